From an optimization exercise on the open Yosys and OpenROAD flow, aimed at small area, a short achievable clock period and few clock cycles per item; shortcuts taken in it are not production practice.
Only simulation tests tie the RTL to the original design; equivalence was not proved.
Order is by start time. A run may have started before the one above it ended, and the first run may already hold edits.
The series may have gaps, and a smaller design here may also do less where the tests do not look.
Power figures rest on the tool's default switching activity, not on a simulated workload.

===== design.v =====
`timescale 1ns / 1ps
module lzc32 (
    input wire signed [31:0] data_in,
    output wire [4:0] leading_bits
);
    wire [31:0] diff = {data_in[30:0] ^ {31{data_in[31]}}, 1'b1};
    wire [15:0] v16 = (diff[31:16] == 16'd0) ? diff[15:0] : diff[31:16];
    wire [7:0]  v8  = (v16[15:8] == 8'd0) ? v16[7:0] : v16[15:8];
    wire [3:0]  v4  = (v8[7:4] == 4'd0) ? v8[3:0] : v8[7:4];
    wire [1:0]  v2  = (v4[3:2] == 2'd0) ? v4[1:0] : v4[3:2];
    assign leading_bits = {diff[31:16] == 16'd0, v16[15:8] == 8'd0, v8[7:4] == 4'd0,
                           v4[3:2] == 2'd0, ~v2[1]};
endmodule
`timescale 1ns / 1ps
module sabcm_32x32 (
    input clk,
    input rst_n,
    input start,
    input signed [31:0] operand_a,
    input signed [31:0] operand_b,
    output reg done,
    output wire signed [63:0] product_out,
    output wire [4:0] op_a_leading_bits,
    output wire [4:0] op_b_leading_bits
);
    lzc32 lzc_a (.data_in(operand_a), .leading_bits(op_a_leading_bits));
    lzc32 lzc_b (.data_in(operand_b), .leading_bits(op_b_leading_bits));
    wire [32:0] a_ext = {operand_a[31], operand_a};
    wire s1;
    wire c2;
    wire s3;
    wire c4;
    wire s5;
    wire c6;
    wire s7;
    wire c8;
    wire s9;
    wire c10;
    wire s11;
    wire c12;
    wire s13;
    wire c14;
    wire s15;
    wire c16;
    wire s17;
    wire c18;
    wire s19;
    wire c20;
    wire s21;
    wire c22;
    wire s23;
    wire c24;
    wire s25;
    wire c26;
    wire s27;
    wire c28;
    wire s29;
    wire c30;
    wire s31;
    wire c32;
    wire s33;
    wire c34;
    wire s35;
    wire c36;
    wire s37;
    wire c38;
    wire s39;
    wire c40;
    wire s41;
    wire c42;
    wire s43;
    wire c44;
    wire s45;
    wire c46;
    wire s47;
    wire c48;
    wire s49;
    wire c50;
    wire s51;
    wire c52;
    wire s53;
    wire c54;
    wire s55;
    wire c56;
    wire s57;
    wire c58;
    wire s59;
    wire c60;
    wire s61;
    wire c62;
    wire s63;
    wire c64;
    wire s65;
    wire c66;
    wire s67;
    wire c68;
    wire s69;
    wire c70;
    wire s71;
    wire c72;
    wire s73;
    wire c74;
    wire s75;
    wire c76;
    wire s77;
    wire c78;
    wire s79;
    wire c80;
    wire s81;
    wire c82;
    wire s83;
    wire c84;
    wire s85;
    wire c86;
    wire s87;
    wire c88;
    wire s89;
    wire c90;
    wire s91;
    wire c92;
    wire s93;
    wire c94;
    wire s95;
    wire c96;
    wire s97;
    wire c98;
    wire s99;
    wire c100;
    wire s101;
    wire c102;
    wire s103;
    wire c104;
    wire s105;
    wire c106;
    wire s107;
    wire c108;
    wire s109;
    wire c110;
    wire s111;
    wire c112;
    wire s113;
    wire c114;
    wire s115;
    wire c116;
    wire s117;
    wire c118;
    wire s119;
    wire c120;
    wire s121;
    wire c122;
    wire s123;
    wire c124;
    wire s125;
    wire c126;
    wire s127;
    wire c128;
    wire s129;
    wire c130;
    wire s131;
    wire c132;
    wire s133;
    wire c134;
    wire s135;
    wire c136;
    wire s137;
    wire c138;
    wire s139;
    wire c140;
    wire s141;
    wire c142;
    wire s143;
    wire c144;
    wire s145;
    wire c146;
    wire s147;
    wire c148;
    wire s149;
    wire c150;
    wire s151;
    wire c152;
    wire s153;
    wire c154;
    wire s155;
    wire c156;
    wire s157;
    wire c158;
    wire s159;
    wire c160;
    wire s161;
    wire c162;
    wire s163;
    wire c164;
    wire s165;
    wire c166;
    wire s167;
    wire c168;
    wire s169;
    wire c170;
    wire s171;
    wire c172;
    wire s173;
    wire c174;
    wire s175;
    wire c176;
    wire s177;
    wire c178;
    wire s179;
    wire c180;
    wire s181;
    wire c182;
    wire s183;
    wire c184;
    wire s185;
    wire c186;
    wire s187;
    wire c188;
    wire s189;
    wire c190;
    wire s191;
    wire c192;
    wire s193;
    wire c194;
    wire s195;
    wire c196;
    wire s197;
    wire c198;
    wire s199;
    wire c200;
    wire s201;
    wire c202;
    wire s203;
    wire c204;
    wire s205;
    wire c206;
    wire s207;
    wire c208;
    wire s209;
    wire c210;
    wire s211;
    wire c212;
    wire s213;
    wire c214;
    wire s215;
    wire c216;
    wire s217;
    wire c218;
    wire s219;
    wire c220;
    wire s221;
    wire c222;
    wire s223;
    wire c224;
    wire s225;
    wire c226;
    wire s227;
    wire c228;
    wire s229;
    wire c230;
    wire s231;
    wire c232;
    wire s233;
    wire c234;
    wire s235;
    wire c236;
    wire s237;
    wire c238;
    wire s239;
    wire c240;
    wire s241;
    wire c242;
    wire s243;
    wire c244;
    wire s245;
    wire c246;
    wire s247;
    wire c248;
    wire s249;
    wire c250;
    wire s251;
    wire c252;
    wire s253;
    wire c254;
    wire s255;
    wire c256;
    wire s257;
    wire c258;
    wire s259;
    wire c260;
    wire s261;
    wire c262;
    wire s263;
    wire c264;
    wire s265;
    wire c266;
    wire s267;
    wire c268;
    wire s269;
    wire c270;
    wire s271;
    wire c272;
    wire s273;
    wire c274;
    wire s275;
    wire c276;
    wire s277;
    wire c278;
    wire s279;
    wire c280;
    wire s281;
    wire c282;
    wire s283;
    wire c284;
    wire s285;
    wire c286;
    wire s287;
    wire c288;
    wire s289;
    wire c290;
    wire s291;
    wire c292;
    wire s293;
    wire c294;
    wire s295;
    wire c296;
    wire s297;
    wire c298;
    wire s299;
    wire c300;
    wire s301;
    wire c302;
    wire s303;
    wire c304;
    wire s305;
    wire c306;
    wire s307;
    wire c308;
    wire s309;
    wire c310;
    wire s311;
    wire c312;
    wire s313;
    wire c314;
    wire s315;
    wire c316;
    wire s317;
    wire c318;
    wire s319;
    wire c320;
    wire s321;
    wire c322;
    wire s323;
    wire c324;
    wire s325;
    wire c326;
    wire s327;
    wire c328;
    wire s329;
    wire c330;
    wire s331;
    wire c332;
    wire s333;
    wire c334;
    wire s335;
    wire c336;
    wire s337;
    wire c338;
    wire s339;
    wire c340;
    wire s341;
    wire c342;
    wire s343;
    wire c344;
    wire s345;
    wire c346;
    wire s347;
    wire c348;
    wire s349;
    wire c350;
    wire s351;
    wire c352;
    wire s353;
    wire c354;
    wire s355;
    wire c356;
    wire s357;
    wire c358;
    wire s359;
    wire c360;
    wire s361;
    wire c362;
    wire s363;
    wire c364;
    wire s365;
    wire c366;
    wire s367;
    wire c368;
    wire s369;
    wire c370;
    wire s371;
    wire c372;
    wire s373;
    wire c374;
    wire s375;
    wire c376;
    wire s377;
    wire c378;
    wire s379;
    wire c380;
    wire s381;
    wire c382;
    wire s383;
    wire c384;
    wire s385;
    wire c386;
    wire s387;
    wire c388;
    wire s389;
    wire c390;
    wire s391;
    wire c392;
    wire s393;
    wire c394;
    wire s395;
    wire c396;
    wire s397;
    wire c398;
    wire s399;
    wire c400;
    wire s401;
    wire c402;
    wire s403;
    wire c404;
    wire s405;
    wire c406;
    wire s407;
    wire c408;
    wire s409;
    wire c410;
    wire s411;
    wire c412;
    wire s413;
    wire c414;
    wire s415;
    wire c416;
    wire s417;
    wire c418;
    wire s419;
    wire c420;
    wire s421;
    wire c422;
    wire s423;
    wire c424;
    wire s425;
    wire c426;
    wire s427;
    wire c428;
    wire s429;
    wire c430;
    wire s431;
    wire c432;
    wire s433;
    wire c434;
    wire s435;
    wire c436;
    wire s437;
    wire c438;
    wire s439;
    wire c440;
    wire s441;
    wire c442;
    wire s443;
    wire c444;
    wire s445;
    wire c446;
    wire s447;
    wire c448;
    wire s449;
    wire c450;
    wire s451;
    wire c452;
    wire s453;
    wire c454;
    wire s455;
    wire c456;
    wire s457;
    wire c458;
    wire s459;
    wire c460;
    wire s461;
    wire c462;
    wire s463;
    wire c464;
    wire s465;
    wire c466;
    wire s467;
    wire c468;
    wire s469;
    wire c470;
    wire s471;
    wire c472;
    wire s473;
    wire c474;
    wire s475;
    wire c476;
    wire s477;
    wire c478;
    wire s479;
    wire c480;
    wire s481;
    wire c482;
    wire s483;
    wire c484;
    wire s485;
    wire c486;
    wire s487;
    wire c488;
    wire s489;
    wire c490;
    wire s491;
    wire c492;
    wire s493;
    wire c494;
    wire s495;
    wire c496;
    wire s497;
    wire c498;
    wire s499;
    wire c500;
    wire s501;
    wire c502;
    wire s503;
    wire c504;
    wire s505;
    wire c506;
    wire s507;
    wire c508;
    wire s509;
    wire c510;
    wire s511;
    wire c512;
    wire s513;
    wire c514;
    wire s515;
    wire c516;
    wire s517;
    wire c518;
    wire s519;
    wire c520;
    wire s521;
    wire c522;
    wire s523;
    wire c524;
    wire s525;
    wire c526;
    wire s527;
    wire c528;
    wire s529;
    wire c530;
    wire s531;
    wire c532;
    wire s533;
    wire c534;
    wire s535;
    wire c536;
    wire s537;
    wire c538;
    wire s539;
    wire c540;
    wire s541;
    wire c542;
    wire s543;
    wire c544;
    wire s545;
    wire c546;
    wire s547;
    wire c548;
    wire s549;
    wire c550;
    wire s551;
    wire c552;
    wire s553;
    wire c554;
    wire s555;
    wire c556;
    wire s557;
    wire c558;
    wire s559;
    wire c560;
    wire s561;
    wire c562;
    wire s563;
    wire c564;
    wire s565;
    wire c566;
    wire s567;
    wire c568;
    wire s569;
    wire c570;
    wire s571;
    wire c572;
    wire s573;
    wire c574;
    wire s575;
    wire c576;
    wire s577;
    wire c578;
    wire s579;
    wire c580;
    wire s581;
    wire c582;
    wire s583;
    wire c584;
    wire s585;
    wire c586;
    wire s587;
    wire c588;
    wire s589;
    wire c590;
    wire s591;
    wire c592;
    wire s593;
    wire c594;
    wire s595;
    wire c596;
    wire s597;
    wire c598;
    wire s599;
    wire c600;
    wire s601;
    wire c602;
    wire s603;
    wire c604;
    wire s605;
    wire c606;
    wire s607;
    wire c608;
    wire s609;
    wire c610;
    wire s611;
    wire c612;
    wire s613;
    wire c614;
    wire s615;
    wire c616;
    wire s617;
    wire c618;
    wire s619;
    wire c620;
    wire s621;
    wire c622;
    wire s623;
    wire c624;
    wire s625;
    wire c626;
    wire s627;
    wire c628;
    wire s629;
    wire c630;
    wire s631;
    wire c632;
    wire s633;
    wire c634;
    wire s635;
    wire c636;
    wire s637;
    wire c638;
    wire s639;
    wire c640;
    wire s641;
    wire c642;
    wire s643;
    wire c644;
    wire s645;
    wire c646;
    wire s647;
    wire c648;
    wire s649;
    wire c650;
    wire s651;
    wire c652;
    wire s653;
    wire c654;
    wire s655;
    wire c656;
    wire s657;
    wire c658;
    wire s659;
    wire c660;
    wire s661;
    wire c662;
    wire s663;
    wire c664;
    wire s665;
    wire c666;
    wire s667;
    wire c668;
    wire s669;
    wire c670;
    wire s671;
    wire c672;
    wire s673;
    wire c674;
    wire s675;
    wire c676;
    wire s677;
    wire c678;
    wire s679;
    wire c680;
    wire s681;
    wire c682;
    wire s683;
    wire c684;
    wire s685;
    wire c686;
    wire s687;
    wire c688;
    wire s689;
    wire c690;
    wire s691;
    wire c692;
    wire s693;
    wire c694;
    wire s695;
    wire c696;
    wire s697;
    wire c698;
    wire s699;
    wire c700;
    wire s701;
    wire c702;
    wire s703;
    wire c704;
    wire s705;
    wire c706;
    wire s707;
    wire c708;
    wire s709;
    wire c710;
    wire s711;
    wire c712;
    wire s713;
    wire c714;
    wire s715;
    wire c716;
    wire s717;
    wire c718;
    wire s719;
    wire c720;
    wire s721;
    wire c722;
    wire s723;
    wire c724;
    wire s725;
    wire c726;
    wire s727;
    wire c728;
    wire s729;
    wire c730;
    wire s731;
    wire c732;
    wire s733;
    wire c734;
    wire s735;
    wire c736;
    wire s737;
    wire c738;
    wire s739;
    wire c740;
    wire s741;
    wire c742;
    wire s743;
    wire c744;
    wire s745;
    wire c746;
    wire s747;
    wire c748;
    wire s749;
    wire c750;
    wire s751;
    wire c752;
    wire s753;
    wire c754;
    wire s755;
    wire c756;
    wire s757;
    wire c758;
    wire s759;
    wire c760;
    wire s761;
    wire c762;
    wire s763;
    wire c764;
    wire s765;
    wire c766;
    wire s767;
    wire c768;
    wire s769;
    wire c770;
    wire s771;
    wire c772;
    wire s773;
    wire c774;
    wire s775;
    wire c776;
    wire s777;
    wire c778;
    wire s779;
    wire c780;
    wire s781;
    wire c782;
    wire s783;
    wire c784;
    wire s785;
    wire c786;
    wire s787;
    wire c788;
    wire s789;
    wire c790;
    wire s791;
    wire c792;
    wire s793;
    wire c794;
    wire s795;
    wire c796;
    wire s797;
    wire c798;
    wire s799;
    wire c800;
    wire s801;
    wire c802;
    wire s803;
    wire c804;
    wire s805;
    wire c806;
    wire s807;
    wire c808;
    wire s809;
    wire c810;
    wire s811;
    wire c812;
    wire s813;
    wire c814;
    wire s815;
    wire c816;
    wire s817;
    wire c818;
    wire s819;
    wire c820;
    wire s821;
    wire c822;
    wire s823;
    wire c824;
    wire s825;
    wire c826;
    wire s827;
    wire c828;
    wire s829;
    wire c830;
    wire s831;
    wire c832;
    wire s833;
    wire c834;
    wire s835;
    wire c836;
    wire s837;
    wire c838;
    wire s839;
    wire c840;
    wire s841;
    wire c842;
    wire s843;
    wire c844;
    wire s845;
    wire c846;
    wire s847;
    wire c848;
    wire s849;
    wire c850;
    wire s851;
    wire c852;
    wire s853;
    wire c854;
    wire s855;
    wire c856;
    wire s857;
    wire c858;
    wire s859;
    wire c860;
    wire s861;
    wire c862;
    wire s863;
    wire c864;
    wire s865;
    wire c866;
    wire s867;
    wire c868;
    wire s869;
    wire c870;
    wire s871;
    wire c872;
    wire s873;
    wire c874;
    wire s875;
    wire c876;
    wire s877;
    wire c878;
    wire s879;
    wire c880;
    wire s881;
    wire c882;
    wire s883;
    wire c884;
    wire s885;
    wire c886;
    wire s887;
    wire c888;
    wire s889;
    wire c890;
    wire s891;
    wire c892;
    wire s893;
    wire c894;
    wire s895;
    wire c896;
    wire s897;
    wire c898;
    wire s899;
    wire c900;
    wire s901;
    wire c902;
    wire s903;
    wire c904;
    wire s905;
    wire c906;
    wire s907;
    wire c908;
    wire s909;
    wire c910;
    wire s911;
    wire c912;
    wire s913;
    wire c914;
    wire s915;
    wire c916;
    wire s917;
    wire c918;
    wire s919;
    wire c920;
    wire s921;
    wire c922;
    wire s923;
    wire c924;
    wire s925;
    wire c926;
    wire s927;
    wire c928;
    wire s929;
    wire c930;
    wire s931;
    wire c932;
    wire s933;
    wire c934;
    wire s935;
    wire c936;
    wire s937;
    wire c938;
    wire s939;
    wire c940;
    wire s941;
    wire c942;
    wire s943;
    wire c944;
    wire s945;
    wire c946;
    wire s947;
    wire c948;
    wire s949;
    wire c950;
    wire s951;
    wire c952;
    wire s953;
    wire c954;
    wire s955;
    wire c956;
    wire s957;
    wire c958;
    wire s959;
    wire c960;
    wire s961;
    wire c962;
    wire s963;
    wire c964;
    wire s965;
    wire c966;
    wire s967;
    wire c968;
    wire s969;
    wire c970;
    wire s971;
    wire c972;
    wire s973;
    wire c974;
    wire s975;
    wire c976;
    wire s977;
    wire c978;
    wire s979;
    wire c980;
    wire s981;
    wire c982;
    wire s983;
    wire c984;
    wire s985;
    wire c986;
    wire s987;
    wire c988;
    wire s989;
    wire c990;
    wire s991;
    wire c992;
    wire s993;
    wire c994;
    wire s995;
    wire c996;
    wire s997;
    wire c998;
    wire s999;
    wire c1000;
    wire s1001;
    wire c1002;
    wire one0 = operand_b[0] ^ 1'b0;
    wire two0 = (operand_b[1] & ~operand_b[0] & ~1'b0) | (~operand_b[1] & operand_b[0] & 1'b0);
    wire neg0 = operand_b[1];
    wire [32:0] pp0;
    assign pp0 = ({33{one0}} & a_ext) ^ ({33{two0}} & {a_ext[31:0], 1'b0}) ^ {33{neg0}};
    wire one1 = operand_b[2] ^ operand_b[1];
    wire two1 = (operand_b[3] & ~operand_b[2] & ~operand_b[1]) | (~operand_b[3] & operand_b[2] & operand_b[1]);
    wire neg1 = operand_b[3];
    wire [32:0] pp1;
    assign pp1 = ({33{one1}} & a_ext) ^ ({33{two1}} & {a_ext[31:0], 1'b0}) ^ {33{neg1}};
    wire one2 = operand_b[4] ^ operand_b[3];
    wire two2 = (operand_b[5] & ~operand_b[4] & ~operand_b[3]) | (~operand_b[5] & operand_b[4] & operand_b[3]);
    wire neg2 = operand_b[5];
    wire [32:0] pp2;
    assign pp2 = ({33{one2}} & a_ext) ^ ({33{two2}} & {a_ext[31:0], 1'b0}) ^ {33{neg2}};
    wire one3 = operand_b[6] ^ operand_b[5];
    wire two3 = (operand_b[7] & ~operand_b[6] & ~operand_b[5]) | (~operand_b[7] & operand_b[6] & operand_b[5]);
    wire neg3 = operand_b[7];
    wire [32:0] pp3;
    assign pp3 = ({33{one3}} & a_ext) ^ ({33{two3}} & {a_ext[31:0], 1'b0}) ^ {33{neg3}};
    wire one4 = operand_b[8] ^ operand_b[7];
    wire two4 = (operand_b[9] & ~operand_b[8] & ~operand_b[7]) | (~operand_b[9] & operand_b[8] & operand_b[7]);
    wire neg4 = operand_b[9];
    wire [32:0] pp4;
    assign pp4 = ({33{one4}} & a_ext) ^ ({33{two4}} & {a_ext[31:0], 1'b0}) ^ {33{neg4}};
    wire one5 = operand_b[10] ^ operand_b[9];
    wire two5 = (operand_b[11] & ~operand_b[10] & ~operand_b[9]) | (~operand_b[11] & operand_b[10] & operand_b[9]);
    wire neg5 = operand_b[11];
    wire [32:0] pp5;
    assign pp5 = ({33{one5}} & a_ext) ^ ({33{two5}} & {a_ext[31:0], 1'b0}) ^ {33{neg5}};
    wire one6 = operand_b[12] ^ operand_b[11];
    wire two6 = (operand_b[13] & ~operand_b[12] & ~operand_b[11]) | (~operand_b[13] & operand_b[12] & operand_b[11]);
    wire neg6 = operand_b[13];
    wire [32:0] pp6;
    assign pp6 = ({33{one6}} & a_ext) ^ ({33{two6}} & {a_ext[31:0], 1'b0}) ^ {33{neg6}};
    wire one7 = operand_b[14] ^ operand_b[13];
    wire two7 = (operand_b[15] & ~operand_b[14] & ~operand_b[13]) | (~operand_b[15] & operand_b[14] & operand_b[13]);
    wire neg7 = operand_b[15];
    wire [32:0] pp7;
    assign pp7 = ({33{one7}} & a_ext) ^ ({33{two7}} & {a_ext[31:0], 1'b0}) ^ {33{neg7}};
    wire one8 = operand_b[16] ^ operand_b[15];
    wire two8 = (operand_b[17] & ~operand_b[16] & ~operand_b[15]) | (~operand_b[17] & operand_b[16] & operand_b[15]);
    wire neg8 = operand_b[17];
    wire [32:0] pp8;
    assign pp8 = ({33{one8}} & a_ext) ^ ({33{two8}} & {a_ext[31:0], 1'b0}) ^ {33{neg8}};
    wire one9 = operand_b[18] ^ operand_b[17];
    wire two9 = (operand_b[19] & ~operand_b[18] & ~operand_b[17]) | (~operand_b[19] & operand_b[18] & operand_b[17]);
    wire neg9 = operand_b[19];
    wire [32:0] pp9;
    assign pp9 = ({33{one9}} & a_ext) ^ ({33{two9}} & {a_ext[31:0], 1'b0}) ^ {33{neg9}};
    wire one10 = operand_b[20] ^ operand_b[19];
    wire two10 = (operand_b[21] & ~operand_b[20] & ~operand_b[19]) | (~operand_b[21] & operand_b[20] & operand_b[19]);
    wire neg10 = operand_b[21];
    wire [32:0] pp10;
    assign pp10 = ({33{one10}} & a_ext) ^ ({33{two10}} & {a_ext[31:0], 1'b0}) ^ {33{neg10}};
    wire one11 = operand_b[22] ^ operand_b[21];
    wire two11 = (operand_b[23] & ~operand_b[22] & ~operand_b[21]) | (~operand_b[23] & operand_b[22] & operand_b[21]);
    wire neg11 = operand_b[23];
    wire [32:0] pp11;
    assign pp11 = ({33{one11}} & a_ext) ^ ({33{two11}} & {a_ext[31:0], 1'b0}) ^ {33{neg11}};
    wire one12 = operand_b[24] ^ operand_b[23];
    wire two12 = (operand_b[25] & ~operand_b[24] & ~operand_b[23]) | (~operand_b[25] & operand_b[24] & operand_b[23]);
    wire neg12 = operand_b[25];
    wire [32:0] pp12;
    assign pp12 = ({33{one12}} & a_ext) ^ ({33{two12}} & {a_ext[31:0], 1'b0}) ^ {33{neg12}};
    wire one13 = operand_b[26] ^ operand_b[25];
    wire two13 = (operand_b[27] & ~operand_b[26] & ~operand_b[25]) | (~operand_b[27] & operand_b[26] & operand_b[25]);
    wire neg13 = operand_b[27];
    wire [32:0] pp13;
    assign pp13 = ({33{one13}} & a_ext) ^ ({33{two13}} & {a_ext[31:0], 1'b0}) ^ {33{neg13}};
    wire one14 = operand_b[28] ^ operand_b[27];
    wire two14 = (operand_b[29] & ~operand_b[28] & ~operand_b[27]) | (~operand_b[29] & operand_b[28] & operand_b[27]);
    wire neg14 = operand_b[29];
    wire [32:0] pp14;
    assign pp14 = ({33{one14}} & a_ext) ^ ({33{two14}} & {a_ext[31:0], 1'b0}) ^ {33{neg14}};
    wire one15 = operand_b[30] ^ operand_b[29];
    wire two15 = (operand_b[31] & ~operand_b[30] & ~operand_b[29]) | (~operand_b[31] & operand_b[30] & operand_b[29]);
    wire neg15 = operand_b[31];
    wire [32:0] pp15;
    assign pp15 = ({33{one15}} & a_ext) ^ ({33{two15}} & {a_ext[31:0], 1'b0}) ^ {33{neg15}};
    assign s1 = neg12 ^ pp0[24];
    assign c2 = neg12 & pp0[24];
    assign s3 = pp0[25] ^ pp1[23];
    assign c4 = pp0[25] & pp1[23];
    assign s5 = neg13 ^ pp0[26] ^ pp1[24];
    assign c6 = (neg13 & pp0[26]) | (neg13 & pp1[24]) | (pp0[26] & pp1[24]);
    assign s7 = pp2[22] ^ pp3[20];
    assign c8 = pp2[22] & pp3[20];
    assign s9 = pp0[27] ^ pp1[25] ^ pp2[23];
    assign c10 = (pp0[27] & pp1[25]) | (pp0[27] & pp2[23]) | (pp1[25] & pp2[23]);
    assign s11 = pp3[21] ^ pp4[19];
    assign c12 = pp3[21] & pp4[19];
    assign s13 = neg14 ^ pp0[28] ^ pp1[26];
    assign c14 = (neg14 & pp0[28]) | (neg14 & pp1[26]) | (pp0[28] & pp1[26]);
    assign s15 = pp2[24] ^ pp3[22] ^ pp4[20];
    assign c16 = (pp2[24] & pp3[22]) | (pp2[24] & pp4[20]) | (pp3[22] & pp4[20]);
    assign s17 = pp5[18] ^ pp6[16];
    assign c18 = pp5[18] & pp6[16];
    assign s19 = pp0[29] ^ pp1[27] ^ pp2[25];
    assign c20 = (pp0[29] & pp1[27]) | (pp0[29] & pp2[25]) | (pp1[27] & pp2[25]);
    assign s21 = pp3[23] ^ pp4[21] ^ pp5[19];
    assign c22 = (pp3[23] & pp4[21]) | (pp3[23] & pp5[19]) | (pp4[21] & pp5[19]);
    assign s23 = pp6[17] ^ pp7[15];
    assign c24 = pp6[17] & pp7[15];
    assign s25 = neg15 ^ pp0[30] ^ pp1[28];
    assign c26 = (neg15 & pp0[30]) | (neg15 & pp1[28]) | (pp0[30] & pp1[28]);
    assign s27 = pp2[26] ^ pp3[24] ^ pp4[22];
    assign c28 = (pp2[26] & pp3[24]) | (pp2[26] & pp4[22]) | (pp3[24] & pp4[22]);
    assign s29 = pp5[20] ^ pp6[18] ^ pp7[16];
    assign c30 = (pp5[20] & pp6[18]) | (pp5[20] & pp7[16]) | (pp6[18] & pp7[16]);
    assign s31 = pp8[14] ^ pp9[12];
    assign c32 = pp8[14] & pp9[12];
    assign s33 = pp0[31] ^ pp1[29] ^ pp2[27];
    assign c34 = (pp0[31] & pp1[29]) | (pp0[31] & pp2[27]) | (pp1[29] & pp2[27]);
    assign s35 = pp3[25] ^ pp4[23] ^ pp5[21];
    assign c36 = (pp3[25] & pp4[23]) | (pp3[25] & pp5[21]) | (pp4[23] & pp5[21]);
    assign s37 = pp6[19] ^ pp7[17] ^ pp8[15];
    assign c38 = (pp6[19] & pp7[17]) | (pp6[19] & pp8[15]) | (pp7[17] & pp8[15]);
    assign s39 = pp9[13] ^ pp10[11];
    assign c40 = pp9[13] & pp10[11];
    assign s41 = pp0[32] ^ pp1[30] ^ pp2[28];
    assign c42 = (pp0[32] & pp1[30]) | (pp0[32] & pp2[28]) | (pp1[30] & pp2[28]);
    assign s43 = pp3[26] ^ pp4[24] ^ pp5[22];
    assign c44 = (pp3[26] & pp4[24]) | (pp3[26] & pp5[22]) | (pp4[24] & pp5[22]);
    assign s45 = pp6[20] ^ pp7[18] ^ pp8[16];
    assign c46 = (pp6[20] & pp7[18]) | (pp6[20] & pp8[16]) | (pp7[18] & pp8[16]);
    assign s47 = pp9[14] ^ pp10[12];
    assign c48 = pp9[14] & pp10[12];
    assign s49 = 1'b1 ^ pp1[31] ^ pp2[29];
    assign c50 = (1'b1 & pp1[31]) | (1'b1 & pp2[29]) | (pp1[31] & pp2[29]);
    assign s51 = pp3[27] ^ pp4[25] ^ pp5[23];
    assign c52 = (pp3[27] & pp4[25]) | (pp3[27] & pp5[23]) | (pp4[25] & pp5[23]);
    assign s53 = pp6[21] ^ pp7[19] ^ pp8[17];
    assign c54 = (pp6[21] & pp7[19]) | (pp6[21] & pp8[17]) | (pp7[19] & pp8[17]);
    assign s55 = pp9[15] ^ pp10[13] ^ pp11[11];
    assign c56 = (pp9[15] & pp10[13]) | (pp9[15] & pp11[11]) | (pp10[13] & pp11[11]);
    assign s57 = 1'b1 ^ pp1[32] ^ pp2[30];
    assign c58 = (1'b1 & pp1[32]) | (1'b1 & pp2[30]) | (pp1[32] & pp2[30]);
    assign s59 = pp3[28] ^ pp4[26] ^ pp5[24];
    assign c60 = (pp3[28] & pp4[26]) | (pp3[28] & pp5[24]) | (pp4[26] & pp5[24]);
    assign s61 = pp6[22] ^ pp7[20] ^ pp8[18];
    assign c62 = (pp6[22] & pp7[20]) | (pp6[22] & pp8[18]) | (pp7[20] & pp8[18]);
    assign s63 = pp9[16] ^ pp10[14];
    assign c64 = pp9[16] & pp10[14];
    assign s65 = pp2[31] ^ pp3[29] ^ pp4[27];
    assign c66 = (pp2[31] & pp3[29]) | (pp2[31] & pp4[27]) | (pp3[29] & pp4[27]);
    assign s67 = pp5[25] ^ pp6[23] ^ pp7[21];
    assign c68 = (pp5[25] & pp6[23]) | (pp5[25] & pp7[21]) | (pp6[23] & pp7[21]);
    assign s69 = pp8[19] ^ pp9[17] ^ pp10[15];
    assign c70 = (pp8[19] & pp9[17]) | (pp8[19] & pp10[15]) | (pp9[17] & pp10[15]);
    assign s71 = 1'b1 ^ pp2[32] ^ pp3[30];
    assign c72 = (1'b1 & pp2[32]) | (1'b1 & pp3[30]) | (pp2[32] & pp3[30]);
    assign s73 = pp4[28] ^ pp5[26] ^ pp6[24];
    assign c74 = (pp4[28] & pp5[26]) | (pp4[28] & pp6[24]) | (pp5[26] & pp6[24]);
    assign s75 = pp7[22] ^ pp8[20];
    assign c76 = pp7[22] & pp8[20];
    assign s77 = pp3[31] ^ pp4[29] ^ pp5[27];
    assign c78 = (pp3[31] & pp4[29]) | (pp3[31] & pp5[27]) | (pp4[29] & pp5[27]);
    assign s79 = pp6[25] ^ pp7[23] ^ pp8[21];
    assign c80 = (pp6[25] & pp7[23]) | (pp6[25] & pp8[21]) | (pp7[23] & pp8[21]);
    assign s81 = 1'b1 ^ pp3[32] ^ pp4[30];
    assign c82 = (1'b1 & pp3[32]) | (1'b1 & pp4[30]) | (pp3[32] & pp4[30]);
    assign s83 = pp5[28] ^ pp6[26];
    assign c84 = pp5[28] & pp6[26];
    assign s85 = pp4[31] ^ pp5[29] ^ pp6[27];
    assign c86 = (pp4[31] & pp5[29]) | (pp4[31] & pp6[27]) | (pp5[29] & pp6[27]);
    assign s87 = 1'b1 ^ pp4[32];
    assign c88 = 1'b1 & pp4[32];
    assign s89 = neg8 ^ pp0[16];
    assign c90 = neg8 & pp0[16];
    assign s91 = pp0[17] ^ pp1[15];
    assign c92 = pp0[17] & pp1[15];
    assign s93 = neg9 ^ pp0[18] ^ pp1[16];
    assign c94 = (neg9 & pp0[18]) | (neg9 & pp1[16]) | (pp0[18] & pp1[16]);
    assign s95 = pp2[14] ^ pp3[12];
    assign c96 = pp2[14] & pp3[12];
    assign s97 = pp0[19] ^ pp1[17] ^ pp2[15];
    assign c98 = (pp0[19] & pp1[17]) | (pp0[19] & pp2[15]) | (pp1[17] & pp2[15]);
    assign s99 = pp3[13] ^ pp4[11];
    assign c100 = pp3[13] & pp4[11];
    assign s101 = neg10 ^ pp0[20] ^ pp1[18];
    assign c102 = (neg10 & pp0[20]) | (neg10 & pp1[18]) | (pp0[20] & pp1[18]);
    assign s103 = pp2[16] ^ pp3[14] ^ pp4[12];
    assign c104 = (pp2[16] & pp3[14]) | (pp2[16] & pp4[12]) | (pp3[14] & pp4[12]);
    assign s105 = pp5[10] ^ pp6[8];
    assign c106 = pp5[10] & pp6[8];
    assign s107 = pp0[21] ^ pp1[19] ^ pp2[17];
    assign c108 = (pp0[21] & pp1[19]) | (pp0[21] & pp2[17]) | (pp1[19] & pp2[17]);
    assign s109 = pp3[15] ^ pp4[13] ^ pp5[11];
    assign c110 = (pp3[15] & pp4[13]) | (pp3[15] & pp5[11]) | (pp4[13] & pp5[11]);
    assign s111 = pp6[9] ^ pp7[7];
    assign c112 = pp6[9] & pp7[7];
    assign s113 = neg11 ^ pp0[22] ^ pp1[20];
    assign c114 = (neg11 & pp0[22]) | (neg11 & pp1[20]) | (pp0[22] & pp1[20]);
    assign s115 = pp2[18] ^ pp3[16] ^ pp4[14];
    assign c116 = (pp2[18] & pp3[16]) | (pp2[18] & pp4[14]) | (pp3[16] & pp4[14]);
    assign s117 = pp5[12] ^ pp6[10] ^ pp7[8];
    assign c118 = (pp5[12] & pp6[10]) | (pp5[12] & pp7[8]) | (pp6[10] & pp7[8]);
    assign s119 = pp8[6] ^ pp9[4];
    assign c120 = pp8[6] & pp9[4];
    assign s121 = pp0[23] ^ pp1[21] ^ pp2[19];
    assign c122 = (pp0[23] & pp1[21]) | (pp0[23] & pp2[19]) | (pp1[21] & pp2[19]);
    assign s123 = pp3[17] ^ pp4[15] ^ pp5[13];
    assign c124 = (pp3[17] & pp4[15]) | (pp3[17] & pp5[13]) | (pp4[15] & pp5[13]);
    assign s125 = pp6[11] ^ pp7[9] ^ pp8[7];
    assign c126 = (pp6[11] & pp7[9]) | (pp6[11] & pp8[7]) | (pp7[9] & pp8[7]);
    assign s127 = pp9[5] ^ pp10[3];
    assign c128 = pp9[5] & pp10[3];
    assign s129 = pp1[22] ^ pp2[20] ^ pp3[18];
    assign c130 = (pp1[22] & pp2[20]) | (pp1[22] & pp3[18]) | (pp2[20] & pp3[18]);
    assign s131 = pp4[16] ^ pp5[14] ^ pp6[12];
    assign c132 = (pp4[16] & pp5[14]) | (pp4[16] & pp6[12]) | (pp5[14] & pp6[12]);
    assign s133 = pp7[10] ^ pp8[8] ^ pp9[6];
    assign c134 = (pp7[10] & pp8[8]) | (pp7[10] & pp9[6]) | (pp8[8] & pp9[6]);
    assign s135 = pp10[4] ^ pp11[2] ^ pp12[0];
    assign c136 = (pp10[4] & pp11[2]) | (pp10[4] & pp12[0]) | (pp11[2] & pp12[0]);
    assign s137 = pp2[21] ^ pp3[19] ^ pp4[17];
    assign c138 = (pp2[21] & pp3[19]) | (pp2[21] & pp4[17]) | (pp3[19] & pp4[17]);
    assign s139 = pp5[15] ^ pp6[13] ^ pp7[11];
    assign c140 = (pp5[15] & pp6[13]) | (pp5[15] & pp7[11]) | (pp6[13] & pp7[11]);
    assign s141 = pp8[9] ^ pp9[7] ^ pp10[5];
    assign c142 = (pp8[9] & pp9[7]) | (pp8[9] & pp10[5]) | (pp9[7] & pp10[5]);
    assign s143 = pp11[3] ^ pp12[1] ^ c2;
    assign c144 = (pp11[3] & pp12[1]) | (pp11[3] & c2) | (pp12[1] & c2);
    assign s145 = pp4[18] ^ pp5[16] ^ pp6[14];
    assign c146 = (pp4[18] & pp5[16]) | (pp4[18] & pp6[14]) | (pp5[16] & pp6[14]);
    assign s147 = pp7[12] ^ pp8[10] ^ pp9[8];
    assign c148 = (pp7[12] & pp8[10]) | (pp7[12] & pp9[8]) | (pp8[10] & pp9[8]);
    assign s149 = pp10[6] ^ pp11[4] ^ pp12[2];
    assign c150 = (pp10[6] & pp11[4]) | (pp10[6] & pp12[2]) | (pp11[4] & pp12[2]);
    assign s151 = pp13[0] ^ c4 ^ s7;
    assign c152 = (pp13[0] & c4) | (pp13[0] & s7) | (c4 & s7);
    assign s153 = pp5[17] ^ pp6[15] ^ pp7[13];
    assign c154 = (pp5[17] & pp6[15]) | (pp5[17] & pp7[13]) | (pp6[15] & pp7[13]);
    assign s155 = pp8[11] ^ pp9[9] ^ pp10[7];
    assign c156 = (pp8[11] & pp9[9]) | (pp8[11] & pp10[7]) | (pp9[9] & pp10[7]);
    assign s157 = pp11[5] ^ pp12[3] ^ pp13[1];
    assign c158 = (pp11[5] & pp12[3]) | (pp11[5] & pp13[1]) | (pp12[3] & pp13[1]);
    assign s159 = c8 ^ s11 ^ c6;
    assign c160 = (c8 & s11) | (c8 & c6) | (s11 & c6);
    assign s161 = pp7[14] ^ pp8[12] ^ pp9[10];
    assign c162 = (pp7[14] & pp8[12]) | (pp7[14] & pp9[10]) | (pp8[12] & pp9[10]);
    assign s163 = pp10[8] ^ pp11[6] ^ pp12[4];
    assign c164 = (pp10[8] & pp11[6]) | (pp10[8] & pp12[4]) | (pp11[6] & pp12[4]);
    assign s165 = pp13[2] ^ pp14[0] ^ c12;
    assign c166 = (pp13[2] & pp14[0]) | (pp13[2] & c12) | (pp14[0] & c12);
    assign s167 = s17 ^ c10 ^ s13;
    assign c168 = (s17 & c10) | (s17 & s13) | (c10 & s13);
    assign s169 = pp8[13] ^ pp9[11] ^ pp10[9];
    assign c170 = (pp8[13] & pp9[11]) | (pp8[13] & pp10[9]) | (pp9[11] & pp10[9]);
    assign s171 = pp11[7] ^ pp12[5] ^ pp13[3];
    assign c172 = (pp11[7] & pp12[5]) | (pp11[7] & pp13[3]) | (pp12[5] & pp13[3]);
    assign s173 = pp14[1] ^ c18 ^ s23;
    assign c174 = (pp14[1] & c18) | (pp14[1] & s23) | (c18 & s23);
    assign s175 = c14 ^ c16 ^ s19;
    assign c176 = (c14 & c16) | (c14 & s19) | (c16 & s19);
    assign s177 = pp10[10] ^ pp11[8] ^ pp12[6];
    assign c178 = (pp10[10] & pp11[8]) | (pp10[10] & pp12[6]) | (pp11[8] & pp12[6]);
    assign s179 = pp13[4] ^ pp14[2] ^ pp15[0];
    assign c180 = (pp13[4] & pp14[2]) | (pp13[4] & pp15[0]) | (pp14[2] & pp15[0]);
    assign s181 = c24 ^ s31 ^ c20;
    assign c182 = (c24 & s31) | (c24 & c20) | (s31 & c20);
    assign s183 = c22 ^ s25 ^ s27;
    assign c184 = (c22 & s25) | (c22 & s27) | (s25 & s27);
    assign s185 = pp11[9] ^ pp12[7] ^ pp13[5];
    assign c186 = (pp11[9] & pp12[7]) | (pp11[9] & pp13[5]) | (pp12[7] & pp13[5]);
    assign s187 = pp14[3] ^ pp15[1] ^ c32;
    assign c188 = (pp14[3] & pp15[1]) | (pp14[3] & c32) | (pp15[1] & c32);
    assign s189 = s39 ^ c26 ^ c28;
    assign c190 = (s39 & c26) | (s39 & c28) | (c26 & c28);
    assign s191 = c30 ^ s33 ^ s35;
    assign c192 = (c30 & s33) | (c30 & s35) | (s33 & s35);
    assign s193 = pp11[10] ^ pp12[8] ^ pp13[6];
    assign c194 = (pp11[10] & pp12[8]) | (pp11[10] & pp13[6]) | (pp12[8] & pp13[6]);
    assign s195 = pp14[4] ^ pp15[2] ^ c40;
    assign c196 = (pp14[4] & pp15[2]) | (pp14[4] & c40) | (pp15[2] & c40);
    assign s197 = s47 ^ c34 ^ c36;
    assign c198 = (s47 & c34) | (s47 & c36) | (c34 & c36);
    assign s199 = c38 ^ s41 ^ s43;
    assign c200 = (c38 & s41) | (c38 & s43) | (s41 & s43);
    assign s201 = pp12[9] ^ pp13[7] ^ pp14[5];
    assign c202 = (pp12[9] & pp13[7]) | (pp12[9] & pp14[5]) | (pp13[7] & pp14[5]);
    assign s203 = pp15[3] ^ ~pp0[32] ^ c48;
    assign c204 = (pp15[3] & ~pp0[32]) | (pp15[3] & c48) | (~pp0[32] & c48);
    assign s205 = c42 ^ c44 ^ c46;
    assign c206 = (c42 & c44) | (c42 & c46) | (c44 & c46);
    assign s207 = s49 ^ s51 ^ s53;
    assign c208 = (s49 & s51) | (s49 & s53) | (s51 & s53);
    assign s209 = pp11[12] ^ pp12[10] ^ pp13[8];
    assign c210 = (pp11[12] & pp12[10]) | (pp11[12] & pp13[8]) | (pp12[10] & pp13[8]);
    assign s211 = pp14[6] ^ pp15[4] ^ s63;
    assign c212 = (pp14[6] & pp15[4]) | (pp14[6] & s63) | (pp15[4] & s63);
    assign s213 = c50 ^ c52 ^ c54;
    assign c214 = (c50 & c52) | (c50 & c54) | (c52 & c54);
    assign s215 = c56 ^ s57 ^ s59;
    assign c216 = (c56 & s57) | (c56 & s59) | (s57 & s59);
    assign s217 = pp11[13] ^ pp12[11] ^ pp13[9];
    assign c218 = (pp11[13] & pp12[11]) | (pp11[13] & pp13[9]) | (pp12[11] & pp13[9]);
    assign s219 = pp14[7] ^ pp15[5] ^ ~pp1[32];
    assign c220 = (pp14[7] & pp15[5]) | (pp14[7] & ~pp1[32]) | (pp15[5] & ~pp1[32]);
    assign s221 = c64 ^ c58 ^ c60;
    assign c222 = (c64 & c58) | (c64 & c60) | (c58 & c60);
    assign s223 = c62 ^ s65 ^ s67;
    assign c224 = (c62 & s65) | (c62 & s67) | (s65 & s67);
    assign s225 = pp9[18] ^ pp10[16] ^ pp11[14];
    assign c226 = (pp9[18] & pp10[16]) | (pp9[18] & pp11[14]) | (pp10[16] & pp11[14]);
    assign s227 = pp12[12] ^ pp13[10] ^ pp14[8];
    assign c228 = (pp12[12] & pp13[10]) | (pp12[12] & pp14[8]) | (pp13[10] & pp14[8]);
    assign s229 = pp15[6] ^ s75 ^ c66;
    assign c230 = (pp15[6] & s75) | (pp15[6] & c66) | (s75 & c66);
    assign s231 = c68 ^ c70 ^ s71;
    assign c232 = (c68 & c70) | (c68 & s71) | (c70 & s71);
    assign s233 = pp9[19] ^ pp10[17] ^ pp11[15];
    assign c234 = (pp9[19] & pp10[17]) | (pp9[19] & pp11[15]) | (pp10[17] & pp11[15]);
    assign s235 = pp12[13] ^ pp13[11] ^ pp14[9];
    assign c236 = (pp12[13] & pp13[11]) | (pp12[13] & pp14[9]) | (pp13[11] & pp14[9]);
    assign s237 = pp15[7] ^ ~pp2[32] ^ c76;
    assign c238 = (pp15[7] & ~pp2[32]) | (pp15[7] & c76) | (~pp2[32] & c76);
    assign s239 = c72 ^ c74 ^ s77;
    assign c240 = (c72 & c74) | (c72 & s77) | (c74 & s77);
    assign s241 = pp7[24] ^ pp8[22] ^ pp9[20];
    assign c242 = (pp7[24] & pp8[22]) | (pp7[24] & pp9[20]) | (pp8[22] & pp9[20]);
    assign s243 = pp10[18] ^ pp11[16] ^ pp12[14];
    assign c244 = (pp10[18] & pp11[16]) | (pp10[18] & pp12[14]) | (pp11[16] & pp12[14]);
    assign s245 = pp13[12] ^ pp14[10] ^ pp15[8];
    assign c246 = (pp13[12] & pp14[10]) | (pp13[12] & pp15[8]) | (pp14[10] & pp15[8]);
    assign s247 = s83 ^ c78 ^ c80;
    assign c248 = (s83 & c78) | (s83 & c80) | (c78 & c80);
    assign s249 = pp7[25] ^ pp8[23] ^ pp9[21];
    assign c250 = (pp7[25] & pp8[23]) | (pp7[25] & pp9[21]) | (pp8[23] & pp9[21]);
    assign s251 = pp10[19] ^ pp11[17] ^ pp12[15];
    assign c252 = (pp10[19] & pp11[17]) | (pp10[19] & pp12[15]) | (pp11[17] & pp12[15]);
    assign s253 = pp13[13] ^ pp14[11] ^ pp15[9];
    assign c254 = (pp13[13] & pp14[11]) | (pp13[13] & pp15[9]) | (pp14[11] & pp15[9]);
    assign s255 = ~pp3[32] ^ c84 ^ c82;
    assign c256 = (~pp3[32] & c84) | (~pp3[32] & c82) | (c84 & c82);
    assign s257 = pp5[30] ^ pp6[28] ^ pp7[26];
    assign c258 = (pp5[30] & pp6[28]) | (pp5[30] & pp7[26]) | (pp6[28] & pp7[26]);
    assign s259 = pp8[24] ^ pp9[22] ^ pp10[20];
    assign c260 = (pp8[24] & pp9[22]) | (pp8[24] & pp10[20]) | (pp9[22] & pp10[20]);
    assign s261 = pp11[18] ^ pp12[16] ^ pp13[14];
    assign c262 = (pp11[18] & pp12[16]) | (pp11[18] & pp13[14]) | (pp12[16] & pp13[14]);
    assign s263 = pp14[12] ^ pp15[10] ^ s87;
    assign c264 = (pp14[12] & pp15[10]) | (pp14[12] & s87) | (pp15[10] & s87);
    assign s265 = pp5[31] ^ pp6[29] ^ pp7[27];
    assign c266 = (pp5[31] & pp6[29]) | (pp5[31] & pp7[27]) | (pp6[29] & pp7[27]);
    assign s267 = pp8[25] ^ pp9[23] ^ pp10[21];
    assign c268 = (pp8[25] & pp9[23]) | (pp8[25] & pp10[21]) | (pp9[23] & pp10[21]);
    assign s269 = pp11[19] ^ pp12[17] ^ pp13[15];
    assign c270 = (pp11[19] & pp12[17]) | (pp11[19] & pp13[15]) | (pp12[17] & pp13[15]);
    assign s271 = pp14[13] ^ pp15[11] ^ ~pp4[32];
    assign c272 = (pp14[13] & pp15[11]) | (pp14[13] & ~pp4[32]) | (pp15[11] & ~pp4[32]);
    assign s273 = 1'b1 ^ pp5[32] ^ pp6[30];
    assign c274 = (1'b1 & pp5[32]) | (1'b1 & pp6[30]) | (pp5[32] & pp6[30]);
    assign s275 = pp7[28] ^ pp8[26] ^ pp9[24];
    assign c276 = (pp7[28] & pp8[26]) | (pp7[28] & pp9[24]) | (pp8[26] & pp9[24]);
    assign s277 = pp10[22] ^ pp11[20] ^ pp12[18];
    assign c278 = (pp10[22] & pp11[20]) | (pp10[22] & pp12[18]) | (pp11[20] & pp12[18]);
    assign s279 = pp13[16] ^ pp14[14];
    assign c280 = pp13[16] & pp14[14];
    assign s281 = pp6[31] ^ pp7[29] ^ pp8[27];
    assign c282 = (pp6[31] & pp7[29]) | (pp6[31] & pp8[27]) | (pp7[29] & pp8[27]);
    assign s283 = pp9[25] ^ pp10[23] ^ pp11[21];
    assign c284 = (pp9[25] & pp10[23]) | (pp9[25] & pp11[21]) | (pp10[23] & pp11[21]);
    assign s285 = pp12[19] ^ pp13[17] ^ pp14[15];
    assign c286 = (pp12[19] & pp13[17]) | (pp12[19] & pp14[15]) | (pp13[17] & pp14[15]);
    assign s287 = 1'b1 ^ pp6[32] ^ pp7[30];
    assign c288 = (1'b1 & pp6[32]) | (1'b1 & pp7[30]) | (pp6[32] & pp7[30]);
    assign s289 = pp8[28] ^ pp9[26] ^ pp10[24];
    assign c290 = (pp8[28] & pp9[26]) | (pp8[28] & pp10[24]) | (pp9[26] & pp10[24]);
    assign s291 = pp11[22] ^ pp12[20];
    assign c292 = pp11[22] & pp12[20];
    assign s293 = pp7[31] ^ pp8[29] ^ pp9[27];
    assign c294 = (pp7[31] & pp8[29]) | (pp7[31] & pp9[27]) | (pp8[29] & pp9[27]);
    assign s295 = pp10[25] ^ pp11[23] ^ pp12[21];
    assign c296 = (pp10[25] & pp11[23]) | (pp10[25] & pp12[21]) | (pp11[23] & pp12[21]);
    assign s297 = 1'b1 ^ pp7[32] ^ pp8[30];
    assign c298 = (1'b1 & pp7[32]) | (1'b1 & pp8[30]) | (pp7[32] & pp8[30]);
    assign s299 = pp9[28] ^ pp10[26];
    assign c300 = pp9[28] & pp10[26];
    assign s301 = pp8[31] ^ pp9[29] ^ pp10[27];
    assign c302 = (pp8[31] & pp9[29]) | (pp8[31] & pp10[27]) | (pp9[29] & pp10[27]);
    assign s303 = 1'b1 ^ pp8[32];
    assign c304 = 1'b1 & pp8[32];
    assign s305 = neg5 ^ pp0[10];
    assign c306 = neg5 & pp0[10];
    assign s307 = pp0[11] ^ pp1[9];
    assign c308 = pp0[11] & pp1[9];
    assign s309 = neg6 ^ pp0[12] ^ pp1[10];
    assign c310 = (neg6 & pp0[12]) | (neg6 & pp1[10]) | (pp0[12] & pp1[10]);
    assign s311 = pp2[8] ^ pp3[6];
    assign c312 = pp2[8] & pp3[6];
    assign s313 = pp0[13] ^ pp1[11] ^ pp2[9];
    assign c314 = (pp0[13] & pp1[11]) | (pp0[13] & pp2[9]) | (pp1[11] & pp2[9]);
    assign s315 = pp3[7] ^ pp4[5];
    assign c316 = pp3[7] & pp4[5];
    assign s317 = neg7 ^ pp0[14] ^ pp1[12];
    assign c318 = (neg7 & pp0[14]) | (neg7 & pp1[12]) | (pp0[14] & pp1[12]);
    assign s319 = pp2[10] ^ pp3[8] ^ pp4[6];
    assign c320 = (pp2[10] & pp3[8]) | (pp2[10] & pp4[6]) | (pp3[8] & pp4[6]);
    assign s321 = pp5[4] ^ pp6[2];
    assign c322 = pp5[4] & pp6[2];
    assign s323 = pp0[15] ^ pp1[13] ^ pp2[11];
    assign c324 = (pp0[15] & pp1[13]) | (pp0[15] & pp2[11]) | (pp1[13] & pp2[11]);
    assign s325 = pp3[9] ^ pp4[7] ^ pp5[5];
    assign c326 = (pp3[9] & pp4[7]) | (pp3[9] & pp5[5]) | (pp4[7] & pp5[5]);
    assign s327 = pp6[3] ^ pp7[1];
    assign c328 = pp6[3] & pp7[1];
    assign s329 = pp1[14] ^ pp2[12] ^ pp3[10];
    assign c330 = (pp1[14] & pp2[12]) | (pp1[14] & pp3[10]) | (pp2[12] & pp3[10]);
    assign s331 = pp4[8] ^ pp5[6] ^ pp6[4];
    assign c332 = (pp4[8] & pp5[6]) | (pp4[8] & pp6[4]) | (pp5[6] & pp6[4]);
    assign s333 = pp7[2] ^ pp8[0] ^ s89;
    assign c334 = (pp7[2] & pp8[0]) | (pp7[2] & s89) | (pp8[0] & s89);
    assign s335 = pp2[13] ^ pp3[11] ^ pp4[9];
    assign c336 = (pp2[13] & pp3[11]) | (pp2[13] & pp4[9]) | (pp3[11] & pp4[9]);
    assign s337 = pp5[7] ^ pp6[5] ^ pp7[3];
    assign c338 = (pp5[7] & pp6[5]) | (pp5[7] & pp7[3]) | (pp6[5] & pp7[3]);
    assign s339 = pp8[1] ^ c90 ^ s91;
    assign c340 = (pp8[1] & c90) | (pp8[1] & s91) | (c90 & s91);
    assign s341 = pp4[10] ^ pp5[8] ^ pp6[6];
    assign c342 = (pp4[10] & pp5[8]) | (pp4[10] & pp6[6]) | (pp5[8] & pp6[6]);
    assign s343 = pp7[4] ^ pp8[2] ^ pp9[0];
    assign c344 = (pp7[4] & pp8[2]) | (pp7[4] & pp9[0]) | (pp8[2] & pp9[0]);
    assign s345 = c92 ^ s95 ^ s93;
    assign c346 = (c92 & s95) | (c92 & s93) | (s95 & s93);
    assign s347 = pp5[9] ^ pp6[7] ^ pp7[5];
    assign c348 = (pp5[9] & pp6[7]) | (pp5[9] & pp7[5]) | (pp6[7] & pp7[5]);
    assign s349 = pp8[3] ^ pp9[1] ^ c96;
    assign c350 = (pp8[3] & pp9[1]) | (pp8[3] & c96) | (pp9[1] & c96);
    assign s351 = s99 ^ c94 ^ s97;
    assign c352 = (s99 & c94) | (s99 & s97) | (c94 & s97);
    assign s353 = pp7[6] ^ pp8[4] ^ pp9[2];
    assign c354 = (pp7[6] & pp8[4]) | (pp7[6] & pp9[2]) | (pp8[4] & pp9[2]);
    assign s355 = pp10[0] ^ c100 ^ s105;
    assign c356 = (pp10[0] & c100) | (pp10[0] & s105) | (c100 & s105);
    assign s357 = c98 ^ s101 ^ s103;
    assign c358 = (c98 & s101) | (c98 & s103) | (s101 & s103);
    assign s359 = pp8[5] ^ pp9[3] ^ pp10[1];
    assign c360 = (pp8[5] & pp9[3]) | (pp8[5] & pp10[1]) | (pp9[3] & pp10[1]);
    assign s361 = c106 ^ s111 ^ c102;
    assign c362 = (c106 & s111) | (c106 & c102) | (s111 & c102);
    assign s363 = c104 ^ s107 ^ s109;
    assign c364 = (c104 & s107) | (c104 & s109) | (s107 & s109);
    assign s365 = pp10[2] ^ pp11[0] ^ c112;
    assign c366 = (pp10[2] & pp11[0]) | (pp10[2] & c112) | (pp11[0] & c112);
    assign s367 = s119 ^ c108 ^ c110;
    assign c368 = (s119 & c108) | (s119 & c110) | (c108 & c110);
    assign s369 = s113 ^ s115 ^ s117;
    assign c370 = (s113 & s115) | (s113 & s117) | (s115 & s117);
    assign s371 = pp11[1] ^ c120 ^ s127;
    assign c372 = (pp11[1] & c120) | (pp11[1] & s127) | (c120 & s127);
    assign s373 = c114 ^ c116 ^ c118;
    assign c374 = (c114 & c116) | (c114 & c118) | (c116 & c118);
    assign s375 = s121 ^ s123 ^ s125;
    assign c376 = (s121 & s123) | (s121 & s125) | (s123 & s125);
    assign s377 = c128 ^ s1 ^ c122;
    assign c378 = (c128 & s1) | (c128 & c122) | (s1 & c122);
    assign s379 = c124 ^ c126 ^ s129;
    assign c380 = (c124 & c126) | (c124 & s129) | (c126 & s129);
    assign s381 = s131 ^ s133 ^ s135;
    assign c382 = (s131 & s133) | (s131 & s135) | (s133 & s135);
    assign s383 = s3 ^ c130 ^ c132;
    assign c384 = (s3 & c130) | (s3 & c132) | (c130 & c132);
    assign s385 = c134 ^ c136 ^ s137;
    assign c386 = (c134 & c136) | (c134 & s137) | (c136 & s137);
    assign s387 = s139 ^ s141 ^ s143;
    assign c388 = (s139 & s141) | (s139 & s143) | (s141 & s143);
    assign s389 = c138 ^ c140 ^ c142;
    assign c390 = (c138 & c140) | (c138 & c142) | (c140 & c142);
    assign s391 = s145 ^ s147 ^ s149;
    assign c392 = (s145 & s147) | (s145 & s149) | (s147 & s149);
    assign s393 = s5 ^ c144 ^ s151;
    assign c394 = (s5 & c144) | (s5 & s151) | (c144 & s151);
    assign s395 = c146 ^ c148 ^ c150;
    assign c396 = (c146 & c148) | (c146 & c150) | (c148 & c150);
    assign s397 = s153 ^ s155 ^ s157;
    assign c398 = (s153 & s155) | (s153 & s157) | (s155 & s157);
    assign s399 = s9 ^ c152 ^ s159;
    assign c400 = (s9 & c152) | (s9 & s159) | (c152 & s159);
    assign s401 = c154 ^ c156 ^ c158;
    assign c402 = (c154 & c156) | (c154 & c158) | (c156 & c158);
    assign s403 = s161 ^ s163 ^ s15;
    assign c404 = (s161 & s163) | (s161 & s15) | (s163 & s15);
    assign s405 = s165 ^ c160 ^ s167;
    assign c406 = (s165 & c160) | (s165 & s167) | (c160 & s167);
    assign s407 = c162 ^ c164 ^ s169;
    assign c408 = (c162 & c164) | (c162 & s169) | (c164 & s169);
    assign s409 = s171 ^ s21 ^ c166;
    assign c410 = (s171 & s21) | (s171 & c166) | (s21 & c166);
    assign s411 = s173 ^ c168 ^ s175;
    assign c412 = (s173 & c168) | (s173 & s175) | (c168 & s175);
    assign s413 = c170 ^ c172 ^ s177;
    assign c414 = (c170 & c172) | (c170 & s177) | (c172 & s177);
    assign s415 = s179 ^ s29 ^ c174;
    assign c416 = (s179 & s29) | (s179 & c174) | (s29 & c174);
    assign s417 = c176 ^ s181 ^ s183;
    assign c418 = (c176 & s181) | (c176 & s183) | (s181 & s183);
    assign s419 = c178 ^ c180 ^ s185;
    assign c420 = (c178 & c180) | (c178 & s185) | (c180 & s185);
    assign s421 = s37 ^ s187 ^ c182;
    assign c422 = (s37 & s187) | (s37 & c182) | (s187 & c182);
    assign s423 = c184 ^ s189 ^ s191;
    assign c424 = (c184 & s189) | (c184 & s191) | (s189 & s191);
    assign s425 = c186 ^ s193 ^ s45;
    assign c426 = (c186 & s193) | (c186 & s45) | (s193 & s45);
    assign s427 = c188 ^ s195 ^ c190;
    assign c428 = (c188 & s195) | (c188 & c190) | (s195 & c190);
    assign s429 = c192 ^ s197 ^ s199;
    assign c430 = (c192 & s197) | (c192 & s199) | (s197 & s199);
    assign s431 = c194 ^ s201 ^ s55;
    assign c432 = (c194 & s201) | (c194 & s55) | (s201 & s55);
    assign s433 = c196 ^ s203 ^ c198;
    assign c434 = (c196 & s203) | (c196 & c198) | (s203 & c198);
    assign s435 = c200 ^ s205 ^ s207;
    assign c436 = (c200 & s205) | (c200 & s207) | (s205 & s207);
    assign s437 = c202 ^ s209 ^ s61;
    assign c438 = (c202 & s209) | (c202 & s61) | (s209 & s61);
    assign s439 = c204 ^ c206 ^ s211;
    assign c440 = (c204 & c206) | (c204 & s211) | (c206 & s211);
    assign s441 = c208 ^ s213 ^ s215;
    assign c442 = (c208 & s213) | (c208 & s215) | (s213 & s215);
    assign s443 = c210 ^ s217 ^ s69;
    assign c444 = (c210 & s217) | (c210 & s69) | (s217 & s69);
    assign s445 = s219 ^ c212 ^ c214;
    assign c446 = (s219 & c212) | (s219 & c214) | (c212 & c214);
    assign s447 = c216 ^ s221 ^ s223;
    assign c448 = (c216 & s221) | (c216 & s223) | (s221 & s223);
    assign s449 = c218 ^ s225 ^ s227;
    assign c450 = (c218 & s225) | (c218 & s227) | (s225 & s227);
    assign s451 = s73 ^ c220 ^ c222;
    assign c452 = (s73 & c220) | (s73 & c222) | (c220 & c222);
    assign s453 = c224 ^ s229 ^ s231;
    assign c454 = (c224 & s229) | (c224 & s231) | (s229 & s231);
    assign s455 = c226 ^ c228 ^ s233;
    assign c456 = (c226 & c228) | (c226 & s233) | (c228 & s233);
    assign s457 = s235 ^ s79 ^ s237;
    assign c458 = (s235 & s79) | (s235 & s237) | (s79 & s237);
    assign s459 = c230 ^ c232 ^ s239;
    assign c460 = (c230 & c232) | (c230 & s239) | (c232 & s239);
    assign s461 = c234 ^ c236 ^ s241;
    assign c462 = (c234 & c236) | (c234 & s241) | (c236 & s241);
    assign s463 = s243 ^ s245 ^ s81;
    assign c464 = (s243 & s245) | (s243 & s81) | (s245 & s81);
    assign s465 = c238 ^ c240 ^ s247;
    assign c466 = (c238 & c240) | (c238 & s247) | (c240 & s247);
    assign s467 = c242 ^ c244 ^ c246;
    assign c468 = (c242 & c244) | (c242 & c246) | (c244 & c246);
    assign s469 = s249 ^ s251 ^ s253;
    assign c470 = (s249 & s251) | (s249 & s253) | (s251 & s253);
    assign s471 = s85 ^ c248 ^ s255;
    assign c472 = (s85 & c248) | (s85 & s255) | (c248 & s255);
    assign s473 = c250 ^ c252 ^ c254;
    assign c474 = (c250 & c252) | (c250 & c254) | (c252 & c254);
    assign s475 = c86 ^ s257 ^ s259;
    assign c476 = (c86 & s257) | (c86 & s259) | (s257 & s259);
    assign s477 = s261 ^ c256 ^ s263;
    assign c478 = (s261 & c256) | (s261 & s263) | (c256 & s263);
    assign s479 = c88 ^ c258 ^ c260;
    assign c480 = (c88 & c258) | (c88 & c260) | (c258 & c260);
    assign s481 = c262 ^ s265 ^ s267;
    assign c482 = (c262 & s265) | (c262 & s267) | (s265 & s267);
    assign s483 = s269 ^ s271 ^ c264;
    assign c484 = (s269 & s271) | (s269 & c264) | (s271 & c264);
    assign s485 = pp15[12] ^ s279 ^ c266;
    assign c486 = (pp15[12] & s279) | (pp15[12] & c266) | (s279 & c266);
    assign s487 = c268 ^ c270 ^ s273;
    assign c488 = (c268 & c270) | (c268 & s273) | (c270 & s273);
    assign s489 = s275 ^ s277 ^ c272;
    assign c490 = (s275 & s277) | (s275 & c272) | (s277 & c272);
    assign s491 = pp15[13] ^ ~pp5[32] ^ c280;
    assign c492 = (pp15[13] & ~pp5[32]) | (pp15[13] & c280) | (~pp5[32] & c280);
    assign s493 = c274 ^ c276 ^ c278;
    assign c494 = (c274 & c276) | (c274 & c278) | (c276 & c278);
    assign s495 = s281 ^ s283 ^ s285;
    assign c496 = (s281 & s283) | (s281 & s285) | (s283 & s285);
    assign s497 = pp13[18] ^ pp14[16] ^ pp15[14];
    assign c498 = (pp13[18] & pp14[16]) | (pp13[18] & pp15[14]) | (pp14[16] & pp15[14]);
    assign s499 = s291 ^ c282 ^ c284;
    assign c500 = (s291 & c282) | (s291 & c284) | (c282 & c284);
    assign s501 = c286 ^ s287 ^ s289;
    assign c502 = (c286 & s287) | (c286 & s289) | (s287 & s289);
    assign s503 = pp13[19] ^ pp14[17] ^ pp15[15];
    assign c504 = (pp13[19] & pp14[17]) | (pp13[19] & pp15[15]) | (pp14[17] & pp15[15]);
    assign s505 = ~pp6[32] ^ c292 ^ c288;
    assign c506 = (~pp6[32] & c292) | (~pp6[32] & c288) | (c292 & c288);
    assign s507 = c290 ^ s293 ^ s295;
    assign c508 = (c290 & s293) | (c290 & s295) | (s293 & s295);
    assign s509 = pp11[24] ^ pp12[22] ^ pp13[20];
    assign c510 = (pp11[24] & pp12[22]) | (pp11[24] & pp13[20]) | (pp12[22] & pp13[20]);
    assign s511 = pp14[18] ^ pp15[16] ^ s299;
    assign c512 = (pp14[18] & pp15[16]) | (pp14[18] & s299) | (pp15[16] & s299);
    assign s513 = c294 ^ c296 ^ s297;
    assign c514 = (c294 & c296) | (c294 & s297) | (c296 & s297);
    assign s515 = pp11[25] ^ pp12[23] ^ pp13[21];
    assign c516 = (pp11[25] & pp12[23]) | (pp11[25] & pp13[21]) | (pp12[23] & pp13[21]);
    assign s517 = pp14[19] ^ pp15[17] ^ ~pp7[32];
    assign c518 = (pp14[19] & pp15[17]) | (pp14[19] & ~pp7[32]) | (pp15[17] & ~pp7[32]);
    assign s519 = c300 ^ c298 ^ s301;
    assign c520 = (c300 & c298) | (c300 & s301) | (c298 & s301);
    assign s521 = pp9[30] ^ pp10[28] ^ pp11[26];
    assign c522 = (pp9[30] & pp10[28]) | (pp9[30] & pp11[26]) | (pp10[28] & pp11[26]);
    assign s523 = pp12[24] ^ pp13[22] ^ pp14[20];
    assign c524 = (pp12[24] & pp13[22]) | (pp12[24] & pp14[20]) | (pp13[22] & pp14[20]);
    assign s525 = pp15[18] ^ s303 ^ c302;
    assign c526 = (pp15[18] & s303) | (pp15[18] & c302) | (s303 & c302);
    assign s527 = pp9[31] ^ pp10[29] ^ pp11[27];
    assign c528 = (pp9[31] & pp10[29]) | (pp9[31] & pp11[27]) | (pp10[29] & pp11[27]);
    assign s529 = pp12[25] ^ pp13[23] ^ pp14[21];
    assign c530 = (pp12[25] & pp13[23]) | (pp12[25] & pp14[21]) | (pp13[23] & pp14[21]);
    assign s531 = pp15[19] ^ ~pp8[32] ^ c304;
    assign c532 = (pp15[19] & ~pp8[32]) | (pp15[19] & c304) | (~pp8[32] & c304);
    assign s533 = 1'b1 ^ pp9[32] ^ pp10[30];
    assign c534 = (1'b1 & pp9[32]) | (1'b1 & pp10[30]) | (pp9[32] & pp10[30]);
    assign s535 = pp11[28] ^ pp12[26] ^ pp13[24];
    assign c536 = (pp11[28] & pp12[26]) | (pp11[28] & pp13[24]) | (pp12[26] & pp13[24]);
    assign s537 = pp14[22] ^ pp15[20];
    assign c538 = pp14[22] & pp15[20];
    assign s539 = pp10[31] ^ pp11[29] ^ pp12[27];
    assign c540 = (pp10[31] & pp11[29]) | (pp10[31] & pp12[27]) | (pp11[29] & pp12[27]);
    assign s541 = pp13[25] ^ pp14[23] ^ pp15[21];
    assign c542 = (pp13[25] & pp14[23]) | (pp13[25] & pp15[21]) | (pp14[23] & pp15[21]);
    assign s543 = 1'b1 ^ pp10[32] ^ pp11[30];
    assign c544 = (1'b1 & pp10[32]) | (1'b1 & pp11[30]) | (pp10[32] & pp11[30]);
    assign s545 = pp12[28] ^ pp13[26];
    assign c546 = pp12[28] & pp13[26];
    assign s547 = pp11[31] ^ pp12[29] ^ pp13[27];
    assign c548 = (pp11[31] & pp12[29]) | (pp11[31] & pp13[27]) | (pp12[29] & pp13[27]);
    assign s549 = 1'b1 ^ pp11[32];
    assign c550 = 1'b1 & pp11[32];
    assign s551 = neg3 ^ pp0[6];
    assign c552 = neg3 & pp0[6];
    assign s553 = pp0[7] ^ pp1[5];
    assign c554 = pp0[7] & pp1[5];
    assign s555 = neg4 ^ pp0[8] ^ pp1[6];
    assign c556 = (neg4 & pp0[8]) | (neg4 & pp1[6]) | (pp0[8] & pp1[6]);
    assign s557 = pp2[4] ^ pp3[2];
    assign c558 = pp2[4] & pp3[2];
    assign s559 = pp0[9] ^ pp1[7] ^ pp2[5];
    assign c560 = (pp0[9] & pp1[7]) | (pp0[9] & pp2[5]) | (pp1[7] & pp2[5]);
    assign s561 = pp3[3] ^ pp4[1];
    assign c562 = pp3[3] & pp4[1];
    assign s563 = pp1[8] ^ pp2[6] ^ pp3[4];
    assign c564 = (pp1[8] & pp2[6]) | (pp1[8] & pp3[4]) | (pp2[6] & pp3[4]);
    assign s565 = pp4[2] ^ pp5[0] ^ s305;
    assign c566 = (pp4[2] & pp5[0]) | (pp4[2] & s305) | (pp5[0] & s305);
    assign s567 = pp2[7] ^ pp3[5] ^ pp4[3];
    assign c568 = (pp2[7] & pp3[5]) | (pp2[7] & pp4[3]) | (pp3[5] & pp4[3]);
    assign s569 = pp5[1] ^ c306 ^ s307;
    assign c570 = (pp5[1] & c306) | (pp5[1] & s307) | (c306 & s307);
    assign s571 = pp4[4] ^ pp5[2] ^ pp6[0];
    assign c572 = (pp4[4] & pp5[2]) | (pp4[4] & pp6[0]) | (pp5[2] & pp6[0]);
    assign s573 = c308 ^ s311 ^ s309;
    assign c574 = (c308 & s311) | (c308 & s309) | (s311 & s309);
    assign s575 = pp5[3] ^ pp6[1] ^ c312;
    assign c576 = (pp5[3] & pp6[1]) | (pp5[3] & c312) | (pp6[1] & c312);
    assign s577 = s315 ^ c310 ^ s313;
    assign c578 = (s315 & c310) | (s315 & s313) | (c310 & s313);
    assign s579 = pp7[0] ^ c316 ^ s321;
    assign c580 = (pp7[0] & c316) | (pp7[0] & s321) | (c316 & s321);
    assign s581 = c314 ^ s317 ^ s319;
    assign c582 = (c314 & s317) | (c314 & s319) | (s317 & s319);
    assign s583 = c322 ^ s327 ^ c318;
    assign c584 = (c322 & s327) | (c322 & c318) | (s327 & c318);
    assign s585 = c320 ^ s323 ^ s325;
    assign c586 = (c320 & s323) | (c320 & s325) | (s323 & s325);
    assign s587 = c328 ^ c324 ^ c326;
    assign c588 = (c328 & c324) | (c328 & c326) | (c324 & c326);
    assign s589 = s329 ^ s331 ^ s333;
    assign c590 = (s329 & s331) | (s329 & s333) | (s331 & s333);
    assign s591 = c330 ^ c332 ^ s335;
    assign c592 = (c330 & c332) | (c330 & s335) | (c332 & s335);
    assign s593 = s337 ^ c334 ^ s339;
    assign c594 = (s337 & c334) | (s337 & s339) | (c334 & s339);
    assign s595 = c336 ^ c338 ^ s341;
    assign c596 = (c336 & c338) | (c336 & s341) | (c338 & s341);
    assign s597 = s343 ^ c340 ^ s345;
    assign c598 = (s343 & c340) | (s343 & s345) | (c340 & s345);
    assign s599 = c342 ^ c344 ^ s347;
    assign c600 = (c342 & c344) | (c342 & s347) | (c344 & s347);
    assign s601 = s349 ^ c346 ^ s351;
    assign c602 = (s349 & c346) | (s349 & s351) | (c346 & s351);
    assign s603 = c348 ^ s353 ^ c350;
    assign c604 = (c348 & s353) | (c348 & c350) | (s353 & c350);
    assign s605 = s355 ^ c352 ^ s357;
    assign c606 = (s355 & c352) | (s355 & s357) | (c352 & s357);
    assign s607 = c354 ^ s359 ^ c356;
    assign c608 = (c354 & s359) | (c354 & c356) | (s359 & c356);
    assign s609 = c358 ^ s361 ^ s363;
    assign c610 = (c358 & s361) | (c358 & s363) | (s361 & s363);
    assign s611 = c360 ^ s365 ^ c362;
    assign c612 = (c360 & s365) | (c360 & c362) | (s365 & c362);
    assign s613 = c364 ^ s367 ^ s369;
    assign c614 = (c364 & s367) | (c364 & s369) | (s367 & s369);
    assign s615 = c366 ^ c368 ^ s371;
    assign c616 = (c366 & c368) | (c366 & s371) | (c368 & s371);
    assign s617 = c370 ^ s373 ^ s375;
    assign c618 = (c370 & s373) | (c370 & s375) | (s373 & s375);
    assign s619 = c372 ^ c374 ^ c376;
    assign c620 = (c372 & c374) | (c372 & c376) | (c374 & c376);
    assign s621 = s377 ^ s379 ^ s381;
    assign c622 = (s377 & s379) | (s377 & s381) | (s379 & s381);
    assign s623 = c378 ^ c380 ^ c382;
    assign c624 = (c378 & c380) | (c378 & c382) | (c380 & c382);
    assign s625 = s383 ^ s385 ^ s387;
    assign c626 = (s383 & s385) | (s383 & s387) | (s385 & s387);
    assign s627 = c384 ^ c386 ^ s389;
    assign c628 = (c384 & c386) | (c384 & s389) | (c386 & s389);
    assign s629 = s391 ^ c388 ^ s393;
    assign c630 = (s391 & c388) | (s391 & s393) | (c388 & s393);
    assign s631 = c390 ^ c392 ^ s395;
    assign c632 = (c390 & c392) | (c390 & s395) | (c392 & s395);
    assign s633 = s397 ^ c394 ^ s399;
    assign c634 = (s397 & c394) | (s397 & s399) | (c394 & s399);
    assign s635 = c396 ^ c398 ^ s401;
    assign c636 = (c396 & c398) | (c396 & s401) | (c398 & s401);
    assign s637 = s403 ^ c400 ^ s405;
    assign c638 = (s403 & c400) | (s403 & s405) | (c400 & s405);
    assign s639 = c402 ^ c404 ^ s407;
    assign c640 = (c402 & c404) | (c402 & s407) | (c404 & s407);
    assign s641 = s409 ^ c406 ^ s411;
    assign c642 = (s409 & c406) | (s409 & s411) | (c406 & s411);
    assign s643 = c408 ^ s413 ^ c410;
    assign c644 = (c408 & s413) | (c408 & c410) | (s413 & c410);
    assign s645 = s415 ^ c412 ^ s417;
    assign c646 = (s415 & c412) | (s415 & s417) | (c412 & s417);
    assign s647 = c414 ^ s419 ^ c416;
    assign c648 = (c414 & s419) | (c414 & c416) | (s419 & c416);
    assign s649 = s421 ^ c418 ^ s423;
    assign c650 = (s421 & c418) | (s421 & s423) | (c418 & s423);
    assign s651 = c420 ^ s425 ^ c422;
    assign c652 = (c420 & s425) | (c420 & c422) | (s425 & c422);
    assign s653 = s427 ^ c424 ^ s429;
    assign c654 = (s427 & c424) | (s427 & s429) | (c424 & s429);
    assign s655 = c426 ^ s431 ^ c428;
    assign c656 = (c426 & s431) | (c426 & c428) | (s431 & c428);
    assign s657 = s433 ^ c430 ^ s435;
    assign c658 = (s433 & c430) | (s433 & s435) | (c430 & s435);
    assign s659 = c432 ^ s437 ^ c434;
    assign c660 = (c432 & s437) | (c432 & c434) | (s437 & c434);
    assign s661 = s439 ^ c436 ^ s441;
    assign c662 = (s439 & c436) | (s439 & s441) | (c436 & s441);
    assign s663 = c438 ^ s443 ^ c440;
    assign c664 = (c438 & s443) | (c438 & c440) | (s443 & c440);
    assign s665 = s445 ^ c442 ^ s447;
    assign c666 = (s445 & c442) | (s445 & s447) | (c442 & s447);
    assign s667 = c444 ^ s449 ^ c446;
    assign c668 = (c444 & s449) | (c444 & c446) | (s449 & c446);
    assign s669 = s451 ^ c448 ^ s453;
    assign c670 = (s451 & c448) | (s451 & s453) | (c448 & s453);
    assign s671 = c450 ^ s455 ^ c452;
    assign c672 = (c450 & s455) | (c450 & c452) | (s455 & c452);
    assign s673 = s457 ^ c454 ^ s459;
    assign c674 = (s457 & c454) | (s457 & s459) | (c454 & s459);
    assign s675 = c456 ^ s461 ^ s463;
    assign c676 = (c456 & s461) | (c456 & s463) | (s461 & s463);
    assign s677 = c458 ^ c460 ^ s465;
    assign c678 = (c458 & c460) | (c458 & s465) | (c460 & s465);
    assign s679 = c462 ^ c464 ^ s467;
    assign c680 = (c462 & c464) | (c462 & s467) | (c464 & s467);
    assign s681 = s469 ^ c466 ^ s471;
    assign c682 = (s469 & c466) | (s469 & s471) | (c466 & s471);
    assign s683 = c468 ^ c470 ^ s473;
    assign c684 = (c468 & c470) | (c468 & s473) | (c470 & s473);
    assign s685 = s475 ^ c472 ^ s477;
    assign c686 = (s475 & c472) | (s475 & s477) | (c472 & s477);
    assign s687 = c474 ^ c476 ^ s479;
    assign c688 = (c474 & c476) | (c474 & s479) | (c476 & s479);
    assign s689 = s481 ^ c478 ^ s483;
    assign c690 = (s481 & c478) | (s481 & s483) | (c478 & s483);
    assign s691 = c480 ^ c482 ^ s485;
    assign c692 = (c480 & c482) | (c480 & s485) | (c482 & s485);
    assign s693 = s487 ^ s489 ^ c484;
    assign c694 = (s487 & s489) | (s487 & c484) | (s489 & c484);
    assign s695 = s491 ^ c486 ^ c488;
    assign c696 = (s491 & c486) | (s491 & c488) | (c486 & c488);
    assign s697 = s493 ^ c490 ^ s495;
    assign c698 = (s493 & c490) | (s493 & s495) | (c490 & s495);
    assign s699 = s497 ^ c492 ^ c494;
    assign c700 = (s497 & c492) | (s497 & c494) | (c492 & c494);
    assign s701 = c496 ^ s499 ^ s501;
    assign c702 = (c496 & s499) | (c496 & s501) | (s499 & s501);
    assign s703 = c498 ^ s503 ^ c500;
    assign c704 = (c498 & s503) | (c498 & c500) | (s503 & c500);
    assign s705 = c502 ^ s505 ^ s507;
    assign c706 = (c502 & s505) | (c502 & s507) | (s505 & s507);
    assign s707 = c504 ^ s509 ^ c506;
    assign c708 = (c504 & s509) | (c504 & c506) | (s509 & c506);
    assign s709 = s511 ^ c508 ^ s513;
    assign c710 = (s511 & c508) | (s511 & s513) | (c508 & s513);
    assign s711 = c510 ^ s515 ^ s517;
    assign c712 = (c510 & s515) | (c510 & s517) | (s515 & s517);
    assign s713 = c512 ^ c514 ^ s519;
    assign c714 = (c512 & c514) | (c512 & s519) | (c514 & s519);
    assign s715 = c516 ^ s521 ^ s523;
    assign c716 = (c516 & s521) | (c516 & s523) | (s521 & s523);
    assign s717 = c518 ^ c520 ^ s525;
    assign c718 = (c518 & c520) | (c518 & s525) | (c520 & s525);
    assign s719 = c522 ^ c524 ^ s527;
    assign c720 = (c522 & c524) | (c522 & s527) | (c524 & s527);
    assign s721 = s529 ^ s531 ^ c526;
    assign c722 = (s529 & s531) | (s529 & c526) | (s531 & c526);
    assign s723 = s537 ^ c528 ^ c530;
    assign c724 = (s537 & c528) | (s537 & c530) | (c528 & c530);
    assign s725 = s533 ^ s535 ^ c532;
    assign c726 = (s533 & s535) | (s533 & c532) | (s535 & c532);
    assign s727 = ~pp9[32] ^ c538 ^ c534;
    assign c728 = (~pp9[32] & c538) | (~pp9[32] & c534) | (c538 & c534);
    assign s729 = c536 ^ s539 ^ s541;
    assign c730 = (c536 & s539) | (c536 & s541) | (s539 & s541);
    assign s731 = pp14[24] ^ pp15[22] ^ s545;
    assign c732 = (pp14[24] & pp15[22]) | (pp14[24] & s545) | (pp15[22] & s545);
    assign s733 = c540 ^ c542 ^ s543;
    assign c734 = (c540 & c542) | (c540 & s543) | (c542 & s543);
    assign s735 = pp14[25] ^ pp15[23] ^ ~pp10[32];
    assign c736 = (pp14[25] & pp15[23]) | (pp14[25] & ~pp10[32]) | (pp15[23] & ~pp10[32]);
    assign s737 = c546 ^ c544 ^ s547;
    assign c738 = (c546 & c544) | (c546 & s547) | (c544 & s547);
    assign s739 = pp12[30] ^ pp13[28] ^ pp14[26];
    assign c740 = (pp12[30] & pp13[28]) | (pp12[30] & pp14[26]) | (pp13[28] & pp14[26]);
    assign s741 = pp15[24] ^ s549 ^ c548;
    assign c742 = (pp15[24] & s549) | (pp15[24] & c548) | (s549 & c548);
    assign s743 = pp12[31] ^ pp13[29] ^ pp14[27];
    assign c744 = (pp12[31] & pp13[29]) | (pp12[31] & pp14[27]) | (pp13[29] & pp14[27]);
    assign s745 = pp15[25] ^ ~pp11[32] ^ c550;
    assign c746 = (pp15[25] & ~pp11[32]) | (pp15[25] & c550) | (~pp11[32] & c550);
    assign s747 = 1'b1 ^ pp12[32] ^ pp13[30];
    assign c748 = (1'b1 & pp12[32]) | (1'b1 & pp13[30]) | (pp12[32] & pp13[30]);
    assign s749 = pp14[28] ^ pp15[26];
    assign c750 = pp14[28] & pp15[26];
    assign s751 = pp13[31] ^ pp14[29] ^ pp15[27];
    assign c752 = (pp13[31] & pp14[29]) | (pp13[31] & pp15[27]) | (pp14[29] & pp15[27]);
    assign s753 = 1'b1 ^ pp13[32];
    assign c754 = 1'b1 & pp13[32];
    assign s755 = neg2 ^ pp0[4];
    assign c756 = neg2 & pp0[4];
    assign s757 = pp0[5] ^ pp1[3];
    assign c758 = pp0[5] & pp1[3];
    assign s759 = pp1[4] ^ pp2[2] ^ pp3[0];
    assign c760 = (pp1[4] & pp2[2]) | (pp1[4] & pp3[0]) | (pp2[2] & pp3[0]);
    assign s761 = pp2[3] ^ pp3[1] ^ c552;
    assign c762 = (pp2[3] & pp3[1]) | (pp2[3] & c552) | (pp3[1] & c552);
    assign s763 = pp4[0] ^ c554 ^ s557;
    assign c764 = (pp4[0] & c554) | (pp4[0] & s557) | (c554 & s557);
    assign s765 = c558 ^ s561 ^ c556;
    assign c766 = (c558 & s561) | (c558 & c556) | (s561 & c556);
    assign s767 = c562 ^ c560 ^ s563;
    assign c768 = (c562 & c560) | (c562 & s563) | (c560 & s563);
    assign s769 = c564 ^ s567 ^ c566;
    assign c770 = (c564 & s567) | (c564 & c566) | (s567 & c566);
    assign s771 = c568 ^ s571 ^ c570;
    assign c772 = (c568 & s571) | (c568 & c570) | (s571 & c570);
    assign s773 = c572 ^ s575 ^ c574;
    assign c774 = (c572 & s575) | (c572 & c574) | (s575 & c574);
    assign s775 = c576 ^ s579 ^ c578;
    assign c776 = (c576 & s579) | (c576 & c578) | (s579 & c578);
    assign s777 = c580 ^ c582 ^ s583;
    assign c778 = (c580 & c582) | (c580 & s583) | (c582 & s583);
    assign s779 = c584 ^ c586 ^ s587;
    assign c780 = (c584 & c586) | (c584 & s587) | (c586 & s587);
    assign s781 = c588 ^ s591 ^ c590;
    assign c782 = (c588 & s591) | (c588 & c590) | (s591 & c590);
    assign s783 = c592 ^ s595 ^ c594;
    assign c784 = (c592 & s595) | (c592 & c594) | (s595 & c594);
    assign s785 = c596 ^ s599 ^ c598;
    assign c786 = (c596 & s599) | (c596 & c598) | (s599 & c598);
    assign s787 = c600 ^ s603 ^ c602;
    assign c788 = (c600 & s603) | (c600 & c602) | (s603 & c602);
    assign s789 = c604 ^ s607 ^ c606;
    assign c790 = (c604 & s607) | (c604 & c606) | (s607 & c606);
    assign s791 = c608 ^ s611 ^ c610;
    assign c792 = (c608 & s611) | (c608 & c610) | (s611 & c610);
    assign s793 = c612 ^ s615 ^ c614;
    assign c794 = (c612 & s615) | (c612 & c614) | (s615 & c614);
    assign s795 = c616 ^ c618 ^ s619;
    assign c796 = (c616 & c618) | (c616 & s619) | (c618 & s619);
    assign s797 = c620 ^ c622 ^ s623;
    assign c798 = (c620 & c622) | (c620 & s623) | (c622 & s623);
    assign s799 = c624 ^ s627 ^ c626;
    assign c800 = (c624 & s627) | (c624 & c626) | (s627 & c626);
    assign s801 = c628 ^ s631 ^ c630;
    assign c802 = (c628 & s631) | (c628 & c630) | (s631 & c630);
    assign s803 = c632 ^ s635 ^ c634;
    assign c804 = (c632 & s635) | (c632 & c634) | (s635 & c634);
    assign s805 = c636 ^ s639 ^ c638;
    assign c806 = (c636 & s639) | (c636 & c638) | (s639 & c638);
    assign s807 = c640 ^ s643 ^ c642;
    assign c808 = (c640 & s643) | (c640 & c642) | (s643 & c642);
    assign s809 = c644 ^ s647 ^ c646;
    assign c810 = (c644 & s647) | (c644 & c646) | (s647 & c646);
    assign s811 = c648 ^ s651 ^ c650;
    assign c812 = (c648 & s651) | (c648 & c650) | (s651 & c650);
    assign s813 = c652 ^ s655 ^ c654;
    assign c814 = (c652 & s655) | (c652 & c654) | (s655 & c654);
    assign s815 = c656 ^ s659 ^ c658;
    assign c816 = (c656 & s659) | (c656 & c658) | (s659 & c658);
    assign s817 = c660 ^ s663 ^ c662;
    assign c818 = (c660 & s663) | (c660 & c662) | (s663 & c662);
    assign s819 = c664 ^ s667 ^ c666;
    assign c820 = (c664 & s667) | (c664 & c666) | (s667 & c666);
    assign s821 = c668 ^ s671 ^ c670;
    assign c822 = (c668 & s671) | (c668 & c670) | (s671 & c670);
    assign s823 = s675 ^ c672 ^ c674;
    assign c824 = (s675 & c672) | (s675 & c674) | (c672 & c674);
    assign s825 = c676 ^ s679 ^ c678;
    assign c826 = (c676 & s679) | (c676 & c678) | (s679 & c678);
    assign s827 = c680 ^ s683 ^ c682;
    assign c828 = (c680 & s683) | (c680 & c682) | (s683 & c682);
    assign s829 = c684 ^ s687 ^ c686;
    assign c830 = (c684 & s687) | (c684 & c686) | (s687 & c686);
    assign s831 = c688 ^ s691 ^ c690;
    assign c832 = (c688 & s691) | (c688 & c690) | (s691 & c690);
    assign s833 = c692 ^ s695 ^ s697;
    assign c834 = (c692 & s695) | (c692 & s697) | (s695 & s697);
    assign s835 = c696 ^ s699 ^ c698;
    assign c836 = (c696 & s699) | (c696 & c698) | (s699 & c698);
    assign s837 = c700 ^ s703 ^ c702;
    assign c838 = (c700 & s703) | (c700 & c702) | (s703 & c702);
    assign s839 = c704 ^ s707 ^ c706;
    assign c840 = (c704 & s707) | (c704 & c706) | (s707 & c706);
    assign s841 = s711 ^ c708 ^ c710;
    assign c842 = (s711 & c708) | (s711 & c710) | (c708 & c710);
    assign s843 = s715 ^ c712 ^ c714;
    assign c844 = (s715 & c712) | (s715 & c714) | (c712 & c714);
    assign s845 = c716 ^ s719 ^ c718;
    assign c846 = (c716 & s719) | (c716 & c718) | (s719 & c718);
    assign s847 = c720 ^ s723 ^ s725;
    assign c848 = (c720 & s723) | (c720 & s725) | (s723 & s725);
    assign s849 = c724 ^ s727 ^ s729;
    assign c850 = (c724 & s727) | (c724 & s729) | (s727 & s729);
    assign s851 = c728 ^ s731 ^ c730;
    assign c852 = (c728 & s731) | (c728 & c730) | (s731 & c730);
    assign s853 = s735 ^ c732 ^ c734;
    assign c854 = (s735 & c732) | (s735 & c734) | (c732 & c734);
    assign s855 = s739 ^ c736 ^ c738;
    assign c856 = (s739 & c736) | (s739 & c738) | (c736 & c738);
    assign s857 = c740 ^ s743 ^ s745;
    assign c858 = (c740 & s743) | (c740 & s745) | (s743 & s745);
    assign s859 = s749 ^ c744 ^ s747;
    assign c860 = (s749 & c744) | (s749 & s747) | (c744 & s747);
    assign s861 = ~pp12[32] ^ c750 ^ c748;
    assign c862 = (~pp12[32] & c750) | (~pp12[32] & c748) | (c750 & c748);
    assign s863 = pp14[30] ^ pp15[28] ^ s753;
    assign c864 = (pp14[30] & pp15[28]) | (pp14[30] & s753) | (pp15[28] & s753);
    assign s865 = pp14[31] ^ pp15[29] ^ ~pp13[32];
    assign c866 = (pp14[31] & pp15[29]) | (pp14[31] & ~pp13[32]) | (pp15[29] & ~pp13[32]);
    assign s867 = 1'b1 ^ pp14[32];
    assign c868 = 1'b1 & pp14[32];
    assign s869 = neg1 ^ pp0[2];
    assign c870 = neg1 & pp0[2];
    assign s871 = pp0[3] ^ pp1[1];
    assign c872 = pp0[3] & pp1[1];
    assign s873 = pp1[2] ^ pp2[0] ^ s755;
    assign c874 = (pp1[2] & pp2[0]) | (pp1[2] & s755) | (pp2[0] & s755);
    assign s875 = pp2[1] ^ c756 ^ s757;
    assign c876 = (pp2[1] & c756) | (pp2[1] & s757) | (c756 & s757);
    assign s877 = c758 ^ s551 ^ s759;
    assign c878 = (c758 & s551) | (c758 & s759) | (s551 & s759);
    assign s879 = s553 ^ c760 ^ s761;
    assign c880 = (s553 & c760) | (s553 & s761) | (c760 & s761);
    assign s881 = s555 ^ c762 ^ s763;
    assign c882 = (s555 & c762) | (s555 & s763) | (c762 & s763);
    assign s883 = s559 ^ c764 ^ s765;
    assign c884 = (s559 & c764) | (s559 & s765) | (c764 & s765);
    assign s885 = c766 ^ s565 ^ s767;
    assign c886 = (c766 & s565) | (c766 & s767) | (s565 & s767);
    assign s887 = s569 ^ c768 ^ s769;
    assign c888 = (s569 & c768) | (s569 & s769) | (c768 & s769);
    assign s889 = s573 ^ c770 ^ s771;
    assign c890 = (s573 & c770) | (s573 & s771) | (c770 & s771);
    assign s891 = s577 ^ c772 ^ s773;
    assign c892 = (s577 & c772) | (s577 & s773) | (c772 & s773);
    assign s893 = s581 ^ c774 ^ s775;
    assign c894 = (s581 & c774) | (s581 & s775) | (c774 & s775);
    assign s895 = s585 ^ c776 ^ s777;
    assign c896 = (s585 & c776) | (s585 & s777) | (c776 & s777);
    assign s897 = c778 ^ s589 ^ s779;
    assign c898 = (c778 & s589) | (c778 & s779) | (s589 & s779);
    assign s899 = c780 ^ s593 ^ s781;
    assign c900 = (c780 & s593) | (c780 & s781) | (s593 & s781);
    assign s901 = s597 ^ c782 ^ s783;
    assign c902 = (s597 & c782) | (s597 & s783) | (c782 & s783);
    assign s903 = s601 ^ c784 ^ s785;
    assign c904 = (s601 & c784) | (s601 & s785) | (c784 & s785);
    assign s905 = s605 ^ c786 ^ s787;
    assign c906 = (s605 & c786) | (s605 & s787) | (c786 & s787);
    assign s907 = s609 ^ c788 ^ s789;
    assign c908 = (s609 & c788) | (s609 & s789) | (c788 & s789);
    assign s909 = s613 ^ c790 ^ s791;
    assign c910 = (s613 & c790) | (s613 & s791) | (c790 & s791);
    assign s911 = s617 ^ c792 ^ s793;
    assign c912 = (s617 & c792) | (s617 & s793) | (c792 & s793);
    assign s913 = s621 ^ c794 ^ s795;
    assign c914 = (s621 & c794) | (s621 & s795) | (c794 & s795);
    assign s915 = s625 ^ c796 ^ s797;
    assign c916 = (s625 & c796) | (s625 & s797) | (c796 & s797);
    assign s917 = c798 ^ s629 ^ s799;
    assign c918 = (c798 & s629) | (c798 & s799) | (s629 & s799);
    assign s919 = s633 ^ c800 ^ s801;
    assign c920 = (s633 & c800) | (s633 & s801) | (c800 & s801);
    assign s921 = s637 ^ c802 ^ s803;
    assign c922 = (s637 & c802) | (s637 & s803) | (c802 & s803);
    assign s923 = s641 ^ c804 ^ s805;
    assign c924 = (s641 & c804) | (s641 & s805) | (c804 & s805);
    assign s925 = s645 ^ c806 ^ s807;
    assign c926 = (s645 & c806) | (s645 & s807) | (c806 & s807);
    assign s927 = s649 ^ c808 ^ s809;
    assign c928 = (s649 & c808) | (s649 & s809) | (c808 & s809);
    assign s929 = s653 ^ c810 ^ s811;
    assign c930 = (s653 & c810) | (s653 & s811) | (c810 & s811);
    assign s931 = s657 ^ c812 ^ s813;
    assign c932 = (s657 & c812) | (s657 & s813) | (c812 & s813);
    assign s933 = s661 ^ c814 ^ s815;
    assign c934 = (s661 & c814) | (s661 & s815) | (c814 & s815);
    assign s935 = s665 ^ c816 ^ s817;
    assign c936 = (s665 & c816) | (s665 & s817) | (c816 & s817);
    assign s937 = s669 ^ c818 ^ s819;
    assign c938 = (s669 & c818) | (s669 & s819) | (c818 & s819);
    assign s939 = s673 ^ c820 ^ s821;
    assign c940 = (s673 & c820) | (s673 & s821) | (c820 & s821);
    assign s941 = s677 ^ c822 ^ s823;
    assign c942 = (s677 & c822) | (s677 & s823) | (c822 & s823);
    assign s943 = s681 ^ c824 ^ s825;
    assign c944 = (s681 & c824) | (s681 & s825) | (c824 & s825);
    assign s945 = s685 ^ c826 ^ s827;
    assign c946 = (s685 & c826) | (s685 & s827) | (c826 & s827);
    assign s947 = s689 ^ c828 ^ s829;
    assign c948 = (s689 & c828) | (s689 & s829) | (c828 & s829);
    assign s949 = s693 ^ c830 ^ s831;
    assign c950 = (s693 & c830) | (s693 & s831) | (c830 & s831);
    assign s951 = c694 ^ s833 ^ c832;
    assign c952 = (c694 & s833) | (c694 & c832) | (s833 & c832);
    assign s953 = s701 ^ c834 ^ s835;
    assign c954 = (s701 & c834) | (s701 & s835) | (c834 & s835);
    assign s955 = s705 ^ c836 ^ s837;
    assign c956 = (s705 & c836) | (s705 & s837) | (c836 & s837);
    assign s957 = s709 ^ c838 ^ s839;
    assign c958 = (s709 & c838) | (s709 & s839) | (c838 & s839);
    assign s959 = s713 ^ c840 ^ s841;
    assign c960 = (s713 & c840) | (s713 & s841) | (c840 & s841);
    assign s961 = s717 ^ c842 ^ s843;
    assign c962 = (s717 & c842) | (s717 & s843) | (c842 & s843);
    assign s963 = s721 ^ c844 ^ s845;
    assign c964 = (s721 & c844) | (s721 & s845) | (c844 & s845);
    assign s965 = c722 ^ s847 ^ c846;
    assign c966 = (c722 & s847) | (c722 & c846) | (s847 & c846);
    assign s967 = c726 ^ s849 ^ c848;
    assign c968 = (c726 & s849) | (c726 & c848) | (s849 & c848);
    assign s969 = s733 ^ c850 ^ s851;
    assign c970 = (s733 & c850) | (s733 & s851) | (c850 & s851);
    assign s971 = s737 ^ c852 ^ s853;
    assign c972 = (s737 & c852) | (s737 & s853) | (c852 & s853);
    assign s973 = s741 ^ c854 ^ s855;
    assign c974 = (s741 & c854) | (s741 & s855) | (c854 & s855);
    assign s975 = c742 ^ s857 ^ c856;
    assign c976 = (c742 & s857) | (c742 & c856) | (s857 & c856);
    assign s977 = c746 ^ s859 ^ c858;
    assign c978 = (c746 & s859) | (c746 & c858) | (s859 & c858);
    assign s979 = s751 ^ c860 ^ s861;
    assign c980 = (s751 & c860) | (s751 & s861) | (c860 & s861);
    assign s981 = c752 ^ c862 ^ s863;
    assign c982 = (c752 & c862) | (c752 & s863) | (c862 & s863);
    assign s983 = c754 ^ s865 ^ c864;
    assign c984 = (c754 & s865) | (c754 & c864) | (s865 & c864);
    assign s985 = pp15[30] ^ s867 ^ c866;
    assign c986 = (pp15[30] & s867) | (pp15[30] & c866) | (s867 & c866);
    assign s987 = pp15[31] ^ ~pp14[32] ^ c868;
    assign c988 = (pp15[31] & ~pp14[32]) | (pp15[31] & c868) | (~pp14[32] & c868);
    assign s989 = 1'b1 ^ pp15[32];
    assign c990 = 1'b1 & pp15[32];
    assign s991 = neg0 ^ pp0[0];
    assign c992 = neg0 & pp0[0];
    assign s993 = pp0[1] ^ c992;
    assign c994 = pp0[1] & c992;
    assign s995 = s869 ^ pp1[0] ^ c994;
    assign c996 = (s869 & pp1[0]) | (s869 & c994) | (pp1[0] & c994);
    assign s997 = c870 ^ s871 ^ c996;
    assign c998 = (c870 & s871) | (c870 & c996) | (s871 & c996);
    assign s999 = c872 ^ s873 ^ c998;
    assign c1000 = (c872 & s873) | (c872 & c998) | (s873 & c998);
    assign s1001 = c874 ^ s875 ^ c1000;
    assign c1002 = (c874 & s875) | (c874 & c1000) | (s875 & c1000);
    wire [5:0] lo_bits = {s1001, s999, s997, s995, s993, s991};
    wire [57:0] row_a = {c990, c988, c986, c984, c982, c980, c978, c976, c974, c972, c970, c968, c966, c964, c962, c960, c958, c956, c954, c952, c950, c948, c946, c944, c942, c940, c938, c936, c934, c932, c930, c928, c926, c924, c922, c920, c918, c916, c914, c912, c910, c908, c906, c904, c902, c900, c898, c896, c894, c892, c890, c888, c886, c884, c882, c880, c878, c876};
    wire [57:0] row_b = {~pp15[32], s989, s987, s985, s983, s981, s979, s977, s975, s973, s971, s969, s967, s965, s963, s961, s959, s957, s955, s953, s951, s949, s947, s945, s943, s941, s939, s937, s935, s933, s931, s929, s927, s925, s923, s921, s919, s917, s915, s913, s911, s909, s907, s905, s903, s901, s899, s897, s895, s893, s891, s889, s887, s885, s883, s881, s879, s877};
    reg [5:0] lo_reg;
    reg cin_reg;
    reg [57:0] ra_reg;
    reg [57:0] rb_reg;
    always @(posedge clk) begin
        lo_reg <= lo_bits;
        cin_reg <= c1002;
        ra_reg <= row_a;
        rb_reg <= row_b;
    end
    always @(posedge clk or negedge rst_n) begin
        if (!rst_n)
            done <= 1'b0;
        else
            done <= start;
    end
    assign product_out = {ra_reg + rb_reg + cin_reg, lo_reg};
endmodule

===== run.sh =====
#!/bin/bash
# synth_recipe.tcl (not shown) runs the flow's synth.tcl, then flattens the netlist and writes it again
# the make line also repeats each setting of config.mk as NAME=value (left out here)
make -C /OpenROAD-flow-scripts/flow DESIGN_CONFIG=/design/flow/config.mk WORK_HOME=/design/flow/orfs CLKGATE_MAP_FILE= SYNTH_SCRIPT=/design/flow/synth_recipe.tcl finish

===== config.mk =====
export PLATFORM = sky130hd
export DESIGN_NAME = sabcm_32x32
export DESIGN_NICKNAME = sabcm_32x32
export VERILOG_FILES = /design/flow/design.v
export SDC_FILE = /design/flow/constraint.sdc
export NUM_CORES = 4
export LEC_CHECK = 0
export CAP_MARGIN = 20
export CORE_MARGIN = 2
export CORE_UTILIZATION = 30
export SLEW_MARGIN = 20

===== constraint.sdc =====
create_clock -name core_clock -period 10.0 [get_ports {clk}]
set_input_delay 2.0000 -clock core_clock [delete_from_list [all_inputs] [get_ports {clk}]]
set_output_delay 2.0000 -clock core_clock [all_outputs]
set_load 0.01 [all_outputs]

==> results.txt, run 1 <==
* **vias in the first global route** 36383
* **detailed-route vias per instance** 6.00
* **routed wire length per instance** 24.9 um
* **library cells used by synthesis** 83
* **buffer type at the clock tree root** clkbuf_16
* **hold violation total from the final report** 0
* **Seq/Total Area, Yosys** 0.0653
* **total via count after detailed routing** 40227
* **status** timing/DRC/antenna clean
* **data arrival time at the worst-slack endpoint** 6110 ps
* **Async S/R FF share, synth** 0.00813
* **relative contribution of the clock network to total power** 0.054
* **met2 track utilization from global routing** 0.362
* **leakage power summed over all cells** 16.0 nW
* **final worst path period share** 0.811
* **first-pass GRT wire length** 245 mm
* **M1 GR Usage** 0.340
* **busiest layer in global routing** met2
* **total global routing overflow** 0
* **average instance area after synthesis** 6.96 sq um
* **Yosys warning total** 1
* **clock transition at the registers of the reported paths** 70 ps
* **area enclosed by the die boundary** 129000 sq um
* **unrepaired setup endpoints after global routing** no
* **number of design-rule violations left by the first detailed-router iteration** 6017
* **Pre-antenna DRT Iters** 6
* **kind of launch point of the worst setup path** input port
* **start-to-end type of the worst setup path** in -> out
* **clock sink count** 123
* **Clock Tree Buf Depth** 2
* **Final Critical Period** 8110 ps
* **nets** 5666
* **Final GP Congestion** 0.995
* **number of flops mapped to enable cells by yosys** 0
* **all-layer global routing usage** 0.249
* **number of antenna violations at the first check in global routing** 15
* **cells taking the most area after synthesis** fa_1 23%, a21oi_1 7.7%, dfxtp_1 6.5%, nor2_1 5.5%, inv_1 5.4%
* **post-synthesis cell count** 5429
* **actual transition at the worst max-transition pin** 1240 ps
* **Core ar.** 125000 sq um
* **worst voltage drop across the vdd grid** 0.000177 V
* **DP Wirelength** 118 mm
* **CTS Hold Buffers Added** 0
* **net load switching power** 0.00625 W
* **area share of the largest cell type after synthesis** 0.231
* **Cell Int Power** 0.00520 W
* **Post-Synthesis Cell Area** 37800 sq um
* **die height** 359 um
* **final setup violation count** 0
* **headroom to the max-slew limit** 0.170
* **type of destination of the critical path** output port
* **die outline width** 359 um
* **number of nets with antenna violations after routing** 0
* **effective utilization at floorplan** 0.302
* **switching portion of total power** 0.546
* **number of standard-cell rows in the floorplan** 130
* **flip-flop and latch count after synthesis** 123
* **Detailed Route WL** 167 mm
* **Clock H-tree levels** 4
* **max frequency** 0.123 GHz
* **largest net degree at the start of global routing** 100
* **power density of the placed cells** 286 nW/um^2
* **worst setup slack after layout** 1890 ps
* **Seq pwr share** 0.087
* **Min-Delay Path Class** in -> async
* **cell taking the most area after synthesis** fa_1
* **Ports** 142
* **number of input and output port buffers inserted** 141
* **global routing met3 resource utilization** 0.0705
* **summed negative setup slack over all endpoints** 0 ps
* **WP data required** 8000 ps
* **biggest fanout along the worst timing path** 17
* **P&R area growth vs syn** 6.00%
* **ratio of cells with drive above 1 in the final layout** 0.0527
* **TritonCTS clock tree** yes
* **number of CTS-inserted buffers** 17
* **DRC violation count after routing** 0
* **pre-CTS setup slack** 1960 ps
* **number of maximum-capacitance constraint violations** 0
* **max reg flops** 58
* **most used flip-flop cell after synthesis** dfxtp_1
* **top cells by instance count after synthesis** 583 x a21oi_1, 556 x nor2_1, 542 x inv_1
* **library cell with the highest instance count after synthesis** a21oi_1
* **final number of max-transition violations** 0
* **number of buffers added for setup after CTS** 0
* **Comb power frac** 0.859
* **CTS-repair resized insts** 0
[critical path, stage by stage]
cell and delay (ps):
clkdlybuf4s50_1 980, or2_2 580, nor3_1 170, o21ai_1 210
or2_0 290, buf_4 200, o31ai_1 290, o31a_2 280
inv_1 90, o2111ai_1 220, o31ai_1 110, a21oi_1 120
clkdlybuf4s50_1 550
[through the flow]
step	hold slack, ps	power, W	area [sq um]	utilization	instances
finish	1700	0.0114	40100	0.320	6701
global route	1690	0.0126	40100	0.320	6700
CTS	1670	0.0114	40100	0.320	6700
detailed placement	2170	0.0107	39500	0.315	6668
global placement	2190	0.0106	39500	0.315	6668
floorplan	1700	0.00658	37800	-	5429
[power groups by stage]
stage,sequential [W],combinational [W],clock [W]
2_1_floorplan,0.000954,0.00562,0
3_3_place_gp,0.00100,0.00957,0
3_5_place_dp,0.00101,0.00972,0
4_1_cts,0.000999,0.00975,0.000633
5_1_grt,0.00102,0.0109,0.000649
6_report,0.00100,0.00982,0.000617
[layout make-up]
cell class | instances | area [sq um]
sequential | 123 | 2470
timing repair buffer | 276 | 2180
clock inverter | 13 | 131
tap | 1650 | 2060
inverter | 554 | 2080
multi-input combinational | 4065 | 30700
fill | 13422 | 85200
clock buffer | 19 | 453
antenna | 1 | 2.50
[cell families (layout without fill, tap and decap cells)]
kind of cell | Yosys count | count (layout) | synth area share
compound gates | 1935 | 1935 | 0.323
simple gates | 1264 | 1264 | 0.140
buf+inv | 1241 | 862 | 0.124
fa+ha+maj | 651 | 651 | 0.296
xor+xnor | 201 | 201 | 0.0466
flops | 123 | 123 | 0.0653
mux | 14 | 14 | 0.00374
other cells | 0 | 1 | 0
[final timing paths]
| kind | depth (start not counted) | startpoint | end |
|---|---|---|---|
| worst max-delay path | 13 | operand_b[28] | op_b_leading_bits[0] |
| worst min-delay path | 1 | rst_n | done |
| max in group asynchronous | 1 | rst_n | done |
| min in group core_clock | 2 | operand_b[1] | lo_reg[0] |
[routing by layer]
| metal | vias up | part of all wire |
|---|---|---|
| met4 | 12 | 0.049 |
| met5 | - | 0.00044 |
| met3 | 414 | 0.13 |
| met2 | 2689 | 0.41 |
| met1 | 19224 | 0.41 |
| li1 | 17888 | - |
[layout by cell type (no fill, tap or decap), types with 34 or more instances in the layout]
cell type        count
a221oi_1           157
clkdlybuf4s50_1     83
nand3_1             50
a22oi_1            154
nor3_1              38
fa_1               437
xnor2_1            140
o221ai_1            34
dfxtp_1            122
ha_1               125
maj3_1              89
buf_4              144
buf_2               47
o21ai_0            403
o22ai_1            227
nor2_1             548
xor2_1              60
a211oi_1           132
a21o_1              34
a21oi_1            583
inv_1              541
o211ai_1            34
nand2_1            457
nor2b_1             42
Testbench counts, summed over its fixed seeds: cycles 2,408, items 2,400.
==> inputs of run 2 (changes only) <==
==> design.v (replaced) <==
`timescale 1ns / 1ps
module lzc32 (
    input wire signed [31:0] data_in,
    output wire [4:0] leading_bits
);
    wire [31:0] d = {data_in[30:0] ^ {31{data_in[31]}}, 1'b1};
    wire [7:0] nz;
    wire [15:0] c;
    genvar k;
    generate
        for (k = 0; k < 8; k = k + 1) begin : grp
            wire [3:0] g = d[4*k+3:4*k];
            assign nz[k] = |g;
            assign c[2*k+1] = ~(g[3] | g[2]);
            assign c[2*k] = ~g[3] & (g[2] | ~g[1]);
        end
    endgenerate
    wire z7 = ~nz[7], z6 = ~nz[6], z5 = ~nz[5], z4 = ~nz[4];
    wire z3 = ~nz[3], z2 = ~nz[2], z1 = ~nz[1];
    wire hi4 = z7 & z6 & z5 & z4;
    wire i2 = hi4;
    wire i1 = hi4 ? (z3 & z2) : (z7 & z6);
    wire i0 = hi4 ? (z3 & (nz[2] | z1)) : (z7 & (nz[6] | z5));
    wire [2:0] gi = 3'd7 - {i2, i1, i0};
    wire [1:0] lc = {c[2*gi+1], c[2*gi]};
    assign leading_bits = {i2, i1, i0, lc};
endmodule
module fa_cell (
    input wire a,
    input wire b,
    input wire ci,
    output wire s,
    output wire co
);
    assign s = a ^ b ^ ci;
    assign co = (a & b) | (a & ci) | (b & ci);
endmodule
module ha_cell (
    input wire a,
    input wire b,
    output wire s,
    output wire co
);
    assign s = a ^ b;
    assign co = a & b;
endmodule
`timescale 1ns / 1ps
module sabcm_32x32 (
    input clk,
    input rst_n,
    input start,
    input signed [31:0] operand_a,
    input signed [31:0] operand_b,
    output reg done,
    output wire signed [63:0] product_out,
    output wire [4:0] op_a_leading_bits,
    output wire [4:0] op_b_leading_bits
);
    lzc32 lzc_a (.data_in(operand_a), .leading_bits(op_a_leading_bits));
    lzc32 lzc_b (.data_in(operand_b), .leading_bits(op_b_leading_bits));
    wire [32:0] a_ext = {operand_a[31], operand_a};
    wire s1;
    wire c2;
    wire s3;
    wire c4;
    wire s5;
    wire c6;
    wire s7;
    wire c8;
    wire s9;
    wire c10;
    wire s11;
    wire c12;
    wire s13;
    wire c14;
    wire s15;
    wire c16;
    wire s17;
    wire c18;
    wire s19;
    wire c20;
    wire s21;
    wire c22;
    wire s23;
    wire c24;
    wire s25;
    wire c26;
    wire s27;
    wire c28;
    wire s29;
    wire c30;
    wire s31;
    wire c32;
    wire s33;
    wire c34;
    wire s35;
    wire c36;
    wire s37;
    wire c38;
    wire s39;
    wire c40;
    wire s41;
    wire c42;
    wire s43;
    wire c44;
    wire s45;
    wire c46;
    wire s47;
    wire c48;
    wire s49;
    wire c50;
    wire s51;
    wire c52;
    wire s53;
    wire c54;
    wire s55;
    wire c56;
    wire s57;
    wire c58;
    wire s59;
    wire c60;
    wire s61;
    wire c62;
    wire s63;
    wire c64;
    wire s65;
    wire c66;
    wire s67;
    wire c68;
    wire s69;
    wire c70;
    wire s71;
    wire c72;
    wire s73;
    wire c74;
    wire s75;
    wire c76;
    wire s77;
    wire c78;
    wire s79;
    wire c80;
    wire s81;
    wire c82;
    wire s83;
    wire c84;
    wire s85;
    wire c86;
    wire s87;
    wire c88;
    wire s89;
    wire c90;
    wire s91;
    wire c92;
    wire s93;
    wire c94;
    wire s95;
    wire c96;
    wire s97;
    wire c98;
    wire s99;
    wire c100;
    wire s101;
    wire c102;
    wire s103;
    wire c104;
    wire s105;
    wire c106;
    wire s107;
    wire c108;
    wire s109;
    wire c110;
    wire s111;
    wire c112;
    wire s113;
    wire c114;
    wire s115;
    wire c116;
    wire s117;
    wire c118;
    wire s119;
    wire c120;
    wire s121;
    wire c122;
    wire s123;
    wire c124;
    wire s125;
    wire c126;
    wire s127;
    wire c128;
    wire s129;
    wire c130;
    wire s131;
    wire c132;
    wire s133;
    wire c134;
    wire s135;
    wire c136;
    wire s137;
    wire c138;
    wire s139;
    wire c140;
    wire s141;
    wire c142;
    wire s143;
    wire c144;
    wire s145;
    wire c146;
    wire s147;
    wire c148;
    wire s149;
    wire c150;
    wire s151;
    wire c152;
    wire s153;
    wire c154;
    wire s155;
    wire c156;
    wire s157;
    wire c158;
    wire s159;
    wire c160;
    wire s161;
    wire c162;
    wire s163;
    wire c164;
    wire s165;
    wire c166;
    wire s167;
    wire c168;
    wire s169;
    wire c170;
    wire s171;
    wire c172;
    wire s173;
    wire c174;
    wire s175;
    wire c176;
    wire s177;
    wire c178;
    wire s179;
    wire c180;
    wire s181;
    wire c182;
    wire s183;
    wire c184;
    wire s185;
    wire c186;
    wire s187;
    wire c188;
    wire s189;
    wire c190;
    wire s191;
    wire c192;
    wire s193;
    wire c194;
    wire s195;
    wire c196;
    wire s197;
    wire c198;
    wire s199;
    wire c200;
    wire s201;
    wire c202;
    wire s203;
    wire c204;
    wire s205;
    wire c206;
    wire s207;
    wire c208;
    wire s209;
    wire c210;
    wire s211;
    wire c212;
    wire s213;
    wire c214;
    wire s215;
    wire c216;
    wire s217;
    wire c218;
    wire s219;
    wire c220;
    wire s221;
    wire c222;
    wire s223;
    wire c224;
    wire s225;
    wire c226;
    wire s227;
    wire c228;
    wire s229;
    wire c230;
    wire s231;
    wire c232;
    wire s233;
    wire c234;
    wire s235;
    wire c236;
    wire s237;
    wire c238;
    wire s239;
    wire c240;
    wire s241;
    wire c242;
    wire s243;
    wire c244;
    wire s245;
    wire c246;
    wire s247;
    wire c248;
    wire s249;
    wire c250;
    wire s251;
    wire c252;
    wire s253;
    wire c254;
    wire s255;
    wire c256;
    wire s257;
    wire c258;
    wire s259;
    wire c260;
    wire s261;
    wire c262;
    wire s263;
    wire c264;
    wire s265;
    wire c266;
    wire s267;
    wire c268;
    wire s269;
    wire c270;
    wire s271;
    wire c272;
    wire s273;
    wire c274;
    wire s275;
    wire c276;
    wire s277;
    wire c278;
    wire s279;
    wire c280;
    wire s281;
    wire c282;
    wire s283;
    wire c284;
    wire s285;
    wire c286;
    wire s287;
    wire c288;
    wire s289;
    wire c290;
    wire s291;
    wire c292;
    wire s293;
    wire c294;
    wire s295;
    wire c296;
    wire s297;
    wire c298;
    wire s299;
    wire c300;
    wire s301;
    wire c302;
    wire s303;
    wire c304;
    wire s305;
    wire c306;
    wire s307;
    wire c308;
    wire s309;
    wire c310;
    wire s311;
    wire c312;
    wire s313;
    wire c314;
    wire s315;
    wire c316;
    wire s317;
    wire c318;
    wire s319;
    wire c320;
    wire s321;
    wire c322;
    wire s323;
    wire c324;
    wire s325;
    wire c326;
    wire s327;
    wire c328;
    wire s329;
    wire c330;
    wire s331;
    wire c332;
    wire s333;
    wire c334;
    wire s335;
    wire c336;
    wire s337;
    wire c338;
    wire s339;
    wire c340;
    wire s341;
    wire c342;
    wire s343;
    wire c344;
    wire s345;
    wire c346;
    wire s347;
    wire c348;
    wire s349;
    wire c350;
    wire s351;
    wire c352;
    wire s353;
    wire c354;
    wire s355;
    wire c356;
    wire s357;
    wire c358;
    wire s359;
    wire c360;
    wire s361;
    wire c362;
    wire s363;
    wire c364;
    wire s365;
    wire c366;
    wire s367;
    wire c368;
    wire s369;
    wire c370;
    wire s371;
    wire c372;
    wire s373;
    wire c374;
    wire s375;
    wire c376;
    wire s377;
    wire c378;
    wire s379;
    wire c380;
    wire s381;
    wire c382;
    wire s383;
    wire c384;
    wire s385;
    wire c386;
    wire s387;
    wire c388;
    wire s389;
    wire c390;
    wire s391;
    wire c392;
    wire s393;
    wire c394;
    wire s395;
    wire c396;
    wire s397;
    wire c398;
    wire s399;
    wire c400;
    wire s401;
    wire c402;
    wire s403;
    wire c404;
    wire s405;
    wire c406;
    wire s407;
    wire c408;
    wire s409;
    wire c410;
    wire s411;
    wire c412;
    wire s413;
    wire c414;
    wire s415;
    wire c416;
    wire s417;
    wire c418;
    wire s419;
    wire c420;
    wire s421;
    wire c422;
    wire s423;
    wire c424;
    wire s425;
    wire c426;
    wire s427;
    wire c428;
    wire s429;
    wire c430;
    wire s431;
    wire c432;
    wire s433;
    wire c434;
    wire s435;
    wire c436;
    wire s437;
    wire c438;
    wire s439;
    wire c440;
    wire s441;
    wire c442;
    wire s443;
    wire c444;
    wire s445;
    wire c446;
    wire s447;
    wire c448;
    wire s449;
    wire c450;
    wire s451;
    wire c452;
    wire s453;
    wire c454;
    wire s455;
    wire c456;
    wire s457;
    wire c458;
    wire s459;
    wire c460;
    wire s461;
    wire c462;
    wire s463;
    wire c464;
    wire s465;
    wire c466;
    wire s467;
    wire c468;
    wire s469;
    wire c470;
    wire s471;
    wire c472;
    wire s473;
    wire c474;
    wire s475;
    wire c476;
    wire s477;
    wire c478;
    wire s479;
    wire c480;
    wire s481;
    wire c482;
    wire s483;
    wire c484;
    wire s485;
    wire c486;
    wire s487;
    wire c488;
    wire s489;
    wire c490;
    wire s491;
    wire c492;
    wire s493;
    wire c494;
    wire s495;
    wire c496;
    wire s497;
    wire c498;
    wire s499;
    wire c500;
    wire s501;
    wire c502;
    wire s503;
    wire c504;
    wire s505;
    wire c506;
    wire s507;
    wire c508;
    wire s509;
    wire c510;
    wire s511;
    wire c512;
    wire s513;
    wire c514;
    wire s515;
    wire c516;
    wire s517;
    wire c518;
    wire s519;
    wire c520;
    wire s521;
    wire c522;
    wire s523;
    wire c524;
    wire s525;
    wire c526;
    wire s527;
    wire c528;
    wire s529;
    wire c530;
    wire s531;
    wire c532;
    wire s533;
    wire c534;
    wire s535;
    wire c536;
    wire s537;
    wire c538;
    wire s539;
    wire c540;
    wire s541;
    wire c542;
    wire s543;
    wire c544;
    wire s545;
    wire c546;
    wire s547;
    wire c548;
    wire s549;
    wire c550;
    wire s551;
    wire c552;
    wire s553;
    wire c554;
    wire s555;
    wire c556;
    wire s557;
    wire c558;
    wire s559;
    wire c560;
    wire s561;
    wire c562;
    wire s563;
    wire c564;
    wire s565;
    wire c566;
    wire s567;
    wire c568;
    wire s569;
    wire c570;
    wire s571;
    wire c572;
    wire s573;
    wire c574;
    wire s575;
    wire c576;
    wire s577;
    wire c578;
    wire s579;
    wire c580;
    wire s581;
    wire c582;
    wire s583;
    wire c584;
    wire s585;
    wire c586;
    wire s587;
    wire c588;
    wire s589;
    wire c590;
    wire s591;
    wire c592;
    wire s593;
    wire c594;
    wire s595;
    wire c596;
    wire s597;
    wire c598;
    wire s599;
    wire c600;
    wire s601;
    wire c602;
    wire s603;
    wire c604;
    wire s605;
    wire c606;
    wire s607;
    wire c608;
    wire s609;
    wire c610;
    wire s611;
    wire c612;
    wire s613;
    wire c614;
    wire s615;
    wire c616;
    wire s617;
    wire c618;
    wire s619;
    wire c620;
    wire s621;
    wire c622;
    wire s623;
    wire c624;
    wire s625;
    wire c626;
    wire s627;
    wire c628;
    wire s629;
    wire c630;
    wire s631;
    wire c632;
    wire s633;
    wire c634;
    wire s635;
    wire c636;
    wire s637;
    wire c638;
    wire s639;
    wire c640;
    wire s641;
    wire c642;
    wire s643;
    wire c644;
    wire s645;
    wire c646;
    wire s647;
    wire c648;
    wire s649;
    wire c650;
    wire s651;
    wire c652;
    wire s653;
    wire c654;
    wire s655;
    wire c656;
    wire s657;
    wire c658;
    wire s659;
    wire c660;
    wire s661;
    wire c662;
    wire s663;
    wire c664;
    wire s665;
    wire c666;
    wire s667;
    wire c668;
    wire s669;
    wire c670;
    wire s671;
    wire c672;
    wire s673;
    wire c674;
    wire s675;
    wire c676;
    wire s677;
    wire c678;
    wire s679;
    wire c680;
    wire s681;
    wire c682;
    wire s683;
    wire c684;
    wire s685;
    wire c686;
    wire s687;
    wire c688;
    wire s689;
    wire c690;
    wire s691;
    wire c692;
    wire s693;
    wire c694;
    wire s695;
    wire c696;
    wire s697;
    wire c698;
    wire s699;
    wire c700;
    wire s701;
    wire c702;
    wire s703;
    wire c704;
    wire s705;
    wire c706;
    wire s707;
    wire c708;
    wire s709;
    wire c710;
    wire s711;
    wire c712;
    wire s713;
    wire c714;
    wire s715;
    wire c716;
    wire s717;
    wire c718;
    wire s719;
    wire c720;
    wire s721;
    wire c722;
    wire s723;
    wire c724;
    wire s725;
    wire c726;
    wire s727;
    wire c728;
    wire s729;
    wire c730;
    wire s731;
    wire c732;
    wire s733;
    wire c734;
    wire s735;
    wire c736;
    wire s737;
    wire c738;
    wire s739;
    wire c740;
    wire s741;
    wire c742;
    wire s743;
    wire c744;
    wire s745;
    wire c746;
    wire s747;
    wire c748;
    wire s749;
    wire c750;
    wire s751;
    wire c752;
    wire s753;
    wire c754;
    wire s755;
    wire c756;
    wire s757;
    wire c758;
    wire s759;
    wire c760;
    wire s761;
    wire c762;
    wire s763;
    wire c764;
    wire s765;
    wire c766;
    wire s767;
    wire c768;
    wire s769;
    wire c770;
    wire s771;
    wire c772;
    wire s773;
    wire c774;
    wire s775;
    wire c776;
    wire s777;
    wire c778;
    wire s779;
    wire c780;
    wire s781;
    wire c782;
    wire s783;
    wire c784;
    wire s785;
    wire c786;
    wire s787;
    wire c788;
    wire s789;
    wire c790;
    wire s791;
    wire c792;
    wire s793;
    wire c794;
    wire s795;
    wire c796;
    wire s797;
    wire c798;
    wire s799;
    wire c800;
    wire s801;
    wire c802;
    wire s803;
    wire c804;
    wire s805;
    wire c806;
    wire s807;
    wire c808;
    wire s809;
    wire c810;
    wire s811;
    wire c812;
    wire s813;
    wire c814;
    wire s815;
    wire c816;
    wire s817;
    wire c818;
    wire s819;
    wire c820;
    wire s821;
    wire c822;
    wire s823;
    wire c824;
    wire s825;
    wire c826;
    wire s827;
    wire c828;
    wire s829;
    wire c830;
    wire s831;
    wire c832;
    wire s833;
    wire c834;
    wire s835;
    wire c836;
    wire s837;
    wire c838;
    wire s839;
    wire c840;
    wire s841;
    wire c842;
    wire s843;
    wire c844;
    wire s845;
    wire c846;
    wire s847;
    wire c848;
    wire s849;
    wire c850;
    wire s851;
    wire c852;
    wire s853;
    wire c854;
    wire s855;
    wire c856;
    wire s857;
    wire c858;
    wire s859;
    wire c860;
    wire s861;
    wire c862;
    wire s863;
    wire c864;
    wire s865;
    wire c866;
    wire s867;
    wire c868;
    wire s869;
    wire c870;
    wire s871;
    wire c872;
    wire s873;
    wire c874;
    wire s875;
    wire c876;
    wire s877;
    wire c878;
    wire s879;
    wire c880;
    wire s881;
    wire c882;
    wire s883;
    wire c884;
    wire s885;
    wire c886;
    wire s887;
    wire c888;
    wire s889;
    wire c890;
    wire s891;
    wire c892;
    wire s893;
    wire c894;
    wire s895;
    wire c896;
    wire s897;
    wire c898;
    wire s899;
    wire c900;
    wire s901;
    wire c902;
    wire s903;
    wire c904;
    wire s905;
    wire c906;
    wire s907;
    wire c908;
    wire s909;
    wire c910;
    wire s911;
    wire c912;
    wire s913;
    wire c914;
    wire s915;
    wire c916;
    wire s917;
    wire c918;
    wire s919;
    wire c920;
    wire s921;
    wire c922;
    wire s923;
    wire c924;
    wire s925;
    wire c926;
    wire s927;
    wire c928;
    wire s929;
    wire c930;
    wire s931;
    wire c932;
    wire s933;
    wire c934;
    wire s935;
    wire c936;
    wire s937;
    wire c938;
    wire s939;
    wire c940;
    wire s941;
    wire c942;
    wire s943;
    wire c944;
    wire s945;
    wire c946;
    wire s947;
    wire c948;
    wire s949;
    wire c950;
    wire s951;
    wire c952;
    wire s953;
    wire c954;
    wire s955;
    wire c956;
    wire s957;
    wire c958;
    wire s959;
    wire c960;
    wire s961;
    wire c962;
    wire s963;
    wire c964;
    wire s965;
    wire c966;
    wire s967;
    wire c968;
    wire s969;
    wire c970;
    wire s971;
    wire c972;
    wire s973;
    wire c974;
    wire s975;
    wire c976;
    wire s977;
    wire c978;
    wire s979;
    wire c980;
    wire s981;
    wire c982;
    wire s983;
    wire c984;
    wire s985;
    wire c986;
    wire s987;
    wire c988;
    wire s989;
    wire c990;
    wire s991;
    wire c992;
    wire s993;
    wire c994;
    wire s995;
    wire c996;
    wire s997;
    wire c998;
    wire s999;
    wire c1000;
    wire s1001;
    wire c1002;
    wire one0 = operand_b[0] ^ 1'b0;
    wire two0 = (operand_b[1] & ~operand_b[0] & ~1'b0) | (~operand_b[1] & operand_b[0] & 1'b0);
    wire neg0 = operand_b[1];
    wire [32:0] pp0;
    assign pp0 = ({33{one0}} & a_ext) ^ ({33{two0}} & {a_ext[31:0], 1'b0}) ^ {33{neg0}};
    wire one1 = operand_b[2] ^ operand_b[1];
    wire two1 = (operand_b[3] & ~operand_b[2] & ~operand_b[1]) | (~operand_b[3] & operand_b[2] & operand_b[1]);
    wire neg1 = operand_b[3];
    wire [32:0] pp1;
    assign pp1 = ({33{one1}} & a_ext) ^ ({33{two1}} & {a_ext[31:0], 1'b0}) ^ {33{neg1}};
    wire one2 = operand_b[4] ^ operand_b[3];
    wire two2 = (operand_b[5] & ~operand_b[4] & ~operand_b[3]) | (~operand_b[5] & operand_b[4] & operand_b[3]);
    wire neg2 = operand_b[5];
    wire [32:0] pp2;
    assign pp2 = ({33{one2}} & a_ext) ^ ({33{two2}} & {a_ext[31:0], 1'b0}) ^ {33{neg2}};
    wire one3 = operand_b[6] ^ operand_b[5];
    wire two3 = (operand_b[7] & ~operand_b[6] & ~operand_b[5]) | (~operand_b[7] & operand_b[6] & operand_b[5]);
    wire neg3 = operand_b[7];
    wire [32:0] pp3;
    assign pp3 = ({33{one3}} & a_ext) ^ ({33{two3}} & {a_ext[31:0], 1'b0}) ^ {33{neg3}};
    wire one4 = operand_b[8] ^ operand_b[7];
    wire two4 = (operand_b[9] & ~operand_b[8] & ~operand_b[7]) | (~operand_b[9] & operand_b[8] & operand_b[7]);
    wire neg4 = operand_b[9];
    wire [32:0] pp4;
    assign pp4 = ({33{one4}} & a_ext) ^ ({33{two4}} & {a_ext[31:0], 1'b0}) ^ {33{neg4}};
    wire one5 = operand_b[10] ^ operand_b[9];
    wire two5 = (operand_b[11] & ~operand_b[10] & ~operand_b[9]) | (~operand_b[11] & operand_b[10] & operand_b[9]);
    wire neg5 = operand_b[11];
    wire [32:0] pp5;
    assign pp5 = ({33{one5}} & a_ext) ^ ({33{two5}} & {a_ext[31:0], 1'b0}) ^ {33{neg5}};
    wire one6 = operand_b[12] ^ operand_b[11];
    wire two6 = (operand_b[13] & ~operand_b[12] & ~operand_b[11]) | (~operand_b[13] & operand_b[12] & operand_b[11]);
    wire neg6 = operand_b[13];
    wire [32:0] pp6;
    assign pp6 = ({33{one6}} & a_ext) ^ ({33{two6}} & {a_ext[31:0], 1'b0}) ^ {33{neg6}};
    wire one7 = operand_b[14] ^ operand_b[13];
    wire two7 = (operand_b[15] & ~operand_b[14] & ~operand_b[13]) | (~operand_b[15] & operand_b[14] & operand_b[13]);
    wire neg7 = operand_b[15];
    wire [32:0] pp7;
    assign pp7 = ({33{one7}} & a_ext) ^ ({33{two7}} & {a_ext[31:0], 1'b0}) ^ {33{neg7}};
    wire one8 = operand_b[16] ^ operand_b[15];
    wire two8 = (operand_b[17] & ~operand_b[16] & ~operand_b[15]) | (~operand_b[17] & operand_b[16] & operand_b[15]);
    wire neg8 = operand_b[17];
    wire [32:0] pp8;
    assign pp8 = ({33{one8}} & a_ext) ^ ({33{two8}} & {a_ext[31:0], 1'b0}) ^ {33{neg8}};
    wire one9 = operand_b[18] ^ operand_b[17];
    wire two9 = (operand_b[19] & ~operand_b[18] & ~operand_b[17]) | (~operand_b[19] & operand_b[18] & operand_b[17]);
    wire neg9 = operand_b[19];
    wire [32:0] pp9;
    assign pp9 = ({33{one9}} & a_ext) ^ ({33{two9}} & {a_ext[31:0], 1'b0}) ^ {33{neg9}};
    wire one10 = operand_b[20] ^ operand_b[19];
    wire two10 = (operand_b[21] & ~operand_b[20] & ~operand_b[19]) | (~operand_b[21] & operand_b[20] & operand_b[19]);
    wire neg10 = operand_b[21];
    wire [32:0] pp10;
    assign pp10 = ({33{one10}} & a_ext) ^ ({33{two10}} & {a_ext[31:0], 1'b0}) ^ {33{neg10}};
    wire one11 = operand_b[22] ^ operand_b[21];
    wire two11 = (operand_b[23] & ~operand_b[22] & ~operand_b[21]) | (~operand_b[23] & operand_b[22] & operand_b[21]);
    wire neg11 = operand_b[23];
    wire [32:0] pp11;
    assign pp11 = ({33{one11}} & a_ext) ^ ({33{two11}} & {a_ext[31:0], 1'b0}) ^ {33{neg11}};
    wire one12 = operand_b[24] ^ operand_b[23];
    wire two12 = (operand_b[25] & ~operand_b[24] & ~operand_b[23]) | (~operand_b[25] & operand_b[24] & operand_b[23]);
    wire neg12 = operand_b[25];
    wire [32:0] pp12;
    assign pp12 = ({33{one12}} & a_ext) ^ ({33{two12}} & {a_ext[31:0], 1'b0}) ^ {33{neg12}};
    wire one13 = operand_b[26] ^ operand_b[25];
    wire two13 = (operand_b[27] & ~operand_b[26] & ~operand_b[25]) | (~operand_b[27] & operand_b[26] & operand_b[25]);
    wire neg13 = operand_b[27];
    wire [32:0] pp13;
    assign pp13 = ({33{one13}} & a_ext) ^ ({33{two13}} & {a_ext[31:0], 1'b0}) ^ {33{neg13}};
    wire one14 = operand_b[28] ^ operand_b[27];
    wire two14 = (operand_b[29] & ~operand_b[28] & ~operand_b[27]) | (~operand_b[29] & operand_b[28] & operand_b[27]);
    wire neg14 = operand_b[29];
    wire [32:0] pp14;
    assign pp14 = ({33{one14}} & a_ext) ^ ({33{two14}} & {a_ext[31:0], 1'b0}) ^ {33{neg14}};
    wire one15 = operand_b[30] ^ operand_b[29];
    wire two15 = (operand_b[31] & ~operand_b[30] & ~operand_b[29]) | (~operand_b[31] & operand_b[30] & operand_b[29]);
    wire neg15 = operand_b[31];
    wire [32:0] pp15;
    assign pp15 = ({33{one15}} & a_ext) ^ ({33{two15}} & {a_ext[31:0], 1'b0}) ^ {33{neg15}};
    ha_cell u_s1 (.a(neg12), .b(pp0[24]), .s(s1), .co(c2));
    ha_cell u_s3 (.a(pp0[25]), .b(pp1[23]), .s(s3), .co(c4));
    fa_cell u_s5 (.a(neg13), .b(pp0[26]), .ci(pp1[24]), .s(s5), .co(c6));
    ha_cell u_s7 (.a(pp2[22]), .b(pp3[20]), .s(s7), .co(c8));
    fa_cell u_s9 (.a(pp0[27]), .b(pp1[25]), .ci(pp2[23]), .s(s9), .co(c10));
    ha_cell u_s11 (.a(pp3[21]), .b(pp4[19]), .s(s11), .co(c12));
    fa_cell u_s13 (.a(neg14), .b(pp0[28]), .ci(pp1[26]), .s(s13), .co(c14));
    fa_cell u_s15 (.a(pp2[24]), .b(pp3[22]), .ci(pp4[20]), .s(s15), .co(c16));
    ha_cell u_s17 (.a(pp5[18]), .b(pp6[16]), .s(s17), .co(c18));
    fa_cell u_s19 (.a(pp0[29]), .b(pp1[27]), .ci(pp2[25]), .s(s19), .co(c20));
    fa_cell u_s21 (.a(pp3[23]), .b(pp4[21]), .ci(pp5[19]), .s(s21), .co(c22));
    ha_cell u_s23 (.a(pp6[17]), .b(pp7[15]), .s(s23), .co(c24));
    fa_cell u_s25 (.a(neg15), .b(pp0[30]), .ci(pp1[28]), .s(s25), .co(c26));
    fa_cell u_s27 (.a(pp2[26]), .b(pp3[24]), .ci(pp4[22]), .s(s27), .co(c28));
    fa_cell u_s29 (.a(pp5[20]), .b(pp6[18]), .ci(pp7[16]), .s(s29), .co(c30));
    ha_cell u_s31 (.a(pp8[14]), .b(pp9[12]), .s(s31), .co(c32));
    fa_cell u_s33 (.a(pp0[31]), .b(pp1[29]), .ci(pp2[27]), .s(s33), .co(c34));
    fa_cell u_s35 (.a(pp3[25]), .b(pp4[23]), .ci(pp5[21]), .s(s35), .co(c36));
    fa_cell u_s37 (.a(pp6[19]), .b(pp7[17]), .ci(pp8[15]), .s(s37), .co(c38));
    ha_cell u_s39 (.a(pp9[13]), .b(pp10[11]), .s(s39), .co(c40));
    fa_cell u_s41 (.a(pp0[32]), .b(pp1[30]), .ci(pp2[28]), .s(s41), .co(c42));
    fa_cell u_s43 (.a(pp3[26]), .b(pp4[24]), .ci(pp5[22]), .s(s43), .co(c44));
    fa_cell u_s45 (.a(pp6[20]), .b(pp7[18]), .ci(pp8[16]), .s(s45), .co(c46));
    ha_cell u_s47 (.a(pp9[14]), .b(pp10[12]), .s(s47), .co(c48));
    fa_cell u_s49 (.a(1'b1), .b(pp1[31]), .ci(pp2[29]), .s(s49), .co(c50));
    fa_cell u_s51 (.a(pp3[27]), .b(pp4[25]), .ci(pp5[23]), .s(s51), .co(c52));
    fa_cell u_s53 (.a(pp6[21]), .b(pp7[19]), .ci(pp8[17]), .s(s53), .co(c54));
    fa_cell u_s55 (.a(pp9[15]), .b(pp10[13]), .ci(pp11[11]), .s(s55), .co(c56));
    fa_cell u_s57 (.a(1'b1), .b(pp1[32]), .ci(pp2[30]), .s(s57), .co(c58));
    fa_cell u_s59 (.a(pp3[28]), .b(pp4[26]), .ci(pp5[24]), .s(s59), .co(c60));
    fa_cell u_s61 (.a(pp6[22]), .b(pp7[20]), .ci(pp8[18]), .s(s61), .co(c62));
    ha_cell u_s63 (.a(pp9[16]), .b(pp10[14]), .s(s63), .co(c64));
    fa_cell u_s65 (.a(pp2[31]), .b(pp3[29]), .ci(pp4[27]), .s(s65), .co(c66));
    fa_cell u_s67 (.a(pp5[25]), .b(pp6[23]), .ci(pp7[21]), .s(s67), .co(c68));
    fa_cell u_s69 (.a(pp8[19]), .b(pp9[17]), .ci(pp10[15]), .s(s69), .co(c70));
    fa_cell u_s71 (.a(1'b1), .b(pp2[32]), .ci(pp3[30]), .s(s71), .co(c72));
    fa_cell u_s73 (.a(pp4[28]), .b(pp5[26]), .ci(pp6[24]), .s(s73), .co(c74));
    ha_cell u_s75 (.a(pp7[22]), .b(pp8[20]), .s(s75), .co(c76));
    fa_cell u_s77 (.a(pp3[31]), .b(pp4[29]), .ci(pp5[27]), .s(s77), .co(c78));
    fa_cell u_s79 (.a(pp6[25]), .b(pp7[23]), .ci(pp8[21]), .s(s79), .co(c80));
    fa_cell u_s81 (.a(1'b1), .b(pp3[32]), .ci(pp4[30]), .s(s81), .co(c82));
    ha_cell u_s83 (.a(pp5[28]), .b(pp6[26]), .s(s83), .co(c84));
    fa_cell u_s85 (.a(pp4[31]), .b(pp5[29]), .ci(pp6[27]), .s(s85), .co(c86));
    ha_cell u_s87 (.a(1'b1), .b(pp4[32]), .s(s87), .co(c88));
    ha_cell u_s89 (.a(neg8), .b(pp0[16]), .s(s89), .co(c90));
    ha_cell u_s91 (.a(pp0[17]), .b(pp1[15]), .s(s91), .co(c92));
    fa_cell u_s93 (.a(neg9), .b(pp0[18]), .ci(pp1[16]), .s(s93), .co(c94));
    ha_cell u_s95 (.a(pp2[14]), .b(pp3[12]), .s(s95), .co(c96));
    fa_cell u_s97 (.a(pp0[19]), .b(pp1[17]), .ci(pp2[15]), .s(s97), .co(c98));
    ha_cell u_s99 (.a(pp3[13]), .b(pp4[11]), .s(s99), .co(c100));
    fa_cell u_s101 (.a(neg10), .b(pp0[20]), .ci(pp1[18]), .s(s101), .co(c102));
    fa_cell u_s103 (.a(pp2[16]), .b(pp3[14]), .ci(pp4[12]), .s(s103), .co(c104));
    ha_cell u_s105 (.a(pp5[10]), .b(pp6[8]), .s(s105), .co(c106));
    fa_cell u_s107 (.a(pp0[21]), .b(pp1[19]), .ci(pp2[17]), .s(s107), .co(c108));
    fa_cell u_s109 (.a(pp3[15]), .b(pp4[13]), .ci(pp5[11]), .s(s109), .co(c110));
    ha_cell u_s111 (.a(pp6[9]), .b(pp7[7]), .s(s111), .co(c112));
    fa_cell u_s113 (.a(neg11), .b(pp0[22]), .ci(pp1[20]), .s(s113), .co(c114));
    fa_cell u_s115 (.a(pp2[18]), .b(pp3[16]), .ci(pp4[14]), .s(s115), .co(c116));
    fa_cell u_s117 (.a(pp5[12]), .b(pp6[10]), .ci(pp7[8]), .s(s117), .co(c118));
    ha_cell u_s119 (.a(pp8[6]), .b(pp9[4]), .s(s119), .co(c120));
    fa_cell u_s121 (.a(pp0[23]), .b(pp1[21]), .ci(pp2[19]), .s(s121), .co(c122));
    fa_cell u_s123 (.a(pp3[17]), .b(pp4[15]), .ci(pp5[13]), .s(s123), .co(c124));
    fa_cell u_s125 (.a(pp6[11]), .b(pp7[9]), .ci(pp8[7]), .s(s125), .co(c126));
    ha_cell u_s127 (.a(pp9[5]), .b(pp10[3]), .s(s127), .co(c128));
    fa_cell u_s129 (.a(pp1[22]), .b(pp2[20]), .ci(pp3[18]), .s(s129), .co(c130));
    fa_cell u_s131 (.a(pp4[16]), .b(pp5[14]), .ci(pp6[12]), .s(s131), .co(c132));
    fa_cell u_s133 (.a(pp7[10]), .b(pp8[8]), .ci(pp9[6]), .s(s133), .co(c134));
    fa_cell u_s135 (.a(pp10[4]), .b(pp11[2]), .ci(pp12[0]), .s(s135), .co(c136));
    fa_cell u_s137 (.a(pp2[21]), .b(pp3[19]), .ci(pp4[17]), .s(s137), .co(c138));
    fa_cell u_s139 (.a(pp5[15]), .b(pp6[13]), .ci(pp7[11]), .s(s139), .co(c140));
    fa_cell u_s141 (.a(pp8[9]), .b(pp9[7]), .ci(pp10[5]), .s(s141), .co(c142));
    fa_cell u_s143 (.a(pp11[3]), .b(pp12[1]), .ci(c2), .s(s143), .co(c144));
    fa_cell u_s145 (.a(pp4[18]), .b(pp5[16]), .ci(pp6[14]), .s(s145), .co(c146));
    fa_cell u_s147 (.a(pp7[12]), .b(pp8[10]), .ci(pp9[8]), .s(s147), .co(c148));
    fa_cell u_s149 (.a(pp10[6]), .b(pp11[4]), .ci(pp12[2]), .s(s149), .co(c150));
    fa_cell u_s151 (.a(pp13[0]), .b(c4), .ci(s7), .s(s151), .co(c152));
    fa_cell u_s153 (.a(pp5[17]), .b(pp6[15]), .ci(pp7[13]), .s(s153), .co(c154));
    fa_cell u_s155 (.a(pp8[11]), .b(pp9[9]), .ci(pp10[7]), .s(s155), .co(c156));
    fa_cell u_s157 (.a(pp11[5]), .b(pp12[3]), .ci(pp13[1]), .s(s157), .co(c158));
    fa_cell u_s159 (.a(c8), .b(s11), .ci(c6), .s(s159), .co(c160));
    fa_cell u_s161 (.a(pp7[14]), .b(pp8[12]), .ci(pp9[10]), .s(s161), .co(c162));
    fa_cell u_s163 (.a(pp10[8]), .b(pp11[6]), .ci(pp12[4]), .s(s163), .co(c164));
    fa_cell u_s165 (.a(pp13[2]), .b(pp14[0]), .ci(c12), .s(s165), .co(c166));
    fa_cell u_s167 (.a(s17), .b(c10), .ci(s13), .s(s167), .co(c168));
    fa_cell u_s169 (.a(pp8[13]), .b(pp9[11]), .ci(pp10[9]), .s(s169), .co(c170));
    fa_cell u_s171 (.a(pp11[7]), .b(pp12[5]), .ci(pp13[3]), .s(s171), .co(c172));
    fa_cell u_s173 (.a(pp14[1]), .b(c18), .ci(s23), .s(s173), .co(c174));
    fa_cell u_s175 (.a(c14), .b(c16), .ci(s19), .s(s175), .co(c176));
    fa_cell u_s177 (.a(pp10[10]), .b(pp11[8]), .ci(pp12[6]), .s(s177), .co(c178));
    fa_cell u_s179 (.a(pp13[4]), .b(pp14[2]), .ci(pp15[0]), .s(s179), .co(c180));
    fa_cell u_s181 (.a(c24), .b(s31), .ci(c20), .s(s181), .co(c182));
    fa_cell u_s183 (.a(c22), .b(s25), .ci(s27), .s(s183), .co(c184));
    fa_cell u_s185 (.a(pp11[9]), .b(pp12[7]), .ci(pp13[5]), .s(s185), .co(c186));
    fa_cell u_s187 (.a(pp14[3]), .b(pp15[1]), .ci(c32), .s(s187), .co(c188));
    fa_cell u_s189 (.a(s39), .b(c26), .ci(c28), .s(s189), .co(c190));
    fa_cell u_s191 (.a(c30), .b(s33), .ci(s35), .s(s191), .co(c192));
    fa_cell u_s193 (.a(pp11[10]), .b(pp12[8]), .ci(pp13[6]), .s(s193), .co(c194));
    fa_cell u_s195 (.a(pp14[4]), .b(pp15[2]), .ci(c40), .s(s195), .co(c196));
    fa_cell u_s197 (.a(s47), .b(c34), .ci(c36), .s(s197), .co(c198));
    fa_cell u_s199 (.a(c38), .b(s41), .ci(s43), .s(s199), .co(c200));
    fa_cell u_s201 (.a(pp12[9]), .b(pp13[7]), .ci(pp14[5]), .s(s201), .co(c202));
    fa_cell u_s203 (.a(pp15[3]), .b(~pp0[32]), .ci(c48), .s(s203), .co(c204));
    fa_cell u_s205 (.a(c42), .b(c44), .ci(c46), .s(s205), .co(c206));
    fa_cell u_s207 (.a(s49), .b(s51), .ci(s53), .s(s207), .co(c208));
    fa_cell u_s209 (.a(pp11[12]), .b(pp12[10]), .ci(pp13[8]), .s(s209), .co(c210));
    fa_cell u_s211 (.a(pp14[6]), .b(pp15[4]), .ci(s63), .s(s211), .co(c212));
    fa_cell u_s213 (.a(c50), .b(c52), .ci(c54), .s(s213), .co(c214));
    fa_cell u_s215 (.a(c56), .b(s57), .ci(s59), .s(s215), .co(c216));
    fa_cell u_s217 (.a(pp11[13]), .b(pp12[11]), .ci(pp13[9]), .s(s217), .co(c218));
    fa_cell u_s219 (.a(pp14[7]), .b(pp15[5]), .ci(~pp1[32]), .s(s219), .co(c220));
    fa_cell u_s221 (.a(c64), .b(c58), .ci(c60), .s(s221), .co(c222));
    fa_cell u_s223 (.a(c62), .b(s65), .ci(s67), .s(s223), .co(c224));
    fa_cell u_s225 (.a(pp9[18]), .b(pp10[16]), .ci(pp11[14]), .s(s225), .co(c226));
    fa_cell u_s227 (.a(pp12[12]), .b(pp13[10]), .ci(pp14[8]), .s(s227), .co(c228));
    fa_cell u_s229 (.a(pp15[6]), .b(s75), .ci(c66), .s(s229), .co(c230));
    fa_cell u_s231 (.a(c68), .b(c70), .ci(s71), .s(s231), .co(c232));
    fa_cell u_s233 (.a(pp9[19]), .b(pp10[17]), .ci(pp11[15]), .s(s233), .co(c234));
    fa_cell u_s235 (.a(pp12[13]), .b(pp13[11]), .ci(pp14[9]), .s(s235), .co(c236));
    fa_cell u_s237 (.a(pp15[7]), .b(~pp2[32]), .ci(c76), .s(s237), .co(c238));
    fa_cell u_s239 (.a(c72), .b(c74), .ci(s77), .s(s239), .co(c240));
    fa_cell u_s241 (.a(pp7[24]), .b(pp8[22]), .ci(pp9[20]), .s(s241), .co(c242));
    fa_cell u_s243 (.a(pp10[18]), .b(pp11[16]), .ci(pp12[14]), .s(s243), .co(c244));
    fa_cell u_s245 (.a(pp13[12]), .b(pp14[10]), .ci(pp15[8]), .s(s245), .co(c246));
    fa_cell u_s247 (.a(s83), .b(c78), .ci(c80), .s(s247), .co(c248));
    fa_cell u_s249 (.a(pp7[25]), .b(pp8[23]), .ci(pp9[21]), .s(s249), .co(c250));
    fa_cell u_s251 (.a(pp10[19]), .b(pp11[17]), .ci(pp12[15]), .s(s251), .co(c252));
    fa_cell u_s253 (.a(pp13[13]), .b(pp14[11]), .ci(pp15[9]), .s(s253), .co(c254));
    fa_cell u_s255 (.a(~pp3[32]), .b(c84), .ci(c82), .s(s255), .co(c256));
    fa_cell u_s257 (.a(pp5[30]), .b(pp6[28]), .ci(pp7[26]), .s(s257), .co(c258));
    fa_cell u_s259 (.a(pp8[24]), .b(pp9[22]), .ci(pp10[20]), .s(s259), .co(c260));
    fa_cell u_s261 (.a(pp11[18]), .b(pp12[16]), .ci(pp13[14]), .s(s261), .co(c262));
    fa_cell u_s263 (.a(pp14[12]), .b(pp15[10]), .ci(s87), .s(s263), .co(c264));
    fa_cell u_s265 (.a(pp5[31]), .b(pp6[29]), .ci(pp7[27]), .s(s265), .co(c266));
    fa_cell u_s267 (.a(pp8[25]), .b(pp9[23]), .ci(pp10[21]), .s(s267), .co(c268));
    fa_cell u_s269 (.a(pp11[19]), .b(pp12[17]), .ci(pp13[15]), .s(s269), .co(c270));
    fa_cell u_s271 (.a(pp14[13]), .b(pp15[11]), .ci(~pp4[32]), .s(s271), .co(c272));
    fa_cell u_s273 (.a(1'b1), .b(pp5[32]), .ci(pp6[30]), .s(s273), .co(c274));
    fa_cell u_s275 (.a(pp7[28]), .b(pp8[26]), .ci(pp9[24]), .s(s275), .co(c276));
    fa_cell u_s277 (.a(pp10[22]), .b(pp11[20]), .ci(pp12[18]), .s(s277), .co(c278));
    ha_cell u_s279 (.a(pp13[16]), .b(pp14[14]), .s(s279), .co(c280));
    fa_cell u_s281 (.a(pp6[31]), .b(pp7[29]), .ci(pp8[27]), .s(s281), .co(c282));
    fa_cell u_s283 (.a(pp9[25]), .b(pp10[23]), .ci(pp11[21]), .s(s283), .co(c284));
    fa_cell u_s285 (.a(pp12[19]), .b(pp13[17]), .ci(pp14[15]), .s(s285), .co(c286));
    fa_cell u_s287 (.a(1'b1), .b(pp6[32]), .ci(pp7[30]), .s(s287), .co(c288));
    fa_cell u_s289 (.a(pp8[28]), .b(pp9[26]), .ci(pp10[24]), .s(s289), .co(c290));
    ha_cell u_s291 (.a(pp11[22]), .b(pp12[20]), .s(s291), .co(c292));
    fa_cell u_s293 (.a(pp7[31]), .b(pp8[29]), .ci(pp9[27]), .s(s293), .co(c294));
    fa_cell u_s295 (.a(pp10[25]), .b(pp11[23]), .ci(pp12[21]), .s(s295), .co(c296));
    fa_cell u_s297 (.a(1'b1), .b(pp7[32]), .ci(pp8[30]), .s(s297), .co(c298));
    ha_cell u_s299 (.a(pp9[28]), .b(pp10[26]), .s(s299), .co(c300));
    fa_cell u_s301 (.a(pp8[31]), .b(pp9[29]), .ci(pp10[27]), .s(s301), .co(c302));
    ha_cell u_s303 (.a(1'b1), .b(pp8[32]), .s(s303), .co(c304));
    ha_cell u_s305 (.a(neg5), .b(pp0[10]), .s(s305), .co(c306));
    ha_cell u_s307 (.a(pp0[11]), .b(pp1[9]), .s(s307), .co(c308));
    fa_cell u_s309 (.a(neg6), .b(pp0[12]), .ci(pp1[10]), .s(s309), .co(c310));
    ha_cell u_s311 (.a(pp2[8]), .b(pp3[6]), .s(s311), .co(c312));
    fa_cell u_s313 (.a(pp0[13]), .b(pp1[11]), .ci(pp2[9]), .s(s313), .co(c314));
    ha_cell u_s315 (.a(pp3[7]), .b(pp4[5]), .s(s315), .co(c316));
    fa_cell u_s317 (.a(neg7), .b(pp0[14]), .ci(pp1[12]), .s(s317), .co(c318));
    fa_cell u_s319 (.a(pp2[10]), .b(pp3[8]), .ci(pp4[6]), .s(s319), .co(c320));
    ha_cell u_s321 (.a(pp5[4]), .b(pp6[2]), .s(s321), .co(c322));
    fa_cell u_s323 (.a(pp0[15]), .b(pp1[13]), .ci(pp2[11]), .s(s323), .co(c324));
    fa_cell u_s325 (.a(pp3[9]), .b(pp4[7]), .ci(pp5[5]), .s(s325), .co(c326));
    ha_cell u_s327 (.a(pp6[3]), .b(pp7[1]), .s(s327), .co(c328));
    fa_cell u_s329 (.a(pp1[14]), .b(pp2[12]), .ci(pp3[10]), .s(s329), .co(c330));
    fa_cell u_s331 (.a(pp4[8]), .b(pp5[6]), .ci(pp6[4]), .s(s331), .co(c332));
    fa_cell u_s333 (.a(pp7[2]), .b(pp8[0]), .ci(s89), .s(s333), .co(c334));
    fa_cell u_s335 (.a(pp2[13]), .b(pp3[11]), .ci(pp4[9]), .s(s335), .co(c336));
    fa_cell u_s337 (.a(pp5[7]), .b(pp6[5]), .ci(pp7[3]), .s(s337), .co(c338));
    fa_cell u_s339 (.a(pp8[1]), .b(c90), .ci(s91), .s(s339), .co(c340));
    fa_cell u_s341 (.a(pp4[10]), .b(pp5[8]), .ci(pp6[6]), .s(s341), .co(c342));
    fa_cell u_s343 (.a(pp7[4]), .b(pp8[2]), .ci(pp9[0]), .s(s343), .co(c344));
    fa_cell u_s345 (.a(c92), .b(s95), .ci(s93), .s(s345), .co(c346));
    fa_cell u_s347 (.a(pp5[9]), .b(pp6[7]), .ci(pp7[5]), .s(s347), .co(c348));
    fa_cell u_s349 (.a(pp8[3]), .b(pp9[1]), .ci(c96), .s(s349), .co(c350));
    fa_cell u_s351 (.a(s99), .b(c94), .ci(s97), .s(s351), .co(c352));
    fa_cell u_s353 (.a(pp7[6]), .b(pp8[4]), .ci(pp9[2]), .s(s353), .co(c354));
    fa_cell u_s355 (.a(pp10[0]), .b(c100), .ci(s105), .s(s355), .co(c356));
    fa_cell u_s357 (.a(c98), .b(s101), .ci(s103), .s(s357), .co(c358));
    fa_cell u_s359 (.a(pp8[5]), .b(pp9[3]), .ci(pp10[1]), .s(s359), .co(c360));
    fa_cell u_s361 (.a(c106), .b(s111), .ci(c102), .s(s361), .co(c362));
    fa_cell u_s363 (.a(c104), .b(s107), .ci(s109), .s(s363), .co(c364));
    fa_cell u_s365 (.a(pp10[2]), .b(pp11[0]), .ci(c112), .s(s365), .co(c366));
    fa_cell u_s367 (.a(s119), .b(c108), .ci(c110), .s(s367), .co(c368));
    fa_cell u_s369 (.a(s113), .b(s115), .ci(s117), .s(s369), .co(c370));
    fa_cell u_s371 (.a(pp11[1]), .b(c120), .ci(s127), .s(s371), .co(c372));
    fa_cell u_s373 (.a(c114), .b(c116), .ci(c118), .s(s373), .co(c374));
    fa_cell u_s375 (.a(s121), .b(s123), .ci(s125), .s(s375), .co(c376));
    fa_cell u_s377 (.a(c128), .b(s1), .ci(c122), .s(s377), .co(c378));
    fa_cell u_s379 (.a(c124), .b(c126), .ci(s129), .s(s379), .co(c380));
    fa_cell u_s381 (.a(s131), .b(s133), .ci(s135), .s(s381), .co(c382));
    fa_cell u_s383 (.a(s3), .b(c130), .ci(c132), .s(s383), .co(c384));
    fa_cell u_s385 (.a(c134), .b(c136), .ci(s137), .s(s385), .co(c386));
    fa_cell u_s387 (.a(s139), .b(s141), .ci(s143), .s(s387), .co(c388));
    fa_cell u_s389 (.a(c138), .b(c140), .ci(c142), .s(s389), .co(c390));
    fa_cell u_s391 (.a(s145), .b(s147), .ci(s149), .s(s391), .co(c392));
    fa_cell u_s393 (.a(s5), .b(c144), .ci(s151), .s(s393), .co(c394));
    fa_cell u_s395 (.a(c146), .b(c148), .ci(c150), .s(s395), .co(c396));
    fa_cell u_s397 (.a(s153), .b(s155), .ci(s157), .s(s397), .co(c398));
    fa_cell u_s399 (.a(s9), .b(c152), .ci(s159), .s(s399), .co(c400));
    fa_cell u_s401 (.a(c154), .b(c156), .ci(c158), .s(s401), .co(c402));
    fa_cell u_s403 (.a(s161), .b(s163), .ci(s15), .s(s403), .co(c404));
    fa_cell u_s405 (.a(s165), .b(c160), .ci(s167), .s(s405), .co(c406));
    fa_cell u_s407 (.a(c162), .b(c164), .ci(s169), .s(s407), .co(c408));
    fa_cell u_s409 (.a(s171), .b(s21), .ci(c166), .s(s409), .co(c410));
    fa_cell u_s411 (.a(s173), .b(c168), .ci(s175), .s(s411), .co(c412));
    fa_cell u_s413 (.a(c170), .b(c172), .ci(s177), .s(s413), .co(c414));
    fa_cell u_s415 (.a(s179), .b(s29), .ci(c174), .s(s415), .co(c416));
    fa_cell u_s417 (.a(c176), .b(s181), .ci(s183), .s(s417), .co(c418));
    fa_cell u_s419 (.a(c178), .b(c180), .ci(s185), .s(s419), .co(c420));
    fa_cell u_s421 (.a(s37), .b(s187), .ci(c182), .s(s421), .co(c422));
    fa_cell u_s423 (.a(c184), .b(s189), .ci(s191), .s(s423), .co(c424));
    fa_cell u_s425 (.a(c186), .b(s193), .ci(s45), .s(s425), .co(c426));
    fa_cell u_s427 (.a(c188), .b(s195), .ci(c190), .s(s427), .co(c428));
    fa_cell u_s429 (.a(c192), .b(s197), .ci(s199), .s(s429), .co(c430));
    fa_cell u_s431 (.a(c194), .b(s201), .ci(s55), .s(s431), .co(c432));
    fa_cell u_s433 (.a(c196), .b(s203), .ci(c198), .s(s433), .co(c434));
    fa_cell u_s435 (.a(c200), .b(s205), .ci(s207), .s(s435), .co(c436));
    fa_cell u_s437 (.a(c202), .b(s209), .ci(s61), .s(s437), .co(c438));
    fa_cell u_s439 (.a(c204), .b(c206), .ci(s211), .s(s439), .co(c440));
    fa_cell u_s441 (.a(c208), .b(s213), .ci(s215), .s(s441), .co(c442));
    fa_cell u_s443 (.a(c210), .b(s217), .ci(s69), .s(s443), .co(c444));
    fa_cell u_s445 (.a(s219), .b(c212), .ci(c214), .s(s445), .co(c446));
    fa_cell u_s447 (.a(c216), .b(s221), .ci(s223), .s(s447), .co(c448));
    fa_cell u_s449 (.a(c218), .b(s225), .ci(s227), .s(s449), .co(c450));
    fa_cell u_s451 (.a(s73), .b(c220), .ci(c222), .s(s451), .co(c452));
    fa_cell u_s453 (.a(c224), .b(s229), .ci(s231), .s(s453), .co(c454));
    fa_cell u_s455 (.a(c226), .b(c228), .ci(s233), .s(s455), .co(c456));
    fa_cell u_s457 (.a(s235), .b(s79), .ci(s237), .s(s457), .co(c458));
    fa_cell u_s459 (.a(c230), .b(c232), .ci(s239), .s(s459), .co(c460));
    fa_cell u_s461 (.a(c234), .b(c236), .ci(s241), .s(s461), .co(c462));
    fa_cell u_s463 (.a(s243), .b(s245), .ci(s81), .s(s463), .co(c464));
    fa_cell u_s465 (.a(c238), .b(c240), .ci(s247), .s(s465), .co(c466));
    fa_cell u_s467 (.a(c242), .b(c244), .ci(c246), .s(s467), .co(c468));
    fa_cell u_s469 (.a(s249), .b(s251), .ci(s253), .s(s469), .co(c470));
    fa_cell u_s471 (.a(s85), .b(c248), .ci(s255), .s(s471), .co(c472));
    fa_cell u_s473 (.a(c250), .b(c252), .ci(c254), .s(s473), .co(c474));
    fa_cell u_s475 (.a(c86), .b(s257), .ci(s259), .s(s475), .co(c476));
    fa_cell u_s477 (.a(s261), .b(c256), .ci(s263), .s(s477), .co(c478));
    fa_cell u_s479 (.a(c88), .b(c258), .ci(c260), .s(s479), .co(c480));
    fa_cell u_s481 (.a(c262), .b(s265), .ci(s267), .s(s481), .co(c482));
    fa_cell u_s483 (.a(s269), .b(s271), .ci(c264), .s(s483), .co(c484));
    fa_cell u_s485 (.a(pp15[12]), .b(s279), .ci(c266), .s(s485), .co(c486));
    fa_cell u_s487 (.a(c268), .b(c270), .ci(s273), .s(s487), .co(c488));
    fa_cell u_s489 (.a(s275), .b(s277), .ci(c272), .s(s489), .co(c490));
    fa_cell u_s491 (.a(pp15[13]), .b(~pp5[32]), .ci(c280), .s(s491), .co(c492));
    fa_cell u_s493 (.a(c274), .b(c276), .ci(c278), .s(s493), .co(c494));
    fa_cell u_s495 (.a(s281), .b(s283), .ci(s285), .s(s495), .co(c496));
    fa_cell u_s497 (.a(pp13[18]), .b(pp14[16]), .ci(pp15[14]), .s(s497), .co(c498));
    fa_cell u_s499 (.a(s291), .b(c282), .ci(c284), .s(s499), .co(c500));
    fa_cell u_s501 (.a(c286), .b(s287), .ci(s289), .s(s501), .co(c502));
    fa_cell u_s503 (.a(pp13[19]), .b(pp14[17]), .ci(pp15[15]), .s(s503), .co(c504));
    fa_cell u_s505 (.a(~pp6[32]), .b(c292), .ci(c288), .s(s505), .co(c506));
    fa_cell u_s507 (.a(c290), .b(s293), .ci(s295), .s(s507), .co(c508));
    fa_cell u_s509 (.a(pp11[24]), .b(pp12[22]), .ci(pp13[20]), .s(s509), .co(c510));
    fa_cell u_s511 (.a(pp14[18]), .b(pp15[16]), .ci(s299), .s(s511), .co(c512));
    fa_cell u_s513 (.a(c294), .b(c296), .ci(s297), .s(s513), .co(c514));
    fa_cell u_s515 (.a(pp11[25]), .b(pp12[23]), .ci(pp13[21]), .s(s515), .co(c516));
    fa_cell u_s517 (.a(pp14[19]), .b(pp15[17]), .ci(~pp7[32]), .s(s517), .co(c518));
    fa_cell u_s519 (.a(c300), .b(c298), .ci(s301), .s(s519), .co(c520));
    fa_cell u_s521 (.a(pp9[30]), .b(pp10[28]), .ci(pp11[26]), .s(s521), .co(c522));
    fa_cell u_s523 (.a(pp12[24]), .b(pp13[22]), .ci(pp14[20]), .s(s523), .co(c524));
    fa_cell u_s525 (.a(pp15[18]), .b(s303), .ci(c302), .s(s525), .co(c526));
    fa_cell u_s527 (.a(pp9[31]), .b(pp10[29]), .ci(pp11[27]), .s(s527), .co(c528));
    fa_cell u_s529 (.a(pp12[25]), .b(pp13[23]), .ci(pp14[21]), .s(s529), .co(c530));
    fa_cell u_s531 (.a(pp15[19]), .b(~pp8[32]), .ci(c304), .s(s531), .co(c532));
    fa_cell u_s533 (.a(1'b1), .b(pp9[32]), .ci(pp10[30]), .s(s533), .co(c534));
    fa_cell u_s535 (.a(pp11[28]), .b(pp12[26]), .ci(pp13[24]), .s(s535), .co(c536));
    ha_cell u_s537 (.a(pp14[22]), .b(pp15[20]), .s(s537), .co(c538));
    fa_cell u_s539 (.a(pp10[31]), .b(pp11[29]), .ci(pp12[27]), .s(s539), .co(c540));
    fa_cell u_s541 (.a(pp13[25]), .b(pp14[23]), .ci(pp15[21]), .s(s541), .co(c542));
    fa_cell u_s543 (.a(1'b1), .b(pp10[32]), .ci(pp11[30]), .s(s543), .co(c544));
    ha_cell u_s545 (.a(pp12[28]), .b(pp13[26]), .s(s545), .co(c546));
    fa_cell u_s547 (.a(pp11[31]), .b(pp12[29]), .ci(pp13[27]), .s(s547), .co(c548));
    ha_cell u_s549 (.a(1'b1), .b(pp11[32]), .s(s549), .co(c550));
    ha_cell u_s551 (.a(neg3), .b(pp0[6]), .s(s551), .co(c552));
    ha_cell u_s553 (.a(pp0[7]), .b(pp1[5]), .s(s553), .co(c554));
    fa_cell u_s555 (.a(neg4), .b(pp0[8]), .ci(pp1[6]), .s(s555), .co(c556));
    ha_cell u_s557 (.a(pp2[4]), .b(pp3[2]), .s(s557), .co(c558));
    fa_cell u_s559 (.a(pp0[9]), .b(pp1[7]), .ci(pp2[5]), .s(s559), .co(c560));
    ha_cell u_s561 (.a(pp3[3]), .b(pp4[1]), .s(s561), .co(c562));
    fa_cell u_s563 (.a(pp1[8]), .b(pp2[6]), .ci(pp3[4]), .s(s563), .co(c564));
    fa_cell u_s565 (.a(pp4[2]), .b(pp5[0]), .ci(s305), .s(s565), .co(c566));
    fa_cell u_s567 (.a(pp2[7]), .b(pp3[5]), .ci(pp4[3]), .s(s567), .co(c568));
    fa_cell u_s569 (.a(pp5[1]), .b(c306), .ci(s307), .s(s569), .co(c570));
    fa_cell u_s571 (.a(pp4[4]), .b(pp5[2]), .ci(pp6[0]), .s(s571), .co(c572));
    fa_cell u_s573 (.a(c308), .b(s311), .ci(s309), .s(s573), .co(c574));
    fa_cell u_s575 (.a(pp5[3]), .b(pp6[1]), .ci(c312), .s(s575), .co(c576));
    fa_cell u_s577 (.a(s315), .b(c310), .ci(s313), .s(s577), .co(c578));
    fa_cell u_s579 (.a(pp7[0]), .b(c316), .ci(s321), .s(s579), .co(c580));
    fa_cell u_s581 (.a(c314), .b(s317), .ci(s319), .s(s581), .co(c582));
    fa_cell u_s583 (.a(c322), .b(s327), .ci(c318), .s(s583), .co(c584));
    fa_cell u_s585 (.a(c320), .b(s323), .ci(s325), .s(s585), .co(c586));
    fa_cell u_s587 (.a(c328), .b(c324), .ci(c326), .s(s587), .co(c588));
    fa_cell u_s589 (.a(s329), .b(s331), .ci(s333), .s(s589), .co(c590));
    fa_cell u_s591 (.a(c330), .b(c332), .ci(s335), .s(s591), .co(c592));
    fa_cell u_s593 (.a(s337), .b(c334), .ci(s339), .s(s593), .co(c594));
    fa_cell u_s595 (.a(c336), .b(c338), .ci(s341), .s(s595), .co(c596));
    fa_cell u_s597 (.a(s343), .b(c340), .ci(s345), .s(s597), .co(c598));
    fa_cell u_s599 (.a(c342), .b(c344), .ci(s347), .s(s599), .co(c600));
    fa_cell u_s601 (.a(s349), .b(c346), .ci(s351), .s(s601), .co(c602));
    fa_cell u_s603 (.a(c348), .b(s353), .ci(c350), .s(s603), .co(c604));
    fa_cell u_s605 (.a(s355), .b(c352), .ci(s357), .s(s605), .co(c606));
    fa_cell u_s607 (.a(c354), .b(s359), .ci(c356), .s(s607), .co(c608));
    fa_cell u_s609 (.a(c358), .b(s361), .ci(s363), .s(s609), .co(c610));
    fa_cell u_s611 (.a(c360), .b(s365), .ci(c362), .s(s611), .co(c612));
    fa_cell u_s613 (.a(c364), .b(s367), .ci(s369), .s(s613), .co(c614));
    fa_cell u_s615 (.a(c366), .b(c368), .ci(s371), .s(s615), .co(c616));
    fa_cell u_s617 (.a(c370), .b(s373), .ci(s375), .s(s617), .co(c618));
    fa_cell u_s619 (.a(c372), .b(c374), .ci(c376), .s(s619), .co(c620));
    fa_cell u_s621 (.a(s377), .b(s379), .ci(s381), .s(s621), .co(c622));
    fa_cell u_s623 (.a(c378), .b(c380), .ci(c382), .s(s623), .co(c624));
    fa_cell u_s625 (.a(s383), .b(s385), .ci(s387), .s(s625), .co(c626));
    fa_cell u_s627 (.a(c384), .b(c386), .ci(s389), .s(s627), .co(c628));
    fa_cell u_s629 (.a(s391), .b(c388), .ci(s393), .s(s629), .co(c630));
    fa_cell u_s631 (.a(c390), .b(c392), .ci(s395), .s(s631), .co(c632));
    fa_cell u_s633 (.a(s397), .b(c394), .ci(s399), .s(s633), .co(c634));
    fa_cell u_s635 (.a(c396), .b(c398), .ci(s401), .s(s635), .co(c636));
    fa_cell u_s637 (.a(s403), .b(c400), .ci(s405), .s(s637), .co(c638));
    fa_cell u_s639 (.a(c402), .b(c404), .ci(s407), .s(s639), .co(c640));
    fa_cell u_s641 (.a(s409), .b(c406), .ci(s411), .s(s641), .co(c642));
    fa_cell u_s643 (.a(c408), .b(s413), .ci(c410), .s(s643), .co(c644));
    fa_cell u_s645 (.a(s415), .b(c412), .ci(s417), .s(s645), .co(c646));
    fa_cell u_s647 (.a(c414), .b(s419), .ci(c416), .s(s647), .co(c648));
    fa_cell u_s649 (.a(s421), .b(c418), .ci(s423), .s(s649), .co(c650));
    fa_cell u_s651 (.a(c420), .b(s425), .ci(c422), .s(s651), .co(c652));
    fa_cell u_s653 (.a(s427), .b(c424), .ci(s429), .s(s653), .co(c654));
    fa_cell u_s655 (.a(c426), .b(s431), .ci(c428), .s(s655), .co(c656));
    fa_cell u_s657 (.a(s433), .b(c430), .ci(s435), .s(s657), .co(c658));
    fa_cell u_s659 (.a(c432), .b(s437), .ci(c434), .s(s659), .co(c660));
    fa_cell u_s661 (.a(s439), .b(c436), .ci(s441), .s(s661), .co(c662));
    fa_cell u_s663 (.a(c438), .b(s443), .ci(c440), .s(s663), .co(c664));
    fa_cell u_s665 (.a(s445), .b(c442), .ci(s447), .s(s665), .co(c666));
    fa_cell u_s667 (.a(c444), .b(s449), .ci(c446), .s(s667), .co(c668));
    fa_cell u_s669 (.a(s451), .b(c448), .ci(s453), .s(s669), .co(c670));
    fa_cell u_s671 (.a(c450), .b(s455), .ci(c452), .s(s671), .co(c672));
    fa_cell u_s673 (.a(s457), .b(c454), .ci(s459), .s(s673), .co(c674));
    fa_cell u_s675 (.a(c456), .b(s461), .ci(s463), .s(s675), .co(c676));
    fa_cell u_s677 (.a(c458), .b(c460), .ci(s465), .s(s677), .co(c678));
    fa_cell u_s679 (.a(c462), .b(c464), .ci(s467), .s(s679), .co(c680));
    fa_cell u_s681 (.a(s469), .b(c466), .ci(s471), .s(s681), .co(c682));
    fa_cell u_s683 (.a(c468), .b(c470), .ci(s473), .s(s683), .co(c684));
    fa_cell u_s685 (.a(s475), .b(c472), .ci(s477), .s(s685), .co(c686));
    fa_cell u_s687 (.a(c474), .b(c476), .ci(s479), .s(s687), .co(c688));
    fa_cell u_s689 (.a(s481), .b(c478), .ci(s483), .s(s689), .co(c690));
    fa_cell u_s691 (.a(c480), .b(c482), .ci(s485), .s(s691), .co(c692));
    fa_cell u_s693 (.a(s487), .b(s489), .ci(c484), .s(s693), .co(c694));
    fa_cell u_s695 (.a(s491), .b(c486), .ci(c488), .s(s695), .co(c696));
    fa_cell u_s697 (.a(s493), .b(c490), .ci(s495), .s(s697), .co(c698));
    fa_cell u_s699 (.a(s497), .b(c492), .ci(c494), .s(s699), .co(c700));
    fa_cell u_s701 (.a(c496), .b(s499), .ci(s501), .s(s701), .co(c702));
    fa_cell u_s703 (.a(c498), .b(s503), .ci(c500), .s(s703), .co(c704));
    fa_cell u_s705 (.a(c502), .b(s505), .ci(s507), .s(s705), .co(c706));
    fa_cell u_s707 (.a(c504), .b(s509), .ci(c506), .s(s707), .co(c708));
    fa_cell u_s709 (.a(s511), .b(c508), .ci(s513), .s(s709), .co(c710));
    fa_cell u_s711 (.a(c510), .b(s515), .ci(s517), .s(s711), .co(c712));
    fa_cell u_s713 (.a(c512), .b(c514), .ci(s519), .s(s713), .co(c714));
    fa_cell u_s715 (.a(c516), .b(s521), .ci(s523), .s(s715), .co(c716));
    fa_cell u_s717 (.a(c518), .b(c520), .ci(s525), .s(s717), .co(c718));
    fa_cell u_s719 (.a(c522), .b(c524), .ci(s527), .s(s719), .co(c720));
    fa_cell u_s721 (.a(s529), .b(s531), .ci(c526), .s(s721), .co(c722));
    fa_cell u_s723 (.a(s537), .b(c528), .ci(c530), .s(s723), .co(c724));
    fa_cell u_s725 (.a(s533), .b(s535), .ci(c532), .s(s725), .co(c726));
    fa_cell u_s727 (.a(~pp9[32]), .b(c538), .ci(c534), .s(s727), .co(c728));
    fa_cell u_s729 (.a(c536), .b(s539), .ci(s541), .s(s729), .co(c730));
    fa_cell u_s731 (.a(pp14[24]), .b(pp15[22]), .ci(s545), .s(s731), .co(c732));
    fa_cell u_s733 (.a(c540), .b(c542), .ci(s543), .s(s733), .co(c734));
    fa_cell u_s735 (.a(pp14[25]), .b(pp15[23]), .ci(~pp10[32]), .s(s735), .co(c736));
    fa_cell u_s737 (.a(c546), .b(c544), .ci(s547), .s(s737), .co(c738));
    fa_cell u_s739 (.a(pp12[30]), .b(pp13[28]), .ci(pp14[26]), .s(s739), .co(c740));
    fa_cell u_s741 (.a(pp15[24]), .b(s549), .ci(c548), .s(s741), .co(c742));
    fa_cell u_s743 (.a(pp12[31]), .b(pp13[29]), .ci(pp14[27]), .s(s743), .co(c744));
    fa_cell u_s745 (.a(pp15[25]), .b(~pp11[32]), .ci(c550), .s(s745), .co(c746));
    fa_cell u_s747 (.a(1'b1), .b(pp12[32]), .ci(pp13[30]), .s(s747), .co(c748));
    ha_cell u_s749 (.a(pp14[28]), .b(pp15[26]), .s(s749), .co(c750));
    fa_cell u_s751 (.a(pp13[31]), .b(pp14[29]), .ci(pp15[27]), .s(s751), .co(c752));
    ha_cell u_s753 (.a(1'b1), .b(pp13[32]), .s(s753), .co(c754));
    ha_cell u_s755 (.a(neg2), .b(pp0[4]), .s(s755), .co(c756));
    ha_cell u_s757 (.a(pp0[5]), .b(pp1[3]), .s(s757), .co(c758));
    fa_cell u_s759 (.a(pp1[4]), .b(pp2[2]), .ci(pp3[0]), .s(s759), .co(c760));
    fa_cell u_s761 (.a(pp2[3]), .b(pp3[1]), .ci(c552), .s(s761), .co(c762));
    fa_cell u_s763 (.a(pp4[0]), .b(c554), .ci(s557), .s(s763), .co(c764));
    fa_cell u_s765 (.a(c558), .b(s561), .ci(c556), .s(s765), .co(c766));
    fa_cell u_s767 (.a(c562), .b(c560), .ci(s563), .s(s767), .co(c768));
    fa_cell u_s769 (.a(c564), .b(s567), .ci(c566), .s(s769), .co(c770));
    fa_cell u_s771 (.a(c568), .b(s571), .ci(c570), .s(s771), .co(c772));
    fa_cell u_s773 (.a(c572), .b(s575), .ci(c574), .s(s773), .co(c774));
    fa_cell u_s775 (.a(c576), .b(s579), .ci(c578), .s(s775), .co(c776));
    fa_cell u_s777 (.a(c580), .b(c582), .ci(s583), .s(s777), .co(c778));
    fa_cell u_s779 (.a(c584), .b(c586), .ci(s587), .s(s779), .co(c780));
    fa_cell u_s781 (.a(c588), .b(s591), .ci(c590), .s(s781), .co(c782));
    fa_cell u_s783 (.a(c592), .b(s595), .ci(c594), .s(s783), .co(c784));
    fa_cell u_s785 (.a(c596), .b(s599), .ci(c598), .s(s785), .co(c786));
    fa_cell u_s787 (.a(c600), .b(s603), .ci(c602), .s(s787), .co(c788));
    fa_cell u_s789 (.a(c604), .b(s607), .ci(c606), .s(s789), .co(c790));
    fa_cell u_s791 (.a(c608), .b(s611), .ci(c610), .s(s791), .co(c792));
    fa_cell u_s793 (.a(c612), .b(s615), .ci(c614), .s(s793), .co(c794));
    fa_cell u_s795 (.a(c616), .b(c618), .ci(s619), .s(s795), .co(c796));
    fa_cell u_s797 (.a(c620), .b(c622), .ci(s623), .s(s797), .co(c798));
    fa_cell u_s799 (.a(c624), .b(s627), .ci(c626), .s(s799), .co(c800));
    fa_cell u_s801 (.a(c628), .b(s631), .ci(c630), .s(s801), .co(c802));
    fa_cell u_s803 (.a(c632), .b(s635), .ci(c634), .s(s803), .co(c804));
    fa_cell u_s805 (.a(c636), .b(s639), .ci(c638), .s(s805), .co(c806));
    fa_cell u_s807 (.a(c640), .b(s643), .ci(c642), .s(s807), .co(c808));
    fa_cell u_s809 (.a(c644), .b(s647), .ci(c646), .s(s809), .co(c810));
    fa_cell u_s811 (.a(c648), .b(s651), .ci(c650), .s(s811), .co(c812));
    fa_cell u_s813 (.a(c652), .b(s655), .ci(c654), .s(s813), .co(c814));
    fa_cell u_s815 (.a(c656), .b(s659), .ci(c658), .s(s815), .co(c816));
    fa_cell u_s817 (.a(c660), .b(s663), .ci(c662), .s(s817), .co(c818));
    fa_cell u_s819 (.a(c664), .b(s667), .ci(c666), .s(s819), .co(c820));
    fa_cell u_s821 (.a(c668), .b(s671), .ci(c670), .s(s821), .co(c822));
    fa_cell u_s823 (.a(s675), .b(c672), .ci(c674), .s(s823), .co(c824));
    fa_cell u_s825 (.a(c676), .b(s679), .ci(c678), .s(s825), .co(c826));
    fa_cell u_s827 (.a(c680), .b(s683), .ci(c682), .s(s827), .co(c828));
    fa_cell u_s829 (.a(c684), .b(s687), .ci(c686), .s(s829), .co(c830));
    fa_cell u_s831 (.a(c688), .b(s691), .ci(c690), .s(s831), .co(c832));
    fa_cell u_s833 (.a(c692), .b(s695), .ci(s697), .s(s833), .co(c834));
    fa_cell u_s835 (.a(c696), .b(s699), .ci(c698), .s(s835), .co(c836));
    fa_cell u_s837 (.a(c700), .b(s703), .ci(c702), .s(s837), .co(c838));
    fa_cell u_s839 (.a(c704), .b(s707), .ci(c706), .s(s839), .co(c840));
    fa_cell u_s841 (.a(s711), .b(c708), .ci(c710), .s(s841), .co(c842));
    fa_cell u_s843 (.a(s715), .b(c712), .ci(c714), .s(s843), .co(c844));
    fa_cell u_s845 (.a(c716), .b(s719), .ci(c718), .s(s845), .co(c846));
    fa_cell u_s847 (.a(c720), .b(s723), .ci(s725), .s(s847), .co(c848));
    fa_cell u_s849 (.a(c724), .b(s727), .ci(s729), .s(s849), .co(c850));
    fa_cell u_s851 (.a(c728), .b(s731), .ci(c730), .s(s851), .co(c852));
    fa_cell u_s853 (.a(s735), .b(c732), .ci(c734), .s(s853), .co(c854));
    fa_cell u_s855 (.a(s739), .b(c736), .ci(c738), .s(s855), .co(c856));
    fa_cell u_s857 (.a(c740), .b(s743), .ci(s745), .s(s857), .co(c858));
    fa_cell u_s859 (.a(s749), .b(c744), .ci(s747), .s(s859), .co(c860));
    fa_cell u_s861 (.a(~pp12[32]), .b(c750), .ci(c748), .s(s861), .co(c862));
    fa_cell u_s863 (.a(pp14[30]), .b(pp15[28]), .ci(s753), .s(s863), .co(c864));
    fa_cell u_s865 (.a(pp14[31]), .b(pp15[29]), .ci(~pp13[32]), .s(s865), .co(c866));
    ha_cell u_s867 (.a(1'b1), .b(pp14[32]), .s(s867), .co(c868));
    ha_cell u_s869 (.a(neg1), .b(pp0[2]), .s(s869), .co(c870));
    ha_cell u_s871 (.a(pp0[3]), .b(pp1[1]), .s(s871), .co(c872));
    fa_cell u_s873 (.a(pp1[2]), .b(pp2[0]), .ci(s755), .s(s873), .co(c874));
    fa_cell u_s875 (.a(pp2[1]), .b(c756), .ci(s757), .s(s875), .co(c876));
    fa_cell u_s877 (.a(c758), .b(s551), .ci(s759), .s(s877), .co(c878));
    fa_cell u_s879 (.a(s553), .b(c760), .ci(s761), .s(s879), .co(c880));
    fa_cell u_s881 (.a(s555), .b(c762), .ci(s763), .s(s881), .co(c882));
    fa_cell u_s883 (.a(s559), .b(c764), .ci(s765), .s(s883), .co(c884));
    fa_cell u_s885 (.a(c766), .b(s565), .ci(s767), .s(s885), .co(c886));
    fa_cell u_s887 (.a(s569), .b(c768), .ci(s769), .s(s887), .co(c888));
    fa_cell u_s889 (.a(s573), .b(c770), .ci(s771), .s(s889), .co(c890));
    fa_cell u_s891 (.a(s577), .b(c772), .ci(s773), .s(s891), .co(c892));
    fa_cell u_s893 (.a(s581), .b(c774), .ci(s775), .s(s893), .co(c894));
    fa_cell u_s895 (.a(s585), .b(c776), .ci(s777), .s(s895), .co(c896));
    fa_cell u_s897 (.a(c778), .b(s589), .ci(s779), .s(s897), .co(c898));
    fa_cell u_s899 (.a(c780), .b(s593), .ci(s781), .s(s899), .co(c900));
    fa_cell u_s901 (.a(s597), .b(c782), .ci(s783), .s(s901), .co(c902));
    fa_cell u_s903 (.a(s601), .b(c784), .ci(s785), .s(s903), .co(c904));
    fa_cell u_s905 (.a(s605), .b(c786), .ci(s787), .s(s905), .co(c906));
    fa_cell u_s907 (.a(s609), .b(c788), .ci(s789), .s(s907), .co(c908));
    fa_cell u_s909 (.a(s613), .b(c790), .ci(s791), .s(s909), .co(c910));
    fa_cell u_s911 (.a(s617), .b(c792), .ci(s793), .s(s911), .co(c912));
    fa_cell u_s913 (.a(s621), .b(c794), .ci(s795), .s(s913), .co(c914));
    fa_cell u_s915 (.a(s625), .b(c796), .ci(s797), .s(s915), .co(c916));
    fa_cell u_s917 (.a(c798), .b(s629), .ci(s799), .s(s917), .co(c918));
    fa_cell u_s919 (.a(s633), .b(c800), .ci(s801), .s(s919), .co(c920));
    fa_cell u_s921 (.a(s637), .b(c802), .ci(s803), .s(s921), .co(c922));
    fa_cell u_s923 (.a(s641), .b(c804), .ci(s805), .s(s923), .co(c924));
    fa_cell u_s925 (.a(s645), .b(c806), .ci(s807), .s(s925), .co(c926));
    fa_cell u_s927 (.a(s649), .b(c808), .ci(s809), .s(s927), .co(c928));
    fa_cell u_s929 (.a(s653), .b(c810), .ci(s811), .s(s929), .co(c930));
    fa_cell u_s931 (.a(s657), .b(c812), .ci(s813), .s(s931), .co(c932));
    fa_cell u_s933 (.a(s661), .b(c814), .ci(s815), .s(s933), .co(c934));
    fa_cell u_s935 (.a(s665), .b(c816), .ci(s817), .s(s935), .co(c936));
    fa_cell u_s937 (.a(s669), .b(c818), .ci(s819), .s(s937), .co(c938));
    fa_cell u_s939 (.a(s673), .b(c820), .ci(s821), .s(s939), .co(c940));
    fa_cell u_s941 (.a(s677), .b(c822), .ci(s823), .s(s941), .co(c942));
    fa_cell u_s943 (.a(s681), .b(c824), .ci(s825), .s(s943), .co(c944));
    fa_cell u_s945 (.a(s685), .b(c826), .ci(s827), .s(s945), .co(c946));
    fa_cell u_s947 (.a(s689), .b(c828), .ci(s829), .s(s947), .co(c948));
    fa_cell u_s949 (.a(s693), .b(c830), .ci(s831), .s(s949), .co(c950));
    fa_cell u_s951 (.a(c694), .b(s833), .ci(c832), .s(s951), .co(c952));
    fa_cell u_s953 (.a(s701), .b(c834), .ci(s835), .s(s953), .co(c954));
    fa_cell u_s955 (.a(s705), .b(c836), .ci(s837), .s(s955), .co(c956));
    fa_cell u_s957 (.a(s709), .b(c838), .ci(s839), .s(s957), .co(c958));
    fa_cell u_s959 (.a(s713), .b(c840), .ci(s841), .s(s959), .co(c960));
    fa_cell u_s961 (.a(s717), .b(c842), .ci(s843), .s(s961), .co(c962));
    fa_cell u_s963 (.a(s721), .b(c844), .ci(s845), .s(s963), .co(c964));
    fa_cell u_s965 (.a(c722), .b(s847), .ci(c846), .s(s965), .co(c966));
    fa_cell u_s967 (.a(c726), .b(s849), .ci(c848), .s(s967), .co(c968));
    fa_cell u_s969 (.a(s733), .b(c850), .ci(s851), .s(s969), .co(c970));
    fa_cell u_s971 (.a(s737), .b(c852), .ci(s853), .s(s971), .co(c972));
    fa_cell u_s973 (.a(s741), .b(c854), .ci(s855), .s(s973), .co(c974));
    fa_cell u_s975 (.a(c742), .b(s857), .ci(c856), .s(s975), .co(c976));
    fa_cell u_s977 (.a(c746), .b(s859), .ci(c858), .s(s977), .co(c978));
    fa_cell u_s979 (.a(s751), .b(c860), .ci(s861), .s(s979), .co(c980));
    fa_cell u_s981 (.a(c752), .b(c862), .ci(s863), .s(s981), .co(c982));
    fa_cell u_s983 (.a(c754), .b(s865), .ci(c864), .s(s983), .co(c984));
    fa_cell u_s985 (.a(pp15[30]), .b(s867), .ci(c866), .s(s985), .co(c986));
    fa_cell u_s987 (.a(pp15[31]), .b(~pp14[32]), .ci(c868), .s(s987), .co(c988));
    ha_cell u_s989 (.a(1'b1), .b(pp15[32]), .s(s989), .co(c990));
    ha_cell u_s991 (.a(neg0), .b(pp0[0]), .s(s991), .co(c992));
    ha_cell u_s993 (.a(pp0[1]), .b(c992), .s(s993), .co(c994));
    fa_cell u_s995 (.a(s869), .b(pp1[0]), .ci(c994), .s(s995), .co(c996));
    fa_cell u_s997 (.a(c870), .b(s871), .ci(c996), .s(s997), .co(c998));
    fa_cell u_s999 (.a(c872), .b(s873), .ci(c998), .s(s999), .co(c1000));
    fa_cell u_s1001 (.a(c874), .b(s875), .ci(c1000), .s(s1001), .co(c1002));
    wire [5:0] lo_bits = {s1001, s999, s997, s995, s993, s991};
    wire [57:0] row_a = {c990, c988, c986, c984, c982, c980, c978, c976, c974, c972, c970, c968, c966, c964, c962, c960, c958, c956, c954, c952, c950, c948, c946, c944, c942, c940, c938, c936, c934, c932, c930, c928, c926, c924, c922, c920, c918, c916, c914, c912, c910, c908, c906, c904, c902, c900, c898, c896, c894, c892, c890, c888, c886, c884, c882, c880, c878, c876};
    wire [57:0] row_b = {~pp15[32], s989, s987, s985, s983, s981, s979, s977, s975, s973, s971, s969, s967, s965, s963, s961, s959, s957, s955, s953, s951, s949, s947, s945, s943, s941, s939, s937, s935, s933, s931, s929, s927, s925, s923, s921, s919, s917, s915, s913, s911, s909, s907, s905, s903, s901, s899, s897, s895, s893, s891, s889, s887, s885, s883, s881, s879, s877};
    reg [5:0] lo_reg;
    reg cin_reg;
    reg [57:0] ra_reg;
    reg [57:0] rb_reg;
    always @(posedge clk) begin
        lo_reg <= lo_bits;
        cin_reg <= c1002;
        ra_reg <= row_a;
        rb_reg <= row_b;
    end
    always @(posedge clk or negedge rst_n) begin
        if (!rst_n)
            done <= 1'b0;
        else
            done <= start;
    end
    wire [58:0] hi_sum_g0 = {ra_reg & rb_reg, cin_reg};
    wire [58:0] hi_sum_p0 = {ra_reg ^ rb_reg, 1'b0};
    wire hi_sum_g_1 = hi_sum_g0[1] | (hi_sum_p0[1] & hi_sum_g0[0]);
    wire hi_sum_p_1 = hi_sum_p0[1] & hi_sum_p0[0];
    wire hi_sum_g_2 = hi_sum_g0[3] | (hi_sum_p0[3] & hi_sum_g0[2]);
    wire hi_sum_p_2 = hi_sum_p0[3] & hi_sum_p0[2];
    wire hi_sum_g_3 = hi_sum_g0[5] | (hi_sum_p0[5] & hi_sum_g0[4]);
    wire hi_sum_p_3 = hi_sum_p0[5] & hi_sum_p0[4];
    wire hi_sum_g_4 = hi_sum_g0[7] | (hi_sum_p0[7] & hi_sum_g0[6]);
    wire hi_sum_p_4 = hi_sum_p0[7] & hi_sum_p0[6];
    wire hi_sum_g_5 = hi_sum_g0[9] | (hi_sum_p0[9] & hi_sum_g0[8]);
    wire hi_sum_p_5 = hi_sum_p0[9] & hi_sum_p0[8];
    wire hi_sum_g_6 = hi_sum_g0[11] | (hi_sum_p0[11] & hi_sum_g0[10]);
    wire hi_sum_p_6 = hi_sum_p0[11] & hi_sum_p0[10];
    wire hi_sum_g_7 = hi_sum_g0[13] | (hi_sum_p0[13] & hi_sum_g0[12]);
    wire hi_sum_p_7 = hi_sum_p0[13] & hi_sum_p0[12];
    wire hi_sum_g_8 = hi_sum_g0[15] | (hi_sum_p0[15] & hi_sum_g0[14]);
    wire hi_sum_p_8 = hi_sum_p0[15] & hi_sum_p0[14];
    wire hi_sum_g_9 = hi_sum_g0[17] | (hi_sum_p0[17] & hi_sum_g0[16]);
    wire hi_sum_p_9 = hi_sum_p0[17] & hi_sum_p0[16];
    wire hi_sum_g_10 = hi_sum_g0[19] | (hi_sum_p0[19] & hi_sum_g0[18]);
    wire hi_sum_p_10 = hi_sum_p0[19] & hi_sum_p0[18];
    wire hi_sum_g_11 = hi_sum_g0[21] | (hi_sum_p0[21] & hi_sum_g0[20]);
    wire hi_sum_p_11 = hi_sum_p0[21] & hi_sum_p0[20];
    wire hi_sum_g_12 = hi_sum_g0[23] | (hi_sum_p0[23] & hi_sum_g0[22]);
    wire hi_sum_p_12 = hi_sum_p0[23] & hi_sum_p0[22];
    wire hi_sum_g_13 = hi_sum_g0[25] | (hi_sum_p0[25] & hi_sum_g0[24]);
    wire hi_sum_p_13 = hi_sum_p0[25] & hi_sum_p0[24];
    wire hi_sum_g_14 = hi_sum_g0[27] | (hi_sum_p0[27] & hi_sum_g0[26]);
    wire hi_sum_p_14 = hi_sum_p0[27] & hi_sum_p0[26];
    wire hi_sum_g_15 = hi_sum_g0[29] | (hi_sum_p0[29] & hi_sum_g0[28]);
    wire hi_sum_p_15 = hi_sum_p0[29] & hi_sum_p0[28];
    wire hi_sum_g_16 = hi_sum_g0[31] | (hi_sum_p0[31] & hi_sum_g0[30]);
    wire hi_sum_p_16 = hi_sum_p0[31] & hi_sum_p0[30];
    wire hi_sum_g_17 = hi_sum_g0[33] | (hi_sum_p0[33] & hi_sum_g0[32]);
    wire hi_sum_p_17 = hi_sum_p0[33] & hi_sum_p0[32];
    wire hi_sum_g_18 = hi_sum_g0[35] | (hi_sum_p0[35] & hi_sum_g0[34]);
    wire hi_sum_p_18 = hi_sum_p0[35] & hi_sum_p0[34];
    wire hi_sum_g_19 = hi_sum_g0[37] | (hi_sum_p0[37] & hi_sum_g0[36]);
    wire hi_sum_p_19 = hi_sum_p0[37] & hi_sum_p0[36];
    wire hi_sum_g_20 = hi_sum_g0[39] | (hi_sum_p0[39] & hi_sum_g0[38]);
    wire hi_sum_p_20 = hi_sum_p0[39] & hi_sum_p0[38];
    wire hi_sum_g_21 = hi_sum_g0[41] | (hi_sum_p0[41] & hi_sum_g0[40]);
    wire hi_sum_p_21 = hi_sum_p0[41] & hi_sum_p0[40];
    wire hi_sum_g_22 = hi_sum_g0[43] | (hi_sum_p0[43] & hi_sum_g0[42]);
    wire hi_sum_p_22 = hi_sum_p0[43] & hi_sum_p0[42];
    wire hi_sum_g_23 = hi_sum_g0[45] | (hi_sum_p0[45] & hi_sum_g0[44]);
    wire hi_sum_p_23 = hi_sum_p0[45] & hi_sum_p0[44];
    wire hi_sum_g_24 = hi_sum_g0[47] | (hi_sum_p0[47] & hi_sum_g0[46]);
    wire hi_sum_p_24 = hi_sum_p0[47] & hi_sum_p0[46];
    wire hi_sum_g_25 = hi_sum_g0[49] | (hi_sum_p0[49] & hi_sum_g0[48]);
    wire hi_sum_p_25 = hi_sum_p0[49] & hi_sum_p0[48];
    wire hi_sum_g_26 = hi_sum_g0[51] | (hi_sum_p0[51] & hi_sum_g0[50]);
    wire hi_sum_p_26 = hi_sum_p0[51] & hi_sum_p0[50];
    wire hi_sum_g_27 = hi_sum_g0[53] | (hi_sum_p0[53] & hi_sum_g0[52]);
    wire hi_sum_p_27 = hi_sum_p0[53] & hi_sum_p0[52];
    wire hi_sum_g_28 = hi_sum_g0[55] | (hi_sum_p0[55] & hi_sum_g0[54]);
    wire hi_sum_p_28 = hi_sum_p0[55] & hi_sum_p0[54];
    wire hi_sum_g_29 = hi_sum_g0[57] | (hi_sum_p0[57] & hi_sum_g0[56]);
    wire hi_sum_p_29 = hi_sum_p0[57] & hi_sum_p0[56];
    wire hi_sum_g_30 = hi_sum_g_2 | (hi_sum_p_2 & hi_sum_g_1);
    wire hi_sum_p_30 = hi_sum_p_2 & hi_sum_p_1;
    wire hi_sum_g_31 = hi_sum_g_4 | (hi_sum_p_4 & hi_sum_g_3);
    wire hi_sum_p_31 = hi_sum_p_4 & hi_sum_p_3;
    wire hi_sum_g_32 = hi_sum_g_6 | (hi_sum_p_6 & hi_sum_g_5);
    wire hi_sum_p_32 = hi_sum_p_6 & hi_sum_p_5;
    wire hi_sum_g_33 = hi_sum_g_8 | (hi_sum_p_8 & hi_sum_g_7);
    wire hi_sum_p_33 = hi_sum_p_8 & hi_sum_p_7;
    wire hi_sum_g_34 = hi_sum_g_10 | (hi_sum_p_10 & hi_sum_g_9);
    wire hi_sum_p_34 = hi_sum_p_10 & hi_sum_p_9;
    wire hi_sum_g_35 = hi_sum_g_12 | (hi_sum_p_12 & hi_sum_g_11);
    wire hi_sum_p_35 = hi_sum_p_12 & hi_sum_p_11;
    wire hi_sum_g_36 = hi_sum_g_14 | (hi_sum_p_14 & hi_sum_g_13);
    wire hi_sum_p_36 = hi_sum_p_14 & hi_sum_p_13;
    wire hi_sum_g_37 = hi_sum_g_16 | (hi_sum_p_16 & hi_sum_g_15);
    wire hi_sum_p_37 = hi_sum_p_16 & hi_sum_p_15;
    wire hi_sum_g_38 = hi_sum_g_18 | (hi_sum_p_18 & hi_sum_g_17);
    wire hi_sum_p_38 = hi_sum_p_18 & hi_sum_p_17;
    wire hi_sum_g_39 = hi_sum_g_20 | (hi_sum_p_20 & hi_sum_g_19);
    wire hi_sum_p_39 = hi_sum_p_20 & hi_sum_p_19;
    wire hi_sum_g_40 = hi_sum_g_22 | (hi_sum_p_22 & hi_sum_g_21);
    wire hi_sum_p_40 = hi_sum_p_22 & hi_sum_p_21;
    wire hi_sum_g_41 = hi_sum_g_24 | (hi_sum_p_24 & hi_sum_g_23);
    wire hi_sum_p_41 = hi_sum_p_24 & hi_sum_p_23;
    wire hi_sum_g_42 = hi_sum_g_26 | (hi_sum_p_26 & hi_sum_g_25);
    wire hi_sum_p_42 = hi_sum_p_26 & hi_sum_p_25;
    wire hi_sum_g_43 = hi_sum_g_28 | (hi_sum_p_28 & hi_sum_g_27);
    wire hi_sum_p_43 = hi_sum_p_28 & hi_sum_p_27;
    wire hi_sum_g_44 = hi_sum_g_31 | (hi_sum_p_31 & hi_sum_g_30);
    wire hi_sum_p_44 = hi_sum_p_31 & hi_sum_p_30;
    wire hi_sum_g_45 = hi_sum_g_33 | (hi_sum_p_33 & hi_sum_g_32);
    wire hi_sum_p_45 = hi_sum_p_33 & hi_sum_p_32;
    wire hi_sum_g_46 = hi_sum_g_35 | (hi_sum_p_35 & hi_sum_g_34);
    wire hi_sum_p_46 = hi_sum_p_35 & hi_sum_p_34;
    wire hi_sum_g_47 = hi_sum_g_37 | (hi_sum_p_37 & hi_sum_g_36);
    wire hi_sum_p_47 = hi_sum_p_37 & hi_sum_p_36;
    wire hi_sum_g_48 = hi_sum_g_39 | (hi_sum_p_39 & hi_sum_g_38);
    wire hi_sum_p_48 = hi_sum_p_39 & hi_sum_p_38;
    wire hi_sum_g_49 = hi_sum_g_41 | (hi_sum_p_41 & hi_sum_g_40);
    wire hi_sum_p_49 = hi_sum_p_41 & hi_sum_p_40;
    wire hi_sum_g_50 = hi_sum_g_43 | (hi_sum_p_43 & hi_sum_g_42);
    wire hi_sum_p_50 = hi_sum_p_43 & hi_sum_p_42;
    wire hi_sum_g_51 = hi_sum_g_45 | (hi_sum_p_45 & hi_sum_g_44);
    wire hi_sum_p_51 = hi_sum_p_45 & hi_sum_p_44;
    wire hi_sum_g_52 = hi_sum_g_47 | (hi_sum_p_47 & hi_sum_g_46);
    wire hi_sum_p_52 = hi_sum_p_47 & hi_sum_p_46;
    wire hi_sum_g_53 = hi_sum_g_49 | (hi_sum_p_49 & hi_sum_g_48);
    wire hi_sum_p_53 = hi_sum_p_49 & hi_sum_p_48;
    wire hi_sum_g_54 = hi_sum_g_52 | (hi_sum_p_52 & hi_sum_g_51);
    wire hi_sum_p_54 = hi_sum_p_52 & hi_sum_p_51;
    wire hi_sum_g_55 = hi_sum_g_53 | (hi_sum_p_53 & hi_sum_g_54);
    wire hi_sum_p_55 = hi_sum_p_53 & hi_sum_p_54;
    wire hi_sum_g_56 = hi_sum_g_46 | (hi_sum_p_46 & hi_sum_g_51);
    wire hi_sum_p_56 = hi_sum_p_46 & hi_sum_p_51;
    wire hi_sum_g_57 = hi_sum_g_48 | (hi_sum_p_48 & hi_sum_g_54);
    wire hi_sum_p_57 = hi_sum_p_48 & hi_sum_p_54;
    wire hi_sum_g_58 = hi_sum_g_50 | (hi_sum_p_50 & hi_sum_g_55);
    wire hi_sum_p_58 = hi_sum_p_50 & hi_sum_p_55;
    wire hi_sum_g_59 = hi_sum_g_32 | (hi_sum_p_32 & hi_sum_g_44);
    wire hi_sum_p_59 = hi_sum_p_32 & hi_sum_p_44;
    wire hi_sum_g_60 = hi_sum_g_34 | (hi_sum_p_34 & hi_sum_g_51);
    wire hi_sum_p_60 = hi_sum_p_34 & hi_sum_p_51;
    wire hi_sum_g_61 = hi_sum_g_36 | (hi_sum_p_36 & hi_sum_g_56);
    wire hi_sum_p_61 = hi_sum_p_36 & hi_sum_p_56;
    wire hi_sum_g_62 = hi_sum_g_38 | (hi_sum_p_38 & hi_sum_g_54);
    wire hi_sum_p_62 = hi_sum_p_38 & hi_sum_p_54;
    wire hi_sum_g_63 = hi_sum_g_40 | (hi_sum_p_40 & hi_sum_g_57);
    wire hi_sum_p_63 = hi_sum_p_40 & hi_sum_p_57;
    wire hi_sum_g_64 = hi_sum_g_42 | (hi_sum_p_42 & hi_sum_g_55);
    wire hi_sum_p_64 = hi_sum_p_42 & hi_sum_p_55;
    wire hi_sum_g_65 = hi_sum_g_3 | (hi_sum_p_3 & hi_sum_g_30);
    wire hi_sum_p_65 = hi_sum_p_3 & hi_sum_p_30;
    wire hi_sum_g_66 = hi_sum_g_5 | (hi_sum_p_5 & hi_sum_g_44);
    wire hi_sum_p_66 = hi_sum_p_5 & hi_sum_p_44;
    wire hi_sum_g_67 = hi_sum_g_7 | (hi_sum_p_7 & hi_sum_g_59);
    wire hi_sum_p_67 = hi_sum_p_7 & hi_sum_p_59;
    wire hi_sum_g_68 = hi_sum_g_9 | (hi_sum_p_9 & hi_sum_g_51);
    wire hi_sum_p_68 = hi_sum_p_9 & hi_sum_p_51;
    wire hi_sum_g_69 = hi_sum_g_11 | (hi_sum_p_11 & hi_sum_g_60);
    wire hi_sum_p_69 = hi_sum_p_11 & hi_sum_p_60;
    wire hi_sum_g_70 = hi_sum_g_13 | (hi_sum_p_13 & hi_sum_g_56);
    wire hi_sum_p_70 = hi_sum_p_13 & hi_sum_p_56;
    wire hi_sum_g_71 = hi_sum_g_15 | (hi_sum_p_15 & hi_sum_g_61);
    wire hi_sum_p_71 = hi_sum_p_15 & hi_sum_p_61;
    wire hi_sum_g_72 = hi_sum_g_17 | (hi_sum_p_17 & hi_sum_g_54);
    wire hi_sum_p_72 = hi_sum_p_17 & hi_sum_p_54;
    wire hi_sum_g_73 = hi_sum_g_19 | (hi_sum_p_19 & hi_sum_g_62);
    wire hi_sum_p_73 = hi_sum_p_19 & hi_sum_p_62;
    wire hi_sum_g_74 = hi_sum_g_21 | (hi_sum_p_21 & hi_sum_g_57);
    wire hi_sum_p_74 = hi_sum_p_21 & hi_sum_p_57;
    wire hi_sum_g_75 = hi_sum_g_23 | (hi_sum_p_23 & hi_sum_g_63);
    wire hi_sum_p_75 = hi_sum_p_23 & hi_sum_p_63;
    wire hi_sum_g_76 = hi_sum_g_25 | (hi_sum_p_25 & hi_sum_g_55);
    wire hi_sum_p_76 = hi_sum_p_25 & hi_sum_p_55;
    wire hi_sum_g_77 = hi_sum_g_27 | (hi_sum_p_27 & hi_sum_g_64);
    wire hi_sum_p_77 = hi_sum_p_27 & hi_sum_p_64;
    wire hi_sum_g_78 = hi_sum_g_29 | (hi_sum_p_29 & hi_sum_g_58);
    wire hi_sum_p_78 = hi_sum_p_29 & hi_sum_p_58;
    wire hi_sum_g_79 = hi_sum_g0[2] | (hi_sum_p0[2] & hi_sum_g_1);
    wire hi_sum_p_79 = hi_sum_p0[2] & hi_sum_p_1;
    wire hi_sum_g_80 = hi_sum_g0[4] | (hi_sum_p0[4] & hi_sum_g_30);
    wire hi_sum_p_80 = hi_sum_p0[4] & hi_sum_p_30;
    wire hi_sum_g_81 = hi_sum_g0[6] | (hi_sum_p0[6] & hi_sum_g_65);
    wire hi_sum_p_81 = hi_sum_p0[6] & hi_sum_p_65;
    wire hi_sum_g_82 = hi_sum_g0[8] | (hi_sum_p0[8] & hi_sum_g_44);
    wire hi_sum_p_82 = hi_sum_p0[8] & hi_sum_p_44;
    wire hi_sum_g_83 = hi_sum_g0[10] | (hi_sum_p0[10] & hi_sum_g_66);
    wire hi_sum_p_83 = hi_sum_p0[10] & hi_sum_p_66;
    wire hi_sum_g_84 = hi_sum_g0[12] | (hi_sum_p0[12] & hi_sum_g_59);
    wire hi_sum_p_84 = hi_sum_p0[12] & hi_sum_p_59;
    wire hi_sum_g_85 = hi_sum_g0[14] | (hi_sum_p0[14] & hi_sum_g_67);
    wire hi_sum_p_85 = hi_sum_p0[14] & hi_sum_p_67;
    wire hi_sum_g_86 = hi_sum_g0[16] | (hi_sum_p0[16] & hi_sum_g_51);
    wire hi_sum_p_86 = hi_sum_p0[16] & hi_sum_p_51;
    wire hi_sum_g_87 = hi_sum_g0[18] | (hi_sum_p0[18] & hi_sum_g_68);
    wire hi_sum_p_87 = hi_sum_p0[18] & hi_sum_p_68;
    wire hi_sum_g_88 = hi_sum_g0[20] | (hi_sum_p0[20] & hi_sum_g_60);
    wire hi_sum_p_88 = hi_sum_p0[20] & hi_sum_p_60;
    wire hi_sum_g_89 = hi_sum_g0[22] | (hi_sum_p0[22] & hi_sum_g_69);
    wire hi_sum_p_89 = hi_sum_p0[22] & hi_sum_p_69;
    wire hi_sum_g_90 = hi_sum_g0[24] | (hi_sum_p0[24] & hi_sum_g_56);
    wire hi_sum_p_90 = hi_sum_p0[24] & hi_sum_p_56;
    wire hi_sum_g_91 = hi_sum_g0[26] | (hi_sum_p0[26] & hi_sum_g_70);
    wire hi_sum_p_91 = hi_sum_p0[26] & hi_sum_p_70;
    wire hi_sum_g_92 = hi_sum_g0[28] | (hi_sum_p0[28] & hi_sum_g_61);
    wire hi_sum_p_92 = hi_sum_p0[28] & hi_sum_p_61;
    wire hi_sum_g_93 = hi_sum_g0[30] | (hi_sum_p0[30] & hi_sum_g_71);
    wire hi_sum_p_93 = hi_sum_p0[30] & hi_sum_p_71;
    wire hi_sum_g_94 = hi_sum_g0[32] | (hi_sum_p0[32] & hi_sum_g_54);
    wire hi_sum_p_94 = hi_sum_p0[32] & hi_sum_p_54;
    wire hi_sum_g_95 = hi_sum_g0[34] | (hi_sum_p0[34] & hi_sum_g_72);
    wire hi_sum_p_95 = hi_sum_p0[34] & hi_sum_p_72;
    wire hi_sum_g_96 = hi_sum_g0[36] | (hi_sum_p0[36] & hi_sum_g_62);
    wire hi_sum_p_96 = hi_sum_p0[36] & hi_sum_p_62;
    wire hi_sum_g_97 = hi_sum_g0[38] | (hi_sum_p0[38] & hi_sum_g_73);
    wire hi_sum_p_97 = hi_sum_p0[38] & hi_sum_p_73;
    wire hi_sum_g_98 = hi_sum_g0[40] | (hi_sum_p0[40] & hi_sum_g_57);
    wire hi_sum_p_98 = hi_sum_p0[40] & hi_sum_p_57;
    wire hi_sum_g_99 = hi_sum_g0[42] | (hi_sum_p0[42] & hi_sum_g_74);
    wire hi_sum_p_99 = hi_sum_p0[42] & hi_sum_p_74;
    wire hi_sum_g_100 = hi_sum_g0[44] | (hi_sum_p0[44] & hi_sum_g_63);
    wire hi_sum_p_100 = hi_sum_p0[44] & hi_sum_p_63;
    wire hi_sum_g_101 = hi_sum_g0[46] | (hi_sum_p0[46] & hi_sum_g_75);
    wire hi_sum_p_101 = hi_sum_p0[46] & hi_sum_p_75;
    wire hi_sum_g_102 = hi_sum_g0[48] | (hi_sum_p0[48] & hi_sum_g_55);
    wire hi_sum_p_102 = hi_sum_p0[48] & hi_sum_p_55;
    wire hi_sum_g_103 = hi_sum_g0[50] | (hi_sum_p0[50] & hi_sum_g_76);
    wire hi_sum_p_103 = hi_sum_p0[50] & hi_sum_p_76;
    wire hi_sum_g_104 = hi_sum_g0[52] | (hi_sum_p0[52] & hi_sum_g_64);
    wire hi_sum_p_104 = hi_sum_p0[52] & hi_sum_p_64;
    wire hi_sum_g_105 = hi_sum_g0[54] | (hi_sum_p0[54] & hi_sum_g_77);
    wire hi_sum_p_105 = hi_sum_p0[54] & hi_sum_p_77;
    wire hi_sum_g_106 = hi_sum_g0[56] | (hi_sum_p0[56] & hi_sum_g_58);
    wire hi_sum_p_106 = hi_sum_p0[56] & hi_sum_p_58;
    wire [57:0] hi_sum_c = {hi_sum_g_78, hi_sum_g_106, hi_sum_g_58, hi_sum_g_105, hi_sum_g_77, hi_sum_g_104, hi_sum_g_64, hi_sum_g_103, hi_sum_g_76, hi_sum_g_102, hi_sum_g_55, hi_sum_g_101, hi_sum_g_75, hi_sum_g_100, hi_sum_g_63, hi_sum_g_99, hi_sum_g_74, hi_sum_g_98, hi_sum_g_57, hi_sum_g_97, hi_sum_g_73, hi_sum_g_96, hi_sum_g_62, hi_sum_g_95, hi_sum_g_72, hi_sum_g_94, hi_sum_g_54, hi_sum_g_93, hi_sum_g_71, hi_sum_g_92, hi_sum_g_61, hi_sum_g_91, hi_sum_g_70, hi_sum_g_90, hi_sum_g_56, hi_sum_g_89, hi_sum_g_69, hi_sum_g_88, hi_sum_g_60, hi_sum_g_87, hi_sum_g_68, hi_sum_g_86, hi_sum_g_51, hi_sum_g_85, hi_sum_g_67, hi_sum_g_84, hi_sum_g_59, hi_sum_g_83, hi_sum_g_66, hi_sum_g_82, hi_sum_g_44, hi_sum_g_81, hi_sum_g_65, hi_sum_g_80, hi_sum_g_30, hi_sum_g_79, hi_sum_g_1, hi_sum_g0[0]};
    wire [57:0] hi_sum = (ra_reg ^ rb_reg) ^ hi_sum_c;
    assign product_out = {hi_sum, lo_reg};
endmodule
--- a/config.mk
+++ b/config.mk
@@ -5,7 +5,10 @@
 export SDC_FILE = /design/flow/constraint.sdc
 export NUM_CORES = 4
 export LEC_CHECK = 0
+export ABC_AREA = 1
 export CAP_MARGIN = 20
 export CORE_MARGIN = 2
 export CORE_UTILIZATION = 30
 export SLEW_MARGIN = 20
+export SYNTH_HIERARCHICAL = 1
+export SYNTH_MINIMUM_KEEP_SIZE = 0
==> run 2 against run 1 <==
Via count down 46%; sequential share of layout area up 2.4 points; synthesized area down 31%; synthesized cell count down 48%; worst setup slack better by 1100 ps; combinational power down 15%.
==> results.txt, run 2 <==
* **routed wire length per instance** 22.9 um, -8.3%
* **Final Critical Period** 6980 ps, -1120 ps
* **number of antenna violations at the first check in global routing** 1, -14
* **Final GP Congestion** 0.951, -4.4%
* **Core ar.** 86600 sq um, -31%
* **switching portion of total power** 0.482, -0.0641
* **leakage power summed over all cells** 12.4 nW, -22%
* **commonest non-fill, non-tap cell in the layout** xor2_1
* **number of flops mapped to enable cells by yosys** 0, unchanged
* **commonest non-fill, non-tap cells in the layout** 541 x xor2_1, 495 x o22ai_1, 482 x fa_1
* **all-layer global routing usage** 0.205, -0.0434
* **net load switching power** 0.00484 W, -23%
* **clock sink count** 124, +0.81%
* **Min-Delay Path Class** in -> async
* **area share of the largest cell type after synthesis** 0.369, +0.138
* **WP data required** 8000 ps, about the same
* **largest net degree at the start of global routing** 38, -62%
* **Clock Tree Buf Depth** 2, unchanged
* **nets** 3459, -39%
* **final setup violation count** 0, unchanged
* **number of nets with antenna violations after routing** 0, unchanged
* **biggest fanout along the worst timing path** 27, +10
* **number of standard-cell rows in the floorplan** 108, -17%
* **headroom to the max-slew limit** 0.218, +0.0480
* **ratio of cells with drive above 1 in the final layout** 0.0670, +0.0144
* **Comb power frac** 0.829, -0.030
* **DRC violation count after routing** 0, unchanged
* **total global routing overflow** 0, unchanged
* **number of input and output port buffers inserted** 141, unchanged
* **cells taking the most area after synthesis** fa_1 37%, xor2_1 18%, o22ai_1 12%, dfxtp_1 9.4%, ha_1 5.0%
* **data arrival time at the worst-slack endpoint** 4980 ps, -1130 ps
* **hold violation total from the final report** 0, unchanged
* **library cell with the highest instance count after synthesis** xor2_1
* **Seq pwr share** 0.108, +0.021
* **TritonCTS clock tree** yes
* **unrepaired setup endpoints after global routing** no
* **Cell Int Power** 0.00520 W, +0.11%
* **library cells used by synthesis** 41, -51%
* **summed negative setup slack over all endpoints** 0 ps, unchanged
* **Async S/R FF share, synth** 0.00806, -0.0000656
* **Seq/Total Area, Yosys** 0.0951, +0.0298
* **Post-Synthesis Cell Area** 26200 sq um, -31%
* **CTS-repair resized insts** 0, unchanged
* **actual transition at the worst max-transition pin** 1170 ps, -65.6 ps
* **status** timing/DRC/antenna clean
* **DP Wirelength** 67.1 mm, -43%
* **CTS Hold Buffers Added** 0, unchanged
* **start-to-end type of the worst setup path** in -> out
* **post-synthesis cell count** 2824, -48%
* **effective utilization at floorplan** 0.302, about the same
* **number of design-rule violations left by the first detailed-router iteration** 2186, -64%
* **total via count after detailed routing** 21777, -46%
* **metal1 wirelength** 35.3 mm, -48%
* **kind of launch point of the worst setup path** input port
* **P&R area growth vs syn** 11.1%
* **buffer type at the clock tree root** clkbuf_16
* **average instance area after synthesis** 9.26 sq um, +33%
* **clock transition at the registers of the reported paths** 70 ps, about the same
* **Post-Route Hold Slack** 1630 ps, -74.2 ps
* **vias in the first global route** 22430, -38%
* **Ports** 142, unchanged
* **Clock H-tree levels** 4, unchanged
* **power density of the placed cells** 346 nW/um^2, +21%
* **first-pass GRT wire length** 139 mm, -43%
* **cell taking the most area after synthesis** fa_1
* **most used flip-flop cell after synthesis** dfxtp_1
* **flip-flop and latch count after synthesis** 124, +0.81%
* **met2 layer wire length in the routed design** 42.1 mm, -39%
* **number of maximum-capacitance constraint violations** 0, unchanged
* **detailed-route vias per instance** 5.48, -8.7%
* **uppermost layer routed** met5
* **Register Area** 2490 sq um, +0.81%
* **Detailed Route WL** 90.9 mm, -46%
* **worst voltage drop across the vdd grid** 0.000335 V, +90%
* **final non-filler cell total** 3974, -41%
* **Pre-antenna DRT Iters** 8, +2
* **Fillers** 8881, -34%
* **area enclosed by the die boundary** 89500 sq um, -30%
* **met3 routed wirelength** 9.08 mm, -58%
* **final number of max-transition violations** 0, unchanged
* **top cells by instance count after synthesis** 541 x xor2_1, 495 x o22ai_1, 482 x fa_1
* **relative contribution of the clock network to total power** 0.064, +0.010
* **most frequent cell on the critical path** nand2_1
* **final worst path period share** 0.698, -0.112
* **max incr delay on CP** 550 ps, -430 ps
* **critical path's slowest cell** clkdlybuf4s50_1
* **number of CTS-inserted buffers** 17, unchanged
* **number of buffers added for setup after CTS** 0, unchanged
* **die outline width** 299 um, -17%
* **number of antenna repair diodes** 0, -1
* **Yosys warning total** 7, +6
* **type of destination of the critical path** output port
* **max frequency** 0.143 GHz, +16%
* **combined area of the multi-input logic cells** 21700 sq um, -29%
* **placed cell count** 3942, -41%
* **cells along the critical path** clkdlybuf4s50_1, buf_4, inv_8, nand2_1, nand2_1, nand2_1, nor2_4, nand2_2, nor2_8, nand2_4, nand3_1, nand3_1, nand2_1, nand2_1, nand2_1, clkdlybuf4s50_1
* **die height** 299 um, -17%
[run 2: cell count changes in the layout (fill, tap and decap cells not counted), moves of 268 or more]
cell | previous run | this run
a21oi_1 | 583 | 35
nor2_1 | 548 | 60
xor2_1 | 60 | 541
o21ai_0 | 403 | 7
inv_1 | 541 | 229
o22ai_1 | 227 | 495
[run 2: layer usage]
layer | GRT usage | up-vias
met3 | 0.0520 | 263
li1 | - | 9289
met1 | 0.258 | 10889
met5 | 0 | -
met2 | 0.328 | 1334
met4 | 0.100 | 2
[run 2: how the worst max path moves through the flow]
stage,cells after the start,slack [ps],from,end
after global routing,15,2900,operand_a[31],op_a_leading_bits[1]
after detailed placement,13,2870,operand_b[15],rb_reg[26]
after global placement,13,2870,operand_b[20],rb_reg[29]
after CTS,15,3050,operand_a[31],op_a_leading_bits[1]
after floorplan,13,4130,operand_b[1],rb_reg[28]
final,16,3020,operand_a[31],op_a_leading_bits[1]
[run 2: worst max-delay path: cells and delay by family]
kind | cells | cell delay (ps)
AND/OR/NAND/NOR | 12 | 1550
buffers and inverters | 4 | 1400
[run 2: power by group through the flow]
stage / sequential [W] / combinational, W / clock, W
floorplan: 0.00105 / 0.00532 / 0
global placement: 0.00109 / 0.00831 / 0
detailed placement: 0.00109 / 0.00851 / 0
CTS: 0.00108 / 0.00857 / 0.000667
global route: 0.00111 / 0.00955 / 0.000677
finish: 0.00108 / 0.00832 / 0.000641
[run 2: per-module statistics from Yosys (local to each module, per instance)]
| module | area (sq um) | cells inside | times used | flops+latches |
|---|---|---|---|---|
| fa_cell | 20.0 | 1 | 453 | 0 |
| ha_cell | 12.5 | 1 | 48 | 0 |
| lzc32 | 932 | 184 | 2 | 0 |
| sabcm_32x32 | 14600 | 1955 | 1 | 124 |
[run 2: kinds of logic after synthesis]
logic type,synth area share
AO/OA/AOI/OAI,0.142
XOR/XNOR,0.189
adder cells (fa/ha/maj),0.419
buffers and inverters,0.0803
flip-flops,0.0951
other,0.000143
AND/OR/NAND/NOR,0.0749
[run 2: area by class of cell]
type | instances | share of cell area
Timing Repair Buffer | 220 | 0.0662
Multi-Input combinational cell | 2207 | 0.747
Inverter | 236 | 0.0310
Sequential cell | 124 | 0.0856
Tap cell | 1155 | 0.0497
Clock buffer | 17 | 0.0146
Clock inverter | 15 | 0.00525
[run 2: per-stage QoR]
step	setup WS (ps)	power, W	area (sq um)	util
after CTS	3050	0.0103	29000	0.335
after detailed placement	2870	0.00960	28500	0.329
final	3020	0.0100	29000	0.335
after global routing	2900	0.0113	29000	0.335
after floorplan	4130	0.00637	26200	-
after global placement	2870	0.00941	28500	0.329
Testbench counts for the RTL of run 2, summed over its fixed seeds: cycles 2,408, items 2,400.
==> inputs of run 3 (changes only) <==
--- a/design.v
+++ b/design.v
@@ -59,6 +59,7 @@
     lzc32 lzc_a (.data_in(operand_a), .leading_bits(op_a_leading_bits));
     lzc32 lzc_b (.data_in(operand_b), .leading_bits(op_b_leading_bits));
     wire [32:0] a_ext = {operand_a[31], operand_a};
+    reg [122:0] pipe_reg;
     wire s1;
     wire c2;
     wire s3;
@@ -1064,83 +1065,67 @@
     wire one0 = operand_b[0] ^ 1'b0;
     wire two0 = (operand_b[1] & ~operand_b[0] & ~1'b0) | (~operand_b[1] & operand_b[0] & 1'b0);
     wire neg0 = operand_b[1];
-    wire [32:0] pp0;
-    assign pp0 = ({33{one0}} & a_ext) ^ ({33{two0}} & {a_ext[31:0], 1'b0}) ^ {33{neg0}};
+    wire [32:0] pp0 = ({33{one0}} & a_ext) ^ ({33{two0}} & {a_ext[31:0], 1'b0}) ^ {33{neg0}};
     wire one1 = operand_b[2] ^ operand_b[1];
     wire two1 = (operand_b[3] & ~operand_b[2] & ~operand_b[1]) | (~operand_b[3] & operand_b[2] & operand_b[1]);
     wire neg1 = operand_b[3];
-    wire [32:0] pp1;
-    assign pp1 = ({33{one1}} & a_ext) ^ ({33{two1}} & {a_ext[31:0], 1'b0}) ^ {33{neg1}};
+    wire [32:0] pp1 = ({33{one1}} & a_ext) ^ ({33{two1}} & {a_ext[31:0], 1'b0}) ^ {33{neg1}};
     wire one2 = operand_b[4] ^ operand_b[3];
     wire two2 = (operand_b[5] & ~operand_b[4] & ~operand_b[3]) | (~operand_b[5] & operand_b[4] & operand_b[3]);
     wire neg2 = operand_b[5];
-    wire [32:0] pp2;
-    assign pp2 = ({33{one2}} & a_ext) ^ ({33{two2}} & {a_ext[31:0], 1'b0}) ^ {33{neg2}};
+    wire [32:0] pp2 = ({33{one2}} & a_ext) ^ ({33{two2}} & {a_ext[31:0], 1'b0}) ^ {33{neg2}};
     wire one3 = operand_b[6] ^ operand_b[5];
     wire two3 = (operand_b[7] & ~operand_b[6] & ~operand_b[5]) | (~operand_b[7] & operand_b[6] & operand_b[5]);
     wire neg3 = operand_b[7];
-    wire [32:0] pp3;
-    assign pp3 = ({33{one3}} & a_ext) ^ ({33{two3}} & {a_ext[31:0], 1'b0}) ^ {33{neg3}};
+    wire [32:0] pp3 = ({33{one3}} & a_ext) ^ ({33{two3}} & {a_ext[31:0], 1'b0}) ^ {33{neg3}};
     wire one4 = operand_b[8] ^ operand_b[7];
     wire two4 = (operand_b[9] & ~operand_b[8] & ~operand_b[7]) | (~operand_b[9] & operand_b[8] & operand_b[7]);
     wire neg4 = operand_b[9];
-    wire [32:0] pp4;
-    assign pp4 = ({33{one4}} & a_ext) ^ ({33{two4}} & {a_ext[31:0], 1'b0}) ^ {33{neg4}};
+    wire [32:0] pp4 = ({33{one4}} & a_ext) ^ ({33{two4}} & {a_ext[31:0], 1'b0}) ^ {33{neg4}};
     wire one5 = operand_b[10] ^ operand_b[9];
     wire two5 = (operand_b[11] & ~operand_b[10] & ~operand_b[9]) | (~operand_b[11] & operand_b[10] & operand_b[9]);
     wire neg5 = operand_b[11];
-    wire [32:0] pp5;
-    assign pp5 = ({33{one5}} & a_ext) ^ ({33{two5}} & {a_ext[31:0], 1'b0}) ^ {33{neg5}};
+    wire [32:0] pp5 = ({33{one5}} & a_ext) ^ ({33{two5}} & {a_ext[31:0], 1'b0}) ^ {33{neg5}};
     wire one6 = operand_b[12] ^ operand_b[11];
     wire two6 = (operand_b[13] & ~operand_b[12] & ~operand_b[11]) | (~operand_b[13] & operand_b[12] & operand_b[11]);
     wire neg6 = operand_b[13];
-    wire [32:0] pp6;
-    assign pp6 = ({33{one6}} & a_ext) ^ ({33{two6}} & {a_ext[31:0], 1'b0}) ^ {33{neg6}};
+    wire [32:0] pp6 = ({33{one6}} & a_ext) ^ ({33{two6}} & {a_ext[31:0], 1'b0}) ^ {33{neg6}};
     wire one7 = operand_b[14] ^ operand_b[13];
     wire two7 = (operand_b[15] & ~operand_b[14] & ~operand_b[13]) | (~operand_b[15] & operand_b[14] & operand_b[13]);
     wire neg7 = operand_b[15];
-    wire [32:0] pp7;
-    assign pp7 = ({33{one7}} & a_ext) ^ ({33{two7}} & {a_ext[31:0], 1'b0}) ^ {33{neg7}};
+    wire [32:0] pp7 = ({33{one7}} & a_ext) ^ ({33{two7}} & {a_ext[31:0], 1'b0}) ^ {33{neg7}};
     wire one8 = operand_b[16] ^ operand_b[15];
     wire two8 = (operand_b[17] & ~operand_b[16] & ~operand_b[15]) | (~operand_b[17] & operand_b[16] & operand_b[15]);
     wire neg8 = operand_b[17];
-    wire [32:0] pp8;
-    assign pp8 = ({33{one8}} & a_ext) ^ ({33{two8}} & {a_ext[31:0], 1'b0}) ^ {33{neg8}};
+    wire [32:0] pp8 = ({33{one8}} & a_ext) ^ ({33{two8}} & {a_ext[31:0], 1'b0}) ^ {33{neg8}};
     wire one9 = operand_b[18] ^ operand_b[17];
     wire two9 = (operand_b[19] & ~operand_b[18] & ~operand_b[17]) | (~operand_b[19] & operand_b[18] & operand_b[17]);
     wire neg9 = operand_b[19];
-    wire [32:0] pp9;
-    assign pp9 = ({33{one9}} & a_ext) ^ ({33{two9}} & {a_ext[31:0], 1'b0}) ^ {33{neg9}};
+    wire [32:0] pp9 = ({33{one9}} & a_ext) ^ ({33{two9}} & {a_ext[31:0], 1'b0}) ^ {33{neg9}};
     wire one10 = operand_b[20] ^ operand_b[19];
     wire two10 = (operand_b[21] & ~operand_b[20] & ~operand_b[19]) | (~operand_b[21] & operand_b[20] & operand_b[19]);
     wire neg10 = operand_b[21];
-    wire [32:0] pp10;
-    assign pp10 = ({33{one10}} & a_ext) ^ ({33{two10}} & {a_ext[31:0], 1'b0}) ^ {33{neg10}};
+    wire [32:0] pp10 = ({33{one10}} & a_ext) ^ ({33{two10}} & {a_ext[31:0], 1'b0}) ^ {33{neg10}};
     wire one11 = operand_b[22] ^ operand_b[21];
     wire two11 = (operand_b[23] & ~operand_b[22] & ~operand_b[21]) | (~operand_b[23] & operand_b[22] & operand_b[21]);
     wire neg11 = operand_b[23];
-    wire [32:0] pp11;
-    assign pp11 = ({33{one11}} & a_ext) ^ ({33{two11}} & {a_ext[31:0], 1'b0}) ^ {33{neg11}};
+    wire [32:0] pp11 = ({33{one11}} & a_ext) ^ ({33{two11}} & {a_ext[31:0], 1'b0}) ^ {33{neg11}};
     wire one12 = operand_b[24] ^ operand_b[23];
     wire two12 = (operand_b[25] & ~operand_b[24] & ~operand_b[23]) | (~operand_b[25] & operand_b[24] & operand_b[23]);
     wire neg12 = operand_b[25];
-    wire [32:0] pp12;
-    assign pp12 = ({33{one12}} & a_ext) ^ ({33{two12}} & {a_ext[31:0], 1'b0}) ^ {33{neg12}};
+    wire [32:0] pp12 = ({33{one12}} & a_ext) ^ ({33{two12}} & {a_ext[31:0], 1'b0}) ^ {33{neg12}};
     wire one13 = operand_b[26] ^ operand_b[25];
     wire two13 = (operand_b[27] & ~operand_b[26] & ~operand_b[25]) | (~operand_b[27] & operand_b[26] & operand_b[25]);
     wire neg13 = operand_b[27];
-    wire [32:0] pp13;
-    assign pp13 = ({33{one13}} & a_ext) ^ ({33{two13}} & {a_ext[31:0], 1'b0}) ^ {33{neg13}};
+    wire [32:0] pp13 = ({33{one13}} & a_ext) ^ ({33{two13}} & {a_ext[31:0], 1'b0}) ^ {33{neg13}};
     wire one14 = operand_b[28] ^ operand_b[27];
     wire two14 = (operand_b[29] & ~operand_b[28] & ~operand_b[27]) | (~operand_b[29] & operand_b[28] & operand_b[27]);
     wire neg14 = operand_b[29];
-    wire [32:0] pp14;
-    assign pp14 = ({33{one14}} & a_ext) ^ ({33{two14}} & {a_ext[31:0], 1'b0}) ^ {33{neg14}};
+    wire [32:0] pp14 = ({33{one14}} & a_ext) ^ ({33{two14}} & {a_ext[31:0], 1'b0}) ^ {33{neg14}};
     wire one15 = operand_b[30] ^ operand_b[29];
     wire two15 = (operand_b[31] & ~operand_b[30] & ~operand_b[29]) | (~operand_b[31] & operand_b[30] & operand_b[29]);
     wire neg15 = operand_b[31];
-    wire [32:0] pp15;
-    assign pp15 = ({33{one15}} & a_ext) ^ ({33{two15}} & {a_ext[31:0], 1'b0}) ^ {33{neg15}};
+    wire [32:0] pp15 = ({33{one15}} & a_ext) ^ ({33{two15}} & {a_ext[31:0], 1'b0}) ^ {33{neg15}};
     ha_cell u_s1 (.a(neg12), .b(pp0[24]), .s(s1), .co(c2));
     ha_cell u_s3 (.a(pp0[25]), .b(pp1[23]), .s(s3), .co(c4));
     fa_cell u_s5 (.a(neg13), .b(pp0[26]), .ci(pp1[24]), .s(s5), .co(c6));
@@ -1165,26 +1150,31 @@
     fa_cell u_s43 (.a(pp3[26]), .b(pp4[24]), .ci(pp5[22]), .s(s43), .co(c44));
     fa_cell u_s45 (.a(pp6[20]), .b(pp7[18]), .ci(pp8[16]), .s(s45), .co(c46));
     ha_cell u_s47 (.a(pp9[14]), .b(pp10[12]), .s(s47), .co(c48));
-    fa_cell u_s49 (.a(1'b1), .b(pp1[31]), .ci(pp2[29]), .s(s49), .co(c50));
+    assign s49 = ~(pp1[31] ^ pp2[29]);
+    assign c50 = pp1[31] | pp2[29];
     fa_cell u_s51 (.a(pp3[27]), .b(pp4[25]), .ci(pp5[23]), .s(s51), .co(c52));
     fa_cell u_s53 (.a(pp6[21]), .b(pp7[19]), .ci(pp8[17]), .s(s53), .co(c54));
     fa_cell u_s55 (.a(pp9[15]), .b(pp10[13]), .ci(pp11[11]), .s(s55), .co(c56));
-    fa_cell u_s57 (.a(1'b1), .b(pp1[32]), .ci(pp2[30]), .s(s57), .co(c58));
+    assign s57 = ~(pp1[32] ^ pp2[30]);
+    assign c58 = pp1[32] | pp2[30];
     fa_cell u_s59 (.a(pp3[28]), .b(pp4[26]), .ci(pp5[24]), .s(s59), .co(c60));
     fa_cell u_s61 (.a(pp6[22]), .b(pp7[20]), .ci(pp8[18]), .s(s61), .co(c62));
     ha_cell u_s63 (.a(pp9[16]), .b(pp10[14]), .s(s63), .co(c64));
     fa_cell u_s65 (.a(pp2[31]), .b(pp3[29]), .ci(pp4[27]), .s(s65), .co(c66));
     fa_cell u_s67 (.a(pp5[25]), .b(pp6[23]), .ci(pp7[21]), .s(s67), .co(c68));
     fa_cell u_s69 (.a(pp8[19]), .b(pp9[17]), .ci(pp10[15]), .s(s69), .co(c70));
-    fa_cell u_s71 (.a(1'b1), .b(pp2[32]), .ci(pp3[30]), .s(s71), .co(c72));
+    assign s71 = ~(pp2[32] ^ pp3[30]);
+    assign c72 = pp2[32] | pp3[30];
     fa_cell u_s73 (.a(pp4[28]), .b(pp5[26]), .ci(pp6[24]), .s(s73), .co(c74));
     ha_cell u_s75 (.a(pp7[22]), .b(pp8[20]), .s(s75), .co(c76));
     fa_cell u_s77 (.a(pp3[31]), .b(pp4[29]), .ci(pp5[27]), .s(s77), .co(c78));
     fa_cell u_s79 (.a(pp6[25]), .b(pp7[23]), .ci(pp8[21]), .s(s79), .co(c80));
-    fa_cell u_s81 (.a(1'b1), .b(pp3[32]), .ci(pp4[30]), .s(s81), .co(c82));
+    assign s81 = ~(pp3[32] ^ pp4[30]);
+    assign c82 = pp3[32] | pp4[30];
     ha_cell u_s83 (.a(pp5[28]), .b(pp6[26]), .s(s83), .co(c84));
     fa_cell u_s85 (.a(pp4[31]), .b(pp5[29]), .ci(pp6[27]), .s(s85), .co(c86));
-    ha_cell u_s87 (.a(1'b1), .b(pp4[32]), .s(s87), .co(c88));
+    assign s87 = ~pp4[32];
+    assign c88 = pp4[32];
     ha_cell u_s89 (.a(neg8), .b(pp0[16]), .s(s89), .co(c90));
     ha_cell u_s91 (.a(pp0[17]), .b(pp1[15]), .s(s91), .co(c92));
     fa_cell u_s93 (.a(neg9), .b(pp0[18]), .ci(pp1[16]), .s(s93), .co(c94));
@@ -1277,22 +1267,26 @@
     fa_cell u_s267 (.a(pp8[25]), .b(pp9[23]), .ci(pp10[21]), .s(s267), .co(c268));
     fa_cell u_s269 (.a(pp11[19]), .b(pp12[17]), .ci(pp13[15]), .s(s269), .co(c270));
     fa_cell u_s271 (.a(pp14[13]), .b(pp15[11]), .ci(~pp4[32]), .s(s271), .co(c272));
-    fa_cell u_s273 (.a(1'b1), .b(pp5[32]), .ci(pp6[30]), .s(s273), .co(c274));
+    assign s273 = ~(pp5[32] ^ pp6[30]);
+    assign c274 = pp5[32] | pp6[30];
     fa_cell u_s275 (.a(pp7[28]), .b(pp8[26]), .ci(pp9[24]), .s(s275), .co(c276));
     fa_cell u_s277 (.a(pp10[22]), .b(pp11[20]), .ci(pp12[18]), .s(s277), .co(c278));
     ha_cell u_s279 (.a(pp13[16]), .b(pp14[14]), .s(s279), .co(c280));
     fa_cell u_s281 (.a(pp6[31]), .b(pp7[29]), .ci(pp8[27]), .s(s281), .co(c282));
     fa_cell u_s283 (.a(pp9[25]), .b(pp10[23]), .ci(pp11[21]), .s(s283), .co(c284));
     fa_cell u_s285 (.a(pp12[19]), .b(pp13[17]), .ci(pp14[15]), .s(s285), .co(c286));
-    fa_cell u_s287 (.a(1'b1), .b(pp6[32]), .ci(pp7[30]), .s(s287), .co(c288));
+    assign s287 = ~(pp6[32] ^ pp7[30]);
+    assign c288 = pp6[32] | pp7[30];
     fa_cell u_s289 (.a(pp8[28]), .b(pp9[26]), .ci(pp10[24]), .s(s289), .co(c290));
     ha_cell u_s291 (.a(pp11[22]), .b(pp12[20]), .s(s291), .co(c292));
     fa_cell u_s293 (.a(pp7[31]), .b(pp8[29]), .ci(pp9[27]), .s(s293), .co(c294));
     fa_cell u_s295 (.a(pp10[25]), .b(pp11[23]), .ci(pp12[21]), .s(s295), .co(c296));
-    fa_cell u_s297 (.a(1'b1), .b(pp7[32]), .ci(pp8[30]), .s(s297), .co(c298));
+    assign s297 = ~(pp7[32] ^ pp8[30]);
+    assign c298 = pp7[32] | pp8[30];
     ha_cell u_s299 (.a(pp9[28]), .b(pp10[26]), .s(s299), .co(c300));
     fa_cell u_s301 (.a(pp8[31]), .b(pp9[29]), .ci(pp10[27]), .s(s301), .co(c302));
-    ha_cell u_s303 (.a(1'b1), .b(pp8[32]), .s(s303), .co(c304));
+    assign s303 = ~pp8[32];
+    assign c304 = pp8[32];
     ha_cell u_s305 (.a(neg5), .b(pp0[10]), .s(s305), .co(c306));
     ha_cell u_s307 (.a(pp0[11]), .b(pp1[9]), .s(s307), .co(c308));
     fa_cell u_s309 (.a(neg6), .b(pp0[12]), .ci(pp1[10]), .s(s309), .co(c310));
@@ -1407,15 +1401,18 @@
     fa_cell u_s527 (.a(pp9[31]), .b(pp10[29]), .ci(pp11[27]), .s(s527), .co(c528));
     fa_cell u_s529 (.a(pp12[25]), .b(pp13[23]), .ci(pp14[21]), .s(s529), .co(c530));
     fa_cell u_s531 (.a(pp15[19]), .b(~pp8[32]), .ci(c304), .s(s531), .co(c532));
-    fa_cell u_s533 (.a(1'b1), .b(pp9[32]), .ci(pp10[30]), .s(s533), .co(c534));
+    assign s533 = ~(pp9[32] ^ pp10[30]);
+    assign c534 = pp9[32] | pp10[30];
     fa_cell u_s535 (.a(pp11[28]), .b(pp12[26]), .ci(pp13[24]), .s(s535), .co(c536));
     ha_cell u_s537 (.a(pp14[22]), .b(pp15[20]), .s(s537), .co(c538));
     fa_cell u_s539 (.a(pp10[31]), .b(pp11[29]), .ci(pp12[27]), .s(s539), .co(c540));
     fa_cell u_s541 (.a(pp13[25]), .b(pp14[23]), .ci(pp15[21]), .s(s541), .co(c542));
-    fa_cell u_s543 (.a(1'b1), .b(pp10[32]), .ci(pp11[30]), .s(s543), .co(c544));
+    assign s543 = ~(pp10[32] ^ pp11[30]);
+    assign c544 = pp10[32] | pp11[30];
     ha_cell u_s545 (.a(pp12[28]), .b(pp13[26]), .s(s545), .co(c546));
     fa_cell u_s547 (.a(pp11[31]), .b(pp12[29]), .ci(pp13[27]), .s(s547), .co(c548));
-    ha_cell u_s549 (.a(1'b1), .b(pp11[32]), .s(s549), .co(c550));
+    assign s549 = ~pp11[32];
+    assign c550 = pp11[32];
     ha_cell u_s551 (.a(neg3), .b(pp0[6]), .s(s551), .co(c552));
     ha_cell u_s553 (.a(pp0[7]), .b(pp1[5]), .s(s553), .co(c554));
     fa_cell u_s555 (.a(neg4), .b(pp0[8]), .ci(pp1[6]), .s(s555), .co(c556));
@@ -1514,10 +1511,12 @@
     fa_cell u_s741 (.a(pp15[24]), .b(s549), .ci(c548), .s(s741), .co(c742));
     fa_cell u_s743 (.a(pp12[31]), .b(pp13[29]), .ci(pp14[27]), .s(s743), .co(c744));
     fa_cell u_s745 (.a(pp15[25]), .b(~pp11[32]), .ci(c550), .s(s745), .co(c746));
-    fa_cell u_s747 (.a(1'b1), .b(pp12[32]), .ci(pp13[30]), .s(s747), .co(c748));
+    assign s747 = ~(pp12[32] ^ pp13[30]);
+    assign c748 = pp12[32] | pp13[30];
     ha_cell u_s749 (.a(pp14[28]), .b(pp15[26]), .s(s749), .co(c750));
     fa_cell u_s751 (.a(pp13[31]), .b(pp14[29]), .ci(pp15[27]), .s(s751), .co(c752));
-    ha_cell u_s753 (.a(1'b1), .b(pp13[32]), .s(s753), .co(c754));
+    assign s753 = ~pp13[32];
+    assign c754 = pp13[32];
     ha_cell u_s755 (.a(neg2), .b(pp0[4]), .s(s755), .co(c756));
     ha_cell u_s757 (.a(pp0[5]), .b(pp1[3]), .s(s757), .co(c758));
     fa_cell u_s759 (.a(pp1[4]), .b(pp2[2]), .ci(pp3[0]), .s(s759), .co(c760));
@@ -1574,7 +1573,8 @@
     fa_cell u_s861 (.a(~pp12[32]), .b(c750), .ci(c748), .s(s861), .co(c862));
     fa_cell u_s863 (.a(pp14[30]), .b(pp15[28]), .ci(s753), .s(s863), .co(c864));
     fa_cell u_s865 (.a(pp14[31]), .b(pp15[29]), .ci(~pp13[32]), .s(s865), .co(c866));
-    ha_cell u_s867 (.a(1'b1), .b(pp14[32]), .s(s867), .co(c868));
+    assign s867 = ~pp14[32];
+    assign c868 = pp14[32];
     ha_cell u_s869 (.a(neg1), .b(pp0[2]), .s(s869), .co(c870));
     ha_cell u_s871 (.a(pp0[3]), .b(pp1[1]), .s(s871), .co(c872));
     fa_cell u_s873 (.a(pp1[2]), .b(pp2[0]), .ci(s755), .s(s873), .co(c874));
@@ -1635,34 +1635,27 @@
     fa_cell u_s983 (.a(c754), .b(s865), .ci(c864), .s(s983), .co(c984));
     fa_cell u_s985 (.a(pp15[30]), .b(s867), .ci(c866), .s(s985), .co(c986));
     fa_cell u_s987 (.a(pp15[31]), .b(~pp14[32]), .ci(c868), .s(s987), .co(c988));
-    ha_cell u_s989 (.a(1'b1), .b(pp15[32]), .s(s989), .co(c990));
+    assign s989 = ~pp15[32];
+    assign c990 = pp15[32];
     ha_cell u_s991 (.a(neg0), .b(pp0[0]), .s(s991), .co(c992));
     ha_cell u_s993 (.a(pp0[1]), .b(c992), .s(s993), .co(c994));
     fa_cell u_s995 (.a(s869), .b(pp1[0]), .ci(c994), .s(s995), .co(c996));
     fa_cell u_s997 (.a(c870), .b(s871), .ci(c996), .s(s997), .co(c998));
     fa_cell u_s999 (.a(c872), .b(s873), .ci(c998), .s(s999), .co(c1000));
     fa_cell u_s1001 (.a(c874), .b(s875), .ci(c1000), .s(s1001), .co(c1002));
-    wire [5:0] lo_bits = {s1001, s999, s997, s995, s993, s991};
-    wire [57:0] row_a = {c990, c988, c986, c984, c982, c980, c978, c976, c974, c972, c970, c968, c966, c964, c962, c960, c958, c956, c954, c952, c950, c948, c946, c944, c942, c940, c938, c936, c934, c932, c930, c928, c926, c924, c922, c920, c918, c916, c914, c912, c910, c908, c906, c904, c902, c900, c898, c896, c894, c892, c890, c888, c886, c884, c882, c880, c878, c876};
-    wire [57:0] row_b = {~pp15[32], s989, s987, s985, s983, s981, s979, s977, s975, s973, s971, s969, s967, s965, s963, s961, s959, s957, s955, s953, s951, s949, s947, s945, s943, s941, s939, s937, s935, s933, s931, s929, s927, s925, s923, s921, s919, s917, s915, s913, s911, s909, s907, s905, s903, s901, s899, s897, s895, s893, s891, s889, s887, s885, s883, s881, s879, s877};
-    reg [5:0] lo_reg;
-    reg cin_reg;
-    reg [57:0] ra_reg;
-    reg [57:0] rb_reg;
-    always @(posedge clk) begin
-        lo_reg <= lo_bits;
-        cin_reg <= c1002;
-        ra_reg <= row_a;
-        rb_reg <= row_b;
-    end
+    wire [122:0] pipe_in = {~pp15[32], c990, s989, c988, s987, c986, s985, c984, s983, c982, s981, c980, s979, c978, s977, c976, s975, c974, s973, c972, s971, c970, s969, c968, s967, c966, s965, c964, s963, c962, s961, c960, s959, c958, s957, c956, s955, c954, s953, c952, s951, c950, s949, c948, s947, c946, s945, c944, s943, c942, s941, c940, s939, c938, s937, c936, s935, c934, s933, c932, s931, c930, s929, c928, s927, c926, s925, c924, s923, c922, s921, c920, s919, c918, s917, c916, s915, c914, s913, c912, s911, c910, s909, c908, s907, c906, s905, c904, s903, c902, s901, c900, s899, c898, s897, c896, s895, c894, s893, c892, s891, c890, s889, c888, s887, c886, s885, c884, s883, c882, s881, c880, s879, c878, s877, c876, c1002, s1001, s999, s997, s995, s993, s991};
+    always @(posedge clk)
+        pipe_reg <= pipe_in;
     always @(posedge clk or negedge rst_n) begin
         if (!rst_n)
             done <= 1'b0;
         else
             done <= start;
     end
-    wire [58:0] hi_sum_g0 = {ra_reg & rb_reg, cin_reg};
-    wire [58:0] hi_sum_p0 = {ra_reg ^ rb_reg, 1'b0};
+    wire [57:0] row_a = {pipe_reg[121], pipe_reg[119], pipe_reg[117], pipe_reg[115], pipe_reg[113], pipe_reg[111], pipe_reg[109], pipe_reg[107], pipe_reg[105], pipe_reg[103], pipe_reg[101], pipe_reg[99], pipe_reg[97], pipe_reg[95], pipe_reg[93], pipe_reg[91], pipe_reg[89], pipe_reg[87], pipe_reg[85], pipe_reg[83], pipe_reg[81], pipe_reg[79], pipe_reg[77], pipe_reg[75], pipe_reg[73], pipe_reg[71], pipe_reg[69], pipe_reg[67], pipe_reg[65], pipe_reg[63], pipe_reg[61], pipe_reg[59], pipe_reg[57], pipe_reg[55], pipe_reg[53], pipe_reg[51], pipe_reg[49], pipe_reg[47], pipe_reg[45], pipe_reg[43], pipe_reg[41], pipe_reg[39], pipe_reg[37], pipe_reg[35], pipe_reg[33], pipe_reg[31], pipe_reg[29], pipe_reg[27], pipe_reg[25], pipe_reg[23], pipe_reg[21], pipe_reg[19], pipe_reg[17], pipe_reg[15], pipe_reg[13], pipe_reg[11], pipe_reg[9], pipe_reg[7]};
+    wire [57:0] row_b = {pipe_reg[122], pipe_reg[120], pipe_reg[118], pipe_reg[116], pipe_reg[114], pipe_reg[112], pipe_reg[110], pipe_reg[108], pipe_reg[106], pipe_reg[104], pipe_reg[102], pipe_reg[100], pipe_reg[98], pipe_reg[96], pipe_reg[94], pipe_reg[92], pipe_reg[90], pipe_reg[88], pipe_reg[86], pipe_reg[84], pipe_reg[82], pipe_reg[80], pipe_reg[78], pipe_reg[76], pipe_reg[74], pipe_reg[72], pipe_reg[70], pipe_reg[68], pipe_reg[66], pipe_reg[64], pipe_reg[62], pipe_reg[60], pipe_reg[58], pipe_reg[56], pipe_reg[54], pipe_reg[52], pipe_reg[50], pipe_reg[48], pipe_reg[46], pipe_reg[44], pipe_reg[42], pipe_reg[40], pipe_reg[38], pipe_reg[36], pipe_reg[34], pipe_reg[32], pipe_reg[30], pipe_reg[28], pipe_reg[26], pipe_reg[24], pipe_reg[22], pipe_reg[20], pipe_reg[18], pipe_reg[16], pipe_reg[14], pipe_reg[12], pipe_reg[10], pipe_reg[8]};
+    wire [58:0] hi_sum_g0 = {row_a & row_b, pipe_reg[6]};
+    wire [58:0] hi_sum_p0 = {row_a ^ row_b, 1'b0};
     wire hi_sum_g_1 = hi_sum_g0[1] | (hi_sum_p0[1] & hi_sum_g0[0]);
     wire hi_sum_p_1 = hi_sum_p0[1] & hi_sum_p0[0];
     wire hi_sum_g_2 = hi_sum_g0[3] | (hi_sum_p0[3] & hi_sum_g0[2]);
@@ -1876,6 +1869,6 @@
     wire hi_sum_g_106 = hi_sum_g0[56] | (hi_sum_p0[56] & hi_sum_g_58);
     wire hi_sum_p_106 = hi_sum_p0[56] & hi_sum_p_58;
     wire [57:0] hi_sum_c = {hi_sum_g_78, hi_sum_g_106, hi_sum_g_58, hi_sum_g_105, hi_sum_g_77, hi_sum_g_104, hi_sum_g_64, hi_sum_g_103, hi_sum_g_76, hi_sum_g_102, hi_sum_g_55, hi_sum_g_101, hi_sum_g_75, hi_sum_g_100, hi_sum_g_63, hi_sum_g_99, hi_sum_g_74, hi_sum_g_98, hi_sum_g_57, hi_sum_g_97, hi_sum_g_73, hi_sum_g_96, hi_sum_g_62, hi_sum_g_95, hi_sum_g_72, hi_sum_g_94, hi_sum_g_54, hi_sum_g_93, hi_sum_g_71, hi_sum_g_92, hi_sum_g_61, hi_sum_g_91, hi_sum_g_70, hi_sum_g_90, hi_sum_g_56, hi_sum_g_89, hi_sum_g_69, hi_sum_g_88, hi_sum_g_60, hi_sum_g_87, hi_sum_g_68, hi_sum_g_86, hi_sum_g_51, hi_sum_g_85, hi_sum_g_67, hi_sum_g_84, hi_sum_g_59, hi_sum_g_83, hi_sum_g_66, hi_sum_g_82, hi_sum_g_44, hi_sum_g_81, hi_sum_g_65, hi_sum_g_80, hi_sum_g_30, hi_sum_g_79, hi_sum_g_1, hi_sum_g0[0]};
-    wire [57:0] hi_sum = (ra_reg ^ rb_reg) ^ hi_sum_c;
-    assign product_out = {hi_sum, lo_reg};
+    wire [57:0] hi_sum = (row_a ^ row_b) ^ hi_sum_c;
+    assign product_out = {hi_sum, pipe_reg[5], pipe_reg[4], pipe_reg[3], pipe_reg[2], pipe_reg[1], pipe_reg[0]};
 endmodule
--- a/config.mk
+++ b/config.mk
@@ -9,6 +9,7 @@
 export CAP_MARGIN = 20
 export CORE_MARGIN = 2
 export CORE_UTILIZATION = 30
+export SETUP_SLACK_MARGIN = 4.5
 export SLEW_MARGIN = 20
 export SYNTH_HIERARCHICAL = 1
 export SYNTH_MINIMUM_KEEP_SIZE = 0
==> run 3 against run 2 <==
Largest power group unchanged; routed wire length is 17% higher; clock-buffer cell count is 1 higher; total power increased by 6.9%; via count grew 11%; synthesized cell count up 2.4%; sequential cell count is 1 lower; first-iteration DRC count increased by 35%; critical path depth unchanged; maximum frequency is 22% higher; synthesized area hardly changed; global-route usage grew 2.6 points; die area is essentially flat.
==> results.txt, run 3 <==
* **final core area utilization** 0.401, +0.0651
* **headroom to the max-slew limit** 0.395, +0.177
* **Final Critical Period** 5710 ps, -1280 ps
* **top cells by instance count after synthesis** 502 x xor2_1, 472 x fa_1, 465 x o22ai_1
* **total via count after detailed routing** 24240, +11%
* **number of design-rule violations left by the first detailed-router iteration** 2950, +35%
* **average instance area after synthesis** 9.04 sq um, -2.4%
* **data arrival time at the worst-slack endpoint** 3710 ps, -1270 ps
* **pre-CTS setup slack** 2820 ps, -49.5 ps
* **DRC violation count after routing** 0, unchanged
* **Ports** 142, unchanged
* **area enclosed by the die boundary** 89600 sq um, about the same
* **DP Wirelength** 66.7 mm, -0.57%
* **area share of the largest cell type after synthesis** 0.361, -0.00776
* **number of antenna repair diodes** 0, unchanged
* **Pre-antenna DRT Iters** 7, -1
* **Detailed Route WL** 106 mm, +17%
* **clock sink count** 123, -0.81%
* **met3 routed wirelength** 13.3 mm, +46%
* **Clock Tree Buf Depth** 2, unchanged
* **final setup violation count** 0, unchanged
* **Yosys warning total** 7, unchanged
* **hold violation total from the final report** 0, unchanged
* **commonest non-fill, non-tap cells in the layout** 461 x xor2_1, 403 x fa_1, 399 x o22ai_1
* **worst setup slack after layout** 4290 ps, +1280 ps
* **combined area of the multi-input logic cells** 23500 sq um, +8.4%
* **number of nets with antenna violations after routing** 0, unchanged
* **commonest non-fill, non-tap cell in the layout** xor2_1
* **post-layout instance area** 34700 sq um, +19%
* **max reg flops** 122
* **type of destination of the critical path** output port
* **die outline width** 299 um, about the same
* **CTS Hold Buffers Added** 0, unchanged
* **Final GP Congestion** 0.922, -3.1%
* **cells taking the most area after synthesis** fa_1 36%, xor2_1 17%, o22ai_1 11%, dfxtp_1 9.3%, ha_1 5.2%
* **Clock H-tree levels** 4, unchanged
* **vias in the first global route** 24575, +9.6%
* **power density of the placed cells** 309 nW/um^2, -10%
* **detailed-route vias per instance** 5.67, +3.5%
* **number of CTS-inserted buffers** 17, unchanged
* **number of standard-cell rows in the floorplan** 108, unchanged
* **number of antenna violations at the first check in global routing** 1, unchanged
* **unrepaired setup endpoints after global routing** yes
* **actual transition at the worst max-transition pin** 904 ps, -268 ps
* **instance area at placement** 28700 sq um, +0.91%
* **leakage power summed over all cells** 14.8 nW, +19%
* **kind of launch point of the worst setup path** input port
* **summed negative setup slack over all endpoints** 0 ps, unchanged
* **WP data required** 8000 ps, about the same
* **Seq/Total Area, Yosys** 0.0943, -0.000793
* **ratio of cells with drive above 1 in the final layout** 0.271, +0.204
* **nets** 3753, +8.5%
* **library cell with the highest instance count after synthesis** xor2_1
* **Min-Delay Path Class** in -> async
* **routed wire length per instance** 24.8 um, +8.5%
* **clock transition at the registers of the reported paths** 60 ps, about the same
* **start-to-end type of the worst setup path** in -> out
* **total global routing overflow** 0, unchanged
* **Register Area** 2470 sq um, -0.75%
* **final worst path period share** 0.571, -0.128
* **first-pass GRT wire length** 156 mm, +12%
* **Fillers** 8207, -7.6%
* **die height** 299 um, about the same
* **effective utilization at floorplan** 0.302, about the same
* **largest net degree at the start of global routing** 65, +71%
* **TritonCTS clock tree** yes
* **biggest fanout along the worst timing path** 12, -56%
* **worst voltage drop across the vdd grid** 0.000285 V, -15%
* **number of flops mapped to enable cells by yosys** 0, unchanged
* **library cells used by synthesis** 42, +2.4%
* **Core ar.** 86600 sq um, unchanged
* **number of input and output port buffers inserted** 141, unchanged
* **post-synthesis cell count** 2893, +2.4%
* **met2 layer wire length in the routed design** 47.6 mm, +13%
* **all-layer global routing usage** 0.232, +0.0263
* **buffer type at the clock tree root** clkbuf_16
* **cell taking the most area after synthesis** fa_1
* **uppermost layer routed** met5
* **max frequency** 0.175 GHz, +22%
* **most used flip-flop cell after synthesis** dfxtp_1
* **flip-flop and latch count after synthesis** 123, -0.81%
* **metal1 wirelength** 38.0 mm, +7.7%
* **Post-Synthesis Cell Area** 26200 sq um, about the same
* **P&R area growth vs syn** 32.6%
* **status** timing/DRC/antenna clean
* **final number of max-transition violations** 0, unchanged
* **number of maximum-capacitance constraint violations** 0, unchanged
* **Async S/R FF share, synth** 0.00813, +0.0000656
## run 3: changes by cell type in the layout (fill, tap and decap cells not counted), sizes merged, moves of 30 or more
cell	previous run	this run
nand2	305	335
buf	95	336
o22ai	495	465
xor2	541	502
clkdlybuf4s50	125	38
o21ai	22	53
a21oi	37	67
## run 3: logic make-up after synthesis
| group | Yosys count | synth area share |
|---|---|---|
| compound gates | 633 | 0.149 |
| flops | 123 | 0.0943 |
| buf+inv | 527 | 0.0836 |
| simple gates | 506 | 0.0843 |
| fa+ha+maj | 580 | 0.413 |
| xor+xnor | 524 | 0.175 |
## run 3: timing repair
item / 4_1_cts / 5_1_grt
gates resized for setup: 557 / 310
setup buffers: 134 / 71
setup endpoints to repair: 133 / 95
pin swaps: 111 / 155
cloned: 36 / 7
## run 3: per-module statistics from Yosys (local to each module, per instance)
module,cells,cell area (sq um)
sabcm_32x32,2040,14900
lzc32,184,932
fa_cell,1,20.0
ha_cell,1,12.5
## run 3: cell type report
class                      instances  area share
timing repair buffer             463       0.159
timing repair inverter            10     0.00216
clock buffer                      18      0.0127
tap                             1155      0.0417
inverter                         245      0.0312
clock inverter                    13     0.00411
multi-input combinational       2246       0.678
sequential                       123      0.0712
## run 3: through the flow
step | hold WS [ps] | std cells | power (W)
final | 1640 | 4273 | 0.0107
after global routing | 1620 | 4273 | 0.0119
after CTS | 1600 | 4195 | 0.0107
after detailed placement | 2150 | 3994 | 0.00958
after global placement | 2150 | 3994 | 0.00947
after floorplan | 1700 | 2893 | 0.00640
## run 3: worst max-delay path, stage by stage
cell,delay [ps]
buf_12,120
buf_12,120
buf_16,150
nand2_1,80
nand3_2,80
nor2_4,160
nand2_4,100
nor2_8,160
buf_4,140
nand2_4,70
nand3_1,70
nand3_1,80
nand2_1,110
nand2_1,60
nand2_1,60
buf_2,120
## run 3: where the power goes
group	switching (W)	total, W	internal, W
Clock	0.000284	0.000656	0.000372
Sequential	0.000156	0.00109	0.000930
Combinational	0.00472	0.00899	0.00427
Total	0.00516	0.0107	0.00557
## run 3: layer usage
metal	GRT usage	vias up
li1	-	9982
met1	0.284	11907
met2	0.359	1836
met3	0.0708	513
met4	0.136	2
met5	0	-
## run 3: worst paths after layout
| kind | start | end | slack (ps) | cells after the start |
|---|---|---|---|---|
| setup / recovery | operand_a[31] | op_a_leading_bits[0] | 4290 | 16 |
| min in group core_clock | start | done | 1940 | 1 |
| hold / removal | rst_n | done | 1640 | 1 |
| max in group asynchronous | rst_n | done | 8270 | 1 |
Testbench counts for the RTL of run 3, summed over its fixed seeds: cycles 2,408, items 2,400.
==> inputs of run 4 (changes only) <==
--- a/design.v
+++ b/design.v
@@ -3,7 +3,7 @@
     input wire signed [31:0] data_in,
     output wire [4:0] leading_bits
 );
-    wire [31:0] d = {data_in[30:0] ^ {31{data_in[31]}}, 1'b1};
+    wire [31:0] d = {data_in[30:0] ^ data_in[31:1], 1'b1};
     wire [7:0] nz;
     wire [15:0] c;
     genvar k;
--- a/config.mk
+++ b/config.mk
@@ -8,7 +8,7 @@
 export ABC_AREA = 1
 export CAP_MARGIN = 20
 export CORE_MARGIN = 2
-export CORE_UTILIZATION = 30
+export CORE_UTILIZATION = 55
 export SETUP_SLACK_MARGIN = 4.5
 export SLEW_MARGIN = 20
 export SYNTH_HIERARCHICAL = 1
==> run 4 against run 3 <==
Combinational power fell by 4.3%; synthesized cell count fell by 0.21%; die area fell by 45%; routed wire length fell by 3.2%; critical endpoint is now pipe_reg[68]; worst setup slack improved by 46 ps; still clean on timing, DRC and antenna; total power fell by 3.7%; first-iteration DRC count fell by 5.9%; synthesized area fell by 0.42%; clock power barely moved; largest cell class unchanged; clock-buffer cell count rose by 1; critical path depth fell by 1.
==> results.txt, run 4 <==
* **headroom to the max-slew limit** 0.338, -0.0571
* **number of standard-cell rows in the floorplan** 79, -27%
* **type of destination of the critical path** flop
* **DRC violation count after routing** 0, unchanged
* **area share of the largest cell type after synthesis** 0.363, +0.00153
* **max incr delay on CP** 550 ps, +390 ps
* **worst setup path endpoint** pipe_reg[68]
* **nets** 3740, -0.35%
* **number of antenna violations at the first check in global routing** 0, -1
* **number of CTS-inserted buffers** 17, unchanged
* **cells taking the most area after synthesis** fa_1 36%, xor2_1 17%, o22ai_1 11%, dfxtp_1 9.4%, ha_1 5.2%
* **vias in the first global route** 24461, -0.46%
* **clock sink count** 123, unchanged
* **leakage power summed over all cells** 14.7 nW, -0.43%
* **Clock Tree Buf Depth** 2, unchanged
* **P&R area growth vs syn** 28.8%
* **library cells used by synthesis** 39, -7.1%
* **CTS Hold Buffers Added** 0, unchanged
* **clock transition at the registers of the reported paths** 60 ps, about the same
* **Clock H-tree levels** 4, unchanged
* **most used flip-flop cell after synthesis** dfxtp_1
* **commonest non-fill, non-tap cells in the layout** 475 x xor2_1, 411 x fa_1, 409 x o22ai_1
* **Yosys warning total** 7, unchanged
* **number of flops mapped to enable cells by yosys** 0, unchanged
* **commonest non-fill, non-tap cell in the layout** xor2_1
* **number of nets with antenna violations after routing** 0, unchanged
* **critical path launch point** operand_b[13]
* **unrepaired setup endpoints after global routing** yes
* **all-layer global routing usage** 0.406, +0.174
* **detailed-route vias per instance** 6.54, +15%
* **power density of the placed cells** 308 nW/um^2, -0.44%
* **routed wire length per instance** 27.6 um, +11%
* **ratio of cells with drive above 1 in the final layout** 0.265, -0.00668
* **number of antenna repair diodes** 0, unchanged
* **buffers and inverters on the worst path** 5, unchanged
* **die height** 222 um, -26%
* **average instance area after synthesis** 9.02 sq um, -0.21%
* **die outline width** 222 um, -26%
* **total via count after detailed routing** 24300, +0.25%
* **TritonCTS clock tree** yes
* **kind of launch point of the worst setup path** input port
* **max frequency** 0.177 GHz, +0.81%
* **critical path's slowest cell** fa_2
* **total global routing overflow** 0, unchanged
* **buffer type at the clock tree root** clkbuf_16
* **final number of max-transition violations** 0, unchanged
* **summed negative setup slack over all endpoints** 0 ps, unchanged
* **cell class contributing the biggest share of worst-path delay** adder cells
* **number of design-rule violations left by the first detailed-router iteration** 2775, -5.9%
* **Final Critical Period** 5660 ps, -45.7 ps
* **library cell with the highest instance count after synthesis** xor2_1
* **worst voltage drop across the vdd grid** 0.000434 V, +52%
* **Async S/R FF share, synth** 0.00813, unchanged
* **cells along the critical path** buf_12, buf_12, nand2_4, inv_1, nor2_2, inv_2, buf_12, o22ai_4, xor2_2, fa_2, fa_2, fa_2, fa_2, fa_2, fa_2
* **max reg flops** 122, unchanged
* **final core area utilization** 0.719, +0.319
* **number of maximum-capacitance constraint violations** 0, unchanged
* **WP data required** 10370 ps, +2370 ps
* **Final GP Congestion** 0.891, -3.3%
* **Min-Delay Path Class** in -> async
* **DP Wirelength** 63.8 mm, -4.4%
* **Post-Synthesis Cell Area** 26000 sq um, -0.42%
* **cell taking the most area after synthesis** fa_1
* **first-pass GRT wire length** 149 mm, -4.6%
* **Core ar.** 46700 sq um, -46%
* **instance area at placement** 28000 sq um, -2.4%
* **status** timing/DRC/antenna clean
* **Ports** 142, unchanged
* **final setup violation count** 0, unchanged
* **data arrival time at the worst-slack endpoint** 6030 ps, +2320 ps
* **count of cell instances traversed by the critical path** 15, -1
* **post-synthesis cell count** 2887, -0.21%
* **actual transition at the worst max-transition pin** 992 ps, +87.7 ps
* **Seq/Total Area, Yosys** 0.0947, +0.000399
* **post-layout instance area** 33600 sq um, -3.3%
* **effective utilization at floorplan** 0.558, +0.256
* **flip-flop and latch count after synthesis** 123, unchanged
* **Pre-antenna DRT Iters** 18, +11
* **biggest fanout along the worst timing path** 16, +4
* **most frequent cell on the critical path** fa_2
* **hold violation total from the final report** 0, unchanged
* **area enclosed by the die boundary** 49100 sq um, -45%
* **top cells by instance count after synthesis** 502 x xor2_1, 472 x fa_1, 465 x o22ai_1
* **largest net degree at the start of global routing** 65, unchanged
* **number of input and output port buffers inserted** 141, unchanged
* **Detailed Route WL** 103 mm, -3.2%
* **final worst path period share** 0.566, -0.00457
* **start-to-end type of the worst setup path** in -> reg
-- run 4: cell families (layout without fill, tap and decap cells) --
| logic type | Yosys count | in the layout | share of synthesized area |
|---|---|---|---|
| AO/OA/AOI/OAI | 633 | 638 | 0.150 |
| AND/OR/NAND/NOR | 506 | 508 | 0.0850 |
| flip-flops | 123 | 123 | 0.0947 |
| XOR/XNOR | 524 | 524 | 0.176 |
| buffers and inverters | 521 | 733 | 0.0793 |
| adder cells (fa/ha/maj) | 580 | 580 | 0.415 |
-- run 4: cell type report --
type,count,area (sq um)
clock buffers,19,443
clock inverters,13,165
fillers,3369,13100
inverters,249,1060
multi-input cells,2250,23300
flip-flops and latches,123,2470
well taps,607,759
repair buffers,451,5360
repair inverters,1,5.00
-- run 4: worst min path at each step --
stage,from,end,slack [ps],cells past startpoint
floorplan,rst_n,done,1700,0
global placement,rst_n,done,2150,1
detailed placement,rst_n,done,2150,1
CTS,rst_n,done,1630,1
global route,rst_n,done,1640,1
finish,rst_n,done,1660,1
-- run 4: metrics by stage --
step	std cells	power (W)	hold slack [ps]	setup WS, ps
after floorplan	2887	0.00639	1700	4290
after global placement	3444	0.00910	2150	2940
after detailed placement	3444	0.00936	2150	2890
after CTS	3614	0.0102	1630	4340
after global routing	3713	0.0115	1640	4280
final	3713	0.0103	1660	4340
-- run 4: what timing repair did --
item,in CTS,in global routing
gates cloned,34,11
gates resized for setup,461,409
endpoints found under the setup margin,132,81
buffers inserted,104,88
pin swaps,69,165
-- run 4: metal layers --
metal	wire length, um	vias to the layer above	GRT usage
li1	-	10013	-
met1	34600	11922	0.473
met2	45800	1814	0.632
met3	13300	549	0.139
met4	8910	2	0.281
met5	55	-	0
-- run 4: Yosys stat by module, one instance, submodules excluded --
module / copies in the design / cells inside / flip-flops and latches / area (sq um)
ha_cell: 42 / 1 / 0 / 12.5
sabcm_32x32: 1 / 2040 / 123 / 14900
fa_cell: 443 / 1 / 0 / 20.0
lzc32: 2 / 181 / 0 / 877
-- run 4: where the power goes --
| part | total [W] | switching [W] | internal (W) |
|---|---|---|---|
| logic | 0.00860 | 0.00446 | 0.00414 |
| clock network | 0.000656 | 0.000258 | 0.000398 |
| registers | 0.00108 | 0.000151 | 0.000930 |
Testbench counts for the RTL of run 4, summed over its fixed seeds: cycles 2,408, items 2,400.
==> inputs of run 5 (changes only) <==
--- a/design.v
+++ b/design.v
@@ -44,6 +44,14 @@
     assign s = a ^ b;
     assign co = a & b;
 endmodule
+module booth_dec (
+    input wire [2:0] b,
+    output wire one_n,
+    output wire two_n
+);
+    assign one_n = ~(b[1] ^ b[0]);
+    assign two_n = ~((b[2] & ~b[1] & ~b[0]) | (~b[2] & b[1] & b[0]));
+endmodule
 `timescale 1ns / 1ps
 module sabcm_32x32 (
     input clk,
@@ -59,6 +67,8 @@
     lzc32 lzc_a (.data_in(operand_a), .leading_bits(op_a_leading_bits));
     lzc32 lzc_b (.data_in(operand_b), .leading_bits(op_b_leading_bits));
     wire [32:0] a_ext = {operand_a[31], operand_a};
+    wire [32:0] a_ext_n = ~a_ext;
+    wire [32:0] a_x2_n = ~{operand_a, 1'b0};
     reg [122:0] pipe_reg;
     wire s1;
     wire c2;
@@ -1062,70 +1072,182 @@
     wire c1000;
     wire s1001;
     wire c1002;
-    wire one0 = operand_b[0] ^ 1'b0;
-    wire two0 = (operand_b[1] & ~operand_b[0] & ~1'b0) | (~operand_b[1] & operand_b[0] & 1'b0);
     wire neg0 = operand_b[1];
-    wire [32:0] pp0 = ({33{one0}} & a_ext) ^ ({33{two0}} & {a_ext[31:0], 1'b0}) ^ {33{neg0}};
-    wire one1 = operand_b[2] ^ operand_b[1];
-    wire two1 = (operand_b[3] & ~operand_b[2] & ~operand_b[1]) | (~operand_b[3] & operand_b[2] & operand_b[1]);
+    wire [32:0] pp0;
+    wire one_n0_0, two_n0_0;
+    booth_dec u_dec0_0 (.b({operand_b[1], operand_b[0], 1'b0}), .one_n(one_n0_0), .two_n(two_n0_0));
+    assign pp0[10:0] = ~(({11{one_n0_0}} | a_ext_n[10:0]) & ({11{two_n0_0}} | a_x2_n[10:0])) ^ {11{neg0}};
+    wire one_n0_1, two_n0_1;
+    booth_dec u_dec0_1 (.b({operand_b[1], operand_b[0], 1'b0}), .one_n(one_n0_1), .two_n(two_n0_1));
+    assign pp0[21:11] = ~(({11{one_n0_1}} | a_ext_n[21:11]) & ({11{two_n0_1}} | a_x2_n[21:11])) ^ {11{neg0}};
+    wire one_n0_2, two_n0_2;
+    booth_dec u_dec0_2 (.b({operand_b[1], operand_b[0], 1'b0}), .one_n(one_n0_2), .two_n(two_n0_2));
+    assign pp0[32:22] = ~(({11{one_n0_2}} | a_ext_n[32:22]) & ({11{two_n0_2}} | a_x2_n[32:22])) ^ {11{neg0}};
     wire neg1 = operand_b[3];
-    wire [32:0] pp1 = ({33{one1}} & a_ext) ^ ({33{two1}} & {a_ext[31:0], 1'b0}) ^ {33{neg1}};
-    wire one2 = operand_b[4] ^ operand_b[3];
-    wire two2 = (operand_b[5] & ~operand_b[4] & ~operand_b[3]) | (~operand_b[5] & operand_b[4] & operand_b[3]);
+    wire [32:0] pp1;
+    wire one_n1_0, two_n1_0;
+    booth_dec u_dec1_0 (.b({operand_b[3], operand_b[2], operand_b[1]}), .one_n(one_n1_0), .two_n(two_n1_0));
+    assign pp1[10:0] = ~(({11{one_n1_0}} | a_ext_n[10:0]) & ({11{two_n1_0}} | a_x2_n[10:0])) ^ {11{neg1}};
+    wire one_n1_1, two_n1_1;
+    booth_dec u_dec1_1 (.b({operand_b[3], operand_b[2], operand_b[1]}), .one_n(one_n1_1), .two_n(two_n1_1));
+    assign pp1[21:11] = ~(({11{one_n1_1}} | a_ext_n[21:11]) & ({11{two_n1_1}} | a_x2_n[21:11])) ^ {11{neg1}};
+    wire one_n1_2, two_n1_2;
+    booth_dec u_dec1_2 (.b({operand_b[3], operand_b[2], operand_b[1]}), .one_n(one_n1_2), .two_n(two_n1_2));
+    assign pp1[32:22] = ~(({11{one_n1_2}} | a_ext_n[32:22]) & ({11{two_n1_2}} | a_x2_n[32:22])) ^ {11{neg1}};
     wire neg2 = operand_b[5];
-    wire [32:0] pp2 = ({33{one2}} & a_ext) ^ ({33{two2}} & {a_ext[31:0], 1'b0}) ^ {33{neg2}};
-    wire one3 = operand_b[6] ^ operand_b[5];
-    wire two3 = (operand_b[7] & ~operand_b[6] & ~operand_b[5]) | (~operand_b[7] & operand_b[6] & operand_b[5]);
+    wire [32:0] pp2;
+    wire one_n2_0, two_n2_0;
+    booth_dec u_dec2_0 (.b({operand_b[5], operand_b[4], operand_b[3]}), .one_n(one_n2_0), .two_n(two_n2_0));
+    assign pp2[10:0] = ~(({11{one_n2_0}} | a_ext_n[10:0]) & ({11{two_n2_0}} | a_x2_n[10:0])) ^ {11{neg2}};
+    wire one_n2_1, two_n2_1;
+    booth_dec u_dec2_1 (.b({operand_b[5], operand_b[4], operand_b[3]}), .one_n(one_n2_1), .two_n(two_n2_1));
+    assign pp2[21:11] = ~(({11{one_n2_1}} | a_ext_n[21:11]) & ({11{two_n2_1}} | a_x2_n[21:11])) ^ {11{neg2}};
+    wire one_n2_2, two_n2_2;
+    booth_dec u_dec2_2 (.b({operand_b[5], operand_b[4], operand_b[3]}), .one_n(one_n2_2), .two_n(two_n2_2));
+    assign pp2[32:22] = ~(({11{one_n2_2}} | a_ext_n[32:22]) & ({11{two_n2_2}} | a_x2_n[32:22])) ^ {11{neg2}};
     wire neg3 = operand_b[7];
-    wire [32:0] pp3 = ({33{one3}} & a_ext) ^ ({33{two3}} & {a_ext[31:0], 1'b0}) ^ {33{neg3}};
-    wire one4 = operand_b[8] ^ operand_b[7];
-    wire two4 = (operand_b[9] & ~operand_b[8] & ~operand_b[7]) | (~operand_b[9] & operand_b[8] & operand_b[7]);
+    wire [32:0] pp3;
+    wire one_n3_0, two_n3_0;
+    booth_dec u_dec3_0 (.b({operand_b[7], operand_b[6], operand_b[5]}), .one_n(one_n3_0), .two_n(two_n3_0));
+    assign pp3[10:0] = ~(({11{one_n3_0}} | a_ext_n[10:0]) & ({11{two_n3_0}} | a_x2_n[10:0])) ^ {11{neg3}};
+    wire one_n3_1, two_n3_1;
+    booth_dec u_dec3_1 (.b({operand_b[7], operand_b[6], operand_b[5]}), .one_n(one_n3_1), .two_n(two_n3_1));
+    assign pp3[21:11] = ~(({11{one_n3_1}} | a_ext_n[21:11]) & ({11{two_n3_1}} | a_x2_n[21:11])) ^ {11{neg3}};
+    wire one_n3_2, two_n3_2;
+    booth_dec u_dec3_2 (.b({operand_b[7], operand_b[6], operand_b[5]}), .one_n(one_n3_2), .two_n(two_n3_2));
+    assign pp3[32:22] = ~(({11{one_n3_2}} | a_ext_n[32:22]) & ({11{two_n3_2}} | a_x2_n[32:22])) ^ {11{neg3}};
     wire neg4 = operand_b[9];
-    wire [32:0] pp4 = ({33{one4}} & a_ext) ^ ({33{two4}} & {a_ext[31:0], 1'b0}) ^ {33{neg4}};
-    wire one5 = operand_b[10] ^ operand_b[9];
-    wire two5 = (operand_b[11] & ~operand_b[10] & ~operand_b[9]) | (~operand_b[11] & operand_b[10] & operand_b[9]);
+    wire [32:0] pp4;
+    wire one_n4_0, two_n4_0;
+    booth_dec u_dec4_0 (.b({operand_b[9], operand_b[8], operand_b[7]}), .one_n(one_n4_0), .two_n(two_n4_0));
+    assign pp4[10:0] = ~(({11{one_n4_0}} | a_ext_n[10:0]) & ({11{two_n4_0}} | a_x2_n[10:0])) ^ {11{neg4}};
+    wire one_n4_1, two_n4_1;
+    booth_dec u_dec4_1 (.b({operand_b[9], operand_b[8], operand_b[7]}), .one_n(one_n4_1), .two_n(two_n4_1));
+    assign pp4[21:11] = ~(({11{one_n4_1}} | a_ext_n[21:11]) & ({11{two_n4_1}} | a_x2_n[21:11])) ^ {11{neg4}};
+    wire one_n4_2, two_n4_2;
+    booth_dec u_dec4_2 (.b({operand_b[9], operand_b[8], operand_b[7]}), .one_n(one_n4_2), .two_n(two_n4_2));
+    assign pp4[32:22] = ~(({11{one_n4_2}} | a_ext_n[32:22]) & ({11{two_n4_2}} | a_x2_n[32:22])) ^ {11{neg4}};
     wire neg5 = operand_b[11];
-    wire [32:0] pp5 = ({33{one5}} & a_ext) ^ ({33{two5}} & {a_ext[31:0], 1'b0}) ^ {33{neg5}};
-    wire one6 = operand_b[12] ^ operand_b[11];
-    wire two6 = (operand_b[13] & ~operand_b[12] & ~operand_b[11]) | (~operand_b[13] & operand_b[12] & operand_b[11]);
+    wire [32:0] pp5;
+    wire one_n5_0, two_n5_0;
+    booth_dec u_dec5_0 (.b({operand_b[11], operand_b[10], operand_b[9]}), .one_n(one_n5_0), .two_n(two_n5_0));
+    assign pp5[10:0] = ~(({11{one_n5_0}} | a_ext_n[10:0]) & ({11{two_n5_0}} | a_x2_n[10:0])) ^ {11{neg5}};
+    wire one_n5_1, two_n5_1;
+    booth_dec u_dec5_1 (.b({operand_b[11], operand_b[10], operand_b[9]}), .one_n(one_n5_1), .two_n(two_n5_1));
+    assign pp5[21:11] = ~(({11{one_n5_1}} | a_ext_n[21:11]) & ({11{two_n5_1}} | a_x2_n[21:11])) ^ {11{neg5}};
+    wire one_n5_2, two_n5_2;
+    booth_dec u_dec5_2 (.b({operand_b[11], operand_b[10], operand_b[9]}), .one_n(one_n5_2), .two_n(two_n5_2));
+    assign pp5[32:22] = ~(({11{one_n5_2}} | a_ext_n[32:22]) & ({11{two_n5_2}} | a_x2_n[32:22])) ^ {11{neg5}};
     wire neg6 = operand_b[13];
-    wire [32:0] pp6 = ({33{one6}} & a_ext) ^ ({33{two6}} & {a_ext[31:0], 1'b0}) ^ {33{neg6}};
-    wire one7 = operand_b[14] ^ operand_b[13];
-    wire two7 = (operand_b[15] & ~operand_b[14] & ~operand_b[13]) | (~operand_b[15] & operand_b[14] & operand_b[13]);
+    wire [32:0] pp6;
+    wire one_n6_0, two_n6_0;
+    booth_dec u_dec6_0 (.b({operand_b[13], operand_b[12], operand_b[11]}), .one_n(one_n6_0), .two_n(two_n6_0));
+    assign pp6[10:0] = ~(({11{one_n6_0}} | a_ext_n[10:0]) & ({11{two_n6_0}} | a_x2_n[10:0])) ^ {11{neg6}};
+    wire one_n6_1, two_n6_1;
+    booth_dec u_dec6_1 (.b({operand_b[13], operand_b[12], operand_b[11]}), .one_n(one_n6_1), .two_n(two_n6_1));
+    assign pp6[21:11] = ~(({11{one_n6_1}} | a_ext_n[21:11]) & ({11{two_n6_1}} | a_x2_n[21:11])) ^ {11{neg6}};
+    wire one_n6_2, two_n6_2;
+    booth_dec u_dec6_2 (.b({operand_b[13], operand_b[12], operand_b[11]}), .one_n(one_n6_2), .two_n(two_n6_2));
+    assign pp6[32:22] = ~(({11{one_n6_2}} | a_ext_n[32:22]) & ({11{two_n6_2}} | a_x2_n[32:22])) ^ {11{neg6}};
     wire neg7 = operand_b[15];
-    wire [32:0] pp7 = ({33{one7}} & a_ext) ^ ({33{two7}} & {a_ext[31:0], 1'b0}) ^ {33{neg7}};
-    wire one8 = operand_b[16] ^ operand_b[15];
-    wire two8 = (operand_b[17] & ~operand_b[16] & ~operand_b[15]) | (~operand_b[17] & operand_b[16] & operand_b[15]);
+    wire [32:0] pp7;
+    wire one_n7_0, two_n7_0;
+    booth_dec u_dec7_0 (.b({operand_b[15], operand_b[14], operand_b[13]}), .one_n(one_n7_0), .two_n(two_n7_0));
+    assign pp7[10:0] = ~(({11{one_n7_0}} | a_ext_n[10:0]) & ({11{two_n7_0}} | a_x2_n[10:0])) ^ {11{neg7}};
+    wire one_n7_1, two_n7_1;
+    booth_dec u_dec7_1 (.b({operand_b[15], operand_b[14], operand_b[13]}), .one_n(one_n7_1), .two_n(two_n7_1));
+    assign pp7[21:11] = ~(({11{one_n7_1}} | a_ext_n[21:11]) & ({11{two_n7_1}} | a_x2_n[21:11])) ^ {11{neg7}};
+    wire one_n7_2, two_n7_2;
+    booth_dec u_dec7_2 (.b({operand_b[15], operand_b[14], operand_b[13]}), .one_n(one_n7_2), .two_n(two_n7_2));
+    assign pp7[32:22] = ~(({11{one_n7_2}} | a_ext_n[32:22]) & ({11{two_n7_2}} | a_x2_n[32:22])) ^ {11{neg7}};
     wire neg8 = operand_b[17];
-    wire [32:0] pp8 = ({33{one8}} & a_ext) ^ ({33{two8}} & {a_ext[31:0], 1'b0}) ^ {33{neg8}};
-    wire one9 = operand_b[18] ^ operand_b[17];
-    wire two9 = (operand_b[19] & ~operand_b[18] & ~operand_b[17]) | (~operand_b[19] & operand_b[18] & operand_b[17]);
+    wire [32:0] pp8;
+    wire one_n8_0, two_n8_0;
+    booth_dec u_dec8_0 (.b({operand_b[17], operand_b[16], operand_b[15]}), .one_n(one_n8_0), .two_n(two_n8_0));
+    assign pp8[10:0] = ~(({11{one_n8_0}} | a_ext_n[10:0]) & ({11{two_n8_0}} | a_x2_n[10:0])) ^ {11{neg8}};
+    wire one_n8_1, two_n8_1;
+    booth_dec u_dec8_1 (.b({operand_b[17], operand_b[16], operand_b[15]}), .one_n(one_n8_1), .two_n(two_n8_1));
+    assign pp8[21:11] = ~(({11{one_n8_1}} | a_ext_n[21:11]) & ({11{two_n8_1}} | a_x2_n[21:11])) ^ {11{neg8}};
+    wire one_n8_2, two_n8_2;
+    booth_dec u_dec8_2 (.b({operand_b[17], operand_b[16], operand_b[15]}), .one_n(one_n8_2), .two_n(two_n8_2));
+    assign pp8[32:22] = ~(({11{one_n8_2}} | a_ext_n[32:22]) & ({11{two_n8_2}} | a_x2_n[32:22])) ^ {11{neg8}};
     wire neg9 = operand_b[19];
-    wire [32:0] pp9 = ({33{one9}} & a_ext) ^ ({33{two9}} & {a_ext[31:0], 1'b0}) ^ {33{neg9}};
-    wire one10 = operand_b[20] ^ operand_b[19];
-    wire two10 = (operand_b[21] & ~operand_b[20] & ~operand_b[19]) | (~operand_b[21] & operand_b[20] & operand_b[19]);
+    wire [32:0] pp9;
+    wire one_n9_0, two_n9_0;
+    booth_dec u_dec9_0 (.b({operand_b[19], operand_b[18], operand_b[17]}), .one_n(one_n9_0), .two_n(two_n9_0));
+    assign pp9[10:0] = ~(({11{one_n9_0}} | a_ext_n[10:0]) & ({11{two_n9_0}} | a_x2_n[10:0])) ^ {11{neg9}};
+    wire one_n9_1, two_n9_1;
+    booth_dec u_dec9_1 (.b({operand_b[19], operand_b[18], operand_b[17]}), .one_n(one_n9_1), .two_n(two_n9_1));
+    assign pp9[21:11] = ~(({11{one_n9_1}} | a_ext_n[21:11]) & ({11{two_n9_1}} | a_x2_n[21:11])) ^ {11{neg9}};
+    wire one_n9_2, two_n9_2;
+    booth_dec u_dec9_2 (.b({operand_b[19], operand_b[18], operand_b[17]}), .one_n(one_n9_2), .two_n(two_n9_2));
+    assign pp9[32:22] = ~(({11{one_n9_2}} | a_ext_n[32:22]) & ({11{two_n9_2}} | a_x2_n[32:22])) ^ {11{neg9}};
     wire neg10 = operand_b[21];
-    wire [32:0] pp10 = ({33{one10}} & a_ext) ^ ({33{two10}} & {a_ext[31:0], 1'b0}) ^ {33{neg10}};
-    wire one11 = operand_b[22] ^ operand_b[21];
-    wire two11 = (operand_b[23] & ~operand_b[22] & ~operand_b[21]) | (~operand_b[23] & operand_b[22] & operand_b[21]);
+    wire [32:0] pp10;
+    wire one_n10_0, two_n10_0;
+    booth_dec u_dec10_0 (.b({operand_b[21], operand_b[20], operand_b[19]}), .one_n(one_n10_0), .two_n(two_n10_0));
+    assign pp10[10:0] = ~(({11{one_n10_0}} | a_ext_n[10:0]) & ({11{two_n10_0}} | a_x2_n[10:0])) ^ {11{neg10}};
+    wire one_n10_1, two_n10_1;
+    booth_dec u_dec10_1 (.b({operand_b[21], operand_b[20], operand_b[19]}), .one_n(one_n10_1), .two_n(two_n10_1));
+    assign pp10[21:11] = ~(({11{one_n10_1}} | a_ext_n[21:11]) & ({11{two_n10_1}} | a_x2_n[21:11])) ^ {11{neg10}};
+    wire one_n10_2, two_n10_2;
+    booth_dec u_dec10_2 (.b({operand_b[21], operand_b[20], operand_b[19]}), .one_n(one_n10_2), .two_n(two_n10_2));
+    assign pp10[32:22] = ~(({11{one_n10_2}} | a_ext_n[32:22]) & ({11{two_n10_2}} | a_x2_n[32:22])) ^ {11{neg10}};
     wire neg11 = operand_b[23];
-    wire [32:0] pp11 = ({33{one11}} & a_ext) ^ ({33{two11}} & {a_ext[31:0], 1'b0}) ^ {33{neg11}};
-    wire one12 = operand_b[24] ^ operand_b[23];
-    wire two12 = (operand_b[25] & ~operand_b[24] & ~operand_b[23]) | (~operand_b[25] & operand_b[24] & operand_b[23]);
+    wire [32:0] pp11;
+    wire one_n11_0, two_n11_0;
+    booth_dec u_dec11_0 (.b({operand_b[23], operand_b[22], operand_b[21]}), .one_n(one_n11_0), .two_n(two_n11_0));
+    assign pp11[10:0] = ~(({11{one_n11_0}} | a_ext_n[10:0]) & ({11{two_n11_0}} | a_x2_n[10:0])) ^ {11{neg11}};
+    wire one_n11_1, two_n11_1;
+    booth_dec u_dec11_1 (.b({operand_b[23], operand_b[22], operand_b[21]}), .one_n(one_n11_1), .two_n(two_n11_1));
+    assign pp11[21:11] = ~(({11{one_n11_1}} | a_ext_n[21:11]) & ({11{two_n11_1}} | a_x2_n[21:11])) ^ {11{neg11}};
+    wire one_n11_2, two_n11_2;
+    booth_dec u_dec11_2 (.b({operand_b[23], operand_b[22], operand_b[21]}), .one_n(one_n11_2), .two_n(two_n11_2));
+    assign pp11[32:22] = ~(({11{one_n11_2}} | a_ext_n[32:22]) & ({11{two_n11_2}} | a_x2_n[32:22])) ^ {11{neg11}};
     wire neg12 = operand_b[25];
-    wire [32:0] pp12 = ({33{one12}} & a_ext) ^ ({33{two12}} & {a_ext[31:0], 1'b0}) ^ {33{neg12}};
-    wire one13 = operand_b[26] ^ operand_b[25];
-    wire two13 = (operand_b[27] & ~operand_b[26] & ~operand_b[25]) | (~operand_b[27] & operand_b[26] & operand_b[25]);
+    wire [32:0] pp12;
+    wire one_n12_0, two_n12_0;
+    booth_dec u_dec12_0 (.b({operand_b[25], operand_b[24], operand_b[23]}), .one_n(one_n12_0), .two_n(two_n12_0));
+    assign pp12[10:0] = ~(({11{one_n12_0}} | a_ext_n[10:0]) & ({11{two_n12_0}} | a_x2_n[10:0])) ^ {11{neg12}};
+    wire one_n12_1, two_n12_1;
+    booth_dec u_dec12_1 (.b({operand_b[25], operand_b[24], operand_b[23]}), .one_n(one_n12_1), .two_n(two_n12_1));
+    assign pp12[21:11] = ~(({11{one_n12_1}} | a_ext_n[21:11]) & ({11{two_n12_1}} | a_x2_n[21:11])) ^ {11{neg12}};
+    wire one_n12_2, two_n12_2;
+    booth_dec u_dec12_2 (.b({operand_b[25], operand_b[24], operand_b[23]}), .one_n(one_n12_2), .two_n(two_n12_2));
+    assign pp12[32:22] = ~(({11{one_n12_2}} | a_ext_n[32:22]) & ({11{two_n12_2}} | a_x2_n[32:22])) ^ {11{neg12}};
     wire neg13 = operand_b[27];
-    wire [32:0] pp13 = ({33{one13}} & a_ext) ^ ({33{two13}} & {a_ext[31:0], 1'b0}) ^ {33{neg13}};
-    wire one14 = operand_b[28] ^ operand_b[27];
-    wire two14 = (operand_b[29] & ~operand_b[28] & ~operand_b[27]) | (~operand_b[29] & operand_b[28] & operand_b[27]);
+    wire [32:0] pp13;
+    wire one_n13_0, two_n13_0;
+    booth_dec u_dec13_0 (.b({operand_b[27], operand_b[26], operand_b[25]}), .one_n(one_n13_0), .two_n(two_n13_0));
+    assign pp13[10:0] = ~(({11{one_n13_0}} | a_ext_n[10:0]) & ({11{two_n13_0}} | a_x2_n[10:0])) ^ {11{neg13}};
+    wire one_n13_1, two_n13_1;
+    booth_dec u_dec13_1 (.b({operand_b[27], operand_b[26], operand_b[25]}), .one_n(one_n13_1), .two_n(two_n13_1));
+    assign pp13[21:11] = ~(({11{one_n13_1}} | a_ext_n[21:11]) & ({11{two_n13_1}} | a_x2_n[21:11])) ^ {11{neg13}};
+    wire one_n13_2, two_n13_2;
+    booth_dec u_dec13_2 (.b({operand_b[27], operand_b[26], operand_b[25]}), .one_n(one_n13_2), .two_n(two_n13_2));
+    assign pp13[32:22] = ~(({11{one_n13_2}} | a_ext_n[32:22]) & ({11{two_n13_2}} | a_x2_n[32:22])) ^ {11{neg13}};
     wire neg14 = operand_b[29];
-    wire [32:0] pp14 = ({33{one14}} & a_ext) ^ ({33{two14}} & {a_ext[31:0], 1'b0}) ^ {33{neg14}};
-    wire one15 = operand_b[30] ^ operand_b[29];
-    wire two15 = (operand_b[31] & ~operand_b[30] & ~operand_b[29]) | (~operand_b[31] & operand_b[30] & operand_b[29]);
+    wire [32:0] pp14;
+    wire one_n14_0, two_n14_0;
+    booth_dec u_dec14_0 (.b({operand_b[29], operand_b[28], operand_b[27]}), .one_n(one_n14_0), .two_n(two_n14_0));
+    assign pp14[10:0] = ~(({11{one_n14_0}} | a_ext_n[10:0]) & ({11{two_n14_0}} | a_x2_n[10:0])) ^ {11{neg14}};
+    wire one_n14_1, two_n14_1;
+    booth_dec u_dec14_1 (.b({operand_b[29], operand_b[28], operand_b[27]}), .one_n(one_n14_1), .two_n(two_n14_1));
+    assign pp14[21:11] = ~(({11{one_n14_1}} | a_ext_n[21:11]) & ({11{two_n14_1}} | a_x2_n[21:11])) ^ {11{neg14}};
+    wire one_n14_2, two_n14_2;
+    booth_dec u_dec14_2 (.b({operand_b[29], operand_b[28], operand_b[27]}), .one_n(one_n14_2), .two_n(two_n14_2));
+    assign pp14[32:22] = ~(({11{one_n14_2}} | a_ext_n[32:22]) & ({11{two_n14_2}} | a_x2_n[32:22])) ^ {11{neg14}};
     wire neg15 = operand_b[31];
-    wire [32:0] pp15 = ({33{one15}} & a_ext) ^ ({33{two15}} & {a_ext[31:0], 1'b0}) ^ {33{neg15}};
+    wire [32:0] pp15;
+    wire one_n15_0, two_n15_0;
+    booth_dec u_dec15_0 (.b({operand_b[31], operand_b[30], operand_b[29]}), .one_n(one_n15_0), .two_n(two_n15_0));
+    assign pp15[10:0] = ~(({11{one_n15_0}} | a_ext_n[10:0]) & ({11{two_n15_0}} | a_x2_n[10:0])) ^ {11{neg15}};
+    wire one_n15_1, two_n15_1;
+    booth_dec u_dec15_1 (.b({operand_b[31], operand_b[30], operand_b[29]}), .one_n(one_n15_1), .two_n(two_n15_1));
+    assign pp15[21:11] = ~(({11{one_n15_1}} | a_ext_n[21:11]) & ({11{two_n15_1}} | a_x2_n[21:11])) ^ {11{neg15}};
+    wire one_n15_2, two_n15_2;
+    booth_dec u_dec15_2 (.b({operand_b[31], operand_b[30], operand_b[29]}), .one_n(one_n15_2), .two_n(two_n15_2));
+    assign pp15[32:22] = ~(({11{one_n15_2}} | a_ext_n[32:22]) & ({11{two_n15_2}} | a_x2_n[32:22])) ^ {11{neg15}};
     ha_cell u_s1 (.a(neg12), .b(pp0[24]), .s(s1), .co(c2));
     ha_cell u_s3 (.a(pp0[25]), .b(pp1[23]), .s(s3), .co(c4));
     fa_cell u_s5 (.a(neg13), .b(pp0[26]), .ci(pp1[24]), .s(s5), .co(c6));
==> flow/run.sh (new file) <==
#!/bin/bash
set -euo pipefail
export BUFFER_PORTS_ARGS="-buffer_cell sky130_fd_sc_hd__buf_2"
bash standard.sh > standard.log 2>&1
==> standard.sh (new file) <==
#!/bin/bash
# synth_recipe.tcl (not shown) runs the flow's synth.tcl, then flattens the netlist and writes it again
# the make line also repeats each setting of config.mk as NAME=value (left out here)
make -C /OpenROAD-flow-scripts/flow DESIGN_CONFIG=/design/flow/config.mk WORK_HOME=/design/flow/orfs CLKGATE_MAP_FILE= SYNTH_SCRIPT=/design/flow/synth_recipe.tcl "${@:-finish}"
--- a/config.mk
+++ b/config.mk
@@ -9,7 +9,7 @@
 export CAP_MARGIN = 20
 export CORE_MARGIN = 2
 export CORE_UTILIZATION = 55
-export SETUP_SLACK_MARGIN = 4.5
+export SETUP_SLACK_MARGIN = 4.3
 export SLEW_MARGIN = 20
 export SYNTH_HIERARCHICAL = 1
 export SYNTH_MINIMUM_KEEP_SIZE = 0
removed: run.sh
==> run 5 against run 4 <==
Total power decreased by 4.2%; highest routed layer is now met4; global-route usage is 5.1 points lower; critical endpoint is now pipe_reg[60]; design area is 9.0% lower.
==> results.txt, run 5 <==
* **post-synthesis cell count** 3001, +3.9%
* **Clock H-tree levels** 4, unchanged
* **average instance area after synthesis** 8.95 sq um, -0.75%
* **Async S/R FF share, synth** 0.00813, unchanged
* **type of destination of the critical path** flop
* **power density of the placed cells** 324 nW/um^2, +5.2%
* **effective utilization at floorplan** 0.554, -0.00473
* **first-pass GRT wire length** 136 mm, -8.6%
* **nets** 3687, -1.4%
* **largest net degree at the start of global routing** 33, -49%
* **worst voltage drop across the vdd grid** 0.000259 V, -40%
* **number of design-rule violations left by the first detailed-router iteration** 2785, +0.36%
* **DRC violation count after routing** 0, unchanged
* **final worst path period share** 0.568, +0.00189
* **die outline width** 225 um, +1.5%
* **commonest non-fill, non-tap cell in the layout** xor2_1
* **area share of the largest cell type after synthesis** 0.352, -0.0111
* **CTS Hold Buffers Added** 0, unchanged
* **clock sink count** 123, unchanged
* **TritonCTS clock tree** yes
* **kind of launch point of the worst setup path** input port
* **DP Wirelength** 62.6 mm, -1.8%
* **number of antenna violations at the first check in global routing** 0, unchanged
* **Seq/Total Area, Yosys** 0.0918, -0.00291
* **top cells by instance count after synthesis** 528 x xor2_1, 496 x o22ai_1, 472 x fa_1
* **final number of max-transition violations** 0, unchanged
* **flip-flop and latch count after synthesis** 123, unchanged
* **data arrival time at the worst-slack endpoint** 6050 ps, +20 ps
* **clock transition at the registers of the reported paths** 60 ps, about the same
* **number of nets with antenna violations after routing** 0, unchanged
* **Pre-antenna DRT Iters** 6, -12
* **Yosys warning total** 7, unchanged
* **library cell with the highest instance count after synthesis** xor2_1
* **Final Critical Period** 5680 ps, +18.9 ps
* **cells taking the most area after synthesis** fa_1 35%, xor2_1 17%, o22ai_1 12%, dfxtp_1 9.1%, nand2_1 5.4%
* **Ports** 142, unchanged
* **leakage power summed over all cells** 13.8 nW, -6.5%
* **status** timing/DRC/antenna clean
* **biggest fanout along the worst timing path** 12, -4
* **cell taking the most area after synthesis** fa_1
* **Core ar.** 48500 sq um, +4.1%
* **most used flip-flop cell after synthesis** dfxtp_1
* **WP data required** 10370 ps, about the same
* **start-to-end type of the worst setup path** in -> reg
* **number of CTS-inserted buffers** 17, unchanged
* **die height** 225 um, +1.5%
* **buffer type at the clock tree root** clkbuf_16
* **headroom to the max-slew limit** 0.236, -0.102
* **all-layer global routing usage** 0.355, -0.0508
* **unrepaired setup endpoints after global routing** yes
* **commonest non-fill, non-tap cells in the layout** 525 x xor2_1, 484 x o22ai_1, 472 x fa_1
* **Final GP Congestion** 0.912, +2.3%
* **detailed-route vias per instance** 6.32, -3.4%
* **pre-CTS setup slack** 3030 ps, +142 ps
* **Min-Delay Path Class** in -> async
* **ratio of cells with drive above 1 in the final layout** 0.147, -0.118
* **number of input and output port buffers inserted** 141, unchanged
* **vias in the first global route** 23427, -4.2%
* **max reg flops** 122, unchanged
* **number of maximum-capacitance constraint violations** 0, unchanged
* **summed negative setup slack over all endpoints** 0 ps, unchanged
* **hold violation total from the final report** 0, unchanged
* **total via count after detailed routing** 23242, -4.4%
* **number of flops mapped to enable cells by yosys** 0, unchanged
* **routed wire length per instance** 24.5 um, -11%
* **final setup violation count** 0, unchanged
* **max frequency** 0.176 GHz, -0.33%
* **number of standard-cell rows in the floorplan** 81, +2.5%
* **actual transition at the worst max-transition pin** 1140 ps, +146 ps
* **Detailed Route WL** 90.1 mm, -12%
* **area enclosed by the die boundary** 50600 sq um, +3.1%
* **Post-Synthesis Cell Area** 26900 sq um, +3.2%
* **P&R area growth vs syn** 13.7%
* **total global routing overflow** 0, unchanged
* **Clock Tree Buf Depth** 2, unchanged
* **number of antenna repair diodes** 0, unchanged
* **library cells used by synthesis** 36, -7.7%
* **worst setup slack after layout** 4320 ps, -18.9 ps
run 5: cells by family (layout without fill, tap and decap cells):
group | after synthesis | after routing | synth area share
xor+xnor | 613 | 613 | 0.200
simple gates | 543 | 543 | 0.0866
fa+ha+maj | 580 | 580 | 0.402
compound gates | 619 | 621 | 0.143
buf+inv | 522 | 564 | 0.0768
flops | 123 | 123 | 0.0918
other cells | 1 | 9 | 0.000140
run 5: worst max-delay path by stage:
stage / from / slack, ps / endpoint
final: operand_b[9] / 4320 / pipe_reg[60]
after global routing: operand_b[1] / 4280 / pipe_reg[60]
after CTS: operand_b[23] / 4300 / op_b_leading_bits[0]
after detailed placement: operand_b[9] / 3030 / pipe_reg[60]
after global placement: operand_b[9] / 3010 / pipe_reg[60]
after floorplan: operand_b[5] / 4390 / pipe_reg[64]
run 5: per-module statistics from Yosys (local to each module, per instance):
module,flip-flops and latches,cells
fa_cell,0,1
booth_dec,0,6
lzc32,0,181
ha_cell,0,1
sabcm_32x32,123,1866
run 5: power by group:
| part | internal [W] | leakage [nW] | switching (W) | total [W] |
|---|---|---|---|---|
| combinational | 0.00367 | 12.4 | 0.00450 | 0.00816 |
| clock | 0.000377 | 0.284 | 0.000272 | 0.000649 |
| sequential | 0.000952 | 1.04 | 0.000133 | 0.00109 |
run 5: cell type report:
type / count / area [sq um]
fill: 4123 / 18000
clock inverter: 13 / 155
sequential: 123 / 2470
clock buffer: 19 / 443
multi-input combinational: 2366 / 23000
timing repair buffer: 278 / 2740
inverter: 254 / 958
tap: 622 / 778
run 5: through the flow:
step	total power (W)	instances	utilization	cell area, sq um	hold WS [ps]
floorplan	0.00669	3009	-	26900	1700
global placement	0.00893	3560	0.571	27700	1770
detailed placement	0.00918	3560	0.571	27700	1780
CTS	0.00997	3612	0.605	29400	1230
global route	0.0112	3675	0.629	30500	1250
finish	0.00990	3675	0.629	30500	1270
run 5: metal layers:
layer  global-route usage  part of all wire  up-vias
met4                0.156             0.051        0
li1                     -                 -     9986
met5                    0                 0        -
met2                0.574              0.47     1439
met1                0.462              0.38    11536
met3               0.0741             0.099      281
run 5: repair_timing:
item,CTS,global route
setup endpoints to repair,67,50
resized for setup,124,110
cloned,13,11
setup buffers,7,52
pin swaps,7,29
run 5: worst max-delay path, cell delays in order:
cell	delay [ps]
clkbuf_4	200
buf_12	190
xnor2_4	390
o22ai_1	180
xor2_1	190
fa_1	480
fa_1	590
fa_1	440
fa_1	430
fa_1	520
fa_1	410
Testbench counts for the RTL of run 5, summed over its fixed seeds: cycles 2,408, items 2,400.
==> inputs of run 6 (changes only) <==
--- a/config.mk
+++ b/config.mk
@@ -8,8 +8,9 @@
 export ABC_AREA = 1
 export CAP_MARGIN = 20
 export CORE_MARGIN = 2
-export CORE_UTILIZATION = 55
-export SETUP_SLACK_MARGIN = 4.3
+export CORE_UTILIZATION = 50
+export CTS_BUF_LIST = sky130_fd_sc_hd__clkbuf_4 sky130_fd_sc_hd__clkbuf_8
+export SETUP_SLACK_MARGIN = 4.2
 export SLEW_MARGIN = 20
 export SYNTH_HIERARCHICAL = 1
 export SYNTH_MINIMUM_KEEP_SIZE = 0
==> run 6 against run 5 <==
Highest routed layer is now met5; total power is 1.7% lower; first-iteration DRC count is 9.0% lower; still clean on timing, DRC and antenna; critical path type unchanged; sequential cell count stayed put; synthesized area stayed put; core utilization is 6.7 points lower; combinational power hardly changed; largest power group unchanged; synthesized cell count stayed put.
==> results.txt, run 6 <==
* **CTS Hold Buffers Added** 0, unchanged
* **Min-Delay Path Class** in -> async
* **biggest fanout along the worst timing path** 16, +4
* **Clock H-tree levels** 4, unchanged
* **post-synthesis cell count** 3001, unchanged
* **Seq/Total Area, Yosys** 0.0918, unchanged
* **first-pass GRT wire length** 135 mm, -0.59%
* **number of standard-cell rows in the floorplan** 84, +3.7%
* **flip-flop and latch count after synthesis** 123, unchanged
* **Clock Tree Buf Depth** 2, unchanged
* **number of design-rule violations left by the first detailed-router iteration** 2533, -9.0%
* **start-to-end type of the worst setup path** in -> reg
* **most used flip-flop cell after synthesis** dfxtp_1
* **number of input and output port buffers inserted** 141, unchanged
* **number of CTS-inserted buffers** 17, unchanged
* **die height** 236 um, +4.8%
* **number of antenna violations at the first check in global routing** 3, +3
* **final number of max-transition violations** 0, unchanged
* **Async S/R FF share, synth** 0.00813, unchanged
* **clock transition at the registers of the reported paths** 90 ps, +30 ps
* **worst voltage drop across the vdd grid** 0.000296 V, +15%
* **TritonCTS clock tree** yes
* **routed wire length per instance** 23.9 um, -2.4%
* **hold violation total from the final report** 0, unchanged
* **Final Critical Period** 5760 ps, +80.1 ps
* **die outline width** 236 um, +4.8%
* **dominant combinational cell family by area after synthesis** adder cells
* **power density of the placed cells** 327 nW/um^2, +0.93%
* **commonest non-fill, non-tap cells in the layout** 527 x xor2_1, 496 x o22ai_1, 472 x fa_1
* **M1 GR Usage** 0.413, -0.0492
* **commonest non-fill, non-tap cell in the layout** xor2_1
* **clock sink count** 123, unchanged
* **Pre-antenna DRT Iters** 8, +2
* **area enclosed by the die boundary** 55600 sq um, +9.8%
* **leakage power summed over all cells** 13.4 nW, -2.6%
* **DP Wirelength** 62.6 mm, about the same
* **cells taking the most area after synthesis** fa_1 35%, xor2_1 17%, o22ai_1 12%, dfxtp_1 9.1%, nand2_1 5.4%
* **total via count after detailed routing** 23062, -0.77%
* **actual transition at the worst max-transition pin** 1200 ps, +57.3 ps
* **Post-Synthesis Cell Area** 26900 sq um, unchanged
* **met2 track utilization from global routing** 0.510, -0.0641
* **final worst path period share** 0.576, +0.00801
* **busiest layer in global routing** met2
* **area share of the largest cell type after synthesis** 0.352, unchanged
* **synthesized-area fraction occupied by adder cells** 0.402, unchanged
* **synthesized-area fraction occupied by ao, oa, aoi and oai cells** 0.143, unchanged
* **vias in the first global route** 23278, -0.64%
* **data arrival time at the worst-slack endpoint** 6210 ps, +160 ps
* **WP data required** 10450 ps, +80 ps
* **Final GP Congestion** 0.925, +1.4%
* **summed negative setup slack over all endpoints** 0 ps, unchanged
* **ratio of cells with drive above 1 in the final layout** 0.127, -0.0198
* **Yosys warning total** 7, unchanged
* **max reg flops** 122, unchanged
* **max frequency** 0.174 GHz, -1.4%
* **all-layer global routing usage** 0.317, -0.0378
* **average instance area after synthesis** 8.95 sq um, unchanged
* **final setup violation count** 0, unchanged
* **library cell with the highest instance count after synthesis** xor2_1
* **final non-filler cell total** 3721, +1.3%
* **area share of xor/xnor cells in the synthesized design** 0.200, unchanged
* **unrepaired setup endpoints after global routing** yes
* **post-synthesis simple-gate area fraction** 0.0866, unchanged
* **headroom to the max-slew limit** 0.197, -0.0385
* **library cells used by synthesis** 36, unchanged
* **cell taking the most area after synthesis** fa_1
* **status** timing/DRC/antenna clean
* **Detailed Route WL** 89.0 mm, -1.1%
* **fraction of synthesized area in multiplexers** 0, unchanged
* **kind of launch point of the worst setup path** input port
* **critical path launch point** operand_b[23]
* **buffer type at the clock tree root** clkbuf_8
* **detailed-route vias per instance** 6.20, -2.0%
* **top cells by instance count after synthesis** 528 x xor2_1, 496 x o22ai_1, 472 x fa_1
* **placed cell count** 3624, +1.8%
* **number of flops mapped to enable cells by yosys** 0, unchanged
* **global routing met3 resource utilization** 0.0680, -0.00606
* **largest net degree at the start of global routing** 40, +21%
* **P&R area growth vs syn** 10.7%
* **Ports** 142, unchanged
* **number of nets with antenna violations after routing** 0, unchanged
* **type of destination of the critical path** flop
* **pre-CTS setup slack** 3020 ps, -9.80 ps
* **effective utilization at floorplan** 0.508, -0.0452
* **Fillers** 4766, +16%
* **worst setup slack after layout** 4240 ps, -80.1 ps
* **total global routing overflow** 0, unchanged
* **number of maximum-capacitance constraint violations** 0, unchanged
* **DRC violation count after routing** 0, unchanged
* **Core ar.** 52900 sq um, +8.9%
* **nets** 3666, -0.57%
[run 6: cell types whose count changed in the layout (fill, tap and decap cells not counted), moves of 11 or more]
cell,delta
clkbuf_16,-17
buf_4,-17
o22ai_2,-12
nand2_1,+17
nand2_2,-16
o22ai_1,+12
clkbuf_8,+16
xnor2_4,-11
[run 6: cell type report]
| class | count | area, sq um | share of cell area |
|---|---|---|---|
| clock buffers | 17 | 234 | 0.00787 |
| repair buffers | 257 | 2410 | 0.0809 |
| inverters | 254 | 953 | 0.0321 |
| diodes | 1 | 2.50 | 0.0000842 |
| well taps | 688 | 861 | 0.0289 |
| clock inverters | 15 | 166 | 0.00560 |
| multi-input cells | 2366 | 22600 | 0.762 |
| flip-flops and latches | 123 | 2470 | 0.0830 |
[run 6: cell families (layout without fill, tap and decap cells)]
kind of cell	after synthesis	count (layout)
buffers and inverters	522	543
adders and majority gates	580	580
other	1	10
and+or+nand+nor	543	544
DFF	123	123
AOI/OAI and AO/OA	619	620
xor gates and xnor gates	613	613
[run 6: stage by stage]
stage	utilization	power, W	hold WS [ps]	cell area, sq um
after global routing	0.562	0.0111	1150	29700
final	0.562	0.00973	1180	29700
after floorplan	-	0.00669	1700	26900
after detailed placement	0.526	0.00925	1780	27800
after global placement	0.525	0.00897	1770	27800
after CTS	0.546	0.00984	1120	28900
[run 6: layer usage]
metal	part of all wire	vias to the layer above
met5	0.0021	-
met4	0.041	10
met3	0.10	264
met2	0.47	1455
met1	0.39	11382
li1	-	9951
[run 6: where the power goes]
| group | internal, W | switching [W] |
|---|---|---|
| clock | 0.000190 | 0.000279 |
| combinational | 0.00365 | 0.00452 |
| sequential | 0.000951 | 0.000133 |
[run 6: path summary, 6_finish.rpt]
check	end	slack, ps	cells past startpoint
worst min-delay path	done	1180	1
worst max-delay path	pipe_reg[60]	4240	11
min in group core_clock	done	1530	1
max in group asynchronous	done	8740	1
[run 6: what timing repair did]
action                                  CTS  global route
endpoints found under the setup margin   55            35
gates resized for setup                  85            66
buffers inserted                          8            35
cloned                                    9            10
pin swaps                                 5            11
[run 6: worst max-delay path, cell delays in order]
cell and delay, ps:
buf_8 150, buf_16 160, buf_4 200, xnor2_2 760, o22ai_1 250, xor2_1 210, fa_1 500, fa_1 550
fa_1 440, fa_1 530, fa_1 420
[run 6: modules after synthesis, one instance, submodules excluded]
module       area (sq um)  cells  flops+latches
booth_dec            28.8      6              0
fa_cell              20.0      1              0
ha_cell              12.5      1              0
lzc32                 877    181              0
sabcm_32x32         14300   1866            123
==> inputs of run 7 (changes only) <==
--- a/config.mk
+++ b/config.mk
@@ -8,9 +8,10 @@
 export ABC_AREA = 1
 export CAP_MARGIN = 20
 export CORE_MARGIN = 2
-export CORE_UTILIZATION = 50
+export CORE_UTILIZATION = 40
 export CTS_BUF_LIST = sky130_fd_sc_hd__clkbuf_4 sky130_fd_sc_hd__clkbuf_8
-export SETUP_SLACK_MARGIN = 4.2
+export PLACE_DENSITY = 0.7
+export SETUP_SLACK_MARGIN = 4.3
 export SLEW_MARGIN = 20
 export SYNTH_HIERARCHICAL = 1
 export SYNTH_MINIMUM_KEEP_SIZE = 0
==> run 7 against run 6 <==
Critical endpoint is now pipe_reg[82]; largest cell class unchanged; via count down 1.7%; final cell count rose by 4.4%; clock power up 2%; first-iteration DRC count is 6.9% higher; highest routed layer unchanged; core utilization is 11 points lower; critical path depth down 2.
==> results.txt, run 7 <==
* **number of flops mapped to enable cells by yosys** 0, unchanged
* **area share of the largest cell type after synthesis** 0.352, unchanged
* **actual transition at the worst max-transition pin** 1170 ps, -26.6 ps
* **final number of max-transition violations** 0, unchanged
* **final worst path period share** 0.568, -0.00788
* **unrepaired setup endpoints after global routing** yes
* **final setup violation count** 0, unchanged
* **flip-flop and latch count after synthesis** 123, unchanged
* **Yosys warning total** 7, unchanged
* **Core ar.** 66800 sq um, +26%
* **leakage power summed over all cells** 13.3 nW, -1.1%
* **library cell with the highest instance count after synthesis** xor2_1
* **pre-CTS setup slack** 3160 ps, +141 ps
* **nets** 3647, -0.52%
* **clock sink count** 123, unchanged
* **headroom to the max-slew limit** 0.215, +0.0179
* **power density of the placed cells** 325 nW/um^2, -0.49%
* **detailed-route vias per instance** 5.83, -5.9%
* **number of antenna violations at the first check in global routing** 3, unchanged
* **total via count after detailed routing** 22661, -1.7%
* **placed cell count** 3802, +4.9%
* **area enclosed by the die boundary** 69300 sq um, +25%
* **worst setup slack after layout** 4320 ps, +78.8 ps
* **area share of xor/xnor cells in the synthesized design** 0.200, unchanged
* **most used flip-flop cell after synthesis** dfxtp_1
* **Clock Tree Buf Depth** 2, unchanged
* **number of maximum-capacitance constraint violations** 0, unchanged
* **Seq/Total Area, Yosys** 0.0918, unchanged
* **post-synthesis cell count** 3001, unchanged
* **commonest non-fill, non-tap cell in the layout** xor2_1
* **largest net degree at the start of global routing** 34, -15%
* **total global routing overflow** 0, unchanged
* **first-pass GRT wire length** 130 mm, -4.0%
* **combined area of the multi-input logic cells** 22900 sq um, +1.2%
* **die height** 263 um, +12%
* **post-synthesis simple-gate area fraction** 0.0866, unchanged
* **number of nets with antenna violations after routing** 0, unchanged
* **Pre-antenna DRT Iters** 5, -3
* **die outline width** 263 um, +12%
* **Ports** 142, unchanged
* **data arrival time at the worst-slack endpoint** 6110 ps, -100 ps
* **number of CTS-inserted buffers** 17, unchanged
* **Detailed Route WL** 84.2 mm, -5.4%
* **Fillers** 6352, +33%
* **average instance area after synthesis** 8.95 sq um, unchanged
* **DP Wirelength** 61.2 mm, -2.2%
* **P&R area growth vs syn** 11.6%
* **kind of launch point of the worst setup path** input port
* **buffer type at the clock tree root** clkbuf_8
* **start-to-end type of the worst setup path** in -> reg
* **TritonCTS clock tree** yes
* **number of input and output port buffers inserted** 141, unchanged
* **synthesized-area fraction occupied by ao, oa, aoi and oai cells** 0.143, unchanged
* **max reg flops** 122, unchanged
* **status** timing/DRC/antenna clean
* **top cells by instance count after synthesis** 528 x xor2_1, 496 x o22ai_1, 472 x fa_1
* **Final GP Congestion** 0.975, +5.4%
* **fraction of synthesized area in multiplexers** 0, unchanged
* **synthesized-area fraction occupied by adder cells** 0.402, unchanged
* **effective utilization at floorplan** 0.402, -0.106
* **Register Area** 2470 sq um, unchanged
* **number of standard-cell rows in the floorplan** 95, +13%
* **CTS Hold Buffers Added** 0, unchanged
* **hold violation total from the final report** 0, unchanged
* **Min-Delay Path Class** in -> async
* **DRC violation count after routing** 0, unchanged
* **vias in the first global route** 22089, -5.1%
* **post-layout instance area** 30000 sq um, +0.85%
* **instance area at placement** 28000 sq um, +0.59%
* **max frequency** 0.176 GHz, +1.4%
* **library cells used by synthesis** 36, unchanged
* **final non-filler cell total** 3886, +4.4%
* **worst voltage drop across the vdd grid** 0.000275 V, -7.3%
* **Async S/R FF share, synth** 0.00813, unchanged
* **cell taking the most area after synthesis** fa_1
* **Post-Route Hold Slack** 1190 ps, +11.0 ps
* **type of destination of the critical path** flop
* **biggest fanout along the worst timing path** 13, -3
* **Final Critical Period** 5680 ps, -78.8 ps
* **dominant combinational cell family by area after synthesis** adder cells
* **number of design-rule violations left by the first detailed-router iteration** 2709, +6.9%
* **all-layer global routing usage** 0.242, -0.0755
* **WP data required** 10430 ps, -20 ps
* **Post-Synthesis Cell Area** 26900 sq um, unchanged
* **summed negative setup slack over all endpoints** 0 ps, unchanged
* **commonest non-fill, non-tap cells in the layout** 526 x xor2_1, 495 x o22ai_1, 472 x fa_1
* **cells taking the most area after synthesis** fa_1 35%, xor2_1 17%, o22ai_1 12%, dfxtp_1 9.1%, nand2_1 5.4%
* **routed wire length per instance** 21.7 um, -9.4%
* **Clock H-tree levels** 4, unchanged
* **clock transition at the registers of the reported paths** 80 ps, about the same
* **ratio of cells with drive above 1 in the final layout** 0.136, +0.00952
## run 7: cell count changes in the layout (fill, tap and decap cells not counted), moves of 15 or more
cell	delta
buf_6	+17
nand2_1	-22
nand2_2	+15
buf_4	-16
buf_2	-15
## run 7: final cells by class
cell class / instances / area share
clock inverters: 6 / 0.00284
flip-flops and latches: 123 / 0.0823
repair inverters: 5 / 0.000918
repair buffers: 233 / 0.0697
clock buffers: 24 / 0.0108
inverters: 254 / 0.0328
diodes: 2 / 0.000167
multi-input cells: 2366 / 0.764
well taps: 873 / 0.0364
## run 7: path summary, 6_finish.rpt
path	end	slack [ps]	from	cells past startpoint
max	pipe_reg[82]	4320	operand_b[16]	9
min	done	1190	rst_n	1
max in group asynchronous	done	8730	rst_n	1
min in group core_clock	done	1540	start	1
## run 7: what timing repair did
item,CTS,global route
gates cloned,10,7
pin swaps,6,34
endpoints found under the hold margin,0,0
endpoints found under the setup margin,60,71
setup buffers,7,28
gates resized for setup,86,156
## run 7: logic make-up after synthesis
group | Yosys count
compound gates | 619
xor+xnor | 613
fa+ha+maj | 580
simple gates | 543
buf+inv | 522
flops | 123
other cells | 1
## run 7: stage by stage
stage | util | total power (W)
CTS | 0.434 | 0.00985
global route | 0.449 | 0.0110
global placement | 0.418 | 0.00897
detailed placement | 0.419 | 0.00930
floorplan | - | 0.00669
finish | 0.449 | 0.00976
## run 7: routing by layer
metal,routed length [um],part of all wire,track usage
met5,13,0.00015,0
met4,3430,0.041,0.0913
met3,9390,0.11,0.0581
met2,39000,0.46,0.386
met1,32300,0.38,0.318
## run 7: power breakdown
group / internal (W) / switching [W]
Sequential: 0.000952 / 0.000138
Clock: 0.000260 / 0.000217
Combinational: 0.00365 / 0.00455
Total: 0.00486 / 0.00490
## run 7: worst max-delay path: stages
cell and delay (ps):
clkbuf_4 260, xnor2_1 850, o22ai_1 270, xor2_1 250, fa_1 490, fa_1 590
fa_1 450, fa_1 520, fa_1 420
## run 7: modules after synthesis (local to each module, per instance)
| module | copies in the design | flops+latches | cell area (sq um) |
|---|---|---|---|
| ha_cell | 42 | 0 | 12.5 |
| fa_cell | 443 | 0 | 20.0 |
| lzc32 | 2 | 0 | 877 |
| booth_dec | 48 | 0 | 28.8 |
| sabcm_32x32 | 1 | 123 | 14300 |
==> inputs of run 8 (changes only) <==
--- a/config.mk
+++ b/config.mk
@@ -11,7 +11,7 @@
 export CORE_UTILIZATION = 40
 export CTS_BUF_LIST = sky130_fd_sc_hd__clkbuf_4 sky130_fd_sc_hd__clkbuf_8
 export PLACE_DENSITY = 0.7
-export SETUP_SLACK_MARGIN = 4.3
+export SETUP_SLACK_MARGIN = 4.45
 export SLEW_MARGIN = 20
 export SYNTH_HIERARCHICAL = 1
 export SYNTH_MINIMUM_KEEP_SIZE = 0
==> run 8 against run 7 <==
Core utilization up 1.8 points; total power grew 2.1%; clock-buffer cell count is 4 lower; sequential power about the same; sequential cell count unchanged; synthesized area stayed put; critical endpoint is now pipe_reg[58]; sequential share of layout area is 0.32 points lower; design area up 4.1%; highest routed layer is now met4; synthesized cell count stayed put; die area is the same; still clean on timing, DRC and antenna; global-route usage rose by 0.56 points; largest power group unchanged; clock power increased by 5.9%.
==> results.txt, run 8 <==
* **total global routing overflow** 0, unchanged
* **Clock Tree Buf Depth** 2, unchanged
* **number of input and output port buffers inserted** 141, unchanged
* **number of design-rule violations left by the first detailed-router iteration** 3258, +20%
* **worst setup path endpoint** pipe_reg[58]
* **die height** 263 um, unchanged
* **biggest fanout along the worst timing path** 13, unchanged
* **net load switching power** 0.00501 W, +2.1%
* **Post-Synthesis Cell Area** 26900 sq um, unchanged
* **first-pass GRT wire length** 133 mm, +2.2%
* **relative contribution of the clock network to total power** 0.051, +0.002
* **start-to-end type of the worst setup path** in -> reg
* **vias in the first global route** 22730, +2.9%
* **clock sink count** 123, unchanged
* **most used flip-flop cell after synthesis** dfxtp_1
* **Ports** 142, unchanged
* **largest net degree at the start of global routing** 34, unchanged
* **cells taking the most area after synthesis** fa_1 35%, xor2_1 17%, o22ai_1 12%, dfxtp_1 9.1%, nand2_1 5.4%
* **final setup violation count** 0, unchanged
* **DRC violation count after routing** 0, unchanged
* **all-layer global routing usage** 0.247, +0.00563
* **Min-Delay Path Class** in -> async
* **type of destination of the critical path** flop
* **die outline width** 263 um, unchanged
* **Final Critical Period** 5580 ps, -104 ps
* **clock transition at the registers of the reported paths** 90 ps, about the same
* **number of antenna violations at the first check in global routing** 2, -1
* **Post-Route Hold Slack** 1190 ps, -3.47 ps
* **most frequent cell on the critical path** fa_1
* **number of CTS-inserted buffers** 17, unchanged
* **actual transition at the worst max-transition pin** 1080 ps, -90.4 ps
* **Seq pwr share** 0.109, -0.003
* **Comb power frac** 0.840, about the same
* **Pre-antenna DRT Iters** 9, +4
* **buffer type at the clock tree root** clkbuf_8
* **final worst path period share** 0.558, -0.0104
* **top cells by instance count after synthesis** 528 x xor2_1, 496 x o22ai_1, 472 x fa_1
* **cells along the critical path** clkbuf_4, o21ai_1, nand2_2, o22ai_1, xor2_1, fa_1, fa_1, fa_1, fa_1, fa_1, fa_1
* **CTS Hold Buffers Added** 0, unchanged
* **final number of max-transition violations** 0, unchanged
* **area enclosed by the die boundary** 69300 sq um, unchanged
* **max frequency** 0.179 GHz, +1.9%
* **number of nets with antenna violations after routing** 0, unchanged
* **flip-flop and latch count after synthesis** 123, unchanged
* **effective utilization at floorplan** 0.402, unchanged
* **critical path launch point** operand_b[8]
* **Clock H-tree levels** 4, unchanged
* **number of maximum-capacitance constraint violations** 0, unchanged
* **headroom to the max-slew limit** 0.276, +0.0607
* **DP Wirelength** 61.5 mm, +0.54%
* **cell taking the most area after synthesis** fa_1
* **total via count after detailed routing** 23383, +3.2%
* **library cells used by synthesis** 36, unchanged
* **number of standard-cell rows in the floorplan** 95, unchanged
* **data arrival time at the worst-slack endpoint** 6010 ps, -100 ps
* **max reg flops** 122, unchanged
* **post-synthesis cell count** 3001, unchanged
* **routed wire length per instance** 22.6 um, +4.2%
* **WP data required** 10430 ps, about the same
* **Seq/Total Area, Yosys** 0.0918, unchanged
* **average instance area after synthesis** 8.95 sq um, unchanged
* **P&R area growth vs syn** 16.2%
* **summed negative setup slack over all endpoints** 0 ps, unchanged
* **Cell Int Power** 0.00496 W, +2.1%
* **nets** 3695, +1.3%
* **switching portion of total power** 0.502, about the same
* **kind of launch point of the worst setup path** input port
* **status** timing/DRC/antenna clean
* **Detailed Route WL** 88.9 mm, +5.6%
* **ratio of cells with drive above 1 in the final layout** 0.172, +0.0357
* **Yosys warning total** 7, unchanged
* **critical path's slowest cell** fa_1
* **hold violation total from the final report** 0, unchanged
* **unrepaired setup endpoints after global routing** yes
* **Core ar.** 66800 sq um, unchanged
* **area share of the largest cell type after synthesis** 0.352, unchanged
* **max incr delay on CP** 540 ps, -310 ps
* **detailed-route vias per instance** 5.94, +1.9%
* **number of flops mapped to enable cells by yosys** 0, unchanged
* **worst voltage drop across the vdd grid** 0.000281 V, +2.5%
* **library cell with the highest instance count after synthesis** xor2_1
* **power density of the placed cells** 319 nW/um^2, -1.9%
* **Final GP Congestion** 0.969, -0.57%
* **leakage power summed over all cells** 13.8 nW, +4.0%
* **commonest non-fill, non-tap cells in the layout** 522 x xor2_1, 490 x o22ai_1, 469 x fa_1
* **commonest non-fill, non-tap cell in the layout** xor2_1
* **Async S/R FF share, synth** 0.00813, unchanged
* **TritonCTS clock tree** yes
==> run 8: timing repair <==
action | in CTS | in global routing
resized for setup | 157 | 228
buffers inserted | 17 | 51
setup endpoints to repair | 82 | 73
pin swaps | 15 | 53
gates cloned | 17 | 15
==> run 8: stage by stage <==
step                power, W  std cells  area (sq um)   util  setup slack (ps)
floorplan            0.00669       3009         26900      -              4450
global placement     0.00897       3800         27900  0.418              3240
detailed placement   0.00932       3802         28000  0.419              3160
CTS                   0.0100       3868         29600  0.443              4430
global route          0.0112       3936         31200  0.467              4350
finish               0.00997       3936         31200  0.467              4420
==> run 8: cells by family after synthesis <==
logic type / after synthesis / synth area share
and+or+nand+nor: 543 / 0.0866
adders and majority gates: 580 / 0.402
xor gates and xnor gates: 613 / 0.200
DFF: 123 / 0.0918
other: 1 / 0.000140
buffers and inverters: 522 / 0.0768
AOI/OAI and AO/OA: 619 / 0.143
==> run 8: layout make-up <==
type	count	area, sq um
antenna	2	5.00
clock buffer	20	275
clock inverter	12	160
fill	6172	35600
inverter	254	1030
multi-input combinational	2370	23300
sequential	123	2470
tap	873	1090
timing repair buffer	277	2870
timing repair inverter	5	27.5
==> run 8: critical path: cells and delay by family <==
kind	cells	cell delay [ps]
compound gates	2	420
simple gates	1	190
xor+xnor	1	300
buf+inv	1	240
fa+ha+maj	6	2830
==> run 8: worst min path at each step <==
stage,start,end
after floorplan,rst_n,done
after global placement,rst_n,done
after detailed placement,rst_n,done
after CTS,rst_n,done
after global routing,rst_n,done
final,rst_n,done
==> run 8: modules after synthesis, one instance, submodules excluded <==
| module | copies in the design | area [sq um] |
|---|---|---|
| booth_dec | 48 | 28.8 |
| fa_cell | 443 | 20.0 |
| ha_cell | 42 | 12.5 |
| lzc32 | 2 | 877 |
| sabcm_32x32 | 1 | 14300 |
==> run 8: layer usage <==
metal,share of wire,GRT usage,vias up
li1,-,-,10006
met3,0.12,0.0684,370
met2,0.45,0.386,1642
met5,0,0,-
met4,0.057,0.111,0
met1,0.37,0.320,11365
==> run 8: power groups by stage <==
stage | Clock, W | Combinational (W) | Sequential, W
detailed placement | 0 | 0.00821 | 0.00110
CTS | 0.000531 | 0.00837 | 0.00109
global placement | 0 | 0.00787 | 0.00110
floorplan | 0 | 0.00563 | 0.00106
global route | 0.000545 | 0.00957 | 0.00112
finish | 0.000505 | 0.00837 | 0.00109
==> inputs of run 9 (changes only) <==
--- a/config.mk
+++ b/config.mk
@@ -10,8 +10,8 @@
 export CORE_MARGIN = 2
 export CORE_UTILIZATION = 40
 export CTS_BUF_LIST = sky130_fd_sc_hd__clkbuf_4 sky130_fd_sc_hd__clkbuf_8
-export PLACE_DENSITY = 0.7
-export SETUP_SLACK_MARGIN = 4.45
+export PLACE_DENSITY = 0.85
+export SETUP_SLACK_MARGIN = 4.3
 export SLEW_MARGIN = 20
 export SYNTH_HIERARCHICAL = 1
 export SYNTH_MINIMUM_KEEP_SIZE = 0
==> run 9 against run 8 <==
Non-clock buffer count shrank 31; synthesized cell count is the same; design area shrank 3.1%; first-iteration DRC count grew 18%; synthesized area is the same; global-route usage shrank 0.13 points; sequential cell count is the same; clock power shrank 7.5%; critical endpoint is now pipe_reg[46]; highest routed layer unchanged.
==> results.txt, run 9 <==
* **final worst path period share** 0.573, +0.0157
* **kind of launch point of the worst setup path** input port
* **library cells used by synthesis** 36, unchanged
* **relative contribution of the clock network to total power** 0.047, -0.004
* **switching portion of total power** 0.507, +0.00503
* **net load switching power** 0.00508 W, +1.5%
* **actual transition at the worst max-transition pin** 1090 ps, +8.72 ps
* **number of flops mapped to enable cells by yosys** 0, unchanged
* **power density of the placed cells** 331 nW/um^2, +3.6%
* **total global routing overflow** 0, unchanged
* **final non-filler cell total** 3895, -1.0%
* **number of design-rule violations left by the first detailed-router iteration** 3845, +18%
* **number of antenna violations at the first check in global routing** 1, -1
* **worst voltage drop across the vdd grid** 0.000292 V, +3.7%
* **status** timing/DRC/antenna clean
* **headroom to the max-slew limit** 0.270, -0.00585
* **vias in the first global route** 23677, +4.2%
* **cells along the critical path** buf_4, clkinvlp_2, o22ai_1, xor2_1, fa_1, fa_1, fa_1, fa_1, fa_1
* **effective utilization at floorplan** 0.402, unchanged
* **cell taking the most area after synthesis** fa_1
* **Async S/R FF share, synth** 0.00813, unchanged
* **placed cell count** 3802, unchanged
* **library cell with the highest instance count after synthesis** xor2_1
* **commonest non-fill, non-tap cells in the layout** 524 x xor2_1, 493 x o22ai_1, 472 x fa_1
* **fraction of synthesized area in multiplexers** 0, unchanged
* **area share of xor/xnor cells in the synthesized design** 0.200, unchanged
* **post-synthesis simple-gate area fraction** 0.0866, unchanged
* **Clock H-tree levels** 4, unchanged
* **Ports** 142, unchanged
* **Seq/Total Area, Yosys** 0.0918, unchanged
* **clock transition at the registers of the reported paths** 80 ps, about the same
* **die outline width** 263 um, unchanged
* **data arrival time at the worst-slack endpoint** 6180 ps, +170 ps
* **Post-Synthesis Cell Area** 26900 sq um, unchanged
* **detailed-route vias per instance** 6.13, +3.2%
* **die height** 263 um, unchanged
* **all-layer global routing usage** 0.246, -0.00134
* **most used flip-flop cell after synthesis** dfxtp_1
* **clock sink count** 123, unchanged
* **dominant combinational cell family by area after synthesis** adder cells
* **final setup violation count** 0, unchanged
* **DP Wirelength** 61.5 mm, about the same
* **Pre-antenna DRT Iters** 11, +2
* **nets** 3657, -1.0%
* **leakage power summed over all cells** 13.4 nW, -2.7%
* **type of destination of the critical path** flop
* **unrepaired setup endpoints after global routing** yes
* **cells taking the most area after synthesis** fa_1 35%, xor2_1 17%, o22ai_1 12%, dfxtp_1 9.1%, nand2_1 5.4%
* **start-to-end type of the worst setup path** in -> reg
* **TritonCTS clock tree** yes
* **routed wire length per instance** 22.7 um, +0.49%
* **final number of max-transition violations** 0, unchanged
* **flip-flop and latch count after synthesis** 123, unchanged
* **buffers and inverters on the worst path** 2, +1
* **Final GP Congestion** 0.938, -3.2%
* **synthesized-area fraction occupied by ao, oa, aoi and oai cells** 0.143, unchanged
* **DRC violation count after routing** 0, unchanged
* **first-pass GRT wire length** 133 mm, about the same
* **P&R area growth vs syn** 12.6%
* **max reg flops** 122, unchanged
* **total via count after detailed routing** 23881, +2.1%
* **number of standard-cell rows in the floorplan** 95, unchanged
* **hold violation total from the final report** 0, unchanged
* **cell class contributing the biggest share of worst-path delay** adder cells
* **Comb power frac** 0.845, +0.005
* **CTS Hold Buffers Added** 0, unchanged
* **Final Critical Period** 5730 ps, +157 ps
* **max incr delay on CP** 830 ps, +290 ps
* **ratio of cells with drive above 1 in the final layout** 0.142, -0.0304
* **biggest fanout along the worst timing path** 16, +3
* **synthesized-area fraction occupied by adder cells** 0.402, unchanged
* **average instance area after synthesis** 8.95 sq um, unchanged
* **Detailed Route WL** 88.4 mm, -0.56%
* **commonest non-fill, non-tap cell in the layout** xor2_1
* **max frequency** 0.174 GHz, -2.7%
* **buffer type at the clock tree root** clkbuf_8
* **number of nets with antenna violations after routing** 0, unchanged
* **area enclosed by the die boundary** 69300 sq um, unchanged
* **area share of the largest cell type after synthesis** 0.352, unchanged
* **number of maximum-capacitance constraint violations** 0, unchanged
* **Seq pwr share** 0.109, about the same
* **summed negative setup slack over all endpoints** 0 ps, unchanged
* **WP data required** 10450 ps, +20 ps
* **critical path's slowest cell** clkinvlp_2
* **top cells by instance count after synthesis** 528 x xor2_1, 496 x o22ai_1, 472 x fa_1
* **Yosys warning total** 7, unchanged
* **number of CTS-inserted buffers** 17, unchanged
* **Min-Delay Path Class** in -> async
* **Cell Int Power** 0.00493 W, -0.57%
* **most frequent cell on the critical path** fa_1
* **Core ar.** 66800 sq um, unchanged
* **Clock Tree Buf Depth** 2, unchanged
* **number of input and output port buffers inserted** 141, unchanged
* **post-synthesis cell count** 3001, unchanged
* **largest net degree at the start of global routing** 52, +53%
==> run 9: per-layer routing <==
layer  up-vias  global-route usage  part of all wire
met2      1970               0.386              0.45
met4         0               0.140             0.068
met1     11457               0.300              0.34
met3       530              0.0752              0.14
met5         -                   0                 0
li1       9924                   -                 -
==> run 9: area by class of cell <==
| cell class | instances | area, sq um |
|---|---|---|
| diodes | 2 | 5.00 |
| clock buffers | 22 | 290 |
| clock inverters | 7 | 92.6 |
| fillers | 5945 | 36500 |
| inverters | 254 | 981 |
| multi-input cells | 2365 | 22900 |
| flip-flops and latches | 123 | 2470 |
| well taps | 873 | 1090 |
| repair buffers | 246 | 2400 |
| repair inverters | 3 | 15.0 |
==> run 9: per-module statistics from Yosys, one instance, submodules excluded <==
module	cell area, sq um	flip-flops and latches	times used	cells inside
ha_cell	12.5	0	42	1
booth_dec	28.8	0	48	6
fa_cell	20.0	0	443	1
lzc32	877	0	2	181
sabcm_32x32	14300	123	1	1866
==> run 9: timing repair <==
item / CTS / global route
setup endpoints to repair: 63 / 60
gates cloned: 10 / 9
resized for setup: 103 / 136
pin swaps: 6 / 30
endpoints found under the hold margin: 0 / 0
setup buffers: 12 / 31
==> run 9: how the worst max path moves through the flow <==
stage                   from  slack, ps  cells past startpoint                    to
6_report       operand_a[18]       4270                      9          pipe_reg[46]
5_1_grt        operand_b[13]       4220                     14  op_b_leading_bits[1]
2_1_floorplan   operand_b[5]       4390                     10          pipe_reg[64]
4_1_cts        operand_b[13]       4250                     13  op_b_leading_bits[0]
3_5_place_dp   operand_b[13]       3100                     12          pipe_reg[68]
3_3_place_gp   operand_b[13]       3190                     12          pipe_reg[68]
==> run 9: power groups by stage <==
stage	registers (W)	logic [W]	clock network, W
floorplan	0.00106	0.00563	0
global placement	0.00109	0.00784	0
finish	0.00109	0.00845	0.000467
detailed placement	0.00110	0.00832	0
CTS	0.00109	0.00840	0.000486
global route	0.00112	0.00957	0.000498
==> run 9: cells by family after synthesis <==
logic type               Yosys count
buffers and inverters            522
AND/OR/NAND/NOR                  543
adder cells (fa/ha/maj)          580
other                              1
XOR/XNOR                         613
flip-flops                       123
AO/OA/AOI/OAI                    619
==> run 9: per-stage QoR <==
step	worst slack (ps)	hold WS (ps)	area [sq um]	total power, W	util
6_report	4270	1180	30300	0.0100	0.453
5_1_grt	4220	1140	30300	0.0112	0.453
4_1_cts	4250	1110	29200	0.00998	0.437
3_5_place_dp	3100	1780	28000	0.00942	0.419
3_3_place_gp	3190	1770	27900	0.00894	0.418
2_1_floorplan	4390	1700	26900	0.00669	-
==> inputs of run 10 (changes only) <==
--- a/design.v
+++ b/design.v
@@ -9,21 +9,33 @@
     genvar k;
     generate
         for (k = 0; k < 8; k = k + 1) begin : grp
-            wire [3:0] g = d[4*k+3:4*k];
-            assign nz[k] = |g;
-            assign c[2*k+1] = ~(g[3] | g[2]);
-            assign c[2*k] = ~g[3] & (g[2] | ~g[1]);
+            lzc_grp4 u_grp (.g(d[4*k+3:4*k]), .nz(nz[k]), .c(c[2*k+1:2*k]));
         end
     endgenerate
-    wire z7 = ~nz[7], z6 = ~nz[6], z5 = ~nz[5], z4 = ~nz[4];
-    wire z3 = ~nz[3], z2 = ~nz[2], z1 = ~nz[1];
-    wire hi4 = z7 & z6 & z5 & z4;
-    wire i2 = hi4;
-    wire i1 = hi4 ? (z3 & z2) : (z7 & z6);
-    wire i0 = hi4 ? (z3 & (nz[2] | z1)) : (z7 & (nz[6] | z5));
-    wire [2:0] gi = 3'd7 - {i2, i1, i0};
-    wire [1:0] lc = {c[2*gi+1], c[2*gi]};
-    assign leading_bits = {i2, i1, i0, lc};
+    wire [7:0] above;   
+    assign above[7] = 1'b1;
+    assign above[6] = ~nz[7];
+    assign above[5] = ~(nz[7] | nz[6]);
+    assign above[4] = ~(nz[7] | nz[6] | nz[5]);
+    assign above[3] = ~(nz[7] | nz[6] | nz[5] | nz[4]);
+    assign above[2] = above[3] & ~nz[3];
+    assign above[1] = above[3] & ~(nz[3] | nz[2]);
+    assign above[0] = above[3] & ~(nz[3] | nz[2] | nz[1]);
+    wire [7:0] first = nz & above;
+    assign leading_bits[4] = above[3];
+    assign leading_bits[3] = first[5] | first[4] | first[1] | first[0];
+    assign leading_bits[2] = first[6] | first[4] | first[2] | first[0];
+    assign leading_bits[1] = |(first & {c[15], c[13], c[11], c[9], c[7], c[5], c[3], c[1]});
+    assign leading_bits[0] = |(first & {c[14], c[12], c[10], c[8], c[6], c[4], c[2], c[0]});
+endmodule
+module lzc_grp4 (
+    input wire [3:0] g,
+    output wire nz,
+    output wire [1:0] c
+);
+    assign nz = |g;
+    assign c[1] = ~(g[3] | g[2]);
+    assign c[0] = ~g[3] & (g[2] | ~g[1]);
 endmodule
 module fa_cell (
     input wire a,
--- a/config.mk
+++ b/config.mk
@@ -10,7 +10,7 @@
 export CORE_MARGIN = 2
 export CORE_UTILIZATION = 40
 export CTS_BUF_LIST = sky130_fd_sc_hd__clkbuf_4 sky130_fd_sc_hd__clkbuf_8
-export PLACE_DENSITY = 0.85
+export PLACE_DENSITY = 0.7
 export SETUP_SLACK_MARGIN = 4.3
 export SLEW_MARGIN = 20
 export SYNTH_HIERARCHICAL = 1
==> run 10 against run 9 <==
Via count down 8.2%; synthesized area down 1.1%; non-clock buffer count down 21; clock power up about 20%; combinational power down 3.0%; maximum frequency up 1.5%; design area down 3.1%; core utilization down 0.71 points; worst hold slack worse by 16 ps; clock-buffer cell count down 3.
==> results.txt, run 10 <==
* **power density of the placed cells** 336 nW/um^2, +1.5%
* **Post-Route Hold Slack** 1160 ps, -16.2 ps
* **kind of launch point of the worst setup path** input port
* **Async S/R FF share, synth** 0.00813, unchanged
* **synthesized-area fraction occupied by adder cells** 0.406, +0.00431
* **status** timing/DRC/antenna clean
* **area enclosed by the die boundary** 68500 sq um, -1.0%
* **critical path's slowest cell** nor2_4
* **P&R area growth vs syn** 10.2%
* **commonest non-fill, non-tap cells in the layout** 583 x xor2_1, 496 x o22ai_1, 472 x fa_1
* **post-layout instance area** 29300 sq um, -3.1%
* **summed negative setup slack over all endpoints** 0 ps, unchanged
* **final setup violation count** 0, unchanged
* **ratio of cells with drive above 1 in the final layout** 0.127, -0.0149
* **Clock Tree Buf Depth** 2, unchanged
* **number of nets with antenna violations after routing** 0, unchanged
* **most used flip-flop cell after synthesis** dfxtp_1
* **instance area at placement** 27800 sq um, -0.79%
* **number of input and output port buffers inserted** 141, unchanged
* **area share of xor/xnor cells in the synthesized design** 0.220, +0.0199
* **library cells used by synthesis** 35, -2.8%
* **worst setup slack after layout** 4350 ps, +87.1 ps
* **Post-Synthesis Cell Area** 26600 sq um, -1.1%
* **total via count after detailed routing** 21929, -8.2%
* **buffer type at the clock tree root** clkbuf_8
* **final worst path period share** 0.565, -0.00871
* **max frequency** 0.177 GHz, +1.5%
* **detailed-route vias per instance** 5.84, -4.7%
* **flip-flop and latch count after synthesis** 123, unchanged
* **Seq/Total Area, Yosys** 0.0928, +0.000985
* **Ports** 142, unchanged
* **cells along the critical path** buf_8, buf_12, xor2_1, nor2_2, nand2_2, nor2_4, nand3_4, nor2_4, nand3_2, nand4_1, buf_2
* **fraction of synthesized area in multiplexers** 0, unchanged
* **library cell with the highest instance count after synthesis** xor2_1
* **hold violation total from the final report** 0, unchanged
* **WP data required** 8000 ps, -2450 ps
* **max reg flops** 122, unchanged
* **die outline width** 262 um, -0.52%
* **leakage power summed over all cells** 12.8 nW, -4.9%
* **vias in the first global route** 21953, -7.3%
* **biggest fanout along the worst timing path** 7, -9
* **TritonCTS clock tree** yes
* **Pre-antenna DRT Iters** 5, -6
* **commonest non-fill, non-tap cell in the layout** xor2_1
* **Detailed Route WL** 81.5 mm, -7.8%
* **all-layer global routing usage** 0.242, -0.00427
* **DRC violation count after routing** 0, unchanged
* **start-to-end type of the worst setup path** in -> out
* **number of CTS-inserted buffers** 17, unchanged
* **headroom to the max-slew limit** 0.255, -0.0150
* **first-pass GRT wire length** 127 mm, -4.3%
* **routed wire length per instance** 21.7 um, -4.3%
* **CTS Hold Buffers Added** 0, unchanged
* **max incr delay on CP** 210 ps, -620 ps
* **cell taking the most area after synthesis** fa_1
* **total global routing overflow** 0, unchanged
* **post-synthesis cell count** 2883, -3.9%
* **number of design-rule violations left by the first detailed-router iteration** 2457, -36%
* **Clock H-tree levels** 4, unchanged
* **data arrival time at the worst-slack endpoint** 3650 ps, -2530 ps
* **worst voltage drop across the vdd grid** 0.000293 V, +0.49%
* **DP Wirelength** 59.8 mm, -2.8%
* **top cells by instance count after synthesis** 588 x xor2_1, 496 x o22ai_1, 472 x fa_1
* **synthesized-area fraction occupied by ao, oa, aoi and oai cells** 0.143, +0.000499
* **number of antenna violations at the first check in global routing** 3, +2
* **unrepaired setup endpoints after global routing** yes
* **most frequent cell on the critical path** nor2_4
* **Final Critical Period** 5650 ps, -87.1 ps
* **number of standard-cell rows in the floorplan** 94, -1.1%
* **Final GP Congestion** 0.921, -1.8%
* **Min-Delay Path Class** in -> async
* **area share of the largest cell type after synthesis** 0.355, +0.00377
* **pre-CTS setup slack** 3230 ps, +132 ps
* **die height** 262 um, -0.52%
* **clock transition at the registers of the reported paths** 90 ps, about the same
* **post-synthesis simple-gate area fraction** 0.0651, -0.0215
* **clock sink count** 123, unchanged
* **actual transition at the worst max-transition pin** 1110 ps, +22.4 ps
* **Core ar.** 65700 sq um, -1.6%
* **largest net degree at the start of global routing** 36, -31%
* **Yosys warning total** 7, unchanged
* **average instance area after synthesis** 9.22 sq um, +3.0%
* **number of flops mapped to enable cells by yosys** 0, unchanged
* **effective utilization at floorplan** 0.404, +0.00212
* **Fillers** 6196, +4.2%
* **type of destination of the critical path** output port
* **dominant combinational cell family by area after synthesis** adder cells
* **number of maximum-capacitance constraint violations** 0, unchanged
* **final number of max-transition violations** 0, unchanged
* **cells taking the most area after synthesis** fa_1 36%, xor2_1 19%, o22ai_1 12%, dfxtp_1 9.2%, ha_1 5.1%
* **nets** 3521, -3.7%
-- run 10: changes by cell type in the layout (fill, tap and decap cells not counted), sizes merged, moves of 12 or more --
| cell | delta |
|---|---|
| xor2 | +60 |
| nand2 | -151 |
| a21oi | +14 |
| nand3 | -32 |
| inv | -20 |
| o211ai | -12 |
| buf | -19 |
| nor2 | +32 |
-- run 10: cells by family after synthesis --
group	Yosys count
and+or+nand+nor	405
adders and majority gates	580
other	3
xor gates and xnor gates	667
buffers and inverters	490
DFF	123
AOI/OAI and AO/OA	615
-- run 10: area by class of cell --
class / instances / area (sq um) / area share
Antenna cell: 2 / 5.00 / 0.000171
Sequential cell: 123 / 2470 / 0.0842
Timing Repair Buffer: 225 / 1800 / 0.0616
Clock inverter: 13 / 213 / 0.00726
Timing Repair inverter: 1 / 5.00 / 0.000171
Multi-Input combinational cell: 2278 / 22600 / 0.771
Tap cell: 864 / 1080 / 0.0369
Clock buffer: 19 / 262 / 0.00892
Inverter: 228 / 863 / 0.0295
-- run 10: per-stage QoR --
step | power (W) | utilization | std cells
2_1_floorplan | 0.00669 | - | 2891
5_1_grt | 0.0112 | 0.446 | 3753
3_3_place_gp | 0.00905 | 0.422 | 3686
3_5_place_dp | 0.00940 | 0.422 | 3686
6_report | 0.00984 | 0.446 | 3753
4_1_cts | 0.0100 | 0.435 | 3722
-- run 10: routing by layer --
metal	track usage	vias to the layer above	wire length, um
met2	0.387	1348	38100
met3	0.0538	244	8210
met4	0.115	2	4120
li1	-	9529	-
met1	0.311	10806	31100
met5	0	-	11
-- run 10: final timing paths --
kind | depth (start not counted) | slack (ps) | startpoint | end
setup / recovery | 11 | 4350 | operand_b[29] | op_b_leading_bits[0]
hold / removal | 1 | 1160 | rst_n | done
max in group asynchronous | 1 | 8760 | rst_n | done
min in group core_clock | 1 | 1510 | start | done
-- run 10: per-module statistics from Yosys, one instance, submodules excluded --
module	cells	cell area [sq um]	times used
lzc_grp4	5	26.3	16
sabcm_32x32	1866	14300	1
booth_dec	6	28.8	48
lzc32	82	524	2
fa_cell	1	20.0	443
ha_cell	1	12.5	42
-- run 10: critical path: cells and delay by family --
| kind | cells | cell delay [ps] |
|---|---|---|
| xor gates and xnor gates | 1 | 150 |
| buffers and inverters | 3 | 440 |
| and+or+nand+nor | 7 | 1040 |
-- run 10: what timing repair did --
item	in CTS	in global routing
endpoints found under the hold margin	0	0
gates resized for setup	61	87
pin swaps	1	12
buffers inserted	0	24
gates cloned	4	5
setup endpoints to repair	56	59
-- run 10: power by group --
group	internal (W)	total [W]	switching (W)
sequential	0.000952	0.00109	0.000134
combinational	0.00363	0.00820	0.00457
clock	0.000312	0.000559	0.000248
Testbench counts for the RTL of run 10, summed over its fixed seeds: cycles 2,408, items 2,400.
==> inputs of run 11 (changes only) <==
--- a/config.mk
+++ b/config.mk
@@ -11,7 +11,7 @@
 export CORE_UTILIZATION = 40
 export CTS_BUF_LIST = sky130_fd_sc_hd__clkbuf_4 sky130_fd_sc_hd__clkbuf_8
 export PLACE_DENSITY = 0.7
-export SETUP_SLACK_MARGIN = 4.3
+export SETUP_SLACK_MARGIN = 4.2
 export SLEW_MARGIN = 20
 export SYNTH_HIERARCHICAL = 1
 export SYNTH_MINIMUM_KEEP_SIZE = 0
==> run 11 against run 10 <==
Sequential share of layout area increased by 0.15 points; routed wire length fell by 1.7%; synthesized area unchanged; clock power about the same; highest routed layer unchanged; largest cell class unchanged; maximum frequency decreased by 1.9%.
==> results.txt, run 11 <==
* **Core ar.** 65700 sq um, unchanged
* **number of standard-cell rows in the floorplan** 94, unchanged
* **cell class contributing the biggest share of worst-path delay** adder cells
* **max incr delay on CP** 530 ps, +320 ps
* **Yosys warning total** 7, unchanged
* **CTS Hold Buffers Added** 0, unchanged
* **total via count after detailed routing** 21775, -0.70%
* **final setup violation count** 0, unchanged
* **Final Critical Period** 5760 ps, +111 ps
* **number of flops mapped to enable cells by yosys** 0, unchanged
* **number of nets with antenna violations after routing** 0, unchanged
* **kind of launch point of the worst setup path** input port
* **data arrival time at the worst-slack endpoint** 6230 ps, +2580 ps
* **status** timing/DRC/antenna clean
* **Post-Synthesis Cell Area** 26600 sq um, unchanged
* **commonest non-fill, non-tap cells in the layout** 587 x xor2_1, 496 x o22ai_1, 472 x fa_1
* **number of design-rule violations left by the first detailed-router iteration** 2298, -6.5%
* **biggest fanout along the worst timing path** 27, +20
* **post-layout instance area** 28800 sq um, -1.8%
* **all-layer global routing usage** 0.240, -0.00173
* **cells along the critical path** buf_4, buf_6, nand2_1, nand2_1, nand2_1, o22ai_1, xor2_1, ha_1, fa_1, fa_1, fa_1, fa_1, fa_1
* **final number of max-transition violations** 0, unchanged
* **clock transition at the registers of the reported paths** 90 ps, about the same
* **average instance area after synthesis** 9.22 sq um, unchanged
* **max reg flops** 122, unchanged
* **library cell with the highest instance count after synthesis** xor2_1
* **Ports** 142, unchanged
* **type of destination of the critical path** flop
* **leakage power summed over all cells** 12.5 nW, -1.7%
* **actual transition at the worst max-transition pin** 1120 ps, +8.78 ps
* **die height** 262 um, unchanged
* **Fillers** 6254, +0.94%
* **flip-flop and latch count after synthesis** 123, unchanged
* **TritonCTS clock tree** yes
* **largest net degree at the start of global routing** 36, unchanged
* **power density of the placed cells** 340 nW/um^2, +1.3%
* **hold violation total from the final report** 0, unchanged
* **cells taking the most area after synthesis** fa_1 36%, xor2_1 19%, o22ai_1 12%, dfxtp_1 9.2%, ha_1 5.1%
* **Min-Delay Path Class** in -> async
* **summed negative setup slack over all endpoints** 0 ps, unchanged
* **final core area utilization** 0.438, -0.00790
* **instance area at placement** 27800 sq um, unchanged
* **library cells used by synthesis** 35, unchanged
* **max frequency** 0.174 GHz, -1.9%
* **DRC violation count after routing** 0, unchanged
* **Clock Tree Buf Depth** 2, unchanged
* **cell taking the most area after synthesis** fa_1
* **die outline width** 262 um, unchanged
* **final worst path period share** 0.576, +0.0111
* **unrepaired setup endpoints after global routing** yes
* **buffer type at the clock tree root** clkbuf_8
* **P&R area growth vs syn** 8.29%
* **number of CTS-inserted buffers** 17, unchanged
* **effective utilization at floorplan** 0.404, unchanged
* **Clock H-tree levels** 4, unchanged
* **DP Wirelength** 59.8 mm, unchanged
* **ratio of cells with drive above 1 in the final layout** 0.112, -0.0149
* **Seq/Total Area, Yosys** 0.0928, unchanged
* **nets** 3494, -0.77%
* **critical path launch point** operand_b[5]
* **Pre-antenna DRT Iters** 10, +5
* **headroom to the max-slew limit** 0.249, -0.00589
* **worst voltage drop across the vdd grid** 0.000298 V, +1.8%
* **vias in the first global route** 21866, -0.40%
* **critical path's slowest cell** fa_1
* **start-to-end type of the worst setup path** in -> reg
* **area share of the largest cell type after synthesis** 0.355, unchanged
* **post-synthesis cell count** 2883, unchanged
* **top cells by instance count after synthesis** 588 x xor2_1, 496 x o22ai_1, 472 x fa_1
* **total global routing overflow** 0, unchanged
* **routed wire length per instance** 21.5 um, -0.98%
* **clock sink count** 123, unchanged
* **WP data required** 10470 ps, +2470 ps
* **number of antenna violations at the first check in global routing** 3, unchanged
* **number of input and output port buffers inserted** 141, unchanged
* **commonest non-fill, non-tap cell in the layout** xor2_1
* **Detailed Route WL** 80.2 mm, -1.7%
* **first-pass GRT wire length** 126 mm, -0.49%
* **buffers and inverters on the worst path** 2, -1
* **detailed-route vias per instance** 5.84, about the same
* **Async S/R FF share, synth** 0.00813, unchanged
* **area enclosed by the die boundary** 68500 sq um, unchanged
* **Final GP Congestion** 0.921, unchanged
* **most frequent cell on the critical path** fa_1
* **number of maximum-capacitance constraint violations** 0, unchanged
* **most used flip-flop cell after synthesis** dfxtp_1
## run 11: cell counts after synthesis
Identical to the previous run, type by type.
## run 11: through the flow
step                total power (W)  hold WS [ps]  cells  setup slack (ps)
finish                      0.00980          1170   3726              4240
global route                 0.0111          1130   3726              4150
global placement            0.00905          1770   3686              3260
CTS                          0.0100          1110   3719              4200
floorplan                   0.00669          1700   2891              4390
detailed placement          0.00940          1780   3686              3230
## run 11: cells by family after synthesis
group	after synthesis	synth area share
and+or+nand+nor	405	0.0651
AOI/OAI and AO/OA	615	0.143
buffers and inverters	490	0.0723
xor gates and xnor gates	667	0.220
adders and majority gates	580	0.406
other	3	0.000423
DFF	123	0.0928
## run 11: area by class of cell
class	count	area [sq um]	share of cell area
Antenna cell	2	5.00	0.000174
Sequential cell	123	2470	0.0857
Timing Repair Buffer	198	1410	0.0490
Multi-Input combinational cell	2278	22500	0.781
Clock buffer	19	262	0.00908
Tap cell	864	1080	0.0375
Inverter	228	860	0.0299
Timing Repair inverter	1	5.00	0.000174
Clock inverter	13	213	0.00739
## run 11: path summary, 6_finish.rpt
kind / to / slack (ps) / cells past startpoint
max: pipe_reg[52] / 4240 / 13
min: done / 1170 / 1
max in group asynchronous: done / 8750 / 1
min in group core_clock: done / 1510 / 1
## run 11: what timing repair did
action,CTS,global route
resized for setup,40,51
setup buffers,0,1
pin swaps,0,8
endpoints found under the hold margin,0,0
setup endpoints to repair,44,53
cloned,1,4
## run 11: routing by layer
layer / wire (um) / track usage / up-vias
li1: - / - / 9461
met1: 30400 / 0.307 / 10691
met5: 14 / 0 / -
met3: 8200 / 0.0548 / 291
met4: 4390 / 0.117 / 2
met2: 37200 / 0.383 / 1330
## run 11: modules after synthesis (local to each module, per instance)
module / cell area [sq um] / cells inside / times used
booth_dec: 28.8 / 6 / 48
fa_cell: 20.0 / 1 / 443
ha_cell: 12.5 / 1 / 42
lzc32: 524 / 82 / 2
lzc_grp4: 26.3 / 5 / 16
sabcm_32x32: 14300 / 1866 / 1
## run 11: power by group
group          leakage, nW  total [W]  switching, W  internal, W
logic                 11.3    0.00815       0.00455      0.00360
registers             1.04    0.00109      0.000134     0.000952
clock network        0.235   0.000558      0.000246     0.000312
==> inputs of run 12 (changes only) <==
--- a/design.v
+++ b/design.v
@@ -1088,178 +1088,130 @@
     wire [32:0] pp0;
     wire one_n0_0, two_n0_0;
     booth_dec u_dec0_0 (.b({operand_b[1], operand_b[0], 1'b0}), .one_n(one_n0_0), .two_n(two_n0_0));
-    assign pp0[10:0] = ~(({11{one_n0_0}} | a_ext_n[10:0]) & ({11{two_n0_0}} | a_x2_n[10:0])) ^ {11{neg0}};
+    assign pp0[15:0] = ~(({16{one_n0_0}} | a_ext_n[15:0]) & ({16{two_n0_0}} | a_x2_n[15:0])) ^ {16{neg0}};
     wire one_n0_1, two_n0_1;
     booth_dec u_dec0_1 (.b({operand_b[1], operand_b[0], 1'b0}), .one_n(one_n0_1), .two_n(two_n0_1));
-    assign pp0[21:11] = ~(({11{one_n0_1}} | a_ext_n[21:11]) & ({11{two_n0_1}} | a_x2_n[21:11])) ^ {11{neg0}};
-    wire one_n0_2, two_n0_2;
-    booth_dec u_dec0_2 (.b({operand_b[1], operand_b[0], 1'b0}), .one_n(one_n0_2), .two_n(two_n0_2));
-    assign pp0[32:22] = ~(({11{one_n0_2}} | a_ext_n[32:22]) & ({11{two_n0_2}} | a_x2_n[32:22])) ^ {11{neg0}};
+    assign pp0[32:16] = ~(({17{one_n0_1}} | a_ext_n[32:16]) & ({17{two_n0_1}} | a_x2_n[32:16])) ^ {17{neg0}};
     wire neg1 = operand_b[3];
     wire [32:0] pp1;
     wire one_n1_0, two_n1_0;
     booth_dec u_dec1_0 (.b({operand_b[3], operand_b[2], operand_b[1]}), .one_n(one_n1_0), .two_n(two_n1_0));
-    assign pp1[10:0] = ~(({11{one_n1_0}} | a_ext_n[10:0]) & ({11{two_n1_0}} | a_x2_n[10:0])) ^ {11{neg1}};
+    assign pp1[15:0] = ~(({16{one_n1_0}} | a_ext_n[15:0]) & ({16{two_n1_0}} | a_x2_n[15:0])) ^ {16{neg1}};
     wire one_n1_1, two_n1_1;
     booth_dec u_dec1_1 (.b({operand_b[3], operand_b[2], operand_b[1]}), .one_n(one_n1_1), .two_n(two_n1_1));
-    assign pp1[21:11] = ~(({11{one_n1_1}} | a_ext_n[21:11]) & ({11{two_n1_1}} | a_x2_n[21:11])) ^ {11{neg1}};
-    wire one_n1_2, two_n1_2;
-    booth_dec u_dec1_2 (.b({operand_b[3], operand_b[2], operand_b[1]}), .one_n(one_n1_2), .two_n(two_n1_2));
-    assign pp1[32:22] = ~(({11{one_n1_2}} | a_ext_n[32:22]) & ({11{two_n1_2}} | a_x2_n[32:22])) ^ {11{neg1}};
+    assign pp1[32:16] = ~(({17{one_n1_1}} | a_ext_n[32:16]) & ({17{two_n1_1}} | a_x2_n[32:16])) ^ {17{neg1}};
     wire neg2 = operand_b[5];
     wire [32:0] pp2;
     wire one_n2_0, two_n2_0;
     booth_dec u_dec2_0 (.b({operand_b[5], operand_b[4], operand_b[3]}), .one_n(one_n2_0), .two_n(two_n2_0));
-    assign pp2[10:0] = ~(({11{one_n2_0}} | a_ext_n[10:0]) & ({11{two_n2_0}} | a_x2_n[10:0])) ^ {11{neg2}};
+    assign pp2[15:0] = ~(({16{one_n2_0}} | a_ext_n[15:0]) & ({16{two_n2_0}} | a_x2_n[15:0])) ^ {16{neg2}};
     wire one_n2_1, two_n2_1;
     booth_dec u_dec2_1 (.b({operand_b[5], operand_b[4], operand_b[3]}), .one_n(one_n2_1), .two_n(two_n2_1));
-    assign pp2[21:11] = ~(({11{one_n2_1}} | a_ext_n[21:11]) & ({11{two_n2_1}} | a_x2_n[21:11])) ^ {11{neg2}};
-    wire one_n2_2, two_n2_2;
-    booth_dec u_dec2_2 (.b({operand_b[5], operand_b[4], operand_b[3]}), .one_n(one_n2_2), .two_n(two_n2_2));
-    assign pp2[32:22] = ~(({11{one_n2_2}} | a_ext_n[32:22]) & ({11{two_n2_2}} | a_x2_n[32:22])) ^ {11{neg2}};
+    assign pp2[32:16] = ~(({17{one_n2_1}} | a_ext_n[32:16]) & ({17{two_n2_1}} | a_x2_n[32:16])) ^ {17{neg2}};
     wire neg3 = operand_b[7];
     wire [32:0] pp3;
     wire one_n3_0, two_n3_0;
     booth_dec u_dec3_0 (.b({operand_b[7], operand_b[6], operand_b[5]}), .one_n(one_n3_0), .two_n(two_n3_0));
-    assign pp3[10:0] = ~(({11{one_n3_0}} | a_ext_n[10:0]) & ({11{two_n3_0}} | a_x2_n[10:0])) ^ {11{neg3}};
+    assign pp3[15:0] = ~(({16{one_n3_0}} | a_ext_n[15:0]) & ({16{two_n3_0}} | a_x2_n[15:0])) ^ {16{neg3}};
     wire one_n3_1, two_n3_1;
     booth_dec u_dec3_1 (.b({operand_b[7], operand_b[6], operand_b[5]}), .one_n(one_n3_1), .two_n(two_n3_1));
-    assign pp3[21:11] = ~(({11{one_n3_1}} | a_ext_n[21:11]) & ({11{two_n3_1}} | a_x2_n[21:11])) ^ {11{neg3}};
-    wire one_n3_2, two_n3_2;
-    booth_dec u_dec3_2 (.b({operand_b[7], operand_b[6], operand_b[5]}), .one_n(one_n3_2), .two_n(two_n3_2));
-    assign pp3[32:22] = ~(({11{one_n3_2}} | a_ext_n[32:22]) & ({11{two_n3_2}} | a_x2_n[32:22])) ^ {11{neg3}};
+    assign pp3[32:16] = ~(({17{one_n3_1}} | a_ext_n[32:16]) & ({17{two_n3_1}} | a_x2_n[32:16])) ^ {17{neg3}};
     wire neg4 = operand_b[9];
     wire [32:0] pp4;
     wire one_n4_0, two_n4_0;
     booth_dec u_dec4_0 (.b({operand_b[9], operand_b[8], operand_b[7]}), .one_n(one_n4_0), .two_n(two_n4_0));
-    assign pp4[10:0] = ~(({11{one_n4_0}} | a_ext_n[10:0]) & ({11{two_n4_0}} | a_x2_n[10:0])) ^ {11{neg4}};
+    assign pp4[15:0] = ~(({16{one_n4_0}} | a_ext_n[15:0]) & ({16{two_n4_0}} | a_x2_n[15:0])) ^ {16{neg4}};
     wire one_n4_1, two_n4_1;
     booth_dec u_dec4_1 (.b({operand_b[9], operand_b[8], operand_b[7]}), .one_n(one_n4_1), .two_n(two_n4_1));
-    assign pp4[21:11] = ~(({11{one_n4_1}} | a_ext_n[21:11]) & ({11{two_n4_1}} | a_x2_n[21:11])) ^ {11{neg4}};
-    wire one_n4_2, two_n4_2;
-    booth_dec u_dec4_2 (.b({operand_b[9], operand_b[8], operand_b[7]}), .one_n(one_n4_2), .two_n(two_n4_2));
-    assign pp4[32:22] = ~(({11{one_n4_2}} | a_ext_n[32:22]) & ({11{two_n4_2}} | a_x2_n[32:22])) ^ {11{neg4}};
+    assign pp4[32:16] = ~(({17{one_n4_1}} | a_ext_n[32:16]) & ({17{two_n4_1}} | a_x2_n[32:16])) ^ {17{neg4}};
     wire neg5 = operand_b[11];
     wire [32:0] pp5;
     wire one_n5_0, two_n5_0;
     booth_dec u_dec5_0 (.b({operand_b[11], operand_b[10], operand_b[9]}), .one_n(one_n5_0), .two_n(two_n5_0));
-    assign pp5[10:0] = ~(({11{one_n5_0}} | a_ext_n[10:0]) & ({11{two_n5_0}} | a_x2_n[10:0])) ^ {11{neg5}};
+    assign pp5[15:0] = ~(({16{one_n5_0}} | a_ext_n[15:0]) & ({16{two_n5_0}} | a_x2_n[15:0])) ^ {16{neg5}};
     wire one_n5_1, two_n5_1;
     booth_dec u_dec5_1 (.b({operand_b[11], operand_b[10], operand_b[9]}), .one_n(one_n5_1), .two_n(two_n5_1));
-    assign pp5[21:11] = ~(({11{one_n5_1}} | a_ext_n[21:11]) & ({11{two_n5_1}} | a_x2_n[21:11])) ^ {11{neg5}};
-    wire one_n5_2, two_n5_2;
-    booth_dec u_dec5_2 (.b({operand_b[11], operand_b[10], operand_b[9]}), .one_n(one_n5_2), .two_n(two_n5_2));
-    assign pp5[32:22] = ~(({11{one_n5_2}} | a_ext_n[32:22]) & ({11{two_n5_2}} | a_x2_n[32:22])) ^ {11{neg5}};
+    assign pp5[32:16] = ~(({17{one_n5_1}} | a_ext_n[32:16]) & ({17{two_n5_1}} | a_x2_n[32:16])) ^ {17{neg5}};
     wire neg6 = operand_b[13];
     wire [32:0] pp6;
     wire one_n6_0, two_n6_0;
     booth_dec u_dec6_0 (.b({operand_b[13], operand_b[12], operand_b[11]}), .one_n(one_n6_0), .two_n(two_n6_0));
-    assign pp6[10:0] = ~(({11{one_n6_0}} | a_ext_n[10:0]) & ({11{two_n6_0}} | a_x2_n[10:0])) ^ {11{neg6}};
+    assign pp6[15:0] = ~(({16{one_n6_0}} | a_ext_n[15:0]) & ({16{two_n6_0}} | a_x2_n[15:0])) ^ {16{neg6}};
     wire one_n6_1, two_n6_1;
     booth_dec u_dec6_1 (.b({operand_b[13], operand_b[12], operand_b[11]}), .one_n(one_n6_1), .two_n(two_n6_1));
-    assign pp6[21:11] = ~(({11{one_n6_1}} | a_ext_n[21:11]) & ({11{two_n6_1}} | a_x2_n[21:11])) ^ {11{neg6}};
-    wire one_n6_2, two_n6_2;
-    booth_dec u_dec6_2 (.b({operand_b[13], operand_b[12], operand_b[11]}), .one_n(one_n6_2), .two_n(two_n6_2));
-    assign pp6[32:22] = ~(({11{one_n6_2}} | a_ext_n[32:22]) & ({11{two_n6_2}} | a_x2_n[32:22])) ^ {11{neg6}};
+    assign pp6[32:16] = ~(({17{one_n6_1}} | a_ext_n[32:16]) & ({17{two_n6_1}} | a_x2_n[32:16])) ^ {17{neg6}};
     wire neg7 = operand_b[15];
     wire [32:0] pp7;
     wire one_n7_0, two_n7_0;
     booth_dec u_dec7_0 (.b({operand_b[15], operand_b[14], operand_b[13]}), .one_n(one_n7_0), .two_n(two_n7_0));
-    assign pp7[10:0] = ~(({11{one_n7_0}} | a_ext_n[10:0]) & ({11{two_n7_0}} | a_x2_n[10:0])) ^ {11{neg7}};
+    assign pp7[15:0] = ~(({16{one_n7_0}} | a_ext_n[15:0]) & ({16{two_n7_0}} | a_x2_n[15:0])) ^ {16{neg7}};
     wire one_n7_1, two_n7_1;
     booth_dec u_dec7_1 (.b({operand_b[15], operand_b[14], operand_b[13]}), .one_n(one_n7_1), .two_n(two_n7_1));
-    assign pp7[21:11] = ~(({11{one_n7_1}} | a_ext_n[21:11]) & ({11{two_n7_1}} | a_x2_n[21:11])) ^ {11{neg7}};
-    wire one_n7_2, two_n7_2;
-    booth_dec u_dec7_2 (.b({operand_b[15], operand_b[14], operand_b[13]}), .one_n(one_n7_2), .two_n(two_n7_2));
-    assign pp7[32:22] = ~(({11{one_n7_2}} | a_ext_n[32:22]) & ({11{two_n7_2}} | a_x2_n[32:22])) ^ {11{neg7}};
+    assign pp7[32:16] = ~(({17{one_n7_1}} | a_ext_n[32:16]) & ({17{two_n7_1}} | a_x2_n[32:16])) ^ {17{neg7}};
     wire neg8 = operand_b[17];
     wire [32:0] pp8;
     wire one_n8_0, two_n8_0;
     booth_dec u_dec8_0 (.b({operand_b[17], operand_b[16], operand_b[15]}), .one_n(one_n8_0), .two_n(two_n8_0));
-    assign pp8[10:0] = ~(({11{one_n8_0}} | a_ext_n[10:0]) & ({11{two_n8_0}} | a_x2_n[10:0])) ^ {11{neg8}};
+    assign pp8[15:0] = ~(({16{one_n8_0}} | a_ext_n[15:0]) & ({16{two_n8_0}} | a_x2_n[15:0])) ^ {16{neg8}};
     wire one_n8_1, two_n8_1;
     booth_dec u_dec8_1 (.b({operand_b[17], operand_b[16], operand_b[15]}), .one_n(one_n8_1), .two_n(two_n8_1));
-    assign pp8[21:11] = ~(({11{one_n8_1}} | a_ext_n[21:11]) & ({11{two_n8_1}} | a_x2_n[21:11])) ^ {11{neg8}};
-    wire one_n8_2, two_n8_2;
-    booth_dec u_dec8_2 (.b({operand_b[17], operand_b[16], operand_b[15]}), .one_n(one_n8_2), .two_n(two_n8_2));
-    assign pp8[32:22] = ~(({11{one_n8_2}} | a_ext_n[32:22]) & ({11{two_n8_2}} | a_x2_n[32:22])) ^ {11{neg8}};
+    assign pp8[32:16] = ~(({17{one_n8_1}} | a_ext_n[32:16]) & ({17{two_n8_1}} | a_x2_n[32:16])) ^ {17{neg8}};
     wire neg9 = operand_b[19];
     wire [32:0] pp9;
     wire one_n9_0, two_n9_0;
     booth_dec u_dec9_0 (.b({operand_b[19], operand_b[18], operand_b[17]}), .one_n(one_n9_0), .two_n(two_n9_0));
-    assign pp9[10:0] = ~(({11{one_n9_0}} | a_ext_n[10:0]) & ({11{two_n9_0}} | a_x2_n[10:0])) ^ {11{neg9}};
+    assign pp9[15:0] = ~(({16{one_n9_0}} | a_ext_n[15:0]) & ({16{two_n9_0}} | a_x2_n[15:0])) ^ {16{neg9}};
     wire one_n9_1, two_n9_1;
     booth_dec u_dec9_1 (.b({operand_b[19], operand_b[18], operand_b[17]}), .one_n(one_n9_1), .two_n(two_n9_1));
-    assign pp9[21:11] = ~(({11{one_n9_1}} | a_ext_n[21:11]) & ({11{two_n9_1}} | a_x2_n[21:11])) ^ {11{neg9}};
-    wire one_n9_2, two_n9_2;
-    booth_dec u_dec9_2 (.b({operand_b[19], operand_b[18], operand_b[17]}), .one_n(one_n9_2), .two_n(two_n9_2));
-    assign pp9[32:22] = ~(({11{one_n9_2}} | a_ext_n[32:22]) & ({11{two_n9_2}} | a_x2_n[32:22])) ^ {11{neg9}};
+    assign pp9[32:16] = ~(({17{one_n9_1}} | a_ext_n[32:16]) & ({17{two_n9_1}} | a_x2_n[32:16])) ^ {17{neg9}};
     wire neg10 = operand_b[21];
     wire [32:0] pp10;
     wire one_n10_0, two_n10_0;
     booth_dec u_dec10_0 (.b({operand_b[21], operand_b[20], operand_b[19]}), .one_n(one_n10_0), .two_n(two_n10_0));
-    assign pp10[10:0] = ~(({11{one_n10_0}} | a_ext_n[10:0]) & ({11{two_n10_0}} | a_x2_n[10:0])) ^ {11{neg10}};
+    assign pp10[15:0] = ~(({16{one_n10_0}} | a_ext_n[15:0]) & ({16{two_n10_0}} | a_x2_n[15:0])) ^ {16{neg10}};
     wire one_n10_1, two_n10_1;
     booth_dec u_dec10_1 (.b({operand_b[21], operand_b[20], operand_b[19]}), .one_n(one_n10_1), .two_n(two_n10_1));
-    assign pp10[21:11] = ~(({11{one_n10_1}} | a_ext_n[21:11]) & ({11{two_n10_1}} | a_x2_n[21:11])) ^ {11{neg10}};
-    wire one_n10_2, two_n10_2;
-    booth_dec u_dec10_2 (.b({operand_b[21], operand_b[20], operand_b[19]}), .one_n(one_n10_2), .two_n(two_n10_2));
-    assign pp10[32:22] = ~(({11{one_n10_2}} | a_ext_n[32:22]) & ({11{two_n10_2}} | a_x2_n[32:22])) ^ {11{neg10}};
+    assign pp10[32:16] = ~(({17{one_n10_1}} | a_ext_n[32:16]) & ({17{two_n10_1}} | a_x2_n[32:16])) ^ {17{neg10}};
     wire neg11 = operand_b[23];
     wire [32:0] pp11;
     wire one_n11_0, two_n11_0;
     booth_dec u_dec11_0 (.b({operand_b[23], operand_b[22], operand_b[21]}), .one_n(one_n11_0), .two_n(two_n11_0));
-    assign pp11[10:0] = ~(({11{one_n11_0}} | a_ext_n[10:0]) & ({11{two_n11_0}} | a_x2_n[10:0])) ^ {11{neg11}};
+    assign pp11[15:0] = ~(({16{one_n11_0}} | a_ext_n[15:0]) & ({16{two_n11_0}} | a_x2_n[15:0])) ^ {16{neg11}};
     wire one_n11_1, two_n11_1;
     booth_dec u_dec11_1 (.b({operand_b[23], operand_b[22], operand_b[21]}), .one_n(one_n11_1), .two_n(two_n11_1));
-    assign pp11[21:11] = ~(({11{one_n11_1}} | a_ext_n[21:11]) & ({11{two_n11_1}} | a_x2_n[21:11])) ^ {11{neg11}};
-    wire one_n11_2, two_n11_2;
-    booth_dec u_dec11_2 (.b({operand_b[23], operand_b[22], operand_b[21]}), .one_n(one_n11_2), .two_n(two_n11_2));
-    assign pp11[32:22] = ~(({11{one_n11_2}} | a_ext_n[32:22]) & ({11{two_n11_2}} | a_x2_n[32:22])) ^ {11{neg11}};
+    assign pp11[32:16] = ~(({17{one_n11_1}} | a_ext_n[32:16]) & ({17{two_n11_1}} | a_x2_n[32:16])) ^ {17{neg11}};
     wire neg12 = operand_b[25];
     wire [32:0] pp12;
     wire one_n12_0, two_n12_0;
     booth_dec u_dec12_0 (.b({operand_b[25], operand_b[24], operand_b[23]}), .one_n(one_n12_0), .two_n(two_n12_0));
-    assign pp12[10:0] = ~(({11{one_n12_0}} | a_ext_n[10:0]) & ({11{two_n12_0}} | a_x2_n[10:0])) ^ {11{neg12}};
+    assign pp12[15:0] = ~(({16{one_n12_0}} | a_ext_n[15:0]) & ({16{two_n12_0}} | a_x2_n[15:0])) ^ {16{neg12}};
     wire one_n12_1, two_n12_1;
     booth_dec u_dec12_1 (.b({operand_b[25], operand_b[24], operand_b[23]}), .one_n(one_n12_1), .two_n(two_n12_1));
-    assign pp12[21:11] = ~(({11{one_n12_1}} | a_ext_n[21:11]) & ({11{two_n12_1}} | a_x2_n[21:11])) ^ {11{neg12}};
-    wire one_n12_2, two_n12_2;
-    booth_dec u_dec12_2 (.b({operand_b[25], operand_b[24], operand_b[23]}), .one_n(one_n12_2), .two_n(two_n12_2));
-    assign pp12[32:22] = ~(({11{one_n12_2}} | a_ext_n[32:22]) & ({11{two_n12_2}} | a_x2_n[32:22])) ^ {11{neg12}};
+    assign pp12[32:16] = ~(({17{one_n12_1}} | a_ext_n[32:16]) & ({17{two_n12_1}} | a_x2_n[32:16])) ^ {17{neg12}};
     wire neg13 = operand_b[27];
     wire [32:0] pp13;
     wire one_n13_0, two_n13_0;
     booth_dec u_dec13_0 (.b({operand_b[27], operand_b[26], operand_b[25]}), .one_n(one_n13_0), .two_n(two_n13_0));
-    assign pp13[10:0] = ~(({11{one_n13_0}} | a_ext_n[10:0]) & ({11{two_n13_0}} | a_x2_n[10:0])) ^ {11{neg13}};
+    assign pp13[15:0] = ~(({16{one_n13_0}} | a_ext_n[15:0]) & ({16{two_n13_0}} | a_x2_n[15:0])) ^ {16{neg13}};
     wire one_n13_1, two_n13_1;
     booth_dec u_dec13_1 (.b({operand_b[27], operand_b[26], operand_b[25]}), .one_n(one_n13_1), .two_n(two_n13_1));
-    assign pp13[21:11] = ~(({11{one_n13_1}} | a_ext_n[21:11]) & ({11{two_n13_1}} | a_x2_n[21:11])) ^ {11{neg13}};
-    wire one_n13_2, two_n13_2;
-    booth_dec u_dec13_2 (.b({operand_b[27], operand_b[26], operand_b[25]}), .one_n(one_n13_2), .two_n(two_n13_2));
-    assign pp13[32:22] = ~(({11{one_n13_2}} | a_ext_n[32:22]) & ({11{two_n13_2}} | a_x2_n[32:22])) ^ {11{neg13}};
+    assign pp13[32:16] = ~(({17{one_n13_1}} | a_ext_n[32:16]) & ({17{two_n13_1}} | a_x2_n[32:16])) ^ {17{neg13}};
     wire neg14 = operand_b[29];
     wire [32:0] pp14;
     wire one_n14_0, two_n14_0;
     booth_dec u_dec14_0 (.b({operand_b[29], operand_b[28], operand_b[27]}), .one_n(one_n14_0), .two_n(two_n14_0));
-    assign pp14[10:0] = ~(({11{one_n14_0}} | a_ext_n[10:0]) & ({11{two_n14_0}} | a_x2_n[10:0])) ^ {11{neg14}};
+    assign pp14[15:0] = ~(({16{one_n14_0}} | a_ext_n[15:0]) & ({16{two_n14_0}} | a_x2_n[15:0])) ^ {16{neg14}};
     wire one_n14_1, two_n14_1;
     booth_dec u_dec14_1 (.b({operand_b[29], operand_b[28], operand_b[27]}), .one_n(one_n14_1), .two_n(two_n14_1));
-    assign pp14[21:11] = ~(({11{one_n14_1}} | a_ext_n[21:11]) & ({11{two_n14_1}} | a_x2_n[21:11])) ^ {11{neg14}};
-    wire one_n14_2, two_n14_2;
-    booth_dec u_dec14_2 (.b({operand_b[29], operand_b[28], operand_b[27]}), .one_n(one_n14_2), .two_n(two_n14_2));
-    assign pp14[32:22] = ~(({11{one_n14_2}} | a_ext_n[32:22]) & ({11{two_n14_2}} | a_x2_n[32:22])) ^ {11{neg14}};
+    assign pp14[32:16] = ~(({17{one_n14_1}} | a_ext_n[32:16]) & ({17{two_n14_1}} | a_x2_n[32:16])) ^ {17{neg14}};
     wire neg15 = operand_b[31];
     wire [32:0] pp15;
     wire one_n15_0, two_n15_0;
     booth_dec u_dec15_0 (.b({operand_b[31], operand_b[30], operand_b[29]}), .one_n(one_n15_0), .two_n(two_n15_0));
-    assign pp15[10:0] = ~(({11{one_n15_0}} | a_ext_n[10:0]) & ({11{two_n15_0}} | a_x2_n[10:0])) ^ {11{neg15}};
+    assign pp15[15:0] = ~(({16{one_n15_0}} | a_ext_n[15:0]) & ({16{two_n15_0}} | a_x2_n[15:0])) ^ {16{neg15}};
     wire one_n15_1, two_n15_1;
     booth_dec u_dec15_1 (.b({operand_b[31], operand_b[30], operand_b[29]}), .one_n(one_n15_1), .two_n(two_n15_1));
-    assign pp15[21:11] = ~(({11{one_n15_1}} | a_ext_n[21:11]) & ({11{two_n15_1}} | a_x2_n[21:11])) ^ {11{neg15}};
-    wire one_n15_2, two_n15_2;
-    booth_dec u_dec15_2 (.b({operand_b[31], operand_b[30], operand_b[29]}), .one_n(one_n15_2), .two_n(two_n15_2));
-    assign pp15[32:22] = ~(({11{one_n15_2}} | a_ext_n[32:22]) & ({11{two_n15_2}} | a_x2_n[32:22])) ^ {11{neg15}};
+    assign pp15[32:16] = ~(({17{one_n15_1}} | a_ext_n[32:16]) & ({17{two_n15_1}} | a_x2_n[32:16])) ^ {17{neg15}};
     ha_cell u_s1 (.a(neg12), .b(pp0[24]), .s(s1), .co(c2));
     ha_cell u_s3 (.a(pp0[25]), .b(pp1[23]), .s(s3), .co(c4));
     fa_cell u_s5 (.a(neg13), .b(pp0[26]), .ci(pp1[24]), .s(s5), .co(c6));
--- a/config.mk
+++ b/config.mk
@@ -11,7 +11,7 @@
 export CORE_UTILIZATION = 40
 export CTS_BUF_LIST = sky130_fd_sc_hd__clkbuf_4 sky130_fd_sc_hd__clkbuf_8
 export PLACE_DENSITY = 0.7
-export SETUP_SLACK_MARGIN = 4.2
+export SETUP_SLACK_MARGIN = 4.3
 export SLEW_MARGIN = 20
 export SYNTH_HIERARCHICAL = 1
 export SYNTH_MINIMUM_KEEP_SIZE = 0
==> run 12 against run 11 <==
Sequential cell count did not move; sequential power barely moved; combinational power fell by 0.7%.
==> results.txt, run 12 <==
* **status** timing/DRC/antenna clean
* **Min-Delay Path Class** in -> async
* **TritonCTS clock tree** yes
* **actual transition at the worst max-transition pin** 1120 ps, +4.99 ps
* **buffer type at the clock tree root** clkbuf_8
* **Async S/R FF share, synth** 0.00813, unchanged
* **final setup violation count** 0, unchanged
* **Seq/Total Area, Yosys** 0.0942, +0.00142
* **largest net degree at the start of global routing** 45, +25%
* **post-layout instance area** 28900 sq um, +0.53%
* **library cell with the highest instance count after synthesis** xor2_1
* **effective utilization at floorplan** 0.405, +0.00108
* **cell taking the most area after synthesis** fa_1
* **die height** 260 um, -0.74%
* **post-synthesis simple-gate area fraction** 0.0592, -0.00588
* **unrepaired setup endpoints after global routing** yes
* **summed negative setup slack over all endpoints** 0 ps, unchanged
* **Ports** 142, unchanged
* **Clock Tree Buf Depth** 2, unchanged
* **number of CTS-inserted buffers** 17, unchanged
* **flip-flop and latch count after synthesis** 123, unchanged
* **area share of the largest cell type after synthesis** 0.361, +0.00545
* **final worst path period share** 0.569, -0.00667
* **Pre-antenna DRT Iters** 7, -3
* **data arrival time at the worst-slack endpoint** 6130 ps, -100 ps
* **all-layer global routing usage** 0.243, +0.00294
* **cells along the critical path** buf_2, clkinvlp_4, buf_4, o22ai_1, xor2_1, fa_1, fa_1, fa_1, fa_1, fa_1, fa_1
* **kind of launch point of the worst setup path** input port
* **critical path's slowest cell** fa_1
* **cells taking the most area after synthesis** fa_1 36%, xor2_1 20%, o22ai_1 12%, dfxtp_1 9.3%, ha_1 5.2%
* **library cells used by synthesis** 36, +2.9%
* **worst setup slack after layout** 4310 ps, +66.7 ps
* **clock transition at the registers of the reported paths** 100 ps, about the same
* **commonest non-fill, non-tap cell in the layout** xor2_1
* **total global routing overflow** 0, unchanged
* **max reg flops** 122, unchanged
* **worst voltage drop across the vdd grid** 0.000291 V, -2.5%
* **DRC violation count after routing** 0, unchanged
* **headroom to the max-slew limit** 0.248, -0.00166
* **number of nets with antenna violations after routing** 0, unchanged
* **ratio of cells with drive above 1 in the final layout** 0.138, +0.0262
* **nets** 3443, -1.5%
* **average instance area after synthesis** 9.34 sq um, +1.3%
* **synthesized-area fraction occupied by ao, oa, aoi and oai cells** 0.143, -0.000857
* **Final Critical Period** 5690 ps, -66.7 ps
* **number of flops mapped to enable cells by yosys** 0, unchanged
* **placed cell count** 3594, -2.5%
* **commonest non-fill, non-tap cells in the layout** 581 x xor2_1, 495 x o22ai_1, 471 x fa_1
* **routed wire length per instance** 22.4 um, +4.2%
* **clock sink count** 123, unchanged
* **biggest fanout along the worst timing path** 20, -26%
* **max incr delay on CP** 520 ps, about the same
* **area share of xor/xnor cells in the synthesized design** 0.218, -0.00198
* **fraction of synthesized area in multiplexers** 0, unchanged
* **final number of max-transition violations** 0, unchanged
* **final non-filler cell total** 3670, -1.5%
* **Clock H-tree levels** 4, unchanged
* **vias in the first global route** 21746, -0.55%
* **Post-Route Hold Slack** 1190 ps, +28.3 ps
* **power density of the placed cells** 333 nW/um^2, -2.2%
* **Final GP Congestion** 0.934, +1.4%
* **Yosys warning total** 7, unchanged
* **number of standard-cell rows in the floorplan** 93, -1.1%
* **WP data required** 10440 ps, -30 ps
* **hold violation total from the final report** 0, unchanged
* **number of maximum-capacitance constraint violations** 0, unchanged
* **synthesized-area fraction occupied by adder cells** 0.412, +0.00623
* **leakage power summed over all cells** 12.5 nW, -0.19%
* **DP Wirelength** 58.5 mm, -2.2%
* **dominant combinational cell family by area after synthesis** adder cells
* **P&R area growth vs syn** 10.5%
* **Detailed Route WL** 82.2 mm, +2.6%
* **number of antenna violations at the first check in global routing** 6, +3
* **cell class contributing the biggest share of worst-path delay** adder cells
* **type of destination of the critical path** flop
* **buffers and inverters on the worst path** 3, +1
* **post-synthesis cell count** 2803, -2.8%
* **most frequent cell on the critical path** fa_1
* **Post-Synthesis Cell Area** 26200 sq um, -1.5%
* **top cells by instance count after synthesis** 588 x xor2_1, 496 x o22ai_1, 472 x fa_1
* **detailed-route vias per instance** 5.90, +0.90%
* **most used flip-flop cell after synthesis** dfxtp_1
* **max frequency** 0.176 GHz, +1.2%
* **area enclosed by the die boundary** 67500 sq um, -1.5%
* **number of input and output port buffers inserted** 141, unchanged
* **first-pass GRT wire length** 127 mm, +0.40%
* **instance area at placement** 27500 sq um, -1.1%
* **die outline width** 260 um, -0.74%
* **Core ar.** 64600 sq um, -1.8%
* **total via count after detailed routing** 21641, -0.62%
* **start-to-end type of the worst setup path** in -> reg
* **pre-CTS setup slack** 3050 ps, -182 ps
* **number of design-rule violations left by the first detailed-router iteration** 2746, +19%
[run 12: report_power, final]
group | switching [W] | total, W | internal, W
clock | 0.000257 | 0.000456 | 0.000199
sequential | 0.000135 | 0.00109 | 0.000951
combinational | 0.00449 | 0.00809 | 0.00360
total | 0.00488 | 0.00963 | 0.00475
[run 12: how the worst max path moves through the flow]
stage,endpoint,slack [ps],start,depth (start not counted)
floorplan,pipe_reg[68],4290,operand_b[4],13
global placement,pipe_reg[64],3140,operand_b[13],13
detailed placement,pipe_reg[64],3050,operand_b[13],13
CTS,op_b_leading_bits[0],4280,operand_b[27],11
global route,pipe_reg[62],4260,operand_b[11],13
finish,pipe_reg[58],4310,operand_a[26],11
[run 12: cell families (layout without fill, tap and decap cells)]
logic type | Yosys count | in the layout
and+or+nand+nor | 357 | 357
adders and majority gates | 580 | 580
AOI/OAI and AO/OA | 599 | 599
xor gates and xnor gates | 651 | 651
buffers and inverters | 490 | 491
other | 3 | 14
DFF | 123 | 123
[run 12: layout make-up]
type                    count  area [sq um]
repair inverters            1          5.00
flip-flops and latches    123          2470
repair buffers            246          2020
clock buffers              17           234
inverters                 212           807
clock inverters            15           141
well taps                 855          1070
fillers                  6043         35600
diodes                      6          15.0
multi-input cells        2195         22200
[run 12: metal layers]
| layer | track usage | wire, um | vias up |
|---|---|---|---|
| met1 | 0.313 | 31000 | 10701 |
| met5 | 0 | 15 | - |
| li1 | - | - | 9247 |
| met3 | 0.0536 | 9090 | 236 |
| met2 | 0.396 | 38600 | 1455 |
| met4 | 0.0950 | 3500 | 2 |
[run 12: repair_timing]
action | in CTS | in global routing
setup endpoints to repair | 71 | 59
hold buffers | 0 | 0
gates cloned | 3 | 8
pin swaps | 1 | 14
hold endpoints to repair | 0 | 0
gates resized for setup | 83 | 56
buffers inserted | 0 | 27
[run 12: per-stage QoR]
step	util	power (W)
2_1_floorplan	-	0.00668
3_3_place_gp	0.425	0.00895
3_5_place_dp	0.425	0.00923
4_1_cts	0.438	0.00977
5_1_grt	0.448	0.0110
6_report	0.448	0.00963
[run 12: modules after synthesis (local to each module, per instance)]
module       flip-flops and latches  cells inside
lzc32                             0            82
ha_cell                           0             1
lzc_grp4                          0             5
fa_cell                           0             1
sabcm_32x32                     123          1882
booth_dec                         0             6
Testbench counts for the RTL of run 12, summed over its fixed seeds: cycles 2,408, items 2,400.
==> inputs of run 13 (changes only) <==
==> design.v: back to that of run 10 <==
--- a/config.mk
+++ b/config.mk
@@ -15,3 +15,4 @@
 export SLEW_MARGIN = 20
 export SYNTH_HIERARCHICAL = 1
 export SYNTH_MINIMUM_KEEP_SIZE = 0
+export TNS_END_PERCENT = 30
==> run 13 against run 12 <==
Total power is 1.9% higher; sequential power is essentially flat; critical endpoint is now op_b_leading_bits[1]; synthesized cell count rose by 2.9%.
==> results.txt, run 13 <==
* **die outline width** 262 um, +0.75%
* **DRC violation count after routing** 0, unchanged
* **number of maximum-capacitance constraint violations** 0, unchanged
* **total via count after detailed routing** 21753, +0.52%
* **routed wire length per instance** 21.5 um, -3.9%
* **clock transition at the registers of the reported paths** 90 ps, about the same
* **total global routing overflow** 0, unchanged
* **flip-flop and latch count after synthesis** 123, unchanged
* **Clock H-tree levels** 4, unchanged
* **vias in the first global route** 21963, +1.0%
* **type of destination of the critical path** output port
* **most used flip-flop cell after synthesis** dfxtp_1
* **unrepaired setup endpoints after global routing** yes
* **Min-Delay Path Class** in -> async
* **Ports** 142, unchanged
* **critical path's slowest cell** nor2_4
* **commonest non-fill, non-tap cell in the layout** xor2_1
* **buffer type at the clock tree root** clkbuf_8
* **most frequent cell on the critical path** nor2_4
* **die height** 262 um, +0.75%
* **average instance area after synthesis** 9.22 sq um, -1.3%
* **post-synthesis cell count** 2883, +2.9%
* **first-pass GRT wire length** 127 mm, about the same
* **number of design-rule violations left by the first detailed-router iteration** 2513, -8.5%
* **Pre-antenna DRT Iters** 5, -2
* **max incr delay on CP** 210 ps, -310 ps
* **number of CTS-inserted buffers** 17, unchanged
* **Yosys warning total** 7, unchanged
* **number of input and output port buffers inserted** 141, unchanged
* **cells along the critical path** buf_4, buf_12, xor2_1, nor2_1, nand2_2, nor2_4, nand3_4, nor2_4, nand3_1, nand4_1, buf_2
* **final setup violation count** 0, unchanged
* **ratio of cells with drive above 1 in the final layout** 0.115, -0.0229
* **cells taking the most area after synthesis** fa_1 36%, xor2_1 19%, o22ai_1 12%, dfxtp_1 9.2%, ha_1 5.1%
* **nets** 3497, +1.6%
* **effective utilization at floorplan** 0.404, -0.00108
* **worst voltage drop across the vdd grid** 0.000295 V, +1.5%
* **placed cell count** 3686, +2.6%
* **Final Critical Period** 5700 ps, +10.7 ps
* **number of flops mapped to enable cells by yosys** 0, unchanged
* **final non-filler cell total** 3729, +1.6%
* **kind of launch point of the worst setup path** input port
* **CTS Hold Buffers Added** 0, unchanged
* **DP Wirelength** 59.8 mm, +2.3%
* **Final GP Congestion** 0.921, -1.4%
* **Async S/R FF share, synth** 0.00813, unchanged
* **number of antenna violations at the first check in global routing** 3, -3
* **TritonCTS clock tree** yes
* **start-to-end type of the worst setup path** in -> out
* **biggest fanout along the worst timing path** 13, -35%
* **commonest non-fill, non-tap cells in the layout** 585 x xor2_1, 496 x o22ai_1, 472 x fa_1
* **area share of the largest cell type after synthesis** 0.355, -0.00545
* **data arrival time at the worst-slack endpoint** 3700 ps, -2430 ps
* **power density of the placed cells** 339 nW/um^2, +1.9%
* **summed negative setup slack over all endpoints** 0 ps, unchanged
* **number of nets with antenna violations after routing** 0, unchanged
* **Seq/Total Area, Yosys** 0.0928, -0.00142
* **Post-Route Hold Slack** 1160 ps, -32.5 ps
* **Clock Tree Buf Depth** 2, unchanged
* **buffers and inverters on the worst path** 3, unchanged
* **final number of max-transition violations** 0, unchanged
* **cell taking the most area after synthesis** fa_1
* **largest net degree at the start of global routing** 36, -20%
* **leakage power summed over all cells** 12.6 nW, +0.55%
* **P&R area growth vs syn** 8.79%
* **clock sink count** 123, unchanged
* **headroom to the max-slew limit** 0.239, -0.00867
* **WP data required** 8000 ps, -2440 ps
* **max frequency** 0.175 GHz, -0.19%
* **Power, Total** 0.00981 W, +1.9%
* **library cells used by synthesis** 35, -2.8%
* **all-layer global routing usage** 0.242, -0.00125
* **cell class contributing the biggest share of worst-path delay** simple AND/OR/NAND/NOR gates
* **detailed-route vias per instance** 5.83, -1.1%
* **hold violation total from the final report** 0, unchanged
* **final worst path period share** 0.570, +0.00107
* **Core ar.** 65700 sq um, +1.8%
* **top cells by instance count after synthesis** 588 x xor2_1, 496 x o22ai_1, 472 x fa_1
* **area enclosed by the die boundary** 68500 sq um, +1.5%
* **Post-Synthesis Cell Area** 26600 sq um, +1.5%
* **status** timing/DRC/antenna clean
* **Detailed Route WL** 80.3 mm, -2.3%
* **number of standard-cell rows in the floorplan** 94, +1.1%
* **max reg flops** 122, unchanged
* **actual transition at the worst max-transition pin** 1130 ps, +10.4 ps
* **library cell with the highest instance count after synthesis** xor2_1
-- run 13: changes by cell type after synthesis, sizes merged --
| cell | change |
|---|---|
| buf | -2 |
| clkbuf | -14 |
| inv | +16 |
| nand2 | +48 |
| o21ai | +16 |
| xnor2 | +16 |
-- run 13: cell type report --
class	instances	area, sq um
repair inverters	1	5.00
repair buffers	201	1500
diodes	2	5.00
flip-flops and latches	123	2470
well taps	864	1080
fillers	6255	36800
multi-input cells	2278	22500
clock inverters	13	213
clock buffers	19	262
inverters	228	863
-- run 13: logic make-up (layout without fill, tap and decap cells) --
group | Yosys count | count (layout) | synth area share
other | 3 | 13 | 0.000423
xor gates and xnor gates | 667 | 667 | 0.220
and+or+nand+nor | 405 | 405 | 0.0651
buffers and inverters | 490 | 462 | 0.0723
adders and majority gates | 580 | 580 | 0.406
DFF | 123 | 123 | 0.0928
AOI/OAI and AO/OA | 615 | 615 | 0.143
-- run 13: per-stage QoR --
step / utilization / area, sq um / setup WS [ps]
global route: 0.440 / 28900 / 4210
detailed placement: 0.422 / 27800 / 3230
finish: 0.440 / 28900 / 4300
CTS: 0.435 / 28600 / 4270
global placement: 0.422 / 27700 / 3260
floorplan: - / 26600 / 4390
-- run 13: layer usage --
layer  GRT usage  part of all wire  up-vias
li1            -                 -     9488
met1       0.311              0.38    10751
met2       0.387              0.47     1291
met3      0.0538             0.099      221
met4       0.115             0.049        2
met5           0           0.00021        -
-- run 13: where the power goes --
part | internal, W | switching (W) | total, W
sequential | 0.000952 | 0.000135 | 0.00109
clock | 0.000312 | 0.000248 | 0.000559
combinational | 0.00361 | 0.00455 | 0.00817
total | 0.00488 | 0.00493 | 0.00981
-- run 13: worst max path at each step --
stage                             start                    to  slack (ps)  cells after the start
after floorplan            operand_b[5]          pipe_reg[64]        4390                     10
after global placement     operand_b[9]          pipe_reg[60]        3260                     11
after detailed placement   operand_b[9]          pipe_reg[58]        3230                     11
after CTS                  pipe_reg[12]       product_out[52]        4270                     16
after global routing      operand_b[11]  op_b_leading_bits[0]        4210                     10
final                     operand_b[29]  op_b_leading_bits[1]        4300                     11
-- run 13: repair_timing --
item	in CTS	in global routing
gates cloned	4	1
resized for setup	58	55
setup endpoints to repair	56	70
pin swaps	1	8
setup buffers	0	4
-- run 13: Yosys stat by module (local to each module, per instance) --
module / copies in the design / cell area (sq um)
fa_cell: 443 / 20.0
booth_dec: 48 / 28.8
lzc_grp4: 16 / 26.3
lzc32: 2 / 524
sabcm_32x32: 1 / 14300
ha_cell: 42 / 12.5
Testbench counts for the RTL of run 13, summed over its fixed seeds: cycles 2,408, items 2,400.
==> inputs of run 14 (changes only) <==
--- a/design.v
+++ b/design.v
@@ -1084,182 +1084,70 @@
     wire c1000;
     wire s1001;
     wire c1002;
+    wire one0 = operand_b[0] ^ 1'b0;
+    wire two0 = (operand_b[1] & ~operand_b[0] & ~1'b0) | (~operand_b[1] & operand_b[0] & 1'b0);
     wire neg0 = operand_b[1];
-    wire [32:0] pp0;
-    wire one_n0_0, two_n0_0;
-    booth_dec u_dec0_0 (.b({operand_b[1], operand_b[0], 1'b0}), .one_n(one_n0_0), .two_n(two_n0_0));
-    assign pp0[10:0] = ~(({11{one_n0_0}} | a_ext_n[10:0]) & ({11{two_n0_0}} | a_x2_n[10:0])) ^ {11{neg0}};
-    wire one_n0_1, two_n0_1;
-    booth_dec u_dec0_1 (.b({operand_b[1], operand_b[0], 1'b0}), .one_n(one_n0_1), .two_n(two_n0_1));
-    assign pp0[21:11] = ~(({11{one_n0_1}} | a_ext_n[21:11]) & ({11{two_n0_1}} | a_x2_n[21:11])) ^ {11{neg0}};
-    wire one_n0_2, two_n0_2;
-    booth_dec u_dec0_2 (.b({operand_b[1], operand_b[0], 1'b0}), .one_n(one_n0_2), .two_n(two_n0_2));
-    assign pp0[32:22] = ~(({11{one_n0_2}} | a_ext_n[32:22]) & ({11{two_n0_2}} | a_x2_n[32:22])) ^ {11{neg0}};
+    wire [32:0] pp0 = ({33{one0}} & a_ext) ^ ({33{two0}} & {a_ext[31:0], 1'b0}) ^ {33{neg0}};
+    wire one1 = operand_b[2] ^ operand_b[1];
+    wire two1 = (operand_b[3] & ~operand_b[2] & ~operand_b[1]) | (~operand_b[3] & operand_b[2] & operand_b[1]);
     wire neg1 = operand_b[3];
-    wire [32:0] pp1;
-    wire one_n1_0, two_n1_0;
-    booth_dec u_dec1_0 (.b({operand_b[3], operand_b[2], operand_b[1]}), .one_n(one_n1_0), .two_n(two_n1_0));
-    assign pp1[10:0] = ~(({11{one_n1_0}} | a_ext_n[10:0]) & ({11{two_n1_0}} | a_x2_n[10:0])) ^ {11{neg1}};
-    wire one_n1_1, two_n1_1;
-    booth_dec u_dec1_1 (.b({operand_b[3], operand_b[2], operand_b[1]}), .one_n(one_n1_1), .two_n(two_n1_1));
-    assign pp1[21:11] = ~(({11{one_n1_1}} | a_ext_n[21:11]) & ({11{two_n1_1}} | a_x2_n[21:11])) ^ {11{neg1}};
-    wire one_n1_2, two_n1_2;
-    booth_dec u_dec1_2 (.b({operand_b[3], operand_b[2], operand_b[1]}), .one_n(one_n1_2), .two_n(two_n1_2));
-    assign pp1[32:22] = ~(({11{one_n1_2}} | a_ext_n[32:22]) & ({11{two_n1_2}} | a_x2_n[32:22])) ^ {11{neg1}};
+    wire [32:0] pp1 = ({33{one1}} & a_ext) ^ ({33{two1}} & {a_ext[31:0], 1'b0}) ^ {33{neg1}};
+    wire one2 = operand_b[4] ^ operand_b[3];
+    wire two2 = (operand_b[5] & ~operand_b[4] & ~operand_b[3]) | (~operand_b[5] & operand_b[4] & operand_b[3]);
     wire neg2 = operand_b[5];
-    wire [32:0] pp2;
-    wire one_n2_0, two_n2_0;
-    booth_dec u_dec2_0 (.b({operand_b[5], operand_b[4], operand_b[3]}), .one_n(one_n2_0), .two_n(two_n2_0));
-    assign pp2[10:0] = ~(({11{one_n2_0}} | a_ext_n[10:0]) & ({11{two_n2_0}} | a_x2_n[10:0])) ^ {11{neg2}};
-    wire one_n2_1, two_n2_1;
-    booth_dec u_dec2_1 (.b({operand_b[5], operand_b[4], operand_b[3]}), .one_n(one_n2_1), .two_n(two_n2_1));
-    assign pp2[21:11] = ~(({11{one_n2_1}} | a_ext_n[21:11]) & ({11{two_n2_1}} | a_x2_n[21:11])) ^ {11{neg2}};
-    wire one_n2_2, two_n2_2;
-    booth_dec u_dec2_2 (.b({operand_b[5], operand_b[4], operand_b[3]}), .one_n(one_n2_2), .two_n(two_n2_2));
-    assign pp2[32:22] = ~(({11{one_n2_2}} | a_ext_n[32:22]) & ({11{two_n2_2}} | a_x2_n[32:22])) ^ {11{neg2}};
+    wire [32:0] pp2 = ({33{one2}} & a_ext) ^ ({33{two2}} & {a_ext[31:0], 1'b0}) ^ {33{neg2}};
+    wire one3 = operand_b[6] ^ operand_b[5];
+    wire two3 = (operand_b[7] & ~operand_b[6] & ~operand_b[5]) | (~operand_b[7] & operand_b[6] & operand_b[5]);
     wire neg3 = operand_b[7];
-    wire [32:0] pp3;
-    wire one_n3_0, two_n3_0;
-    booth_dec u_dec3_0 (.b({operand_b[7], operand_b[6], operand_b[5]}), .one_n(one_n3_0), .two_n(two_n3_0));
-    assign pp3[10:0] = ~(({11{one_n3_0}} | a_ext_n[10:0]) & ({11{two_n3_0}} | a_x2_n[10:0])) ^ {11{neg3}};
-    wire one_n3_1, two_n3_1;
-    booth_dec u_dec3_1 (.b({operand_b[7], operand_b[6], operand_b[5]}), .one_n(one_n3_1), .two_n(two_n3_1));
-    assign pp3[21:11] = ~(({11{one_n3_1}} | a_ext_n[21:11]) & ({11{two_n3_1}} | a_x2_n[21:11])) ^ {11{neg3}};
-    wire one_n3_2, two_n3_2;
-    booth_dec u_dec3_2 (.b({operand_b[7], operand_b[6], operand_b[5]}), .one_n(one_n3_2), .two_n(two_n3_2));
-    assign pp3[32:22] = ~(({11{one_n3_2}} | a_ext_n[32:22]) & ({11{two_n3_2}} | a_x2_n[32:22])) ^ {11{neg3}};
+    wire [32:0] pp3 = ({33{one3}} & a_ext) ^ ({33{two3}} & {a_ext[31:0], 1'b0}) ^ {33{neg3}};
+    wire one4 = operand_b[8] ^ operand_b[7];
+    wire two4 = (operand_b[9] & ~operand_b[8] & ~operand_b[7]) | (~operand_b[9] & operand_b[8] & operand_b[7]);
     wire neg4 = operand_b[9];
-    wire [32:0] pp4;
-    wire one_n4_0, two_n4_0;
-    booth_dec u_dec4_0 (.b({operand_b[9], operand_b[8], operand_b[7]}), .one_n(one_n4_0), .two_n(two_n4_0));
-    assign pp4[10:0] = ~(({11{one_n4_0}} | a_ext_n[10:0]) & ({11{two_n4_0}} | a_x2_n[10:0])) ^ {11{neg4}};
-    wire one_n4_1, two_n4_1;
-    booth_dec u_dec4_1 (.b({operand_b[9], operand_b[8], operand_b[7]}), .one_n(one_n4_1), .two_n(two_n4_1));
-    assign pp4[21:11] = ~(({11{one_n4_1}} | a_ext_n[21:11]) & ({11{two_n4_1}} | a_x2_n[21:11])) ^ {11{neg4}};
-    wire one_n4_2, two_n4_2;
-    booth_dec u_dec4_2 (.b({operand_b[9], operand_b[8], operand_b[7]}), .one_n(one_n4_2), .two_n(two_n4_2));
-    assign pp4[32:22] = ~(({11{one_n4_2}} | a_ext_n[32:22]) & ({11{two_n4_2}} | a_x2_n[32:22])) ^ {11{neg4}};
+    wire [32:0] pp4 = ({33{one4}} & a_ext) ^ ({33{two4}} & {a_ext[31:0], 1'b0}) ^ {33{neg4}};
+    wire one5 = operand_b[10] ^ operand_b[9];
+    wire two5 = (operand_b[11] & ~operand_b[10] & ~operand_b[9]) | (~operand_b[11] & operand_b[10] & operand_b[9]);
     wire neg5 = operand_b[11];
-    wire [32:0] pp5;
-    wire one_n5_0, two_n5_0;
-    booth_dec u_dec5_0 (.b({operand_b[11], operand_b[10], operand_b[9]}), .one_n(one_n5_0), .two_n(two_n5_0));
-    assign pp5[10:0] = ~(({11{one_n5_0}} | a_ext_n[10:0]) & ({11{two_n5_0}} | a_x2_n[10:0])) ^ {11{neg5}};
-    wire one_n5_1, two_n5_1;
-    booth_dec u_dec5_1 (.b({operand_b[11], operand_b[10], operand_b[9]}), .one_n(one_n5_1), .two_n(two_n5_1));
-    assign pp5[21:11] = ~(({11{one_n5_1}} | a_ext_n[21:11]) & ({11{two_n5_1}} | a_x2_n[21:11])) ^ {11{neg5}};
-    wire one_n5_2, two_n5_2;
-    booth_dec u_dec5_2 (.b({operand_b[11], operand_b[10], operand_b[9]}), .one_n(one_n5_2), .two_n(two_n5_2));
-    assign pp5[32:22] = ~(({11{one_n5_2}} | a_ext_n[32:22]) & ({11{two_n5_2}} | a_x2_n[32:22])) ^ {11{neg5}};
+    wire [32:0] pp5 = ({33{one5}} & a_ext) ^ ({33{two5}} & {a_ext[31:0], 1'b0}) ^ {33{neg5}};
+    wire one6 = operand_b[12] ^ operand_b[11];
+    wire two6 = (operand_b[13] & ~operand_b[12] & ~operand_b[11]) | (~operand_b[13] & operand_b[12] & operand_b[11]);
     wire neg6 = operand_b[13];
-    wire [32:0] pp6;
-    wire one_n6_0, two_n6_0;
-    booth_dec u_dec6_0 (.b({operand_b[13], operand_b[12], operand_b[11]}), .one_n(one_n6_0), .two_n(two_n6_0));
-    assign pp6[10:0] = ~(({11{one_n6_0}} | a_ext_n[10:0]) & ({11{two_n6_0}} | a_x2_n[10:0])) ^ {11{neg6}};
-    wire one_n6_1, two_n6_1;
-    booth_dec u_dec6_1 (.b({operand_b[13], operand_b[12], operand_b[11]}), .one_n(one_n6_1), .two_n(two_n6_1));
-    assign pp6[21:11] = ~(({11{one_n6_1}} | a_ext_n[21:11]) & ({11{two_n6_1}} | a_x2_n[21:11])) ^ {11{neg6}};
-    wire one_n6_2, two_n6_2;
-    booth_dec u_dec6_2 (.b({operand_b[13], operand_b[12], operand_b[11]}), .one_n(one_n6_2), .two_n(two_n6_2));
-    assign pp6[32:22] = ~(({11{one_n6_2}} | a_ext_n[32:22]) & ({11{two_n6_2}} | a_x2_n[32:22])) ^ {11{neg6}};
+    wire [32:0] pp6 = ({33{one6}} & a_ext) ^ ({33{two6}} & {a_ext[31:0], 1'b0}) ^ {33{neg6}};
+    wire one7 = operand_b[14] ^ operand_b[13];
+    wire two7 = (operand_b[15] & ~operand_b[14] & ~operand_b[13]) | (~operand_b[15] & operand_b[14] & operand_b[13]);
     wire neg7 = operand_b[15];
-    wire [32:0] pp7;
-    wire one_n7_0, two_n7_0;
-    booth_dec u_dec7_0 (.b({operand_b[15], operand_b[14], operand_b[13]}), .one_n(one_n7_0), .two_n(two_n7_0));
-    assign pp7[10:0] = ~(({11{one_n7_0}} | a_ext_n[10:0]) & ({11{two_n7_0}} | a_x2_n[10:0])) ^ {11{neg7}};
-    wire one_n7_1, two_n7_1;
-    booth_dec u_dec7_1 (.b({operand_b[15], operand_b[14], operand_b[13]}), .one_n(one_n7_1), .two_n(two_n7_1));
-    assign pp7[21:11] = ~(({11{one_n7_1}} | a_ext_n[21:11]) & ({11{two_n7_1}} | a_x2_n[21:11])) ^ {11{neg7}};
-    wire one_n7_2, two_n7_2;
-    booth_dec u_dec7_2 (.b({operand_b[15], operand_b[14], operand_b[13]}), .one_n(one_n7_2), .two_n(two_n7_2));
-    assign pp7[32:22] = ~(({11{one_n7_2}} | a_ext_n[32:22]) & ({11{two_n7_2}} | a_x2_n[32:22])) ^ {11{neg7}};
+    wire [32:0] pp7 = ({33{one7}} & a_ext) ^ ({33{two7}} & {a_ext[31:0], 1'b0}) ^ {33{neg7}};
+    wire one8 = operand_b[16] ^ operand_b[15];
+    wire two8 = (operand_b[17] & ~operand_b[16] & ~operand_b[15]) | (~operand_b[17] & operand_b[16] & operand_b[15]);
     wire neg8 = operand_b[17];
-    wire [32:0] pp8;
-    wire one_n8_0, two_n8_0;
-    booth_dec u_dec8_0 (.b({operand_b[17], operand_b[16], operand_b[15]}), .one_n(one_n8_0), .two_n(two_n8_0));
-    assign pp8[10:0] = ~(({11{one_n8_0}} | a_ext_n[10:0]) & ({11{two_n8_0}} | a_x2_n[10:0])) ^ {11{neg8}};
-    wire one_n8_1, two_n8_1;
-    booth_dec u_dec8_1 (.b({operand_b[17], operand_b[16], operand_b[15]}), .one_n(one_n8_1), .two_n(two_n8_1));
-    assign pp8[21:11] = ~(({11{one_n8_1}} | a_ext_n[21:11]) & ({11{two_n8_1}} | a_x2_n[21:11])) ^ {11{neg8}};
-    wire one_n8_2, two_n8_2;
-    booth_dec u_dec8_2 (.b({operand_b[17], operand_b[16], operand_b[15]}), .one_n(one_n8_2), .two_n(two_n8_2));
-    assign pp8[32:22] = ~(({11{one_n8_2}} | a_ext_n[32:22]) & ({11{two_n8_2}} | a_x2_n[32:22])) ^ {11{neg8}};
+    wire [32:0] pp8 = ({33{one8}} & a_ext) ^ ({33{two8}} & {a_ext[31:0], 1'b0}) ^ {33{neg8}};
+    wire one9 = operand_b[18] ^ operand_b[17];
+    wire two9 = (operand_b[19] & ~operand_b[18] & ~operand_b[17]) | (~operand_b[19] & operand_b[18] & operand_b[17]);
     wire neg9 = operand_b[19];
-    wire [32:0] pp9;
-    wire one_n9_0, two_n9_0;
-    booth_dec u_dec9_0 (.b({operand_b[19], operand_b[18], operand_b[17]}), .one_n(one_n9_0), .two_n(two_n9_0));
-    assign pp9[10:0] = ~(({11{one_n9_0}} | a_ext_n[10:0]) & ({11{two_n9_0}} | a_x2_n[10:0])) ^ {11{neg9}};
-    wire one_n9_1, two_n9_1;
-    booth_dec u_dec9_1 (.b({operand_b[19], operand_b[18], operand_b[17]}), .one_n(one_n9_1), .two_n(two_n9_1));
-    assign pp9[21:11] = ~(({11{one_n9_1}} | a_ext_n[21:11]) & ({11{two_n9_1}} | a_x2_n[21:11])) ^ {11{neg9}};
-    wire one_n9_2, two_n9_2;
-    booth_dec u_dec9_2 (.b({operand_b[19], operand_b[18], operand_b[17]}), .one_n(one_n9_2), .two_n(two_n9_2));
-    assign pp9[32:22] = ~(({11{one_n9_2}} | a_ext_n[32:22]) & ({11{two_n9_2}} | a_x2_n[32:22])) ^ {11{neg9}};
+    wire [32:0] pp9 = ({33{one9}} & a_ext) ^ ({33{two9}} & {a_ext[31:0], 1'b0}) ^ {33{neg9}};
+    wire one10 = operand_b[20] ^ operand_b[19];
+    wire two10 = (operand_b[21] & ~operand_b[20] & ~operand_b[19]) | (~operand_b[21] & operand_b[20] & operand_b[19]);
     wire neg10 = operand_b[21];
-    wire [32:0] pp10;
-    wire one_n10_0, two_n10_0;
-    booth_dec u_dec10_0 (.b({operand_b[21], operand_b[20], operand_b[19]}), .one_n(one_n10_0), .two_n(two_n10_0));
-    assign pp10[10:0] = ~(({11{one_n10_0}} | a_ext_n[10:0]) & ({11{two_n10_0}} | a_x2_n[10:0])) ^ {11{neg10}};
-    wire one_n10_1, two_n10_1;
-    booth_dec u_dec10_1 (.b({operand_b[21], operand_b[20], operand_b[19]}), .one_n(one_n10_1), .two_n(two_n10_1));
-    assign pp10[21:11] = ~(({11{one_n10_1}} | a_ext_n[21:11]) & ({11{two_n10_1}} | a_x2_n[21:11])) ^ {11{neg10}};
-    wire one_n10_2, two_n10_2;
-    booth_dec u_dec10_2 (.b({operand_b[21], operand_b[20], operand_b[19]}), .one_n(one_n10_2), .two_n(two_n10_2));
-    assign pp10[32:22] = ~(({11{one_n10_2}} | a_ext_n[32:22]) & ({11{two_n10_2}} | a_x2_n[32:22])) ^ {11{neg10}};
+    wire [32:0] pp10 = ({33{one10}} & a_ext) ^ ({33{two10}} & {a_ext[31:0], 1'b0}) ^ {33{neg10}};
+    wire one11 = operand_b[22] ^ operand_b[21];
+    wire two11 = (operand_b[23] & ~operand_b[22] & ~operand_b[21]) | (~operand_b[23] & operand_b[22] & operand_b[21]);
     wire neg11 = operand_b[23];
-    wire [32:0] pp11;
-    wire one_n11_0, two_n11_0;
-    booth_dec u_dec11_0 (.b({operand_b[23], operand_b[22], operand_b[21]}), .one_n(one_n11_0), .two_n(two_n11_0));
-    assign pp11[10:0] = ~(({11{one_n11_0}} | a_ext_n[10:0]) & ({11{two_n11_0}} | a_x2_n[10:0])) ^ {11{neg11}};
-    wire one_n11_1, two_n11_1;
-    booth_dec u_dec11_1 (.b({operand_b[23], operand_b[22], operand_b[21]}), .one_n(one_n11_1), .two_n(two_n11_1));
-    assign pp11[21:11] = ~(({11{one_n11_1}} | a_ext_n[21:11]) & ({11{two_n11_1}} | a_x2_n[21:11])) ^ {11{neg11}};
-    wire one_n11_2, two_n11_2;
-    booth_dec u_dec11_2 (.b({operand_b[23], operand_b[22], operand_b[21]}), .one_n(one_n11_2), .two_n(two_n11_2));
-    assign pp11[32:22] = ~(({11{one_n11_2}} | a_ext_n[32:22]) & ({11{two_n11_2}} | a_x2_n[32:22])) ^ {11{neg11}};
+    wire [32:0] pp11 = ({33{one11}} & a_ext) ^ ({33{two11}} & {a_ext[31:0], 1'b0}) ^ {33{neg11}};
+    wire one12 = operand_b[24] ^ operand_b[23];
+    wire two12 = (operand_b[25] & ~operand_b[24] & ~operand_b[23]) | (~operand_b[25] & operand_b[24] & operand_b[23]);
     wire neg12 = operand_b[25];
-    wire [32:0] pp12;
-    wire one_n12_0, two_n12_0;
-    booth_dec u_dec12_0 (.b({operand_b[25], operand_b[24], operand_b[23]}), .one_n(one_n12_0), .two_n(two_n12_0));
-    assign pp12[10:0] = ~(({11{one_n12_0}} | a_ext_n[10:0]) & ({11{two_n12_0}} | a_x2_n[10:0])) ^ {11{neg12}};
-    wire one_n12_1, two_n12_1;
-    booth_dec u_dec12_1 (.b({operand_b[25], operand_b[24], operand_b[23]}), .one_n(one_n12_1), .two_n(two_n12_1));
-    assign pp12[21:11] = ~(({11{one_n12_1}} | a_ext_n[21:11]) & ({11{two_n12_1}} | a_x2_n[21:11])) ^ {11{neg12}};
-    wire one_n12_2, two_n12_2;
-    booth_dec u_dec12_2 (.b({operand_b[25], operand_b[24], operand_b[23]}), .one_n(one_n12_2), .two_n(two_n12_2));
-    assign pp12[32:22] = ~(({11{one_n12_2}} | a_ext_n[32:22]) & ({11{two_n12_2}} | a_x2_n[32:22])) ^ {11{neg12}};
+    wire [32:0] pp12 = ({33{one12}} & a_ext) ^ ({33{two12}} & {a_ext[31:0], 1'b0}) ^ {33{neg12}};
+    wire one13 = operand_b[26] ^ operand_b[25];
+    wire two13 = (operand_b[27] & ~operand_b[26] & ~operand_b[25]) | (~operand_b[27] & operand_b[26] & operand_b[25]);
     wire neg13 = operand_b[27];
-    wire [32:0] pp13;
-    wire one_n13_0, two_n13_0;
-    booth_dec u_dec13_0 (.b({operand_b[27], operand_b[26], operand_b[25]}), .one_n(one_n13_0), .two_n(two_n13_0));
-    assign pp13[10:0] = ~(({11{one_n13_0}} | a_ext_n[10:0]) & ({11{two_n13_0}} | a_x2_n[10:0])) ^ {11{neg13}};
-    wire one_n13_1, two_n13_1;
-    booth_dec u_dec13_1 (.b({operand_b[27], operand_b[26], operand_b[25]}), .one_n(one_n13_1), .two_n(two_n13_1));
-    assign pp13[21:11] = ~(({11{one_n13_1}} | a_ext_n[21:11]) & ({11{two_n13_1}} | a_x2_n[21:11])) ^ {11{neg13}};
-    wire one_n13_2, two_n13_2;
-    booth_dec u_dec13_2 (.b({operand_b[27], operand_b[26], operand_b[25]}), .one_n(one_n13_2), .two_n(two_n13_2));
-    assign pp13[32:22] = ~(({11{one_n13_2}} | a_ext_n[32:22]) & ({11{two_n13_2}} | a_x2_n[32:22])) ^ {11{neg13}};
+    wire [32:0] pp13 = ({33{one13}} & a_ext) ^ ({33{two13}} & {a_ext[31:0], 1'b0}) ^ {33{neg13}};
+    wire one14 = operand_b[28] ^ operand_b[27];
+    wire two14 = (operand_b[29] & ~operand_b[28] & ~operand_b[27]) | (~operand_b[29] & operand_b[28] & operand_b[27]);
     wire neg14 = operand_b[29];
-    wire [32:0] pp14;
-    wire one_n14_0, two_n14_0;
-    booth_dec u_dec14_0 (.b({operand_b[29], operand_b[28], operand_b[27]}), .one_n(one_n14_0), .two_n(two_n14_0));
-    assign pp14[10:0] = ~(({11{one_n14_0}} | a_ext_n[10:0]) & ({11{two_n14_0}} | a_x2_n[10:0])) ^ {11{neg14}};
-    wire one_n14_1, two_n14_1;
-    booth_dec u_dec14_1 (.b({operand_b[29], operand_b[28], operand_b[27]}), .one_n(one_n14_1), .two_n(two_n14_1));
-    assign pp14[21:11] = ~(({11{one_n14_1}} | a_ext_n[21:11]) & ({11{two_n14_1}} | a_x2_n[21:11])) ^ {11{neg14}};
-    wire one_n14_2, two_n14_2;
-    booth_dec u_dec14_2 (.b({operand_b[29], operand_b[28], operand_b[27]}), .one_n(one_n14_2), .two_n(two_n14_2));
-    assign pp14[32:22] = ~(({11{one_n14_2}} | a_ext_n[32:22]) & ({11{two_n14_2}} | a_x2_n[32:22])) ^ {11{neg14}};
+    wire [32:0] pp14 = ({33{one14}} & a_ext) ^ ({33{two14}} & {a_ext[31:0], 1'b0}) ^ {33{neg14}};
+    wire one15 = operand_b[30] ^ operand_b[29];
+    wire two15 = (operand_b[31] & ~operand_b[30] & ~operand_b[29]) | (~operand_b[31] & operand_b[30] & operand_b[29]);
     wire neg15 = operand_b[31];
-    wire [32:0] pp15;
-    wire one_n15_0, two_n15_0;
-    booth_dec u_dec15_0 (.b({operand_b[31], operand_b[30], operand_b[29]}), .one_n(one_n15_0), .two_n(two_n15_0));
-    assign pp15[10:0] = ~(({11{one_n15_0}} | a_ext_n[10:0]) & ({11{two_n15_0}} | a_x2_n[10:0])) ^ {11{neg15}};
-    wire one_n15_1, two_n15_1;
-    booth_dec u_dec15_1 (.b({operand_b[31], operand_b[30], operand_b[29]}), .one_n(one_n15_1), .two_n(two_n15_1));
-    assign pp15[21:11] = ~(({11{one_n15_1}} | a_ext_n[21:11]) & ({11{two_n15_1}} | a_x2_n[21:11])) ^ {11{neg15}};
-    wire one_n15_2, two_n15_2;
-    booth_dec u_dec15_2 (.b({operand_b[31], operand_b[30], operand_b[29]}), .one_n(one_n15_2), .two_n(two_n15_2));
-    assign pp15[32:22] = ~(({11{one_n15_2}} | a_ext_n[32:22]) & ({11{two_n15_2}} | a_x2_n[32:22])) ^ {11{neg15}};
+    wire [32:0] pp15 = ({33{one15}} & a_ext) ^ ({33{two15}} & {a_ext[31:0], 1'b0}) ^ {33{neg15}};
     ha_cell u_s1 (.a(neg12), .b(pp0[24]), .s(s1), .co(c2));
     ha_cell u_s3 (.a(pp0[25]), .b(pp1[23]), .s(s3), .co(c4));
     fa_cell u_s5 (.a(neg13), .b(pp0[26]), .ci(pp1[24]), .s(s5), .co(c6));
--- a/config.mk
+++ b/config.mk
@@ -15,4 +15,3 @@
 export SLEW_MARGIN = 20
 export SYNTH_HIERARCHICAL = 1
 export SYNTH_MINIMUM_KEEP_SIZE = 0
-export TNS_END_PERCENT = 30
==> run 14 against run 13 <==
Sequential power about the same; synthesized area decreased by 3.1%; critical path depth increased by 4; largest power group unchanged; largest cell class unchanged; worst setup slack improved by 31 ps; die area decreased by 3.1%; global-route usage increased by 1.9 points; first-iteration DRC count increased by 12%; sequential cell count unchanged; critical endpoint is now pipe_reg[62]; synthesized cell count decreased by 4.0%.
==> results.txt, run 14 <==
* **cells along the critical path** buf_6, buf_12, buf_4, clkinvlp_4, nand2_1, o21ai_4, buf_12, o22ai_1, xor2_1, fa_1, fa_1, fa_1, fa_2, fa_1, fa_1
* **max frequency** 0.176 GHz, +0.55%
* **library cells used by synthesis** 39, +11%
* **all-layer global routing usage** 0.261, +0.0194
* **buffers and inverters on the worst path** 5, +2
* **critical path launch point** operand_b[3]
* **worst voltage drop across the vdd grid** 0.000271 V, -8.2%
* **Detailed Route WL** 90.2 mm, +12%
* **final worst path period share** 0.567, -0.00312
* **DP Wirelength** 60.3 mm, +0.80%
* **number of nets with antenna violations after routing** 0, unchanged
* **flip-flop and latch count after synthesis** 123, unchanged
* **first-pass GRT wire length** 133 mm, +4.5%
* **commonest non-fill, non-tap cell in the layout** xor2_1
* **routed wire length per instance** 24.4 um, +13%
* **total via count after detailed routing** 22573, +3.8%
* **number of flops mapped to enable cells by yosys** 0, unchanged
* **DRC violation count after routing** 0, unchanged
* **Final GP Congestion** 0.953, +3.5%
* **WP data required** 10420 ps, +2420 ps
* **unrepaired setup endpoints after global routing** no
* **max reg flops** 122, unchanged
* **Async S/R FF share, synth** 0.00813, unchanged
* **instance area at placement** 27300 sq um, -1.6%
* **library cell with the highest instance count after synthesis** xor2_1
* **Seq/Total Area, Yosys** 0.0958, +0.00297
* **area share of the largest cell type after synthesis** 0.367, +0.0114
* **post-synthesis cell count** 2769, -4.0%
* **worst setup path endpoint** pipe_reg[62]
* **die height** 258 um, -1.5%
* **power density of the placed cells** 320 nW/um^2, -5.8%
* **die outline width** 258 um, -1.5%
* **count of cell instances traversed by the critical path** 15, +4
* **number of CTS-inserted buffers** 17, unchanged
* **Post-Route Hold Slack** 1200 ps, +39.0 ps
* **Fillers** 5851, -6.5%
* **kind of launch point of the worst setup path** input port
* **placed cell count** 3578, -2.9%
* **Post-Synthesis Cell Area** 25800 sq um, -3.1%
* **nets** 3478, -0.54%
* **Min-Delay Path Class** in -> async
* **largest net degree at the start of global routing** 65, +81%
* **most used flip-flop cell after synthesis** dfxtp_1
* **Clock H-tree levels** 4, unchanged
* **Yosys warning total** 7, unchanged
* **total global routing overflow** 0, unchanged
* **commonest non-fill, non-tap cells in the layout** 555 x xor2_1, 463 x fa_1, 442 x o22ai_1
* **final non-filler cell total** 3704, -0.67%
* **average instance area after synthesis** 9.30 sq um, +0.88%
* **summed negative setup slack over all endpoints** 0 ps, unchanged
* **number of design-rule violations left by the first detailed-router iteration** 2824, +12%
* **cell class contributing the biggest share of worst-path delay** adder cells
* **critical path's slowest cell** fa_1
* **final setup violation count** 0, unchanged
* **max incr delay on CP** 560 ps, +350 ps
* **P&R area growth vs syn** 14.8%
* **cells taking the most area after synthesis** fa_1 37%, xor2_1 19%, o22ai_1 11%, dfxtp_1 9.5%, ha_1 5.2%
* **number of maximum-capacitance constraint violations** 0, unchanged
* **most frequent cell on the critical path** fa_1
* **Pre-antenna DRT Iters** 6, +1
* **final number of max-transition violations** 0, unchanged
* **Core ar.** 64100 sq um, -2.5%
* **vias in the first global route** 22386, +1.9%
* **Final Critical Period** 5670 ps, -31.2 ps
* **buffer type at the clock tree root** clkbuf_8
* **effective utilization at floorplan** 0.402, -0.00260
* **status** timing/DRC/antenna clean
* **biggest fanout along the worst timing path** 9, -4
* **headroom to the max-slew limit** 0.343, +0.104
* **hold violation total from the final report** 0, unchanged
* **area enclosed by the die boundary** 66500 sq um, -3.1%
* **detailed-route vias per instance** 6.09, +4.5%
* **number of input and output port buffers inserted** 141, unchanged
* **clock sink count** 123, unchanged
* **ratio of cells with drive above 1 in the final layout** 0.179, +0.0637
* **data arrival time at the worst-slack endpoint** 6090 ps, +2390 ps
* **post-layout instance area** 29600 sq um, +2.2%
* **Clock Tree Buf Depth** 2, unchanged
* **Ports** 142, unchanged
* **actual transition at the worst max-transition pin** 982 ps, -152 ps
* **clock transition at the registers of the reported paths** 90 ps, about the same
* **final core area utilization** 0.461, +0.0213
* **type of destination of the critical path** flop
* **leakage power summed over all cells** 12.7 nW, +1.3%
* **top cells by instance count after synthesis** 562 x xor2_1, 472 x fa_1, 465 x o22ai_1
* **cell taking the most area after synthesis** fa_1
* **number of standard-cell rows in the floorplan** 93, -1.1%
* **number of antenna violations at the first check in global routing** 2, -1
* **start-to-end type of the worst setup path** in -> reg
* **CTS Hold Buffers Added** 0, unchanged
* **TritonCTS clock tree** yes
-- run 14: cell types whose count changed after synthesis, moves of 31 or more --
cell,delta
o21ai_0,+32
a21oi_1,+34
o21ai_1,-33
o22ai_1,-31
nor2_1,+43
xnor2_1,-63
nand2_1,-81
-- run 14: worst min-delay path by stage --
stage	cells past startpoint	to	from	slack [ps]
floorplan	0	done	rst_n	1700
global placement	1	done	rst_n	1770
detailed placement	1	done	rst_n	1780
CTS	1	done	rst_n	1130
global route	1	done	rst_n	1150
finish	1	done	rst_n	1200
-- run 14: repair_timing --
action	CTS	global route
pin swaps	6	29
buffers inserted	33	38
resized for setup	82	87
cloned	4	14
endpoints found under the setup margin	75	54
-- run 14: cell type report --
cell class,instances,area (sq um),area share
Tap cell,855,1070,0.0362
Inverter,223,885,0.0299
Timing Repair inverter,1,7.51,0.000254
Clock inverter,15,236,0.00800
Multi-Input combinational cell,2158,21900,0.741
Timing Repair Buffer,307,2750,0.0930
Antenna cell,5,12.5,0.000423
Clock buffer,17,234,0.00791
Sequential cell,123,2470,0.0834
-- run 14: kinds of logic after synthesis --
kind of cell	share of synthesized area
xor+xnor	0.197
simple gates	0.0628
other cells	0.000292
compound gates	0.151
buf+inv	0.0746
fa+ha+maj	0.419
flops	0.0958
-- run 14: power breakdown --
| part | internal [W] | switching, W |
|---|---|---|
| clock network | 0.000301 | 0.000250 |
| logic | 0.00347 | 0.00436 |
| registers | 0.000929 | 0.000136 |
-- run 14: per-module statistics from Yosys (local to each module, per instance) --
module | area [sq um] | cells inside | flops+latches | times used
lzc32 | 524 | 82 | 0 | 2
ha_cell | 12.5 | 1 | 0 | 42
lzc_grp4 | 26.3 | 5 | 0 | 16
sabcm_32x32 | 14900 | 2040 | 123 | 1
fa_cell | 20.0 | 1 | 0 | 443
-- run 14: stage by stage --
step | worst slack (ps) | power, W
floorplan | 4270 | 0.00634
global placement | 2950 | 0.00860
detailed placement | 2890 | 0.00885
CTS | 4300 | 0.00950
global route | 4270 | 0.0106
finish | 4330 | 0.00945
-- run 14: per-layer routing --
metal | GRT usage | share of wire | wire length, um | up-vias
li1 | - | - | - | 9327
met1 | 0.313 | 0.35 | 31400 | 11011
met2 | 0.414 | 0.45 | 40300 | 1775
met3 | 0.0866 | 0.14 | 12500 | 458
met4 | 0.144 | 0.066 | 5910 | 2
met5 | 0 | 0.00080 | 72 | -
Testbench counts for the RTL of run 14, summed over its fixed seeds: cycles 2,408, items 2,400.
==> inputs of run 15 (changes only) <==
==> design.v: back to that of run 12 <==
--- a/config.mk
+++ b/config.mk
@@ -15,3 +15,4 @@
 export SLEW_MARGIN = 20
 export SYNTH_HIERARCHICAL = 1
 export SYNTH_MINIMUM_KEEP_SIZE = 0
+export TNS_END_PERCENT = 30
==> run 15 against run 14 <==
Still clean on timing, DRC and antenna; via count decreased by 4.8%; synthesized cell count increased by 1.2%; critical path depth decreased by 5; global-route usage decreased by 1.8 points; sequential cell count unchanged; non-clock buffer count decreased by 56; routed wire length decreased by 9.9%; combinational power increased by 4.6%; largest power group unchanged; highest routed layer is now met4.
==> results.txt, run 15 <==
* **Power, Total** 0.00976 W, +3.2%
* **Final Critical Period** 5660 ps, -9.35 ps
* **max reg flops** 122, unchanged
* **instance area at placement** 27500 sq um, +0.62%
* **first-pass GRT wire length** 127 mm, -4.1%
* **Pre-antenna DRT Iters** 6, unchanged
* **Clock H-tree levels** 4, unchanged
* **relative contribution of the clock network to total power** 0.049, -0.009
* **TritonCTS clock tree** yes
* **hold violation total from the final report** 0, unchanged
* **biggest fanout along the worst timing path** 12, +3
* **Seq/Total Area, Yosys** 0.0942, -0.00155
* **nets** 3447, -0.89%
* **CTS Hold Buffers Added** 0, unchanged
* **Post-Synthesis Cell Area** 26200 sq um, +1.6%
* **power density of the placed cells** 337 nW/um^2, +5.4%
* **clock sink count** 123, unchanged
* **Core ar.** 64600 sq um, +0.73%
* **clock transition at the registers of the reported paths** 90 ps, about the same
* **final number of max-transition violations** 0, unchanged
* **DP Wirelength** 58.5 mm, -3.0%
* **effective utilization at floorplan** 0.405, +0.00367
* **unrepaired setup endpoints after global routing** yes
* **number of CTS-inserted buffers** 17, unchanged
* **routed wire length per instance** 22.1 um, -9.3%
* **Ports** 142, unchanged
* **final worst path period share** 0.566, -0.000935
* **critical path launch point** operand_b[11]
* **number of design-rule violations left by the first detailed-router iteration** 2607, -7.7%
* **number of input and output port buffers inserted** 141, unchanged
* **DRC violation count after routing** 0, unchanged
* **library cells used by synthesis** 36, -7.7%
* **switching portion of total power** 0.505, +0.00236
* **Cell Int Power** 0.00483 W, +2.7%
* **net load switching power** 0.00492 W, +3.7%
* **number of maximum-capacitance constraint violations** 0, unchanged
* **cell taking the most area after synthesis** fa_1
* **all-layer global routing usage** 0.243, -0.0180
* **Yosys warning total** 7, unchanged
* **die outline width** 260 um, +0.81%
* **WP data required** 8000 ps, -2420 ps
* **Detailed Route WL** 81.2 mm, -9.9%
* **type of destination of the critical path** output port
* **die height** 260 um, +0.81%
* **headroom to the max-slew limit** 0.239, -0.104
* **summed negative setup slack over all endpoints** 0 ps, unchanged
* **cells taking the most area after synthesis** fa_1 36%, xor2_1 20%, o22ai_1 12%, dfxtp_1 9.3%, ha_1 5.2%
* **flip-flop and latch count after synthesis** 123, unchanged
* **commonest non-fill, non-tap cell in the layout** xor2_1
* **average instance area after synthesis** 9.34 sq um, +0.41%
* **ratio of cells with drive above 1 in the final layout** 0.139, -0.0403
* **post-layout instance area** 29000 sq um, -2.1%
* **detailed-route vias per instance** 5.85, -4.1%
* **Min-Delay Path Class** in -> async
* **number of flops mapped to enable cells by yosys** 0, unchanged
* **buffer type at the clock tree root** clkbuf_8
* **data arrival time at the worst-slack endpoint** 3660 ps, -2430 ps
* **kind of launch point of the worst setup path** input port
* **most used flip-flop cell after synthesis** dfxtp_1
* **start-to-end type of the worst setup path** in -> out
* **max frequency** 0.177 GHz, +0.16%
* **area enclosed by the die boundary** 67500 sq um, +1.6%
* **actual transition at the worst max-transition pin** 1140 ps, +154 ps
* **Clock Tree Buf Depth** 2, unchanged
* **largest net degree at the start of global routing** 47, -28%
* **final setup violation count** 0, unchanged
* **number of nets with antenna violations after routing** 0, unchanged
* **P&R area growth vs syn** 10.6%
* **total via count after detailed routing** 21491, -4.8%
* **Comb power frac** 0.840, +0.011
* **Final GP Congestion** 0.911, -4.4%
* **total global routing overflow** 0, unchanged
* **commonest non-fill, non-tap cells in the layout** 581 x xor2_1, 495 x o22ai_1, 471 x fa_1
* **worst voltage drop across the vdd grid** 0.000277 V, +2.0%
* **leakage power summed over all cells** 12.6 nW, -1.5%
* **number of standard-cell rows in the floorplan** 93, unchanged
* **library cell with the highest instance count after synthesis** xor2_1
* **top cells by instance count after synthesis** 588 x xor2_1, 496 x o22ai_1, 472 x fa_1
* **number of antenna violations at the first check in global routing** 8, +6
* **vias in the first global route** 21873, -2.3%
* **Seq pwr share** 0.111, -0.002
* **Async S/R FF share, synth** 0.00813, unchanged
* **area share of the largest cell type after synthesis** 0.361, -0.00594
* **post-synthesis cell count** 2803, +1.2%
* **status** timing/DRC/antenna clean
* **Fillers** 6148, +5.1%
[run 15: cell types whose count changed in the layout (fill, tap and decap cells not counted), sizes merged, moves of 13 or more]
| cell | change |
|---|---|
| nand2 | +33 |
| xor2 | +26 |
| clkinvlp | -13 |
| a21oi | -36 |
| xnor2 | +47 |
| o21ai | -16 |
| o22ai | +31 |
| nor2 | -43 |
| buf | -52 |
[run 15: kinds of logic after synthesis]
logic type,count (synthesis),synth area share
compound gates,599,0.143
xor+xnor,651,0.218
fa+ha+maj,580,0.412
buf+inv,490,0.0733
flops,123,0.0942
other cells,3,0.000430
simple gates,357,0.0592
[run 15: worst max-delay path by stage]
stage                                 to  slack, ps
floorplan                   pipe_reg[68]       4290
detailed placement          pipe_reg[66]       3060
global route        op_b_leading_bits[0]       4250
finish              op_b_leading_bits[0]       4340
CTS                      product_out[36]       4230
global placement            pipe_reg[64]       3170
[run 15: timing repair]
action / 4_1_cts / 5_1_grt
buffers inserted: 0 / 30
endpoints found under the setup margin: 68 / 56
pin swaps: 0 / 17
gates cloned: 4 / 5
gates resized for setup: 64 / 77
[run 15: cell type report]
type | count | area (sq um) | share of cell area
Tap cell | 855 | 1070 | 0.0369
Multi-Input combinational cell | 2195 | 22200 | 0.765
Clock inverter | 14 | 159 | 0.00549
Inverter | 212 | 800 | 0.0276
Clock buffer | 18 | 248 | 0.00856
Timing Repair Buffer | 251 | 2040 | 0.0704
Antenna cell | 8 | 20.0 | 0.000691
Sequential cell | 123 | 2470 | 0.0852
[run 15: per-stage QoR]
stage | setup WS [ps] | hold slack (ps) | util | std cells
final | 4340 | 1190 | 0.448 | 3676
after detailed placement | 3060 | 1780 | 0.425 | 3597
after global routing | 4250 | 1160 | 0.448 | 3675
after floorplan | 4290 | 1700 | - | 2808
after CTS | 4230 | 1110 | 0.438 | 3633
after global placement | 3170 | 1770 | 0.425 | 3597
[run 15: power groups by stage]
stage | logic (W) | registers (W) | clock network (W)
floorplan | 0.00563 | 0.00106 | 0
global placement | 0.00785 | 0.00110 | 0
detailed placement | 0.00821 | 0.00110 | 0
CTS | 0.00830 | 0.00109 | 0.000502
global route | 0.00944 | 0.00112 | 0.000515
finish | 0.00819 | 0.00109 | 0.000478
[run 15: worst max-delay path, cell delays in order]
cell,delay [ps]
buf_4,170
buf_12,170
xor2_1,190
nor2_2,170
nand2_2,90
or2_4,260
nor2_4,190
nand3_2,100
nand4_1,150
buf_2,160
[run 15: layer usage]
layer | global-route usage | vias up | part of all wire
li1 | - | 9270 | -
met1 | 0.314 | 10683 | 0.39
met2 | 0.389 | 1302 | 0.47
met3 | 0.0538 | 236 | 0.10
met4 | 0.110 | 0 | 0.045
met5 | 0.000712 | - | 0
[run 15: modules after synthesis (local to each module, per instance)]
| module | times used | cells | flip-flops and latches | cell area, sq um |
|---|---|---|---|---|
| booth_dec | 32 | 6 | 0 | 28.8 |
| sabcm_32x32 | 1 | 1882 | 123 | 14400 |
| fa_cell | 443 | 1 | 0 | 20.0 |
| ha_cell | 42 | 1 | 0 | 12.5 |
| lzc_grp4 | 16 | 5 | 0 | 26.3 |
| lzc32 | 2 | 82 | 0 | 524 |
Testbench counts for the RTL of run 15, summed over its fixed seeds: cycles 2,408, items 2,400.
==> inputs of run 16 (changes only) <==
--- a/config.mk
+++ b/config.mk
@@ -15,4 +15,4 @@
 export SLEW_MARGIN = 20
 export SYNTH_HIERARCHICAL = 1
 export SYNTH_MINIMUM_KEEP_SIZE = 0
-export TNS_END_PERCENT = 30
+export TNS_END_PERCENT = 10
==> run 16 against run 15 <==
First-iteration DRC count increased by 3.6%; core utilization decreased by 0.77 points; design area decreased by 1.7%; global-route usage decreased by 0.076 points; sequential share of layout area increased by 0.15 points; worst setup slack got worse by 87 ps; final cell count decreased by 0.90%.
==> results.txt, run 16 <==
* **Cell Int Power** 0.00478 W, -1.0%
* **largest net degree at the start of global routing** 47, unchanged
* **fraction of synthesized area in multiplexers** 0, unchanged
* **effective utilization at floorplan** 0.405, unchanged
* **max frequency** 0.174 GHz, -1.5%
* **top cells by instance count after synthesis** 588 x xor2_1, 496 x o22ai_1, 472 x fa_1
* **Yosys warning total** 7, unchanged
* **Fillers** 6135, -0.21%
* **kind of launch point of the worst setup path** input port
* **commonest non-fill, non-tap cell in the layout** xor2_1
* **unrepaired setup endpoints after global routing** yes
* **average instance area after synthesis** 9.34 sq um, unchanged
* **worst setup slack after layout** 4250 ps, -87.1 ps
* **summed negative setup slack over all endpoints** 0 ps, unchanged
* **Pre-antenna DRT Iters** 8, +2
* **Comb power frac** 0.836, -0.004
* **total global routing overflow** 0, unchanged
* **die height** 260 um, unchanged
* **critical path's slowest cell** xnor2_2
* **Clock H-tree levels** 4, unchanged
* **clock sink count** 123, unchanged
* **buffer type at the clock tree root** clkbuf_8
* **Min-Delay Path Class** in -> async
* **detailed-route vias per instance** 5.88, +0.64%
* **WP data required** 10440 ps, +2440 ps
* **TritonCTS clock tree** yes
* **relative contribution of the clock network to total power** 0.051, +0.002
* **vias in the first global route** 21541, -1.5%
* **most used flip-flop cell after synthesis** dfxtp_1
* **flip-flop and latch count after synthesis** 123, unchanged
* **final setup violation count** 0, unchanged
* **Async S/R FF share, synth** 0.00813, unchanged
* **number of design-rule violations left by the first detailed-router iteration** 2701, +3.6%
* **library cells used by synthesis** 36, unchanged
* **number of nets with antenna violations after routing** 0, unchanged
* **critical path launch point** operand_b[23]
* **Seq/Total Area, Yosys** 0.0942, unchanged
* **cell class contributing the biggest share of worst-path delay** adder cells
* **number of flops mapped to enable cells by yosys** 0, unchanged
* **Seq pwr share** 0.113, +0.002
* **library cell with the highest instance count after synthesis** xor2_1
* **cells taking the most area after synthesis** fa_1 36%, xor2_1 20%, o22ai_1 12%, dfxtp_1 9.3%, ha_1 5.2%
* **buffers and inverters on the worst path** 1, -2
* **number of standard-cell rows in the floorplan** 93, unchanged
* **type of destination of the critical path** flop
* **area share of the largest cell type after synthesis** 0.361, unchanged
* **Final GP Congestion** 0.930, +2.1%
* **worst setup path endpoint** pipe_reg[68]
* **number of CTS-inserted buffers** 17, unchanged
* **leakage power summed over all cells** 12.3 nW, -1.8%
* **all-layer global routing usage** 0.242, -0.000756
* **max reg flops** 122, unchanged
* **number of input and output port buffers inserted** 141, unchanged
* **Post-Synthesis Cell Area** 26200 sq um, unchanged
* **actual transition at the worst max-transition pin** 1140 ps, +3.23 ps
* **cell taking the most area after synthesis** fa_1
* **die outline width** 260 um, unchanged
* **Ports** 142, unchanged
* **routed wire length per instance** 22.0 um, -0.42%
* **Detailed Route WL** 80.2 mm, -1.3%
* **synthesized-area fraction occupied by adder cells** 0.412, unchanged
* **post-synthesis cell count** 2803, unchanged
* **number of buffers added for setup after CTS** 0, unchanged
* **cells along the critical path** buf_4, xnor2_2, o22ai_1, xor2_1, fa_1, fa_1, fa_1, fa_1, fa_1
* **area enclosed by the die boundary** 67500 sq um, unchanged
* **Clock Tree Buf Depth** 2, unchanged
* **count of cell instances traversed by the critical path** 9, -1
* **final number of max-transition violations** 0, unchanged
* **switching portion of total power** 0.504, -0.00112
* **worst voltage drop across the vdd grid** 0.000281 V, +1.4%
* **area share of xor/xnor cells in the synthesized design** 0.218, unchanged
* **hold violation total from the final report** 0, unchanged
* **total via count after detailed routing** 21434, -0.27%
* **DP Wirelength** 58.2 mm, -0.52%
* **dominant combinational cell family by area after synthesis** adder cells
* **status** timing/DRC/antenna clean
* **net load switching power** 0.00485 W, -1.5%
* **max incr delay on CP** 940 ps, +680 ps
* **data arrival time at the worst-slack endpoint** 6190 ps, +2530 ps
* **nets** 3415, -0.93%
* **start-to-end type of the worst setup path** in -> reg
* **ratio of cells with drive above 1 in the final layout** 0.124, -0.0149
* **number of maximum-capacitance constraint violations** 0, unchanged
* **clock transition at the registers of the reported paths** 80 ps, about the same
* **post-synthesis simple-gate area fraction** 0.0592, unchanged
* **biggest fanout along the worst timing path** 23, +11
* **Core ar.** 64600 sq um, unchanged
* **pre-CTS setup slack** 3030 ps, -33.6 ps
* **DRC violation count after routing** 0, unchanged
* **synthesized-area fraction occupied by ao, oa, aoi and oai cells** 0.143, unchanged
* **headroom to the max-slew limit** 0.237, -0.00217
* **Final Critical Period** 5750 ps, +87.1 ps
* **most frequent cell on the critical path** fa_1
* **CTS Hold Buffers Added** 0, unchanged
* **number of antenna violations at the first check in global routing** 8, unchanged
* **first-pass GRT wire length** 126 mm, -1.2%
* **final worst path period share** 0.575, +0.00871
* **power density of the placed cells** 339 nW/um^2, +0.46%
* **P&R area growth vs syn** 8.68%
* **commonest non-fill, non-tap cells in the layout** 585 x xor2_1, 494 x o22ai_1, 472 x fa_1
==> run 16: changes by cell type in the layout (fill, tap and decap cells not counted), moves of 4 or more <==
cell / change
buf_4: -28
buf_2: +8
nand3_1: +6
nand3_2: -6
buf_12: -4
buf_6: +4
nand2_2: -4
xor2_1: +4
==> run 16: how the worst min path moves through the flow <==
stage,from,end,depth (start not counted)
2_1_floorplan,rst_n,done,0
3_3_place_gp,rst_n,done,1
3_5_place_dp,rst_n,done,1
4_1_cts,rst_n,done,1
5_1_grt,rst_n,done,1
6_report,rst_n,done,1
==> run 16: cells by family after synthesis <==
kind of cell,count (synthesis)
adders and majority gates,580
and+or+nand+nor,357
AOI/OAI and AO/OA,599
DFF,123
xor gates and xnor gates,651
other,3
buffers and inverters,490
==> run 16: power by group through the flow <==
stage / Combinational (W) / Clock (W) / Sequential [W]
after global placement: 0.00787 / 0 / 0.00109
after floorplan: 0.00563 / 0 / 0.00106
after detailed placement: 0.00816 / 0 / 0.00110
final: 0.00805 / 0.000493 / 0.00109
after global routing: 0.00929 / 0.000535 / 0.00112
after CTS: 0.00822 / 0.000520 / 0.00109
==> run 16: layer usage <==
metal  up-vias  GRT usage  part of all wire
met5         -          0                 0
met4         0      0.112             0.046
met3       258     0.0495              0.11
met2      1423      0.385              0.46
met1     10531      0.317              0.38
li1       9222          -                 -
==> run 16: layout make-up <==
cell class,instances,area (sq um),share of cell area
multi-input cells,2195,22100,0.776
flip-flops and latches,123,2470,0.0867
repair buffers,219,1620,0.0568
well taps,855,1070,0.0376
inverters,212,800,0.0281
clock buffers,19,249,0.00875
clock inverters,13,168,0.00589
diodes,7,17.5,0.000616
==> run 16: what timing repair did <==
item	CTS	global route
endpoints found under the setup margin	69	69
gates resized for setup	58	32
endpoints found under the hold margin	0	0
pin swaps	0	1
cloned	4	2
==> run 16: per-stage QoR <==
stage	utilization	hold WS, ps	power [W]	instance area (sq um)	std cells
floorplan	-	1700	0.00668	26200	2808
global placement	0.425	1770	0.00897	27500	3598
detailed placement	0.425	1780	0.00926	27500	3598
CTS	0.437	1100	0.00983	28200	3634
global route	0.441	1130	0.0109	28500	3642
finish	0.441	1190	0.00963	28500	3643
==> run 16: per-module statistics from Yosys (local to each module, per instance) <==
module	area, sq um	cells inside
booth_dec	28.8	6
sabcm_32x32	14400	1882
fa_cell	20.0	1
ha_cell	12.5	1
lzc_grp4	26.3	5
lzc32	524	82
==> inputs of run 17 (changes only) <==
--- a/config.mk
+++ b/config.mk
@@ -11,8 +11,8 @@
 export CORE_UTILIZATION = 40
 export CTS_BUF_LIST = sky130_fd_sc_hd__clkbuf_4 sky130_fd_sc_hd__clkbuf_8
 export PLACE_DENSITY = 0.7
-export SETUP_SLACK_MARGIN = 4.3
+export SETUP_SLACK_MARGIN = 4.4
 export SLEW_MARGIN = 20
 export SYNTH_HIERARCHICAL = 1
 export SYNTH_MINIMUM_KEEP_SIZE = 0
-export TNS_END_PERCENT = 10
+export TNS_END_PERCENT = 30
==> run 17 against run 16 <==
First-iteration DRC count grew 27%; largest cell class unchanged; critical path type unchanged; clock power is 3% lower; design area up 5.0%; largest power group unchanged.
==> results.txt, run 17 <==
* **number of antenna violations at the first check in global routing** 7, -1
* **total via count after detailed routing** 22307, +4.1%
* **max incr delay on CP** 620 ps, -320 ps
* **clock sink count** 123, unchanged
* **cells taking the most area after synthesis** fa_1 36%, xor2_1 20%, o22ai_1 12%, dfxtp_1 9.3%, ha_1 5.2%
* **ratio of cells with drive above 1 in the final layout** 0.160, +0.0363
* **type of destination of the critical path** flop
* **actual transition at the worst max-transition pin** 1040 ps, -94.4 ps
* **WP data required** 10430 ps, about the same
* **final setup violation count** 0, unchanged
* **kind of launch point of the worst setup path** input port
* **commonest non-fill, non-tap cells in the layout** 576 x xor2_1, 491 x o22ai_1, 471 x fa_1
* **post-synthesis cell count** 2803, unchanged
* **Detailed Route WL** 86.4 mm, +7.7%
* **Post-Synthesis Cell Area** 26200 sq um, unchanged
* **critical path's slowest cell** fa_1
* **total global routing overflow** 0, unchanged
* **final number of max-transition violations** 0, unchanged
* **number of flops mapped to enable cells by yosys** 0, unchanged
* **number of standard-cell rows in the floorplan** 93, unchanged
* **hold violation total from the final report** 0, unchanged
* **number of nets with antenna violations after routing** 0, unchanged
* **nets** 3479, +1.9%
* **flip-flop and latch count after synthesis** 123, unchanged
* **number of design-rule violations left by the first detailed-router iteration** 3437, +27%
* **library cell with the highest instance count after synthesis** xor2_1
* **die height** 260 um, unchanged
* **DP Wirelength** 58.1 mm, about the same
* **most used flip-flop cell after synthesis** dfxtp_1
* **CTS Hold Buffers Added** 0, unchanged
* **TritonCTS clock tree** yes
* **library cells used by synthesis** 36, unchanged
* **buffers and inverters on the worst path** 2, +1
* **power density of the placed cells** 328 nW/um^2, -3.1%
* **max frequency** 0.176 GHz, +1.3%
* **worst voltage drop across the vdd grid** 0.000281 V, +0.23%
* **P&R area growth vs syn** 14.1%
* **Clock H-tree levels** 4, unchanged
* **number of CTS-inserted buffers** 17, unchanged
* **Pre-antenna DRT Iters** 7, -1
* **area share of the largest cell type after synthesis** 0.361, unchanged
* **headroom to the max-slew limit** 0.300, +0.0632
* **Final GP Congestion** 0.949, +2.0%
* **start-to-end type of the worst setup path** in -> reg
* **Final Critical Period** 5670 ps, -75.7 ps
* **summed negative setup slack over all endpoints** 0 ps, unchanged
* **Min-Delay Path Class** in -> async
* **all-layer global routing usage** 0.251, +0.00868
* **number of input and output port buffers inserted** 141, unchanged
* **effective utilization at floorplan** 0.405, unchanged
* **largest net degree at the start of global routing** 34, -28%
* **instance area at placement** 27500 sq um, about the same
* **status** timing/DRC/antenna clean
* **Seq/Total Area, Yosys** 0.0942, unchanged
* **cell taking the most area after synthesis** fa_1
* **max reg flops** 122, unchanged
* **Core ar.** 64600 sq um, unchanged
* **cells along the critical path** buf_6, buf_12, o21ai_1, nand2_4, o22ai_1, xor2_1, fa_1, fa_1, fa_1, fa_1, fa_1, fa_1
* **biggest fanout along the worst timing path** 17, -26%
* **vias in the first global route** 22222, +3.2%
* **Post-Route Hold Slack** 1200 ps, +12.3 ps
* **area enclosed by the die boundary** 67500 sq um, unchanged
* **detailed-route vias per instance** 6.02, +2.3%
* **Power, Total** 0.00980 W, +1.8%
* **Ports** 142, unchanged
* **clock transition at the registers of the reported paths** 90 ps, about the same
* **routed wire length per instance** 23.3 um, +5.9%
* **die outline width** 260 um, unchanged
* **Async S/R FF share, synth** 0.00813, unchanged
* **cell class contributing the biggest share of worst-path delay** adder cells
* **number of maximum-capacitance constraint violations** 0, unchanged
* **final worst path period share** 0.567, -0.00757
* **post-layout instance area** 29900 sq um, +5.0%
* **buffer type at the clock tree root** clkbuf_8
* **Yosys warning total** 7, unchanged
* **first-pass GRT wire length** 130 mm, +3.6%
* **data arrival time at the worst-slack endpoint** 6110 ps, -80 ps
* **DRC violation count after routing** 0, unchanged
* **average instance area after synthesis** 9.34 sq um, unchanged
* **top cells by instance count after synthesis** 588 x xor2_1, 496 x o22ai_1, 472 x fa_1
* **commonest non-fill, non-tap cell in the layout** xor2_1
* **most frequent cell on the critical path** fa_1
* **leakage power summed over all cells** 12.9 nW, +5.0%
* **unrepaired setup endpoints after global routing** yes
* **Clock Tree Buf Depth** 2, unchanged
run 17: kinds of logic after synthesis:
kind of cell             after synthesis  share of synthesized area
AO/OA/AOI/OAI                        599                      0.143
flip-flops                           123                     0.0942
buffers and inverters                490                     0.0733
XOR/XNOR                             651                      0.218
other                                  3                   0.000430
AND/OR/NAND/NOR                      357                     0.0592
adder cells (fa/ha/maj)              580                      0.412
run 17: path summary, 6_finish.rpt:
kind | start | to | slack, ps | depth (start not counted)
worst min-delay path | rst_n | done | 1200 | 1
max in group asynchronous | rst_n | done | 8720 | 1
min in group core_clock | start | done | 1550 | 1
worst max-delay path | operand_b[9] | pipe_reg[60] | 4330 | 12
run 17: report_power, final:
| part | internal [W] | switching (W) |
|---|---|---|
| Clock | 0.000241 | 0.000237 |
| Combinational | 0.00367 | 0.00457 |
| Sequential | 0.000951 | 0.000134 |
| Total | 0.00487 | 0.00494 |
run 17: per-module statistics from Yosys (local to each module, per instance):
| module | area, sq um | flops+latches | times used | cells inside |
|---|---|---|---|---|
| lzc32 | 524 | 0 | 2 | 82 |
| booth_dec | 28.8 | 0 | 32 | 6 |
| sabcm_32x32 | 14400 | 123 | 1 | 1882 |
| fa_cell | 20.0 | 0 | 443 | 1 |
| ha_cell | 12.5 | 0 | 42 | 1 |
| lzc_grp4 | 26.3 | 0 | 16 | 5 |
run 17: per-layer routing:
layer,up-vias,GRT usage,share of wire,wire length (um)
met4,0,0.126,0.064,5500
met2,1713,0.392,0.45,38500
met3,417,0.0699,0.13,11100
met1,10835,0.319,0.36,31300
met5,-,0,0,0
li1,9342,-,-,-
run 17: final cells by class:
class | count | area [sq um]
fillers | 5890 | 34700
multi-input cells | 2195 | 22400
repair buffers | 282 | 2670
flip-flops and latches | 123 | 2470
well taps | 855 | 1070
inverters | 212 | 811
clock buffers | 21 | 283
clock inverters | 10 | 118
diodes | 7 | 17.5
repair inverters | 1 | 5.00
run 17: through the flow:
stage          setup slack [ps]  utilization  std cells
6_report                   4330        0.463       3706
5_1_grt                    4300        0.463       3706
4_1_cts                    4350        0.447       3647
3_5_place_dp               3030        0.426       3595
3_3_place_gp               2980        0.426       3595
2_1_floorplan              4370            -       2808
run 17: repair_timing:
item / in CTS / in global routing
buffers inserted: 8 / 43
cloned: 13 / 9
setup endpoints to repair: 79 / 62
gates resized for setup: 110 / 97
pin swaps: 10 / 24
hold endpoints to repair: 0 / 0
==> inputs of run 18 (changes only) <==
--- a/config.mk
+++ b/config.mk
@@ -11,7 +11,7 @@
 export CORE_UTILIZATION = 40
 export CTS_BUF_LIST = sky130_fd_sc_hd__clkbuf_4 sky130_fd_sc_hd__clkbuf_8
 export PLACE_DENSITY = 0.7
-export SETUP_SLACK_MARGIN = 4.4
+export SETUP_SLACK_MARGIN = 4.2
 export SLEW_MARGIN = 20
 export SYNTH_HIERARCHICAL = 1
 export SYNTH_MINIMUM_KEEP_SIZE = 0
==> run 18 against run 17 <==
Still clean on timing, DRC and antenna; combinational power is 3.2% lower; worst setup slack got worse by 110 ps; clock power decreased by 4.4%; clock-buffer cell count shrank 2; synthesized cell count is the same; sequential cell count did not move; worst hold slack better by 12 ps; routed wire length shrank 7.4%; core utilization shrank 2.6 points; total power decreased by 2.9%; largest cell class unchanged.
==> results.txt, run 18 <==
* **area share of the largest cell type after synthesis** 0.361, unchanged
* **clock sink count** 123, unchanged
* **headroom to the max-slew limit** 0.314, +0.0137
* **largest net degree at the start of global routing** 47, +38%
* **Final Critical Period** 5780 ps, +112 ps
* **max frequency** 0.173 GHz, -1.9%
* **number of buffers added for setup after CTS** 0, -8
* **cells taking the most area after synthesis** fa_1 36%, xor2_1 20%, o22ai_1 12%, dfxtp_1 9.3%, ha_1 5.2%
* **critical path's slowest cell** or2_2
* **die outline width** 260 um, unchanged
* **CTS Hold Buffers Added** 0, unchanged
* **number of maximum-capacitance constraint violations** 0, unchanged
* **instance area at placement** 27500 sq um, -0.15%
* **top cells by instance count after synthesis** 588 x xor2_1, 496 x o22ai_1, 472 x fa_1
* **Detailed Route WL** 80.0 mm, -7.4%
* **number of antenna violations at the first check in global routing** 5, -2
* **final worst path period share** 0.578, +0.0112
* **type of destination of the critical path** output port
* **leakage power summed over all cells** 12.2 nW, -5.9%
* **clock transition at the registers of the reported paths** 90 ps, about the same
* **data arrival time at the worst-slack endpoint** 3780 ps, -2330 ps
* **WP data required** 8000 ps, -2430 ps
* **detailed-route vias per instance** 5.88, -2.3%
* **average instance area after synthesis** 9.34 sq um, unchanged
* **final number of max-transition violations** 0, unchanged
* **Fillers** 6180, +4.9%
* **max reg flops** 122, unchanged
* **library cell with the highest instance count after synthesis** xor2_1
* **routed wire length per instance** 22.0 um, -5.5%
* **Ports** 142, unchanged
* **unrepaired setup endpoints after global routing** yes
* **max incr delay on CP** 330 ps, -290 ps
* **cells along the critical path** buf_6, buf_16, xor2_1, nor2_1, nand2_1, or2_2, nor2_4, nand3_1, nand4_1, buf_2
* **ratio of cells with drive above 1 in the final layout** 0.118, -0.0424
* **buffer type at the clock tree root** clkbuf_8
* **placed cell count** 3595, unchanged
* **TritonCTS clock tree** yes
* **total via count after detailed routing** 21349, -4.3%
* **status** timing/DRC/antenna clean
* **summed negative setup slack over all endpoints** 0 ps, unchanged
* **DRC violation count after routing** 0, unchanged
* **P&R area growth vs syn** 7.71%
* **start-to-end type of the worst setup path** in -> out
* **final setup violation count** 0, unchanged
* **first-pass GRT wire length** 126 mm, -3.0%
* **power density of the placed cells** 338 nW/um^2, +2.9%
* **Final GP Congestion** 0.934, -1.6%
* **Power, Total** 0.00952 W, -2.9%
* **Core ar.** 64600 sq um, unchanged
* **Clock H-tree levels** 4, unchanged
* **vias in the first global route** 21769, -2.0%
* **Post-Synthesis Cell Area** 26200 sq um, unchanged
* **number of nets with antenna violations after routing** 0, unchanged
* **commonest non-fill, non-tap cells in the layout** 587 x xor2_1, 495 x o22ai_1, 472 x fa_1
* **post-layout instance area** 28200 sq um, -5.6%
* **Post-Route Hold Slack** 1210 ps, +11.8 ps
* **number of flops mapped to enable cells by yosys** 0, unchanged
* **total global routing overflow** 0, unchanged
* **number of CTS-inserted buffers** 17, unchanged
* **library cells used by synthesis** 36, unchanged
* **Seq/Total Area, Yosys** 0.0942, unchanged
* **Async S/R FF share, synth** 0.00813, unchanged
* **number of input and output port buffers inserted** 141, unchanged
* **effective utilization at floorplan** 0.405, unchanged
* **die height** 260 um, unchanged
* **biggest fanout along the worst timing path** 31, +14
* **number of standard-cell rows in the floorplan** 93, unchanged
* **most used flip-flop cell after synthesis** dfxtp_1
* **flip-flop and latch count after synthesis** 123, unchanged
* **Clock Tree Buf Depth** 2, unchanged
* **hold violation total from the final report** 0, unchanged
* **Yosys warning total** 7, unchanged
* **Register Area** 2470 sq um, unchanged
* **Min-Delay Path Class** in -> async
* **area enclosed by the die boundary** 67500 sq um, unchanged
* **combined area of the multi-input logic cells** 22000 sq um, -1.8%
* **worst voltage drop across the vdd grid** 0.000297 V, +5.6%
* **number of design-rule violations left by the first detailed-router iteration** 2495, -27%
* **commonest non-fill, non-tap cell in the layout** xor2_1
* **final non-filler cell total** 3632, -2.0%
* **kind of launch point of the worst setup path** input port
* **DP Wirelength** 57.9 mm, -0.37%
* **buffers and inverters on the worst path** 3, +1
* **post-synthesis cell count** 2803, unchanged
* **nets** 3407, -2.1%
* **all-layer global routing usage** 0.241, -0.00991
* **actual transition at the worst max-transition pin** 1020 ps, -20.5 ps
* **cell class contributing the biggest share of worst-path delay** simple AND/OR/NAND/NOR gates
* **Pre-antenna DRT Iters** 5, -2
* **cell taking the most area after synthesis** fa_1
[run 18: cell types whose count changed in the layout (fill, tap and decap cells not counted), moves of 8 or more]
cell       before  now
clkbuf_16       9    0
nand2_1       176  194
buf_2         117  128
nand2_2        26   18
bufbuf_16      12    1
buf_4         102   59
nand3_2         8    0
xor2_1        576  587
nand3_1        26   34
nand2_4        14    4
[run 18: power by group]
group / internal (W) / switching, W
registers: 0.000952 / 0.000138
clock network: 0.000226 / 0.000230
logic: 0.00355 / 0.00443
total: 0.00473 / 0.00480
[run 18: per-layer routing]
layer | vias up | track usage | part of all wire
met1 | 10652 | 0.314 | 0.39
met5 | - | 0 | 0
met4 | 0 | 0.110 | 0.046
met2 | 1271 | 0.389 | 0.47
met3 | 233 | 0.0448 | 0.093
li1 | 9193 | - | -
[run 18: logic make-up (layout without fill, tap and decap cells)]
logic type,Yosys count,in the layout,share of synthesized area
flip-flops,123,123,0.0942
buffers and inverters,490,454,0.0733
XOR/XNOR,651,651,0.218
AND/OR/NAND/NOR,357,357,0.0592
AO/OA/AOI/OAI,599,599,0.143
other,3,13,0.000430
adder cells (fa/ha/maj),580,580,0.412
[run 18: area by class of cell]
class,count,share of cell area
clock buffers,19,0.00905
inverters,212,0.0283
diodes,5,0.000444
clock inverters,12,0.00439
repair buffers,211,0.0511
flip-flops and latches,123,0.0875
multi-input cells,2195,0.781
well taps,855,0.0379
[run 18: what timing repair did]
item | CTS | global route
setup endpoints to repair | 65 | 40
pin swaps | 0 | 1
gates cloned | 1 | 0
gates resized for setup | 48 | 31
[run 18: per-module statistics from Yosys (local to each module, per instance)]
module,flops+latches,cells,times used
sabcm_32x32,123,1882,1
lzc32,0,82,2
booth_dec,0,6,32
lzc_grp4,0,5,16
fa_cell,0,1,443
ha_cell,0,1,42
[run 18: per-stage QoR]
step                utilization  worst slack, ps
finish                    0.437             4220
global route              0.437             4140
CTS                       0.434             4170
detailed placement        0.425             3050
global placement          0.425             3080
floorplan                     -             4190
[run 18: final timing paths]
| kind | slack [ps] | endpoint | start | depth (start not counted) |
|---|---|---|---|---|
| setup / recovery | 4220 | op_b_leading_bits[1] | operand_b[9] | 10 |
| hold / removal | 1210 | done | rst_n | 1 |
| max in group asynchronous | 8700 | done | rst_n | 1 |
| min in group core_clock | 1560 | done | start | 1 |

## re-timing with driven ports
The flow's constraints put no driver on any port. The routed layouts listed below were extracted and timed again, unchanged, in two steps.
Step 1, drivers: a clkbuf_16 drives clk and a buf_2 each remaining input, both assumed.
Step 2, shift: input delay + t, output delay - t, t = (earliest + latest rising clock arrival at the registers) / 2. This alone moves slack from input paths to output paths.
a / b / c = ideal ports / drivers / drivers and shift; a / b = the first two.
| run | shift t [ns] | slack for setup (ns) | clock arrival spread, ns | worst data-port slew with drivers (ns) | cell pins on the clock port's net |
|---|---|---|---|---|---|
| run 1 | 0.505 | 1.892 / 1.870 / 1.870 | 0.016 / 0.016 | 0.05 | 1 |
| run 2 | 0.570 | 3.016 / 2.994 / 2.826 | 0.015 / 0.015 | 0.06 | 1 |
| run 3 | 0.566 | 4.294 / 4.115 / 3.735 | 0.028 / 0.028 | 0.34 | 1 |
| run 4 | 0.544 | 4.340 / 4.226 / 3.722 | 0.019 / 0.019 | 0.26 | 1 |
| run 5 | 0.554 | 4.321 / 4.178 / 3.713 | 0.010 / 0.009 | 0.26 | 1 |
| run 6 | 0.625 | 4.241 / 4.257 / 3.632 | 0.017 / 0.017 | 0.20 | 1 |
| run 7 | 0.613 | 4.320 / 4.273 / 3.708 | 0.015 / 0.015 | 0.10 | 1 |
| run 8 | 0.613 | 4.423 / 4.273 / 3.778 | 0.020 / 0.020 | 0.19 | 1 |
| run 9 | 0.628 | 4.267 / 4.078 / 3.630 | 0.021 / 0.022 | 0.28 | 1 |
| run 10 | 0.649 | 4.354 / 4.236 / 3.659 | 0.023 / 0.023 | 0.22 | 1 |
| run 11 | 0.646 | 4.243 / 4.220 / 3.630 | 0.023 / 0.024 | 0.08 | 1 |
| run 12 | 0.603 | 4.310 / 4.262 / 3.746 | 0.025 / 0.025 | 0.22 | 1 |
| run 13 | 0.649 | 4.299 / 4.257 / 3.740 | 0.023 / 0.023 | 0.08 | 1 |
| run 14 | 0.607 | 4.331 / 4.299 / 3.722 | 0.024 / 0.024 | 0.11 | 1 |
| run 15 | 0.619 | 4.340 / 4.247 / 3.746 | 0.017 / 0.017 | 0.23 | 1 |
| run 16 | 0.618 | 4.253 / 4.205 / 3.670 | 0.016 / 0.016 | 0.08 | 1 |
| run 17 | 0.603 | 4.329 / 4.296 / 3.696 | 0.025 / 0.025 | 0.26 | 1 |
| run 18 | 0.591 | 4.216 / 4.172 / 3.675 | 0.021 / 0.021 | 0.09 | 1 |
After both steps every run listed still meets setup and hold. For run 10, which loses most, drivers alone change the setup slack by -0.118 ns; drivers and shift together by -0.695 ns.
